Background: an optimization exercise with open tools, aiming at small area and a short achievable clock period. Do not read the settings as production practice.
Where RTL was checked, it was by simulation tests only, not by an equivalence proof against the original.
Order is by start time. A run may have started before the one above it ended, and the first run may already hold edits.
The series may have gaps, and a smaller design here may also do less where the tests do not look.
Only the layout flow was run in runs 2 to 10, 12, 16, 18, 24, 25, 27, 28, 30, 38, 41, 45, 46 and 49 to 51; the RTL was not checked for function there.
The flow treats the clock pin as an ideal source, which a real chip does not have.
No activity file was given, so power comes from the tool's default toggle rates.

==> design.v <==
module DSP (a,b,c,d,clk,rst_n,p);
    parameter OPERATION = "ADD" ;
    input [17:0]a,b,d;
    input [47:0]c;
    input clk,rst_n;
    output reg [47:0]p;
    reg [17:0] a0,a1,b0,d0,adder1out;
    reg [47:0] c0,multiout;
    always @(posedge clk or negedge rst_n) begin
        if(!rst_n)begin
            p<=0;
            a0<=0;
            a1<=0;
            b0<=0;
            d0<=0;
            c0<=0;
            adder1out<=0;
            multiout<=0;
        end
        else begin
            a0<=a;
            a1<=a0;
            b0<=b;
            c0<=c;
            d0<=d;
            multiout <= adder1out*a1;
            if (OPERATION == "ADD")begin
                adder1out<= b0+d0;
                p<= c0+multiout;
            end
            else if(OPERATION =="SUBTRACT") begin
                adder1out <= d0-b0;
                p <= multiout - c0;
            end
        end
    end
endmodule
==> run.sh <==
#!/bin/bash
# synth_recipe.tcl (not shown) runs the flow's synth.tcl, then flattens the netlist and writes it again
# the make line also repeats each setting of config.mk as NAME=value (left out here)
make -C /OpenROAD-flow-scripts/flow DESIGN_CONFIG=/design/flow/config.mk WORK_HOME=/design/flow/orfs CLKGATE_MAP_FILE= SYNTH_SCRIPT=/design/flow/synth_recipe.tcl finish
==> config.mk <==
export PLATFORM = sky130hd
export DESIGN_NAME = DSP
export DESIGN_NICKNAME = DSP
export VERILOG_FILES = /design/flow/design.v
export SDC_FILE = /design/flow/constraint.sdc
export NUM_CORES = 4
export LEC_CHECK = 0
export CAP_MARGIN = 20
export CORE_MARGIN = 2
export CORE_UTILIZATION = 40
export SLEW_MARGIN = 20
==> constraint.sdc <==
create_clock -name core_clock -period 7.0 [get_ports {clk}]
set_input_delay 1.4000 -clock core_clock [delete_from_list [all_inputs] [get_ports {clk}]]
set_output_delay 1.4000 -clock core_clock [all_outputs]
set_load 0.01 [all_outputs]
==> metrics.log, run 1 <==
[metrics] Reg clk slew, reported paths: 60 ps
[metrics] number of storage elements in the synthesis netlist: 222
[metrics] NumNets Final: 2469
[metrics] clock latency (worst-skew pair): 560 ps
[metrics] final cell area excluding filler cells: 21800 um^2
[metrics] # setup viols final: 0
[metrics] sequential cell area fraction in the yosys report: 29.5%
[metrics] worst path required time: 7470 ps
[metrics] final critical delay including setup and external delays: 6470 ps
[metrics] largest family of logic cells by synthesized area: adder cells
[metrics] maximum clock path buffer count: 3
[metrics] starting density of the core: 40.5%
[metrics] warnings from Yosys: 1
[metrics] global-route wire length before repair: 71700 um
[metrics] post-route ant nets: 0
[metrics] quantity of hold-fixing buffers added after cts: 0
[metrics] dominant register cell in the synthesized netlist: dfrtp_1
[metrics] total I/O pin count: 152
[metrics] headroom to the max-slew limit: 40.5%
[metrics] die span in y: 221 um
[metrics] simple-gate area share of the yosys netlist: 12.5%
[metrics] count of instances resized after the clock tree is built: 0
[metrics] startpoint kind of the worst setup timing path: register
[metrics] ratio of final minimum period to clock period: 92.4%
[metrics] share of the synthesized area in compound gates (AO/OA/AOI/OAI): 7.94%
[metrics] Crit Path Class: register to register
[metrics] data arrival time at the worst-slack endpoint: 6940 ps
[metrics] Total Routing Usage GR: 18.1%
[metrics] Port Buffers: 151
[metrics] status: complete, no violations
[metrics] post-detailed-placement half-perimeter wirelength: 34000 um
[metrics] largest fanout of any net on the critical path: 18
[metrics] area grow syn2layout: 15.8%
[metrics] fraction of registers with async set or reset after synthesis: 100%
[metrics] fmax: 0.155 GHz
[metrics] largest net degree at the start of global routing: 118
[metrics] WL/cell: 16.8 um
[metrics] count of fill cells added during filler insertion: 4383
[metrics] clock tree skew after final layout: 15.4 ps
[metrics] final RePlAce weighted congestion: 0.947
[metrics] max-slew violation count: 0
[metrics] detailed-route vias per instance: 4.91
[metrics] adder-cell area share of the yosys netlist: 38.3%
[metrics] cell at the root of the clock tree: clkbuf_16
[metrics] count of unique library cells instantiated by Yosys: 64
[metrics] DRC violation count after routing: 0
[metrics] row count: 79
[metrics] cell types occupying the most area after synthesis: dfrtp_1, fa_1, ha_1
[metrics] number of search-and-repair iterations in the first detailed-routing pass: 5
[metrics] portion of netlist area occupied by mux cells: 0%
[metrics] path class of the lowest-slack min-delay path: register to register
[metrics] H-Tree Depth: 1
[metrics] fraction of synthesized cell area taken by the top area cell type: 29.5%
[metrics] Gate Count Post-Synth: 1816
[metrics] Post-CTS Repair Setup Buffers: 0
[metrics] width of the die: 221 um
[metrics] setup repair after global routing missed its margin: no
[metrics] summed instance area of the synthesized netlist: 18800 um^2
[metrics] Worst Max-Slew Pin Slew: 892 ps
[metrics] clock tree from TritonCTS: done
[metrics] vias in the first global route: 13500
[metrics] number of violations reported at the end of detailed-routing iteration 0: 593
[metrics] Sinks on Clock Net: 222
[metrics] detailed-route via count: 12600
[metrics] post-synthesis share of cell area spent on xor and xnor gates: 4.19%
[metrics] Remaining Overflow, GRT: 0
[metrics] multi-input combinational cell area: 11800 um^2
[metrics] total core area: 46500 um^2
[metrics] total negative slack for setup checks: 0 ps
[metrics] number of antenna violations at the first check in global routing: 1
[metrics] fraction of final layout cells sized beyond drive strength 1: 4.18%
[metrics] final-report hold violation count: 0
[metrics] crit path capture type: register
[metrics] max cap viols: 0
[metrics] EDFF count, synth: 0
[metrics] Post-DP Area: 20900 um^2
[metrics] Avg Synthesized Cell Area: 10.4 um^2
[metrics] cell type contributing the most total cell area after synthesis: dfrtp_1
[metrics] TritonCTS buffer count: 26
[metrics] Total Die Area: 48800 um^2
[metrics] Seq. cell area: 5560 um^2
[metrics] wire length after detailed routing: 43100 um
layout make-up:
type,count,share of cell area (%)
Clock inverter,9,0.436
Multi-Input combinational cell,1219,54.4
Tap cell,607,3.48
Sequential cell,222,25.5
Timing Repair Buffer,161,7.36
Clock buffer,37,3.45
Inverter,314,5.41
Antenna cell,1,0.0115
cell families after synthesis:
group	Yosys count
fa+ha+maj	421
compound gates	217
simple gates	491
xor+xnor	90
buf+inv	375
flops	222
synth_stat cells (4+ instances only):
library cell  instances
o21bai_1              7
a21o_2                9
a211oi_1              8
a21o_1               25
xnor2_1              64
fa_1                258
a21oi_1              62
clkbuf_1             56
o21a_1               11
inv_1               314
nor2b_1               7
nand2_1             239
nand2b_1              9
ha_1                163
xor2_1               26
nand3_1              13
dfrtp_1             222
or2_2                 4
nand4_1              15
nor2_1               45
and2_1              135
nor3_1               11
o21ai_0              39
a31oi_1              10
placed cells by master, fill, tap and decap left out, types with 4 or more instances in the layout:
| cell type | n |
|---|---|
| a21oi_1 | 62 |
| nor2b_1 | 7 |
| nand2_1 | 239 |
| nand4_1 | 15 |
| clkbuf_16 | 26 |
| xnor2_1 | 64 |
| clkbuf_8 | 6 |
| o21ai_0 | 39 |
| a21o_1 | 25 |
| o21bai_1 | 7 |
| nand2b_1 | 9 |
| and2_1 | 135 |
| fa_1 | 258 |
| ha_1 | 163 |
| nor2_1 | 45 |
| buf_4 | 9 |
| nor3_1 | 11 |
| xor2_1 | 26 |
| clkbuf_1 | 5 |
| o21a_1 | 11 |
| a21o_2 | 9 |
| dfrtp_1 | 222 |
| or2_2 | 4 |
| inv_1 | 314 |
| a211oi_1 | 8 |
| nand3_1 | 13 |
| clkdlybuf4s50_1 | 150 |
| a31oi_1 | 10 |
critical path, cell delays in order, from the launching register on:
cell	delay, ps
dfrtp_1	880
nand2_1	180
fa_1	540
fa_1	570
fa_1	530
inv_1	60
fa_1	450
fa_1	510
inv_1	40
fa_1	470
inv_1	40
ha_1	350
o21ai_0	110
o21ai_0	250
a211oi_1	130
or2_2	300
a311o_1	380
a21oi_1	130
o21ai_0	110
a21oi_1	200
xnor2_1	130
sequential cells by signal (all words and copies together) (netlist names):
signal     cells
a1            18
b0            18
d0            18
p             48
a0            18
adder1out     18
multiout      36
c0            48
metrics by stage:
step	worst slack, ps	utilization (%)	std cells	hold slack (ps)
finish	531	46.9	2570	346
global route	68.1	46.9	2569	352
CTS	552	46.9	2569	348
detailed placement	539	45.1	2523	336
global placement	613	45.1	2523	334
floorplan	1070	-	1816	331
final timing paths:
check | slack (ps) | from | cells after the start | endpoint
min | 350 | a0[7] | 0 | a1[7]
min reg2reg | 350 | a0[7] | 0 | a1[7]
min in group asynchronous | 810 | rst_n | 1 | a0[17]
max reg2reg | 530 | adder1out[13] | 20 | multiout[35]
max | 530 | adder1out[13] | 20 | multiout[35]
max in group asynchronous | 5090 | rst_n | 2 | multiout[10]
layer usage:
layer	wire length [um]	vias up	track usage (%)
li1	-	5912	-
met1	19800	6277	25.9
met2	19600	360	29.0
met3	2520	64	2.67
met4	1120	0	4.89
met5	0	-	0
Power of run 1 is not shown: default switching activity piles up to over one toggle a cycle in this logic, so the estimate is an artifact.
==> run 2: too many edits to list; what changed since run 1 <==
design.v: 37 -> 585 lines; modules unchanged: 0
  fa: new, 4 lines
  ha: new, 4 lines
  DSP: edited, 37 -> 577 lines, shown in part
==> module fa as of run 2 <==
module fa (input a, input b, input c, output s, output co);
    assign s  = a ^ b ^ c;
    assign co = (a & b) | (a & c) | (b & c);
endmodule
==> module ha as of run 2 <==
module ha (input a, input b, output s, output co);
    assign s  = a ^ b;
    assign co = a & b;
endmodule
==> module DSP, changes in run 2, first 51 of 605 lines <==
@@ -2,34 +2,574 @@
     parameter OPERATION = "ADD" ;
-    input [17:0]a,b,d;
-    input [47:0]c;
+    input [17:0] a,b,d;
+    input [47:0] c;
     input clk,rst_n;
-    output reg [47:0]p;
-    reg [17:0] a0,a1,b0,d0,adder1out;
-    reg [47:0] c0,multiout;
-    always @(posedge clk or negedge rst_n) begin
-        if(!rst_n)begin
-            p<=0;
-            a0<=0;
-            a1<=0;
-            b0<=0;
-            d0<=0;
-            c0<=0;
-            adder1out<=0;
-            multiout<=0;
+    output reg [47:0] p;
+    reg [17:0] a1, s1;
+    reg [35:0] csx, csy;
+    reg [35:0] prod;
+    reg [47:0] c0;
+    wire [323:0] pp;
+    genvar gi, gj;
+    generate for (gi = 0; gi < 18; gi = gi + 1) begin : g_i
+        for (gj = 0; gj < 18; gj = gj + 1) begin : g_j
+            assign pp[gi*18+gj] = a1[gi] & s1[gj];
         end
-        else begin
-            a0<=a;
-            a1<=a0;
-            b0<=b;
-            c0<=c;
-            d0<=d;
-            multiout <= adder1out*a1;
-            if (OPERATION == "ADD")begin
-                adder1out<= b0+d0;
-                p<= c0+multiout;
-            end
-            else if(OPERATION =="SUBTRACT") begin
-                adder1out <= d0-b0;
-                p <= multiout - c0;
-            end
+    end endgenerate
+    wire fs1, fc1;
+    wire fs2, fc2;
+    wire fs3, fc3;
+    wire fs4, fc4;
--- a/config.mk
+++ b/config.mk
@@ -11 +11,3 @@
 export SLEW_MARGIN = 20
+export SYNTH_HIERARCHICAL = 1
+export SYNTH_MINIMUM_KEEP_SIZE = 0
==> run 2 against run 1 <==
Against the previous run: via count decreased by 9.3%; critical path depth fell by 13; count of clock-buffer cells in the layout grew 6; clock skew up 1.7 ps; cell area decreased by 4.0%; synthesized area down 4.4%; non-clock buffer count is 9 lower; die area is 4.3% lower; core utilization increased by 0.29 points; routed wire length fell by 0.62%.
==> metrics.log, run 2 <==
[metrics] global-route wire length before repair: 69800 um
[metrics] Crit Path Class: register to register
[metrics] registers with the most flip-flops: c0: 48 flops, p: 48 flops, prod: 36 flops
[metrics] post-route core utilization: 47.2%
[metrics] final-report hold violation count: 0
[metrics] setup slack after layout: 2920 ps
[metrics] most frequent cells in the layout: and2_1, fa_1, dfrtp_1
[metrics] leading cell type in the layout, fill and taps excluded: and2_1
[metrics] H-Tree Depth: 1
[metrics] maximum clock path buffer count: 3
[metrics] Sinks on Clock Net: 237
[metrics] VDD IR-drop max: 228 uV
[metrics] Reg clk slew, reported paths: 60 ps
[metrics] largest net degree at the start of global routing: 135
[metrics] WHS Path Cells: 0
[metrics] width of the die: 216 um
[metrics] total I/O pin count: 152
[metrics] number of violations reported at the end of detailed-routing iteration 0: 740
[metrics] number of antenna violations at the first check in global routing: 1
[metrics] Worst Max-Slew Pin Slew: 870 ps
[metrics] headroom to the max-slew limit: 42.0%
[metrics] cell at the root of the clock tree: clkbuf_16
[metrics] Crit-path slowest cell: dfrtp_1
[metrics] path class of the lowest-slack min-delay path: register to register
[metrics] Setup WS pre-CTS: 2520 ps
[metrics] summed instance area of the synthesized netlist: 18000 um^2
[metrics] final RePlAce weighted congestion: 0.864
[metrics] max cap viols: 0
[metrics] total core area: 44300 um^2
[metrics] endpoint of the worst register-to-register path: csy[20]
[metrics] fraction of synthesized cell area taken by the top area cell type: 33.0%
[metrics] library cell with the highest instance count after synthesis: and2_1
[metrics] status: complete, no violations
[metrics] antenna diode count: 0
[metrics] wire length after detailed routing: 42800 um
[metrics] NumNets Final: 2092
[metrics] crit path capture type: register
[metrics] Worst path top cell family by delay: adder cells
[metrics] Total Die Area: 46700 um^2
[metrics] largest fanout of any net on the critical path: 18
[metrics] # setup viols final: 0
[metrics] clock tree skew after final layout: 17.1 ps
[metrics] most common library cells after synthesis: and2_1, fa_1, dfrtp_1
[metrics] detailed-route vias per instance: 5.11
[metrics] startpoint kind of the worst setup timing path: register
[metrics] count of unique library cells instantiated by Yosys: 68
[metrics] fraction of final layout cells sized beyond drive strength 1: 4.31%
[metrics] capture endpoint of the worst hold path: prod[0]
[metrics] ratio of final minimum period to clock period: 58.4%
[metrics] Gate Count Post-Synth: 1498
[metrics] Remaining Overflow, GRT: 0
[metrics] worst path required time: 7440 ps
[metrics] final critical delay including setup and external delays: 4080 ps
[metrics] data arrival time at the worst-slack endpoint: 4520 ps
[metrics] clock tree from TritonCTS: done
[metrics] Port Buffers: 151
[metrics] vias in the first global route: 12900
[metrics] post-detailed-placement half-perimeter wirelength: 30500 um
[metrics] cell types occupying the most area after synthesis: dfrtp_1, fa_1, and2_1
[metrics] fraction of registers with async set or reset after synthesis: 100%
[metrics] Post-CTS Repair Setup Buffers: 0
[metrics] EDFF count, synth: 0
[metrics] hold_sp: csx[0]
[metrics] sequential cell area fraction in the yosys report: 33.0%
[metrics] Leakage Power: 9.37 nW
[metrics] clock latency (worst-skew pair): 560 ps
[metrics] number of storage elements in the synthesis netlist: 237
[metrics] cell-by-cell listing of the critical path: and2_1 -> fa_1 -> fa_1 -> fa_1 -> fa_1 -> fa_1 -> fa_1
[metrics] dominant register cell in the synthesized netlist: dfrtp_1
[metrics] detailed-route via count: 11400
[metrics] count of instances resized after the clock tree is built: 0
[metrics] minimum setup slack among reg-to-reg paths: 2920 ps
[metrics] most used cell, CP: fa_1
[metrics] Final Total Pwr: 9.78 mW
[metrics] die span in y: 216 um
[metrics] worst reg2reg path depth: 7
[metrics] origin of the critical flop-to-flop path: s1[16]
[metrics] Power Density: 468 nW/um^2
[metrics] quantity of hold-fixing buffers added after cts: 0
[metrics] setup repair after global routing missed its margin: no
[metrics] worst stage delay on the critical path: 840 ps
[metrics] number of search-and-repair iterations in the first detailed-routing pass: 5
[metrics] fmax: 0.245 GHz
[metrics] DRC violation count after routing: 0
[metrics] Avg Synthesized Cell Area: 12.0 um^2
[metrics] total negative slack for setup checks: 0 ps
[metrics] TritonCTS buffer count: 29
[metrics] max-slew violation count: 0
[metrics] row count: 77
[metrics] area grow syn2layout: 16.3%
[metrics] cell type contributing the most total cell area after synthesis: dfrtp_1
[metrics] WL/cell: 19.1 um
[metrics] starting density of the core: 40.6%
[metrics] post-route ant nets: 0
[metrics] Total Routing Usage GR: 19.0%
[metrics] warnings from Yosys: 7
[metrics] buffering stage count on the worst path with inverters included: 0
==> run 2: changes by cell type in the layout (fill, tap and decap cells not counted), moves of 15 or more <==
cell,previous run,this run
nand2_1,239,45
a21o_1,25,43
dfrtp_1,222,237
ha_1,163,104
and2_1,135,330
inv_1,314,23
==> run 2: layout make-up <==
type | count | area, um^2
fill | 4012 | 23400
clock inverter | 9 | 65.1
clock buffer | 43 | 838
tap | 592 | 741
inverter | 23 | 86.3
multi-input combinational | 1183 | 11700
sequential | 237 | 5930
timing repair buffer | 152 | 1540
==> run 2: Yosys stat by module (local to each module, per instance) <==
module  area [um^2]  flip-flops and latches
DSP           12700                     237
fa             20.0                       0
ha             12.5                       0
==> run 2: how the worst max path moves through the flow <==
stage / from / to / cells after the start
final: s1[16] / csy[20] / 7
after global routing: a1[12] / csy[21] / 7
after CTS: a1[12] / csy[20] / 7
after detailed placement: b[0] / s1[16] / 12
after global placement: b[0] / s1[16] / 12
after floorplan: s1[14] / csy[18] / 8
==> run 2: cells by family (layout without fill, tap and decap cells) <==
family	Yosys count	after routing	share of synthesized area [%]
flops	237	237	33.0
compound gates	237	237	9.15
buf+inv	78	227	1.87
mux	1	1	0.0626
fa+ha+maj	362	362	35.9
xor+xnor	86	86	4.19
simple gates	497	497	15.8
==> run 2: metrics by stage <==
step	std cells	hold slack [ps]	cell area, um^2
6_report	2239	353	20900
5_1_grt	2239	368	20900
4_1_cts	2239	356	20900
3_5_place_dp	2187	343	20000
3_3_place_gp	2187	337	20000
2_1_floorplan	1498	331	18000
==> run 2: power breakdown <==
| group | leakage (nW) | switching (mW) | internal (mW) |
|---|---|---|---|
| logic | 6.13 | 3.24 | 2.87 |
| registers | 2.80 | 0.320 | 1.95 |
| clock network | 0.440 | 0.573 | 0.826 |
| total | 9.37 | 4.14 | 5.65 |
==> run 2: per-layer routing <==
metal / track usage [%] / up-vias / wire length [um]
met5: 0 / - / 0
met4: 5.96 / 0 / 1280
met3: 3.78 / 87 / 2450
met2: 31.3 / 305 / 20000
met1: 25.2 / 5822 / 19100
li1: - / 5230 / -
==> run 3: too many edits to list; what changed since run 2 <==
design.v: 585 -> 853 lines; modules unchanged: 2
  DSP: edited, 577 -> 845 lines, shown in part
==> module DSP as of run 3, first 73 of 845 lines <==
module DSP (a,b,c,d,clk,rst_n,p);
    parameter OPERATION = "ADD" ;
    input [17:0] a,b,d;
    input [47:0] c;
    input clk,rst_n;
    output reg [47:0] p;
    reg [17:0] a1, s1;
    reg [122:0] x;
    reg [47:0] r0, r1;
    wire [122:0] xn;
    wire [323:0] pp;
    genvar gi, gj;
    generate for (gi = 0; gi < 18; gi = gi + 1) begin : g_i
        for (gj = 0; gj < 18; gj = gj + 1) begin : g_j
            assign pp[gi*18+gj] = a1[gi] & s1[gj];
        end
    end endgenerate
    wire hs1, hk1;
    wire fs1, fk1;
    wire fs2, fk2;
    wire fs3, fk3;
    wire hs2, hk2;
    wire fs4, fk4;
    wire fs5, fk5;
    wire fs6, fk6;
    wire fs7, fk7;
    wire fs8, fk8;
    wire fs9, fk9;
    wire hs3, hk3;
    wire fs10, fk10;
    wire fs11, fk11;
    wire fs12, fk12;
    wire fs13, fk13;
    wire fs14, fk14;
    wire fs15, fk15;
    wire fs16, fk16;
    wire fs17, fk17;
    wire fs18, fk18;
    wire hs4, hk4;
    wire fs19, fk19;
    wire fs20, fk20;
    wire fs21, fk21;
    wire fs22, fk22;
    wire fs23, fk23;
    wire fs24, fk24;
    wire fs25, fk25;
    wire fs26, fk26;
    wire fs27, fk27;
    wire fs28, fk28;
    wire fs29, fk29;
    wire fs30, fk30;
    wire hs5, hk5;
    wire fs31, fk31;
    wire fs32, fk32;
    wire fs33, fk33;
    wire fs34, fk34;
    wire fs35, fk35;
    wire fs36, fk36;
    wire fs37, fk37;
    wire fs38, fk38;
    wire fs39, fk39;
    wire fs40, fk40;
    wire fs41, fk41;
    wire fs42, fk42;
    wire fs43, fk43;
    wire fs44, fk44;
    wire fs45, fk45;
    wire hs6, hk6;
    wire fs46, fk46;
    wire fs47, fk47;
    wire fs48, fk48;
    wire fs49, fk49;
    wire fs50, fk50;
--- a/config.mk
+++ b/config.mk
@@ -9,3 +9,4 @@
 export CORE_MARGIN = 2
-export CORE_UTILIZATION = 40
+export CORE_UTILIZATION = 50
+export SETUP_SLACK_MARGIN = 4.3
 export SLEW_MARGIN = 20
==> run 3 against run 2 <==
Against the previous run: via count up 3.9%; die area down 14%; critical path depth up 3; first-iteration DRC count down 19%; non-clock buffer count up 40; clock skew down 1.2 ps; cell area up 12%; global-route usage up 5.0 points; sequential share of layout area up 3.0 points; synthesized area up 7.3%; still clean; critical endpoint is now s1[14].
==> metrics.log, run 3 <==
[metrics] total core area: 37800 um^2
[metrics] minimum setup slack among reg-to-reg paths: 4290 ps
[metrics] width of the die: 200 um
[metrics] largest fanout of any net on the critical path: 2
[metrics] detailed-route via count: 11900
[metrics] antenna diode count: 0
[metrics] leading cell type in the layout, fill and taps excluded: and2_1
[metrics] buffering stage count on the worst path with inverters included: 1
[metrics] combinational fraction of design power: 56.1%
[metrics] H-Tree Depth: 2
[metrics] number of search-and-repair iterations in the first detailed-routing pass: 5
[metrics] Total Routing Usage GR: 24.0%
[metrics] clock tree from TritonCTS: done
[metrics] fraction of registers with async set or reset after synthesis: 100%
[metrics] vias in the first global route: 13100
[metrics] startpoint kind of the worst setup timing path: input pin
[metrics] total negative slack for setup checks: 0 ps
[metrics] status: complete, no violations
[metrics] NumNets Final: 2169
[metrics] cell types occupying the most area after synthesis: dfrtp_1, fa_1, and2_1
[metrics] starting density of the core: 51.0%
[metrics] number of violations reported at the end of detailed-routing iteration 0: 603
[metrics] area grow syn2layout: 21.2%
[metrics] worst path required time: 7450 ps
[metrics] Avg Synthesized Cell Area: 13.0 um^2
[metrics] Crit Path Class: input pin to register
[metrics] count of fill cells added during filler insertion: 3046
[metrics] post-route ant nets: 0
[metrics] Leakage Power: 10.5 nW
[metrics] cell type contributing the most total cell area after synthesis: dfrtp_1
[metrics] max FFs per register: 123
[metrics] cell-by-cell listing of the critical path: buf_6 -> ha_4 -> fa_2 -> a21o_1 -> a21oi_2 -> o21a_1 -> nor3_4 -> o31ai_4 -> or4b_4 -> o211ai_1
[metrics] dominant register cell in the synthesized netlist: dfrtp_1
[metrics] Power Density: 466 nW/um^2
[metrics] clock latency (worst-skew pair): 550 ps
[metrics] wire length after detailed routing: 46300 um
[metrics] sequential fraction of design power: 27.2%
[metrics] cell at the root of the clock tree: clkbuf_16
[metrics] die span in y: 200 um
[metrics] warnings from Yosys: 7
[metrics] most frequent cells in the layout: and2_1, fa_1, dfrtp_1
[metrics] Crit-path slowest cell: or4b_4
[metrics] sw power: 4.44 mW
[metrics] path class of the lowest-slack min-delay path: register to register
[metrics] DRC violation count after routing: 0
[metrics] internal portion of total power: 6.47 mW
[metrics] Reg clk slew, reported paths: 50 ps
[metrics] setup repair after global routing missed its margin: yes
[metrics] count of unique library cells instantiated by Yosys: 63
[metrics] Remaining Overflow, GRT: 0
[metrics] share of total power consumed by net switching: 40.7%
[metrics] number of storage elements in the synthesis netlist: 292
[metrics] WL/cell: 21.0 um
[metrics] sequential cell area fraction in the yosys report: 37.9%
[metrics] summed instance area of the synthesized netlist: 19300 um^2
[metrics] max-slew violation count: 0
[metrics] number of antenna violations at the first check in global routing: 1
[metrics] fraction of synthesized cell area taken by the top area cell type: 37.9%
[metrics] count of instances resized after the clock tree is built: 152
[metrics] clock tree skew after final layout: 16.0 ps
[metrics] quantity of hold-fixing buffers added after cts: 0
[metrics] max cap viols: 0
[metrics] crit path capture type: register
[metrics] worst stage delay on the critical path: 480 ps
[metrics] EDFF count, synth: 0
[metrics] Worst path top cell family by delay: compound AO/OA/AOI/OAI gates
[metrics] fmax: 0.338 GHz
[metrics] VDD IR-drop max: 221 uV
[metrics] final RePlAce weighted congestion: 0.846
[metrics] clock share of power: 16.6%
[metrics] Sinks on Clock Net: 292
[metrics] registers with the most flip-flops: x: 123 flops, p: 48 flops, r0: 48 flops
[metrics] Gate Count Post-Synth: 1481
[metrics] global-route wire length before repair: 74200 um
[metrics] largest net degree at the start of global routing: 140
[metrics] library cell with the highest instance count after synthesis: and2_1
[metrics] TritonCTS buffer count: 35
[metrics] post-detailed-placement half-perimeter wirelength: 31800 um
[metrics] most common library cells after synthesis: and2_1, dfrtp_1, fa_1
[metrics] final-report hold violation count: 0
[metrics] Post-CTS Repair Setup Buffers: 22
[metrics] maximum clock path buffer count: 3
[metrics] final critical delay including setup and external delays: 2960 ps
[metrics] detailed-route vias per instance: 5.40
[metrics] post-route core utilization: 61.8%
[metrics] ratio of final minimum period to clock period: 42.3%
[metrics] Total Die Area: 40200 um^2
[metrics] data arrival time at the worst-slack endpoint: 3410 ps
[metrics] headroom to the max-slew limit: 38.9%
[metrics] # setup viols final: 0
[metrics] register bank with the most flops: x
[metrics] total I/O pin count: 152
[metrics] fraction of final layout cells sized beyond drive strength 1: 13.2%
[metrics] row count: 71
[metrics] Port Buffers: 151
[metrics] Worst Max-Slew Pin Slew: 916 ps
==> run 3: cell type report <==
type | instances | area [um^2] | share of cell area [%]
Clock inverter | 18 | 184 | 0.786
Sequential cell | 292 | 7340 | 31.4
Timing Repair Buffer | 192 | 1780 | 7.61
Inverter | 24 | 90.1 | 0.385
Tap cell | 511 | 639 | 2.73
Clock buffer | 45 | 965 | 4.12
Multi-Input combinational cell | 1119 | 12400 | 53.0
==> run 3: cells by family after synthesis <==
logic type	share of synthesized area, %
adder cells (fa/ha/maj)	37.2
AO/OA/AOI/OAI	6.15
XOR/XNOR	2.13
multiplexers	0.104
buffers and inverters	1.41
AND/OR/NAND/NOR	15.1
flip-flops	37.9
==> run 3: power groups by stage <==
stage,Combinational [mW],Clock (mW),Sequential (mW)
after floorplan,3.96,0,2.79
after global placement,5.60,0,2.94
after detailed placement,5.72,0,2.95
after CTS,5.91,1.86,2.95
after global routing,6.94,1.94,3.04
final,6.13,1.82,2.97
==> run 3: metrics by stage <==
| step | instances | total power [mW] | cell area (um^2) | hold WS (ps) | setup slack (ps) |
|---|---|---|---|---|---|
| floorplan | 1481 | 6.75 | 19300 | 331 | 3620 |
| global placement | 2099 | 8.54 | 21300 | 333 | 2970 |
| detailed placement | 2099 | 8.67 | 21300 | 360 | 2940 |
| CTS | 2184 | 10.7 | 23000 | 371 | 4030 |
| global route | 2201 | 11.9 | 23400 | 377 | 4000 |
| finish | 2201 | 10.9 | 23400 | 364 | 4040 |
==> run 3: final timing paths <==
| kind | from | endpoint | cells after the start |
|---|---|---|---|
| max in group asynchronous | rst_n | x[38] | 2 |
| worst max-delay path | d[0] | s1[14] | 10 |
| worst min-delay path | r0[0] | p[0] | 0 |
| worst max register to register | s1[14] | x[43] | 4 |
| min in group asynchronous | rst_n | r1[37] | 1 |
| worst min register to register | r0[0] | p[0] | 0 |
==> run 3: layer usage <==
| metal | vias to the layer above | track usage (%) | share of wire [%] |
|---|---|---|---|
| met2 | 340 | 37.4 | 46 |
| met1 | 6196 | 34.9 | 46 |
| met3 | 103 | 4.27 | 5.0 |
| met5 | - | 0 | 0 |
| li1 | 5256 | - | - |
| met4 | 0 | 7.14 | 2.7 |
==> run 3: per-module statistics from Yosys, one instance, submodules excluded <==
module | flops+latches | times used | cells | area, um^2
DSP | 292 | 1 | 1136 | 12800
fa | 0 | 287 | 1 | 20.0
ha | 0 | 58 | 1 | 12.5
==> run 4, diff against run 3 <==
--- a/config.mk
+++ b/config.mk
@@ -10,3 +10,2 @@
 export CORE_UTILIZATION = 50
-export SETUP_SLACK_MARGIN = 4.3
 export SLEW_MARGIN = 20
==> run 4 against run 3 <==
Against the previous run: largest power group unchanged; highest routed layer unchanged; clock skew grew 3.1 ps; critical path depth stayed put; cell area down 4.0%; maximum frequency is 24% lower; count of clock-buffer cells in the layout is 2 higher; critical path type unchanged; largest cell class unchanged; register-to-register slack got worse by 100 ps.
==> metrics.log, run 4 <==
[metrics] status: complete, no violations
[metrics] share of total power consumed by net switching: 40.6%
[metrics] clock latency (worst-skew pair): 540 ps
[metrics] WL/cell: 20.4 um
[metrics] capture endpoint of the worst hold path: p[0]
[metrics] width of the die: 200 um
[metrics] fraction of synthesized cell area taken by the top area cell type: 37.9%
[metrics] most common library cells after synthesis: and2_1, dfrtp_1, fa_1
[metrics] antenna diode count: 0
[metrics] most frequent cells in the layout: and2_1, dfrtp_1, fa_1
[metrics] wire length after detailed routing: 44200 um
[metrics] clock share of power: 17.2%
[metrics] Cell Count, Final, Fillers Out: 2164
[metrics] warnings from Yosys: 7
[metrics] fmax: 0.256 GHz
[metrics] Reg clk slew, reported paths: 50 ps
[metrics] origin of the critical flop-to-flop path: r0[6]
[metrics] largest net degree at the start of global routing: 138
[metrics] row count: 71
[metrics] crit path capture type: register
[metrics] setup repair after global routing missed its margin: no
[metrics] max cap viols: 0
[metrics] TritonCTS buffer count: 36
[metrics] met2 Use GR: 36.2%
[metrics] total negative slack for setup checks: 0 ps
[metrics] Total Die Area: 40200 um^2
[metrics] hold_sp: r0[0]
[metrics] registers with the most flip-flops: x: 123 flops, p: 48 flops, r0: 48 flops
[metrics] number of storage elements in the synthesis netlist: 292
[metrics] number of antenna violations at the first check in global routing: 0
[metrics] sequential fraction of design power: 28.1%
[metrics] final critical delay including setup and external delays: 3910 ps
[metrics] worst path required time: 7450 ps
[metrics] worst reg2reg path depth: 8
[metrics] number of search-and-repair iterations in the first detailed-routing pass: 5
[metrics] area grow syn2layout: 16.4%
[metrics] vias in the first global route: 12800
[metrics] cell type contributing the most total cell area after synthesis: dfrtp_1
[metrics] H-Tree Depth: 2
[metrics] Port Buffers: 151
[metrics] Total Routing Usage GR: 23.0%
[metrics] maximum clock path buffer count: 3
[metrics] headroom to the max-slew limit: 39.1%
[metrics] max-slew violation count: 0
[metrics] cell types occupying the most area after synthesis: dfrtp_1, fa_1, and2_1
[metrics] path class of the lowest-slack min-delay path: register to register
[metrics] sequential cell area fraction in the yosys report: 37.9%
[metrics] VDD IR-drop max: 181 uV
[metrics] fraction of registers with async set or reset after synthesis: 100%
[metrics] register bank with the most flops: x
[metrics] combinational fraction of design power: 54.7%
[metrics] final-report hold violation count: 0
[metrics] count of unique library cells instantiated by Yosys: 63
[metrics] clock tree skew after final layout: 19.1 ps
[metrics] Sinks on Clock Net: 292
[metrics] count of instances resized after the clock tree is built: 0
[metrics] WHS Path Cells: 0
[metrics] max FFs per register: 123
[metrics] Crit Path Class: input pin to register
[metrics] endpoint of the worst register-to-register path: p[39]
[metrics] Power Density: 461 nW/um^2
[metrics] detailed-route via count: 11600
[metrics] ratio of final minimum period to clock period: 55.8%
[metrics] Post-CTS Repair Setup Buffers: 0
[metrics] minimum setup slack among reg-to-reg paths: 4190 ps
[metrics] sw power: 4.21 mW
[metrics] internal portion of total power: 6.15 mW
[metrics] Worst Max-Slew Pin Slew: 914 ps
[metrics] post-detailed-placement half-perimeter wirelength: 31500 um
[metrics] number of violations reported at the end of detailed-routing iteration 0: 630
[metrics] total I/O pin count: 152
[metrics] startpoint kind of the worst setup timing path: input pin
[metrics] met3 track demand over resource: 4.77%
[metrics] die span in y: 200 um
[metrics] fraction of final layout cells sized beyond drive strength 1: 4.72%
[metrics] final RePlAce weighted congestion: 0.847
[metrics] leading cell type in the layout, fill and taps excluded: and2_1
[metrics] Worst Hold Slack: 351 ps
[metrics] highest-utilization routing layer at the global route stage: met2
[metrics] Remaining Overflow, GRT: 0
[metrics] clock tree from TritonCTS: done
[metrics] detailed-route vias per instance: 5.37
[metrics] summed instance area of the synthesized netlist: 19300 um^2
[metrics] library cell with the highest instance count after synthesis: and2_1
[metrics] largest fanout of any net on the critical path: 4
[metrics] quantity of hold-fixing buffers added after cts: 0
[metrics] dominant register cell in the synthesized netlist: dfrtp_1
[metrics] global-route wire length before repair: 71400 um
[metrics] DRC violation count after routing: 0
[metrics] number of placed cells counting well taps: 2100
[metrics] data arrival time at the worst-slack endpoint: 4350 ps
[metrics] cell at the root of the clock tree: clkbuf_16
[metrics] starting density of the core: 51.0%
[metrics] total core area: 37800 um^2
[metrics] Avg Synthesized Cell Area: 13.0 um^2
[metrics] EDFF count, synth: 0
[metrics] NumNets Final: 2132
[metrics] # setup viols final: 0
[metrics] Gate Count Post-Synth: 1481
[metrics] Leakage Power: 10.1 nW
[metrics] post-route ant nets: 0
[metrics] met1 track utilization from global routing: 32.7%
## run 4: worst max-delay path by stage
stage          from  endpoint  slack [ps]
2_1_floorplan  b[0]    s1[14]        3330
3_3_place_gp   b[0]    s1[14]        2660
3_5_place_dp   b[0]    s1[14]        2570
4_1_cts        b[0]    s1[14]        3120
5_1_grt        d[0]    s1[14]        2920
6_report       b[0]    s1[14]        3090
## run 4: logic make-up (layout without fill, tap and decap cells)
logic type      Yosys count  in the layout  share of synthesized area (%)
compound gates          167            167                           6.15
xor+xnor                 47             47                           2.13
fa+ha+maj               401            401                           37.2
buf+inv                  70            242                           1.41
flops                   292            292                           37.9
mux                       2              2                          0.104
simple gates            502            502                           15.1
## run 4: area by class of cell
type	instances	area, um^2
repair buffers	154	1550
inverters	24	90.1
multi-input cells	1119	11700
flip-flops and latches	292	7310
clock buffers	47	1010
clock inverters	17	134
well taps	511	639
fillers	3087	15400
## run 4: layer usage
layer	part of all wire [%]	vias to the layer above	wire length [um]
met5	0	-	0
met2	47	348	20600
met3	5.5	87	2430
li1	-	5187	-
met4	2.5	0	1100
met1	45	5998	20100
## run 4: through the flow
| stage | total power [mW] | util (%) | cell area (um^2) | setup slack, ps |
|---|---|---|---|---|
| final | 10.4 | 59.3 | 22500 | 3090 |
| after global routing | 11.4 | 59.3 | 22500 | 2920 |
| after CTS | 10.5 | 59.3 | 22500 | 3120 |
| after detailed placement | 8.66 | 56.3 | 21300 | 2570 |
| after global placement | 8.52 | 56.3 | 21300 | 2660 |
| after floorplan | 6.75 | - | 19300 | 3330 |
## run 4: worst max-delay path: stages
cell and delay, ps:
clkdlybuf4s50_1 400, ha_1 230, fa_1 420, a21o_1 180, a21oi_1 250, o21a_1 180, nor3_1 80, o31ai_1 590
or4b_1 500, o211ai_1 100
## run 4: Yosys stat by module, one instance, submodules excluded
module	cells inside	copies in the design	flip-flops and latches	area, um^2
DSP	1136	1	292	12800
fa	1	287	0	20.0
ha	1	58	0	12.5
## run 4: power groups by stage
| stage | clock network (mW) | logic [mW] | registers [mW] |
|---|---|---|---|
| after floorplan | 0 | 3.95 | 2.79 |
| after global routing | 1.91 | 6.53 | 2.99 |
| after CTS | 1.84 | 5.76 | 2.92 |
| final | 1.78 | 5.67 | 2.91 |
| after global placement | 0 | 5.59 | 2.93 |
| after detailed placement | 0 | 5.71 | 2.95 |
==> run 5, diff against run 4 <==
--- a/config.mk
+++ b/config.mk
@@ -7,2 +7,3 @@
 export LEC_CHECK = 0
+export ABC_CLOCK_PERIOD_IN_PS = 1500
 export CAP_MARGIN = 20
@@ -10,2 +11,3 @@
 export CORE_UTILIZATION = 50
+export SETUP_SLACK_MARGIN = 4.3
 export SLEW_MARGIN = 20
==> run 5 against run 4 <==
Against the previous run: count of clock-buffer cells in the layout shrank 2; synthesized cell count stayed put; non-clock buffer count increased by 38; worst setup slack gained 950 ps; global-route usage rose by 0.96 points; register-to-register slack better by 100 ps; final cell count increased by 1.7%; maximum frequency is 32% higher; critical path type unchanged; critical endpoint unchanged; largest cell class unchanged; largest power group unchanged; highest routed layer unchanged.
==> metrics.log, run 5 <==
[metrics] status: complete, no violations
[metrics] H-Tree Depth: 2
[metrics] Remaining Overflow, GRT: 0
[metrics] internal portion of total power: 6.47 mW
[metrics] maximum clock path buffer count: 3
[metrics] Seq. cell area: 7340 um^2
[metrics] met3 track demand over resource: 4.27%
[metrics] VDD IR-drop max: 221 uV
[metrics] clock tree skew after final layout: 16.0 ps
[metrics] Seq group: 2.97 mW
[metrics] combinational fraction of design power: 56.1%
[metrics] final critical delay including setup and external delays: 2960 ps
[metrics] wire length after detailed routing: 46300 um
[metrics] multi-input combinational cell area: 12400 um^2
[metrics] worst path required time: 7450 ps
[metrics] setup repair after global routing missed its margin: yes
[metrics] amount of wire on met3 after detailed routing: 2330 um
[metrics] final RePlAce weighted congestion: 0.846
[metrics] sequential cell area fraction in the yosys report: 37.9%
[metrics] clock tree from TritonCTS: done
[metrics] highest metal layer with signal wires: met4
[metrics] EDFF count, synth: 0
[metrics] clock share of power: 16.6%
[metrics] most frequent cells in the layout: and2_1, fa_1, dfrtp_1
[metrics] post-detailed-placement half-perimeter wirelength: 31800 um
[metrics] global-route wire length before repair: 74200 um
[metrics] largest net degree at the start of global routing: 140
[metrics] clock latency (worst-skew pair): 550 ps
[metrics] combinational cell power: 6.13 mW
[metrics] Gate Count Post-Synth: 1481
[metrics] Port Buffers: 151
[metrics] max-slew violation count: 0
[metrics] Worst Max-Slew Pin Slew: 916 ps
[metrics] vias in the first global route: 13100
[metrics] Leakage Power: 10.5 nW
[metrics] cell at the root of the clock tree: clkbuf_16
[metrics] Power Density: 466 nW/um^2
[metrics] warnings from Yosys: 7
[metrics] highest-utilization routing layer at the global route stage: met2
[metrics] count of unique library cells instantiated by Yosys: 63
[metrics] detailed-route vias per instance: 5.40
[metrics] post-route ant nets: 0
[metrics] leading cell type in the layout, fill and taps excluded: and2_1
[metrics] number of search-and-repair iterations in the first detailed-routing pass: 5
[metrics] Crit Path Class: input pin to register
[metrics] Total Routing Usage GR: 24.0%
[metrics] most common library cells after synthesis: and2_1, dfrtp_1, fa_1
[metrics] WL/cell: 21.0 um
[metrics] die span in y: 200 um
[metrics] wire length on met1: 21400 um
[metrics] Reg clk slew, reported paths: 50 ps
[metrics] TritonCTS buffer count: 35
[metrics] count of fill cells added during filler insertion: 3046
[metrics] DRC violation count after routing: 0
[metrics] largest fanout of any net on the critical path: 2
[metrics] Total Die Area: 40200 um^2
[metrics] met2 Use GR: 37.4%
[metrics] antenna diode count: 0
[metrics] crit path capture type: register
[metrics] max cap viols: 0
[metrics] fraction of synthesized cell area taken by the top area cell type: 37.9%
[metrics] library cell with the highest instance count after synthesis: and2_1
[metrics] cell type contributing the most total cell area after synthesis: dfrtp_1
[metrics] starting density of the core: 51.0%
[metrics] width of the die: 200 um
[metrics] data arrival time at the worst-slack endpoint: 3410 ps
[metrics] sequential fraction of design power: 27.2%
[metrics] met1 track utilization from global routing: 34.9%
[metrics] number of antenna violations at the first check in global routing: 1
[metrics] cell types occupying the most area after synthesis: dfrtp_1, fa_1, and2_1
[metrics] share of total power consumed by net switching: 40.7%
[metrics] max FFs per register: 123
[metrics] startpoint kind of the worst setup timing path: input pin
[metrics] dominant register cell in the synthesized netlist: dfrtp_1
[metrics] fmax: 0.338 GHz
[metrics] total negative slack for setup checks: 0 ps
[metrics] row count: 71
[metrics] total core area: 37800 um^2
[metrics] # setup viols final: 0
[metrics] registers with the most flip-flops: x: 123 flops, p: 48 flops, r0: 48 flops
[metrics] headroom to the max-slew limit: 38.9%
[metrics] ratio of final minimum period to clock period: 42.3%
[metrics] fraction of final layout cells sized beyond drive strength 1: 13.2%
[metrics] fraction of registers with async set or reset after synthesis: 100%
[metrics] total I/O pin count: 152
[metrics] Sinks on Clock Net: 292
[metrics] heaviest power group: combinational logic
[metrics] Worst Hold Slack: 364 ps
[metrics] sw power: 4.44 mW
[metrics] NumNets Final: 2169
[metrics] detailed-route via count: 11900
[metrics] Avg Synthesized Cell Area: 13.0 um^2
[metrics] power attributed to the clock group: 1.82 mW
[metrics] amount of wire on met2 after detailed routing: 21400 um
[metrics] summed instance area of the synthesized netlist: 19300 um^2
[metrics] number of violations reported at the end of detailed-routing iteration 0: 603
[metrics] register bank with the most flops: x
[metrics] path class of the lowest-slack min-delay path: register to register
[metrics] area grow syn2layout: 21.2%
[metrics] final-report hold violation count: 0
[metrics] number of storage elements in the synthesis netlist: 292
-- run 5: cell types whose count changed in the layout (fill, tap and decap cells not counted), sizes merged --
cell,delta
clkdlybuf4s50,-66
dlygate4sd2,+60
buf,+42
bufinv,+2
clkbuf,-2
clkdlybuf4s15,+2
clkinvlp,-2
clkinv,+1
-- run 5: Yosys stat by module (local to each module, per instance) --
module | times used | flops+latches | cells
fa | 287 | 0 | 1
ha | 58 | 0 | 1
DSP | 1 | 292 | 1136
-- run 5: what timing repair did --
action,4_1_cts,5_1_grt
hold buffers,0,0
buffers inserted,22,17
resized for setup,152,74
pin swaps,28,44
endpoints found under the setup margin,82,63
gates cloned,0,0
-- run 5: worst paths after layout --
| path | from | endpoint | slack, ps | cells past startpoint |
|---|---|---|---|---|
| min in group asynchronous | rst_n | r1[37] | 820 | 1 |
| max reg2reg | s1[14] | x[43] | 4290 | 4 |
| max | d[0] | s1[14] | 4040 | 10 |
| min | r0[0] | p[0] | 360 | 0 |
| max in group asynchronous | rst_n | x[38] | 4780 | 2 |
| min reg2reg | r0[0] | p[0] | 360 | 0 |
-- run 5: kinds of logic after synthesis --
| group | share of synthesized area, % |
|---|---|
| xor gates and xnor gates | 2.13 |
| AOI/OAI and AO/OA | 6.15 |
| DFF | 37.9 |
| and+or+nand+nor | 15.1 |
| buffers and inverters | 1.41 |
| muxes | 0.104 |
| adders and majority gates | 37.2 |
-- run 5: worst max-delay path: stages --
cell and delay (ps):
buf_6 100, ha_4 160, fa_2 340, a21o_1 210, a21oi_2 160, o21a_1 210, nor3_4 60, o31ai_4 200
or4b_4 480, o211ai_1 100
-- run 5: final cells by class --
| cell class | count | area share [%] |
|---|---|---|
| tap | 511 | 2.73 |
| clock buffer | 45 | 4.12 |
| multi-input combinational | 1119 | 53.0 |
| inverter | 24 | 0.385 |
| sequential | 292 | 31.4 |
| clock inverter | 18 | 0.786 |
| timing repair buffer | 192 | 7.61 |
-- run 5: metrics by stage --
stage          setup WS (ps)  cells  instance area, um^2  power, mW  utilization (%)
2_1_floorplan           3620   1481                19300       6.75                -
3_3_place_gp            2970   2099                21300       8.54             56.4
3_5_place_dp            2940   2099                21300       8.67             56.4
6_report                4040   2201                23400       10.9             61.8
5_1_grt                 4000   2201                23400       11.9             61.8
4_1_cts                 4030   2184                23000       10.7             60.7
==> run 6, diff against run 5 <==
--- a/config.mk
+++ b/config.mk
@@ -10,3 +10,4 @@
 export CORE_MARGIN = 2
-export CORE_UTILIZATION = 50
+export CORE_UTILIZATION = 60
+export CTS_BUF_LIST = sky130_fd_sc_hd__clkbuf_4
 export SETUP_SLACK_MARGIN = 4.3
==> run 6 against run 5 <==
Against the previous run: first-iteration DRC count up 22%; cell area decreased by 3.8%; largest cell class unchanged; non-clock buffer count fell by 19; global-route usage increased by 4.2 points; highest routed layer unchanged.
==> metrics.log, run 6 <==
[metrics] dominant register cell in the synthesized netlist: dfrtp_1
[metrics] Worst Max-Slew Pin Slew: 944 ps
[metrics] setup repair after global routing missed its margin: yes
[metrics] DRC violation count after routing: 0
[metrics] setup slack after layout: 4190 ps
[metrics] Cell Count, Final, Fillers Out: 2135
[metrics] WHS Path Cells: 0
[metrics] starting density of the core: 61.0%
[metrics] headroom to the max-slew limit: 37.1%
[metrics] Sinks on Clock Net: 292
[metrics] adder-cell area share of the yosys netlist: 37.2%
[metrics] count of unique library cells instantiated by Yosys: 63
[metrics] Reg clk slew, reported paths: 60 ps
[metrics] warnings from Yosys: 7
[metrics] H-Tree Depth: 3
[metrics] cell at the root of the clock tree: clkbuf_4
[metrics] hold_sp: r0[0]
[metrics] row count: 65
[metrics] Gate Count Post-Synth: 1481
[metrics] clock tree from TritonCTS: done
[metrics] WL/cell: 21.0 um
[metrics] status: complete, no violations
[metrics] count of fill cells added during filler insertion: 2237
[metrics] path class of the lowest-slack min-delay path: register to register
[metrics] cell type contributing the most total cell area after synthesis: dfrtp_1
[metrics] EDFF count, synth: 0
[metrics] minimum setup slack among reg-to-reg paths: 4370 ps
[metrics] max FFs per register: 123
[metrics] max-slew violation count: 0
[metrics] global-route wire length before repair: 71800 um
[metrics] ratio of final minimum period to clock period: 40.1%
[metrics] largest family of logic cells by synthesized area: adder cells
[metrics] Crit-path slowest cell: or4b_1
[metrics] wire length on met1: 18900 um
[metrics] Power Density: 453 nW/um^2
[metrics] clock latency (worst-skew pair): 710 ps
[metrics] fraction of registers with async set or reset after synthesis: 100%
[metrics] portion of netlist area occupied by mux cells: 0.104%
[metrics] Port Buffers: 151
[metrics] registers with the most flip-flops: x: 123 flops, p: 48 flops, r0: 48 flops
[metrics] Total Die Area: 33600 um^2
[metrics] quantity of hold-fixing buffers added after cts: 0
[metrics] clock tree skew after final layout: 48.0 ps
[metrics] detailed-route vias per instance: 5.81
[metrics] endpoint of the worst register-to-register path: p[43]
[metrics] sequential cell area fraction in the yosys report: 37.9%
[metrics] Crit Path Class: input pin to register
[metrics] final-report hold violation count: 0
[metrics] fmax: 0.356 GHz
[metrics] post-route ant nets: 0
[metrics] Remaining Overflow, GRT: 0
[metrics] Avg Synthesized Cell Area: 13.0 um^2
[metrics] width of the die: 183 um
[metrics] summed instance area of the synthesized netlist: 19300 um^2
[metrics] simple-gate area share of the yosys netlist: 15.1%
[metrics] amount of wire on met3 after detailed routing: 3170 um
[metrics] library cell with the highest instance count after synthesis: and2_1
[metrics] total I/O pin count: 152
[metrics] data arrival time at the worst-slack endpoint: 3420 ps
[metrics] worst path required time: 7610 ps
[metrics] number of storage elements in the synthesis netlist: 292
[metrics] wire length after detailed routing: 44900 um
[metrics] register bank with the most flops: x
[metrics] cell-by-cell listing of the critical path: buf_6 -> ha_4 -> fa_2 -> a21o_1 -> a21oi_2 -> o21a_1 -> nor3_4 -> o31ai_4 -> or4b_1 -> o211ai_1
[metrics] Setup WS pre-CTS: 2880 ps
[metrics] Worst path top cell family by delay: compound AO/OA/AOI/OAI gates
[metrics] final RePlAce weighted congestion: 0.848
[metrics] worst reg2reg path depth: 8
[metrics] number of placed cells counting well taps: 1991
[metrics] post-detailed-placement half-perimeter wirelength: 31300 um
[metrics] fraction of final layout cells sized beyond drive strength 1: 16.3%
[metrics] total core area: 31600 um^2
[metrics] maximum clock path buffer count: 3
[metrics] vias in the first global route: 13700
[metrics] highest metal layer with signal wires: met4
[metrics] start point of the critical path: d[0]
[metrics] Seq. cell area: 7340 um^2
[metrics] NumNets Final: 2194
[metrics] TritonCTS buffer count: 79
[metrics] # setup viols final: 0
[metrics] die span in y: 183 um
[metrics] cell types occupying the most area after synthesis: dfrtp_1, fa_1, and2_1
[metrics] Worst Hold Slack: 355 ps
[metrics] amount of wire on met2 after detailed routing: 21500 um
[metrics] Final Total Pwr: 10.2 mW
[metrics] most frequent cells in the layout: and2_1, fa_1, dfrtp_1
[metrics] capture endpoint of the worst hold path: p[0]
[metrics] area grow syn2layout: 16.7%
[metrics] detailed-route via count: 12400
[metrics] most common library cells after synthesis: and2_1, dfrtp_1, fa_1
[metrics] startpoint kind of the worst setup timing path: input pin
[metrics] post-synthesis share of cell area spent on xor and xnor gates: 2.13%
[metrics] multi-input combinational cell area: 12200 um^2
[metrics] number of violations reported at the end of detailed-routing iteration 0: 734
[metrics] number of search-and-repair iterations in the first detailed-routing pass: 7
[metrics] buffering stage count on the worst path with inverters included: 1
[metrics] total negative slack for setup checks: 0 ps
[metrics] Total Routing Usage GR: 28.2%
[metrics] largest net degree at the start of global routing: 122
[metrics] share of the synthesized area in compound gates (AO/OA/AOI/OAI): 6.15%
[metrics] max cap viols: 0
[metrics] crit path capture type: register
run 6: worst max path at each step:
stage | end | slack, ps | depth (start not counted)
finish | s1[14] | 4190 | 10
global route | s1[14] | 4140 | 10
CTS | s1[14] | 4210 | 10
detailed placement | s1[14] | 2880 | 10
global placement | s1[14] | 2940 | 10
floorplan | s1[14] | 3620 | 9
run 6: cells by family (layout without fill, tap and decap cells):
logic type | after synthesis | in the layout
AND/OR/NAND/NOR | 502 | 502
adder cells (fa/ha/maj) | 401 | 401
flip-flops | 292 | 292
AO/OA/AOI/OAI | 167 | 167
buffers and inverters | 70 | 321
XOR/XNOR | 47 | 47
multiplexers | 2 | 2
other | 0 | 1
run 6: metrics by stage:
stage                     area [um^2]  util [%]
after detailed placement        21200      67.0
final                           22500      71.2
after floorplan                 19300         -
after CTS                       22300      70.5
after global placement          21200      67.0
after global routing            22500      71.2
run 6: power by group:
part / total [mW] / switching, mW / internal (mW)
Clock: 1.43 / 0.668 / 0.764
Combinational: 5.82 / 3.12 / 2.70
Sequential: 2.95 / 0.478 / 2.47
Total: 10.2 / 4.26 / 5.93
run 6: Yosys stat by module, one instance, submodules excluded:
module / copies in the design / cells / flops+latches / cell area (um^2)
DSP: 1 / 1136 / 292 / 12800
fa: 287 / 1 / 0 / 20.0
ha: 58 / 1 / 0 / 12.5
run 6: final cells by class:
cell class	count	area share (%)
clock buffers	113	3.77
flip-flops and latches	292	32.6
repair buffers	173	6.42
well taps	402	2.23
multi-input cells	1119	54.3
diodes	1	0.0111
inverters	24	0.400
clock inverters	11	0.317
run 6: timing repair:
action                                  CTS  global route
resized for setup                       244            75
endpoints found under the setup margin   74            51
pin swaps                                26            19
gates cloned                              0             0
buffers inserted                         16             3
run 6: metal layers:
metal  vias up  GRT usage [%]
met5         -              0
met4         0           10.2
met3       123           6.91
met2       480           45.3
met1      6442           37.9
li1       5359              -
run 6: worst reg2reg max path: stages, from the launching register on:
cell and delay, ps:
dfrtp_1 360, ha_1 460, nand2_1 190, or4_4 500, nand4_4 150, a2111oi_4 90
buf_4 160, or4_1 530, o311ai_2 100
==> run 7, diff against run 6 <==
--- a/design.v
+++ b/design.v
@@ -8,2 +8,23 @@
 endmodule
+module ks18 (input [17:0] a, input [17:0] b, output [17:0] s);
+    localparam W = 18;
+    localparam L = $clog2(W);
+    wire [W-1:0] g [0:L];
+    wire [W-1:0] p [0:L];
+    assign g[0] = a & b;
+    assign p[0] = a ^ b;
+    genvar l, i;
+    generate for (l = 0; l < L; l = l + 1) begin : g_l
+        for (i = 0; i < W; i = i + 1) begin : g_i
+            if (i >= (1 << l)) begin : g_m
+                assign g[l+1][i] = g[l][i] | (p[l][i] & g[l][i-(1<<l)]);
+                assign p[l+1][i] = p[l][i] & p[l][i-(1<<l)];
+            end else begin : g_k
+                assign g[l+1][i] = g[l][i];
+                assign p[l+1][i] = p[l][i];
+            end
+        end
+    end endgenerate
+    assign s = p[0] ^ {g[L][W-2:0], 1'b0};
+endmodule
 module DSP (a,b,c,d,clk,rst_n,p);
@@ -15,2 +36,4 @@
     reg [17:0] a1, s1;
+    wire [17:0] s0;
+    ks18 u_pre (.a(b), .b(d), .s(s0));
     reg [122:0] x;
@@ -845,3 +868,3 @@
             a1 <= a;
-            s1 <= b + d;
+            s1 <= s0;
             x  <= xn;
--- a/config.mk
+++ b/config.mk
@@ -7,3 +7,2 @@
 export LEC_CHECK = 0
-export ABC_CLOCK_PERIOD_IN_PS = 1500
 export CAP_MARGIN = 20
@@ -11,3 +10,2 @@
 export CORE_UTILIZATION = 60
-export CTS_BUF_LIST = sky130_fd_sc_hd__clkbuf_4
 export SETUP_SLACK_MARGIN = 4.3
==> run 7 against run 6 <==
Against the previous run: still clean on timing, DRC and antenna; via count down 5.9%; worst hold slack worse by 4.4 ps; clock power up 14%.
==> metrics.log, run 7 <==
[metrics] clock tree skew after final layout: 20.6 ps
[metrics] NumNets Final: 2118
[metrics] Power Density: 452 nW/um^2
[metrics] register bank with the most flops: x
[metrics] Avg Synthesized Cell Area: 13.2 um^2
[metrics] detailed-route via count: 11700
[metrics] die span in y: 183 um
[metrics] count of unique library cells instantiated by Yosys: 68
[metrics] fraction of final layout cells sized beyond drive strength 1: 9.69%
[metrics] number of storage elements in the synthesis netlist: 292
[metrics] headroom to the max-slew limit: 44.8%
[metrics] maximum clock path buffer count: 3
[metrics] post-route ant nets: 0
[metrics] Total Routing Usage GR: 27.7%
[metrics] Leakage Power: 10.2 nW
[metrics] status: complete, no violations
[metrics] simple-gate area share of the yosys netlist: 14.4%
[metrics] hold_sp: r0[0]
[metrics] largest net degree at the start of global routing: 139
[metrics] adder-cell area share of the yosys netlist: 37.4%
[metrics] count of fill cells added during filler insertion: 2246
[metrics] global-route wire length before repair: 70800 um
[metrics] TritonCTS buffer count: 34
[metrics] final RePlAce weighted congestion: 0.849
[metrics] crit path capture type: register
[metrics] clock latency (worst-skew pair): 510 ps
[metrics] Crit Path Class: input pin to register
[metrics] Sinks on Clock Net: 292
[metrics] post-synthesis share of cell area spent on xor and xnor gates: 2.55%
[metrics] cell type contributing the most total cell area after synthesis: dfrtp_1
[metrics] EDFF count, synth: 0
[metrics] Port Buffers: 151
[metrics] leading cell type in the layout, fill and taps excluded: and2_1
[metrics] detailed-route vias per instance: 5.75
[metrics] row count: 65
[metrics] number of placed cells counting well taps: 1964
[metrics] max-slew violation count: 0
[metrics] WL/cell: 21.7 um
[metrics] most common library cells after synthesis: and2_1, dfrtp_1, fa_1
[metrics] largest family of logic cells by synthesized area: adder cells
[metrics] fmax: 0.378 GHz
[metrics] buffering stage count on the worst path with inverters included: 1
[metrics] total I/O pin count: 152
[metrics] fraction of synthesized cell area taken by the top area cell type: 38.0%
[metrics] origin of the critical flop-to-flop path: s1[2]
[metrics] H-Tree Depth: 2
[metrics] final-report hold violation count: 0
[metrics] registers with the most flip-flops: x: 123 flops, p: 48 flops, r0: 48 flops
[metrics] Remaining Overflow, GRT: 0
[metrics] Setup WS pre-CTS: 3560 ps
[metrics] final critical delay including setup and external delays: 2640 ps
[metrics] area grow syn2layout: 17.1%
[metrics] quantity of hold-fixing buffers added after cts: 0
[metrics] worst stage delay on the critical path: 450 ps
[metrics] startpoint kind of the worst setup timing path: input pin
[metrics] Cell Count, Final, Fillers Out: 2032
[metrics] summed instance area of the synthesized netlist: 19200 um^2
[metrics] total core area: 31600 um^2
[metrics] data arrival time at the worst-slack endpoint: 3060 ps
[metrics] cell types occupying the most area after synthesis: dfrtp_1, fa_1, and2_1
[metrics] VDD IR-drop max: 250 uV
[metrics] worst path required time: 7420 ps
[metrics] cell at the root of the clock tree: clkbuf_16
[metrics] setup repair after global routing missed its margin: yes
[metrics] total negative slack for setup checks: 0 ps
[metrics] clock tree from TritonCTS: done
[metrics] Crit-path slowest cell: clkdlybuf4s50_1
[metrics] number of antenna violations at the first check in global routing: 0
[metrics] most frequent cells in the layout: and2_1, fa_1, dfrtp_1
[metrics] warnings from Yosys: 8
[metrics] cell-by-cell listing of the critical path: clkdlybuf4s50_1 -> ha_4 -> nand2_1 -> or3_1 -> o31ai_1 -> xor2_1
[metrics] Final Total Pwr: 10.2 mW
[metrics] Gate Count Post-Synth: 1458
[metrics] largest fanout of any net on the critical path: 6
[metrics] antenna diode count: 0
[metrics] sequential cell area fraction in the yosys report: 38.0%
[metrics] fraction of registers with async set or reset after synthesis: 100%
[metrics] final cell area excluding filler cells: 22500 um^2
[metrics] portion of netlist area occupied by mux cells: 0.111%
[metrics] library cell with the highest instance count after synthesis: and2_1
[metrics] Reg clk slew, reported paths: 60 ps
[metrics] # setup viols final: 0
[metrics] post-detailed-placement half-perimeter wirelength: 30400 um
[metrics] Worst Max-Slew Pin Slew: 828 ps
[metrics] max cap viols: 0
[metrics] vias in the first global route: 12800
[metrics] start point of the critical path: b[8]
[metrics] path class of the lowest-slack min-delay path: register to register
[metrics] number of violations reported at the end of detailed-routing iteration 0: 731
[metrics] share of the synthesized area in compound gates (AO/OA/AOI/OAI): 6.22%
[metrics] starting density of the core: 60.9%
[metrics] Total Die Area: 33500 um^2
[metrics] Post-DP Area: 21100 um^2
[metrics] ratio of final minimum period to clock period: 37.8%
[metrics] width of the die: 183 um
[metrics] max FFs per register: 123
[metrics] number of search-and-repair iterations in the first detailed-routing pass: 5
[metrics] wire length after detailed routing: 44100 um
[metrics] setup slack after layout: 4360 ps
[metrics] DRC violation count after routing: 0
[metrics] dominant register cell in the synthesized netlist: dfrtp_1
[metrics] Worst path top cell family by delay: buffers and inverters
## run 7: cell count changes after synthesis, moves of 6 or more
cell	previous run	this run
a21o_1	17	11
inv_1	24	16
nand4_1	8	15
nor2_1	45	27
o21ai_0	22	28
xor2_1	10	22
## run 7: per-module statistics from Yosys, one instance, submodules excluded
module  flip-flops and latches  cells
DSP                        292    998
ha                           0      1
fa                           0      1
ks18                         0    115
## run 7: final timing paths
path | to | slack [ps] | depth (start not counted)
max | s1[14] | 4360 | 6
max reg2reg | x[34] | 4360 | 4
min reg2reg | p[0] | 350 | 0
min in group asynchronous | p[39] | 870 | 1
min | p[0] | 350 | 0
max in group asynchronous | s1[11] | 4750 | 2
## run 7: per-stage QoR
step	util (%)	hold slack [ps]
3_3_place_gp	66.9	334
4_1_cts	70.3	355
2_1_floorplan	-	331
3_5_place_dp	66.9	342
6_report	71.3	351
5_1_grt	71.3	360
## run 7: area by class of cell
cell class	instances	area, um^2	share of cell area [%]
clock buffer	45	953	4.24
sequential	292	7340	32.6
timing repair buffer	168	1630	7.23
inverter	16	60.1	0.267
multi-input combinational	1101	12000	53.2
clock inverter	8	51.3	0.228
tap	402	503	2.24
## run 7: routing by layer
metal	vias to the layer above	routed length, um	global-route usage [%]
met3	77	2910	5.24
met4	0	994	6.98
met5	-	0	0
met2	421	20300	43.3
met1	6065	19900	40.9
li1	5112	-	-
## run 7: worst register-to-register path, delay by kind of cell (launching register included)
kind	cells	cell delay, ps
adder cells (fa/ha/maj)	3	1450
flip-flops	1	800
AND/OR/NAND/NOR	1	250
## run 7: timing repair
| action | CTS | global route |
|---|---|---|
| cloned | 0 | 0 |
| pin swaps | 8 | 23 |
| gates resized for setup | 77 | 66 |
| setup endpoints to repair | 78 | 43 |
| buffers inserted | 6 | 9 |
## run 7: cells by family after synthesis
kind of cell / count (synthesis)
AO/OA/AOI/OAI: 172
XOR/XNOR: 56
adder cells (fa/ha/maj): 401
buffers and inverters: 65
flip-flops: 292
multiplexers: 2
AND/OR/NAND/NOR: 470
## run 7: where the power goes
| part | total [mW] | internal (mW) | switching [mW] |
|---|---|---|---|
| Sequential | 2.92 | 2.47 | 0.458 |
| Combinational | 5.60 | 2.55 | 3.05 |
| Clock | 1.63 | 0.951 | 0.681 |
| Total | 10.2 | 5.97 | 4.19 |
==> run 8, diff against run 7 <==
==> flow/run.sh (new file) <==
#!/bin/bash
# Standard ORFS layout (standard.sh, unchanged synthesis), except that the
# input and output ports are buffered with a plain buffer cell instead of the
# delay-type buffer that buffer_ports picks by default.
set -euo pipefail
bash standard.sh "BUFFER_PORTS_ARGS=-buffer_cell sky130_fd_sc_hd__buf_2" finish > orfs_make.log 2>&1
==> standard.sh (new file) <==
#!/bin/bash
# synth_recipe.tcl (not shown) runs the flow's synth.tcl, then flattens the netlist and writes it again
# the make line also repeats each setting of config.mk as NAME=value (left out here)
make -C /OpenROAD-flow-scripts/flow DESIGN_CONFIG=/design/flow/config.mk WORK_HOME=/design/flow/orfs CLKGATE_MAP_FILE= SYNTH_SCRIPT=/design/flow/synth_recipe.tcl "${@:-finish}"
removed: run.sh
==> run 8 against run 7 <==
Against the previous run: still clean on timing, DRC and antenna; cell area fell by 3.3%; synthesized cell count did not move; via count fell by 0.86%; combinational power fell by 2%; sequential cell count did not move; critical path type is now register to register; largest cell class unchanged; largest power group unchanged.
==> metrics.log, run 8 <==
[metrics] status: complete, no violations
[metrics] cell type contributing the most total cell area after synthesis: dfrtp_1
[metrics] quantity of hold-fixing buffers added after cts: 0
[metrics] post-synthesis share of cell area spent on xor and xnor gates: 2.55%
[metrics] fraction of registers with async set or reset after synthesis: 100%
[metrics] # setup viols final: 0
[metrics] largest fanout of any net on the critical path: 18
[metrics] row count: 65
[metrics] fmax: 0.378 GHz
[metrics] fraction of synthesized cell area taken by the top area cell type: 38.0%
[metrics] vias in the first global route: 12700
[metrics] post-detailed-placement half-perimeter wirelength: 30500 um
[metrics] most common library cells after synthesis: and2_1, dfrtp_1, fa_1
[metrics] total I/O pin count: 152
[metrics] number of search-and-repair iterations in the first detailed-routing pass: 5
[metrics] wire length after detailed routing: 42800 um
[metrics] TritonCTS buffer count: 35
[metrics] detailed-route vias per instance: 5.71
[metrics] die span in y: 183 um
[metrics] global-route wire length before repair: 69300 um
[metrics] most frequent cells in the layout: and2_1, fa_1, dfrtp_1
[metrics] Leakage Power: 10.1 nW
[metrics] worst path required time: 7400 ps
[metrics] max FFs per register: 123
[metrics] detailed-route via count: 11600
[metrics] Worst Hold Slack: 348 ps
[metrics] startpoint kind of the worst setup timing path: register
[metrics] simple-gate area share of the yosys netlist: 14.4%
[metrics] antenna diode count: 0
[metrics] clock latency (worst-skew pair): 530 ps
[metrics] Total Routing Usage GR: 27.3%
[metrics] portion of netlist area occupied by mux cells: 0.111%
[metrics] DRC violation count after routing: 0
[metrics] clock tree from TritonCTS: done
[metrics] largest family of logic cells by synthesized area: adder cells
[metrics] buffering stage count on the worst path with inverters included: 0
[metrics] number of antenna violations at the first check in global routing: 0
[metrics] library cell with the highest instance count after synthesis: and2_1
[metrics] Crit Path Class: register to register
[metrics] Sinks on Clock Net: 292
[metrics] total negative slack for setup checks: 0 ps
[metrics] worst stage delay on the critical path: 810 ps
[metrics] most used cell, CP: fa_1
[metrics] setup repair after global routing missed its margin: yes
[metrics] largest net degree at the start of global routing: 166
[metrics] post-route ant nets: 0
[metrics] share of the synthesized area in compound gates (AO/OA/AOI/OAI): 6.22%
[metrics] number of placed cells counting well taps: 1963
[metrics] ratio of final minimum period to clock period: 37.8%
[metrics] start point of the critical path: s1[2]
[metrics] number of storage elements in the synthesis netlist: 292
[metrics] H-Tree Depth: 2
[metrics] Setup WS pre-CTS: 3930 ps
[metrics] Total Die Area: 33500 um^2
[metrics] final-report hold violation count: 0
[metrics] end point of the critical path: x[34]
[metrics] Crit-path slowest cell: dfrtp_1
[metrics] VDD IR-drop max: 336 uV
[metrics] register bank with the most flops: x
[metrics] cell types occupying the most area after synthesis: dfrtp_1, fa_1, and2_1
[metrics] max cap viols: 0
[metrics] Port Buffers: 151
[metrics] warnings from Yosys: 8
[metrics] cell at the root of the clock tree: clkbuf_16
[metrics] count of unique library cells instantiated by Yosys: 68
[metrics] worst reg2reg path depth: 4
[metrics] adder-cell area share of the yosys netlist: 37.4%
[metrics] summed instance area of the synthesized netlist: 19200 um^2
[metrics] Reg clk slew, reported paths: 60 ps
[metrics] area grow syn2layout: 13.1%
[metrics] origin of the critical flop-to-flop path: s1[2]
[metrics] fraction of final layout cells sized beyond drive strength 1: 17.5%
[metrics] Worst path top cell family by delay: adder cells
[metrics] number of violations reported at the end of detailed-routing iteration 0: 660
[metrics] max-slew violation count: 0
[metrics] registers with the most flip-flops: x: 123 flops, p: 48 flops, r0: 48 flops
[metrics] Avg Synthesized Cell Area: 13.2 um^2
[metrics] total core area: 31600 um^2
[metrics] endpoint of the worst register-to-register path: x[34]
[metrics] headroom to the max-slew limit: 36.4%
[metrics] Worst Max-Slew Pin Slew: 954 ps
[metrics] cell-by-cell listing of the critical path: and2_1 -> fa_1 -> fa_1 -> fa_1
[metrics] dominant register cell in the synthesized netlist: dfrtp_1
[metrics] final critical delay including setup and external delays: 2640 ps
[metrics] setup slack after layout: 4360 ps
[metrics] Remaining Overflow, GRT: 0
[metrics] leading cell type in the layout, fill and taps excluded: and2_1
[metrics] NumNets Final: 2105
[metrics] minimum setup slack among reg-to-reg paths: 4360 ps
[metrics] Gate Count Post-Synth: 1458
[metrics] Power Density: 473 nW/um^2
[metrics] path class of the lowest-slack min-delay path: register to register
[metrics] clock tree skew after final layout: 13.7 ps
[metrics] data arrival time at the worst-slack endpoint: 3040 ps
[metrics] width of the die: 183 um
[metrics] sequential cell area fraction in the yosys report: 38.0%
[metrics] maximum clock path buffer count: 3
[metrics] WL/cell: 21.1 um
[metrics] crit path capture type: register
[metrics] EDFF count, synth: 0
[metrics] final RePlAce weighted congestion: 0.865
[metrics] starting density of the core: 60.9%
[metrics] number of stages on the worst setup path: 4
[metrics] Cell Count, Final, Fillers Out: 2028
[metrics] hold_sp: r0[0]
-- run 8: timing repair --
action                     in CTS  in global routing
setup buffers                   1                  1
pin swaps                       1                  5
setup endpoints to repair      13                 37
gates resized for setup         9                 41
-- run 8: cell families (layout without fill, tap and decap cells) --
kind of cell	Yosys count	count (layout)
xor+xnor	56	56
flops	292	292
buf+inv	65	233
compound gates	172	172
mux	2	2
simple gates	470	470
fa+ha+maj	401	401
-- run 8: report_power, final --
group	internal, mW	switching (mW)
clock	1.19	0.720
sequential	2.47	0.441
combinational	2.45	3.02
-- run 8: worst reg2reg max path, stage by stage (launching register included) --
cell	delay, ps
dfrtp_1	810
and2_1	250
fa_1	450
fa_1	570
fa_1	430
-- run 8: metrics by stage --
step	power [mW]	utilization, %	cell area (um^2)
floorplan	6.64	-	19300
global placement	8.19	64.5	20400
detailed placement	8.36	64.5	20400
CTS	10.3	68.5	21600
global route	11.3	68.9	21700
finish	10.3	68.9	21700
-- run 8: layout make-up --
| cell class | instances | area (um^2) |
|---|---|---|
| timing repair buffer | 154 | 801 |
| inverter | 16 | 60.1 |
| clock inverter | 13 | 233 |
| sequential | 292 | 7340 |
| multi-input combinational | 1101 | 11800 |
| clock buffer | 50 | 1000 |
| tap | 402 | 503 |
| fill | 2319 | 9810 |
-- run 8: worst min-delay path by stage --
stage	to	slack, ps	cells after the start
floorplan	p[0]	330	0
global placement	p[0]	330	0
detailed placement	p[0]	340	0
CTS	p[0]	350	0
global route	p[0]	350	0
finish	p[0]	350	0
-- run 8: metal layers --
metal  up-vias  GRT usage (%)  wire [um]
li1       5105              -          -
met1      6025           40.7      19900
met2       385           41.7      19400
met3        60           5.46       2670
met4         0           7.01        833
met5         -          0.148          0
-- run 8: per-module statistics from Yosys (local to each module, per instance) --
module / cells inside / flip-flops and latches / area, um^2 / copies in the design
DSP: 998 / 292 / 11900 / 1
fa: 1 / 0 / 20.0 / 287
ha: 1 / 0 / 12.5 / 58
ks18: 115 / 0 / 841 / 1
==> run 9, diff against run 8 <==
--- a/config.mk
+++ b/config.mk
@@ -10,3 +10,3 @@
 export CORE_UTILIZATION = 60
-export SETUP_SLACK_MARGIN = 4.3
+export SETUP_SLACK_MARGIN = 4.5
 export SLEW_MARGIN = 20
==> run 9 against run 8 <==
Against the previous run: still clean; sequential power about the same; register-to-register slack improved by 120 ps; die area unchanged; critical path type unchanged; total power increased by 1.2%; largest cell class unchanged.
==> metrics.log, run 9 <==
[metrics] status: complete, no violations
[metrics] Gate Count Post-Synth: 1458
[metrics] count of fill cells added during filler insertion: 2208
[metrics] Power Density: 463 nW/um^2
[metrics] Worst path top cell family by delay: compound AO/OA/AOI/OAI gates
[metrics] worst stage delay on the critical path: 380 ps
[metrics] most frequent cells in the layout: and2_1, fa_1, dfrtp_1
[metrics] row count: 65
[metrics] fraction of registers with async set or reset after synthesis: 100%
[metrics] total negative slack for setup checks: 0 ps
[metrics] most common library cells after synthesis: and2_1, dfrtp_1, fa_1
[metrics] buffering stage count on the worst path with inverters included: 2
[metrics] registers with the most flip-flops: x: 123 flops, p: 48 flops, r0: 48 flops
[metrics] starting density of the core: 60.9%
[metrics] Worst Max-Slew Pin Slew: 768 ps
[metrics] worst path required time: 7480 ps
[metrics] fmax: 0.396 GHz
[metrics] WL/cell: 22.2 um
[metrics] Seq. cell area: 7400 um^2
[metrics] Total Die Area: 33500 um^2
[metrics] vias in the first global route: 13000
[metrics] # setup viols final: 0
[metrics] headroom to the max-slew limit: 48.8%
[metrics] setup repair after global routing missed its margin: yes
[metrics] largest net degree at the start of global routing: 163
[metrics] TritonCTS buffer count: 31
[metrics] cell-by-cell listing of the critical path: ha_2 -> inv_2 -> fa_2 -> nor2b_2 -> o2111a_2 -> o311ai_2 -> nand2_2 -> nor4_4 -> o31ai_4 -> buf_4 -> nand2_1 -> xnor2_1
[metrics] final critical delay including setup and external delays: 2520 ps
[metrics] max-slew violation count: 0
[metrics] final-report hold violation count: 0
[metrics] Port Buffers: 151
[metrics] number of search-and-repair iterations in the first detailed-routing pass: 5
[metrics] cell type contributing the most total cell area after synthesis: dfrtp_1
[metrics] wire length after detailed routing: 45900 um
[metrics] warnings from Yosys: 8
[metrics] leading cell type in the layout, fill and taps excluded: and2_1
[metrics] number of antenna violations at the first check in global routing: 1
[metrics] max cap viols: 0
[metrics] VDD IR-drop max: 262 uV
[metrics] maximum clock path buffer count: 3
[metrics] register bank with the most flops: x
[metrics] origin of the critical flop-to-flop path: r0[1]
[metrics] Final Total Pwr: 10.4 mW
[metrics] Total Routing Usage GR: 27.5%
[metrics] number of placed cells counting well taps: 1963
[metrics] Post-DP Area: 20500 um^2
[metrics] cell at the root of the clock tree: clkbuf_16
[metrics] number of storage elements in the synthesis netlist: 292
[metrics] max FFs per register: 123
[metrics] Avg Synthesized Cell Area: 13.2 um^2
[metrics] cell types occupying the most area after synthesis: dfrtp_1, fa_1, and2_1
[metrics] ratio of final minimum period to clock period: 36.0%
[metrics] worst reg2reg path depth: 12
[metrics] total core area: 31600 um^2
[metrics] EDFF count, synth: 0
[metrics] multi-input combinational cell area: 12200 um^2
[metrics] WHS Path Cells: 0
[metrics] quantity of hold-fixing buffers added after cts: 0
[metrics] global-route wire length before repair: 70500 um
[metrics] library cell with the highest instance count after synthesis: and2_1
[metrics] Remaining Overflow, GRT: 0
[metrics] number of violations reported at the end of detailed-routing iteration 0: 702
[metrics] fraction of synthesized cell area taken by the top area cell type: 38.0%
[metrics] final cell area excluding filler cells: 22500 um^2
[metrics] final RePlAce weighted congestion: 0.876
[metrics] post-detailed-placement half-perimeter wirelength: 30700 um
[metrics] clock tree from TritonCTS: done
[metrics] capture endpoint of the worst hold path: p[0]
[metrics] post-route ant nets: 0
[metrics] minimum setup slack among reg-to-reg paths: 4480 ps
[metrics] largest fanout of any net on the critical path: 4
[metrics] NumNets Final: 2149
[metrics] detailed-route vias per instance: 5.75
[metrics] total I/O pin count: 152
[metrics] fraction of final layout cells sized beyond drive strength 1: 23.3%
[metrics] die span in y: 183 um
[metrics] Cell Count, Final, Fillers Out: 2067
[metrics] data arrival time at the worst-slack endpoint: 3000 ps
[metrics] startpoint kind of the worst setup timing path: register
[metrics] Reg clk slew, reported paths: 60 ps
[metrics] Sinks on Clock Net: 292
[metrics] Crit Path Class: register to register
[metrics] clock tree skew after final layout: 12.0 ps
[metrics] width of the die: 183 um
[metrics] crit path capture type: register
[metrics] endpoint of the worst register-to-register path: p[39]
[metrics] H-Tree Depth: 1
[metrics] detailed-route via count: 11900
[metrics] summed instance area of the synthesized netlist: 19200 um^2
[metrics] Crit-path slowest cell: dfrtp_1
[metrics] DRC violation count after routing: 0
[metrics] count of unique library cells instantiated by Yosys: 68
[metrics] hold_sp: r0[0]
[metrics] Leakage Power: 10.2 nW
[metrics] clock latency (worst-skew pair): 560 ps
[metrics] area grow syn2layout: 17.0%
[metrics] sequential cell area fraction in the yosys report: 38.0%
[metrics] dominant register cell in the synthesized netlist: dfrtp_1
[metrics] path class of the lowest-slack min-delay path: register to register
-- run 9: cell counts after synthesis --
Identical to the previous run, type by type.
-- run 9: layer usage --
| metal | up-vias | routed length, um | GRT usage [%] |
|---|---|---|---|
| li1 | 5177 | - | - |
| met1 | 6149 | 19500 | 38.8 |
| met2 | 457 | 21700 | 44.7 |
| met3 | 99 | 3440 | 5.34 |
| met4 | 0 | 1320 | 7.10 |
| met5 | - | 0 | 0 |
-- run 9: timing repair --
action                     in CTS  in global routing
resized for setup              74                 65
pin swaps                      19                 34
buffers inserted                6                 44
setup endpoints to repair     107                215
hold endpoints to repair        0                  0
-- run 9: cell type report --
type | instances | area share [%]
inverter | 16 | 0.267
tap | 402 | 2.24
sequential | 292 | 32.9
antenna | 1 | 0.0111
timing repair buffer | 202 | 5.81
clock inverter | 7 | 0.312
clock buffer | 46 | 4.15
multi-input combinational | 1101 | 54.3
-- run 9: Yosys stat by module (local to each module, per instance) --
module | flip-flops and latches | cells | copies in the design | area (um^2)
DSP | 292 | 998 | 1 | 11900
ks18 | 0 | 115 | 1 | 841
ha | 0 | 1 | 58 | 12.5
fa | 0 | 1 | 287 | 20.0
-- run 9: cell families after synthesis --
family	count (synthesis)	share of synthesized area, %
XOR/XNOR	56	2.55
AO/OA/AOI/OAI	172	6.22
multiplexers	2	0.111
buffers and inverters	65	1.30
adder cells (fa/ha/maj)	401	37.4
AND/OR/NAND/NOR	470	14.4
flip-flops	292	38.0
-- run 9: per-stage QoR --
step	hold WS [ps]	setup slack [ps]	util, %
4_1_cts	357	4480	69.2
5_1_grt	368	4380	71.3
3_3_place_gp	335	3940	65.0
6_report	354	4480	71.3
2_1_floorplan	331	4390	-
3_5_place_dp	343	3910	65.0
-- run 9: worst max-delay path by stage --
stage               start      to  slack (ps)  cells after the start
floorplan            b[0]  s1[14]        4390                      7
global placement     b[1]  s1[13]        3940                      7
detailed placement   b[1]  s1[15]        3910                      7
CTS                 r1[1]   p[47]        4480                     11
global route        r0[1]   p[43]        4380                     11
finish              r0[1]   p[39]        4480                     12
-- run 9: power by group --
part,internal (mW),switching [mW],total (mW)
Sequential,2.48,0.432,2.91
Combinational,2.69,3.21,5.91
Clock,0.948,0.649,1.60
--- run 10: outline of the changes from run 9 ---
design.v: 876 -> 693 lines; modules unchanged: 3
  fa1: new, 4 lines
  DSP: edited, 847 -> 660 lines, not shown
==> module fa1 as of run 10 <==
module fa1 (input a, input b, output s, output co);
    assign s  = ~(a ^ b);
    assign co = a | b;
endmodule
--- a/config.mk
+++ b/config.mk
@@ -10,3 +10,3 @@
 export CORE_UTILIZATION = 60
-export SETUP_SLACK_MARGIN = 4.5
+export SETUP_SLACK_MARGIN = 4.3
 export SLEW_MARGIN = 20
==> run 10 against run 9 <==
Against the previous run: critical path type unchanged; highest routed layer unchanged; worst setup slack worse by 130 ps; register-to-register slack worse by 130 ps; synthesized cell count up 9.7%.
==> metrics.log, run 10 <==
[metrics] clock tree from TritonCTS: done
[metrics] sequential fraction of design power: 29.1%
[metrics] most frequent cells in the layout: dfrtp_1, xnor2_1, fa_1
[metrics] number of storage elements in the synthesis netlist: 305
[metrics] Total Die Area: 33100 um^2
[metrics] Port Buffers: 151
[metrics] DRC violation count after routing: 0
[metrics] fmax: 0.378 GHz
[metrics] fraction of final layout cells sized beyond drive strength 1: 17.0%
[metrics] Seq group: 3.17 mW
[metrics] sequential cell area fraction in the yosys report: 40.3%
[metrics] sw power: 4.48 mW
[metrics] setup repair after global routing missed its margin: yes
[metrics] adder-cell area share of the yosys netlist: 25.9%
[metrics] cell type contributing the most total cell area after synthesis: dfrtp_1
[metrics] simple-gate area share of the yosys netlist: 5.39%
[metrics] headroom to the max-slew limit: 38.3%
[metrics] cell types occupying the most area after synthesis: dfrtp_1, fa_1, xnor2_1
[metrics] summed instance area of the synthesized netlist: 19000 um^2
[metrics] vias in the first global route: 12800
[metrics] max-slew violation count: 0
[metrics] buffering stage count on the worst path with inverters included: 0
[metrics] Sinks on Clock Net: 305
[metrics] number of violations reported at the end of detailed-routing iteration 0: 1153
[metrics] worst path required time: 7420 ps
[metrics] worst stage delay on the critical path: 400 ps
[metrics] H-Tree Depth: 2
[metrics] Worst Hold Slack: 360 ps
[metrics] # setup viols final: 0
[metrics] starting density of the core: 60.6%
[metrics] path class of the lowest-slack min-delay path: register to register
[metrics] die span in y: 182 um
[metrics] row count: 65
[metrics] Remaining Overflow, GRT: 0
[metrics] number of search-and-repair iterations in the first detailed-routing pass: 6
[metrics] fraction of synthesized cell area taken by the top area cell type: 37.8%
[metrics] global-route wire length before repair: 69500 um
[metrics] final-report hold violation count: 0
[metrics] data arrival time at the worst-slack endpoint: 3070 ps
[metrics] largest family of logic cells by synthesized area: adder cells
[metrics] status: complete, no violations
[metrics] capture endpoint of the worst hold path: p[0]
[metrics] register bank with the most flops: x
[metrics] Total Routing Usage GR: 26.9%
[metrics] fraction of registers with async set or reset after synthesis: 100%
[metrics] max cap viols: 0
[metrics] post-route ant nets: 0
[metrics] ratio of final minimum period to clock period: 37.8%
[metrics] detailed-route vias per instance: 5.90
[metrics] post-synthesis share of cell area spent on xor and xnor gates: 10.9%
[metrics] cell at the root of the clock tree: clkbuf_16
[metrics] clock latency (worst-skew pair): 520 ps
[metrics] heaviest power group: combinational logic
[metrics] crit path capture type: register
[metrics] antenna diode count: 0
[metrics] registers with the most flip-flops: x: 117 flops, p: 48 flops, r0: 48 flops
[metrics] VDD IR-drop max: 216 uV
[metrics] maximum clock path buffer count: 3
[metrics] max FFs per register: 117
[metrics] share of the synthesized area in compound gates (AO/OA/AOI/OAI): 13.5%
[metrics] Reg clk slew, reported paths: 60 ps
[metrics] count of unique library cells instantiated by Yosys: 64
[metrics] endpoint of the worst register-to-register path: p[42]
[metrics] wire length after detailed routing: 43500 um
[metrics] clock tree skew after final layout: 14.3 ps
[metrics] leading cell type in the layout, fill and taps excluded: dfrtp_1
[metrics] Worst path top cell family by delay: compound AO/OA/AOI/OAI gates
[metrics] largest net degree at the start of global routing: 137
[metrics] detailed-route via count: 12500
[metrics] WL/cell: 20.5 um
[metrics] dominant register cell in the synthesized netlist: dfrtp_1
[metrics] WHS Path Cells: 0
[metrics] startpoint kind of the worst setup timing path: register
[metrics] Gate Count Post-Synth: 1600
[metrics] total core area: 31300 um^2
[metrics] library cell with the highest instance count after synthesis: dfrtp_1
[metrics] Crit Path Class: register to register
[metrics] hold_sp: r0[0]
[metrics] cell-by-cell listing of the critical path: ha_4 -> a21o_1 -> a31o_4 -> o21ai_4 -> o31a_1 -> a211o_1 -> o31a_4 -> o211a_1 -> a211oi_2
[metrics] Worst Max-Slew Pin Slew: 925 ps
[metrics] warnings from Yosys: 8
[metrics] internal portion of total power: 6.44 mW
[metrics] origin of the critical flop-to-flop path: r1[5]
[metrics] power attributed to the clock group: 1.73 mW
[metrics] combinational fraction of design power: 55.0%
[metrics] total I/O pin count: 152
[metrics] number of antenna violations at the first check in global routing: 1
[metrics] portion of netlist area occupied by mux cells: 0.165%
[metrics] Crit-path slowest cell: dfrtp_1
[metrics] NumNets Final: 2090
[metrics] quantity of hold-fixing buffers added after cts: 0
[metrics] EDFF count, synth: 0
[metrics] final RePlAce weighted congestion: 0.875
[metrics] share of total power consumed by net switching: 41.0%
[metrics] final critical delay including setup and external delays: 2650 ps
[metrics] width of the die: 182 um
[metrics] post-detailed-placement half-perimeter wirelength: 30200 um
[metrics] combinational cell power: 6.01 mW
[metrics] Power Density: 510 nW/um^2
[metrics] minimum setup slack among reg-to-reg paths: 4350 ps
[metrics] Leakage Power: 9.33 nW
[metrics] worst reg2reg path depth: 9
[run 10: changes by cell type after synthesis, sizes merged, moves of 8 or more]
cell,change
a21o,+11
a21oi,+16
a22oi,+153
and2,-304
buf,+16
clkbuf,+45
dfstp,+18
fa,-117
inv,+62
nand2,+30
nand2b,+8
o21ai,+15
xnor2,+167
xor2,+13
[run 10: through the flow]
step                power, mW  instance area (um^2)  std cells  utilization (%)  setup slack [ps]
detailed placement       8.79                 19900       2052             63.6              3940
finish                   10.9                 21400       2124             68.3              4350
global placement         8.58                 19900       2052             63.6              4000
global route             11.9                 21400       2124             68.3              4290
CTS                      10.7                 21100       2118             67.5              4250
floorplan                7.02                 19000       1600                -              4300
[run 10: final cells by class]
class	instances	area [um^2]
Clock inverter	13	134
Sequential cell	305	7660
Timing Repair Buffer	169	930
Tap cell	402	503
Inverter	78	293
Multi-Input combinational cell	1107	10900
Fill cell	2346	9930
Clock buffer	50	972
[run 10: modules after synthesis (local to each module, per instance)]
module / cells / times used / flip-flops and latches / area [um^2]
DSP: 1218 / 1 / 305 / 13900
ks18: 117 / 1 / 0 / 845
fa1: 5 / 10 / 0 / 27.5
fa: 1 / 170 / 0 / 20.0
ha: 1 / 45 / 0 / 12.5
[run 10: how the worst max path moves through the flow]
stage | cells after the start | startpoint | end | slack, ps
CTS | 7 | r0[14] | p[27] | 4250
detailed placement | 7 | b[1] | s1[17] | 3940
global placement | 7 | b[1] | s1[17] | 4000
global route | 9 | r1[5] | p[46] | 4290
finish | 9 | r1[5] | p[42] | 4350
floorplan | 6 | b[2] | s1[17] | 4300
[run 10: repair_timing]
action | CTS | global route
endpoints found under the setup margin | 13 | 16
pin swaps | 3 | 16
gates resized for setup | 12 | 41
setup buffers | 3 | 6
[run 10: metal layers]
layer / global-route usage (%) / wire length [um] / vias up
met2: 41.7 / 19900 / 513
met3: 4.85 / 3170 / 70
met4: 7.84 / 845 / 0
met1: 39.4 / 19600 / 6285
met5: 0 / 0 / -
li1: - / - / 5667
[run 10: kinds of logic (layout without fill, tap and decap cells)]
group | Yosys count | after routing
AO/OA/AOI/OAI | 373 | 373
flip-flops | 305 | 305
adder cells (fa/ha/maj) | 290 | 290
XOR/XNOR | 236 | 236
AND/OR/NAND/NOR | 205 | 205
buffers and inverters | 188 | 310
multiplexers | 3 | 3
==> run 11, diff against run 10 <==
--- a/design.v
+++ b/design.v
@@ -14,3 +14,3 @@
     localparam W = 18;
-    localparam L = $clog2(W);
+    localparam L = 5;
     wire [W-1:0] g [0:L];
--- a/config.mk
+++ b/config.mk
@@ -10,3 +10,3 @@
 export CORE_UTILIZATION = 60
-export SETUP_SLACK_MARGIN = 4.3
+export SETUP_SLACK_MARGIN = 4.5
 export SLEW_MARGIN = 20
==> run 11 against run 10 <==
Against the previous run: first-iteration DRC count fell by 9.1%; highest routed layer unchanged; total power increased by 1.3%; worst setup slack improved by 63 ps; largest power group unchanged; sequential share of layout area shrank 0.53 points; critical endpoint unchanged; maximum frequency rose by 2.4%; still clean on timing, DRC and antenna; final cell count is 0.33% higher; sequential power hardly changed; cell area is 2.1% higher; sequential cell count stayed put; critical path type unchanged.
==> metrics.log, run 11 <==
[metrics] post-route ant nets: 0
[metrics] vias in the first global route: 13400
[metrics] final cell area excluding filler cells: 21800 um^2
[metrics] cell types occupying the most area after synthesis: dfrtp_1, fa_1, xnor2_1
[metrics] NumNets Final: 2101
[metrics] path class of the lowest-slack min-delay path: register to register
[metrics] warnings from Yosys: 8
[metrics] Total Die Area: 33100 um^2
[metrics] cell-by-cell listing of the critical path: ha_4 -> nand3_1 -> nor2_2 -> o21ai_2 -> o31a_1 -> a211o_4 -> o31a_4 -> o211a_1 -> a211oi_2
[metrics] fraction of registers with async set or reset after synthesis: 100%
[metrics] Total Routing Usage GR: 27.8%
[metrics] fmax: 0.387 GHz
[metrics] number of storage elements in the synthesis netlist: 305
[metrics] Leakage Power: 9.37 nW
[metrics] fraction of final layout cells sized beyond drive strength 1: 21.3%
[metrics] Crit Path Class: register to register
[metrics] VDD IR-drop max: 237 uV
[metrics] fraction of synthesized cell area taken by the top area cell type: 37.8%
[metrics] final RePlAce weighted congestion: 0.882
[metrics] Final Total Pwr: 11.1 mW
[metrics] Cell Count, Final, Fillers Out: 2131
[metrics] most common library cells after synthesis: dfrtp_1, xnor2_1, fa_1
[metrics] count of fill cells added during filler insertion: 2302
[metrics] clock latency (worst-skew pair): 520 ps
[metrics] total core area: 31300 um^2
[metrics] maximum clock path buffer count: 3
[metrics] buffering stage count on the worst path with inverters included: 0
[metrics] total I/O pin count: 152
[metrics] detailed-route vias per instance: 5.97
[metrics] die span in y: 182 um
[metrics] number of violations reported at the end of detailed-routing iteration 0: 1048
[metrics] antenna diode count: 0
[metrics] setup slack after layout: 4420 ps
[metrics] leading cell type in the layout, fill and taps excluded: dfrtp_1
[metrics] # setup viols final: 0
[metrics] clock tree from TritonCTS: done
[metrics] count of unique library cells instantiated by Yosys: 64
[metrics] startpoint kind of the worst setup timing path: register
[metrics] crit path capture type: register
[metrics] Setup WS pre-CTS: 4020 ps
[metrics] ratio of final minimum period to clock period: 36.9%
[metrics] cell at the root of the clock tree: clkbuf_16
[metrics] cell type contributing the most total cell area after synthesis: dfrtp_1
[metrics] max cap viols: 0
[metrics] H-Tree Depth: 2
[metrics] wire length after detailed routing: 44300 um
[metrics] largest fanout of any net on the critical path: 5
[metrics] TritonCTS buffer count: 34
[metrics] number of placed cells counting well taps: 2054
[metrics] library cell with the highest instance count after synthesis: dfrtp_1
[metrics] data arrival time at the worst-slack endpoint: 3010 ps
[metrics] Port Buffers: 151
[metrics] number of search-and-repair iterations in the first detailed-routing pass: 5
[metrics] summed instance area of the synthesized netlist: 19000 um^2
[metrics] Worst path top cell family by delay: compound AO/OA/AOI/OAI gates
[metrics] starting density of the core: 60.6%
[metrics] worst stage delay on the critical path: 410 ps
[metrics] Worst Max-Slew Pin Slew: 817 ps
[metrics] status: complete, no violations
[metrics] Reg clk slew, reported paths: 60 ps
[metrics] most frequent cells in the layout: dfrtp_1, xnor2_1, fa_1
[metrics] global-route wire length before repair: 71900 um
[metrics] Gate Count Post-Synth: 1600
[metrics] headroom to the max-slew limit: 45.5%
[metrics] post-route core utilization: 69.7%
[metrics] clock tree skew after final layout: 22.1 ps
[metrics] registers with the most flip-flops: x: 117 flops, p: 48 flops, r0: 48 flops
[metrics] detailed-route via count: 12700
[metrics] width of the die: 182 um
[metrics] dominant register cell in the synthesized netlist: dfrtp_1
[metrics] Post-DP Area: 20100 um^2
[metrics] Worst Hold Slack: 351 ps
[metrics] register bank with the most flops: x
[metrics] Crit-path slowest cell: dfrtp_1
[metrics] final-report hold violation count: 0
[metrics] Power Density: 507 nW/um^2
[metrics] post-detailed-placement half-perimeter wirelength: 30600 um
[metrics] Remaining Overflow, GRT: 0
[metrics] setup repair after global routing missed its margin: yes
[metrics] row count: 65
[metrics] max FFs per register: 117
[metrics] DRC violation count after routing: 0
[metrics] Sinks on Clock Net: 305
[metrics] EDFF count, synth: 0
[metrics] total negative slack for setup checks: 0 ps
[metrics] final critical delay including setup and external delays: 2580 ps
[metrics] sequential cell area fraction in the yosys report: 40.3%
[metrics] WL/cell: 20.8 um
[metrics] worst path required time: 7420 ps
[metrics] max-slew violation count: 0
[metrics] Avg Synthesized Cell Area: 11.9 um^2
[metrics] number of antenna violations at the first check in global routing: 1
[metrics] area grow syn2layout: 15.0%
[metrics] largest net degree at the start of global routing: 95
[run 11: what timing repair did]
action | in CTS | in global routing
setup endpoints to repair | 60 | 149
hold buffers | 0 | 0
setup buffers | 14 | 5
pin swaps | 9 | 7
resized for setup | 59 | 48
[run 11: cell type report]
cell class	count	area [um^2]	area share [%]
clock buffer	50	1000	4.59
clock inverter	8	87.6	0.401
inverter	78	293	1.34
multi-input combinational	1107	11200	51.3
sequential	305	7700	35.3
tap	402	503	2.31
timing repair buffer	181	1030	4.73
[run 11: modules after synthesis (local to each module, per instance)]
module / copies in the design / flops+latches
fa1: 10 / 0
DSP: 1 / 305
ha: 45 / 0
ks18: 1 / 0
fa: 170 / 0
[run 11: path summary, 6_finish.rpt]
| kind | depth (start not counted) | from | slack, ps | to |
|---|---|---|---|---|
| min in group asynchronous | 1 | rst_n | 900 | r0[8] |
| min | 0 | r0[0] | 350 | p[0] |
| max in group asynchronous | 2 | rst_n | 4840 | x[108] |
| max reg2reg | 9 | r1[4] | 4420 | p[42] |
| min reg2reg | 0 | r0[0] | 350 | p[0] |
| max | 9 | r1[4] | 4420 | p[42] |
[run 11: worst reg2reg max path: stages (launching register included)]
cell and delay (ps):
dfrtp_1 410, ha_4 320, nand3_1 120, nor2_2 130, o21ai_2 100, o31a_1 320, a211o_4 400, o31a_4 330
o211a_1 240, a211oi_2 150
[run 11: kinds of logic after synthesis]
group | count (synthesis) | share of synthesized area (%)
flip-flops | 305 | 40.3
buffers and inverters | 188 | 3.78
multiplexers | 3 | 0.165
adder cells (fa/ha/maj) | 290 | 25.9
XOR/XNOR | 236 | 10.9
AND/OR/NAND/NOR | 205 | 5.39
AO/OA/AOI/OAI | 373 | 13.5
[run 11: power by group]
| group | internal [mW] | total [mW] | switching [mW] |
|---|---|---|---|
| logic | 2.87 | 6.13 | 3.25 |
| registers | 2.64 | 3.20 | 0.563 |
| clock network | 1.03 | 1.73 | 0.697 |
| total | 6.54 | 11.1 | 4.51 |
[run 11: routing by layer]
| metal | wire length (um) | global-route usage (%) | vias to the layer above | share of wire (%) |
|---|---|---|---|---|
| met5 | 0 | 0 | - | 0 |
| met4 | 1130 | 8.65 | 0 | 2.5 |
| met3 | 3690 | 6.06 | 108 | 8.3 |
| met2 | 19900 | 42.5 | 557 | 45 |
| met1 | 19600 | 40.1 | 6388 | 44 |
| li1 | - | - | 5674 | - |
--- run 12: outline of the changes from run 11 ---
design.v: 693 -> 654 lines; modules unchanged: 4
  DSP: edited, 660 -> 621 lines, not shown
--- a/config.mk
+++ b/config.mk
@@ -10,2 +10,5 @@
 export CORE_UTILIZATION = 60
+export CTS_BUF_LIST = sky130_fd_sc_hd__clkbuf_8
+export CTS_CLUSTER_DIAMETER = 60
+export CTS_CLUSTER_SIZE = 30
 export SETUP_SLACK_MARGIN = 4.5
==> run 12 against run 11 <==
Against the previous run: worst hold slack better by 41 ps; via count down 0.84%; clock power down 33%; routed wire length down 2.1%; sequential power down 3%; still clean; total power down 4.2%; sequential share of layout area up 0.95 points; worst setup slack worse by 47 ps; critical path depth down 1; highest routed layer unchanged.
==> metrics.log, run 12 <==
[metrics] status: complete, no violations
[metrics] post-synthesis share of cell area spent on xor and xnor gates: 11.0%
[metrics] path class of the lowest-slack min-delay path: register to register
[metrics] register bank with the most flops: x
[metrics] TritonCTS buffer count: 27
[metrics] portion of netlist area occupied by mux cells: 0.167%
[metrics] data arrival time at the worst-slack endpoint: 3160 ps
[metrics] setup repair after global routing missed its margin: yes
[metrics] number of search-and-repair iterations in the first detailed-routing pass: 5
[metrics] origin of the critical flop-to-flop path: r0[9]
[metrics] most common library cells after synthesis: dfrtp_1, xnor2_1, fa_1
[metrics] VDD IR-drop max: 224 uV
[metrics] cell types occupying the most area after synthesis: dfrtp_1, fa_1, xnor2_1
[metrics] post-route ant nets: 0
[metrics] number of placed cells counting well taps: 2026
[metrics] cell at the root of the clock tree: clkbuf_8
[metrics] Total Die Area: 32600 um^2
[metrics] summed instance area of the synthesized netlist: 18700 um^2
[metrics] Leakage Power: 9.00 nW
[metrics] Crit-path slowest cell: dfrtp_1
[metrics] # setup viols final: 0
[metrics] Remaining Overflow, GRT: 0
[metrics] DRC violation count after routing: 0
[metrics] antenna diode count: 0
[metrics] most frequent cells in the layout: dfrtp_1, xnor2_1, fa_1
[metrics] ratio of final minimum period to clock period: 37.6%
[metrics] max-slew violation count: 0
[metrics] final RePlAce weighted congestion: 0.896
[metrics] adder-cell area share of the yosys netlist: 25.0%
[metrics] largest family of logic cells by synthesized area: adder cells
[metrics] worst reg2reg path depth: 8
[metrics] leading cell type in the layout, fill and taps excluded: dfrtp_1
[metrics] cell type contributing the most total cell area after synthesis: dfrtp_1
[metrics] crit path capture type: register
[metrics] headroom to the max-slew limit: 44.6%
[metrics] fmax: 0.380 GHz
[metrics] EDFF count, synth: 0
[metrics] post-route core utilization: 69.0%
[metrics] cell-by-cell listing of the critical path: ha_4 -> and3_4 -> nand2_1 -> o31a_1 -> a211o_1 -> o31a_4 -> o31ai_4 -> xor2_1
[metrics] registers with the most flip-flops: x: 116 flops, p: 48 flops, r0: 48 flops
[metrics] Reg clk slew, reported paths: 110 ps
[metrics] total core area: 30700 um^2
[metrics] Avg Synthesized Cell Area: 11.8 um^2
[metrics] worst stage delay on the critical path: 430 ps
[metrics] library cell with the highest instance count after synthesis: dfrtp_1
[metrics] largest fanout of any net on the critical path: 5
[metrics] minimum setup slack among reg-to-reg paths: 4370 ps
[metrics] total negative slack for setup checks: 0 ps
[metrics] sequential cell area fraction in the yosys report: 40.8%
[metrics] number of violations reported at the end of detailed-routing iteration 0: 965
[metrics] vias in the first global route: 13100
[metrics] max FFs per register: 116
[metrics] final critical delay including setup and external delays: 2630 ps
[metrics] Sinks on Clock Net: 304
[metrics] clock tree skew after final layout: 28.3 ps
[metrics] Worst Max-Slew Pin Slew: 831 ps
[metrics] detailed-route vias per instance: 6.00
[metrics] NumNets Final: 2063
[metrics] quantity of hold-fixing buffers added after cts: 0
[metrics] Total Routing Usage GR: 26.7%
[metrics] hold_sp: r0[0]
[metrics] fraction of final layout cells sized beyond drive strength 1: 22.6%
[metrics] WL/cell: 20.6 um
[metrics] detailed-route via count: 12600
[metrics] dominant register cell in the synthesized netlist: dfrtp_1
[metrics] largest net degree at the start of global routing: 147
[metrics] wire length after detailed routing: 43400 um
[metrics] buffering stage count on the worst path with inverters included: 0
[metrics] count of unique library cells instantiated by Yosys: 64
[metrics] number of storage elements in the synthesis netlist: 304
[metrics] number of antenna violations at the first check in global routing: 1
-- run 12: cell types whose count changed after synthesis --
cell	delta
ha_1	-19
dfstp_2	-1
-- run 12: cell type report --
class                           count  area [um^2]
Sequential cell                   304         7670
Multi-Input combinational cell   1088        11000
Tap cell                          396          495
Clock inverter                     20          219
Clock buffer                       30          413
Inverter                           78          293
Fill cell                        2314         9500
Timing Repair Buffer              189         1090
-- run 12: through the flow --
step,area [um^2],worst slack [ps]
final,21200,4370
after global routing,21200,4250
after CTS,20800,4400
after detailed placement,19900,4010
after global placement,19900,4050
after floorplan,18900,4390
-- run 12: kinds of logic (layout without fill, tap and decap cells) --
logic type                 after synthesis  count (layout)
AOI/OAI and AO/OA                      373             373
DFF                                    304             304
adders and majority gates              271             271
xor gates and xnor gates               236             236
and+or+nand+nor                        205             205
buffers and inverters                  188             317
muxes                                    3               3
-- run 12: how the worst max path moves through the flow --
stage | depth (start not counted) | slack [ps] | startpoint | end
after CTS | 8 | 4400 | r0[20] | p[45]
after detailed placement | 7 | 4010 | b[1] | s1[15]
after global routing | 12 | 4250 | r0[1] | p[41]
after global placement | 7 | 4050 | b[1] | s1[17]
final | 8 | 4370 | r0[9] | p[46]
after floorplan | 6 | 4390 | b[1] | s1[17]
-- run 12: worst reg2reg max path, cell delays in order (launching register included) --
cell and delay (ps):
dfrtp_1 430, ha_4 320, and3_4 200, nand2_1 110, o31a_1 380, a211o_1 360, o31a_4 350, o31ai_4 250
xor2_1 160
-- run 12: power breakdown --
part | internal, mW | total [mW] | switching, mW
Sequential | 2.59 | 3.12 | 0.529
Clock | 0.479 | 1.16 | 0.680
Combinational | 2.99 | 6.31 | 3.32
-- run 12: what timing repair did --
action / CTS / global route
setup endpoints to repair: 105 / 94
pin swaps: 14 / 21
buffers inserted: 12 / 17
gates resized for setup: 62 / 61
-- run 12: Yosys stat by module, one instance, submodules excluded --
module,times used,cells,cell area (um^2),flip-flops and latches
ks18,1,117,845,0
ha,26,1,12.5,0
fa1,10,5,27.5,0
DSP,1,1217,13900,304
fa,170,1,20.0,0
-- run 12: metal layers --
| layer | vias to the layer above | wire, um | global-route usage [%] |
|---|---|---|---|
| li1 | 5588 | - | - |
| met1 | 6331 | 19000 | 38.6 |
| met2 | 588 | 19600 | 41.1 |
| met3 | 113 | 3470 | 5.30 |
| met4 | 0 | 1320 | 8.32 |
| met5 | - | 0 | 0 |
==> run 13, diff against run 12 <==
--- a/design.v
+++ b/design.v
@@ -46,3 +46,6 @@
     reg [115:0] x;
-    reg [47:0] r0, r1;
+    reg [47:0] r0;
+    reg [47:8] r1;
+    reg rc;
+    wire [47:0] cd = {c[47:36] - 12'd1, c[35:0]};
     wire [115:0] xn;
@@ -266,14 +269,3 @@
     wire fs170, fk170;
-    wire gs10, gk10;
-    wire ni1;
-    wire ni2;
-    wire ni3;
-    wire ni4;
-    wire ni5;
-    wire ni6;
-    wire ni7;
-    wire ni8;
-    wire ni9;
-    wire ni10;
-    wire ni11;
+    wire hs27, hk27;
     fa u1 (.a(pp0[2]), .b(pp1[0]), .c(bn[1]), .s(fs1), .co(fk1));
@@ -447,50 +439,39 @@
     ha h23 (.a(x[112]), .b(x[113]), .s(hs23), .co(hk23));
-    fa u138 (.a(x[0]), .b(x[1]), .c(c[0]), .s(fs138), .co(fk138));
-    ha h24 (.a(x[2]), .b(c[1]), .s(hs24), .co(hk24));
-    ha h25 (.a(x[3]), .b(c[2]), .s(hs25), .co(hk25));
-    ha h26 (.a(x[4]), .b(c[3]), .s(hs26), .co(hk26));
-    fa u139 (.a(x[7]), .b(hs17), .c(c[4]), .s(fs139), .co(fk139));
-    fa u140 (.a(hk17), .b(hs18), .c(c[5]), .s(fs140), .co(fk140));
-    fa u141 (.a(hk18), .b(hs19), .c(c[6]), .s(fs141), .co(fk141));
-    fa u142 (.a(hk19), .b(hs20), .c(c[7]), .s(fs142), .co(fk142));
-    fa u143 (.a(hk20), .b(hs21), .c(c[8]), .s(fs143), .co(fk143));
-    fa u144 (.a(hk21), .b(fs114), .c(c[9]), .s(fs144), .co(fk144));
-    fa u145 (.a(fk114), .b(fs115), .c(c[10]), .s(fs145), .co(fk145));
-    fa u146 (.a(fk115), .b(fs116), .c(c[11]), .s(fs146), .co(fk146));
-    fa u147 (.a(fk116), .b(fs117), .c(c[12]), .s(fs147), .co(fk147));
-    fa u148 (.a(fk117), .b(fs118), .c(c[13]), .s(fs148), .co(fk148));
-    fa u149 (.a(fk118), .b(fs119), .c(c[14]), .s(fs149), .co(fk149));
-    fa u150 (.a(fk119), .b(fs120), .c(c[15]), .s(fs150), .co(fk150));
-    fa u151 (.a(fk120), .b(fs121), .c(c[16]), .s(fs151), .co(fk151));
-    fa u152 (.a(fk121), .b(fs122), .c(c[17]), .s(fs152), .co(fk152));
-    fa u153 (.a(fk122), .b(fs123), .c(c[18]), .s(fs153), .co(fk153));
-    fa u154 (.a(fk123), .b(fs124), .c(c[19]), .s(fs154), .co(fk154));
-    fa u155 (.a(fk124), .b(fs125), .c(c[20]), .s(fs155), .co(fk155));
-    fa u156 (.a(fk125), .b(fs126), .c(c[21]), .s(fs156), .co(fk156));
-    fa u157 (.a(fk126), .b(fs127), .c(c[22]), .s(fs157), .co(fk157));
-    fa u158 (.a(fk127), .b(fs128), .c(c[23]), .s(fs158), .co(fk158));
-    fa u159 (.a(fk128), .b(fs129), .c(c[24]), .s(fs159), .co(fk159));
-    fa u160 (.a(fk129), .b(fs130), .c(c[25]), .s(fs160), .co(fk160));
-    fa u161 (.a(fk130), .b(fs131), .c(c[26]), .s(fs161), .co(fk161));
-    fa u162 (.a(fk131), .b(fs132), .c(c[27]), .s(fs162), .co(fk162));
-    fa u163 (.a(fk132), .b(fs133), .c(c[28]), .s(fs163), .co(fk163));
-    fa u164 (.a(fk133), .b(fs134), .c(c[29]), .s(fs164), .co(fk164));
-    fa u165 (.a(fk134), .b(fs135), .c(c[30]), .s(fs165), .co(fk165));
-    fa u166 (.a(fk135), .b(fs136), .c(c[31]), .s(fs166), .co(fk166));
-    fa u167 (.a(fk136), .b(hs22), .c(c[32]), .s(fs167), .co(fk167));
-    fa u168 (.a(hk22), .b(fs137), .c(c[33]), .s(fs168), .co(fk168));
-    fa u169 (.a(fk137), .b(hs23), .c(c[34]), .s(fs169), .co(fk169));
-    fa u170 (.a(x[114]), .b(hk23), .c(c[35]), .s(fs170), .co(fk170));
-    fa1 v10 (.a(x[115]), .b(c[36]), .s(gs10), .co(gk10));
-    assign ni1 = ~c[37];
-    assign ni2 = ~c[38];
-    assign ni3 = ~c[39];
-    assign ni4 = ~c[40];
-    assign ni5 = ~c[41];
-    assign ni6 = ~c[42];
-    assign ni7 = ~c[43];
-    assign ni8 = ~c[44];
-    assign ni9 = ~c[45];
-    assign ni10 = ~c[46];
-    assign ni11 = ~c[47];
+    fa u138 (.a(x[0]), .b(x[1]), .c(cd[0]), .s(fs138), .co(fk138));
+    ha h24 (.a(x[2]), .b(cd[1]), .s(hs24), .co(hk24));
+    ha h25 (.a(x[3]), .b(cd[2]), .s(hs25), .co(hk25));
+    ha h26 (.a(x[4]), .b(cd[3]), .s(hs26), .co(hk26));
+    fa u139 (.a(x[7]), .b(hs17), .c(cd[4]), .s(fs139), .co(fk139));
+    fa u140 (.a(hk17), .b(hs18), .c(cd[5]), .s(fs140), .co(fk140));
+    fa u141 (.a(hk18), .b(hs19), .c(cd[6]), .s(fs141), .co(fk141));
+    fa u142 (.a(hk19), .b(hs20), .c(cd[7]), .s(fs142), .co(fk142));
+    fa u143 (.a(hk20), .b(hs21), .c(cd[8]), .s(fs143), .co(fk143));
+    fa u144 (.a(hk21), .b(fs114), .c(cd[9]), .s(fs144), .co(fk144));
+    fa u145 (.a(fk114), .b(fs115), .c(cd[10]), .s(fs145), .co(fk145));
+    fa u146 (.a(fk115), .b(fs116), .c(cd[11]), .s(fs146), .co(fk146));
+    fa u147 (.a(fk116), .b(fs117), .c(cd[12]), .s(fs147), .co(fk147));
+    fa u148 (.a(fk117), .b(fs118), .c(cd[13]), .s(fs148), .co(fk148));
+    fa u149 (.a(fk118), .b(fs119), .c(cd[14]), .s(fs149), .co(fk149));
+    fa u150 (.a(fk119), .b(fs120), .c(cd[15]), .s(fs150), .co(fk150));
+    fa u151 (.a(fk120), .b(fs121), .c(cd[16]), .s(fs151), .co(fk151));
+    fa u152 (.a(fk121), .b(fs122), .c(cd[17]), .s(fs152), .co(fk152));
+    fa u153 (.a(fk122), .b(fs123), .c(cd[18]), .s(fs153), .co(fk153));
+    fa u154 (.a(fk123), .b(fs124), .c(cd[19]), .s(fs154), .co(fk154));
+    fa u155 (.a(fk124), .b(fs125), .c(cd[20]), .s(fs155), .co(fk155));
+    fa u156 (.a(fk125), .b(fs126), .c(cd[21]), .s(fs156), .co(fk156));
+    fa u157 (.a(fk126), .b(fs127), .c(cd[22]), .s(fs157), .co(fk157));
+    fa u158 (.a(fk127), .b(fs128), .c(cd[23]), .s(fs158), .co(fk158));
+    fa u159 (.a(fk128), .b(fs129), .c(cd[24]), .s(fs159), .co(fk159));
+    fa u160 (.a(fk129), .b(fs130), .c(cd[25]), .s(fs160), .co(fk160));
+    fa u161 (.a(fk130), .b(fs131), .c(cd[26]), .s(fs161), .co(fk161));
+    fa u162 (.a(fk131), .b(fs132), .c(cd[27]), .s(fs162), .co(fk162));
+    fa u163 (.a(fk132), .b(fs133), .c(cd[28]), .s(fs163), .co(fk163));
+    fa u164 (.a(fk133), .b(fs134), .c(cd[29]), .s(fs164), .co(fk164));
+    fa u165 (.a(fk134), .b(fs135), .c(cd[30]), .s(fs165), .co(fk165));
+    fa u166 (.a(fk135), .b(fs136), .c(cd[31]), .s(fs166), .co(fk166));
+    fa u167 (.a(fk136), .b(hs22), .c(cd[32]), .s(fs167), .co(fk167));
+    fa u168 (.a(hk22), .b(fs137), .c(cd[33]), .s(fs168), .co(fk168));
+    fa u169 (.a(fk137), .b(hs23), .c(cd[34]), .s(fs169), .co(fk169));
+    fa u170 (.a(x[114]), .b(hk23), .c(cd[35]), .s(fs170), .co(fk170));
+    ha h27 (.a(x[115]), .b(cd[36]), .s(hs27), .co(hk27));
     assign xn[0] = pp0[0];
@@ -611,4 +592,6 @@
     assign xn[115] = fk91;
-    wire [47:0] r0n = {c[46], c[45], c[44], c[43], c[42], c[41], c[40], c[39], c[38], c[37], gk10, fk170, fk169, fk168, fk167, fk166, fk165, fk164, fk163, fk162, fk161, fk160, fk159, fk158, fk157, fk156, fk155, fk154, fk153, fk152, fk151, fk150, fk149, fk148, fk147, fk146, fk145, fk144, fk143, fk142, fk141, fk140, fk139, hk26, hk25, hk24, fk138, fs138};
-    wire [47:0] r1n = {ni11, ni10, ni9, ni8, ni7, ni6, ni5, ni4, ni3, ni2, ni1, gs10, fs170, fs169, fs168, fs167, fs166, fs165, fs164, fs163, fs162, fs161, fs160, fs159, fs158, fs157, fs156, fs155, fs154, fs153, fs152, fs151, fs150, fs149, fs148, fs147, fs146, fs145, fs144, fs143, fs142, fs141, fs140, fs139, hs26, hs25, hs24, 1'b0};
+    wire [47:0] r0n = {cd[47], cd[46], cd[45], cd[44], cd[43], cd[42], cd[41], cd[40], cd[39], cd[38], hk27, fk170, fk169, fk168, fk167, fk166, fk165, fk164, fk163, fk162, fk161, fk160, fk159, fk158, fk157, fk156, fk155, fk154, fk153, fk152, fk151, fk150, fk149, fk148, fk147, fk146, fk145, fk144, fk143, fk142, fk141, fk140, fk139, hk26, hk25, hk24, fk138, fs138};
+    wire [47:0] r1n = {1'b0, 1'b0, 1'b0, 1'b0, 1'b0, 1'b0, 1'b0, 1'b0, 1'b0, 1'b0, cd[37], hs27, fs170, fs169, fs168, fs167, fs166, fs165, fs164, fs163, fs162, fs161, fs160, fs159, fs158, fs157, fs156, fs155, fs154, fs153, fs152, fs151, fs150, fs149, fs148, fs147, fs146, fs145, fs144, fs143, fs142, fs141, fs140, fs139, hs26, hs25, hs24, 1'b0};
+    wire [8:0] lo = r0n[7:0] + r1n[7:0];
+    wire [40:0] hi = {r0[47:8], 1'b1} + {r1[47:8], rc};
     always @(posedge clk or negedge rst_n) begin
@@ -616,3 +599,3 @@
             bo <= 0; bt <= 0; bn <= 0; bz <= 0;
-            s1 <= 0; x <= 116'b01101001010010001001001000100010001000100010001000011000000000000000000000000000000000000000000000000000000000000000; r0 <= 0; r1 <= 0; p <= 0;
+            s1 <= 0; x <= 116'b01101001010010001001001000100010001000100010001000011000000000000000000000000000000000000000000000000000000000000000; r0 <= 0; r1 <= 0; rc <= 0; p <= 0;
         end else begin
@@ -648,5 +631,6 @@
             x  <= xn;
-            r0 <= r0n;
-            r1 <= r1n;
-            p  <= r0 + r1;
+            r0 <= {r0n[47:8], lo[7:0]};
+            r1 <= r1n[47:8];
+            rc <= lo[8];
+            p  <= {hi[40:1], r0[7:0]};
         end
--- a/config.mk
+++ b/config.mk
@@ -10,5 +10,2 @@
 export CORE_UTILIZATION = 60
-export CTS_BUF_LIST = sky130_fd_sc_hd__clkbuf_8
-export CTS_CLUSTER_DIAMETER = 60
-export CTS_CLUSTER_SIZE = 30
 export SETUP_SLACK_MARGIN = 4.5
==> run 13 against run 12 <==
Against the previous run: still clean; clock skew shrank 17 ps; register-to-register slack gained 70 ps; clock power grew 59%; critical path type is now input pin to register.
==> metrics.log, run 13 <==
[metrics] Worst Max-Slew Pin Slew: 847 ps
[metrics] Remaining Overflow, GRT: 0
[metrics] met1 track utilization from global routing: 39.2%
[metrics] Crit Path Class: input pin to register
[metrics] hold_sp: r0[4]
[metrics] Avg Synthesized Cell Area: 11.9 um^2
[metrics] Total Die Area: 31500 um^2
[metrics] detailed-route via count: 12100
[metrics] total negative slack for setup checks: 0 ps
[metrics] origin of the critical flop-to-flop path: x[63]
[metrics] leading cell type in the layout, fill and taps excluded: dfrtp_1
[metrics] clock tree skew after final layout: 11.2 ps
[metrics] Seq. cell area: 7270 um^2
[metrics] number of violations reported at the end of detailed-routing iteration 0: 977
[metrics] multi-input combinational cell area: 10500 um^2
[metrics] status: complete, no violations
[metrics] final-report hold violation count: 0
[metrics] start point of the critical path: c[0]
[metrics] WL/cell: 20.7 um
[metrics] clock latency (worst-skew pair): 510 ps
[metrics] area grow syn2layout: 14.4%
[metrics] sequential cell area fraction in the yosys report: 40.0%
[metrics] global-route wire length before repair: 67200 um
[metrics] fmax: 0.389 GHz
[metrics] final RePlAce weighted congestion: 0.849
[metrics] largest fanout of any net on the critical path: 2
[metrics] post-route ant nets: 0
[metrics] Port Buffers: 151
[metrics] Sinks on Clock Net: 288
[metrics] warnings from Yosys: 8
[metrics] Leakage Power: 8.71 nW
[metrics] Power Density: 512 nW/um^2
[metrics] Post-DP Area: 19200 um^2
[metrics] fraction of final layout cells sized beyond drive strength 1: 21.0%
[metrics] max FFs per register: 116
[metrics] largest net degree at the start of global routing: 162
[metrics] row count: 63
[metrics] EDFF count, synth: 0
[metrics] DRC violation count after routing: 0
[metrics] highest-utilization routing layer at the global route stage: met2
[metrics] maximum clock path buffer count: 3
[metrics] VDD IR-drop max: 221 uV
[metrics] max-slew violation count: 0
[metrics] most frequent cells in the layout: dfrtp_1, xnor2_1, fa_1
[metrics] registers with the most flip-flops: x: 116 flops, p: 48 flops, r0: 48 flops
[metrics] fraction of synthesized cell area taken by the top area cell type: 37.5%
[metrics] met2 Use GR: 42.6%
[metrics] cell types occupying the most area after synthesis: dfrtp_1, fa_1, xnor2_1
[metrics] wire length after detailed routing: 42000 um
[metrics] cell-by-cell listing of the critical path: buf_6 -> fa_2 -> ha_4 -> inv_2 -> fa_2 -> inv_2 -> a21oi_2 -> o21bai_1 -> a21o_1 -> a21oi_2 -> xnor2_1
[metrics] startpoint kind of the worst setup timing path: input pin
[metrics] # setup viols final: 0
[metrics] number of search-and-repair iterations in the first detailed-routing pass: 6
[metrics] total core area: 29600 um^2
[metrics] met3 track demand over resource: 5.98%
[metrics] cell type contributing the most total cell area after synthesis: dfrtp_1
[metrics] headroom to the max-slew limit: 43.5%
[metrics] ratio of final minimum period to clock period: 36.7%
[metrics] vias in the first global route: 12700
[metrics] width of the die: 178 um
[metrics] worst path required time: 7430 ps
[metrics] TritonCTS buffer count: 34
[metrics] Gate Count Post-Synth: 1515
[metrics] data arrival time at the worst-slack endpoint: 3000 ps
[metrics] final cell area excluding filler cells: 20700 um^2
[metrics] post-detailed-placement half-perimeter wirelength: 29100 um
[metrics] number of antenna violations at the first check in global routing: 0
[metrics] number of storage elements in the synthesis netlist: 288
[metrics] H-Tree Depth: 2
[metrics] count of fill cells added during filler insertion: 2161
[metrics] clock tree from TritonCTS: done
[metrics] crit path capture type: register
[metrics] detailed-route vias per instance: 5.95
[metrics] Crit-path slowest cell: fa_2
[metrics] library cell with the highest instance count after synthesis: dfrtp_1
[metrics] total I/O pin count: 152
[metrics] fraction of registers with async set or reset after synthesis: 100%
[metrics] dominant register cell in the synthesized netlist: dfrtp_1
[metrics] summed instance area of the synthesized netlist: 18100 um^2
[metrics] path class of the lowest-slack min-delay path: register to register
[metrics] register bank with the most flops: x
[metrics] Total Routing Usage GR: 27.5%
[metrics] starting density of the core: 61.0%
[metrics] setup repair after global routing missed its margin: yes
[metrics] most common library cells after synthesis: dfrtp_1, xnor2_1, fa_1
[metrics] antenna diode count: 0
[metrics] NumNets Final: 1979
[metrics] die span in y: 178 um
[metrics] worst stage delay on the critical path: 380 ps
[metrics] count of unique library cells instantiated by Yosys: 58
[metrics] max cap viols: 0
[metrics] Reg clk slew, reported paths: 60 ps
[metrics] final critical delay including setup and external delays: 2570 ps
[metrics] cell at the root of the clock tree: clkbuf_16
-- run 13: changes by cell type after synthesis, moves of 8 or more --
| cell | delta |
|---|---|
| buf_1 | +9 |
| nand2_1 | -16 |
| a21oi_1 | -17 |
| ha_1 | -8 |
| nand4_1 | +8 |
| inv_1 | -10 |
| dfrtp_1 | -16 |
-- run 13: modules after synthesis (local to each module, per instance) --
module  copies in the design  area, um^2  cells  flops+latches
ks18                       1         845    117              0
ha                        27        12.5      1              0
fa                       170        20.0      1              0
DSP                        1       13200   1156            288
fa1                        9        27.5      5              0
-- run 13: worst max-delay path, delay by kind of cell --
kind                       cells  cell delay, ps
xor gates and xnor gates       1             130
buffers and inverters          3             180
adders and majority gates      3             760
AOI/OAI and AO/OA              4             540
-- run 13: cells by family after synthesis --
kind of cell / synth area share (%)
buf+inv: 3.77
simple gates: 5.58
compound gates: 13.3
xor+xnor: 11.7
mux: 0.166
flops: 40.0
fa+ha+maj: 25.5
-- run 13: per-stage QoR --
step                setup WS, ps  util (%)  total power, mW  cells  hold slack (ps)
finish                      4430      69.7             10.6   2026              347
global route                4370      69.7             11.5   2026              341
CTS                         4450      69.3             10.6   2022              348
detailed placement          3850      64.9             8.57   1953              335
global placement            3880      64.9             8.34   1952              332
floorplan                   4120         -             6.85   1515              331
-- run 13: power breakdown --
group          internal (mW)  total, mW  switching (mW)
combinational           2.63       5.77            3.14
sequential              2.49       2.98           0.485
clock                   1.15       1.84           0.694
-- run 13: per-layer routing --
metal / vias up / routed length [um]
li1: 5382 / -
met1: 6071 / 18400
met2: 522 / 19300
met3: 85 / 3430
met4: 0 / 923
met5: - / 0
-- run 13: final timing paths --
kind | to | slack [ps] | cells after the start
worst max-delay path | r0[7] | 4430 | 11
worst min-delay path | p[4] | 350 | 0
worst max register to register | r1[12] | 4440 | 4
worst min register to register | p[4] | 350 | 0
max in group asynchronous | s1[14] | 4760 | 2
min in group asynchronous | p[2] | 880 | 1
-- run 13: final cells by class --
cell class | instances | share of cell area, %
Tap cell | 390 | 2.36
Sequential cell | 288 | 35.2
Multi-Input combinational cell | 1048 | 50.8
Inverter | 68 | 1.24
Clock inverter | 17 | 1.17
Clock buffer | 44 | 4.59
Timing Repair Buffer | 171 | 4.60
-- run 13: what timing repair did --
action	4_1_cts	5_1_grt
endpoints found under the setup margin	40	217
setup buffers	8	4
hold endpoints to repair	0	0
resized for setup	23	34
hold buffers	0	0
pin swaps	9	16
==> run 14, diff against run 13 <==
--- a/config.mk
+++ b/config.mk
@@ -10,2 +10,3 @@
 export CORE_UTILIZATION = 60
+export CTS_BUF_LIST = sky130_fd_sc_hd__clkbuf_8
 export SETUP_SLACK_MARGIN = 4.5
==> run 14 against run 13 <==
Against the previous run: first-iteration DRC count up 0.10%; largest cell class unchanged; register-to-register slack about the same; worst setup slack better by 17 ps; final cell count up 1.0%; synthesized cell count unchanged; die area unchanged; routed wire length down 2.1%; clock power down 21%; maximum frequency up 0.66%.
==> metrics.log, run 14 <==
[metrics] clock tree from TritonCTS: done
[metrics] fraction of final layout cells sized beyond drive strength 1: 21.4%
[metrics] area grow syn2layout: 13.1%
[metrics] most frequent cells in the layout: dfrtp_1, xnor2_1, fa_1
[metrics] leading cell type in the layout, fill and taps excluded: dfrtp_1
[metrics] crit path capture type: register
[metrics] global-route wire length before repair: 66300 um
[metrics] wire length after detailed routing: 41200 um
[metrics] detailed-route via count: 12100
[metrics] fmax: 0.392 GHz
[metrics] clock tree skew after final layout: 37.0 ps
[metrics] antenna diode count: 0
[metrics] Worst Hold Slack: 339 ps
[metrics] row count: 63
[metrics] Worst Max-Slew Pin Slew: 834 ps
[metrics] final cell area excluding filler cells: 20400 um^2
[metrics] Setup WS pre-CTS: 3850 ps
[metrics] Post-DP Area: 19200 um^2
[metrics] hold_sp: r0[1]
[metrics] capture endpoint of the worst hold path: p[1]
[metrics] most common library cells after synthesis: dfrtp_1, xnor2_1, fa_1
[metrics] EDFF count, synth: 0
[metrics] final-report hold violation count: 0
[metrics] max FFs per register: 116
[metrics] Leakage Power: 8.68 nW
[metrics] post-route ant nets: 0
[metrics] cell type contributing the most total cell area after synthesis: dfrtp_1
[metrics] warnings from Yosys: 8
[metrics] setup slack after layout: 4450 ps
[metrics] number of storage elements in the synthesis netlist: 288
[metrics] count of unique library cells instantiated by Yosys: 58
[metrics] final critical delay including setup and external delays: 2550 ps
[metrics] dominant register cell in the synthesized netlist: dfrtp_1
[metrics] total negative slack for setup checks: 0 ps
[metrics] minimum setup slack among reg-to-reg paths: 4450 ps
[metrics] start point of the critical path: x[63]
[metrics] H-Tree Depth: 2
[metrics] die span in y: 178 um
[metrics] Avg Synthesized Cell Area: 11.9 um^2
[metrics] vias in the first global route: 12600
[metrics] share of total power consumed by net switching: 41.9%
[metrics] sequential fraction of design power: 29.3%
[metrics] number of search-and-repair iterations in the first detailed-routing pass: 6
[metrics] register bank with the most flops: x
[metrics] starting density of the core: 61.0%
[metrics] sequential cell area fraction in the yosys report: 40.0%
[metrics] multi-input combinational cell area: 10500 um^2
[metrics] total core area: 29600 um^2
[metrics] registers with the most flip-flops: x: 116 flops, p: 48 flops, r0: 48 flops
[metrics] combinational fraction of design power: 56.4%
[metrics] headroom to the max-slew limit: 44.4%
[metrics] status: complete, no violations
[metrics] count of fill cells added during filler insertion: 2197
[metrics] DRC violation count after routing: 0
[metrics] Total Routing Usage GR: 27.0%
[metrics] path class of the lowest-slack min-delay path: register to register
[metrics] max cap viols: 0
[metrics] data arrival time at the worst-slack endpoint: 2990 ps
[metrics] clock latency (worst-skew pair): 590 ps
[metrics] endpoint of the worst register-to-register path: r1[12]
[metrics] number of violations reported at the end of detailed-routing iteration 0: 978
[metrics] cell types occupying the most area after synthesis: dfrtp_1, fa_1, xnor2_1
[metrics] number of antenna violations at the first check in global routing: 0
[metrics] Remaining Overflow, GRT: 0
[metrics] ratio of final minimum period to clock period: 36.5%
[metrics] library cell with the highest instance count after synthesis: dfrtp_1
[metrics] worst reg2reg path depth: 4
[metrics] WHS Path Cells: 0
[metrics] Port Buffers: 151
[metrics] largest net degree at the start of global routing: 162
[metrics] Seq. cell area: 7270 um^2
[metrics] summed instance area of the synthesized netlist: 18100 um^2
[metrics] width of the die: 178 um
[metrics] post-detailed-placement half-perimeter wirelength: 29100 um
[metrics] TritonCTS buffer count: 47
[metrics] internal portion of total power: 5.89 mW
[metrics] VDD IR-drop max: 200 uV
[metrics] NumNets Final: 1990
[metrics] setup repair after global routing missed its margin: yes
[metrics] final RePlAce weighted congestion: 0.849
[metrics] Total Die Area: 31500 um^2
[metrics] total I/O pin count: 152
[metrics] detailed-route vias per instance: 5.90
[metrics] fraction of synthesized cell area taken by the top area cell type: 37.5%
[metrics] startpoint kind of the worst setup timing path: register
[metrics] quantity of hold-fixing buffers added after cts: 0
[metrics] origin of the critical flop-to-flop path: x[63]
[metrics] maximum clock path buffer count: 3
[metrics] Crit Path Class: register to register
[metrics] Gate Count Post-Synth: 1515
[metrics] fraction of registers with async set or reset after synthesis: 100%
[metrics] cell at the root of the clock tree: clkbuf_8
[metrics] Sinks on Clock Net: 288
[metrics] Power Density: 497 nW/um^2
[metrics] sw power: 4.25 mW
[metrics] # setup viols final: 0
[metrics] largest fanout of any net on the critical path: 1
[metrics] clock share of power: 14.3%
[metrics] WL/cell: 20.1 um
[metrics] Reg clk slew, reported paths: 60 ps
[metrics] worst path required time: 7440 ps
[metrics] max-slew violation count: 0
run 14: cell counts after synthesis:
Identical to the previous run, type by type.
run 14: worst max path at each step:
stage	slack (ps)	cells past startpoint	to
after global routing	4390	4	r1[12]
after CTS	4460	4	r1[12]
after global placement	3880	11	r0[7]
after detailed placement	3850	11	r0[7]
final	4450	4	r1[12]
after floorplan	4120	10	r0[7]
run 14: worst max-delay path, cell delays in order (launching register included):
cell and delay [ps]:
dfstp_2 530, fa_1 440, fa_1 470, fa_2 550, fa_1 410
run 14: per-stage QoR:
stage / total power [mW] / instances / util [%]
detailed placement: 8.57 / 1953 / 64.9
finish: 10.1 / 2047 / 69.0
global placement: 8.34 / 1952 / 64.9
global route: 11.1 / 2047 / 69.0
floorplan: 6.85 / 1515 / -
CTS: 10.1 / 2043 / 68.5
run 14: what timing repair did:
item,in CTS,in global routing
pin swaps,8,12
resized for setup,18,40
hold endpoints to repair,0,0
cloned,0,0
buffers inserted,6,4
endpoints found under the setup margin,53,203
run 14: layout make-up:
class | count | area share (%)
multi-input cells | 1048 | 51.4
flip-flops and latches | 288 | 35.6
repair buffers | 169 | 4.67
clock buffers | 58 | 3.91
well taps | 390 | 2.39
inverters | 68 | 1.25
clock inverters | 26 | 0.778
run 14: Yosys stat by module, one instance, submodules excluded:
module | cell area (um^2) | cells | flops+latches
fa1 | 27.5 | 5 | 0
ks18 | 845 | 117 | 0
fa | 20.0 | 1 | 0
ha | 12.5 | 1 | 0
DSP | 13200 | 1156 | 288
run 14: per-layer routing:
layer | track usage (%) | vias up | part of all wire, %
met5 | 0 | - | 0
met4 | 8.71 | 0 | 2.5
met3 | 5.42 | 91 | 8.2
met2 | 41.6 | 518 | 45
met1 | 39.0 | 6062 | 44
li1 | - | 5398 | -
run 14: kinds of logic after synthesis:
| family | after synthesis | synth area share [%] |
|---|---|---|
| buffers and inverters | 179 | 3.77 |
| AO/OA/AOI/OAI | 344 | 13.3 |
| AND/OR/NAND/NOR | 196 | 5.58 |
| multiplexers | 3 | 0.166 |
| flip-flops | 288 | 40.0 |
| XOR/XNOR | 241 | 11.7 |
| adder cells (fa/ha/maj) | 264 | 25.5 |
run 14: power groups by stage:
stage	sequential, mW	combinational [mW]	clock, mW
3_5_place_dp	2.98	5.59	0
3_3_place_gp	2.96	5.38	0
2_1_floorplan	2.78	4.07	0
4_1_cts	2.96	5.69	1.49
5_1_grt	3.04	6.48	1.58
6_report	2.97	5.73	1.45
==> run 15, diff against run 14 <==
--- a/config.mk
+++ b/config.mk
@@ -9,3 +9,3 @@
 export CORE_MARGIN = 2
-export CORE_UTILIZATION = 60
+export CORE_UTILIZATION = 70
 export CTS_BUF_LIST = sky130_fd_sc_hd__clkbuf_8
==> run 15 against run 14 <==
Against the previous run: synthesized area unchanged; worst hold slack improved by 9.3 ps; total power increased by 1.3%; register-to-register slack about the same; global-route usage increased by 5.1 points; cell area decreased by 0.41%; routed wire length increased by 2.7%; clock power about the same; count of clock-buffer cells in the layout unchanged; still clean.
==> metrics.log, run 15 <==
[metrics] clock latency (worst-skew pair): 570 ps
[metrics] fraction of registers with async set or reset after synthesis: 100%
[metrics] library cell with the highest instance count after synthesis: dfrtp_1
[metrics] final RePlAce weighted congestion: 0.908
[metrics] Setup WS pre-CTS: 3820 ps
[metrics] Reg clk slew, reported paths: 60 ps
[metrics] Worst Max-Slew Pin Slew: 866 ps
[metrics] number of storage elements in the synthesis netlist: 288
[metrics] sequential cell area fraction in the yosys report: 40.0%
[metrics] Worst Hold Slack: 348 ps
[metrics] total negative slack for setup checks: 0 ps
[metrics] Sinks on Clock Net: 288
[metrics] setup slack after layout: 4300 ps
[metrics] VDD IR-drop max: 316 uV
[metrics] status: complete, no violations
[metrics] H-Tree Depth: 2
[metrics] largest family of logic cells by synthesized area: adder cells
[metrics] sequential fraction of design power: 29.1%
[metrics] final-report hold violation count: 0
[metrics] fmax: 0.371 GHz
[metrics] Crit Path Class: input pin to register
[metrics] Crit-path slowest cell: fa_2
[metrics] sw power: 4.35 mW
[metrics] Total Routing Usage GR: 32.2%
[metrics] number of search-and-repair iterations in the first detailed-routing pass: 5
[metrics] final cell area excluding filler cells: 20400 um^2
[metrics] width of the die: 165 um
[metrics] headroom to the max-slew limit: 42.3%
[metrics] fraction of final layout cells sized beyond drive strength 1: 21.6%
[metrics] clock tree skew after final layout: 18.3 ps
[metrics] detailed-route vias per instance: 6.27
[metrics] number of antenna violations at the first check in global routing: 2
[metrics] NumNets Final: 1990
[metrics] TritonCTS buffer count: 46
[metrics] EDFF count, synth: 0
[metrics] leading cell type in the layout, fill and taps excluded: dfrtp_1
[metrics] global-route wire length before repair: 67500 um
[metrics] ratio of final minimum period to clock period: 38.5%
[metrics] cell at the root of the clock tree: clkbuf_8
[metrics] largest fanout of any net on the critical path: 2
[metrics] adder-cell area share of the yosys netlist: 25.5%
[metrics] share of total power consumed by net switching: 42.3%
[metrics] dominant register cell in the synthesized netlist: dfrtp_1
[metrics] Final Total Pwr: 10.3 mW
[metrics] quantity of hold-fixing buffers added after cts: 0
[metrics] most common library cells after synthesis: dfrtp_1, xnor2_1, fa_1
[metrics] internal portion of total power: 5.93 mW
[metrics] number of violations reported at the end of detailed-routing iteration 0: 1512
[metrics] share of the synthesized area in compound gates (AO/OA/AOI/OAI): 13.3%
[metrics] startpoint kind of the worst setup timing path: input pin
[metrics] die span in y: 165 um
[metrics] Total Die Area: 27100 um^2
[metrics] data arrival time at the worst-slack endpoint: 3180 ps
[metrics] simple-gate area share of the yosys netlist: 5.58%
[metrics] post-synthesis share of cell area spent on xor and xnor gates: 11.7%
[metrics] cell type contributing the most total cell area after synthesis: dfrtp_1
[metrics] combinational fraction of design power: 56.9%
[metrics] Port Buffers: 151
[metrics] most frequent cells in the layout: dfrtp_1, xnor2_1, fa_1
[metrics] detailed-route via count: 12400
[metrics] fraction of synthesized cell area taken by the top area cell type: 37.5%
[metrics] WL/cell: 21.3 um
[metrics] max-slew violation count: 0
[metrics] Leakage Power: 8.68 nW
[metrics] total core area: 25300 um^2
[metrics] warnings from Yosys: 8
[metrics] clock tree from TritonCTS: done
[metrics] Gate Count Post-Synth: 1515
[metrics] area grow syn2layout: 12.6%
[metrics] clock share of power: 13.9%
[metrics] DRC violation count after routing: 0
[metrics] vias in the first global route: 13000
[metrics] post-detailed-placement half-perimeter wirelength: 29000 um
[metrics] setup repair after global routing missed its margin: yes
[metrics] Avg Synthesized Cell Area: 11.9 um^2
[metrics] summed instance area of the synthesized netlist: 18100 um^2
[metrics] registers with the most flip-flops: x: 116 flops, p: 48 flops, r0: 48 flops
[metrics] register bank with the most flops: x
[metrics] antenna diode count: 0
[metrics] max cap viols: 0
[metrics] max FFs per register: 116
[metrics] Post-DP Area: 19100 um^2
[metrics] crit path capture type: register
[metrics] cell-by-cell listing of the critical path: buf_6 -> fa_2 -> ha_4 -> inv_2 -> fa_2 -> inv_2 -> a21oi_4 -> o21bai_2 -> a21o_1 -> a21oi_2 -> xnor2_1
[metrics] wire length after detailed routing: 42300 um
[metrics] total I/O pin count: 152
[metrics] Power Density: 505 nW/um^2
[metrics] final critical delay including setup and external delays: 2700 ps
[metrics] buffering stage count on the worst path with inverters included: 3
[metrics] starting density of the core: 71.6%
[metrics] row count: 58
[metrics] post-route ant nets: 0
[metrics] path class of the lowest-slack min-delay path: register to register
[metrics] worst path required time: 7480 ps
[metrics] largest net degree at the start of global routing: 171
[metrics] Remaining Overflow, GRT: 0
[metrics] Worst path top cell family by delay: adder cells
[metrics] worst stage delay on the critical path: 380 ps
[metrics] # setup viols final: 0
[metrics] maximum clock path buffer count: 3
[metrics] cell types occupying the most area after synthesis: dfrtp_1, fa_1, xnor2_1
[metrics] count of unique library cells instantiated by Yosys: 58
[metrics] portion of netlist area occupied by mux cells: 0.166%
run 15: per-stage QoR:
step,util [%],cells
global route,80.6,1981
floorplan,-,1515
finish,80.6,1981
CTS,79.9,1976
detailed placement,75.8,1892
global placement,75.8,1892
run 15: power by group through the flow:
| stage | logic [mW] | clock network, mW | registers (mW) |
|---|---|---|---|
| floorplan | 4.07 | 0 | 2.78 |
| global placement | 5.27 | 0 | 2.96 |
| detailed placement | 5.61 | 0 | 2.99 |
| CTS | 5.72 | 1.45 | 2.98 |
| global route | 6.56 | 1.53 | 3.06 |
| finish | 5.85 | 1.43 | 3.00 |
run 15: final timing paths:
check,start,end,slack (ps),depth (start not counted)
hold reg to reg,r0[3],p[3],350,0
setup / recovery,c[0],r0[7],4300,11
max in group asynchronous,rst_n,x[85],5060,2
setup reg to reg,x[63],r1[12],4460,4
min in group asynchronous,rst_n,p[8],890,1
hold / removal,r0[3],p[3],350,0
run 15: routing by layer:
| metal | GRT usage [%] | share of wire (%) |
|---|---|---|
| met1 | 45.9 | 41 |
| met3 | 6.50 | 9.1 |
| met2 | 50.8 | 48 |
| met5 | 0 | 0.026 |
| met4 | 10.0 | 2.3 |
run 15: area by class of cell:
cell class              instances  area [um^2]
well taps                     330          413
flip-flops and latches        288         7270
fillers                      1501         4900
clock inverters                19          121
multi-input cells            1048        10500
repair buffers                170          985
clock buffers                  58          798
inverters                      68          255
run 15: Yosys stat by module, one instance, submodules excluded:
module,cells,times used,flip-flops and latches,area (um^2)
ks18,117,1,0,845
fa1,5,9,0,27.5
ha,1,27,0,12.5
fa,1,170,0,20.0
DSP,1156,1,288,13200
run 15: logic make-up after synthesis:
group	Yosys count
adders and majority gates	264
AOI/OAI and AO/OA	344
DFF	288
buffers and inverters	179
and+or+nand+nor	196
muxes	3
xor gates and xnor gates	241
run 15: repair_timing:
| item | 4_1_cts | 5_1_grt |
|---|---|---|
| endpoints found under the setup margin | 47 | 215 |
| gates resized for setup | 25 | 45 |
| pin swaps | 9 | 24 |
| setup buffers | 7 | 4 |
| gates cloned | 0 | 1 |
==> run 16: too many edits to list; what changed since run 15 <==
design.v: 638 -> 1047 lines; modules unchanged: 2
  xn2: new, 3 lines
  or2: new, 3 lines
  fa1: edited, 4 -> 4 lines
  add18: new, 140 lines, not shown
  addlo: new, 37 lines, not shown
  addhi: new, 245 lines, shown in part
  DSP: edited, 605 -> 607 lines, not shown
  removed: ks18
==> module xn2 as of run 16 <==
module xn2 (input a, input b, output y);
    assign y = ~(a ^ b);
endmodule
==> module or2 as of run 16 <==
module or2 (input a, input b, output y);
    assign y = a | b;
endmodule
==> module fa1 as of run 16 <==
module fa1 (input a, input b, output s, output co);
    xn2 u_s (.a(a), .b(b), .y(s));
    or2 u_c (.a(a), .b(b), .y(co));
endmodule
==> module addhi as of run 16, first 30 of 245 lines <==
module addhi (input [39:0] a, input [39:0] b, input ci, output [39:0] s);
    wire [39:0] g0 = a & b;
    wire [39:0] p0 = a | b;
    wire gc0 = g0[0] | (p0[0] & ci);
    wire gg1 = g0[1] | (p0[1] & gc0);
    wire pp1 = p0[1] & p0[0];
    wire gg2 = g0[3] | (p0[3] & g0[2]);
    wire pp2 = p0[3] & p0[2];
    wire gg3 = g0[5] | (p0[5] & g0[4]);
    wire pp3 = p0[5] & p0[4];
    wire gg4 = g0[7] | (p0[7] & g0[6]);
    wire pp4 = p0[7] & p0[6];
    wire gg5 = g0[9] | (p0[9] & g0[8]);
    wire pp5 = p0[9] & p0[8];
    wire gg6 = g0[11] | (p0[11] & g0[10]);
    wire pp6 = p0[11] & p0[10];
    wire gg7 = g0[13] | (p0[13] & g0[12]);
    wire pp7 = p0[13] & p0[12];
    wire gg8 = g0[15] | (p0[15] & g0[14]);
    wire pp8 = p0[15] & p0[14];
    wire gg9 = g0[17] | (p0[17] & g0[16]);
    wire pp9 = p0[17] & p0[16];
    wire gg10 = g0[19] | (p0[19] & g0[18]);
    wire pp10 = p0[19] & p0[18];
    wire gg11 = g0[21] | (p0[21] & g0[20]);
    wire pp11 = p0[21] & p0[20];
    wire gg12 = g0[23] | (p0[23] & g0[22]);
    wire pp12 = p0[23] & p0[22];
    wire gg13 = g0[25] | (p0[25] & g0[24]);
    wire pp13 = p0[25] & p0[24];
--- a/config.mk
+++ b/config.mk
@@ -9,3 +9,3 @@
 export CORE_MARGIN = 2
-export CORE_UTILIZATION = 70
+export CORE_UTILIZATION = 60
 export CTS_BUF_LIST = sky130_fd_sc_hd__clkbuf_8
==> run 16 against run 15 <==
Against the previous run: count of clock-buffer cells in the layout is the same; routed wire length down 9.6%; via count down 7.4%; clock skew up 2.7 ps; first-iteration DRC count fell by 42%; synthesized area decreased by 1.7%; worst setup slack got worse by 1200 ps; global-route usage down 7.2 points; register-to-register slack got worse by 1300 ps; worst hold slack improved by 1.1 ps; critical path type is now register to register; critical endpoint is now p[23].
==> metrics.log, run 16 <==
[metrics] number of antenna violations at the first check in global routing: 0
[metrics] total I/O pin count: 152
[metrics] NumNets Final: 1933
[metrics] library cell with the highest instance count after synthesis: xnor2_1
[metrics] simple-gate area share of the yosys netlist: 5.77%
[metrics] antenna diode count: 0
[metrics] EDFF count, synth: 0
[metrics] Gate Count Post-Synth: 1431
[metrics] DRC violation count after routing: 0
[metrics] fraction of synthesized cell area taken by the top area cell type: 38.2%
[metrics] highest-utilization routing layer at the global route stage: met2
[metrics] number of search-and-repair iterations in the first detailed-routing pass: 6
[metrics] crit path capture type: register
[metrics] Total Die Area: 31000 um^2
[metrics] multi-input combinational cell area: 10500 um^2
[metrics] clock tree from TritonCTS: done
[metrics] vias in the first global route: 12100
[metrics] cell type contributing the most total cell area after synthesis: dfrtp_1
[metrics] minimum setup slack among reg-to-reg paths: 3140 ps
[metrics] path class of the lowest-slack min-delay path: register to register
[metrics] VDD IR-drop max: 313 uV
[metrics] fmax: 0.259 GHz
[metrics] Sinks on Clock Net: 288
[metrics] dominant register cell in the synthesized netlist: dfrtp_1
[metrics] post-detailed-placement half-perimeter wirelength: 25500 um
[metrics] status: complete, no violations
[metrics] clock latency (worst-skew pair): 570 ps
[metrics] wire length after detailed routing: 38200 um
[metrics] final cell area excluding filler cells: 20700 um^2
[metrics] registers with the most flip-flops: x: 116 flops, p: 48 flops, r0: 48 flops
[metrics] post-synthesis share of cell area spent on xor and xnor gates: 14.8%
[metrics] sw power: 3.77 mW
[metrics] detailed-route via count: 11500
[metrics] wire length on met1: 16800 um
[metrics] headroom to the max-slew limit: 42.2%
[metrics] clock share of power: 14.8%
[metrics] row count: 62
[metrics] fraction of registers with async set or reset after synthesis: 100%
[metrics] register bank with the most flops: x
[metrics] largest fanout of any net on the critical path: 2
[metrics] amount of wire on met2 after detailed routing: 18000 um
[metrics] cell types occupying the most area after synthesis: dfrtp_1, fa_1, xnor2_1
[metrics] Power Density: 470 nW/um^2
[metrics] Seq. cell area: 7270 um^2
[metrics] total core area: 28900 um^2
[metrics] Worst Max-Slew Pin Slew: 867 ps
[metrics] width of the die: 176 um
[metrics] most frequent cells in the layout: xnor2_1, dfrtp_1, fa_1
[metrics] H-Tree Depth: 2
[metrics] data arrival time at the worst-slack endpoint: 4300 ps
[metrics] met1 track utilization from global routing: 36.3%
[metrics] ratio of final minimum period to clock period: 55.2%
[metrics] Avg Synthesized Cell Area: 12.4 um^2
[metrics] count of unique library cells instantiated by Yosys: 67
[metrics] final critical delay including setup and external delays: 3860 ps
[metrics] worst path required time: 7430 ps
[metrics] setup repair after global routing missed its margin: yes
[metrics] summed instance area of the synthesized netlist: 17800 um^2
[metrics] post-route core utilization: 71.5%
[metrics] fraction of final layout cells sized beyond drive strength 1: 25.5%
[metrics] max-slew violation count: 0
[metrics] die span in y: 176 um
[metrics] # setup viols final: 0
[metrics] detailed-route vias per instance: 5.64
[metrics] sequential fraction of design power: 32.0%
[metrics] share of total power consumed by net switching: 38.7%
[metrics] final RePlAce weighted congestion: 0.845
[metrics] max cap viols: 0
[metrics] largest net degree at the start of global routing: 184
[metrics] combinational fraction of design power: 53.2%
[metrics] internal portion of total power: 5.96 mW
[metrics] global-route wire length before repair: 61400 um
[metrics] met3 track demand over resource: 4.78%
[metrics] TritonCTS buffer count: 48
[metrics] leading cell type in the layout, fill and taps excluded: xnor2_1
[metrics] cell at the root of the clock tree: clkbuf_8
[metrics] starting density of the core: 61.4%
[metrics] met2 Use GR: 39.0%
[metrics] Leakage Power: 8.51 nW
[metrics] post-route ant nets: 0
[metrics] most common library cells after synthesis: xnor2_1, dfrtp_1, fa_1
[metrics] sequential cell area fraction in the yosys report: 40.7%
[metrics] largest family of logic cells by synthesized area: adder cells
[metrics] number of placed cells counting well taps: 1907
[metrics] Total Routing Usage GR: 25.0%
[metrics] number of violations reported at the end of detailed-routing iteration 0: 870
[metrics] number of storage elements in the synthesis netlist: 288
[metrics] portion of netlist area occupied by mux cells: 0%
[metrics] Cell Count, Final, Fillers Out: 2037
[metrics] highest metal layer with signal wires: met4
[metrics] Remaining Overflow, GRT: 0
[metrics] adder-cell area share of the yosys netlist: 24.1%
[metrics] total negative slack for setup checks: 0 ps
[metrics] startpoint kind of the worst setup timing path: register
[metrics] maximum clock path buffer count: 3
[metrics] Crit Path Class: register to register
[metrics] final-report hold violation count: 0
[metrics] quantity of hold-fixing buffers added after cts: 0
[metrics] max FFs per register: 116
[metrics] Port Buffers: 151
[metrics] area grow syn2layout: 16.5%
[metrics] Final Total Pwr: 9.72 mW
-- run 16: changes by cell type in the layout (fill, tap and decap cells not counted), sizes merged, moves of 28 or more --
cell | previous run | this run
buf | 169 | 201
xnor2 | 205 | 275
inv | 83 | 55
a21oi | 54 | 16
conb | 0 | 31
ha | 91 | 30
-- run 16: modules after synthesis (local to each module, per instance), a selection --
module | cell area (um^2) | times used
addhi | 1690 | 1
xn2 | 8.76 | 9
DSP | 11000 | 1
ha | 12.5 | 27
addlo | 233 | 1
fa | 20.0 | 170
-- run 16: final cells by class --
cell class,count,area share [%]
sequential,288,35.1
clock buffer,58,3.86
inverter,39,0.708
clock inverter,27,0.726
timing repair buffer,202,6.29
tap,384,2.32
multi-input combinational,1039,51.0
-- run 16: worst max-delay path, stage by stage, from the launching register on --
cell and delay (ps):
dfrtp_1 390, fa_2 410, fa_2 370, maj3_2 330, o211a_4 250, o31ai_4 230, buf_4 170, a21oi_4 50
maj3_2 330, o21ai_2 70, nand2_2 70, maj3_2 310, maj3_2 320, maj3_2 300, xnor2_1 120
-- run 16: kinds of logic after synthesis --
family / count (synthesis)
AND/OR/NAND/NOR: 200
other: 1
XOR/XNOR: 300
AO/OA/AOI/OAI: 270
adder cells (fa/ha/maj): 238
flip-flops: 288
buffers and inverters: 134
-- run 16: power groups by stage --
stage               logic, mW  clock network, mW  registers (mW)
floorplan                3.57                  0            2.90
global placement         4.53                  0            3.10
detailed placement       4.73                  0            3.12
CTS                      5.03               1.48            3.10
global route             5.92               1.55            3.20
finish                   5.17               1.44            3.11
-- run 16: final timing paths --
| kind | from | endpoint | cells past startpoint |
|---|---|---|---|
| max | rc | p[23] | 14 |
| min | r0[6] | p[6] | 0 |
| max reg2reg | rc | p[23] | 14 |
| min reg2reg | r0[6] | p[6] | 0 |
| max in group asynchronous | rst_n | x[93] | 2 |
| min in group asynchronous | rst_n | p[12] | 1 |
-- run 16: per-stage QoR --
step | hold slack, ps | worst slack [ps]
after global placement | 333 | 2980
after global routing | 353 | 3010
after detailed placement | 337 | 2960
after floorplan | 331 | 3380
final | 349 | 3140
after CTS | 351 | 3090
-- run 16: what timing repair did --
action                                  in CTS  in global routing
gates resized for setup                     43                 80
pin swaps                                   39                 34
cloned                                       0                  1
endpoints found under the setup margin      71                187
buffers inserted                            33                 11
==> run 17, diff against run 16 <==
==> design.v: back to that of run 13 <==
--- a/config.mk
+++ b/config.mk
@@ -11,3 +11,3 @@
 export CTS_BUF_LIST = sky130_fd_sc_hd__clkbuf_8
-export SETUP_SLACK_MARGIN = 4.5
+export SETUP_SLACK_MARGIN = 4.7
 export SLEW_MARGIN = 20
==> run 17 against run 16 <==
Against the previous run: die area is 1.7% higher; sequential share of layout area shrank 0.74 points; worst hold slack better by 5.6 ps; worst setup slack improved by 1300 ps; still clean on timing, DRC and antenna; combinational power is 22% higher; maximum frequency up 52%; register-to-register slack better by 1300 ps; sequential cell count is the same; critical endpoint is now r1[12].
==> metrics.log, run 17 <==
[metrics] status: complete, no violations
[metrics] H-Tree Depth: 2
[metrics] Setup WS pre-CTS: 3870 ps
[metrics] final RePlAce weighted congestion: 0.859
[metrics] fraction of synthesized cell area taken by the top area cell type: 37.5%
[metrics] VDD IR-drop max: 215 uV
[metrics] width of the die: 178 um
[metrics] Gate Count Post-Synth: 1515
[metrics] cell at the root of the clock tree: clkbuf_8
[metrics] met3 track demand over resource: 5.46%
[metrics] post-detailed-placement half-perimeter wirelength: 29100 um
[metrics] largest fanout of any net on the critical path: 1
[metrics] clock tree skew after final layout: 29.9 ps
[metrics] Crit-path slowest cell: fa_2
[metrics] startpoint kind of the worst setup timing path: register
[metrics] met1 track utilization from global routing: 40.0%
[metrics] Leakage Power: 8.93 nW
[metrics] quantity of hold-fixing buffers added after cts: 0
[metrics] largest net degree at the start of global routing: 122
[metrics] data arrival time at the worst-slack endpoint: 3060 ps
[metrics] buffering stage count on the worst path with inverters included: 0
[metrics] area grow syn2layout: 17.6%
[metrics] registers with the most flip-flops: x: 116 flops, p: 48 flops, r0: 48 flops
[metrics] NumNets Final: 2021
[metrics] antenna diode count: 0
[metrics] detailed-route via count: 12500
[metrics] library cell with the highest instance count after synthesis: dfrtp_1
[metrics] max FFs per register: 116
[metrics] Sinks on Clock Net: 288
[metrics] register bank with the most flops: x
[metrics] fraction of final layout cells sized beyond drive strength 1: 27.0%
[metrics] total negative slack for setup checks: 0 ps
[metrics] setup repair after global routing missed its margin: yes
[metrics] Worst Max-Slew Pin Slew: 885 ps
[metrics] Total Die Area: 31500 um^2
[metrics] cell types occupying the most area after synthesis: dfrtp_1, fa_1, xnor2_1
[metrics] path class of the lowest-slack min-delay path: register to register
[metrics] headroom to the max-slew limit: 41.0%
[metrics] maximum clock path buffer count: 3
[metrics] sequential cell area fraction in the yosys report: 40.0%
[metrics] Crit Path Class: register to register
[metrics] fraction of registers with async set or reset after synthesis: 100%
[metrics] worst stage delay on the critical path: 550 ps
[metrics] warnings from Yosys: 8
[metrics] total I/O pin count: 152
[metrics] global-route wire length before repair: 68100 um
[metrics] post-route ant nets: 0
[metrics] final cell area excluding filler cells: 21300 um^2
[metrics] detailed-route vias per instance: 6.00
[metrics] dominant register cell in the synthesized netlist: dfrtp_1
[metrics] final critical delay including setup and external delays: 2540 ps
[metrics] number of violations reported at the end of detailed-routing iteration 0: 1038
[metrics] starting density of the core: 61.0%
[metrics] total core area: 29600 um^2
[metrics] Reg clk slew, reported paths: 60 ps
[metrics] summed instance area of the synthesized netlist: 18100 um^2
[metrics] Power Density: 509 nW/um^2
[metrics] highest-utilization routing layer at the global route stage: met2
[metrics] Port Buffers: 151
[metrics] worst path required time: 7520 ps
[metrics] number of storage elements in the synthesis netlist: 288
[metrics] most common library cells after synthesis: dfrtp_1, xnor2_1, fa_1
[metrics] TritonCTS buffer count: 48
[metrics] final-report hold violation count: 0
[metrics] vias in the first global route: 12800
[metrics] row count: 63
[metrics] die span in y: 178 um
[metrics] most used cell, CP: fa_2
[metrics] cell type contributing the most total cell area after synthesis: dfrtp_1
[metrics] count of unique library cells instantiated by Yosys: 58
[metrics] clock tree from TritonCTS: done
[metrics] cell-by-cell listing of the critical path: fa_2 -> fa_2 -> fa_2 -> fa_2
[metrics] fmax: 0.393 GHz
[metrics] ratio of final minimum period to clock period: 36.3%
[metrics] Total Routing Usage GR: 27.9%
[metrics] Remaining Overflow, GRT: 0
[metrics] Post-DP Area: 19200 um^2
[metrics] max-slew violation count: 0
[metrics] most frequent cells in the layout: dfrtp_1, xnor2_1, fa_1
[metrics] setup slack after layout: 4460 ps
[metrics] clock latency (worst-skew pair): 590 ps
[metrics] minimum setup slack among reg-to-reg paths: 4460 ps
[metrics] Worst path top cell family by delay: adder cells
[metrics] met2 Use GR: 43.3%
[metrics] max cap viols: 0
[metrics] EDFF count, synth: 0
[metrics] leading cell type in the layout, fill and taps excluded: dfrtp_1
[metrics] crit path capture type: register
[metrics] count of fill cells added during filler insertion: 2097
[metrics] number of search-and-repair iterations in the first detailed-routing pass: 5
[metrics] DRC violation count after routing: 0
[metrics] number of antenna violations at the first check in global routing: 2
[metrics] WL/cell: 20.7 um
[metrics] wire length after detailed routing: 43100 um
[metrics] Avg Synthesized Cell Area: 11.9 um^2
[metrics] # setup viols final: 0
run 17: cell types whose count changed after synthesis, sizes merged, moves of 27 or more:
cell    before  now
xnor2      275  205
ha          30   91
clkbuf      32   82
a21oi       16   54
buf         63   29
inv         39   68
maj3        27    0
run 17: final timing paths:
| kind | from | end | cells after the start |
|---|---|---|---|
| hold reg to reg | r0[2] | p[2] | 0 |
| hold / removal | r0[2] | p[2] | 0 |
| setup / recovery | x[63] | r1[12] | 4 |
| max in group asynchronous | rst_n | x[93] | 2 |
| setup reg to reg | x[63] | r1[12] | 4 |
| min in group asynchronous | rst_n | p[8] | 1 |
run 17: logic make-up (layout without fill, tap and decap cells):
logic type / count (synthesis) / after routing / synth area share (%)
XOR/XNOR: 241 / 241 / 11.7
adder cells (fa/ha/maj): 264 / 264 / 25.5
multiplexers: 3 / 3 / 0.166
AO/OA/AOI/OAI: 344 / 344 / 13.3
AND/OR/NAND/NOR: 196 / 196 / 5.58
flip-flops: 288 / 288 / 40.0
buffers and inverters: 179 / 356 / 3.77
run 17: per-stage QoR:
stage	power [mW]	util [%]	instances	hold WS, ps
floorplan	6.86	-	1515	331
global placement	8.33	64.9	1952	332
detailed placement	8.59	64.9	1952	339
CTS	10.4	69.7	2057	357
global route	11.8	71.7	2082	366
finish	10.8	71.7	2082	355
run 17: power breakdown:
part / switching, mW / internal [mW]
Sequential: 0.521 / 2.50
Combinational: 3.33 / 2.98
Clock: 0.673 / 0.804
Total: 4.53 / 6.29
run 17: what timing repair did:
item | 4_1_cts | 5_1_grt
resized for setup | 84 | 90
gates cloned | 1 | 0
pin swaps | 30 | 53
buffers inserted | 15 | 25
setup endpoints to repair | 219 | 103
endpoints found under the hold margin | 0 | 0
run 17: Yosys stat by module, one instance, submodules excluded:
module,flops+latches,times used
DSP,288,1
fa,0,170
fa1,0,9
ha,0,27
ks18,0,1
run 17: final cells by class:
type	instances	area [um^2]	area share, %
multi-input combinational	1048	10900	51.5
sequential	288	7310	34.4
timing repair buffer	199	1270	5.96
clock buffer	59	812	3.82
tap	390	488	2.30
inverter	68	255	1.20
clock inverter	30	174	0.818
run 17: metal layers:
metal | routed length [um] | vias to the layer above
met4 | 1170 | 0
met1 | 18300 | 6329
li1 | - | 5469
met5 | 0 | -
met3 | 3400 | 107
met2 | 20300 | 578
## Run 18: large edit since run 17, in outline
design.v: 638 -> 619 lines; modules unchanged: 3
  xn2: new, 3 lines
  or2: new, 3 lines
  fa1: edited, 4 -> 4 lines
  DSP: edited, 605 -> 580 lines, shown in part
==> module xn2 as of run 18 <==
module xn2 (input a, input b, output y);
    assign y = ~(a ^ b);
endmodule
==> module or2 as of run 18 <==
module or2 (input a, input b, output y);
    assign y = a | b;
endmodule
==> module fa1 as of run 18 <==
module fa1 (input a, input b, output s, output co);
    xn2 u_s (.a(a), .b(b), .y(s));
    or2 u_c (.a(a), .b(b), .y(co));
endmodule
==> module DSP, changes in run 18, first 55 of 514 lines <==
@@ -12,3 +12,3 @@
     ks18 u_pre (.a(b), .b(d), .s(s0));
-    reg [115:0] x;
+    reg [90:0] x;
     reg [47:0] r0;
@@ -17,3 +17,3 @@
     wire [47:0] cd = {c[47:36] - 12'd1, c[35:0]};
-    wire [115:0] xn;
+    wire [90:0] xn;
     wire [8:0] nn = ~bn;
@@ -131,22 +131,8 @@
     wire fs91, fk91;
-    wire hs1, hk1;
-    wire hs2, hk2;
-    wire hs3, hk3;
-    wire hs4, hk4;
-    wire hs5, hk5;
     wire fs92, fk92;
     wire fs93, fk93;
-    wire hs6, hk6;
     wire fs94, fk94;
-    wire hs7, hk7;
     wire fs95, fk95;
-    wire hs8, hk8;
     wire fs96, fk96;
-    wire hs9, hk9;
     wire fs97, fk97;
-    wire hs10, hk10;
-    wire hs11, hk11;
-    wire hs12, hk12;
-    wire hs13, hk13;
-    wire hs14, hk14;
     wire fs98, fk98;
@@ -159,2 +145,3 @@
     wire fs105, fk105;
+    wire hs1, hk1;
     wire fs106, fk106;
@@ -166,10 +153,3 @@
     wire fs112, fk112;
-    wire hs15, hk15;
     wire fs113, fk113;
-    wire hs16, hk16;
-    wire hs17, hk17;
-    wire hs18, hk18;
-    wire hs19, hk19;
-    wire hs20, hk20;
-    wire hs21, hk21;
     wire fs114, fk114;
@@ -177,7 +157,24 @@
     wire fs116, fk116;
+    wire hs2, hk2;
+    wire hs3, hk3;
+    wire hs4, hk4;
+    wire hs5, hk5;
+    wire hs6, hk6;
--- a/config.mk
+++ b/config.mk
@@ -11,3 +11,3 @@
 export CTS_BUF_LIST = sky130_fd_sc_hd__clkbuf_8
-export SETUP_SLACK_MARGIN = 4.7
+export SETUP_SLACK_MARGIN = 4.5
 export SLEW_MARGIN = 20
==> run 18 against run 17 <==
Against the previous run: maximum frequency is 7.1% lower; sequential cell count shrank 25; die area is 4.0% lower; count of clock-buffer cells in the layout is 3 lower; global-route usage rose by 1.1 points; worst hold slack got worse by 7.9 ps; cell area rose by 0.22%; sequential share of layout area down 2.7 points; synthesized cell count shrank 3.4%; clock skew rose by 7.6 ps; first-iteration DRC count increased by 5.6%; sequential power shrank 11%; critical path type unchanged; highest routed layer unchanged.
==> metrics.log, run 18 <==
[metrics] status: complete, no violations
[metrics] fraction of registers with async set or reset after synthesis: 100%
[metrics] max cap viols: 0
[metrics] max-slew violation count: 0
[metrics] clock latency (worst-skew pair): 570 ps
[metrics] width of the die: 174 um
[metrics] cell at the root of the clock tree: clkbuf_8
[metrics] Worst Hold Slack: 347 ps
[metrics] most common library cells after synthesis: dfrtp_1, xnor2_1, fa_1
[metrics] end point of the critical path: x[65]
[metrics] clock tree from TritonCTS: done
[metrics] H-Tree Depth: 2
[metrics] path class of the lowest-slack min-delay path: register to register
[metrics] final RePlAce weighted congestion: 0.878
[metrics] summed instance area of the synthesized netlist: 17300 um^2
[metrics] # setup viols final: 0
[metrics] row count: 62
[metrics] ratio of final minimum period to clock period: 39.1%
[metrics] Sinks on Clock Net: 263
[metrics] quantity of hold-fixing buffers added after cts: 0
[metrics] data arrival time at the worst-slack endpoint: 3220 ps
[metrics] maximum clock path buffer count: 3
[metrics] leading cell type in the layout, fill and taps excluded: dfrtp_1
[metrics] wire length after detailed routing: 44700 um
[metrics] final critical delay including setup and external delays: 2740 ps
[metrics] Remaining Overflow, GRT: 0
[metrics] fraction of final layout cells sized beyond drive strength 1: 35.9%
[metrics] headroom to the max-slew limit: 40.6%
[metrics] vias in the first global route: 12800
[metrics] most frequent cells in the layout: dfrtp_1, xnor2_1, buf_2
[metrics] antenna diode count: 0
[metrics] heaviest power group: combinational logic
[metrics] number of search-and-repair iterations in the first detailed-routing pass: 6
[metrics] library cell with the highest instance count after synthesis: dfrtp_1
[metrics] Port Buffers: 151
[metrics] setup repair after global routing missed its margin: yes
[metrics] clock tree skew after final layout: 37.5 ps
[metrics] post-route core utilization: 74.6%
[metrics] Total Routing Usage GR: 28.9%
[metrics] combinational fraction of design power: 58.2%
[metrics] post-route ant nets: 0
[metrics] total negative slack for setup checks: 0 ps
[metrics] Cell Count, Final, Fillers Out: 2057
[metrics] largest fanout of any net on the critical path: 9
[metrics] power attributed to the clock group: 1.39 mW
[metrics] TritonCTS buffer count: 43
[metrics] registers with the most flip-flops: x: 91 flops, p: 48 flops, r0: 48 flops
[metrics] post-detailed-placement half-perimeter wirelength: 28300 um
[metrics] area grow syn2layout: 22.9%
[metrics] clock share of power: 14.2%
[metrics] origin of the critical flop-to-flop path: s1[12]
[metrics] Crit Path Class: register to register
[metrics] warnings from Yosys: 8
[metrics] start point of the critical path: s1[12]
[metrics] share of total power consumed by net switching: 41.7%
[metrics] dominant register cell in the synthesized netlist: dfrtp_1
[metrics] sequential fraction of design power: 27.5%
[metrics] detailed-route vias per instance: 6.02
[metrics] worst reg2reg path depth: 6
[metrics] Reg clk slew, reported paths: 60 ps
[metrics] Avg Synthesized Cell Area: 11.8 um^2
[metrics] VDD IR-drop max: 169 uV
[metrics] number of storage elements in the synthesis netlist: 263
[metrics] sequential cell area fraction in the yosys report: 38.1%
[metrics] sw power: 4.09 mW
[metrics] count of instances resized after the clock tree is built: 137
[metrics] detailed-route via count: 12400
[metrics] die span in y: 174 um
[metrics] fraction of synthesized cell area taken by the top area cell type: 35.5%
[metrics] WL/cell: 21.7 um
[metrics] minimum setup slack among reg-to-reg paths: 4260 ps
-- run 18: per-layer routing --
| metal | up-vias | wire, um | GRT usage, % | part of all wire, % |
|---|---|---|---|---|
| met4 | 0 | 2130 | 10.8 | 4.8 |
| met2 | 653 | 19800 | 44.8 | 44 |
| met1 | 6121 | 18500 | 41.6 | 41 |
| met3 | 186 | 4190 | 5.03 | 9.4 |
| met5 | - | 0 | 0 | 0 |
| li1 | 5426 | - | - | - |
-- run 18: metrics by stage --
step           cell area (um^2)  worst slack, ps  total power, mW
6_report                  21300             4260             9.81
4_1_cts                   20400             4370             9.55
2_1_floorplan             18300             4120             6.47
5_1_grt                   21300             4220             10.7
3_5_place_dp              18700             3900             7.91
3_3_place_gp              18700             3930             7.71
-- run 18: worst min-delay path by stage --
stage	startpoint	endpoint	slack (ps)	depth (start not counted)
6_report	r0[4]	p[4]	350	0
3_5_place_dp	r0[1]	p[1]	340	0
3_3_place_gp	r0[0]	p[0]	330	0
2_1_floorplan	r0[0]	p[0]	330	0
4_1_cts	r0[1]	p[1]	350	0
5_1_grt	r0[4]	p[4]	350	0
-- run 18: area by class of cell --
type	instances	area (um^2)
Multi-Input combinational cell	1057	11300
Fill cell	1966	7250
Sequential cell	263	6750
Timing Repair Buffer	243	1720
Clock buffer	56	771
Tap cell	384	480
Clock inverter	22	158
Inverter	32	120
-- run 18: worst max-delay path, stage by stage, from the launching register on --
cell and delay [ps]:
dfrtp_4 540, buf_6 180, a22oi_1 280, xnor2_1 210, fa_1 490, fa_2 420, fa_2 550
-- run 18: Yosys stat by module (local to each module, per instance), a selection --
| module | copies in the design | area (um^2) | flip-flops and latches | cells |
|---|---|---|---|---|
| DSP | 1 | 12600 | 263 | 1131 |
| ks18 | 1 | 845 | 0 | 117 |
| fa | 170 | 20.0 | 0 | 1 |
| ha | 27 | 12.5 | 0 | 1 |
| xn2 | 9 | 8.76 | 0 | 1 |
| or2 | 9 | 6.26 | 0 | 1 |
-- run 18: cell families (layout without fill, tap and decap cells) --
logic type / after synthesis / in the layout / share of synthesized area [%]
muxes: 3 / 3 / 0.173
xor gates and xnor gates: 250 / 250 / 12.6
buffers and inverters: 143 / 353 / 3.15
adders and majority gates: 255 / 255 / 25.9
and+or+nand+nor: 205 / 205 / 6.14
AOI/OAI and AO/OA: 344 / 344 / 13.9
DFF: 263 / 263 / 38.1
--- run 19: outline of the changes from run 18 ---
design.v: 619 -> 644 lines; modules unchanged: 6
  DSP: edited, 580 -> 605 lines, shown in part
==> module DSP, changes in run 19, first 80 of 514 lines <==
@@ -12,3 +12,3 @@
     ks18 u_pre (.a(b), .b(d), .s(s0));
-    reg [90:0] x;
+    reg [115:0] x;
     reg [47:0] r0;
@@ -17,3 +17,3 @@
     wire [47:0] cd = {c[47:36] - 12'd1, c[35:0]};
-    wire [90:0] xn;
+    wire [115:0] xn;
     wire [8:0] nn = ~bn;
@@ -131,8 +131,22 @@
     wire fs91, fk91;
+    wire hs1, hk1;
+    wire hs2, hk2;
+    wire hs3, hk3;
+    wire hs4, hk4;
+    wire hs5, hk5;
     wire fs92, fk92;
     wire fs93, fk93;
+    wire hs6, hk6;
     wire fs94, fk94;
+    wire hs7, hk7;
     wire fs95, fk95;
+    wire hs8, hk8;
     wire fs96, fk96;
+    wire hs9, hk9;
     wire fs97, fk97;
+    wire hs10, hk10;
+    wire hs11, hk11;
+    wire hs12, hk12;
+    wire hs13, hk13;
+    wire hs14, hk14;
     wire fs98, fk98;
@@ -145,3 +159,2 @@
     wire fs105, fk105;
-    wire hs1, hk1;
     wire fs106, fk106;
@@ -153,3 +166,10 @@
     wire fs112, fk112;
+    wire hs15, hk15;
     wire fs113, fk113;
+    wire hs16, hk16;
+    wire hs17, hk17;
+    wire hs18, hk18;
+    wire hs19, hk19;
+    wire hs20, hk20;
+    wire hs21, hk21;
     wire fs114, fk114;
@@ -157,24 +177,7 @@
     wire fs116, fk116;
-    wire hs2, hk2;
-    wire hs3, hk3;
-    wire hs4, hk4;
-    wire hs5, hk5;
-    wire hs6, hk6;
     wire fs117, fk117;
-    wire hs7, hk7;
     wire fs118, fk118;
     wire fs119, fk119;
-    wire hs8, hk8;
     wire fs120, fk120;
-    wire hs9, hk9;
     wire fs121, fk121;
-    wire hs10, hk10;
-    wire hs11, hk11;
-    wire hs12, hk12;
-    wire hs13, hk13;
-    wire hs14, hk14;
-    wire hs15, hk15;
-    wire hs16, hk16;
-    wire hs17, hk17;
-    wire hs18, hk18;
     wire fs122, fk122;
@@ -194,10 +197,6 @@
     wire fs136, fk136;
-    wire hs19, hk19;
-    wire fs137, fk137;
-    wire hs20, hk20;
-    wire fs138, fk138;
-    wire hs21, hk21;
==> run 19 against run 18 <==
Against the previous run: sequential share of layout area grew 4.3 points; synthesized area is 3.6% higher; sequential cell count is 25 higher; final cell count shrank 1.9%; largest cell class unchanged.
==> metrics.log, run 19 <==
[metrics] fmax: 0.394 GHz
[metrics] # setup viols final: 0
[metrics] path class of the lowest-slack min-delay path: register to register
[metrics] post-route ant nets: 0
[metrics] row count: 63
[metrics] most common library cells after synthesis: dfrtp_1, xnor2_1, fa_1
[metrics] area grow syn2layout: 12.8%
[metrics] Final Total Pwr: 9.99 mW
[metrics] cell types occupying the most area after synthesis: dfrtp_1, fa_1, xnor2_1
[metrics] total core area: 29600 um^2
[metrics] Worst Max-Slew Pin Slew: 854 ps
[metrics] setup repair after global routing missed its margin: yes
[metrics] endpoint of the worst register-to-register path: r1[11]
[metrics] most used cell, CP: fa_1
[metrics] H-Tree Depth: 2
[metrics] Remaining Overflow, GRT: 0
[metrics] ratio of final minimum period to clock period: 36.3%
[metrics] setup slack after layout: 4460 ps
[metrics] buffering stage count on the worst path with inverters included: 0
[metrics] max cap viols: 0
[metrics] Worst path top cell family by delay: adder cells
[metrics] Crit-path slowest cell: fa_2
[metrics] origin of the critical flop-to-flop path: x[55]
[metrics] dominant register cell in the synthesized netlist: dfrtp_1
[metrics] crit path capture type: register
[metrics] headroom to the max-slew limit: 43.0%
[metrics] worst path required time: 7440 ps
[metrics] final critical delay including setup and external delays: 2540 ps
[metrics] fraction of registers with async set or reset after synthesis: 100%
[metrics] post-detailed-placement half-perimeter wirelength: 28200 um
[metrics] total negative slack for setup checks: 0 ps
[metrics] number of storage elements in the synthesis netlist: 288
[metrics] starting density of the core: 60.8%
[metrics] Sinks on Clock Net: 288
[metrics] total I/O pin count: 152
[metrics] clock latency (worst-skew pair): 580 ps
[metrics] fraction of final layout cells sized beyond drive strength 1: 21.8%
[metrics] Total Routing Usage GR: 27.3%
[metrics] worst stage delay on the critical path: 620 ps
[metrics] max FFs per register: 116
[metrics] cell at the root of the clock tree: clkbuf_8
[metrics] VDD IR-drop max: 252 uV
[metrics] register bank with the most flops: x
[metrics] Reg clk slew, reported paths: 60 ps
[metrics] number of placed cells counting well taps: 1925
[metrics] number of violations reported at the end of detailed-routing iteration 0: 1002
[metrics] EDFF count, synth: 0
[metrics] number of antenna violations at the first check in global routing: 1
[metrics] post-route core utilization: 68.5%
[metrics] Gate Count Post-Synth: 1488
[metrics] WL/cell: 20.5 um
[metrics] count of unique library cells instantiated by Yosys: 59
[metrics] library cell with the highest instance count after synthesis: dfrtp_1
[metrics] sequential cell area fraction in the yosys report: 40.2%
[metrics] NumNets Final: 1949
[metrics] max-slew violation count: 0
[metrics] registers with the most flip-flops: x: 116 flops, p: 48 flops, r0: 48 flops
[metrics] capture endpoint of the worst hold path: p[5]
[metrics] startpoint kind of the worst setup timing path: register
[metrics] Total Die Area: 31300 um^2
[metrics] final RePlAce weighted congestion: 0.843
[metrics] Power Density: 493 nW/um^2
[metrics] most frequent cells in the layout: dfrtp_1, xnor2_1, fa_1
[metrics] quantity of hold-fixing buffers added after cts: 0
[metrics] DRC violation count after routing: 0
[metrics] Port Buffers: 151
[metrics] cell type contributing the most total cell area after synthesis: dfrtp_1
[metrics] warnings from Yosys: 8
[metrics] data arrival time at the worst-slack endpoint: 2980 ps
[metrics] status: complete, no violations
[metrics] global-route wire length before repair: 66500 um
[metrics] Leakage Power: 8.45 nW
[metrics] Setup WS pre-CTS: 3870 ps
[metrics] width of the die: 177 um
[metrics] Cell Count, Final, Fillers Out: 2017
[metrics] summed instance area of the synthesized netlist: 18000 um^2
[metrics] maximum clock path buffer count: 3
[metrics] Avg Synthesized Cell Area: 12.1 um^2
[metrics] leading cell type in the layout, fill and taps excluded: dfrtp_1
[metrics] minimum setup slack among reg-to-reg paths: 4460 ps
[metrics] wire length after detailed routing: 41300 um
[metrics] TritonCTS buffer count: 47
[metrics] detailed-route via count: 12100
[metrics] clock tree skew after final layout: 27.7 ps
[metrics] cell-by-cell listing of the critical path: fa_2 -> fa_1 -> fa_1 -> fa_1
[metrics] antenna diode count: 0
[metrics] WHS Path Cells: 0
[metrics] hold_sp: r0[5]
[metrics] largest net degree at the start of global routing: 174
[metrics] number of search-and-repair iterations in the first detailed-routing pass: 6
[metrics] clock tree from TritonCTS: done
[metrics] vias in the first global route: 12500
[metrics] final-report hold violation count: 0
[metrics] fraction of synthesized cell area taken by the top area cell type: 37.8%
[metrics] Crit Path Class: register to register
[metrics] largest fanout of any net on the critical path: 1
[metrics] die span in y: 177 um
[metrics] detailed-route vias per instance: 6.00
[metrics] worst reg2reg path depth: 4
run 19: changes by cell type in the layout (fill, tap and decap cells not counted), moves of 38 or more:
cell	delta
dfrtp_4	-38
fa_1	+63
fa_2	-63
buf_4	-50
dfrtp_2	+38
a22oi_2	-86
a22oi_1	+86
run 19: worst max path at each step:
stage                     startpoint  endpoint  cells past startpoint  slack (ps)
after global routing           x[61]    r1[12]                      4        4410
final                          x[55]    r1[11]                      4        4460
after CTS                      x[57]    r1[11]                      4        4450
after floorplan                 c[1]     r0[7]                     10        4120
after global placement          c[0]     r0[7]                     11        3890
after detailed placement        c[1]     r0[7]                     11        3870
run 19: modules after synthesis (local to each module, per instance), excerpt:
module	cells	copies in the design	area, um^2
fa	1	170	20.0
DSP	1156	1	13200
or2	1	9	6.26
xn2	1	9	8.76
ks18	117	1	845
ha	1	27	12.5
run 19: stage by stage:
| step | area [um^2] | hold slack, ps |
|---|---|---|
| finish | 20300 | 345 |
| global route | 20300 | 357 |
| CTS | 20100 | 346 |
| global placement | 19100 | 333 |
| floorplan | 18200 | 331 |
| detailed placement | 19100 | 336 |
run 19: layout make-up:
type                    instances  area, um^2
clock buffers                  57         785
clock inverters                29         169
fillers                      2241        9310
inverters                      32         120
multi-input cells            1057       10500
flip-flops and latches        288        7280
well taps                     390         488
repair buffers                164         913
run 19: layer usage:
metal / routed length [um] / GRT usage (%)
met1: 18100 / 40.0
met2: 18200 / 40.6
met3: 3600 / 6.29
met4: 1330 / 9.13
met5: 7 / 0
run 19: repair_timing:
| action | in CTS | in global routing |
|---|---|---|
| setup buffers | 4 | 1 |
| pin swaps | 7 | 9 |
| endpoints found under the setup margin | 41 | 230 |
| resized for setup | 23 | 35 |
| gates cloned | 0 | 1 |
run 19: cells by family after synthesis:
logic type | synth area share [%]
buffers and inverters | 3.04
DFF | 40.2
and+or+nand+nor | 5.93
AOI/OAI and AO/OA | 13.4
adders and majority gates | 25.0
xor gates and xnor gates | 12.2
muxes | 0.167
run 19: report_power, final:
group	internal (mW)	switching [mW]	total (mW)	leakage [nW]
Clock	0.782	0.672	1.45	0.548
Combinational	2.54	3.02	5.56	4.58
Sequential	2.49	0.490	2.98	3.32
==> run 20, diff against run 19 <==
--- a/config.mk
+++ b/config.mk
@@ -7,2 +7,3 @@
 export LEC_CHECK = 0
+export ABC_AREA = 1
 export CAP_MARGIN = 20
==> run 20 against run 19 <==
Against the previous run: cell area up 3.5%; non-clock buffer count decreased by 5; clock skew decreased by 0.97 ps; register-to-register slack improved by 70 ps; critical path depth decreased by 3; global-route usage grew 0.78 points; synthesized area up 4.1%; clock power increased by 3%; highest routed layer is now met4; synthesized cell count is 28% higher.
==> metrics.log, run 20 <==
[metrics] width of the die: 181 um
[metrics] clock tree skew after final layout: 26.7 ps
[metrics] max-slew violation count: 0
[metrics] fmax: 0.403 GHz
[metrics] number of violations reported at the end of detailed-routing iteration 0: 862
[metrics] wire length after detailed routing: 44500 um
[metrics] total I/O pin count: 152
[metrics] detailed-route vias per instance: 5.43
[metrics] Port Buffers: 151
[metrics] # setup viols final: 0
[metrics] total negative slack for setup checks: 0 ps
[metrics] Avg Synthesized Cell Area: 9.84 um^2
[metrics] Remaining Overflow, GRT: 0
[metrics] count of unique library cells instantiated by Yosys: 35
[metrics] Crit Path Class: register to output pin
[metrics] fraction of synthesized cell area taken by the top area cell type: 36.3%
[metrics] cell at the root of the clock tree: clkbuf_8
[metrics] largest fanout of any net on the critical path: 1
[metrics] quantity of hold-fixing buffers added after cts: 0
[metrics] sequential cell area fraction in the yosys report: 38.7%
[metrics] count of fill cells added during filler insertion: 2464
[metrics] starting density of the core: 61.0%
[metrics] number of storage elements in the synthesis netlist: 288
[metrics] clock latency (worst-skew pair): 580 ps
[metrics] cell-by-cell listing of the critical path: buf_2
[metrics] summed instance area of the synthesized netlist: 18700 um^2
[metrics] largest net degree at the start of global routing: 77
[metrics] final critical delay including setup and external delays: 2480 ps
[metrics] max FFs per register: 116
[metrics] Total Routing Usage GR: 28.1%
[metrics] crit path capture type: output pin
[metrics] buffering stage count on the worst path with inverters included: 1
[metrics] worst path required time: 5600 ps
[metrics] status: complete, no violations
[metrics] final RePlAce weighted congestion: 0.948
[metrics] Worst Max-Slew Pin Slew: 927 ps
[metrics] Worst path top cell family by delay: flip-flops
[metrics] dominant register cell in the synthesized netlist: dfrtp_1
[metrics] headroom to the max-slew limit: 38.2%
[metrics] NumNets Final: 2411
[metrics] post-route ant nets: 0
[metrics] Reg clk slew, reported paths: 70 ps
[metrics] DRC violation count after routing: 0
[metrics] Total Die Area: 32600 um^2
[metrics] setup slack after layout: 4520 ps
[metrics] ratio of final minimum period to clock period: 35.4%
[metrics] cell type contributing the most total cell area after synthesis: dfrtp_1
[metrics] number of search-and-repair iterations in the first detailed-routing pass: 6
[metrics] register bank with the most flops: x
[metrics] row count: 64
[metrics] fraction of final layout cells sized beyond drive strength 1: 16.7%
[metrics] Gate Count Post-Synth: 1901
[metrics] Seq. cell area: 7240 um^2
[metrics] Crit-path slowest cell: dfrtp_1
[metrics] Post-DP Area: 19800 um^2
[metrics] EDFF count, synth: 0
[metrics] Leakage Power: 10.6 nW
[metrics] detailed-route via count: 13500
[metrics] antenna diode count: 0
[metrics] Sinks on Clock Net: 288
[metrics] final-report hold violation count: 0
[metrics] Final Total Pwr: 9.99 mW
[metrics] warnings from Yosys: 8
[metrics] leading cell type in the layout, fill and taps excluded: nand2_1
[metrics] H-Tree Depth: 2
[metrics] global-route wire length before repair: 72400 um
[metrics] library cell with the highest instance count after synthesis: nand2_1
[metrics] Setup WS pre-CTS: 3960 ps
[metrics] setup repair after global routing missed its margin: yes
[metrics] final cell area excluding filler cells: 21000 um^2
[metrics] fraction of registers with async set or reset after synthesis: 100%
[metrics] worst stage delay on the critical path: 370 ps
[metrics] VDD IR-drop max: 346 uV
[metrics] area grow syn2layout: 12.1%
[metrics] data arrival time at the worst-slack endpoint: 1080 ps
[metrics] Power Density: 477 nW/um^2
[metrics] Worst Hold Slack: 351 ps
[metrics] clock tree from TritonCTS: done
[metrics] die span in y: 181 um
[metrics] most frequent cells in the layout: nand2_1, dfrtp_1, inv_1
[metrics] registers with the most flip-flops: x: 116 flops, p: 48 flops, r0: 48 flops
[metrics] cell types occupying the most area after synthesis: dfrtp_1, fa_1, xor2_1
[metrics] path class of the lowest-slack min-delay path: register to register
[metrics] max cap viols: 0
[metrics] WL/cell: 17.9 um
[metrics] vias in the first global route: 13900
[metrics] multi-input combinational cell area: 10300 um^2
[metrics] post-detailed-placement half-perimeter wirelength: 33600 um
[metrics] maximum clock path buffer count: 3
[metrics] startpoint kind of the worst setup timing path: register
[metrics] TritonCTS buffer count: 47
[metrics] number of antenna violations at the first check in global routing: 0
[metrics] total core area: 30700 um^2
[metrics] most common library cells after synthesis: nand2_1, dfrtp_1, inv_1
[run 20: changes by cell type in the layout (fill, tap and decap cells not counted), sizes merged, moves of 148 or more]
| cell | before | now |
|---|---|---|
| a22oi | 154 | 0 |
| inv | 49 | 246 |
| nand2 | 57 | 415 |
| o22ai | 5 | 153 |
| xnor2 | 214 | 13 |
| xor2 | 36 | 205 |
[run 20: path summary, 6_finish.rpt]
| check | slack (ps) | start | endpoint | cells past startpoint |
|---|---|---|---|---|
| setup / recovery | 4520 | p[7] | p[7] | 1 |
| hold / removal | 350 | r0[4] | p[4] | 0 |
| hold reg to reg | 350 | r0[4] | p[4] | 0 |
| min in group asynchronous | 770 | rst_n | p[8] | 1 |
| max in group asynchronous | 4810 | rst_n | s1[17] | 2 |
| setup reg to reg | 4530 | x[63] | r1[12] | 4 |
[run 20: metal layers]
metal	global-route usage, %	part of all wire, %	routed length (um)	vias up
met4	9.61	3.3	1460	0
li1	-	-	-	6320
met5	0	0	0	-
met1	38.8	43	19000	6494
met2	44.8	46	20600	556
met3	5.66	7.8	3470	117
[run 20: layout make-up]
cell class / count / share of cell area (%)
clock buffers: 57 / 3.74
clock inverters: 30 / 0.997
inverters: 264 / 5.07
multi-input cells: 1292 / 49.3
flip-flops and latches: 288 / 34.5
well taps: 396 / 2.36
repair buffers: 159 / 3.96
[run 20: report_power, final]
group	leakage (nW)	switching, mW	internal, mW
combinational	6.61	3.40	2.32
clock	0.576	0.675	0.821
sequential	3.36	0.293	2.47
[run 20: logic make-up after synthesis]
group	count (synthesis)	synth area share, %
XOR/XNOR	218	10.2
adder cells (fa/ha/maj)	255	24.0
multiplexers	8	0.482
flip-flops	288	38.7
AND/OR/NAND/NOR	593	13.1
buffers and inverters	321	6.58
AO/OA/AOI/OAI	218	6.97
[run 20: what timing repair did]
item / 4_1_cts / 5_1_grt
endpoints found under the setup margin: 79 / 91
buffers inserted: 0 / 3
pin swaps: 0 / 7
resized for setup: 33 / 15
[run 20: through the flow]
stage	util, %	instances
4_1_cts	68.1	2483
2_1_floorplan	-	1901
3_3_place_gp	64.7	2396
6_report	68.3	2486
3_5_place_dp	64.7	2396
5_1_grt	68.3	2486
[run 20: Yosys stat by module, one instance, submodules excluded, excerpt]
module | flops+latches | cells inside
xn2 | 0 | 5
ks18 | 0 | 180
ha | 0 | 1
fa | 0 | 1
DSP | 288 | 1452
or2 | 0 | 3
==> run 21, diff against run 20 <==
--- a/flow/run.sh
+++ b/flow/run.sh
@@ -5,2 +5,2 @@
 set -euo pipefail
-bash standard.sh "BUFFER_PORTS_ARGS=-buffer_cell sky130_fd_sc_hd__buf_2" finish > orfs_make.log 2>&1
+bash standard.sh "BUFFER_PORTS_ARGS=-buffer_cell sky130_fd_sc_hd__buf_1" finish > orfs_make.log 2>&1
--- a/config.mk
+++ b/config.mk
@@ -7,3 +7,2 @@
 export LEC_CHECK = 0
-export ABC_AREA = 1
 export CAP_MARGIN = 20
==> run 21 against run 20 <==
Against the previous run: maximum frequency decreased by 2.6%; sequential power increased by 7.6%; via count decreased by 12%; sequential share of layout area increased by 1.6 points.
==> metrics.log, run 21 <==
[metrics] highest-utilization routing layer at the global route stage: met2
[metrics] antenna diode count: 0
[metrics] summed instance area of the synthesized netlist: 18000 um^2
[metrics] final critical delay including setup and external delays: 2550 ps
[metrics] post-detailed-placement half-perimeter wirelength: 28200 um
[metrics] path class of the lowest-slack min-delay path: register to register
[metrics] EDFF count, synth: 0
[metrics] largest fanout of any net on the critical path: 1
[metrics] row count: 63
[metrics] clock tree from TritonCTS: done
[metrics] clock tree skew after final layout: 43.4 ps
[metrics] ratio of final minimum period to clock period: 36.4%
[metrics] met2 Use GR: 39.7%
[metrics] sequential cell area fraction in the yosys report: 40.2%
[metrics] max FFs per register: 116
[metrics] crit path capture type: register
[metrics] dominant register cell in the synthesized netlist: dfrtp_1
[metrics] total negative slack for setup checks: 0 ps
[metrics] met3 track demand over resource: 6.74%
[metrics] fraction of synthesized cell area taken by the top area cell type: 37.8%
[metrics] detailed-route vias per instance: 5.87
[metrics] max-slew violation count: 0
[metrics] Total Die Area: 31300 um^2
[metrics] WL/cell: 20.3 um
[metrics] Leakage Power: 8.15 nW
[metrics] VDD IR-drop max: 194 uV
[metrics] Worst Hold Slack: 348 ps
[metrics] max cap viols: 0
[metrics] total core area: 29600 um^2
[metrics] Avg Synthesized Cell Area: 12.1 um^2
[metrics] data arrival time at the worst-slack endpoint: 2990 ps
[metrics] cell type contributing the most total cell area after synthesis: dfrtp_1
[metrics] cell-by-cell listing of the critical path: fa_1 -> fa_1 -> fa_1 -> fa_1
[metrics] most frequent cells in the layout: dfrtp_1, xnor2_1, fa_1
[metrics] library cell with the highest instance count after synthesis: dfrtp_1
[metrics] Remaining Overflow, GRT: 0
[metrics] clock latency (worst-skew pair): 590 ps
[metrics] Crit-path slowest cell: dfstp_2
[metrics] Reg clk slew, reported paths: 60 ps
[metrics] post-route ant nets: 0
[metrics] buffering stage count on the worst path with inverters included: 0
[metrics] largest net degree at the start of global routing: 175
[metrics] Sinks on Clock Net: 288
[metrics] most used cell, CP: fa_1
[metrics] minimum setup slack among reg-to-reg paths: 4450 ps
[metrics] TritonCTS buffer count: 48
[metrics] number of antenna violations at the first check in global routing: 1
[metrics] detailed-route via count: 11900
[metrics] global-route wire length before repair: 65000 um
[metrics] final-report hold violation count: 0
[metrics] starting density of the core: 60.8%
[metrics] cell types occupying the most area after synthesis: dfrtp_1, fa_1, xnor2_1
[metrics] fraction of final layout cells sized beyond drive strength 1: 13.7%
[metrics] wire length after detailed routing: 41100 um
[metrics] DRC violation count after routing: 0
[metrics] count of unique library cells instantiated by Yosys: 59
[metrics] vias in the first global route: 12100
[metrics] quantity of hold-fixing buffers added after cts: 0
[metrics] worst stage delay on the critical path: 530 ps
[metrics] final RePlAce weighted congestion: 0.870
[metrics] fmax: 0.393 GHz
[metrics] maximum clock path buffer count: 3
[metrics] width of the die: 177 um
[metrics] worst path required time: 7440 ps
[metrics] area grow syn2layout: 12.1%
[metrics] Power Density: 498 nW/um^2
[metrics] leading cell type in the layout, fill and taps excluded: dfrtp_1
[metrics] status: complete, no violations
[metrics] startpoint kind of the worst setup timing path: register
[metrics] Crit Path Class: register to register
[metrics] number of violations reported at the end of detailed-routing iteration 0: 946
[metrics] cell at the root of the clock tree: clkbuf_8
[metrics] met1 track utilization from global routing: 38.5%
[metrics] die span in y: 177 um
[metrics] setup repair after global routing missed its margin: yes
[metrics] NumNets Final: 1956
[metrics] registers with the most flip-flops: x: 116 flops, p: 48 flops, r0: 48 flops
[metrics] most common library cells after synthesis: dfrtp_1, xnor2_1, fa_1
[metrics] Worst path top cell family by delay: adder cells
[metrics] register bank with the most flops: x
[metrics] warnings from Yosys: 8
[metrics] # setup viols final: 0
[metrics] headroom to the max-slew limit: 43.2%
[metrics] Worst Max-Slew Pin Slew: 851 ps
[metrics] H-Tree Depth: 2
[metrics] total I/O pin count: 152
[metrics] Gate Count Post-Synth: 1488
[metrics] number of search-and-repair iterations in the first detailed-routing pass: 6
[metrics] number of storage elements in the synthesis netlist: 288
[metrics] Port Buffers: 151
[metrics] fraction of registers with async set or reset after synthesis: 100%
[metrics] Total Routing Usage GR: 26.6%
## run 21: cell count changes in the layout (fill, tap and decap cells not counted), sizes merged, moves of 65 or more
cell	change
nand2	-358
o22ai	-148
xnor2	+201
a22oi	+154
xor2	-169
nor2	-65
inv	-191
## run 21: cell type report
type / count / area, um^2
multi-input cells: 1057 / 10500
fillers: 2221 / 9430
flip-flops and latches: 288 / 7280
repair buffers: 170 / 796
clock buffers: 56 / 771
well taps: 390 / 488
clock inverters: 30 / 166
inverters: 32 / 120
## run 21: timing repair
action,CTS,global route
setup buffers,4,6
setup endpoints to repair,53,146
gates cloned,0,1
pin swaps,4,7
resized for setup,17,67
## run 21: layer usage
metal	part of all wire, %	wire length (um)	up-vias
met1	44	18100	5919
met4	2.6	1070	0
met2	44	18300	522
met3	8.8	3590	83
li1	-	-	5355
met5	0	0	-
## run 21: cell families (layout without fill, tap and decap cells)
group / after synthesis / in the layout / synth area share [%]
buffers and inverters: 143 / 288 / 3.04
xor gates and xnor gates: 250 / 250 / 12.2
DFF: 288 / 288 / 40.2
adders and majority gates: 255 / 255 / 25.0
and+or+nand+nor: 205 / 205 / 5.93
muxes: 3 / 3 / 0.167
AOI/OAI and AO/OA: 344 / 344 / 13.4
## run 21: per-module statistics from Yosys, one instance, submodules excluded, excerpt
module,flip-flops and latches,cells inside,area [um^2]
ha,0,1,12.5
xn2,0,1,8.76
DSP,288,1156,13200
fa,0,1,20.0
or2,0,1,6.26
ks18,0,117,845
## run 21: power by group
part           leakage (nW)  switching, mW  internal (mW)
combinational          4.27           3.07           2.55
sequential             3.32          0.479           2.49
clock                 0.551          0.662          0.767
total                  8.15           4.21           5.81
## run 21: final timing paths
path                       startpoint     end  depth (start not counted)
min in group asynchronous       rst_n    p[8]                          1
max                             x[63]  r1[12]                          4
max reg2reg                     x[63]  r1[12]                          4
max in group asynchronous       rst_n  x[107]                          2
min                             r0[3]    p[3]                          0
min reg2reg                     r0[3]    p[3]                          0
## run 21: through the flow
stage               instances  utilization, %  worst slack, ps  instance area (um^2)  power, mW
floorplan                1488               -             4120                 18200       6.85
global placement         1926            64.0             3910                 18900       8.30
detailed placement       1926            64.0             3890                 18900       8.45
CTS                      2016            67.4             4470                 19900       9.96
global route             2023            68.1             4390                 20100       11.0
finish                   2023            68.1             4450                 20100       10.0
==> run 22, diff against run 21 <==
--- a/flow/run.sh
+++ b/flow/run.sh
@@ -5,2 +5,2 @@
 set -euo pipefail
-bash standard.sh "BUFFER_PORTS_ARGS=-buffer_cell sky130_fd_sc_hd__buf_1" finish > orfs_make.log 2>&1
+bash standard.sh "BUFFER_PORTS_ARGS=-buffer_cell sky130_fd_sc_hd__buf_2" finish > orfs_make.log 2>&1
--- a/config.mk
+++ b/config.mk
@@ -11,3 +11,3 @@
 export CTS_BUF_LIST = sky130_fd_sc_hd__clkbuf_8
-export SETUP_SLACK_MARGIN = 4.5
+export SETUP_SLACK_MARGIN = 4.4
 export SLEW_MARGIN = 20
==> run 22 against run 21 <==
Against the previous run: sequential share of layout area down 0.28 points; via count about the same; critical path depth unchanged; first-iteration DRC count up 10%; global-route usage up 0.43 points; sequential power about the same; non-clock buffer count down 9; sequential cell count unchanged; total power up 1.2%; die area unchanged; maximum frequency down 1.4%; largest cell class unchanged; largest power group unchanged; highest routed layer unchanged.
==> metrics.log, run 22 <==
[metrics] Reg clk slew, reported paths: 60 ps
[metrics] max cap viols: 0
[metrics] summed instance area of the synthesized netlist: 18000 um^2
[metrics] antenna diode count: 0
[metrics] # setup viols final: 0
[metrics] most frequent cells in the layout: dfrtp_1, xnor2_1, fa_1
[metrics] endpoint of the worst register-to-register path: x[49]
[metrics] status: complete, no violations
[metrics] cell at the root of the clock tree: clkbuf_8
[metrics] Sinks on Clock Net: 288
[metrics] clock share of power: 15.9%
[metrics] post-route ant nets: 0
[metrics] die span in y: 177 um
[metrics] registers with the most flip-flops: x: 116 flops, p: 48 flops, r0: 48 flops
[metrics] fraction of synthesized cell area taken by the top area cell type: 37.8%
[metrics] VDD IR-drop max: 187 uV
[metrics] starting density of the core: 60.8%
[metrics] Crit Path Class: register to register
[metrics] minimum setup slack among reg-to-reg paths: 4420 ps
[metrics] number of search-and-repair iterations in the first detailed-routing pass: 6
[metrics] cell-by-cell listing of the critical path: a22oi_1 -> xnor2_1 -> fa_1 -> fa_1
[metrics] total core area: 29600 um^2
[metrics] combinational fraction of design power: 54.8%
[metrics] width of the die: 177 um
[metrics] Worst path top cell family by delay: adder cells
[metrics] Gate Count Post-Synth: 1488
[metrics] register bank with the most flops: x
[metrics] detailed-route via count: 11900
[metrics] Worst Max-Slew Pin Slew: 900 ps
[metrics] warnings from Yosys: 8
[metrics] worst reg2reg path depth: 4
[metrics] post-detailed-placement half-perimeter wirelength: 28400 um
[metrics] clock latency (worst-skew pair): 590 ps
[metrics] Avg Synthesized Cell Area: 12.1 um^2
[metrics] dominant register cell in the synthesized netlist: dfrtp_1
[metrics] Worst Hold Slack: 348 ps
[metrics] largest fanout of any net on the critical path: 18
[metrics] clock tree from TritonCTS: done
[metrics] number of stages on the worst setup path: 4
[metrics] Total Die Area: 31300 um^2
[metrics] ratio of final minimum period to clock period: 36.9%
[metrics] final RePlAce weighted congestion: 0.848
[metrics] number of storage elements in the synthesis netlist: 288
[metrics] hold_sp: r0[6]
[metrics] Remaining Overflow, GRT: 0
[metrics] count of unique library cells instantiated by Yosys: 59
[metrics] fmax: 0.387 GHz
[metrics] wire length after detailed routing: 40900 um
[metrics] Crit-path slowest cell: dfrtp_1
[metrics] TritonCTS buffer count: 47
[metrics] clock tree skew after final layout: 31.6 ps
[metrics] number of antenna violations at the first check in global routing: 1
[metrics] number of placed cells counting well taps: 1925
[metrics] WHS Path Cells: 0
[metrics] largest net degree at the start of global routing: 173
[metrics] worst path required time: 7410 ps
[metrics] buffering stage count on the worst path with inverters included: 0
[metrics] total negative slack for setup checks: 0 ps
[metrics] Port Buffers: 151
[metrics] vias in the first global route: 12400
[metrics] path class of the lowest-slack min-delay path: register to register
[metrics] cell type contributing the most total cell area after synthesis: dfrtp_1
[metrics] maximum clock path buffer count: 3
[metrics] worst stage delay on the critical path: 930 ps
[metrics] NumNets Final: 1946
[metrics] number of violations reported at the end of detailed-routing iteration 0: 1043
[metrics] crit path capture type: register
[metrics] total I/O pin count: 152
[metrics] most used cell, CP: fa_1
[metrics] Power Density: 501 nW/um^2
[metrics] quantity of hold-fixing buffers added after cts: 0
==> run 22: worst max-delay path by stage <==
stage	end	start	slack, ps
finish	x[49]	bt[5]	4420
global route	x[53]	bo[2]	4380
CTS	x[49]	bn[1]	4400
detailed placement	r0[7]	c[0]	3890
global placement	r0[7]	c[0]	3900
floorplan	r0[7]	c[1]	4120
==> run 22: power by group through the flow <==
| stage | Sequential (mW) | Clock (mW) | Combinational [mW] |
|---|---|---|---|
| global route | 3.04 | 1.74 | 6.32 |
| CTS | 2.96 | 1.66 | 5.57 |
| floorplan | 2.78 | 0 | 4.07 |
| detailed placement | 2.99 | 0 | 5.54 |
| finish | 2.97 | 1.61 | 5.56 |
| global placement | 2.97 | 0 | 5.35 |
==> run 22: area by class of cell <==
cell class / instances / area, um^2
timing repair buffer: 161 / 861
sequential: 288 / 7260
tap: 390 / 488
fill: 2240 / 9310
clock inverter: 26 / 260
inverter: 32 / 120
multi-input combinational: 1057 / 10400
clock buffer: 59 / 812
==> run 22: stage by stage <==
step | area [um^2] | utilization (%) | total power [mW]
5_1_grt | 20200 | 68.5 | 11.1
6_report | 20200 | 68.5 | 10.1
3_5_place_dp | 19100 | 64.6 | 8.53
4_1_cts | 20200 | 68.2 | 10.2
3_3_place_gp | 19100 | 64.6 | 8.32
2_1_floorplan | 18200 | - | 6.85
==> run 22: logic make-up (layout without fill, tap and decap cells) <==
family	count (synthesis)	in the layout	synth area share [%]
buf+inv	143	278	3.04
simple gates	205	205	5.93
compound gates	344	344	13.4
fa+ha+maj	255	255	25.0
flops	288	288	40.2
mux	3	3	0.167
xor+xnor	250	250	12.2
==> run 22: worst reg2reg max path, delay by kind of cell (launching register included) <==
family                     cells  cell delay [ps]
AOI/OAI and AO/OA              1              180
xor gates and xnor gates       1              240
DFF                            1              930
adders and majority gates      2             1050
==> run 22: per-module statistics from Yosys, one instance, submodules excluded, a selection <==
module,flip-flops and latches,copies in the design
ks18,0,1
or2,0,9
DSP,288,1
fa,0,170
ha,0,27
xn2,0,9
==> run 22: what timing repair did <==
action / CTS / global route
endpoints found under the setup margin: 9 / 35
gates resized for setup: 1 / 31
pin swaps: 1 / 3
setup buffers: 1 / 2
==> run 22: layer usage <==
metal | wire [um] | vias up | global-route usage (%)
met2 | 18500 | 472 | 40.8
met5 | 0 | - | 0
met4 | 912 | 0 | 8.33
met1 | 18300 | 6004 | 39.4
li1 | - | 5332 | -
met3 | 3200 | 79 | 6.21
==> run 23, diff against run 22 <==
--- a/design.v
+++ b/design.v
@@ -600,2 +600,3 @@
     wire [47:0] r1n = {1'b0, 1'b0, 1'b0, 1'b0, 1'b0, 1'b0, 1'b0, 1'b0, 1'b0, 1'b0, cd[37], hs27, fs170, fs169, fs168, fs167, fs166, fs165, fs164, fs163, fs162, fs161, fs160, fs159, fs158, fs157, fs156, fs155, fs154, fs153, fs152, fs151, fs150, fs149, fs148, fs147, fs146, fs145, fs144, fs143, fs142, fs141, fs140, fs139, hs26, hs25, hs24, 1'b0};
+    always @(posedge clk) s1 <= s0;
     wire [8:0] lo = r0n[7:0] + r1n[7:0];
@@ -605,3 +606,3 @@
             bo <= 0; bt <= 0; bn <= 0; bz <= 0;
-            s1 <= 0; x <= 116'b01101001010010001001001000100010001000100010001000011000000000000000000000000000000000000000000000000000000000000000; r0 <= 0; r1 <= 0; rc <= 0; p <= 0;
+            x <= 116'b01101001010010001001001000100010001000100010001000011000000000000000000000000000000000000000000000000000000000000000; r0 <= 0; r1 <= 0; rc <= 0; p <= 0;
         end else begin
@@ -635,3 +636,2 @@
             bz <= a[17];
-            s1 <= s0;
             x  <= xn;
--- a/flow/run.sh
+++ b/flow/run.sh
@@ -5,2 +5,2 @@
 set -euo pipefail
-bash standard.sh "BUFFER_PORTS_ARGS=-buffer_cell sky130_fd_sc_hd__buf_2" finish > orfs_make.log 2>&1
+bash standard.sh "BUFFER_PORTS_ARGS=-buffer_cell sky130_fd_sc_hd__buf_1" finish > orfs_make.log 2>&1
--- a/config.mk
+++ b/config.mk
@@ -11,3 +11,3 @@
 export CTS_BUF_LIST = sky130_fd_sc_hd__clkbuf_8
-export SETUP_SLACK_MARGIN = 4.4
+export SETUP_SLACK_MARGIN = 4.5
 export SLEW_MARGIN = 20
==> run 23 against run 22 <==
Against the previous run: worst hold slack better by 6.5 ps; synthesized cell count did not move; first-iteration DRC count shrank 14%; non-clock buffer count is 11 higher; total power shrank 1.3%; die area is 0.49% lower; critical path type unchanged; largest cell class unchanged.
==> metrics.log, run 23 <==
[metrics] setup slack after layout: 4460 ps
[metrics] final RePlAce weighted congestion: 0.852
[metrics] number of search-and-repair iterations in the first detailed-routing pass: 5
[metrics] NumNets Final: 1956
[metrics] post-route core utilization: 67.8%
[metrics] headroom to the max-slew limit: 41.4%
[metrics] number of storage elements in the synthesis netlist: 288
[metrics] antenna diode count: 0
[metrics] data arrival time at the worst-slack endpoint: 2970 ps
[metrics] largest fanout of any net on the critical path: 1
[metrics] final cell area excluding filler cells: 20000 um^2
[metrics] count of fill cells added during filler insertion: 2302
[metrics] leading cell type in the layout, fill and taps excluded: dfrtp_1
[metrics] buffering stage count on the worst path with inverters included: 0
[metrics] Remaining Overflow, GRT: 0
[metrics] quantity of hold-fixing buffers added after cts: 0
[metrics] VDD IR-drop max: 203 uV
[metrics] summed instance area of the synthesized netlist: 17900 um^2
[metrics] H-Tree Depth: 2
[metrics] detailed-route vias per instance: 5.94
[metrics] cell-by-cell listing of the critical path: fa_1 -> fa_1 -> fa_1 -> fa_1
[metrics] Leakage Power: 8.05 nW
[metrics] WL/cell: 20.4 um
[metrics] dominant register cell in the synthesized netlist: dfrtp_1
[metrics] fraction of synthesized cell area taken by the top area cell type: 35.4%
[metrics] row count: 63
[metrics] cell types occupying the most area after synthesis: dfrtp_1, fa_1, xnor2_1
[metrics] Crit-path slowest cell: dfstp_2
[metrics] library cell with the highest instance count after synthesis: dfrtp_1
[metrics] Port Buffers: 151
[metrics] Gate Count Post-Synth: 1488
[metrics] max FFs per register: 116
[metrics] most used cell, CP: fa_1
[metrics] width of the die: 177 um
[metrics] final-report hold violation count: 0
[metrics] Power Density: 501 nW/um^2
[metrics] DRC violation count after routing: 0
[metrics] number of violations reported at the end of detailed-routing iteration 0: 897
[metrics] global-route wire length before repair: 66900 um
[metrics] count of unique library cells instantiated by Yosys: 60
[metrics] startpoint kind of the worst setup timing path: register
[metrics] maximum clock path buffer count: 3
[metrics] Total Die Area: 31200 um^2
[metrics] cell type contributing the most total cell area after synthesis: dfrtp_1
[metrics] Worst Max-Slew Pin Slew: 878 ps
[metrics] vias in the first global route: 12400
[metrics] TritonCTS buffer count: 46
[metrics] register bank with the most flops: x
[metrics] detailed-route via count: 12000
[metrics] cell at the root of the clock tree: clkbuf_8
[metrics] wire length after detailed routing: 41100 um
[metrics] EDFF count, synth: 0
[metrics] Reg clk slew, reported paths: 60 ps
[metrics] path class of the lowest-slack min-delay path: register to register
[metrics] warnings from Yosys: 8
[metrics] clock latency (worst-skew pair): 580 ps
[metrics] largest net degree at the start of global routing: 69
[metrics] clock tree from TritonCTS: done
[metrics] Avg Synthesized Cell Area: 12.0 um^2
[metrics] starting density of the core: 60.6%
[metrics] fraction of final layout cells sized beyond drive strength 1: 12.8%
[metrics] ratio of final minimum period to clock period: 36.3%
[metrics] # setup viols final: 0
[metrics] fmax: 0.394 GHz
[metrics] Cell Count, Final, Fillers Out: 2019
[metrics] worst path required time: 7430 ps
[metrics] post-route ant nets: 0
[metrics] Total Routing Usage GR: 27.6%
[metrics] final critical delay including setup and external delays: 2540 ps
[metrics] number of placed cells counting well taps: 1929
[metrics] max cap viols: 0
[metrics] crit path capture type: register
[metrics] sequential cell area fraction in the yosys report: 39.9%
[metrics] most frequent cells in the layout: dfrtp_1, xnor2_1, fa_1
[metrics] status: complete, no violations
[metrics] Final Total Pwr: 10.0 mW
[metrics] registers with the most flip-flops: x: 116 flops, p: 48 flops, r0: 48 flops
[metrics] area grow syn2layout: 11.9%
[metrics] most common library cells after synthesis: dfrtp_1, xnor2_1, fa_1
[metrics] clock tree skew after final layout: 35.6 ps
[metrics] Worst path top cell family by delay: adder cells
[metrics] total I/O pin count: 152
[metrics] total core area: 29500 um^2
[metrics] worst stage delay on the critical path: 520 ps
[metrics] Sinks on Clock Net: 288
[metrics] fraction of registers with async set or reset after synthesis: 93.8%
[metrics] number of antenna violations at the first check in global routing: 0
[metrics] die span in y: 177 um
[metrics] Setup WS pre-CTS: 3840 ps
[metrics] post-detailed-placement half-perimeter wirelength: 28800 um
[metrics] Crit Path Class: register to register
[metrics] Worst Hold Slack: 355 ps
[metrics] max-slew violation count: 0
[metrics] total negative slack for setup checks: 0 ps
[metrics] Post-DP Area: 18900 um^2
[metrics] setup repair after global routing missed its margin: yes
==> run 23: cell count changes after synthesis, sizes merged <==
| cell | before | now |
|---|---|---|
| clkbuf | 90 | 72 |
| dfxtp | 0 | 18 |
| dfrtp | 271 | 253 |
| buf | 21 | 39 |
==> run 23: modules after synthesis (local to each module, per instance), a selection <==
module	flops+latches	times used	area, um^2
or2	0	9	6.26
DSP	288	1	13100
xn2	0	9	8.76
ha	0	27	12.5
ks18	0	1	845
fa	0	170	20.0
==> run 23: power by group <==
group / leakage [nW] / total [mW] / switching, mW / internal, mW
Sequential: 3.28 / 2.98 / 0.486 / 2.50
Clock: 0.546 / 1.46 / 0.643 / 0.817
Combinational: 4.22 / 5.57 / 3.06 / 2.51
==> run 23: cell type report <==
class,count,area (um^2),area share (%)
multi-input combinational,1057,10500,52.5
sequential,288,7190,35.9
clock buffer,58,798,3.99
timing repair buffer,172,753,3.77
tap,390,488,2.44
clock inverter,22,149,0.744
inverter,32,120,0.601
==> run 23: cells by family (layout without fill, tap and decap cells) <==
| group | count (synthesis) | in the layout | share of synthesized area (%) |
|---|---|---|---|
| buffers and inverters | 143 | 284 | 3.05 |
| multiplexers | 3 | 3 | 0.168 |
| adder cells (fa/ha/maj) | 255 | 255 | 25.1 |
| AO/OA/AOI/OAI | 344 | 344 | 13.5 |
| XOR/XNOR | 250 | 250 | 12.3 |
| flip-flops | 288 | 288 | 39.9 |
| AND/OR/NAND/NOR | 205 | 205 | 5.96 |
==> run 23: final timing paths <==
kind / startpoint / endpoint / slack (ps) / depth (start not counted)
max: x[63] / r1[12] / 4460 / 4
min: r0[2] / p[2] / 350 / 0
max reg2reg: x[63] / r1[12] / 4460 / 4
min reg2reg: r0[2] / p[2] / 350 / 0
max in group asynchronous: rst_n / r0[34] / 4790 / 2
min in group asynchronous: rst_n / p[2] / 980 / 1
==> run 23: timing repair <==
action                                 4_1_cts  5_1_grt
gates resized for setup                     27       33
endpoints found under the hold margin        0        0
setup endpoints to repair                   40      106
pin swaps                                    5        9
buffers inserted                             3        7
==> run 23: per-layer routing <==
metal	GRT usage (%)	up-vias	part of all wire, %
li1	-	5340	-
met1	40.6	6060	45
met2	41.1	487	45
met3	6.14	98	8.1
met4	8.75	0	2.4
met5	0	-	0
==> run 24, diff against run 23 <==
--- a/design.v
+++ b/design.v
@@ -53,3 +53,3 @@
     reg [47:0] r0;
-    reg [47:8] r1;
+    reg [47:12] r1;
     reg rc;
@@ -601,4 +601,4 @@
     always @(posedge clk) s1 <= s0;
-    wire [8:0] lo = r0n[7:0] + r1n[7:0];
-    wire [40:0] hi = {r0[47:8], 1'b1} + {r1[47:8], rc};
+    wire [12:0] lo = r0n[11:0] + r1n[11:0];
+    wire [36:0] hi = {r0[47:12], 1'b1} + {r1[47:12], rc};
     always @(posedge clk or negedge rst_n) begin
@@ -637,6 +637,6 @@
             x  <= xn;
-            r0 <= {r0n[47:8], lo[7:0]};
-            r1 <= r1n[47:8];
-            rc <= lo[8];
-            p  <= {hi[40:1], r0[7:0]};
+            r0 <= {r0n[47:12], lo[11:0]};
+            r1 <= r1n[47:12];
+            rc <= lo[12];
+            p  <= {hi[36:1], r0[11:0]};
         end
==> run 24 against run 23 <==
Against the previous run: sequential power about the same; global-route usage decreased by 0.45 points; core utilization increased by 1.9 points; cell area increased by 0.56%; largest power group unchanged; worst hold slack got worse by 15 ps; largest cell class unchanged.
==> metrics.log, run 24 <==
[metrics] library cell with the highest instance count after synthesis: dfrtp_1
[metrics] Remaining Overflow, GRT: 0
[metrics] total I/O pin count: 152
[metrics] WHS Path Cells: 0
[metrics] total core area: 28900 um^2
[metrics] number of search-and-repair iterations in the first detailed-routing pass: 7
[metrics] max cap viols: 0
[metrics] vias in the first global route: 12200
[metrics] Setup WS pre-CTS: 3370 ps
[metrics] max-slew violation count: 0
[metrics] worst stage delay on the critical path: 340 ps
[metrics] post-route ant nets: 0
[metrics] cell type contributing the most total cell area after synthesis: dfrtp_1
[metrics] minimum setup slack among reg-to-reg paths: 4190 ps
[metrics] largest net degree at the start of global routing: 147
[metrics] most common library cells after synthesis: dfrtp_1, xnor2_1, fa_1
[metrics] status: complete, no violations
[metrics] Avg Synthesized Cell Area: 12.1 um^2
[metrics] post-route core utilization: 69.7%
[metrics] fmax: 0.349 GHz
[metrics] summed instance area of the synthesized netlist: 17700 um^2
[metrics] register bank with the most flops: x
[metrics] Power Density: 527 nW/um^2
[metrics] H-Tree Depth: 2
[metrics] buffering stage count on the worst path with inverters included: 1
[metrics] Crit-path slowest cell: fa_2
[metrics] data arrival time at the worst-slack endpoint: 3310 ps
[metrics] NumNets Final: 1943
[metrics] max FFs per register: 116
[metrics] Total Die Area: 30800 um^2
[metrics] global-route wire length before repair: 65600 um
[metrics] Gate Count Post-Synth: 1464
[metrics] clock tree skew after final layout: 30.4 ps
[metrics] WL/cell: 20.0 um
[metrics] clock latency (worst-skew pair): 570 ps
[metrics] origin of the critical flop-to-flop path: x[23]
[metrics] combinational fraction of design power: 57.6%
[metrics] starting density of the core: 61.2%
[metrics] worst reg2reg path depth: 8
[metrics] hold_sp: r0[2]
[metrics] Port Buffers: 151
[metrics] Seq. cell area: 7090 um^2
[metrics] Crit Path Class: input pin to register
[metrics] # setup viols final: 0
[metrics] cell-by-cell listing of the critical path: buf_6 -> fa_2 -> ha_4 -> a21o_1 -> a21oi_2 -> nand2b_4 -> a21boi_4 -> o41ai_4 -> o211ai_1 -> o31a_1
[metrics] maximum clock path buffer count: 3
[metrics] Leakage Power: 8.08 nW
[metrics] fraction of final layout cells sized beyond drive strength 1: 15.3%
[metrics] headroom to the max-slew limit: 49.3%
[metrics] cell types occupying the most area after synthesis: dfrtp_1, fa_1, xnor2_1
[metrics] TritonCTS buffer count: 48
[metrics] worst path required time: 7440 ps
[metrics] largest fanout of any net on the critical path: 2
[metrics] clock tree from TritonCTS: done
[metrics] sequential fraction of design power: 28.0%
[metrics] count of fill cells added during filler insertion: 2145
[metrics] startpoint kind of the worst setup timing path: input pin
[metrics] Total Routing Usage GR: 27.1%
[metrics] area grow syn2layout: 13.9%
[metrics] Worst Max-Slew Pin Slew: 760 ps
[metrics] width of the die: 176 um
[metrics] die span in y: 176 um
[metrics] internal portion of total power: 6.22 mW
[metrics] detailed-route vias per instance: 5.88
[metrics] cell at the root of the clock tree: clkbuf_8
[metrics] endpoint of the worst register-to-register path: r0[11]
[metrics] registers with the most flip-flops: x: 116 flops, p: 48 flops, r0: 48 flops
[metrics] DRC violation count after routing: 0
[metrics] total negative slack for setup checks: 0 ps
[metrics] final RePlAce weighted congestion: 0.876
[metrics] fraction of synthesized cell area taken by the top area cell type: 35.3%
-- run 24: cell types whose count changed after synthesis, sizes merged, moves of 5 or more --
cell and delta:
a21oi -8, and4 +5, o21bai -6, a31oi +8, nor2 -5, nand3 +9
and3 +8, nand2 +7, buf -18, nand4 -11, o21ai -7, clkbuf +9
-- run 24: timing repair --
action	4_1_cts	5_1_grt
gates resized for setup	40	60
setup buffers	4	9
pin swaps	13	12
endpoints found under the setup margin	42	97
-- run 24: cell families after synthesis --
group	synth area share, %
flip-flops	39.9
AND/OR/NAND/NOR	6.50
multiplexers	0.113
buffers and inverters	2.92
adder cells (fa/ha/maj)	25.4
AO/OA/AOI/OAI	13.0
XOR/XNOR	12.2
-- run 24: modules after synthesis, one instance, submodules excluded, a selection --
| module | area (um^2) | flops+latches |
|---|---|---|
| DSP | 12900 | 284 |
| fa | 20.0 | 0 |
| ha | 12.5 | 0 |
| ks18 | 845 | 0 |
| or2 | 6.26 | 0 |
| xn2 | 8.76 | 0 |
-- run 24: power groups by stage --
stage / Combinational [mW] / Sequential (mW) / Clock, mW
finish: 6.11 / 2.97 / 1.53
global placement: 5.52 / 2.94 / 0
floorplan: 4.28 / 2.75 / 0
global route: 6.93 / 3.03 / 1.65
detailed placement: 5.73 / 2.97 / 0
CTS: 5.89 / 2.95 / 1.57
-- run 24: how the worst max path moves through the flow --
stage / from / cells past startpoint / endpoint
2_1_floorplan: c[0] / 9 / rc
3_3_place_gp: c[0] / 10 / rc
3_5_place_dp: c[0] / 10 / rc
4_1_cts: c[0] / 12 / r0[11]
5_1_grt: x[23] / 8 / r0[11]
6_report: c[0] / 10 / rc
-- run 24: final cells by class --
type                       count  share of cell area (%)
timing repair buffer         172                    3.85
inverter                      33                   0.616
clock buffer                  63                    4.31
multi-input combinational   1045                    52.8
tap                          384                    2.39
sequential                   284                    35.2
clock inverter                26                   0.809
-- run 24: layer usage --
metal / global-route usage, % / up-vias / routed length (um)
li1: - / 5292 / -
met1: 40.1 / 5850 / 17800
met2: 40.4 / 581 / 17600
met3: 5.87 / 85 / 3700
met4: 8.92 / 0 / 1070
met5: 0 / - / 0
-- run 24: through the flow --
| stage | instance area [um^2] | cells |
|---|---|---|
| after floorplan | 17900 | 1464 |
| after global placement | 18700 | 1905 |
| after detailed placement | 18700 | 1905 |
| after CTS | 19900 | 1998 |
| after global routing | 20100 | 2007 |
| final | 20100 | 2007 |
==> run 25, diff against run 24 <==
--- a/design.v
+++ b/design.v
@@ -52,4 +52,5 @@
     reg [115:0] x;
+    wire [115:0] xe = x ^ 116'b01101001010010001001001000100010001000100010001000011000000000000000000000000000000000000000000000000000000000000000;
     reg [47:0] r0;
-    reg [47:12] r1;
+    reg [47:8] r1;
     reg rc;
@@ -376,49 +377,49 @@
     fa u91 (.a(gk9), .b(nn[8]), .c(pz[17]), .s(fs91), .co(fk91));
-    ha h1 (.a(x[29]), .b(x[30]), .s(hs1), .co(hk1));
-    ha h2 (.a(x[34]), .b(x[35]), .s(hs2), .co(hk2));
-    ha h3 (.a(x[38]), .b(x[39]), .s(hs3), .co(hk3));
-    ha h4 (.a(x[42]), .b(x[43]), .s(hs4), .co(hk4));
-    ha h5 (.a(x[46]), .b(x[47]), .s(hs5), .co(hk5));
-    fa u92 (.a(x[50]), .b(x[51]), .c(x[52]), .s(fs92), .co(fk92));
-    fa u93 (.a(x[55]), .b(x[56]), .c(x[57]), .s(fs93), .co(fk93));
-    ha h6 (.a(x[58]), .b(x[59]), .s(hs6), .co(hk6));
-    fa u94 (.a(x[61]), .b(x[62]), .c(x[63]), .s(fs94), .co(fk94));
-    ha h7 (.a(x[64]), .b(x[65]), .s(hs7), .co(hk7));
-    fa u95 (.a(x[66]), .b(x[67]), .c(x[68]), .s(fs95), .co(fk95));
-    ha h8 (.a(x[70]), .b(x[71]), .s(hs8), .co(hk8));
-    fa u96 (.a(x[74]), .b(x[75]), .c(x[76]), .s(fs96), .co(fk96));
-    ha h9 (.a(x[79]), .b(x[80]), .s(hs9), .co(hk9));
-    fa u97 (.a(x[83]), .b(x[84]), .c(x[85]), .s(fs97), .co(fk97));
-    ha h10 (.a(x[88]), .b(x[89]), .s(hs10), .co(hk10));
-    ha h11 (.a(x[16]), .b(x[17]), .s(hs11), .co(hk11));
-    ha h12 (.a(x[20]), .b(x[21]), .s(hs12), .co(hk12));
-    ha h13 (.a(x[23]), .b(x[24]), .s(hs13), .co(hk13));
-    ha h14 (.a(x[26]), .b(x[27]), .s(hs14), .co(hk14));
-    fa u98 (.a(x[31]), .b(x[32]), .c(x[33]), .s(fs98), .co(fk98));
-    fa u99 (.a(x[36]), .b(x[37]), .c(hk1), .s(fs99), .co(fk99));
-    fa u100 (.a(x[40]), .b(x[41]), .c(hk2), .s(fs100), .co(fk100));
-    fa u101 (.a(x[44]), .b(x[45]), .c(hk3), .s(fs101), .co(fk101));
-    fa u102 (.a(x[48]), .b(x[49]), .c(hk4), .s(fs102), .co(fk102));
-    fa u103 (.a(x[53]), .b(x[54]), .c(hk5), .s(fs103), .co(fk103));
-    fa u104 (.a(x[60]), .b(fk92), .c(fs93), .s(fs104), .co(fk104));
+    ha h1 (.a(xe[29]), .b(xe[30]), .s(hs1), .co(hk1));
+    ha h2 (.a(xe[34]), .b(xe[35]), .s(hs2), .co(hk2));
+    ha h3 (.a(xe[38]), .b(xe[39]), .s(hs3), .co(hk3));
+    ha h4 (.a(xe[42]), .b(xe[43]), .s(hs4), .co(hk4));
+    ha h5 (.a(xe[46]), .b(xe[47]), .s(hs5), .co(hk5));
+    fa u92 (.a(xe[50]), .b(xe[51]), .c(xe[52]), .s(fs92), .co(fk92));
+    fa u93 (.a(xe[55]), .b(xe[56]), .c(xe[57]), .s(fs93), .co(fk93));
+    ha h6 (.a(xe[58]), .b(xe[59]), .s(hs6), .co(hk6));
+    fa u94 (.a(xe[61]), .b(xe[62]), .c(xe[63]), .s(fs94), .co(fk94));
+    ha h7 (.a(xe[64]), .b(xe[65]), .s(hs7), .co(hk7));
+    fa u95 (.a(xe[66]), .b(xe[67]), .c(xe[68]), .s(fs95), .co(fk95));
+    ha h8 (.a(xe[70]), .b(xe[71]), .s(hs8), .co(hk8));
+    fa u96 (.a(xe[74]), .b(xe[75]), .c(xe[76]), .s(fs96), .co(fk96));
+    ha h9 (.a(xe[79]), .b(xe[80]), .s(hs9), .co(hk9));
+    fa u97 (.a(xe[83]), .b(xe[84]), .c(xe[85]), .s(fs97), .co(fk97));
+    ha h10 (.a(xe[88]), .b(xe[89]), .s(hs10), .co(hk10));
+    ha h11 (.a(xe[16]), .b(xe[17]), .s(hs11), .co(hk11));
+    ha h12 (.a(xe[20]), .b(xe[21]), .s(hs12), .co(hk12));
+    ha h13 (.a(xe[23]), .b(xe[24]), .s(hs13), .co(hk13));
+    ha h14 (.a(xe[26]), .b(xe[27]), .s(hs14), .co(hk14));
+    fa u98 (.a(xe[31]), .b(xe[32]), .c(xe[33]), .s(fs98), .co(fk98));
+    fa u99 (.a(xe[36]), .b(xe[37]), .c(hk1), .s(fs99), .co(fk99));
+    fa u100 (.a(xe[40]), .b(xe[41]), .c(hk2), .s(fs100), .co(fk100));
+    fa u101 (.a(xe[44]), .b(xe[45]), .c(hk3), .s(fs101), .co(fk101));
+    fa u102 (.a(xe[48]), .b(xe[49]), .c(hk4), .s(fs102), .co(fk102));
+    fa u103 (.a(xe[53]), .b(xe[54]), .c(hk5), .s(fs103), .co(fk103));
+    fa u104 (.a(xe[60]), .b(fk92), .c(fs93), .s(fs104), .co(fk104));
     fa u105 (.a(fk93), .b(hk6), .c(fs94), .s(fs105), .co(fk105));
-    fa u106 (.a(x[69]), .b(fk94), .c(hk7), .s(fs106), .co(fk106));
-    fa u107 (.a(x[72]), .b(x[73]), .c(fk95), .s(fs107), .co(fk107));
-    fa u108 (.a(x[77]), .b(x[78]), .c(hk8), .s(fs108), .co(fk108));
-    fa u109 (.a(x[81]), .b(x[82]), .c(fk96), .s(fs109), .co(fk109));
-    fa u110 (.a(x[86]), .b(x[87]), .c(hk9), .s(fs110), .co(fk110));
-    fa u111 (.a(x[90]), .b(x[91]), .c(fk97), .s(fs111), .co(fk111));
-    fa u112 (.a(x[92]), .b(x[93]), .c(x[94]), .s(fs112), .co(fk112));
-    ha h15 (.a(x[95]), .b(x[96]), .s(hs15), .co(hk15));
-    fa u113 (.a(x[98]), .b(x[99]), .c(x[100]), .s(fs113), .co(fk113));
-    ha h16 (.a(x[102]), .b(x[103]), .s(hs16), .co(hk16));
-    ha h17 (.a(x[5]), .b(x[6]), .s(hs17), .co(hk17));
-    ha h18 (.a(x[8]), .b(x[9]), .s(hs18), .co(hk18));
-    ha h19 (.a(x[10]), .b(x[11]), .s(hs19), .co(hk19));
-    ha h20 (.a(x[12]), .b(x[13]), .s(hs20), .co(hk20));
-    ha h21 (.a(x[14]), .b(x[15]), .s(hs21), .co(hk21));
-    fa u114 (.a(x[18]), .b(x[19]), .c(hs11), .s(fs114), .co(fk114));
-    fa u115 (.a(x[22]), .b(hk11), .c(hs12), .s(fs115), .co(fk115));
-    fa u116 (.a(x[25]), .b(hk12), .c(hs13), .s(fs116), .co(fk116));
-    fa u117 (.a(x[28]), .b(hk13), .c(hs14), .s(fs117), .co(fk117));
+    fa u106 (.a(xe[69]), .b(fk94), .c(hk7), .s(fs106), .co(fk106));
+    fa u107 (.a(xe[72]), .b(xe[73]), .c(fk95), .s(fs107), .co(fk107));
+    fa u108 (.a(xe[77]), .b(xe[78]), .c(hk8), .s(fs108), .co(fk108));
+    fa u109 (.a(xe[81]), .b(xe[82]), .c(fk96), .s(fs109), .co(fk109));
+    fa u110 (.a(xe[86]), .b(xe[87]), .c(hk9), .s(fs110), .co(fk110));
+    fa u111 (.a(xe[90]), .b(xe[91]), .c(fk97), .s(fs111), .co(fk111));
+    fa u112 (.a(xe[92]), .b(xe[93]), .c(xe[94]), .s(fs112), .co(fk112));
+    ha h15 (.a(xe[95]), .b(xe[96]), .s(hs15), .co(hk15));
+    fa u113 (.a(xe[98]), .b(xe[99]), .c(xe[100]), .s(fs113), .co(fk113));
+    ha h16 (.a(xe[102]), .b(xe[103]), .s(hs16), .co(hk16));
+    ha h17 (.a(xe[5]), .b(xe[6]), .s(hs17), .co(hk17));
+    ha h18 (.a(xe[8]), .b(xe[9]), .s(hs18), .co(hk18));
+    ha h19 (.a(xe[10]), .b(xe[11]), .s(hs19), .co(hk19));
+    ha h20 (.a(xe[12]), .b(xe[13]), .s(hs20), .co(hk20));
+    ha h21 (.a(xe[14]), .b(xe[15]), .s(hs21), .co(hk21));
+    fa u114 (.a(xe[18]), .b(xe[19]), .c(hs11), .s(fs114), .co(fk114));
+    fa u115 (.a(xe[22]), .b(hk11), .c(hs12), .s(fs115), .co(fk115));
+    fa u116 (.a(xe[25]), .b(hk12), .c(hs13), .s(fs116), .co(fk116));
+    fa u117 (.a(xe[28]), .b(hk13), .c(hs14), .s(fs117), .co(fk117));
     fa u118 (.a(hs1), .b(hk14), .c(fs98), .s(fs118), .co(fk118));
@@ -438,14 +439,14 @@
     fa u132 (.a(hk10), .b(fk111), .c(fs112), .s(fs132), .co(fk132));
-    fa u133 (.a(x[97]), .b(fk112), .c(hs15), .s(fs133), .co(fk133));
-    fa u134 (.a(x[101]), .b(hk15), .c(fs113), .s(fs134), .co(fk134));
-    fa u135 (.a(x[104]), .b(fk113), .c(hs16), .s(fs135), .co(fk135));
-    fa u136 (.a(x[105]), .b(x[106]), .c(hk16), .s(fs136), .co(fk136));
-    ha h22 (.a(x[107]), .b(x[108]), .s(hs22), .co(hk22));
-    fa u137 (.a(x[109]), .b(x[110]), .c(x[111]), .s(fs137), .co(fk137));
-    ha h23 (.a(x[112]), .b(x[113]), .s(hs23), .co(hk23));
-    fa u138 (.a(x[0]), .b(x[1]), .c(cd[0]), .s(fs138), .co(fk138));
-    ha h24 (.a(x[2]), .b(cd[1]), .s(hs24), .co(hk24));
-    ha h25 (.a(x[3]), .b(cd[2]), .s(hs25), .co(hk25));
-    ha h26 (.a(x[4]), .b(cd[3]), .s(hs26), .co(hk26));
-    fa u139 (.a(x[7]), .b(hs17), .c(cd[4]), .s(fs139), .co(fk139));
+    fa u133 (.a(xe[97]), .b(fk112), .c(hs15), .s(fs133), .co(fk133));
+    fa u134 (.a(xe[101]), .b(hk15), .c(fs113), .s(fs134), .co(fk134));
+    fa u135 (.a(xe[104]), .b(fk113), .c(hs16), .s(fs135), .co(fk135));
+    fa u136 (.a(xe[105]), .b(xe[106]), .c(hk16), .s(fs136), .co(fk136));
+    ha h22 (.a(xe[107]), .b(xe[108]), .s(hs22), .co(hk22));
+    fa u137 (.a(xe[109]), .b(xe[110]), .c(xe[111]), .s(fs137), .co(fk137));
+    ha h23 (.a(xe[112]), .b(xe[113]), .s(hs23), .co(hk23));
+    fa u138 (.a(xe[0]), .b(xe[1]), .c(cd[0]), .s(fs138), .co(fk138));
+    ha h24 (.a(xe[2]), .b(cd[1]), .s(hs24), .co(hk24));
+    ha h25 (.a(xe[3]), .b(cd[2]), .s(hs25), .co(hk25));
+    ha h26 (.a(xe[4]), .b(cd[3]), .s(hs26), .co(hk26));
+    fa u139 (.a(xe[7]), .b(hs17), .c(cd[4]), .s(fs139), .co(fk139));
     fa u140 (.a(hk17), .b(hs18), .c(cd[5]), .s(fs140), .co(fk140));
@@ -480,4 +481,4 @@
     fa u169 (.a(fk137), .b(hs23), .c(cd[34]), .s(fs169), .co(fk169));
-    fa u170 (.a(x[114]), .b(hk23), .c(cd[35]), .s(fs170), .co(fk170));
-    ha h27 (.a(x[115]), .b(cd[36]), .s(hs27), .co(hk27));
+    fa u170 (.a(xe[114]), .b(hk23), .c(cd[35]), .s(fs170), .co(fk170));
+    ha h27 (.a(xe[115]), .b(cd[36]), .s(hs27), .co(hk27));
     assign xn[0] = pp0[0];
@@ -601,4 +602,4 @@
     always @(posedge clk) s1 <= s0;
-    wire [12:0] lo = r0n[11:0] + r1n[11:0];
-    wire [36:0] hi = {r0[47:12], 1'b1} + {r1[47:12], rc};
+    wire [8:0] lo = r0n[7:0] + r1n[7:0];
+    wire [40:0] hi = {r0[47:8], 1'b1} + {r1[47:8], rc};
     always @(posedge clk or negedge rst_n) begin
@@ -606,3 +607,3 @@
             bo <= 0; bt <= 0; bn <= 0; bz <= 0;
-            x <= 116'b01101001010010001001001000100010001000100010001000011000000000000000000000000000000000000000000000000000000000000000; r0 <= 0; r1 <= 0; rc <= 0; p <= 0;
+            x <= 0; r0 <= 0; r1 <= 0; rc <= 0; p <= 0;
         end else begin
@@ -636,7 +637,7 @@
             bz <= a[17];
-            x  <= xn;
-            r0 <= {r0n[47:12], lo[11:0]};
-            r1 <= r1n[47:12];
-            rc <= lo[12];
-            p  <= {hi[36:1], r0[11:0]};
+            x  <= xn ^ 116'b01101001010010001001001000100010001000100010001000011000000000000000000000000000000000000000000000000000000000000000;
+            r0 <= {r0n[47:8], lo[7:0]};
+            r1 <= r1n[47:8];
+            rc <= lo[8];
+            p  <= {hi[40:1], r0[7:0]};
         end
==> run 25 against run 24 <==
Against the previous run: total power shrank 5.5%; clock power shrank 8%; synthesized cell count grew 4.0%; first-iteration DRC count shrank 19%; global-route usage shrank 0.23 points; sequential share of layout area grew 0.43 points; final cell count grew 2.3%; register-to-register slack gained 280 ps; largest power group unchanged; highest routed layer unchanged.
==> metrics.log, run 25 <==
[metrics] leading cell type in the layout, fill and taps excluded: dfrtp_1
[metrics] ratio of final minimum period to clock period: 36.2%
[metrics] clock tree from TritonCTS: done
[metrics] EDFF count, synth: 0
[metrics] WL/cell: 19.8 um
[metrics] vias in the first global route: 12300
[metrics] NumNets Final: 1988
[metrics] Crit-path slowest cell: fa_2
[metrics] total core area: 29600 um^2
[metrics] setup repair after global routing missed its margin: yes
[metrics] Cell Count, Final, Fillers Out: 2053
[metrics] maximum clock path buffer count: 3
[metrics] Reg clk slew, reported paths: 60 ps
[metrics] most common library cells after synthesis: dfrtp_1, xnor2_1, fa_1
[metrics] fraction of final layout cells sized beyond drive strength 1: 12.4%
[metrics] Total Routing Usage GR: 26.9%
[metrics] detailed-route via count: 12000
[metrics] met3 track demand over resource: 6.06%
[metrics] detailed-route vias per instance: 5.83
[metrics] max FFs per register: 116
[metrics] number of antenna violations at the first check in global routing: 0
[metrics] die span in y: 177 um
[metrics] path class of the lowest-slack min-delay path: register to register
[metrics] fmax: 0.395 GHz
[metrics] total negative slack for setup checks: 0 ps
[metrics] sequential fraction of design power: 29.2%
[metrics] # setup viols final: 0
[metrics] TritonCTS buffer count: 48
[metrics] quantity of hold-fixing buffers added after cts: 0
[metrics] cell type contributing the most total cell area after synthesis: dfrtp_1
[metrics] wire length after detailed routing: 40800 um
[metrics] number of search-and-repair iterations in the first detailed-routing pass: 5
[metrics] fraction of synthesized cell area taken by the top area cell type: 37.6%
[metrics] Crit Path Class: register to register
[metrics] data arrival time at the worst-slack endpoint: 2990 ps
[metrics] share of the synthesized area in compound gates (AO/OA/AOI/OAI): 13.4%
[metrics] startpoint kind of the worst setup timing path: register
[metrics] cell-by-cell listing of the critical path: fa_2 -> fa_1 -> fa_1 -> fa_1
[metrics] simple-gate area share of the yosys netlist: 5.92%
[metrics] clock latency (worst-skew pair): 600 ps
[metrics] H-Tree Depth: 2
[metrics] final critical delay including setup and external delays: 2530 ps
[metrics] largest net degree at the start of global routing: 156
[metrics] headroom to the max-slew limit: 43.7%
[metrics] largest fanout of any net on the critical path: 1
[metrics] max-slew violation count: 0
[metrics] adder-cell area share of the yosys netlist: 25.0%
[metrics] Gate Count Post-Synth: 1522
[metrics] Total Die Area: 31400 um^2
[metrics] number of violations reported at the end of detailed-routing iteration 0: 929
[metrics] area grow syn2layout: 11.7%
[metrics] count of unique library cells instantiated by Yosys: 59
[metrics] VDD IR-drop max: 200 uV
[metrics] internal portion of total power: 5.77 mW
[metrics] number of placed cells counting well taps: 1961
[metrics] sw power: 4.25 mW
[metrics] Power Density: 499 nW/um^2
[metrics] worst stage delay on the critical path: 620 ps
[metrics] Worst Max-Slew Pin Slew: 845 ps
[metrics] clock share of power: 14.1%
[metrics] Remaining Overflow, GRT: 0
[metrics] count of fill cells added during filler insertion: 2263
[metrics] largest family of logic cells by synthesized area: adder cells
[metrics] Avg Synthesized Cell Area: 11.8 um^2
[metrics] width of the die: 177 um
[metrics] antenna diode count: 0
[metrics] registers with the most flip-flops: x: 116 flops, p: 48 flops, r0: 48 flops
[metrics] final RePlAce weighted congestion: 0.837
[metrics] total I/O pin count: 152
[metrics] post-route ant nets: 0
[metrics] combinational fraction of design power: 56.7%
[metrics] multi-input combinational cell area: 10500 um^2
[metrics] met1 track utilization from global routing: 39.5%
[metrics] number of storage elements in the synthesis netlist: 288
[metrics] share of total power consumed by net switching: 42.4%
[metrics] dominant register cell in the synthesized netlist: dfrtp_1
[metrics] most used cell, CP: fa_1
[metrics] final-report hold violation count: 0
[metrics] highest-utilization routing layer at the global route stage: met2
[metrics] Worst path top cell family by delay: adder cells
[metrics] cell at the root of the clock tree: clkbuf_8
[metrics] max cap viols: 0
[metrics] setup slack after layout: 4470 ps
[metrics] status: complete, no violations
[metrics] most frequent cells in the layout: dfrtp_1, xnor2_1, fa_1
[metrics] Port Buffers: 151
[metrics] Sinks on Clock Net: 288
[metrics] crit path capture type: register
[metrics] register bank with the most flops: x
[metrics] fraction of registers with async set or reset after synthesis: 93.8%
[metrics] warnings from Yosys: 8
[metrics] DRC violation count after routing: 0
[metrics] cell types occupying the most area after synthesis: dfrtp_1, fa_1, xnor2_1
[metrics] clock tree skew after final layout: 48.9 ps
[metrics] Seq. cell area: 7160 um^2
[metrics] summed instance area of the synthesized netlist: 18000 um^2
[metrics] starting density of the core: 60.8%
[metrics] library cell with the highest instance count after synthesis: dfrtp_1
[metrics] portion of netlist area occupied by mux cells: 0.167%
[metrics] post-detailed-placement half-perimeter wirelength: 28600 um
[metrics] global-route wire length before repair: 65600 um
[metrics] Leakage Power: 8.27 nW
run 25: worst register-to-register path, cell delays in order (launching register included):
cell and delay (ps):
dfrtp_1 380, fa_2 620, fa_1 450, fa_1 520
fa_1 410
run 25: layout make-up:
type / instances / share of cell area [%]
Sequential cell: 288 / 35.7
Inverter: 66 / 1.23
Tap cell: 390 / 2.43
Timing Repair Buffer: 168 / 3.71
Clock inverter: 30 / 0.903
Clock buffer: 54 / 3.70
Multi-Input combinational cell: 1057 / 52.4
run 25: final timing paths:
check | startpoint | end | slack [ps] | cells after the start
max | x[56] | r1[11] | 4470 | 4
min | r0[2] | p[2] | 350 | 0
max reg2reg | x[56] | r1[11] | 4470 | 4
min reg2reg | r0[2] | p[2] | 350 | 0
max in group asynchronous | rst_n | bo[8] | 4850 | 2
min in group asynchronous | rst_n | r1[0] | 930 | 1
run 25: logic make-up after synthesis:
kind of cell,after synthesis
AO/OA/AOI/OAI,344
flip-flops,288
adder cells (fa/ha/maj),255
XOR/XNOR,250
AND/OR/NAND/NOR,205
buffers and inverters,177
multiplexers,3
run 25: power groups by stage:
stage / Sequential (mW) / Clock, mW / Combinational [mW]
6_report: 2.93 / 1.41 / 5.68
5_1_grt: 3.00 / 1.54 / 6.47
4_1_cts: 2.92 / 1.45 / 5.62
3_5_place_dp: 2.94 / 0 / 5.56
3_3_place_gp: 2.93 / 0 / 5.36
2_1_floorplan: 2.73 / 0 / 4.12
run 25: what timing repair did:
item | 4_1_cts | 5_1_grt
pin swaps | 9 | 11
resized for setup | 32 | 48
setup endpoints to repair | 52 | 93
hold endpoints to repair | 0 | 0
setup buffers | 4 | 4
run 25: Yosys stat by module (local to each module, per instance), a selection:
module	cells	copies in the design
DSP	1190	1
fa	1	170
ha	1	27
ks18	117	1
or2	1	9
xn2	1	9
run 25: metrics by stage:
stage	hold WS, ps	util, %	instance area, um^2	total power [mW]
2_1_floorplan	331	-	18200	6.86
3_3_place_gp	332	64.1	18900	8.29
3_5_place_dp	338	64.1	18900	8.50
4_1_cts	351	67.5	20000	10.0
5_1_grt	356	67.9	20100	11.0
6_report	349	67.9	20100	10.0
run 25: per-layer routing:
metal,up-vias,part of all wire [%]
met5,-,0
met4,0,2.5
met3,84,8.9
met2,525,44
met1,5941,44
li1,5423,-
==> run 26, diff against run 25 <==
==> design.v: back to that of run 23 <==
--- a/config.mk
+++ b/config.mk
@@ -11,2 +11,4 @@
 export CTS_BUF_LIST = sky130_fd_sc_hd__clkbuf_8
+export CTS_CLUSTER_DIAMETER = 60
+export CTS_CLUSTER_SIZE = 16
 export SETUP_SLACK_MARGIN = 4.5
==> run 26 against run 25 <==
Against the previous run: still clean; routed wire length is 0.53% lower; sequential cell count stayed put; maximum frequency is 0.62% higher; sequential power is 2% higher; core utilization is 1.6 points lower; synthesized cell count is 2.2% lower; largest power group unchanged.
==> metrics.log, run 26 <==
[metrics] worst path required time: 7460 ps
[metrics] starting density of the core: 60.6%
[metrics] number of placed cells counting well taps: 1929
[metrics] library cell with the highest instance count after synthesis: dfrtp_1
[metrics] warnings from Yosys: 8
[metrics] Gate Count Post-Synth: 1488
[metrics] total core area: 29500 um^2
[metrics] count of unique library cells instantiated by Yosys: 60
[metrics] leading cell type in the layout, fill and taps excluded: dfrtp_1
[metrics] row count: 63
[metrics] Crit-path slowest cell: dfstp_2
[metrics] internal portion of total power: 5.42 mW
[metrics] Port Buffers: 151
[metrics] clock latency (worst-skew pair): 580 ps
[metrics] VDD IR-drop max: 231 uV
[metrics] worst reg2reg path depth: 4
[metrics] largest net degree at the start of global routing: 69
[metrics] DRC violation count after routing: 0
[metrics] summed instance area of the synthesized netlist: 17900 um^2
[metrics] H-Tree Depth: 1
[metrics] Worst Max-Slew Pin Slew: 869 ps
[metrics] fraction of registers with async set or reset after synthesis: 93.8%
[metrics] WL/cell: 20.5 um
[metrics] most frequent cells in the layout: dfrtp_1, xnor2_1, fa_1
[metrics] most used cell, CP: fa_1
[metrics] vias in the first global route: 12300
[metrics] cell type contributing the most total cell area after synthesis: dfrtp_1
[metrics] hold_sp: r0[3]
[metrics] sequential cell area fraction in the yosys report: 39.9%
[metrics] fmax: 0.397 GHz
[metrics] max cap viols: 0
[metrics] Reg clk slew, reported paths: 100 ps
[metrics] cell-by-cell listing of the critical path: fa_1 -> fa_1 -> fa_1 -> fa_1
[metrics] buffering stage count on the worst path with inverters included: 0
[metrics] capture endpoint of the worst hold path: p[3]
[metrics] Crit Path Class: register to register
[metrics] clock tree skew after final layout: 25.8 ps
[metrics] max FFs per register: 116
[metrics] # setup viols final: 0
[metrics] TritonCTS buffer count: 25
[metrics] fraction of final layout cells sized beyond drive strength 1: 13.4%
[metrics] origin of the critical flop-to-flop path: x[63]
[metrics] total I/O pin count: 152
[metrics] detailed-route via count: 11800
[metrics] minimum setup slack among reg-to-reg paths: 4480 ps
[metrics] Worst Hold Slack: 353 ps
[metrics] ratio of final minimum period to clock period: 35.9%
[metrics] setup repair after global routing missed its margin: yes
[metrics] EDFF count, synth: 0
[metrics] cell at the root of the clock tree: clkbuf_8
[metrics] number of violations reported at the end of detailed-routing iteration 0: 995
[metrics] NumNets Final: 1934
[metrics] Worst path top cell family by delay: adder cells
[metrics] post-route ant nets: 0
[metrics] headroom to the max-slew limit: 42.1%
[metrics] clock share of power: 10.3%
[metrics] worst stage delay on the critical path: 540 ps
[metrics] share of total power consumed by net switching: 43.0%
[metrics] Leakage Power: 7.88 nW
[metrics] Remaining Overflow, GRT: 0
[metrics] final-report hold violation count: 0
[metrics] global-route wire length before repair: 66000 um
[metrics] Cell Count, Final, Fillers Out: 1981
[metrics] combinational fraction of design power: 58.4%
[metrics] path class of the lowest-slack min-delay path: register to register
[metrics] final cell area excluding filler cells: 19600 um^2
[metrics] final RePlAce weighted congestion: 0.852
[metrics] number of search-and-repair iterations in the first detailed-routing pass: 7
[metrics] most common library cells after synthesis: dfrtp_1, xnor2_1, fa_1
[metrics] fraction of synthesized cell area taken by the top area cell type: 35.4%
[metrics] maximum clock path buffer count: 3
[metrics] area grow syn2layout: 9.49%
[metrics] final critical delay including setup and external delays: 2520 ps
[metrics] sequential fraction of design power: 31.3%
[metrics] registers with the most flip-flops: x: 116 flops, p: 48 flops, r0: 48 flops
[metrics] Power Density: 486 nW/um^2
[metrics] dominant register cell in the synthesized netlist: dfrtp_1
[metrics] die span in y: 177 um
[metrics] total negative slack for setup checks: 0 ps
[metrics] clock tree from TritonCTS: done
[metrics] Sinks on Clock Net: 288
[metrics] quantity of hold-fixing buffers added after cts: 0
[metrics] crit path capture type: register
[metrics] Post-DP Area: 18900 um^2
[metrics] width of the die: 177 um
[metrics] register bank with the most flops: x
[metrics] sw power: 4.09 mW
[metrics] status: complete, no violations
[metrics] startpoint kind of the worst setup timing path: register
[metrics] cell types occupying the most area after synthesis: dfrtp_1, fa_1, xnor2_1
[metrics] WHS Path Cells: 0
[metrics] Total Routing Usage GR: 27.1%
[metrics] Avg Synthesized Cell Area: 12.0 um^2
[metrics] number of storage elements in the synthesis netlist: 288
[metrics] post-detailed-placement half-perimeter wirelength: 28800 um
[metrics] wire length after detailed routing: 40500 um
[metrics] data arrival time at the worst-slack endpoint: 2980 ps
[metrics] detailed-route vias per instance: 5.97
[metrics] Total Die Area: 31200 um^2
[metrics] endpoint of the worst register-to-register path: r1[12]
[metrics] max-slew violation count: 0
[metrics] antenna diode count: 0
[metrics] number of antenna violations at the first check in global routing: 0
[metrics] largest fanout of any net on the critical path: 1
## run 26: power groups by stage
stage          combinational [mW]  sequential, mW  clock (mW)
3_3_place_gp                 5.33            2.98           0
3_5_place_dp                 5.47            2.99           0
5_1_grt                      6.36            3.05        1.07
6_report                     5.56            2.98       0.978
4_1_cts                      5.52            2.96        1.01
2_1_floorplan                4.07            2.78           0
## run 26: cell type report
cell class | count | area [um^2]
clock inverters | 16 | 125
fillers | 2319 | 9920
repair buffers | 171 | 793
flip-flops and latches | 288 | 7190
multi-input cells | 1057 | 10500
inverters | 32 | 120
well taps | 390 | 488
clock buffers | 27 | 372
## run 26: modules after synthesis (local to each module, per instance), excerpt
module	flip-flops and latches	cells inside	area (um^2)
ks18	0	117	845
ha	0	1	12.5
xn2	0	1	8.76
DSP	288	1156	13100
fa	0	1	20.0
or2	0	1	6.26
## run 26: worst max-delay path by stage
stage          startpoint  endpoint  slack, ps  depth (start not counted)
3_5_place_dp         c[0]        rc       3840                          9
2_1_floorplan        c[1]     r0[7]       4120                         10
5_1_grt             x[63]    r1[12]       4420                          4
3_3_place_gp         c[0]     r0[7]       3900                         11
6_report            x[63]    r1[12]       4480                          4
4_1_cts             x[63]    r1[12]       4480                          4
## run 26: routing by layer
metal / GRT usage (%) / wire length [um] / vias to the layer above
met5: 0 / 0 / -
met4: 7.44 / 974 / 0
met3: 5.47 / 3260 / 86
met2: 40.8 / 17900 / 476
met1: 40.3 / 18400 / 5974
li1: - / - / 5284
## run 26: logic make-up (layout without fill, tap and decap cells)
group | after synthesis | count (layout) | synth area share [%]
fa+ha+maj | 255 | 255 | 25.1
compound gates | 344 | 344 | 13.5
xor+xnor | 250 | 250 | 12.3
buf+inv | 143 | 246 | 3.05
mux | 3 | 3 | 0.168
flops | 288 | 288 | 39.9
simple gates | 205 | 205 | 5.96
## run 26: timing repair
action,CTS,global route
hold endpoints to repair,0,0
gates resized for setup,23,72
setup endpoints to repair,58,106
pin swaps,4,8
buffers inserted,3,6
## run 26: per-stage QoR
step           power (mW)  setup slack [ps]  util [%]
4_1_cts              9.49              4480      65.8
3_3_place_gp         8.30              3900      63.9
2_1_floorplan        6.85              4120         -
6_report             9.51              4480      66.4
3_5_place_dp         8.46              3840      64.0
5_1_grt              10.5              4420      66.4
==> run 27, diff against run 26 <==
--- a/design.v
+++ b/design.v
@@ -52,4 +52,5 @@
     reg [115:0] x;
+    wire [115:0] xe = x ^ 116'b01101001010010001001001000100010001000100010001000011000000000000000000000000000000000000000000000000000000000000000;
     reg [47:0] r0;
-    reg [47:8] r1;
+    reg [47:6] r1;
     reg rc;
@@ -376,49 +377,49 @@
     fa u91 (.a(gk9), .b(nn[8]), .c(pz[17]), .s(fs91), .co(fk91));
-    ha h1 (.a(x[29]), .b(x[30]), .s(hs1), .co(hk1));
-    ha h2 (.a(x[34]), .b(x[35]), .s(hs2), .co(hk2));
-    ha h3 (.a(x[38]), .b(x[39]), .s(hs3), .co(hk3));
-    ha h4 (.a(x[42]), .b(x[43]), .s(hs4), .co(hk4));
-    ha h5 (.a(x[46]), .b(x[47]), .s(hs5), .co(hk5));
-    fa u92 (.a(x[50]), .b(x[51]), .c(x[52]), .s(fs92), .co(fk92));
-    fa u93 (.a(x[55]), .b(x[56]), .c(x[57]), .s(fs93), .co(fk93));
-    ha h6 (.a(x[58]), .b(x[59]), .s(hs6), .co(hk6));
-    fa u94 (.a(x[61]), .b(x[62]), .c(x[63]), .s(fs94), .co(fk94));
-    ha h7 (.a(x[64]), .b(x[65]), .s(hs7), .co(hk7));
-    fa u95 (.a(x[66]), .b(x[67]), .c(x[68]), .s(fs95), .co(fk95));
-    ha h8 (.a(x[70]), .b(x[71]), .s(hs8), .co(hk8));
-    fa u96 (.a(x[74]), .b(x[75]), .c(x[76]), .s(fs96), .co(fk96));
-    ha h9 (.a(x[79]), .b(x[80]), .s(hs9), .co(hk9));
-    fa u97 (.a(x[83]), .b(x[84]), .c(x[85]), .s(fs97), .co(fk97));
-    ha h10 (.a(x[88]), .b(x[89]), .s(hs10), .co(hk10));
-    ha h11 (.a(x[16]), .b(x[17]), .s(hs11), .co(hk11));
-    ha h12 (.a(x[20]), .b(x[21]), .s(hs12), .co(hk12));
-    ha h13 (.a(x[23]), .b(x[24]), .s(hs13), .co(hk13));
-    ha h14 (.a(x[26]), .b(x[27]), .s(hs14), .co(hk14));
-    fa u98 (.a(x[31]), .b(x[32]), .c(x[33]), .s(fs98), .co(fk98));
-    fa u99 (.a(x[36]), .b(x[37]), .c(hk1), .s(fs99), .co(fk99));
-    fa u100 (.a(x[40]), .b(x[41]), .c(hk2), .s(fs100), .co(fk100));
-    fa u101 (.a(x[44]), .b(x[45]), .c(hk3), .s(fs101), .co(fk101));
-    fa u102 (.a(x[48]), .b(x[49]), .c(hk4), .s(fs102), .co(fk102));
-    fa u103 (.a(x[53]), .b(x[54]), .c(hk5), .s(fs103), .co(fk103));
-    fa u104 (.a(x[60]), .b(fk92), .c(fs93), .s(fs104), .co(fk104));
+    ha h1 (.a(xe[29]), .b(xe[30]), .s(hs1), .co(hk1));
+    ha h2 (.a(xe[34]), .b(xe[35]), .s(hs2), .co(hk2));
+    ha h3 (.a(xe[38]), .b(xe[39]), .s(hs3), .co(hk3));
+    ha h4 (.a(xe[42]), .b(xe[43]), .s(hs4), .co(hk4));
+    ha h5 (.a(xe[46]), .b(xe[47]), .s(hs5), .co(hk5));
+    fa u92 (.a(xe[50]), .b(xe[51]), .c(xe[52]), .s(fs92), .co(fk92));
+    fa u93 (.a(xe[55]), .b(xe[56]), .c(xe[57]), .s(fs93), .co(fk93));
+    ha h6 (.a(xe[58]), .b(xe[59]), .s(hs6), .co(hk6));
+    fa u94 (.a(xe[61]), .b(xe[62]), .c(xe[63]), .s(fs94), .co(fk94));
+    ha h7 (.a(xe[64]), .b(xe[65]), .s(hs7), .co(hk7));
+    fa u95 (.a(xe[66]), .b(xe[67]), .c(xe[68]), .s(fs95), .co(fk95));
+    ha h8 (.a(xe[70]), .b(xe[71]), .s(hs8), .co(hk8));
+    fa u96 (.a(xe[74]), .b(xe[75]), .c(xe[76]), .s(fs96), .co(fk96));
+    ha h9 (.a(xe[79]), .b(xe[80]), .s(hs9), .co(hk9));
+    fa u97 (.a(xe[83]), .b(xe[84]), .c(xe[85]), .s(fs97), .co(fk97));
+    ha h10 (.a(xe[88]), .b(xe[89]), .s(hs10), .co(hk10));
+    ha h11 (.a(xe[16]), .b(xe[17]), .s(hs11), .co(hk11));
+    ha h12 (.a(xe[20]), .b(xe[21]), .s(hs12), .co(hk12));
+    ha h13 (.a(xe[23]), .b(xe[24]), .s(hs13), .co(hk13));
+    ha h14 (.a(xe[26]), .b(xe[27]), .s(hs14), .co(hk14));
+    fa u98 (.a(xe[31]), .b(xe[32]), .c(xe[33]), .s(fs98), .co(fk98));
+    fa u99 (.a(xe[36]), .b(xe[37]), .c(hk1), .s(fs99), .co(fk99));
+    fa u100 (.a(xe[40]), .b(xe[41]), .c(hk2), .s(fs100), .co(fk100));
+    fa u101 (.a(xe[44]), .b(xe[45]), .c(hk3), .s(fs101), .co(fk101));
+    fa u102 (.a(xe[48]), .b(xe[49]), .c(hk4), .s(fs102), .co(fk102));
+    fa u103 (.a(xe[53]), .b(xe[54]), .c(hk5), .s(fs103), .co(fk103));
+    fa u104 (.a(xe[60]), .b(fk92), .c(fs93), .s(fs104), .co(fk104));
     fa u105 (.a(fk93), .b(hk6), .c(fs94), .s(fs105), .co(fk105));
-    fa u106 (.a(x[69]), .b(fk94), .c(hk7), .s(fs106), .co(fk106));
-    fa u107 (.a(x[72]), .b(x[73]), .c(fk95), .s(fs107), .co(fk107));
-    fa u108 (.a(x[77]), .b(x[78]), .c(hk8), .s(fs108), .co(fk108));
-    fa u109 (.a(x[81]), .b(x[82]), .c(fk96), .s(fs109), .co(fk109));
-    fa u110 (.a(x[86]), .b(x[87]), .c(hk9), .s(fs110), .co(fk110));
-    fa u111 (.a(x[90]), .b(x[91]), .c(fk97), .s(fs111), .co(fk111));
-    fa u112 (.a(x[92]), .b(x[93]), .c(x[94]), .s(fs112), .co(fk112));
-    ha h15 (.a(x[95]), .b(x[96]), .s(hs15), .co(hk15));
-    fa u113 (.a(x[98]), .b(x[99]), .c(x[100]), .s(fs113), .co(fk113));
-    ha h16 (.a(x[102]), .b(x[103]), .s(hs16), .co(hk16));
-    ha h17 (.a(x[5]), .b(x[6]), .s(hs17), .co(hk17));
-    ha h18 (.a(x[8]), .b(x[9]), .s(hs18), .co(hk18));
-    ha h19 (.a(x[10]), .b(x[11]), .s(hs19), .co(hk19));
-    ha h20 (.a(x[12]), .b(x[13]), .s(hs20), .co(hk20));
-    ha h21 (.a(x[14]), .b(x[15]), .s(hs21), .co(hk21));
-    fa u114 (.a(x[18]), .b(x[19]), .c(hs11), .s(fs114), .co(fk114));
-    fa u115 (.a(x[22]), .b(hk11), .c(hs12), .s(fs115), .co(fk115));
-    fa u116 (.a(x[25]), .b(hk12), .c(hs13), .s(fs116), .co(fk116));
-    fa u117 (.a(x[28]), .b(hk13), .c(hs14), .s(fs117), .co(fk117));
+    fa u106 (.a(xe[69]), .b(fk94), .c(hk7), .s(fs106), .co(fk106));
+    fa u107 (.a(xe[72]), .b(xe[73]), .c(fk95), .s(fs107), .co(fk107));
+    fa u108 (.a(xe[77]), .b(xe[78]), .c(hk8), .s(fs108), .co(fk108));
+    fa u109 (.a(xe[81]), .b(xe[82]), .c(fk96), .s(fs109), .co(fk109));
+    fa u110 (.a(xe[86]), .b(xe[87]), .c(hk9), .s(fs110), .co(fk110));
+    fa u111 (.a(xe[90]), .b(xe[91]), .c(fk97), .s(fs111), .co(fk111));
+    fa u112 (.a(xe[92]), .b(xe[93]), .c(xe[94]), .s(fs112), .co(fk112));
+    ha h15 (.a(xe[95]), .b(xe[96]), .s(hs15), .co(hk15));
+    fa u113 (.a(xe[98]), .b(xe[99]), .c(xe[100]), .s(fs113), .co(fk113));
+    ha h16 (.a(xe[102]), .b(xe[103]), .s(hs16), .co(hk16));
+    ha h17 (.a(xe[5]), .b(xe[6]), .s(hs17), .co(hk17));
+    ha h18 (.a(xe[8]), .b(xe[9]), .s(hs18), .co(hk18));
+    ha h19 (.a(xe[10]), .b(xe[11]), .s(hs19), .co(hk19));
+    ha h20 (.a(xe[12]), .b(xe[13]), .s(hs20), .co(hk20));
+    ha h21 (.a(xe[14]), .b(xe[15]), .s(hs21), .co(hk21));
+    fa u114 (.a(xe[18]), .b(xe[19]), .c(hs11), .s(fs114), .co(fk114));
+    fa u115 (.a(xe[22]), .b(hk11), .c(hs12), .s(fs115), .co(fk115));
+    fa u116 (.a(xe[25]), .b(hk12), .c(hs13), .s(fs116), .co(fk116));
+    fa u117 (.a(xe[28]), .b(hk13), .c(hs14), .s(fs117), .co(fk117));
     fa u118 (.a(hs1), .b(hk14), .c(fs98), .s(fs118), .co(fk118));
@@ -438,14 +439,14 @@
     fa u132 (.a(hk10), .b(fk111), .c(fs112), .s(fs132), .co(fk132));
-    fa u133 (.a(x[97]), .b(fk112), .c(hs15), .s(fs133), .co(fk133));
-    fa u134 (.a(x[101]), .b(hk15), .c(fs113), .s(fs134), .co(fk134));
-    fa u135 (.a(x[104]), .b(fk113), .c(hs16), .s(fs135), .co(fk135));
-    fa u136 (.a(x[105]), .b(x[106]), .c(hk16), .s(fs136), .co(fk136));
-    ha h22 (.a(x[107]), .b(x[108]), .s(hs22), .co(hk22));
-    fa u137 (.a(x[109]), .b(x[110]), .c(x[111]), .s(fs137), .co(fk137));
-    ha h23 (.a(x[112]), .b(x[113]), .s(hs23), .co(hk23));
-    fa u138 (.a(x[0]), .b(x[1]), .c(cd[0]), .s(fs138), .co(fk138));
-    ha h24 (.a(x[2]), .b(cd[1]), .s(hs24), .co(hk24));
-    ha h25 (.a(x[3]), .b(cd[2]), .s(hs25), .co(hk25));
-    ha h26 (.a(x[4]), .b(cd[3]), .s(hs26), .co(hk26));
-    fa u139 (.a(x[7]), .b(hs17), .c(cd[4]), .s(fs139), .co(fk139));
+    fa u133 (.a(xe[97]), .b(fk112), .c(hs15), .s(fs133), .co(fk133));
+    fa u134 (.a(xe[101]), .b(hk15), .c(fs113), .s(fs134), .co(fk134));
+    fa u135 (.a(xe[104]), .b(fk113), .c(hs16), .s(fs135), .co(fk135));
+    fa u136 (.a(xe[105]), .b(xe[106]), .c(hk16), .s(fs136), .co(fk136));
+    ha h22 (.a(xe[107]), .b(xe[108]), .s(hs22), .co(hk22));
+    fa u137 (.a(xe[109]), .b(xe[110]), .c(xe[111]), .s(fs137), .co(fk137));
+    ha h23 (.a(xe[112]), .b(xe[113]), .s(hs23), .co(hk23));
+    fa u138 (.a(xe[0]), .b(xe[1]), .c(cd[0]), .s(fs138), .co(fk138));
+    ha h24 (.a(xe[2]), .b(cd[1]), .s(hs24), .co(hk24));
+    ha h25 (.a(xe[3]), .b(cd[2]), .s(hs25), .co(hk25));
+    ha h26 (.a(xe[4]), .b(cd[3]), .s(hs26), .co(hk26));
+    fa u139 (.a(xe[7]), .b(hs17), .c(cd[4]), .s(fs139), .co(fk139));
     fa u140 (.a(hk17), .b(hs18), .c(cd[5]), .s(fs140), .co(fk140));
@@ -480,4 +481,4 @@
     fa u169 (.a(fk137), .b(hs23), .c(cd[34]), .s(fs169), .co(fk169));
-    fa u170 (.a(x[114]), .b(hk23), .c(cd[35]), .s(fs170), .co(fk170));
-    ha h27 (.a(x[115]), .b(cd[36]), .s(hs27), .co(hk27));
+    fa u170 (.a(xe[114]), .b(hk23), .c(cd[35]), .s(fs170), .co(fk170));
+    ha h27 (.a(xe[115]), .b(cd[36]), .s(hs27), .co(hk27));
     assign xn[0] = pp0[0];
@@ -601,4 +602,4 @@
     always @(posedge clk) s1 <= s0;
-    wire [8:0] lo = r0n[7:0] + r1n[7:0];
-    wire [40:0] hi = {r0[47:8], 1'b1} + {r1[47:8], rc};
+    wire [6:0] lo = r0n[5:0] + r1n[5:0];
+    wire [42:0] hi = {r0[47:6], 1'b1} + {r1[47:6], rc};
     always @(posedge clk or negedge rst_n) begin
@@ -606,3 +607,3 @@
             bo <= 0; bt <= 0; bn <= 0; bz <= 0;
-            x <= 116'b01101001010010001001001000100010001000100010001000011000000000000000000000000000000000000000000000000000000000000000; r0 <= 0; r1 <= 0; rc <= 0; p <= 0;
+            x <= 0; r0 <= 0; r1 <= 0; rc <= 0; p <= 0;
         end else begin
@@ -636,7 +637,7 @@
             bz <= a[17];
-            x  <= xn;
-            r0 <= {r0n[47:8], lo[7:0]};
-            r1 <= r1n[47:8];
-            rc <= lo[8];
-            p  <= {hi[40:1], r0[7:0]};
+            x  <= xn ^ 116'b01101001010010001001001000100010001000100010001000011000000000000000000000000000000000000000000000000000000000000000;
+            r0 <= {r0n[47:6], lo[5:0]};
+            r1 <= r1n[47:6];
+            rc <= lo[6];
+            p  <= {hi[42:1], r0[5:0]};
         end
==> run 27 against run 26 <==
Against the previous run: final cell count grew 0.66%; global-route usage fell by 0.88 points; core utilization up 1.8 points; cell area is 2.8% higher; worst hold slack gained 1.4 ps; worst setup slack about the same; largest cell class unchanged.
==> metrics.log, run 27 <==
[metrics] final RePlAce weighted congestion: 0.878
[metrics] Worst Max-Slew Pin Slew: 782 ps
[metrics] area grow syn2layout: 12.3%
[metrics] count of fill cells added during filler insertion: 2234
[metrics] largest net degree at the start of global routing: 137
[metrics] register bank with the most flops: x
[metrics] number of violations reported at the end of detailed-routing iteration 0: 968
[metrics] startpoint kind of the worst setup timing path: register
[metrics] starting density of the core: 60.7%
[metrics] # setup viols final: 0
[metrics] sequential cell area fraction in the yosys report: 40.0%
[metrics] clock tree skew after final layout: 22.1 ps
[metrics] WL/cell: 20.2 um
[metrics] status: complete, no violations
[metrics] Port Buffers: 151
[metrics] Total Die Area: 31200 um^2
[metrics] warnings from Yosys: 8
[metrics] row count: 63
[metrics] most common library cells after synthesis: dfrtp_1, xnor2_1, fa_1
[metrics] data arrival time at the worst-slack endpoint: 2970 ps
[metrics] end point of the critical path: p[36]
[metrics] Setup WS pre-CTS: 3910 ps
[metrics] final critical delay including setup and external delays: 2520 ps
[metrics] max cap viols: 0
[metrics] clock tree from TritonCTS: done
[metrics] Leakage Power: 8.17 nW
[metrics] max-slew violation count: 0
[metrics] setup slack after layout: 4480 ps
[metrics] number of search-and-repair iterations in the first detailed-routing pass: 6
[metrics] VDD IR-drop max: 222 uV
[metrics] dominant register cell in the synthesized netlist: dfrtp_1
[metrics] post-detailed-placement half-perimeter wirelength: 27800 um
[metrics] largest fanout of any net on the critical path: 4
[metrics] number of storage elements in the synthesis netlist: 290
[metrics] cell at the root of the clock tree: clkbuf_8
[metrics] H-Tree Depth: 1
[metrics] cell-by-cell listing of the critical path: ha_4 -> a211oi_4 -> nor2_4 -> o21ai_4 -> o311ai_4 -> a31oi_4 -> o21a_1 -> o41ai_2 -> xnor2_1
[metrics] fraction of registers with async set or reset after synthesis: 93.8%
[metrics] number of antenna violations at the first check in global routing: 0
[metrics] most frequent cells in the layout: dfrtp_1, xnor2_1, fa_1
[metrics] Gate Count Post-Synth: 1491
[metrics] cell types occupying the most area after synthesis: dfrtp_1, fa_1, xnor2_1
[metrics] DRC violation count after routing: 0
[metrics] ratio of final minimum period to clock period: 35.9%
[metrics] Reg clk slew, reported paths: 100 ps
[metrics] Cell Count, Final, Fillers Out: 1994
[metrics] multi-input combinational cell area: 10800 um^2
[metrics] setup repair after global routing missed its margin: yes
[metrics] antenna diode count: 0
[metrics] total I/O pin count: 152
[metrics] detailed-route via count: 11700
[metrics] NumNets Final: 1950
[metrics] Avg Synthesized Cell Area: 12.0 um^2
[metrics] worst reg2reg path depth: 9
[metrics] Seq. cell area: 7210 um^2
[metrics] fmax: 0.397 GHz
[metrics] count of unique library cells instantiated by Yosys: 68
[metrics] number of placed cells counting well taps: 1936
[metrics] registers with the most flip-flops: x: 116 flops, p: 48 flops, r0: 48 flops
[metrics] minimum setup slack among reg-to-reg paths: 4480 ps
[metrics] max FFs per register: 116
[metrics] leading cell type in the layout, fill and taps excluded: dfrtp_1
[metrics] TritonCTS buffer count: 26
[metrics] crit path capture type: register
[metrics] Total Routing Usage GR: 26.2%
[metrics] Worst Hold Slack: 354 ps
[metrics] die span in y: 177 um
[metrics] Remaining Overflow, GRT: 0
[metrics] fraction of final layout cells sized beyond drive strength 1: 15.6%
[metrics] origin of the critical flop-to-flop path: r0[6]
[metrics] Sinks on Clock Net: 290
## run 27: cell count changes in the layout (fill, tap and decap cells not counted), sizes merged, moves of 5 or more
| cell | change |
|---|---|
| nand2 | +6 |
| dfstp | -17 |
| o21ai | -5 |
| xnor2 | +6 |
| nand4 | -6 |
| a21oi | -7 |
| inv | +32 |
| o211ai | -5 |
| dfrtp | +19 |
| o22ai | -5 |
## run 27: where the power goes
group	internal [mW]	switching, mW	total (mW)	leakage, nW
Sequential	2.47	0.541	3.01	3.34
Clock	0.425	0.581	1.01	0.270
Combinational	2.78	3.10	5.88	4.56
Total	5.67	4.22	9.90	8.17
## run 27: worst max-delay path, delay by kind of cell, from the launching register on
| kind | cells | cell delay (ps) |
|---|---|---|
| xor gates and xnor gates | 1 | 130 |
| adders and majority gates | 1 | 300 |
| AOI/OAI and AO/OA | 6 | 1330 |
| and+or+nand+nor | 1 | 170 |
| DFF | 1 | 440 |
## run 27: final cells by class
| type | count | area share (%) |
|---|---|---|
| Clock buffer | 28 | 1.92 |
| Inverter | 65 | 1.21 |
| Sequential cell | 290 | 35.8 |
| Timing Repair Buffer | 178 | 4.25 |
| Multi-Input combinational cell | 1030 | 53.7 |
| Tap cell | 390 | 2.43 |
| Clock inverter | 13 | 0.647 |
## run 27: how the worst min path moves through the flow
stage	end	cells after the start	slack [ps]	start
2_1_floorplan	p[0]	0	330	r0[0]
4_1_cts	p[3]	0	350	r0[3]
3_3_place_gp	p[0]	0	330	r0[0]
6_report	p[5]	0	350	r0[5]
5_1_grt	p[3]	0	360	r0[3]
3_5_place_dp	p[0]	0	340	r0[0]
## run 27: kinds of logic (layout without fill, tap and decap cells)
| group | Yosys count | after routing | synth area share, % |
|---|---|---|---|
| fa+ha+maj | 255 | 255 | 25.1 |
| xor+xnor | 255 | 255 | 12.5 |
| buf+inv | 171 | 284 | 3.87 |
| flops | 290 | 290 | 40.0 |
| mux | 2 | 2 | 0.112 |
| simple gates | 202 | 202 | 5.91 |
| compound gates | 316 | 316 | 12.5 |
## run 27: layer usage
metal,wire length (um),vias to the layer above,track usage (%),part of all wire [%]
met3,2820,100,2.99,7.0
met4,1070,0,7.71,2.7
met1,18100,5915,39.6,45
li1,-,5237,-,-
met5,0,-,0,0
met2,18200,486,40.4,45
## run 27: timing repair
item,4_1_cts,5_1_grt
gates resized for setup,70,84
setup buffers,7,10
endpoints found under the setup margin,87,100
pin swaps,22,35
==> run 28, diff against run 27 <==
--- a/design.v
+++ b/design.v
@@ -45,5 +45,6 @@
     output reg [47:0] p;
-    wire [19:0] ax = {2'b00, a};
-        reg [8:0] bo, bt, bn;
-    reg bz;
+    reg [17:0] a1;
+    wire [19:0] ax = {2'b00, a1};
+    wire [8:0] bo, bt, bn;
+    wire bz;
     reg [17:0] s1;
@@ -52,5 +53,5 @@
     reg [115:0] x;
-    wire [115:0] xe = x ^ 116'b01101001010010001001001000100010001000100010001000011000000000000000000000000000000000000000000000000000000000000000;
+    wire [115:0] xe = x;
     reg [47:0] r0;
-    reg [47:6] r1;
+    reg [47:8] r1;
     reg rc;
@@ -71,2 +72,30 @@
     wire [18:0] pp8 = (({19{bo[8]}} & sx) | ({19{bt[8]}} & sy)) ^ {19{bn[8]}};
+    assign bo[0] = ax[0] ^ 1'b0;
+    assign bt[0] = (ax[1] & ~ax[0] & ~1'b0) | (~ax[1] & ax[0] & 1'b0);
+    assign bn[0] = ax[1];
+    assign bo[1] = ax[2] ^ ax[1];
+    assign bt[1] = (ax[3] & ~ax[2] & ~ax[1]) | (~ax[3] & ax[2] & ax[1]);
+    assign bn[1] = ax[3];
+    assign bo[2] = ax[4] ^ ax[3];
+    assign bt[2] = (ax[5] & ~ax[4] & ~ax[3]) | (~ax[5] & ax[4] & ax[3]);
+    assign bn[2] = ax[5];
+    assign bo[3] = ax[6] ^ ax[5];
+    assign bt[3] = (ax[7] & ~ax[6] & ~ax[5]) | (~ax[7] & ax[6] & ax[5]);
+    assign bn[3] = ax[7];
+    assign bo[4] = ax[8] ^ ax[7];
+    assign bt[4] = (ax[9] & ~ax[8] & ~ax[7]) | (~ax[9] & ax[8] & ax[7]);
+    assign bn[4] = ax[9];
+    assign bo[5] = ax[10] ^ ax[9];
+    assign bt[5] = (ax[11] & ~ax[10] & ~ax[9]) | (~ax[11] & ax[10] & ax[9]);
+    assign bn[5] = ax[11];
+    assign bo[6] = ax[12] ^ ax[11];
+    assign bt[6] = (ax[13] & ~ax[12] & ~ax[11]) | (~ax[13] & ax[12] & ax[11]);
+    assign bn[6] = ax[13];
+    assign bo[7] = ax[14] ^ ax[13];
+    assign bt[7] = (ax[15] & ~ax[14] & ~ax[13]) | (~ax[15] & ax[14] & ax[13]);
+    assign bn[7] = ax[15];
+    assign bo[8] = ax[16] ^ ax[15];
+    assign bt[8] = (ax[17] & ~ax[16] & ~ax[15]) | (~ax[17] & ax[16] & ax[15]);
+    assign bn[8] = ax[17];
+    assign bz = a1[17];
     wire fs1, fk1;
@@ -602,42 +631,15 @@
     always @(posedge clk) s1 <= s0;
-    wire [6:0] lo = r0n[5:0] + r1n[5:0];
-    wire [42:0] hi = {r0[47:6], 1'b1} + {r1[47:6], rc};
+    wire [8:0] lo = r0n[7:0] + r1n[7:0];
+    wire [40:0] hi = {r0[47:8], 1'b1} + {r1[47:8], rc};
     always @(posedge clk or negedge rst_n) begin
         if (!rst_n) begin
-            bo <= 0; bt <= 0; bn <= 0; bz <= 0;
-            x <= 0; r0 <= 0; r1 <= 0; rc <= 0; p <= 0;
+            a1 <= 0;
+            x <= 116'b01101001010010001001001000100010001000100010001000011000000000000000000000000000000000000000000000000000000000000000; r0 <= 0; r1 <= 0; rc <= 0; p <= 0;
         end else begin
-            bo[0] <= ax[0] ^ 1'b0;
-            bt[0] <= (ax[1] & ~ax[0] & ~1'b0) | (~ax[1] & ax[0] & 1'b0);
-            bn[0] <= ax[1];
-            bo[1] <= ax[2] ^ ax[1];
-            bt[1] <= (ax[3] & ~ax[2] & ~ax[1]) | (~ax[3] & ax[2] & ax[1]);
-            bn[1] <= ax[3];
-            bo[2] <= ax[4] ^ ax[3];
-            bt[2] <= (ax[5] & ~ax[4] & ~ax[3]) | (~ax[5] & ax[4] & ax[3]);
-            bn[2] <= ax[5];
-            bo[3] <= ax[6] ^ ax[5];
-            bt[3] <= (ax[7] & ~ax[6] & ~ax[5]) | (~ax[7] & ax[6] & ax[5]);
-            bn[3] <= ax[7];
-            bo[4] <= ax[8] ^ ax[7];
-            bt[4] <= (ax[9] & ~ax[8] & ~ax[7]) | (~ax[9] & ax[8] & ax[7]);
-            bn[4] <= ax[9];
-            bo[5] <= ax[10] ^ ax[9];
-            bt[5] <= (ax[11] & ~ax[10] & ~ax[9]) | (~ax[11] & ax[10] & ax[9]);
-            bn[5] <= ax[11];
-            bo[6] <= ax[12] ^ ax[11];
-            bt[6] <= (ax[13] & ~ax[12] & ~ax[11]) | (~ax[13] & ax[12] & ax[11]);
-            bn[6] <= ax[13];
-            bo[7] <= ax[14] ^ ax[13];
-            bt[7] <= (ax[15] & ~ax[14] & ~ax[13]) | (~ax[15] & ax[14] & ax[13]);
-            bn[7] <= ax[15];
-            bo[8] <= ax[16] ^ ax[15];
-            bt[8] <= (ax[17] & ~ax[16] & ~ax[15]) | (~ax[17] & ax[16] & ax[15]);
-            bn[8] <= ax[17];
-            bz <= a[17];
-            x  <= xn ^ 116'b01101001010010001001001000100010001000100010001000011000000000000000000000000000000000000000000000000000000000000000;
-            r0 <= {r0n[47:6], lo[5:0]};
-            r1 <= r1n[47:6];
-            rc <= lo[6];
-            p  <= {hi[42:1], r0[5:0]};
+            a1 <= a;
+            x  <= xn;
+            r0 <= {r0n[47:8], lo[7:0]};
+            r1 <= r1n[47:8];
+            rc <= lo[8];
+            p  <= {hi[40:1], r0[7:0]};
         end
==> flow/run.sh (replaced) <==
#!/bin/bash
# Standard ORFS layout (standard.sh, unchanged synthesis), except:
# - the input and output ports are buffered with a plain buf_1 instead of the
#   delay-type buffer that buffer_ports picks by default;
# - clock tree synthesis inserts no dummy load cells.
set -euo pipefail
bash standard.sh \
  "BUFFER_PORTS_ARGS=-buffer_cell sky130_fd_sc_hd__buf_1" \
  "CTS_ARGS=-sink_clustering_enable -repair_clock_nets -sink_clustering_size 16 -sink_clustering_max_diameter 60 -buf_list sky130_fd_sc_hd__clkbuf_8 -dont_use_dummy_load" \
  finish > orfs_make.log 2>&1
==> run 28 against run 27 <==
Against the previous run: first-iteration DRC count increased by 93%; combinational power grew 3.6%; critical path type unchanged; die area up 6.1%; core utilization rose by 6.0 points; worst hold slack got worse by 5.5 ps; register-to-register slack worse by 80 ps; sequential share of layout area shrank 6.0 points; routed wire length grew 43%; count of clock-buffer cells in the layout shrank 1; final cell count up 25%.
==> metrics.log, run 28 <==
[metrics] most common library cells after synthesis: nand2_1, dfrtp_1, a21oi_1
[metrics] max FFs per register: 116
[metrics] register bank with the most flops: x
[metrics] number of violations reported at the end of detailed-routing iteration 0: 1865
[metrics] registers with the most flip-flops: x: 116 flops, p: 48 flops, r0: 48 flops
[metrics] combinational fraction of design power: 62.6%
[metrics] Leakage Power: 9.66 nW
[metrics] clock tree skew after final layout: 48.6 ps
[metrics] NumNets Final: 2454
[metrics] library cell with the highest instance count after synthesis: nand2_1
[metrics] final cell area excluding filler cells: 23300 um^2
[metrics] clock tree from TritonCTS: done
[metrics] sequential cell area fraction in the yosys report: 36.4%
[metrics] VDD IR-drop max: 203 uV
[metrics] Gate Count Post-Synth: 1943
[metrics] maximum clock path buffer count: 3
[metrics] post-route core utilization: 74.2%
[metrics] Final Total Pwr: 9.73 mW
[metrics] final RePlAce weighted congestion: 0.909
[metrics] largest fanout of any net on the critical path: 1
[metrics] clock share of power: 8.9%
[metrics] cell at the root of the clock tree: clkbuf_8
[metrics] fmax: 0.385 GHz
[metrics] post-detailed-placement half-perimeter wirelength: 35500 um
[metrics] Sinks on Clock Net: 279
[metrics] fraction of final layout cells sized beyond drive strength 1: 23.4%
[metrics] fraction of synthesized cell area taken by the top area cell type: 32.1%
[metrics] clock latency (worst-skew pair): 600 ps
[metrics] total negative slack for setup checks: 0 ps
[metrics] number of search-and-repair iterations in the first detailed-routing pass: 6
[metrics] buffering stage count on the worst path with inverters included: 0
[metrics] max-slew violation count: 0
[metrics] share of total power consumed by net switching: 44.3%
[metrics] total I/O pin count: 152
[metrics] cell-by-cell listing of the critical path: fa_2 -> fa_2 -> fa_2 -> fa_1
[metrics] final critical delay including setup and external delays: 2600 ps
[metrics] starting density of the core: 60.6%
[metrics] total core area: 31400 um^2
[metrics] die span in y: 182 um
[metrics] post-route ant nets: 0
[metrics] Avg Synthesized Cell Area: 9.78 um^2
[metrics] TritonCTS buffer count: 27
[metrics] antenna diode count: 0
[metrics] area grow syn2layout: 22.6%
[metrics] headroom to the max-slew limit: 43.2%
[metrics] detailed-route via count: 16100
[metrics] ratio of final minimum period to clock period: 37.1%
[metrics] most used cell, CP: fa_2
[metrics] Total Routing Usage GR: 32.9%
[metrics] Port Buffers: 151
[metrics] row count: 65
[metrics] count of unique library cells instantiated by Yosys: 62
[metrics] Worst path top cell family by delay: adder cells
[metrics] Crit Path Class: register to register
[metrics] max cap viols: 0
[metrics] Crit-path slowest cell: fa_2
[metrics] startpoint kind of the worst setup timing path: register
[metrics] crit path capture type: register
[metrics] vias in the first global route: 15200
[metrics] global-route wire length before repair: 85100 um
[metrics] dominant register cell in the synthesized netlist: dfrtp_1
[metrics] Setup WS pre-CTS: 3420 ps
[metrics] status: complete, no violations
[metrics] warnings from Yosys: 8
[metrics] cell types occupying the most area after synthesis: dfrtp_1, fa_1, a221oi_1
[metrics] setup slack after layout: 4400 ps
[metrics] number of storage elements in the synthesis netlist: 279
[metrics] Remaining Overflow, GRT: 0
[metrics] # setup viols final: 0
[metrics] count of fill cells added during filler insertion: 2225
[metrics] internal portion of total power: 5.42 mW
[metrics] path class of the lowest-slack min-delay path: register to register
[metrics] Total Die Area: 33100 um^2
[metrics] cell type contributing the most total cell area after synthesis: dfrtp_1
[metrics] final-report hold violation count: 0
[metrics] Cell Count, Final, Fillers Out: 2495
[metrics] Worst Hold Slack: 349 ps
[metrics] data arrival time at the worst-slack endpoint: 3060 ps
[metrics] DRC violation count after routing: 0
[metrics] Post-DP Area: 20200 um^2
[metrics] summed instance area of the synthesized netlist: 19000 um^2
[metrics] fraction of registers with async set or reset after synthesis: 93.5%
[metrics] number of antenna violations at the first check in global routing: 0
[metrics] largest net degree at the start of global routing: 136
[metrics] sw power: 4.31 mW
[metrics] Reg clk slew, reported paths: 90 ps
[metrics] Worst Max-Slew Pin Slew: 852 ps
[metrics] width of the die: 182 um
[metrics] number of placed cells counting well taps: 2345
[metrics] wire length after detailed routing: 57500 um
[metrics] detailed-route vias per instance: 6.45
[metrics] worst stage delay on the critical path: 560 ps
[metrics] WL/cell: 23.0 um
[metrics] H-Tree Depth: 1
[metrics] sequential fraction of design power: 28.6%
[metrics] Power Density: 418 nW/um^2
[metrics] most frequent cells in the layout: nand2_1, dfrtp_1, nor2_1
[metrics] leading cell type in the layout, fill and taps excluded: nand2_1
[metrics] EDFF count, synth: 0
[metrics] worst path required time: 7460 ps
[metrics] setup repair after global routing missed its margin: yes
==> run 28: cell count changes after synthesis, moves of 14 or more <==
| cell | change |
|---|---|
| a221oi_1 | +136 |
| clkbuf_1 | +69 |
| mux2i_1 | +17 |
| and2_1 | +14 |
| nand2_1 | +236 |
| nor2_1 | +169 |
| xnor2_1 | -172 |
| a22oi_1 | -155 |
| inv_1 | -37 |
| a22o_1 | +17 |
| a21oi_1 | +160 |
| dfstp_2 | +17 |
| o22ai_1 | +17 |
| dfrtp_1 | -28 |
==> run 28: final cells by class <==
class	instances	area [um^2]	area share, %
multi-input cells	1465	13200	56.6
flip-flops and latches	279	6960	29.9
repair buffers	294	2170	9.32
well taps	402	503	2.16
clock buffers	27	372	1.59
inverters	28	105	0.451
==> run 28: per-layer routing <==
| layer | GRT usage [%] | wire [um] | up-vias |
|---|---|---|---|
| li1 | - | - | 7019 |
| met1 | 47.3 | 22800 | 7833 |
| met2 | 50.4 | 25400 | 1036 |
| met3 | 8.44 | 6880 | 207 |
| met4 | 8.65 | 2440 | 0 |
| met5 | 0 | 0 | - |
==> run 28: what timing repair did <==
item / 4_1_cts / 5_1_grt
resized for setup: 180 / 173
setup buffers: 36 / 67
pin swaps: 29 / 61
hold buffers: 0 / 0
gates cloned: 9 / 11
endpoints found under the hold margin: 0 / 0
endpoints found under the setup margin: 138 / 175
==> run 28: cell families (layout without fill, tap and decap cells) <==
group | Yosys count | after routing | synth area share (%)
AOI/OAI and AO/OA | 488 | 488 | 17.4
xor gates and xnor gates | 92 | 92 | 4.24
adders and majority gates | 255 | 255 | 23.6
buffers and inverters | 212 | 349 | 4.29
DFF | 279 | 279 | 36.4
muxes | 19 | 19 | 1.00
and+or+nand+nor | 598 | 611 | 13.1
==> run 28: worst paths after layout <==
check | start | end | slack, ps | cells after the start
max in group asynchronous | rst_n | a1[1] | 4960 | 2
max | x[63] | r1[12] | 4400 | 4
max reg2reg | x[63] | r1[12] | 4400 | 4
min in group asynchronous | rst_n | p[8] | 780 | 1
min reg2reg | r0[5] | p[5] | 350 | 0
min | r0[5] | p[5] | 350 | 0
==> run 28: power groups by stage <==
stage	combinational, mW	sequential, mW	clock (mW)
floorplan	3.95	2.68	0
finish	6.09	2.78	0.862
global route	6.78	2.84	0.941
detailed placement	5.40	2.80	0
global placement	5.16	2.79	0
CTS	5.68	2.79	0.886
==> run 29, diff against run 28 <==
==> design.v: back to that of run 23 <==
--- a/config.mk
+++ b/config.mk
@@ -13,3 +13,3 @@
 export CTS_CLUSTER_SIZE = 16
-export SETUP_SLACK_MARGIN = 4.5
+export SETUP_SLACK_MARGIN = 4.6
 export SLEW_MARGIN = 20
==> run 29 against run 28 <==
Against the previous run: critical path type unchanged; still clean on timing, DRC and antenna; final cell count is 21% lower; core utilization is 7.8 points lower; first-iteration DRC count is 55% lower; clock power is 3.8% lower; cell area is 16% lower.
==> metrics.log, run 29 <==
[metrics] startpoint kind of the worst setup timing path: register
[metrics] Total Routing Usage GR: 26.5%
[metrics] total I/O pin count: 152
[metrics] cell at the root of the clock tree: clkbuf_8
[metrics] Seq group: 2.97 mW
[metrics] Reg clk slew, reported paths: 90 ps
[metrics] data arrival time at the worst-slack endpoint: 2990 ps
[metrics] Port Buffers: 151
[metrics] vias in the first global route: 12000
[metrics] register bank with the most flops: x
[metrics] antenna diode count: 0
[metrics] count of unique library cells instantiated by Yosys: 60
[metrics] Worst Max-Slew Pin Slew: 999 ps
[metrics] DRC violation count after routing: 0
[metrics] most frequent cells in the layout: dfrtp_1, xnor2_1, fa_1
[metrics] quantity of hold-fixing buffers added after cts: 0
[metrics] headroom to the max-slew limit: 33.4%
[metrics] setup slack after layout: 4480 ps
[metrics] number of antenna violations at the first check in global routing: 2
[metrics] end point of the critical path: r1[12]
[metrics] clock tree from TritonCTS: done
[metrics] final-report hold violation count: 0
[metrics] status: complete, no violations
[metrics] most common library cells after synthesis: dfrtp_1, xnor2_1, fa_1
[metrics] cell-by-cell listing of the critical path: fa_2 -> fa_2 -> fa_2 -> fa_1
[metrics] fraction of registers with async set or reset after synthesis: 93.8%
[metrics] H-Tree Depth: 1
[metrics] worst reg2reg path depth: 4
[metrics] post-route ant nets: 0
[metrics] clock share of power: 8.7%
[metrics] starting density of the core: 60.6%
[metrics] capture endpoint of the worst hold path: p[3]
[metrics] buffering stage count on the worst path with inverters included: 0
[metrics] final critical delay including setup and external delays: 2520 ps
[metrics] combinational fraction of design power: 60.3%
[metrics] largest fanout of any net on the critical path: 1
[metrics] library cell with the highest instance count after synthesis: dfrtp_1
[metrics] WL/cell: 20.3 um
[metrics] cell type contributing the most total cell area after synthesis: dfrtp_1
[metrics] crit path capture type: register
[metrics] area grow syn2layout: 9.66%
[metrics] worst stage delay on the critical path: 540 ps
[metrics] clock tree skew after final layout: 51.0 ps
[metrics] dominant register cell in the synthesized netlist: dfrtp_1
[metrics] Crit Path Class: register to register
[metrics] fraction of final layout cells sized beyond drive strength 1: 14.4%
[metrics] sequential cell area fraction in the yosys report: 39.9%
[metrics] Avg Synthesized Cell Area: 12.0 um^2
[metrics] VDD IR-drop max: 206 uV
[metrics] wire length after detailed routing: 40000 um
[metrics] Power Density: 489 nW/um^2
[metrics] setup repair after global routing missed its margin: yes
[metrics] width of the die: 177 um
[metrics] Setup WS pre-CTS: 3900 ps
[metrics] multi-input combinational cell area: 10600 um^2
[metrics] detailed-route vias per instance: 5.91
[metrics] total negative slack for setup checks: 0 ps
[metrics] Leakage Power: 7.80 nW
[metrics] start point of the critical path: x[63]
[metrics] hold_sp: r0[3]
[metrics] fmax: 0.396 GHz
[metrics] maximum clock path buffer count: 3
[metrics] heaviest power group: combinational logic
[metrics] global-route wire length before repair: 64500 um
[metrics] share of total power consumed by net switching: 42.7%
[metrics] number of stages on the worst setup path: 4
[metrics] # setup viols final: 0
[metrics] registers with the most flip-flops: x: 116 flops, p: 48 flops, r0: 48 flops
[metrics] final RePlAce weighted congestion: 0.848
[metrics] worst path required time: 7460 ps
[metrics] Crit-path slowest cell: fa_2
[metrics] Gate Count Post-Synth: 1488
[metrics] max cap viols: 0
[metrics] row count: 63
[metrics] path class of the lowest-slack min-delay path: register to register
[metrics] count of fill cells added during filler insertion: 2303
[metrics] combinational cell power: 5.78 mW
[metrics] post-route core utilization: 66.5%
[metrics] fraction of synthesized cell area taken by the top area cell type: 35.4%
[metrics] most used cell, CP: fa_2
[metrics] origin of the critical flop-to-flop path: x[63]
[metrics] Worst path top cell family by delay: adder cells
[metrics] Seq. cell area: 7190 um^2
[metrics] ratio of final minimum period to clock period: 36.1%
[metrics] NumNets Final: 1940
[metrics] number of storage elements in the synthesis netlist: 288
[metrics] post-detailed-placement half-perimeter wirelength: 28500 um
[metrics] summed instance area of the synthesized netlist: 17900 um^2
[metrics] die span in y: 177 um
[metrics] leading cell type in the layout, fill and taps excluded: dfrtp_1
[metrics] warnings from Yosys: 8
[metrics] TritonCTS buffer count: 26
[metrics] max-slew violation count: 0
[metrics] Total Die Area: 31200 um^2
[metrics] minimum setup slack among reg-to-reg paths: 4480 ps
[metrics] WHS Path Cells: 0
[metrics] largest net degree at the start of global routing: 190
[metrics] Remaining Overflow, GRT: 0
[metrics] internal portion of total power: 5.49 mW
[metrics] EDFF count, synth: 0
[metrics] sw power: 4.10 mW
[metrics] number of violations reported at the end of detailed-routing iteration 0: 834
-- run 29: cell count changes in the layout (fill, tap and decap cells not counted), moves of 18 or more --
cell,change
a21oi_1,-135
a21oi_2,-18
a221oi_1,-46
a221oi_2,-50
a221oi_4,-38
a22oi_1,+153
and2_4,-23
buf_12,-18
buf_4,-75
nand2_1,-230
nor2_1,-156
xnor2_1,+165
-- run 29: worst register-to-register path, delay by kind of cell (launching register included) --
kind	cells	cell delay, ps
flops	1	530
fa+ha+maj	4	1880
-- run 29: Yosys stat by module (local to each module, per instance), excerpt --
| module | cells inside | flip-flops and latches | cell area, um^2 |
|---|---|---|---|
| DSP | 1156 | 288 | 13100 |
| ks18 | 117 | 0 | 845 |
| fa | 1 | 0 | 20.0 |
| ha | 1 | 0 | 12.5 |
| xn2 | 1 | 0 | 8.76 |
| or2 | 1 | 0 | 6.26 |
-- run 29: timing repair --
action / in CTS / in global routing
pin swaps: 12 / 12
buffers inserted: 8 / 8
resized for setup: 42 / 80
setup endpoints to repair: 132 / 121
-- run 29: routing by layer --
| metal | GRT usage (%) | vias up | wire length, um |
|---|---|---|---|
| li1 | - | 5275 | - |
| met1 | 39.3 | 5804 | 18000 |
| met2 | 39.6 | 466 | 17800 |
| met3 | 5.64 | 84 | 3280 |
| met4 | 7.78 | 0 | 954 |
| met5 | 0 | - | 0 |
-- run 29: final cells by class --
cell class                 count  share of cell area, %
clock buffer                  26                   1.83
inverter                      32                  0.613
multi-input combinational   1057                   54.1
sequential                   288                   36.7
tap                          390                   2.49
timing repair buffer         176                   4.34
-- run 29: metrics by stage --
step | hold slack [ps] | std cells | area (um^2) | total power [mW]
3_3_place_gp | 332 | 1927 | 18800 | 8.31
2_1_floorplan | 331 | 1488 | 18100 | 6.85
3_5_place_dp | 339 | 1927 | 18800 | 8.52
6_report | 351 | 1969 | 19600 | 9.58
5_1_grt | 360 | 1969 | 19600 | 10.6
4_1_cts | 351 | 1961 | 19400 | 9.47
-- run 29: cell families after synthesis --
group	synth area share, %
AOI/OAI and AO/OA	13.5
DFF	39.9
and+or+nand+nor	5.96
muxes	0.168
buffers and inverters	3.05
adders and majority gates	25.1
xor gates and xnor gates	12.3
==> run 30: too many edits to list; what changed since run 29 <==
design.v: 644 -> 634 lines; modules unchanged: 6
  benc: new, 5 lines
  DSP: edited, 605 -> 590 lines, not shown
==> module benc as of run 30 <==
module benc (input h, input m, input l, output one, output two, output neg);
    assign one = m ^ l;
    assign two = (h & ~m & ~l) | (~h & m & l);
    assign neg = h;
endmodule
--- a/config.mk
+++ b/config.mk
@@ -13,3 +13,3 @@
 export CTS_CLUSTER_SIZE = 16
-export SETUP_SLACK_MARGIN = 4.6
+export SETUP_SLACK_MARGIN = 4.5
 export SLEW_MARGIN = 20
==> run 30 against run 29 <==
Against the previous run: worst setup slack worse by 150 ps; cell area is 10% higher; via count grew 9.2%; final cell count increased by 6.2%; synthesized cell count rose by 0.20%; register-to-register slack worse by 150 ps; non-clock buffer count increased by 126; sequential power fell by 1%.
==> metrics.log, run 30 <==
[metrics] Worst Max-Slew Pin Slew: 869 ps
[metrics] warnings from Yosys: 8
[metrics] clock tree skew after final layout: 55.0 ps
[metrics] most common library cells after synthesis: dfrtp_1, xnor2_1, fa_1
[metrics] combinational fraction of design power: 61.0%
[metrics] adder-cell area share of the yosys netlist: 25.3%
[metrics] Reg clk slew, reported paths: 90 ps
[metrics] final cell area excluding filler cells: 21600 um^2
[metrics] maximum clock path buffer count: 3
[metrics] wire length after detailed routing: 47400 um
[metrics] registers with the most flip-flops: x: 116 flops, p: 48 flops, r0: 48 flops
[metrics] final critical delay including setup and external delays: 2670 ps
[metrics] Worst path top cell family by delay: adder cells
[metrics] sequential cell area fraction in the yosys report: 38.9%
[metrics] library cell with the highest instance count after synthesis: dfrtp_1
[metrics] sequential fraction of design power: 30.3%
[metrics] Crit Path Class: register to register
[metrics] Setup WS pre-CTS: 3530 ps
[metrics] total I/O pin count: 152
[metrics] fmax: 0.375 GHz
[metrics] detailed-route vias per instance: 6.07
[metrics] vias in the first global route: 12800
[metrics] buffering stage count on the worst path with inverters included: 4
[metrics] sw power: 4.17 mW
[metrics] DRC violation count after routing: 0
[metrics] most frequent cells in the layout: dfrtp_1, xnor2_1, fa_1
[metrics] dominant register cell in the synthesized netlist: dfrtp_1
[metrics] width of the die: 176 um
[metrics] detailed-route via count: 12700
[metrics] Post-DP Area: 18800 um^2
[metrics] Gate Count Post-Synth: 1491
[metrics] Crit-path slowest cell: fa_2
[metrics] H-Tree Depth: 1
[metrics] number of search-and-repair iterations in the first detailed-routing pass: 5
[metrics] path class of the lowest-slack min-delay path: register to register
[metrics] largest net degree at the start of global routing: 64
[metrics] largest family of logic cells by synthesized area: adder cells
[metrics] portion of netlist area occupied by mux cells: 0.169%
[metrics] max-slew violation count: 0
[metrics] cell type contributing the most total cell area after synthesis: dfrtp_1
[metrics] startpoint kind of the worst setup timing path: register
[metrics] Avg Synthesized Cell Area: 11.9 um^2
[metrics] Remaining Overflow, GRT: 0
[metrics] Total Routing Usage GR: 29.5%
[metrics] Port Buffers: 151
[metrics] number of antenna violations at the first check in global routing: 0
[metrics] headroom to the max-slew limit: 42.1%
[metrics] row count: 63
[metrics] post-detailed-placement half-perimeter wirelength: 29300 um
[metrics] clock share of power: 8.7%
[metrics] Leakage Power: 8.77 nW
[metrics] fraction of synthesized cell area taken by the top area cell type: 34.4%
[metrics] multi-input combinational cell area: 11200 um^2
[metrics] share of total power consumed by net switching: 43.2%
[metrics] Sinks on Clock Net: 279
[metrics] data arrival time at the worst-slack endpoint: 3180 ps
[metrics] NumNets Final: 2063
[metrics] die span in y: 176 um
[metrics] count of fill cells added during filler insertion: 2005
[metrics] ratio of final minimum period to clock period: 38.1%
[metrics] max FFs per register: 116
[metrics] fraction of registers with async set or reset after synthesis: 93.5%
[metrics] clock tree from TritonCTS: done
[metrics] crit path capture type: register
[metrics] clock latency (worst-skew pair): 590 ps
[metrics] status: complete, no violations
[metrics] final RePlAce weighted congestion: 0.891
[metrics] quantity of hold-fixing buffers added after cts: 0
[metrics] setup slack after layout: 4330 ps
[metrics] register bank with the most flops: x
[metrics] Seq. cell area: 6950 um^2
[metrics] Total Die Area: 31000 um^2
[metrics] count of unique library cells instantiated by Yosys: 62
[metrics] cell-by-cell listing of the critical path: buf_12 -> buf_8 -> o22ai_4 -> buf_6 -> clkbuf_16 -> a22oi_1 -> xnor2_1 -> fa_1 -> fa_2
[metrics] # setup viols final: 0
[metrics] simple-gate area share of the yosys netlist: 5.85%
[metrics] summed instance area of the synthesized netlist: 17800 um^2
[metrics] worst stage delay on the critical path: 590 ps
[metrics] area grow syn2layout: 21.6%
[metrics] max cap viols: 0
[metrics] fraction of final layout cells sized beyond drive strength 1: 24.3%
[metrics] worst path required time: 7510 ps
[metrics] internal portion of total power: 5.48 mW
[metrics] number of violations reported at the end of detailed-routing iteration 0: 1274
[metrics] largest fanout of any net on the critical path: 6
[metrics] post-route ant nets: 0
[metrics] global-route wire length before repair: 70100 um
[metrics] EDFF count, synth: 0
[metrics] WL/cell: 22.7 um
[metrics] share of the synthesized area in compound gates (AO/OA/AOI/OAI): 14.0%
[metrics] cell at the root of the clock tree: clkbuf_8
[metrics] total negative slack for setup checks: 0 ps
[metrics] TritonCTS buffer count: 26
[metrics] final-report hold violation count: 0
[metrics] setup repair after global routing missed its margin: yes
[metrics] cell types occupying the most area after synthesis: dfrtp_1, fa_1, xnor2_1
[metrics] Power Density: 447 nW/um^2
[metrics] leading cell type in the layout, fill and taps excluded: dfrtp_1
[metrics] number of storage elements in the synthesis netlist: 279
[metrics] antenna diode count: 0
[metrics] VDD IR-drop max: 189 uV
[metrics] post-synthesis share of cell area spent on xor and xnor gates: 12.4%
run 30: kinds of logic (layout without fill, tap and decap cells):
group           count (synthesis)  in the layout
mux                             3              3
buf+inv                       151            360
flops                         279            279
other cells                     1              3
simple gates                  206            206
fa+ha+maj                     255            255
xor+xnor                      251            251
compound gates                345            345
run 30: cell type report:
cell class / count / share of cell area [%]
multi-input combinational: 1063 / 51.7
sequential: 279 / 32.2
timing repair buffer: 302 / 11.6
tap: 390 / 2.26
clock buffer: 26 / 1.66
inverter: 32 / 0.556
run 30: through the flow:
step | instances | power (mW) | utilization [%] | hold WS, ps
after floorplan | 1493 | 6.82 | - | 331
after global placement | 1931 | 8.21 | 63.8 | 332
after detailed placement | 1931 | 8.38 | 63.8 | 336
after CTS | 2043 | 9.41 | 70.1 | 341
after global routing | 2092 | 10.6 | 73.5 | 341
final | 2092 | 9.66 | 73.5 | 341
run 30: path summary, 6_finish.rpt:
check / from / end / slack, ps / cells past startpoint
hold reg to reg: r0[3] / p[3] / 340 / 0
setup / recovery: a1[5] / x[24] / 4330 / 9
min in group asynchronous: rst_n / p[2] / 930 / 1
setup reg to reg: a1[5] / x[24] / 4330 / 9
max in group asynchronous: rst_n / p[37] / 4860 / 2
hold / removal: r0[3] / p[3] / 340 / 0
run 30: modules after synthesis, one instance, submodules excluded, a selection:
module  copies in the design  flops+latches
fa                       170              0
xn2                        9              0
ks18                       1              0
ha                        27              0
benc                       9              0
DSP                        1            279
or2                        9              0
run 30: per-layer routing:
metal  wire length (um)  global-route usage (%)
met1              19500                    41.1
met2              21500                    46.1
met3               4640                    6.55
met4               1790                    10.4
met5                  0                       0
run 30: worst register-to-register path: cells and delay by family (launching register included):
family,cells,cell delay (ps)
buf+inv,4,540
fa+ha+maj,2,1100
flops,1,430
xor+xnor,1,280
compound gates,2,230
run 30: timing repair:
action,CTS,global route
setup endpoints to repair,139,187
setup buffers,74,43
gates resized for setup,84,153
pin swaps,48,97
cloned,12,6
run 30: power groups by stage:
stage	clock network (mW)	registers [mW]	logic [mW]
4_1_cts	0.867	2.88	5.67
3_3_place_gp	0	2.89	5.32
6_report	0.839	2.93	5.89
2_1_floorplan	0	2.73	4.10
5_1_grt	0.929	2.98	6.67
3_5_place_dp	0	2.90	5.48
==> run 31, diff against run 30 <==
==> design.v: back to that of run 23 <==
==> run 31 against run 30 <==
Against the previous run: still clean on timing, DRC and antenna; critical endpoint is now r1[12]; register-to-register slack better by 150 ps; die area is 0.56% higher; highest routed layer unchanged; global-route usage is 2.5 points lower.
==> metrics.log, run 31 <==
[metrics] total core area: 29500 um^2
[metrics] max FFs per register: 116
[metrics] count of fill cells added during filler insertion: 2337
[metrics] NumNets Final: 1935
[metrics] Avg Synthesized Cell Area: 12.0 um^2
[metrics] Total Die Area: 31200 um^2
[metrics] path class of the lowest-slack min-delay path: register to register
[metrics] clock share of power: 8.7%
[metrics] internal portion of total power: 5.33 mW
[metrics] clock tree from TritonCTS: done
[metrics] setup slack after layout: 4480 ps
[metrics] status: complete, no violations
[metrics] wire length after detailed routing: 40500 um
[metrics] cell type contributing the most total cell area after synthesis: dfrtp_1
[metrics] startpoint kind of the worst setup timing path: register
[metrics] sequential fraction of design power: 31.8%
[metrics] number of violations reported at the end of detailed-routing iteration 0: 965
[metrics] detailed-route via count: 11800
[metrics] most common library cells after synthesis: dfrtp_1, xnor2_1, fa_1
[metrics] cell types occupying the most area after synthesis: dfrtp_1, fa_1, xnor2_1
[metrics] ratio of final minimum period to clock period: 36.0%
[metrics] origin of the critical flop-to-flop path: x[63]
[metrics] Reg clk slew, reported paths: 90 ps
[metrics] global-route wire length before repair: 65800 um
[metrics] number of storage elements in the synthesis netlist: 288
[metrics] setup repair after global routing missed its margin: yes
[metrics] crit path capture type: register
[metrics] Port Buffers: 151
[metrics] minimum setup slack among reg-to-reg paths: 4480 ps
[metrics] post-detailed-placement half-perimeter wirelength: 28800 um
[metrics] die span in y: 177 um
[metrics] EDFF count, synth: 0
[metrics] vias in the first global route: 12200
[metrics] clock latency (worst-skew pair): 570 ps
[metrics] max cap viols: 0
[metrics] sw power: 4.03 mW
[metrics] number of antenna violations at the first check in global routing: 0
[metrics] most frequent cells in the layout: dfrtp_1, xnor2_1, fa_1
[metrics] row count: 63
[metrics] Gate Count Post-Synth: 1488
[metrics] dominant register cell in the synthesized netlist: dfrtp_1
[metrics] Setup WS pre-CTS: 3840 ps
[metrics] starting density of the core: 60.6%
[metrics] fraction of synthesized cell area taken by the top area cell type: 35.4%
[metrics] max-slew violation count: 0
[metrics] final RePlAce weighted congestion: 0.852
[metrics] fraction of registers with async set or reset after synthesis: 93.8%
[metrics] Remaining Overflow, GRT: 0
[metrics] clock tree skew after final layout: 64.8 ps
[metrics] hold_sp: r0[4]
[metrics] multi-input combinational cell area: 10500 um^2
[metrics] endpoint of the worst register-to-register path: r1[12]
[metrics] final critical delay including setup and external delays: 2520 ps
[metrics] antenna diode count: 0
[metrics] # setup viols final: 0
[metrics] Crit Path Class: register to register
[metrics] maximum clock path buffer count: 3
[metrics] DRC violation count after routing: 0
[metrics] TritonCTS buffer count: 25
[metrics] share of total power consumed by net switching: 43.1%
[metrics] largest fanout of any net on the critical path: 1
[metrics] data arrival time at the worst-slack endpoint: 2970 ps
[metrics] cell at the root of the clock tree: clkbuf_8
[metrics] registers with the most flip-flops: x: 116 flops, p: 48 flops, r0: 48 flops
[metrics] library cell with the highest instance count after synthesis: dfrtp_1
[metrics] WL/cell: 20.6 um
[metrics] Seq. cell area: 7180 um^2
[metrics] total negative slack for setup checks: 0 ps
[metrics] post-route ant nets: 0
[metrics] start point of the critical path: x[63]
[metrics] fraction of final layout cells sized beyond drive strength 1: 11.9%
[metrics] H-Tree Depth: 1
[metrics] fmax: 0.397 GHz
[metrics] register bank with the most flops: x
[metrics] Total Routing Usage GR: 27.0%
[metrics] Worst Max-Slew Pin Slew: 876 ps
[metrics] Sinks on Clock Net: 288
[metrics] final-report hold violation count: 0
[metrics] leading cell type in the layout, fill and taps excluded: dfrtp_1
[metrics] warnings from Yosys: 8
[metrics] headroom to the max-slew limit: 41.6%
[metrics] count of unique library cells instantiated by Yosys: 60
[metrics] combinational fraction of design power: 59.5%
[metrics] Leakage Power: 7.75 nW
[metrics] number of search-and-repair iterations in the first detailed-routing pass: 5
[metrics] worst path required time: 7450 ps
[metrics] VDD IR-drop max: 221 uV
[metrics] Power Density: 482 nW/um^2
[metrics] total I/O pin count: 152
[metrics] WHS Path Cells: 0
[metrics] worst reg2reg path depth: 4
[metrics] sequential cell area fraction in the yosys report: 39.9%
[metrics] area grow syn2layout: 8.70%
[metrics] summed instance area of the synthesized netlist: 17900 um^2
[metrics] quantity of hold-fixing buffers added after cts: 0
[metrics] width of the die: 177 um
[metrics] capture endpoint of the worst hold path: p[4]
[metrics] largest net degree at the start of global routing: 69
[metrics] detailed-route vias per instance: 6.02
-- run 31: routing by layer --
| metal | part of all wire [%] | global-route usage, % | wire, um | vias up |
|---|---|---|---|---|
| li1 | - | - | - | 5262 |
| met1 | 45 | 40.4 | 18300 | 5959 |
| met2 | 44 | 40.5 | 17800 | 503 |
| met3 | 8.1 | 5.19 | 3260 | 91 |
| met4 | 2.7 | 7.75 | 1100 | 0 |
| met5 | 0 | 0 | 0 | - |
-- run 31: worst max-delay path, stage by stage (launching register included) --
cell and delay, ps:
dfstp_2 530, fa_1 430, fa_1 520, fa_1 440
fa_1 460
-- run 31: cell type report --
class	instances	area share (%)
multi-input cells	1057	54.1
flip-flops and latches	288	37.0
clock buffers	25	1.77
repair buffers	172	4.05
well taps	390	2.51
inverters	32	0.618
-- run 31: per-module statistics from Yosys, one instance, submodules excluded, a selection --
module,copies in the design,cells inside
DSP,1,1156
fa,170,1
ha,27,1
xn2,9,1
or2,9,1
ks18,1,117
-- run 31: cell families (layout without fill, tap and decap cells) --
family | count (synthesis) | in the layout | share of synthesized area, %
DFF | 288 | 288 | 39.9
buffers and inverters | 143 | 229 | 3.05
adders and majority gates | 255 | 255 | 25.1
and+or+nand+nor | 205 | 205 | 5.96
AOI/OAI and AO/OA | 344 | 344 | 13.5
muxes | 3 | 3 | 0.168
xor gates and xnor gates | 250 | 250 | 12.3
-- run 31: through the flow --
stage	power [mW]	cells	hold WS, ps	util, %	area, um^2
3_5_place_dp	8.46	1929	339	64.0	18900
4_1_cts	9.34	1957	361	65.3	19300
6_report	9.36	1964	358	65.9	19400
2_1_floorplan	6.85	1488	331	-	18100
3_3_place_gp	8.30	1928	332	63.9	18800
5_1_grt	10.3	1964	372	65.9	19400
-- run 31: repair_timing --
action / in CTS / in global routing
buffers inserted: 3 / 7
pin swaps: 4 / 8
gates resized for setup: 21 / 62
endpoints found under the setup margin: 43 / 92
-- run 31: worst max path at each step --
stage	to	depth (start not counted)
2_1_floorplan	r0[7]	10
3_3_place_gp	r0[7]	11
3_5_place_dp	rc	9
4_1_cts	r0[7]	11
5_1_grt	r1[12]	4
6_report	r1[12]	4
-- run 31: power by group through the flow --
stage	Combinational, mW	Clock [mW]	Sequential, mW
floorplan	4.07	0	2.78
global placement	5.33	0	2.98
detailed placement	5.47	0	2.99
CTS	5.53	0.846	2.96
global route	6.37	0.910	3.05
finish	5.57	0.813	2.98
==> run 32, diff against run 31 <==
--- a/config.mk
+++ b/config.mk
@@ -9,3 +9,3 @@
 export CORE_MARGIN = 2
-export CORE_UTILIZATION = 60
+export CORE_UTILIZATION = 50
 export CTS_BUF_LIST = sky130_fd_sc_hd__clkbuf_8
==> run 32 against run 31 <==
Against the previous run: worst setup slack lost 47 ps; core utilization shrank 11 points; largest cell class unchanged; sequential cell count is the same; synthesized area is the same; die area grew 20%; clock skew grew 2.8 ps; critical endpoint unchanged; worst hold slack lost 43 ps; still clean; sequential power is essentially flat.
==> metrics.log, run 32 <==
[metrics] worst path required time: 7530 ps
[metrics] detailed-route via count: 11700
[metrics] Reg clk slew, reported paths: 90 ps
[metrics] count of unique library cells instantiated by Yosys: 60
[metrics] total core area: 35400 um^2
[metrics] clock tree from TritonCTS: done
[metrics] Total Routing Usage GR: 23.1%
[metrics] DRC violation count after routing: 0
[metrics] Leakage Power: 7.80 nW
[metrics] fraction of synthesized cell area taken by the top area cell type: 35.4%
[metrics] row count: 69
[metrics] width of the die: 193 um
[metrics] dominant register cell in the synthesized netlist: dfrtp_1
[metrics] summed instance area of the synthesized netlist: 17900 um^2
[metrics] most frequent cells in the layout: dfrtp_1, xnor2_1, fa_1
[metrics] # setup viols final: 0
[metrics] largest net degree at the start of global routing: 157
[metrics] fraction of registers with async set or reset after synthesis: 93.8%
[metrics] number of placed cells counting well taps: 1998
[metrics] sequential cell area fraction in the yosys report: 39.9%
[metrics] status: complete, no violations
[metrics] most common library cells after synthesis: dfrtp_1, xnor2_1, fa_1
[metrics] combinational fraction of design power: 58.9%
[metrics] leading cell type in the layout, fill and taps excluded: dfrtp_1
[metrics] Worst path top cell family by delay: adder cells
[metrics] share of total power consumed by net switching: 42.9%
[metrics] largest fanout of any net on the critical path: 1
[metrics] max cap viols: 0
[metrics] total negative slack for setup checks: 0 ps
[metrics] total I/O pin count: 152
[metrics] Sinks on Clock Net: 288
[metrics] crit path capture type: register
[metrics] registers with the most flip-flops: x: 116 flops, p: 48 flops, r0: 48 flops
[metrics] Gate Count Post-Synth: 1488
[metrics] number of search-and-repair iterations in the first detailed-routing pass: 5
[metrics] Crit Path Class: register to register
[metrics] number of violations reported at the end of detailed-routing iteration 0: 905
[metrics] H-Tree Depth: 1
[metrics] max FFs per register: 116
[metrics] clock tree skew after final layout: 67.5 ps
[metrics] starting density of the core: 50.5%
[metrics] cell-by-cell listing of the critical path: fa_1 -> fa_2 -> fa_2 -> fa_2
[metrics] final-report hold violation count: 0
[metrics] cell type contributing the most total cell area after synthesis: dfrtp_1
[metrics] WL/cell: 20.6 um
[metrics] antenna diode count: 0
[metrics] internal portion of total power: 5.39 mW
[metrics] Power Density: 482 nW/um^2
[metrics] area grow syn2layout: 9.50%
[metrics] startpoint kind of the worst setup timing path: register
[metrics] quantity of hold-fixing buffers added after cts: 0
[metrics] detailed-route vias per instance: 5.74
[metrics] cell at the root of the clock tree: clkbuf_8
[metrics] post-detailed-placement half-perimeter wirelength: 29300 um
[metrics] final RePlAce weighted congestion: 0.838
[metrics] Worst Max-Slew Pin Slew: 818 ps
[metrics] final critical delay including setup and external delays: 2570 ps
[metrics] fraction of final layout cells sized beyond drive strength 1: 13.0%
[metrics] Avg Synthesized Cell Area: 12.0 um^2
[metrics] library cell with the highest instance count after synthesis: dfrtp_1
[metrics] max-slew violation count: 0
[metrics] clock latency (worst-skew pair): 620 ps
[metrics] number of antenna violations at the first check in global routing: 0
[metrics] register bank with the most flops: x
[metrics] post-route ant nets: 0
[metrics] data arrival time at the worst-slack endpoint: 3100 ps
[metrics] vias in the first global route: 12300
[metrics] path class of the lowest-slack min-delay path: register to register
[metrics] global-route wire length before repair: 67000 um
[metrics] Port Buffers: 151
[metrics] maximum clock path buffer count: 3
[metrics] Crit-path slowest cell: fa_2
[metrics] fmax: 0.389 GHz
[metrics] die span in y: 193 um
[metrics] Cell Count, Final, Fillers Out: 2032
[metrics] TritonCTS buffer count: 29
[metrics] Remaining Overflow, GRT: 0
[metrics] cell types occupying the most area after synthesis: dfrtp_1, fa_1, xnor2_1
[metrics] buffering stage count on the worst path with inverters included: 0
[metrics] ratio of final minimum period to clock period: 36.7%
[metrics] Worst Hold Slack: 316 ps
[metrics] warnings from Yosys: 8
[metrics] hold_sp: r0[0]
[metrics] origin of the critical flop-to-flop path: x[63]
[metrics] headroom to the max-slew limit: 45.5%
[metrics] worst stage delay on the critical path: 550 ps
[metrics] EDFF count, synth: 0
[metrics] clock share of power: 9.4%
[metrics] wire length after detailed routing: 41900 um
[metrics] Total Die Area: 37300 um^2
[metrics] sw power: 4.04 mW
[metrics] start point of the critical path: x[63]
[metrics] number of storage elements in the synthesis netlist: 288
[metrics] most used cell, CP: fa_2
[metrics] setup repair after global routing missed its margin: yes
[metrics] NumNets Final: 1932
[metrics] sequential fraction of design power: 31.7%
[metrics] VDD IR-drop max: 219 uV
[run 32: cell counts after synthesis]
Identical to the previous run, type by type.
[run 32: cell families after synthesis]
group / synth area share (%)
compound gates: 13.5
xor+xnor: 12.3
fa+ha+maj: 25.1
buf+inv: 3.05
flops: 39.9
mux: 0.168
simple gates: 5.96
[run 32: worst paths after layout]
path	endpoint	slack, ps	depth (start not counted)
min in group asynchronous	p[22]	890	1
worst max register to register	r1[12]	4430	4
max in group asynchronous	r1[5]	4830	2
worst min register to register	p[0]	320	0
worst max-delay path	r1[12]	4430	4
worst min-delay path	p[0]	320	0
[run 32: through the flow]
stage	total power [mW]	util, %	worst slack, ps	cell area, um^2
after floorplan	6.85	-	4120	18100
after global placement	8.32	53.5	3900	18900
after detailed placement	8.47	53.5	3850	18900
after CTS	9.46	54.8	4410	19400
after global routing	10.4	55.3	4380	19600
final	9.43	55.3	4430	19600
[run 32: Yosys stat by module, one instance, submodules excluded, excerpt]
module,cells inside,flops+latches,cell area [um^2]
DSP,1156,288,13100
ks18,117,0,845
fa,1,0,20.0
ha,1,0,12.5
xn2,1,0,8.76
or2,1,0,6.26
[run 32: area by class of cell]
class,count,area (um^2)
repair buffers,165,763
well taps,461,577
clock buffers,29,399
flip-flops and latches,288,7180
fillers,3072,15800
multi-input cells,1057,10500
inverters,32,120
[run 32: per-layer routing]
metal / vias to the layer above / global-route usage, % / share of wire [%]
li1: 5252 / - / -
met1: 5869 / 33.8 / 45
met2: 472 / 34.7 / 44
met3: 76 / 4.72 / 8.0
met4: 0 / 7.60 / 2.6
met5: - / 0 / 0
[run 32: what timing repair did]
action,CTS,global route
resized for setup,28,73
endpoints found under the setup margin,104,111
cloned,0,0
setup buffers,3,2
pin swaps,6,5
[run 32: power by group through the flow]
stage          Combinational (mW)  Sequential (mW)  Clock (mW)
3_5_place_dp                 5.46             3.01           0
4_1_cts                      5.54             2.98       0.940
5_1_grt                      6.37             3.06        1.01
2_1_floorplan                4.07             2.78           0
6_report                     5.55             2.99       0.890
3_3_place_gp                 5.33             2.99           0
==> run 33, diff against run 32 <==
--- a/config.mk
+++ b/config.mk
@@ -9,3 +9,3 @@
 export CORE_MARGIN = 2
-export CORE_UTILIZATION = 50
+export CORE_UTILIZATION = 67
 export CTS_BUF_LIST = sky130_fd_sc_hd__clkbuf_8
==> run 33 against run 32 <==
Against the previous run: non-clock buffer count grew 3; clock skew shrank 5.8 ps; routed wire length fell by 5.7%; critical endpoint is now r0[7]; largest cell class unchanged; largest power group unchanged; highest routed layer unchanged.
==> metrics.log, run 33 <==
[metrics] data arrival time at the worst-slack endpoint: 3010 ps
[metrics] cell type contributing the most total cell area after synthesis: dfrtp_1
[metrics] Remaining Overflow, GRT: 0
[metrics] clock tree skew after final layout: 61.7 ps
[metrics] Worst Max-Slew Pin Slew: 889 ps
[metrics] headroom to the max-slew limit: 40.7%
[metrics] minimum setup slack among reg-to-reg paths: 4510 ps
[metrics] EDFF count, synth: 0
[metrics] Seq. cell area: 7170 um^2
[metrics] fmax: 0.400 GHz
[metrics] total I/O pin count: 152
[metrics] width of the die: 167 um
[metrics] warnings from Yosys: 8
[metrics] met1 track utilization from global routing: 41.9%
[metrics] post-route ant nets: 0
[metrics] post-route core utilization: 73.7%
[metrics] Total Routing Usage GR: 29.1%
[metrics] Avg Synthesized Cell Area: 12.0 um^2
[metrics] leading cell type in the layout, fill and taps excluded: dfrtp_1
[metrics] cell types occupying the most area after synthesis: dfrtp_1, fa_1, xnor2_1
[metrics] setup slack after layout: 4500 ps
[metrics] # setup viols final: 0
[metrics] cell at the root of the clock tree: clkbuf_8
[metrics] maximum clock path buffer count: 3
[metrics] Crit Path Class: input pin to register
[metrics] die span in y: 167 um
[metrics] TritonCTS buffer count: 23
[metrics] endpoint of the worst register-to-register path: x[13]
[metrics] quantity of hold-fixing buffers added after cts: 0
[metrics] capture endpoint of the worst hold path: p[5]
[metrics] status: complete, no violations
[metrics] vias in the first global route: 12200
[metrics] Final Total Pwr: 9.41 mW
[metrics] total core area: 26100 um^2
[metrics] count of fill cells added during filler insertion: 1800
[metrics] cell-by-cell listing of the critical path: buf_1 -> ha_4 -> ha_4 -> inv_2 -> fa_2 -> inv_2 -> a21oi_2 -> o21bai_1 -> a21o_1 -> a21oi_2 -> xnor2_1
[metrics] Total Die Area: 28000 um^2
[metrics] count of unique library cells instantiated by Yosys: 60
[metrics] Gate Count Post-Synth: 1488
[metrics] area grow syn2layout: 7.85%
[metrics] multi-input combinational cell area: 10500 um^2
[metrics] origin of the critical flop-to-flop path: s1[3]
[metrics] fraction of registers with async set or reset after synthesis: 93.8%
[metrics] NumNets Final: 1929
[metrics] highest-utilization routing layer at the global route stage: met2
[metrics] number of search-and-repair iterations in the first detailed-routing pass: 17
[metrics] fraction of final layout cells sized beyond drive strength 1: 10.8%
[metrics] register bank with the most flops: x
[metrics] met2 Use GR: 45.9%
[metrics] ratio of final minimum period to clock period: 35.7%
[metrics] post-detailed-placement half-perimeter wirelength: 28600 um
[metrics] worst path required time: 7510 ps
[metrics] most frequent cells in the layout: dfrtp_1, xnor2_1, fa_1
[metrics] sequential cell area fraction in the yosys report: 39.9%
[metrics] path class of the lowest-slack min-delay path: register to register
[metrics] final-report hold violation count: 0
[metrics] crit path capture type: register
[metrics] fraction of synthesized cell area taken by the top area cell type: 35.4%
[metrics] final critical delay including setup and external delays: 2500 ps
[metrics] Worst Hold Slack: 356 ps
[metrics] number of violations reported at the end of detailed-routing iteration 0: 1251
[metrics] summed instance area of the synthesized netlist: 17900 um^2
[metrics] clock tree from TritonCTS: done
[metrics] max FFs per register: 116
[metrics] final cell area excluding filler cells: 19300 um^2
[metrics] clock latency (worst-skew pair): 580 ps
[metrics] Cell Count, Final, Fillers Out: 1903
[metrics] WL/cell: 20.8 um
[metrics] registers with the most flip-flops: x: 116 flops, p: 48 flops, r0: 48 flops
[metrics] setup repair after global routing missed its margin: yes
[metrics] Crit-path slowest cell: fa_2
[metrics] number of placed cells counting well taps: 1871
[metrics] DRC violation count after routing: 0
[metrics] Reg clk slew, reported paths: 90 ps
[metrics] antenna diode count: 0
[metrics] largest net degree at the start of global routing: 161
[metrics] Power Density: 488 nW/um^2
[metrics] total negative slack for setup checks: 0 ps
[metrics] max cap viols: 0
[metrics] row count: 59
[metrics] detailed-route via count: 11800
[metrics] VDD IR-drop max: 217 uV
[metrics] Sinks on Clock Net: 288
[metrics] detailed-route vias per instance: 6.20
[metrics] final RePlAce weighted congestion: 0.887
[metrics] WHS Path Cells: 0
[metrics] library cell with the highest instance count after synthesis: dfrtp_1
[metrics] Setup WS pre-CTS: 3850 ps
[metrics] worst stage delay on the critical path: 380 ps
[metrics] met3 track demand over resource: 6.10%
[metrics] hold_sp: r0[5]
[metrics] starting density of the core: 68.4%
[metrics] largest fanout of any net on the critical path: 2
[metrics] H-Tree Depth: 1
[metrics] dominant register cell in the synthesized netlist: dfrtp_1
[metrics] Post-DP Area: 18800 um^2
[metrics] Leakage Power: 7.71 nW
[metrics] number of storage elements in the synthesis netlist: 288
[metrics] worst reg2reg path depth: 4
[metrics] global-route wire length before repair: 64400 um
[metrics] most common library cells after synthesis: dfrtp_1, xnor2_1, fa_1
[metrics] wire length after detailed routing: 39500 um
[run 33: logic make-up after synthesis]
logic type / count (synthesis) / share of synthesized area (%)
and+or+nand+nor: 205 / 5.96
adders and majority gates: 255 / 25.1
buffers and inverters: 143 / 3.05
AOI/OAI and AO/OA: 344 / 13.5
DFF: 288 / 39.9
xor gates and xnor gates: 250 / 12.3
muxes: 3 / 0.168
[run 33: report_power, final]
group,switching (mW),internal [mW],total (mW)
combinational,3.10,2.55,5.66
sequential,0.479,2.49,2.97
clock,0.491,0.294,0.785
total,4.07,5.33,9.41
[run 33: routing by layer]
| metal | vias to the layer above | routed length [um] | share of wire [%] |
|---|---|---|---|
| li1 | 5258 | - | - |
| met1 | 5978 | 16600 | 42 |
| met2 | 502 | 18700 | 47 |
| met3 | 63 | 3380 | 8.5 |
| met4 | 0 | 866 | 2.2 |
| met5 | - | 0 | 0 |
[run 33: per-module statistics from Yosys (local to each module, per instance), a selection]
module | flip-flops and latches | area (um^2) | copies in the design | cells inside
DSP | 288 | 13100 | 1 | 1156
fa | 0 | 20.0 | 170 | 1
ha | 0 | 12.5 | 27 | 1
ks18 | 0 | 845 | 1 | 117
or2 | 0 | 6.26 | 9 | 1
xn2 | 0 | 8.76 | 9 | 1
[run 33: worst max path at each step]
stage | startpoint | to | slack, ps | cells after the start
floorplan | c[1] | r0[7] | 4120 | 10
global placement | c[1] | r0[7] | 3920 | 11
detailed placement | c[1] | r0[7] | 3850 | 11
CTS | p[7] | p[7] | 4470 | 1
global route | c[1] | r0[7] | 4430 | 11
finish | c[1] | r0[7] | 4500 | 11
[run 33: area by class of cell]
cell class | count | share of cell area [%]
clock buffers | 23 | 1.64
inverters | 32 | 0.623
multi-input cells | 1057 | 54.5
flip-flops and latches | 288 | 37.2
well taps | 335 | 2.17
repair buffers | 168 | 3.90
[run 33: what timing repair did]
action	4_1_cts	5_1_grt
endpoints found under the setup margin	42	142
pin swaps	4	7
setup buffers	4	5
gates cloned	0	0
gates resized for setup	4	64
hold endpoints to repair	0	0
[run 33: worst max-delay path: cells and delay by family]
family                     cells  cell delay (ps)
xor gates and xnor gates       1              160
AOI/OAI and AO/OA              4              440
adders and majority gates      3              790
buffers and inverters          3              220
==> run 34, diff against run 33 <==
==> flow/run.sh (replaced) <==
#!/bin/bash
# Standard ORFS layout (standard.sh, unchanged synthesis), except:
# - the input and output ports are buffered with a plain buf_1 instead of the
#   delay-type buffer that buffer_ports picks by default;
# - clock tree synthesis inserts no dummy load cells;
# - after clock tree synthesis, skew.tcl delays the clock of the internal
#   stage-2 registers by one buffer (useful skew between internal stages).
set -euo pipefail
VARS=("BUFFER_PORTS_ARGS=-buffer_cell sky130_fd_sc_hd__buf_1"
      "CTS_ARGS=-sink_clustering_enable -repair_clock_nets -sink_clustering_size 16 -sink_clustering_max_diameter 60 -buf_list sky130_fd_sc_hd__clkbuf_8 -dont_use_dummy_load")
bash standard.sh "${VARS[@]}" cts > orfs_make_cts.log 2>&1
SKEW_ODB=orfs/results/sky130hd/DSP/base/4_cts.odb SKEW_CELL=sky130_fd_sc_hd__clkbuf_16 \
  openroad -no_init -exit flow/skew.tcl > skew.log 2>&1
bash standard.sh "${VARS[@]}" finish > orfs_make.log 2>&1
==> flow/skew.tcl (new file) <==
# Useful skew between internal pipeline stages: the stage-2 registers (r0, r1,
# rc) get their clock through one more buffer, which moves time from the
# stage-3 paths (r -> p) to the stage-2 paths (x -> r). Only internal
# register-to-register paths change: r registers neither take inputs from
# nor drive ports.
read_db $::env(SKEW_ODB)
set block [ord::get_db_block]
set master [[ord::get_db] findMaster $::env(SKEW_CELL)]
array set groups {}
foreach inst [$block getInsts] {
  set name [$inst getName]
  if {[regexp {^(r0|r1)\\?\[} $name] || [regexp {^rc\\?\$} $name]} {
    set it [$inst findITerm CLK]
    lappend groups([[$it getNet] getName]) $inst
  }
}
set n 0
foreach netname [lsort [array names groups]] {
  set net [$block findNet $netname]
  set insts $groups($netname)
  set sx 0; set sy 0
  foreach i $insts {
    set loc [$i getLocation]
    set sx [expr {$sx + [lindex $loc 0]}]
    set sy [expr {$sy + [lindex $loc 1]}]
  }
  set cx [expr {$sx / [llength $insts]}]
  set cy [expr {$sy / [llength $insts]}]
  set buf [odb::dbInst_create $block $master "skewbuf_$n"]
  set nn [odb::dbNet_create $block "skewnet_$n"]
  $nn setSigType CLOCK
  [$buf findITerm A] connect $net
  [$buf findITerm X] connect $nn
  foreach i $insts {
    set it [$i findITerm CLK]
    $it disconnect
    $it connect $nn
  }
  $buf setLocation $cx $cy
  $buf setPlacementStatus PLACED
  puts "skewbuf_$n: [llength $insts] registers from $netname"
  incr n
}
global_connect
detailed_placement
check_placement -verbose
write_db $::env(SKEW_ODB)
--- a/config.mk
+++ b/config.mk
@@ -9,3 +9,3 @@
 export CORE_MARGIN = 2
-export CORE_UTILIZATION = 67
+export CORE_UTILIZATION = 60
 export CTS_BUF_LIST = sky130_fd_sc_hd__clkbuf_8
==> run 34 against run 33 <==
Against the previous run: sequential cell count unchanged; worst setup slack worse by 29 ps; clock power rose by 46%; die area is 11% higher; sequential power about the same; core utilization down 6.7 points; non-clock buffer count up 15; register-to-register slack got worse by 40 ps; combinational power grew 0.9%; sequential share of layout area is 0.85 points lower; final cell count rose by 3.8%; largest power group unchanged; highest routed layer unchanged.
==> metrics.log, run 34 <==
[metrics] fraction of synthesized cell area taken by the top area cell type: 35.4%
[metrics] vias in the first global route: 12300
[metrics] endpoint of the worst register-to-register path: p[33]
[metrics] number of placed cells counting well taps: 1929
[metrics] clock tree from TritonCTS: done
[metrics] fmax: 0.395 GHz
[metrics] maximum clock path buffer count: 3
[metrics] leading cell type in the layout, fill and taps excluded: dfrtp_1
[metrics] fraction of final layout cells sized beyond drive strength 1: 12.7%
[metrics] start point of the critical path: r1[0]
[metrics] number of antenna violations at the first check in global routing: 0
[metrics] hold_sp: x[115]
[metrics] final cell area excluding filler cells: 19800 um^2
[metrics] registers with the most flip-flops: x: 116 flops, p: 48 flops, r0: 48 flops
[metrics] wire length after detailed routing: 41100 um
[metrics] origin of the critical flop-to-flop path: r1[0]
[metrics] post-route ant nets: 0
[metrics] most common library cells after synthesis: dfrtp_1, xnor2_1, fa_1
[metrics] NumNets Final: 1946
[metrics] max FFs per register: 116
[metrics] cell types occupying the most area after synthesis: dfrtp_1, fa_1, xnor2_1
[metrics] Avg Synthesized Cell Area: 12.0 um^2
[metrics] row count: 63
[metrics] starting density of the core: 60.6%
[metrics] setup repair after global routing missed its margin: yes
[metrics] Worst Max-Slew Pin Slew: 869 ps
[metrics] library cell with the highest instance count after synthesis: dfrtp_1
[metrics] dominant register cell in the synthesized netlist: dfrtp_1
[metrics] crit path capture type: register
[metrics] VDD IR-drop max: 221 uV
[metrics] total negative slack for setup checks: 0 ps
[metrics] data arrival time at the worst-slack endpoint: 3020 ps
[metrics] capture endpoint of the worst hold path: r0[37]
[metrics] post-detailed-placement half-perimeter wirelength: 28800 um
[metrics] sequential cell area fraction in the yosys report: 39.9%
[metrics] largest fanout of any net on the critical path: 3
[metrics] worst reg2reg path depth: 7
[metrics] register bank with the most flops: x
[metrics] Leakage Power: 7.86 nW
[metrics] most frequent cells in the layout: dfrtp_1, xnor2_1, fa_1
[metrics] Final Total Pwr: 9.84 mW
[metrics] Remaining Overflow, GRT: 0
[metrics] Reg clk slew, reported paths: 60 ps
[metrics] Worst Hold Slack: 335 ps
[metrics] max-slew violation count: 0
[metrics] startpoint kind of the worst setup timing path: register
[metrics] # setup viols final: 0
[metrics] EDFF count, synth: 0
[metrics] detailed-route vias per instance: 6.01
[metrics] number of search-and-repair iterations in the first detailed-routing pass: 6
[metrics] cell type contributing the most total cell area after synthesis: dfrtp_1
[metrics] Gate Count Post-Synth: 1488
[metrics] Post-DP Area: 18900 um^2
[metrics] quantity of hold-fixing buffers added after cts: 0
[metrics] setup slack after layout: 4470 ps
[metrics] Crit Path Class: register to register
[metrics] final critical delay including setup and external delays: 2530 ps
[metrics] final-report hold violation count: 0
[metrics] Setup WS pre-CTS: 3840 ps
[metrics] clock latency (worst-skew pair): 690 ps
[metrics] clock tree skew after final layout: 183 ps
[metrics] global-route wire length before repair: 66400 um
[metrics] total I/O pin count: 152
[metrics] detailed-route via count: 11900
[metrics] Total Die Area: 31200 um^2
[metrics] total core area: 29500 um^2
[metrics] fraction of registers with async set or reset after synthesis: 93.8%
[metrics] Total Routing Usage GR: 27.3%
[metrics] WHS Path Cells: 1
[metrics] final RePlAce weighted congestion: 0.852
[metrics] Cell Count, Final, Fillers Out: 1975
[metrics] WL/cell: 20.8 um
[metrics] post-route core utilization: 67.1%
[metrics] ratio of final minimum period to clock period: 36.1%
[metrics] die span in y: 177 um
[metrics] minimum setup slack among reg-to-reg paths: 4470 ps
[metrics] Power Density: 498 nW/um^2
[metrics] largest net degree at the start of global routing: 69
[metrics] antenna diode count: 0
[metrics] number of violations reported at the end of detailed-routing iteration 0: 937
[metrics] headroom to the max-slew limit: 42.0%
[metrics] H-Tree Depth: 1
[metrics] Port Buffers: 151
[metrics] width of the die: 177 um
[metrics] worst path required time: 7490 ps
[metrics] cell at the root of the clock tree: clkbuf_8
[metrics] TritonCTS buffer count: 25
[metrics] area grow syn2layout: 10.6%
[metrics] warnings from Yosys: 8
[metrics] number of storage elements in the synthesis netlist: 288
[metrics] max cap viols: 0
[metrics] DRC violation count after routing: 0
[metrics] path class of the lowest-slack min-delay path: register to register
[metrics] status: complete, no violations
[metrics] count of unique library cells instantiated by Yosys: 60
[metrics] summed instance area of the synthesized netlist: 17900 um^2
[metrics] Sinks on Clock Net: 288
## run 34: cell counts after synthesis
No cell type changed its count.
## run 34: kinds of logic (layout without fill, tap and decap cells)
logic type | count (synthesis) | after routing | share of synthesized area (%)
muxes | 3 | 3 | 0.168
buffers and inverters | 143 | 240 | 3.05
xor gates and xnor gates | 250 | 250 | 12.3
AOI/OAI and AO/OA | 344 | 344 | 13.5
and+or+nand+nor | 205 | 205 | 5.96
DFF | 288 | 288 | 39.9
adders and majority gates | 255 | 255 | 25.1
## run 34: report_power, final
part	internal [mW]	switching, mW	leakage, nW	total (mW)
clock network	0.586	0.559	0.315	1.15
logic	2.59	3.12	4.26	5.71
registers	2.49	0.492	3.28	2.99
total	5.67	4.17	7.86	9.84
## run 34: what timing repair did
action | CTS | global route
pin swaps | 4 | 14
resized for setup | 21 | 69
endpoints found under the setup margin | 43 | 86
setup buffers | 3 | 7
## run 34: worst max-delay path, stage by stage, from the launching register on
cell and delay [ps]:
dfrtp_1 400, fa_2 400, a21o_1 210, a221oi_4 310, o2111a_2 290, nor3_4 60
or4_1 540, nand3_2 100
## run 34: worst max path at each step
stage | endpoint
after floorplan | r0[7]
after global placement | r0[7]
after detailed placement | rc
after CTS | r0[7]
after global routing | p[47]
final | p[33]
## run 34: area by class of cell
type | count | area [um^2]
Buffer | 11 | 275
Clock buffer | 25 | 344
Fill cell | 2294 | 9710
Inverter | 32 | 120
Multi-Input combinational cell | 1057 | 10600
Sequential cell | 288 | 7190
Tap cell | 390 | 488
Timing Repair Buffer | 172 | 769
## run 34: metal layers
layer  global-route usage [%]  routed length [um]  up-vias
met4                     7.75                 997        0
met1                     40.8               18500     6014
met3                     5.08                3340       84
li1                         -                   -     5283
met2                     41.1               18300      489
met5                        0                   0        -
## run 34: modules after synthesis, one instance, submodules excluded, a selection
module  cell area, um^2  flip-flops and latches
DSP               13100                     288
ks18                845                       0
fa                 20.0                       0
ha                 12.5                       0
xn2                8.76                       0
or2                6.26                       0
==> run 35, diff against run 34 <==
==> flow/run.sh (replaced) <==
#!/bin/bash
# Standard ORFS layout (standard.sh, unchanged synthesis), except:
# - the input and output ports are buffered with a plain buf_1 instead of the
#   delay-type buffer that buffer_ports picks by default;
# - clock tree synthesis inserts no dummy load cells.
set -euo pipefail
bash standard.sh \
  "BUFFER_PORTS_ARGS=-buffer_cell sky130_fd_sc_hd__buf_1" \
  "CTS_ARGS=-sink_clustering_enable -repair_clock_nets -sink_clustering_size 16 -sink_clustering_max_diameter 60 -buf_list sky130_fd_sc_hd__clkbuf_8 -dont_use_dummy_load" \
  finish > orfs_make.log 2>&1
--- a/config.mk
+++ b/config.mk
@@ -13,2 +13,3 @@
 export CTS_CLUSTER_SIZE = 16
+export PLACE_DENSITY = 0.75
 export SETUP_SLACK_MARGIN = 4.5
removed: flow/skew.tcl
==> run 35 against run 34 <==
Against the previous run: critical path depth fell by 3; largest cell class unchanged; core utilization shrank 0.99 points; count of clock-buffer cells in the layout up 1; global-route usage down 1.3 points; via count decreased by 0.83%.
==> metrics.log, run 35 <==
[metrics] clock latency (worst-skew pair): 590 ps
[metrics] sequential fraction of design power: 31.6%
[metrics] max FFs per register: 116
[metrics] row count: 63
[metrics] adder-cell area share of the yosys netlist: 25.1%
[metrics] hold_sp: r0[4]
[metrics] final-report hold violation count: 0
[metrics] Port Buffers: 151
[metrics] number of antenna violations at the first check in global routing: 1
[metrics] area grow syn2layout: 8.98%
[metrics] setup repair after global routing missed its margin: yes
[metrics] status: complete, no violations
[metrics] global-route wire length before repair: 63800 um
[metrics] WL/cell: 20.1 um
[metrics] register bank with the most flops: x
[metrics] Post-DP Area: 18900 um^2
[metrics] clock share of power: 8.9%
[metrics] library cell with the highest instance count after synthesis: dfrtp_1
[metrics] Cell Count, Final, Fillers Out: 1963
[metrics] wire length after detailed routing: 39500 um
[metrics] detailed-route vias per instance: 6.00
[metrics] fmax: 0.392 GHz
[metrics] cell type contributing the most total cell area after synthesis: dfrtp_1
[metrics] largest family of logic cells by synthesized area: adder cells
[metrics] vias in the first global route: 12200
[metrics] DRC violation count after routing: 0
[metrics] Worst Max-Slew Pin Slew: 898 ps
[metrics] registers with the most flip-flops: x: 116 flops, p: 48 flops, r0: 48 flops
[metrics] maximum clock path buffer count: 3
[metrics] H-Tree Depth: 1
[metrics] summed instance area of the synthesized netlist: 17900 um^2
[metrics] Setup WS pre-CTS: 3840 ps
[metrics] combinational fraction of design power: 59.5%
[metrics] largest fanout of any net on the critical path: 1
[metrics] dominant register cell in the synthesized netlist: dfrtp_1
[metrics] fraction of synthesized cell area taken by the top area cell type: 35.4%
[metrics] setup slack after layout: 4450 ps
[metrics] share of total power consumed by net switching: 42.8%
[metrics] portion of netlist area occupied by mux cells: 0.168%
[metrics] Crit Path Class: register to register
[metrics] Total Die Area: 31200 um^2
[metrics] max-slew violation count: 0
[metrics] sequential cell area fraction in the yosys report: 39.9%
[metrics] crit path capture type: register
[metrics] post-detailed-placement half-perimeter wirelength: 27700 um
[metrics] TritonCTS buffer count: 26
[metrics] path class of the lowest-slack min-delay path: register to register
[metrics] internal portion of total power: 5.36 mW
[metrics] final cell area excluding filler cells: 19500 um^2
[metrics] Avg Synthesized Cell Area: 12.0 um^2
[metrics] largest net degree at the start of global routing: 133
[metrics] worst path required time: 7410 ps
[metrics] Power Density: 482 nW/um^2
[metrics] final RePlAce weighted congestion: 0.874
[metrics] simple-gate area share of the yosys netlist: 5.96%
[metrics] EDFF count, synth: 0
[metrics] Sinks on Clock Net: 288
[metrics] width of the die: 177 um
[metrics] Leakage Power: 7.74 nW
[metrics] antenna diode count: 0
[metrics] fraction of registers with async set or reset after synthesis: 93.8%
[metrics] cell types occupying the most area after synthesis: dfrtp_1, fa_1, xnor2_1
[metrics] NumNets Final: 1934
[metrics] Total Routing Usage GR: 26.0%
[metrics] VDD IR-drop max: 226 uV
[metrics] starting density of the core: 60.6%
[metrics] count of fill cells added during filler insertion: 2291
[metrics] clock tree from TritonCTS: done
[metrics] max cap viols: 0
[metrics] # setup viols final: 0
[metrics] number of violations reported at the end of detailed-routing iteration 0: 1084
[metrics] number of placed cells counting well taps: 1927
[metrics] leading cell type in the layout, fill and taps excluded: dfrtp_1
[metrics] total I/O pin count: 152
[metrics] number of search-and-repair iterations in the first detailed-routing pass: 6
[metrics] Gate Count Post-Synth: 1488
[metrics] clock tree skew after final layout: 50.3 ps
[metrics] number of storage elements in the synthesis netlist: 288
[metrics] ratio of final minimum period to clock period: 36.5%
[metrics] most common library cells after synthesis: dfrtp_1, xnor2_1, fa_1
[metrics] Final Total Pwr: 9.39 mW
[metrics] Worst Hold Slack: 323 ps
[metrics] final critical delay including setup and external delays: 2550 ps
[metrics] most frequent cells in the layout: dfrtp_1, xnor2_1, fa_1
[metrics] data arrival time at the worst-slack endpoint: 2970 ps
[metrics] quantity of hold-fixing buffers added after cts: 0
[metrics] Reg clk slew, reported paths: 100 ps
[metrics] startpoint kind of the worst setup timing path: register
[metrics] fraction of final layout cells sized beyond drive strength 1: 11.8%
[metrics] share of the synthesized area in compound gates (AO/OA/AOI/OAI): 13.5%
[metrics] count of unique library cells instantiated by Yosys: 60
[metrics] headroom to the max-slew limit: 40.0%
[metrics] detailed-route via count: 11800
[metrics] post-synthesis share of cell area spent on xor and xnor gates: 12.3%
[metrics] post-route core utilization: 66.1%
[metrics] origin of the critical flop-to-flop path: x[57]
[metrics] sw power: 4.02 mW
[metrics] cell at the root of the clock tree: clkbuf_8
[metrics] Remaining Overflow, GRT: 0
[metrics] post-route ant nets: 0
[metrics] total negative slack for setup checks: 0 ps
[metrics] warnings from Yosys: 8
[metrics] start point of the critical path: x[57]
[metrics] die span in y: 177 um
[metrics] total core area: 29500 um^2
[run 35: cell count changes in the layout (fill, tap and decap cells not counted), sizes merged]
cell    delta
clkbuf     +2
buf       -14
[run 35: critical path, cell delays in order (launching register included)]
cell and delay (ps):
dfrtp_1 390, fa_1 600, fa_1 450, fa_1 540, fa_1 420
[run 35: power groups by stage]
stage	Combinational (mW)	Clock [mW]	Sequential (mW)
6_report	5.58	0.836	2.97
5_1_grt	6.34	0.933	3.03
4_1_cts	5.54	0.870	2.96
3_5_place_dp	5.46	0	2.99
3_3_place_gp	5.23	0	2.97
2_1_floorplan	4.07	0	2.78
[run 35: worst paths after layout]
path / end / slack [ps] / cells after the start
setup / recovery: r1[11] / 4450 / 4
hold / removal: p[4] / 320 / 0
setup reg to reg: r1[11] / 4450 / 4
hold reg to reg: p[4] / 320 / 0
max in group asynchronous: bo[8] / 4910 / 2
min in group asynchronous: p[8] / 890 / 1
[run 35: cells by family after synthesis]
group                    count (synthesis)
AO/OA/AOI/OAI                          344
adder cells (fa/ha/maj)                255
flip-flops                             288
XOR/XNOR                               250
buffers and inverters                  143
multiplexers                             3
AND/OR/NAND/NOR                        205
[run 35: per-module statistics from Yosys, one instance, submodules excluded, a selection]
module | times used | flops+latches
DSP | 1 | 288
fa | 170 | 0
ha | 27 | 0
ks18 | 1 | 0
or2 | 9 | 0
xn2 | 9 | 0
[run 35: routing by layer]
layer / GRT usage [%] / up-vias / wire length [um]
met4: 7.30 / 2 / 824
li1: - / 5273 / -
met5: 0 / - / 13
met3: 4.82 / 73 / 3560
met2: 40.3 / 591 / 18000
met1: 37.9 / 5832 / 17100
[run 35: cell type report]
cell class                 count  area [um^2]  share of cell area (%)
inverter                      32          120                   0.617
timing repair buffer         170          787                    4.04
sequential                   288         7180                    36.9
clock buffer                  26          358                    1.84
multi-input combinational   1057        10500                    54.1
tap                          390          488                    2.51
[run 35: what timing repair did]
| action | CTS | global route |
|---|---|---|
| setup buffers | 4 | 6 |
| pin swaps | 8 | 11 |
| setup endpoints to repair | 76 | 93 |
| endpoints found under the hold margin | 0 | 0 |
| resized for setup | 23 | 55 |
==> run 36, diff against run 35 <==
--- a/flow/run.sh
+++ b/flow/run.sh
@@ -8,3 +8,3 @@
   "BUFFER_PORTS_ARGS=-buffer_cell sky130_fd_sc_hd__buf_1" \
-  "CTS_ARGS=-sink_clustering_enable -repair_clock_nets -sink_clustering_size 16 -sink_clustering_max_diameter 60 -buf_list sky130_fd_sc_hd__clkbuf_8 -dont_use_dummy_load" \
+  "CTS_ARGS=-sink_clustering_enable -repair_clock_nets -sink_clustering_size 30 -sink_clustering_max_diameter 80 -buf_list sky130_fd_sc_hd__clkbuf_16 -dont_use_dummy_load" \
   finish > orfs_make.log 2>&1
--- a/config.mk
+++ b/config.mk
@@ -10,6 +10,5 @@
 export CORE_UTILIZATION = 60
-export CTS_BUF_LIST = sky130_fd_sc_hd__clkbuf_8
-export CTS_CLUSTER_DIAMETER = 60
-export CTS_CLUSTER_SIZE = 16
-export PLACE_DENSITY = 0.75
+export CTS_BUF_LIST = sky130_fd_sc_hd__clkbuf_16
+export CTS_CLUSTER_DIAMETER = 80
+export CTS_CLUSTER_SIZE = 30
 export SETUP_SLACK_MARGIN = 4.5
==> run 36 against run 35 <==
Against the previous run: critical path depth rose by 7; sequential power barely moved; cell area is 0.12% lower; worst setup slack worse by 9.2 ps; synthesized cell count unchanged; final cell count is 0.36% lower; largest power group unchanged.
==> metrics.log, run 36 <==
[metrics] status: complete, no violations
[metrics] Final Total Pwr: 9.43 mW
[metrics] sequential cell area fraction in the yosys report: 39.9%
[metrics] DRC violation count after routing: 0
[metrics] Worst Max-Slew Pin Slew: 877 ps
[metrics] number of search-and-repair iterations in the first detailed-routing pass: 5
[metrics] Power Density: 485 nW/um^2
[metrics] final RePlAce weighted congestion: 0.852
[metrics] summed instance area of the synthesized netlist: 17900 um^2
[metrics] Gate Count Post-Synth: 1488
[metrics] number of antenna violations at the first check in global routing: 1
[metrics] starting density of the core: 60.6%
[metrics] maximum clock path buffer count: 3
[metrics] minimum setup slack among reg-to-reg paths: 4540 ps
[metrics] wire length after detailed routing: 40500 um
[metrics] Total Routing Usage GR: 27.1%
[metrics] worst path required time: 7450 ps
[metrics] number of stages on the worst setup path: 11
[metrics] clock latency (worst-skew pair): 510 ps
[metrics] Sinks on Clock Net: 288
[metrics] final critical delay including setup and external delays: 2560 ps
[metrics] detailed-route vias per instance: 6.01
[metrics] area grow syn2layout: 8.85%
[metrics] row count: 63
[metrics] setup slack after layout: 4440 ps
[metrics] global-route wire length before repair: 66000 um
[metrics] fmax: 0.390 GHz
[metrics] VDD IR-drop max: 232 uV
[metrics] Total Die Area: 31200 um^2
[metrics] TritonCTS buffer count: 16
[metrics] max-slew violation count: 0
[metrics] Crit Path Class: input pin to register
[metrics] library cell with the highest instance count after synthesis: dfrtp_1
[metrics] path class of the lowest-slack min-delay path: register to register
[metrics] end point of the critical path: r0[7]
[metrics] worst reg2reg path depth: 4
[metrics] data arrival time at the worst-slack endpoint: 3010 ps
[metrics] clock tree skew after final layout: 55.3 ps
[metrics] buffering stage count on the worst path with inverters included: 3
[metrics] setup repair after global routing missed its margin: yes
[metrics] total core area: 29500 um^2
[metrics] worst stage delay on the critical path: 380 ps
[metrics] registers with the most flip-flops: x: 116 flops, p: 48 flops, r0: 48 flops
[metrics] cell type contributing the most total cell area after synthesis: dfrtp_1
[metrics] number of storage elements in the synthesis netlist: 288
[metrics] WL/cell: 20.7 um
[metrics] # setup viols final: 0
[metrics] total I/O pin count: 152
[metrics] dominant register cell in the synthesized netlist: dfrtp_1
[metrics] final cell area excluding filler cells: 19500 um^2
[metrics] Crit-path slowest cell: fa_2
[metrics] EDFF count, synth: 0
[metrics] clock tree from TritonCTS: done
[metrics] startpoint kind of the worst setup timing path: input pin
[metrics] Setup WS pre-CTS: 3840 ps
[metrics] post-route ant nets: 0
[metrics] vias in the first global route: 12200
[metrics] max cap viols: 0
[metrics] cell-by-cell listing of the critical path: buf_1 -> fa_2 -> ha_4 -> inv_2 -> fa_2 -> inv_1 -> a21oi_2 -> o21bai_1 -> a21o_1 -> a21oi_2 -> xnor2_1
[metrics] register bank with the most flops: x
[metrics] count of unique library cells instantiated by Yosys: 60
[metrics] largest net degree at the start of global routing: 69
[metrics] final-report hold violation count: 0
[metrics] fraction of synthesized cell area taken by the top area cell type: 35.4%
[metrics] Worst path top cell family by delay: adder cells
[metrics] most common library cells after synthesis: dfrtp_1, xnor2_1, fa_1
[metrics] Leakage Power: 7.68 nW
[metrics] largest fanout of any net on the critical path: 2
[metrics] number of violations reported at the end of detailed-routing iteration 0: 888
[metrics] Avg Synthesized Cell Area: 12.0 um^2
[metrics] Post-DP Area: 18900 um^2
[metrics] endpoint of the worst register-to-register path: r1[12]
[metrics] width of the die: 177 um
[metrics] fraction of final layout cells sized beyond drive strength 1: 9.83%
[metrics] H-Tree Depth: 1
[metrics] Port Buffers: 151
[metrics] antenna diode count: 0
[metrics] cell at the root of the clock tree: clkbuf_16
[metrics] quantity of hold-fixing buffers added after cts: 0
[metrics] NumNets Final: 1927
[metrics] ratio of final minimum period to clock period: 36.6%
[metrics] headroom to the max-slew limit: 41.5%
[metrics] leading cell type in the layout, fill and taps excluded: dfrtp_1
[metrics] max FFs per register: 116
[metrics] die span in y: 177 um
[metrics] cell types occupying the most area after synthesis: dfrtp_1, fa_1, xnor2_1
[metrics] total negative slack for setup checks: 0 ps
[metrics] start point of the critical path: c[0]
[metrics] fraction of registers with async set or reset after synthesis: 93.8%
[metrics] Reg clk slew, reported paths: 100 ps
[metrics] warnings from Yosys: 8
[metrics] Remaining Overflow, GRT: 0
[metrics] origin of the critical flop-to-flop path: x[63]
[metrics] crit path capture type: register
[metrics] most frequent cells in the layout: dfrtp_1, xnor2_1, fa_1
[metrics] post-detailed-placement half-perimeter wirelength: 28800 um
[metrics] detailed-route via count: 11800
## run 36: cell count changes in the layout (fill, tap and decap cells not counted), sizes merged
cell / before / now
buf: 142 / 171
clkbuf: 54 / 18
## run 36: worst min path at each step
stage	slack, ps	to	depth (start not counted)	start
2_1_floorplan	330	p[0]	0	r0[0]
3_3_place_gp	330	p[4]	0	r0[4]
3_5_place_dp	340	p[3]	0	r0[3]
4_1_cts	360	p[3]	0	r0[3]
5_1_grt	370	p[0]	0	r0[0]
6_report	360	p[0]	0	r0[0]
## run 36: worst register-to-register path: cells and delay by family, from the launching register on
family | cells | cell delay, ps
adders and majority gates | 4 | 1850
DFF | 1 | 530
## run 36: what timing repair did
action	4_1_cts	5_1_grt
buffers inserted	9	2
resized for setup	13	41
pin swaps	12	5
endpoints found under the setup margin	27	156
## run 36: layout make-up
class,instances,area [um^2]
clock buffer,16,400
multi-input combinational,1057,10500
inverter,32,120
fill,2342,10000
sequential,288,7180
tap,390,488
timing repair buffer,173,752
## run 36: logic make-up (layout without fill, tap and decap cells)
group                      count (synthesis)  count (layout)  synth area share, %
xor gates and xnor gates                 250             250                 12.3
AOI/OAI and AO/OA                        344             344                 13.5
adders and majority gates                255             255                 25.1
muxes                                      3               3                0.168
buffers and inverters                    143             221                 3.05
DFF                                      288             288                 39.9
and+or+nand+nor                          205             205                 5.96
## run 36: report_power, final
group	total, mW	switching, mW	internal [mW]
Combinational	5.56	3.05	2.51
Clock	0.902	0.493	0.409
Sequential	2.98	0.488	2.49
Total	9.43	4.03	5.40
## run 36: per-module statistics from Yosys, one instance, submodules excluded, excerpt
module  cells  flops+latches  times used  cell area, um^2
ha          1              0          27             12.5
fa          1              0         170             20.0
ks18      117              0           1              845
xn2         1              0           9             8.76
or2         1              0           9             6.26
DSP      1156            288           1            13100
## run 36: per-stage QoR
stage	utilization, %	cells	hold slack (ps)
2_1_floorplan	-	1488	331
3_3_place_gp	63.9	1928	332
3_5_place_dp	64.0	1929	339
4_1_cts	65.6	1954	363
5_1_grt	66.0	1956	374
6_report	66.0	1956	359
## run 36: metal layers
| layer | wire length, um | GRT usage [%] | vias to the layer above |
|---|---|---|---|
| li1 | - | - | 5254 |
| met3 | 3130 | 5.30 | 89 |
| met4 | 1000 | 7.64 | 2 |
| met5 | 23 | 0 | - |
| met1 | 18300 | 40.4 | 5953 |
| met2 | 18100 | 40.9 | 465 |
==> run 37, diff against run 36 <==
--- a/flow/run.sh
+++ b/flow/run.sh
@@ -8,3 +8,3 @@
   "BUFFER_PORTS_ARGS=-buffer_cell sky130_fd_sc_hd__buf_1" \
-  "CTS_ARGS=-sink_clustering_enable -repair_clock_nets -sink_clustering_size 30 -sink_clustering_max_diameter 80 -buf_list sky130_fd_sc_hd__clkbuf_16 -dont_use_dummy_load" \
+  "CTS_ARGS=-sink_clustering_enable -repair_clock_nets -sink_clustering_size 16 -sink_clustering_max_diameter 60 -buf_list sky130_fd_sc_hd__clkbuf_8 -dont_use_dummy_load" \
   finish > orfs_make.log 2>&1
--- a/config.mk
+++ b/config.mk
@@ -10,6 +10,6 @@
 export CORE_UTILIZATION = 60
-export CTS_BUF_LIST = sky130_fd_sc_hd__clkbuf_16
-export CTS_CLUSTER_DIAMETER = 80
-export CTS_CLUSTER_SIZE = 30
-export SETUP_SLACK_MARGIN = 4.5
+export CTS_BUF_LIST = sky130_fd_sc_hd__clkbuf_8
+export CTS_CLUSTER_DIAMETER = 60
+export CTS_CLUSTER_SIZE = 16
+export SETUP_SLACK_MARGIN = 4.55
 export SLEW_MARGIN = 20
==> run 37 against run 36 <==
Against the previous run: non-clock buffer count decreased by 1; first-iteration DRC count increased by 0.34%; still clean; sequential cell count stayed put; critical path type unchanged; worst hold slack worse by 2.9 ps; critical endpoint unchanged; total power is essentially flat; largest power group unchanged; global-route usage up 0.13 points; highest routed layer is now met4; count of clock-buffer cells in the layout rose by 9; combinational power up 1%.
==> metrics.log, run 37 <==
[metrics] status: complete, no violations
[metrics] portion of netlist area occupied by mux cells: 0.168%
[metrics] Total Die Area: 31200 um^2
[metrics] fmax: 0.396 GHz
[metrics] total negative slack for setup checks: 0 ps
[metrics] worst path required time: 7510 ps
[metrics] crit path capture type: register
[metrics] fraction of final layout cells sized beyond drive strength 1: 13.5%
[metrics] largest fanout of any net on the critical path: 2
[metrics] capture endpoint of the worst hold path: p[3]
[metrics] number of antenna violations at the first check in global routing: 0
[metrics] clock tree from TritonCTS: done
[metrics] NumNets Final: 1935
[metrics] final critical delay including setup and external delays: 2530 ps
[metrics] wire length after detailed routing: 40900 um
[metrics] hold_sp: r0[3]
[metrics] clock latency (worst-skew pair): 580 ps
[metrics] total core area: 29500 um^2
[metrics] Sinks on Clock Net: 288
[metrics] area grow syn2layout: 9.07%
[metrics] post-route ant nets: 0
[metrics] final RePlAce weighted congestion: 0.852
[metrics] count of unique library cells instantiated by Yosys: 60
[metrics] leading cell type in the layout, fill and taps excluded: dfrtp_1
[metrics] summed instance area of the synthesized netlist: 17900 um^2
[metrics] library cell with the highest instance count after synthesis: dfrtp_1
[metrics] registers with the most flip-flops: x: 116 flops, p: 48 flops, r0: 48 flops
[metrics] global-route wire length before repair: 66600 um
[metrics] max cap viols: 0
[metrics] dominant register cell in the synthesized netlist: dfrtp_1
[metrics] # setup viols final: 0
[metrics] fraction of registers with async set or reset after synthesis: 93.8%
[metrics] simple-gate area share of the yosys netlist: 5.96%
[metrics] Power Density: 484 nW/um^2
[metrics] startpoint kind of the worst setup timing path: input pin
[metrics] detailed-route via count: 11700
[metrics] Remaining Overflow, GRT: 0
[metrics] Gate Count Post-Synth: 1488
[metrics] cell types occupying the most area after synthesis: dfrtp_1, fa_1, xnor2_1
[metrics] ratio of final minimum period to clock period: 36.1%
[metrics] number of storage elements in the synthesis netlist: 288
[metrics] Worst Hold Slack: 357 ps
[metrics] TritonCTS buffer count: 25
[metrics] adder-cell area share of the yosys netlist: 25.1%
[metrics] cell type contributing the most total cell area after synthesis: dfrtp_1
[metrics] path class of the lowest-slack min-delay path: register to register
[metrics] number of violations reported at the end of detailed-routing iteration 0: 891
[metrics] post-detailed-placement half-perimeter wirelength: 28800 um
[metrics] antenna diode count: 0
[metrics] H-Tree Depth: 1
[metrics] warnings from Yosys: 8
[metrics] width of the die: 177 um
[metrics] detailed-route vias per instance: 5.98
[metrics] Reg clk slew, reported paths: 100 ps
[metrics] vias in the first global route: 12200
[metrics] share of the synthesized area in compound gates (AO/OA/AOI/OAI): 13.5%
[metrics] row count: 63
[metrics] clock tree skew after final layout: 64.1 ps
[metrics] largest family of logic cells by synthesized area: adder cells
[metrics] starting density of the core: 60.6%
[metrics] Port Buffers: 151
[metrics] DRC violation count after routing: 0
[metrics] sequential cell area fraction in the yosys report: 39.9%
[metrics] cell at the root of the clock tree: clkbuf_8
[metrics] setup repair after global routing missed its margin: yes
[metrics] max-slew violation count: 0
[metrics] most common library cells after synthesis: dfrtp_1, xnor2_1, fa_1
[metrics] fraction of synthesized cell area taken by the top area cell type: 35.4%
[metrics] WHS Path Cells: 0
[metrics] EDFF count, synth: 0
[metrics] data arrival time at the worst-slack endpoint: 3040 ps
[metrics] headroom to the max-slew limit: 46.4%
[metrics] VDD IR-drop max: 237 uV
[metrics] post-synthesis share of cell area spent on xor and xnor gates: 12.3%
[metrics] Total Routing Usage GR: 27.2%
[metrics] count of fill cells added during filler insertion: 2287
[metrics] total I/O pin count: 152
[metrics] post-route core utilization: 66.1%
[metrics] number of search-and-repair iterations in the first detailed-routing pass: 5
[metrics] register bank with the most flops: x
[metrics] maximum clock path buffer count: 3
[metrics] Worst Max-Slew Pin Slew: 805 ps
[metrics] endpoint of the worst register-to-register path: r1[12]
[metrics] largest net degree at the start of global routing: 69
[metrics] max FFs per register: 116
[metrics] minimum setup slack among reg-to-reg paths: 4480 ps
[metrics] Avg Synthesized Cell Area: 12.0 um^2
[metrics] Leakage Power: 7.77 nW
[metrics] Crit Path Class: input pin to register
[metrics] die span in y: 177 um
[metrics] origin of the critical flop-to-flop path: x[63]
[metrics] worst reg2reg path depth: 4
[metrics] WL/cell: 20.8 um
[metrics] final-report hold violation count: 0
[metrics] most frequent cells in the layout: dfrtp_1, xnor2_1, fa_1
run 37: cell counts after synthesis:
Identical to the previous run, type by type.
run 37: cell families (layout without fill, tap and decap cells):
family,after synthesis,count (layout)
simple gates,205,205
xor+xnor,250,250
fa+ha+maj,255,255
mux,3,3
buf+inv,143,229
flops,288,288
compound gates,344,344
run 37: modules after synthesis, one instance, submodules excluded, a selection:
module	flip-flops and latches	cells inside
or2	0	1
ha	0	1
fa	0	1
xn2	0	1
ks18	0	117
DSP	288	1156
run 37: final cells by class:
type                    instances  area (um^2)  share of cell area, %
multi-input cells            1057        10600                   54.1
flip-flops and latches        288         7190                   36.9
repair buffers                172          800                   4.10
well taps                     390          488                   2.50
clock buffers                  25          344                   1.77
inverters                      32          120                  0.616
run 37: where the power goes:
group	switching, mW	internal, mW
combinational	3.07	2.56
sequential	0.492	2.49
clock	0.508	0.317
total	4.07	5.36
run 37: metrics by stage:
| step | power, mW | setup slack (ps) | instances | area [um^2] |
|---|---|---|---|---|
| global route | 10.4 | 4420 | 1964 | 19500 |
| finish | 9.43 | 4470 | 1964 | 19500 |
| floorplan | 6.85 | 4120 | 1488 | 18100 |
| global placement | 8.30 | 3900 | 1928 | 18800 |
| detailed placement | 8.46 | 3850 | 1929 | 18900 |
| CTS | 9.37 | 4480 | 1959 | 19300 |
run 37: worst max path at each step:
stage | start | endpoint | slack [ps] | cells after the start
global route | x[63] | r1[12] | 4420 | 4
global placement | c[0] | r0[7] | 3900 | 11
CTS | p[3] | p[3] | 4480 | 1
floorplan | c[1] | r0[7] | 4120 | 10
finish | c[0] | r0[7] | 4470 | 11
detailed placement | c[0] | r0[7] | 3850 | 11
run 37: metal layers:
metal | global-route usage, % | vias to the layer above | part of all wire [%]
met5 | 0 | - | 0
met4 | 7.61 | 0 | 2.4
met3 | 4.95 | 88 | 7.5
met2 | 41.4 | 474 | 45
met1 | 40.6 | 5917 | 45
li1 | - | 5268 | -
run 37: repair_timing:
item                       CTS  global route
gates resized for setup     33            76
setup endpoints to repair  102           163
hold buffers                 0             0
setup buffers                5             5
pin swaps                    7             8
hold endpoints to repair     0             0
run 37: worst max-delay path, cell delays in order:
cell and delay, ps:
buf_1 90, fa_2 380, ha_4 180, inv_2 50
fa_2 210, inv_1 50, a21oi_2 150, o21bai_2 100
a21o_1 170, a21oi_2 120, xnor2_1 120
--- run 38: outline of the changes from run 37 ---
design.v: 644 -> 677 lines; modules unchanged: 6
  DSP: edited, 605 -> 638 lines, shown in part
==> module DSP, changes in run 38, first 76 of 673 lines <==
@@ -7,3 +7,3 @@
     wire [19:0] ax = {2'b00, a};
-        reg [8:0] bo, bt, bn;
+    reg [8:0] bo, bt, bn;
     reg bz;
@@ -13,4 +13,5 @@
     reg [115:0] x;
+    wire [115:0] xe = x;
     reg [47:0] r0;
-    reg [47:8] r1;
+    reg [47:12] r1;
     reg rc;
@@ -31,3 +32,5 @@
     wire [18:0] pp8 = (({19{bo[8]}} & sx) | ({19{bt[8]}} & sy)) ^ {19{bn[8]}};
+    wire hs1, hk1;
     wire fs1, fk1;
+    wire hs2, hk2;
     wire fs2, fk2;
@@ -35,2 +38,3 @@
     wire fs4, fk4;
+    wire hs3, hk3;
     wire fs5, fk5;
@@ -39,2 +43,3 @@
     wire fs8, fk8;
+    wire hs4, hk4;
     wire fs9, fk9;
@@ -45,2 +50,3 @@
     wire fs14, fk14;
+    wire hs5, hk5;
     wire fs15, fk15;
@@ -52,2 +58,3 @@
     wire fs21, fk21;
+    wire hs6, hk6;
     wire fs22, fk22;
@@ -64,2 +71,3 @@
     wire fs32, fk32;
+    wire hs7, hk7;
     wire gs2, gk2;
@@ -75,4 +83,6 @@
     wire fs41, fk41;
+    wire hs8, hk8;
     wire gs4, gk4;
     wire fs42, fk42;
+    wire hs9, hk9;
     wire fs43, fk43;
@@ -86,3 +96,5 @@
     wire fs49, fk49;
+    wire hs10, hk10;
     wire gs7, gk7;
+    wire hs11, hk11;
     wire fs50, fk50;
@@ -91,3 +103,7 @@
     wire gs9, gk9;
+    wire hs12, hk12;
+    wire hs13, hk13;
+    wire hs14, hk14;
     wire fs52, fk52;
+    wire hs15, hk15;
     wire fs53, fk53;
@@ -97,4 +113,6 @@
     wire fs57, fk57;
+    wire hs16, hk16;
     wire fs58, fk58;
     wire fs59, fk59;
+    wire hs17, hk17;
     wire fs60, fk60;
@@ -102,2 +120,3 @@
     wire fs62, fk62;
+    wire hs18, hk18;
     wire fs63, fk63;
@@ -114,2 +133,3 @@
     wire fs74, fk74;
+    wire hs19, hk19;
     wire fs75, fk75;
@@ -125,2 +145,3 @@
     wire fs85, fk85;
--- a/config.mk
+++ b/config.mk
@@ -13,3 +13,3 @@
 export CTS_CLUSTER_SIZE = 16
-export SETUP_SLACK_MARGIN = 4.55
+export SETUP_SLACK_MARGIN = 4.5
 export SLEW_MARGIN = 20
==> run 38 against run 37 <==
Against the previous run: still clean; largest cell class unchanged; register-to-register slack got worse by 190 ps; synthesized cell count decreased by 3.1%; via count decreased by 1.8%.
==> metrics.log, run 38 <==
[metrics] status: complete, no violations
[metrics] Avg Synthesized Cell Area: 12.2 um^2
[metrics] Crit Path Class: input pin to register
[metrics] library cell with the highest instance count after synthesis: dfrtp_1
[metrics] number of storage elements in the synthesis netlist: 285
[metrics] H-Tree Depth: 1
[metrics] TritonCTS buffer count: 25
[metrics] ratio of final minimum period to clock period: 39.1%
[metrics] Setup WS pre-CTS: 3530 ps
[metrics] max FFs per register: 116
[metrics] # setup viols final: 0
[metrics] DRC violation count after routing: 0
[metrics] sequential cell area fraction in the yosys report: 40.1%
[metrics] wire length after detailed routing: 39300 um
[metrics] crit path capture type: register
[metrics] most frequent cells in the layout: dfrtp_1, xnor2_1, fa_1
[metrics] die span in y: 175 um
[metrics] Worst Max-Slew Pin Slew: 942 ps
[metrics] register bank with the most flops: x
[metrics] clock tree from TritonCTS: done
[metrics] area grow syn2layout: 13.3%
[metrics] final cell area excluding filler cells: 20000 um^2
[metrics] starting density of the core: 61.3%
[metrics] clock tree skew after final layout: 42.1 ps
[metrics] largest fanout of any net on the critical path: 2
[metrics] max cap viols: 0
[metrics] vias in the first global route: 11900
[metrics] setup slack after layout: 4260 ps
[metrics] summed instance area of the synthesized netlist: 17600 um^2
[metrics] total negative slack for setup checks: 0 ps
[metrics] Total Die Area: 30800 um^2
[metrics] total core area: 28800 um^2
[metrics] VDD IR-drop max: 319 uV
[metrics] setup repair after global routing missed its margin: yes
[metrics] final critical delay including setup and external delays: 2740 ps
[metrics] max-slew violation count: 0
[metrics] Sinks on Clock Net: 285
[metrics] post-detailed-placement half-perimeter wirelength: 27300 um
[metrics] quantity of hold-fixing buffers added after cts: 0
[metrics] path class of the lowest-slack min-delay path: register to register
[metrics] Gate Count Post-Synth: 1442
[metrics] number of placed cells counting well taps: 1888
[metrics] final RePlAce weighted congestion: 0.862
[metrics] antenna diode count: 0
[metrics] registers with the most flip-flops: x: 116 flops, p: 48 flops, r0: 48 flops
[metrics] warnings from Yosys: 8
[metrics] data arrival time at the worst-slack endpoint: 3200 ps
[metrics] detailed-route via count: 11500
[metrics] fraction of synthesized cell area taken by the top area cell type: 35.5%
[metrics] width of the die: 175 um
[metrics] Post-DP Area: 18800 um^2
[metrics] number of violations reported at the end of detailed-routing iteration 0: 791
[metrics] detailed-route vias per instance: 5.90
[metrics] EDFF count, synth: 0
[metrics] worst path required time: 7460 ps
[metrics] leading cell type in the layout, fill and taps excluded: dfrtp_1
[metrics] maximum clock path buffer count: 3
[metrics] cell at the root of the clock tree: clkbuf_8
[metrics] Power Density: 490 nW/um^2
[metrics] most common library cells after synthesis: dfrtp_1, xnor2_1, fa_1
[metrics] Leakage Power: 8.01 nW
[metrics] cell types occupying the most area after synthesis: dfrtp_1, fa_1, xnor2_1
[metrics] fmax: 0.365 GHz
[metrics] fraction of registers with async set or reset after synthesis: 93.7%
[metrics] count of unique library cells instantiated by Yosys: 57
[metrics] Cell Count, Final, Fillers Out: 1954
[metrics] post-route ant nets: 0
[metrics] dominant register cell in the synthesized netlist: dfrtp_1
[metrics] total I/O pin count: 152
[metrics] Remaining Overflow, GRT: 0
[metrics] Final Total Pwr: 9.78 mW
[metrics] NumNets Final: 1949
[metrics] clock latency (worst-skew pair): 580 ps
[metrics] fraction of final layout cells sized beyond drive strength 1: 18.1%
[metrics] number of search-and-repair iterations in the first detailed-routing pass: 5
[metrics] WL/cell: 20.1 um
[metrics] Total Routing Usage GR: 26.1%
[metrics] global-route wire length before repair: 63800 um
[metrics] headroom to the max-slew limit: 37.2%
[metrics] row count: 62
[metrics] number of antenna violations at the first check in global routing: 0
[metrics] startpoint kind of the worst setup timing path: input pin
[metrics] Reg clk slew, reported paths: 100 ps
[metrics] final-report hold violation count: 0
[metrics] Port Buffers: 151
[metrics] largest net degree at the start of global routing: 173
[metrics] cell type contributing the most total cell area after synthesis: dfrtp_1
-- run 38: cell count changes after synthesis, sizes merged, moves of 5 or more --
cell	before	now
xnor2	214	223
ha	82	102
buf	39	19
clkbuf	72	77
xor2	36	30
nor2b	4	9
nand4	16	2
-- run 38: path summary, 6_finish.rpt --
kind | cells past startpoint | slack, ps | to | startpoint
max | 9 | 4260 | rc | c[4]
max reg2reg | 10 | 4290 | p[36] | r1[0]
min | 0 | 330 | p[4] | r0[4]
min in group asynchronous | 1 | 770 | p[9] | rst_n
max in group asynchronous | 2 | 4930 | bo[8] | rst_n
min reg2reg | 0 | 330 | p[4] | r0[4]
-- run 38: worst max-delay path, stage by stage --
cell,delay (ps)
buf_6,90
fa_1,510
ha_4,210
a21boi_4,140
o21ai_2,170
a21oi_2,90
o211a_1,240
a211oi_2,230
a21oi_1,110
-- run 38: logic make-up (layout without fill, tap and decap cells) --
kind of cell               Yosys count  count (layout)  synth area share, %
buffers and inverters              125             253                 2.68
muxes                                2               2                0.114
xor gates and xnor gates           253             253                 12.6
AOI/OAI and AO/OA                  320             320                 12.7
adders and majority gates          273             273                 26.7
DFF                                285             285                 40.1
and+or+nand+nor                    184             184                 5.23
-- run 38: repair_timing --
action                     4_1_cts  5_1_grt
pin swaps                       16       45
gates resized for setup         50      113
setup endpoints to repair       61       87
setup buffers                    8       33
-- run 38: power by group --
part	leakage (nW)	internal (mW)	switching (mW)
Sequential	3.27	2.48	0.547
Clock	0.180	0.318	0.506
Combinational	4.56	2.90	3.03
-- run 38: stage by stage --
step	hold WS [ps]	util, %
finish	327	69.4
global route	326	69.4
CTS	327	67.2
detailed placement	336	65.2
global placement	332	65.2
floorplan	331	-
-- run 38: layout make-up --
class                      count  area [um^2]
clock buffer                  25          344
fill                        2130         8810
inverter                      29          109
multi-input combinational   1032        10900
sequential                   285         7110
tap                          384          480
timing repair buffer         199         1010
-- run 38: Yosys stat by module, one instance, submodules excluded, a selection --
module | times used | area [um^2] | cells inside
xn2 | 9 | 8.76 | 1
ha | 45 | 12.5 | 1
ks18 | 1 | 845 | 117
or2 | 9 | 6.26 | 1
DSP | 1 | 12700 | 1094
fa | 168 | 20.0 | 1
-- run 38: layer usage --
metal	wire length [um]	global-route usage (%)	vias up
met4	884	6.39	0
li1	-	-	5170
met5	0	0	-
met2	17700	39.5	481
met1	17700	39.9	5800
met3	3050	4.26	79
==> run 39, diff against run 38 <==
--- a/design.v
+++ b/design.v
@@ -54,3 +54,3 @@
     reg [47:0] r0;
-    reg [47:12] r1;
+    reg [47:8] r1;
     reg rc;
@@ -634,4 +634,4 @@
     always @(posedge clk) s1 <= s0;
-    wire [12:0] lo = r0n[11:0] + r1n[11:0];
-    wire [36:0] hi = {r0[47:12], 1'b1} + {r1[47:12], rc};
+    wire [8:0] lo = r0n[7:0] + r1n[7:0];
+    wire [40:0] hi = {r0[47:8], 1'b1} + {r1[47:8], rc};
     always @(posedge clk or negedge rst_n) begin
@@ -670,6 +670,6 @@
             x  <= xn;
-            r0 <= {r0n[47:12], lo[11:0]};
-            r1 <= r1n[47:12];
-            rc <= lo[12];
-            p  <= {hi[36:1], r0[11:0]};
+            r0 <= {r0n[47:8], lo[7:0]};
+            r1 <= r1n[47:8];
+            rc <= lo[8];
+            p  <= {hi[40:1], r0[7:0]};
         end
==> run 39 against run 38 <==
Against the previous run: still clean on timing, DRC and antenna; worst setup slack better by 250 ps; global-route usage rose by 0.055 points; non-clock buffer count down 33; synthesized area rose by 1.6%; clock skew rose by 13 ps; critical path type is now register to output pin; largest cell class unchanged; highest routed layer unchanged.
==> metrics.log, run 39 <==
[metrics] Setup WS pre-CTS: 3920 ps
[metrics] post-route ant nets: 0
[metrics] largest family of logic cells by synthesized area: adder cells
[metrics] width of the die: 177 um
[metrics] Sinks on Clock Net: 289
[metrics] sequential cell area fraction in the yosys report: 40.0%
[metrics] clock tree skew after final layout: 55.5 ps
[metrics] NumNets Final: 1956
[metrics] antenna diode count: 0
[metrics] share of the synthesized area in compound gates (AO/OA/AOI/OAI): 12.6%
[metrics] total negative slack for setup checks: 0 ps
[metrics] Port Buffers: 151
[metrics] die span in y: 177 um
[metrics] total core area: 29500 um^2
[metrics] VDD IR-drop max: 196 uV
[metrics] setup slack after layout: 4510 ps
[metrics] fraction of registers with async set or reset after synthesis: 93.8%
[metrics] detailed-route via count: 11600
[metrics] startpoint kind of the worst setup timing path: register
[metrics] row count: 63
[metrics] leading cell type in the layout, fill and taps excluded: dfrtp_1
[metrics] Remaining Overflow, GRT: 0
[metrics] EDFF count, synth: 0
[metrics] number of antenna violations at the first check in global routing: 0
[metrics] area grow syn2layout: 9.07%
[metrics] crit path capture type: output pin
[metrics] DRC violation count after routing: 0
[metrics] Avg Synthesized Cell Area: 12.1 um^2
[metrics] cell at the root of the clock tree: clkbuf_8
[metrics] maximum clock path buffer count: 3
[metrics] H-Tree Depth: 1
[metrics] portion of netlist area occupied by mux cells: 0.175%
[metrics] largest fanout of any net on the critical path: 1
[metrics] Crit-path slowest cell: dfrtp_1
[metrics] fmax: 0.401 GHz
[metrics] Worst Hold Slack: 330 ps
[metrics] Power Density: 462 nW/um^2
[metrics] Crit Path Class: register to output pin
[metrics] dominant register cell in the synthesized netlist: dfrtp_1
[metrics] status: complete, no violations
[metrics] final critical delay including setup and external delays: 2490 ps
[metrics] Total Die Area: 31200 um^2
[metrics] registers with the most flip-flops: x: 116 flops, p: 48 flops, r0: 48 flops
[metrics] max cap viols: 0
[metrics] fraction of final layout cells sized beyond drive strength 1: 12.4%
[metrics] warnings from Yosys: 8
[metrics] global-route wire length before repair: 63400 um
[metrics] worst path required time: 5600 ps
[metrics] setup repair after global routing missed its margin: yes
[metrics] # setup viols final: 0
[metrics] total I/O pin count: 152
[metrics] max FFs per register: 116
[metrics] data arrival time at the worst-slack endpoint: 1090 ps
[metrics] Worst Max-Slew Pin Slew: 845 ps
[metrics] post-route core utilization: 66.3%
[metrics] most common library cells after synthesis: dfrtp_1, xnor2_1, fa_1
[metrics] number of violations reported at the end of detailed-routing iteration 0: 1148
[metrics] largest net degree at the start of global routing: 68
[metrics] cell type contributing the most total cell area after synthesis: dfrtp_1
[metrics] post-detailed-placement half-perimeter wirelength: 29100 um
[metrics] vias in the first global route: 11600
[metrics] headroom to the max-slew limit: 43.6%
[metrics] quantity of hold-fixing buffers added after cts: 0
[metrics] cell types occupying the most area after synthesis: dfrtp_1, fa_1, xnor2_1
[metrics] Total Routing Usage GR: 26.2%
[metrics] Reg clk slew, reported paths: 100 ps
[metrics] clock latency (worst-skew pair): 580 ps
[metrics] post-synthesis share of cell area spent on xor and xnor gates: 12.4%
[metrics] number of storage elements in the synthesis netlist: 289
[metrics] fraction of synthesized cell area taken by the top area cell type: 35.5%
[metrics] WL/cell: 20.3 um
[metrics] summed instance area of the synthesized netlist: 17900 um^2
[metrics] Final Total Pwr: 9.02 mW
[metrics] count of unique library cells instantiated by Yosys: 63
[metrics] most frequent cells in the layout: dfrtp_1, xnor2_1, fa_1
[metrics] Worst path top cell family by delay: flip-flops
[metrics] cell-by-cell listing of the critical path: buf_6
[metrics] final RePlAce weighted congestion: 0.913
[metrics] buffering stage count on the worst path with inverters included: 1
[metrics] worst stage delay on the critical path: 390 ps
[metrics] simple-gate area share of the yosys netlist: 5.88%
[metrics] TritonCTS buffer count: 24
[metrics] library cell with the highest instance count after synthesis: dfrtp_1
[metrics] register bank with the most flops: x
[metrics] max-slew violation count: 0
[metrics] starting density of the core: 60.8%
[metrics] wire length after detailed routing: 39900 um
[metrics] Gate Count Post-Synth: 1486
[metrics] Leakage Power: 7.90 nW
[metrics] number of search-and-repair iterations in the first detailed-routing pass: 7
[metrics] detailed-route vias per instance: 5.88
[metrics] path class of the lowest-slack min-delay path: register to register
[metrics] adder-cell area share of the yosys netlist: 26.2%
[metrics] final-report hold violation count: 0
[metrics] ratio of final minimum period to clock period: 35.6%
[metrics] clock tree from TritonCTS: done
-- run 39: per-layer routing --
metal  track usage, %  vias up  routed length [um]
met5                0        -                   0
met4             5.44        0                 646
met3             5.48       54                3440
met2             38.9      466               17600
met1             40.2     5783               18300
li1                 -     5264                   -
-- run 39: cell type report --
| cell class | count | area (um^2) |
|---|---|---|
| clock buffers | 24 | 330 |
| fillers | 2298 | 9940 |
| inverters | 28 | 105 |
| multi-input cells | 1070 | 10700 |
| flip-flops and latches | 289 | 7210 |
| well taps | 390 | 488 |
| repair buffers | 166 | 732 |
-- run 39: path summary, 6_finish.rpt --
check	start	depth (start not counted)	slack, ps	end
setup / recovery	p[2]	1	4510	p[2]
hold / removal	r0[3]	0	330	p[3]
setup reg to reg	bt[8]	4	4610	x[69]
hold reg to reg	r0[3]	0	330	p[3]
max in group asynchronous	rst_n	2	4910	r0[34]
min in group asynchronous	rst_n	1	840	x[15]
-- run 39: Yosys stat by module (local to each module, per instance), a selection --
| module | cells | copies in the design | area (um^2) | flops+latches |
|---|---|---|---|---|
| DSP | 1138 | 1 | 13000 | 289 |
| fa | 1 | 168 | 20.0 | 0 |
| ha | 1 | 45 | 12.5 | 0 |
| ks18 | 117 | 1 | 845 | 0 |
| xn2 | 1 | 9 | 8.76 | 0 |
| or2 | 1 | 9 | 6.26 | 0 |
-- run 39: repair_timing --
action / in CTS / in global routing
pin swaps: 1 / 9
gates resized for setup: 23 / 66
endpoints found under the setup margin: 57 / 90
buffers inserted: 2 / 2
-- run 39: power by group --
part           switching [mW]  internal (mW)  total, mW
Clock                   0.500          0.305      0.805
Sequential              0.505           2.51       3.01
Combinational            2.85           2.35       5.21
-- run 39: cell families after synthesis --
| group | Yosys count |
|---|---|
| AO/OA/AOI/OAI | 331 |
| flip-flops | 289 |
| adder cells (fa/ha/maj) | 273 |
| XOR/XNOR | 253 |
| AND/OR/NAND/NOR | 210 |
| buffers and inverters | 127 |
| multiplexers | 3 |
-- run 39: per-stage QoR --
stage / instances / instance area [um^2]
after floorplan: 1486 / 18300
after global placement: 1939 / 19000
after detailed placement: 1939 / 19000
after CTS: 1965 / 19400
after global routing: 1967 / 19500
final: 1967 / 19500
==> run 40, diff against run 39 <==
--- a/config.mk
+++ b/config.mk
@@ -13,3 +13,3 @@
 export CTS_CLUSTER_SIZE = 16
-export SETUP_SLACK_MARGIN = 4.5
+export SETUP_SLACK_MARGIN = 4.6
 export SLEW_MARGIN = 20
==> run 40 against run 39 <==
Against the previous run: still clean; worst setup slack lost 26 ps; sequential share of layout area shrank 0.52 points; register-to-register slack is essentially flat; worst hold slack gained 24 ps; count of clock-buffer cells in the layout is the same; core utilization grew 0.97 points.
==> metrics.log, run 40 <==
[metrics] status: complete, no violations
[metrics] starting density of the core: 60.8%
[metrics] post-synthesis share of cell area spent on xor and xnor gates: 12.4%
[metrics] area grow syn2layout: 10.7%
[metrics] final cell area excluding filler cells: 19800 um^2
[metrics] DRC violation count after routing: 0
[metrics] fraction of final layout cells sized beyond drive strength 1: 15.6%
[metrics] Power Density: 467 nW/um^2
[metrics] dominant register cell in the synthesized netlist: dfrtp_1
[metrics] Post-DP Area: 19100 um^2
[metrics] number of placed cells counting well taps: 1937
[metrics] summed instance area of the synthesized netlist: 17900 um^2
[metrics] Crit-path slowest cell: fa_1
[metrics] global-route wire length before repair: 63500 um
[metrics] clock tree skew after final layout: 59.1 ps
[metrics] row count: 63
[metrics] Gate Count Post-Synth: 1486
[metrics] die span in y: 177 um
[metrics] number of storage elements in the synthesis netlist: 289
[metrics] fmax: 0.397 GHz
[metrics] cell-by-cell listing of the critical path: buf_6 -> fa_1 -> ha_4 -> a21boi_4 -> o21ai_2 -> nand2b_1 -> a21o_1 -> a21o_1
[metrics] number of antenna violations at the first check in global routing: 1
[metrics] adder-cell area share of the yosys netlist: 26.2%
[metrics] hold_sp: r0[7]
[metrics] vias in the first global route: 11900
[metrics] warnings from Yosys: 8
[metrics] WL/cell: 20.2 um
[metrics] share of the synthesized area in compound gates (AO/OA/AOI/OAI): 12.6%
[metrics] register bank with the most flops: x
[metrics] registers with the most flip-flops: x: 116 flops, p: 48 flops, r0: 48 flops
[metrics] final-report hold violation count: 0
[metrics] VDD IR-drop max: 180 uV
[metrics] startpoint kind of the worst setup timing path: input pin
[metrics] width of the die: 177 um
[metrics] cell at the root of the clock tree: clkbuf_8
[metrics] NumNets Final: 1962
[metrics] worst path required time: 7460 ps
[metrics] worst reg2reg path depth: 9
[metrics] total I/O pin count: 152
[metrics] clock latency (worst-skew pair): 570 ps
[metrics] Remaining Overflow, GRT: 0
[metrics] EDFF count, synth: 0
[metrics] max-slew violation count: 0
[metrics] cell types occupying the most area after synthesis: dfrtp_1, fa_1, xnor2_1
[metrics] crit path capture type: register
[metrics] start point of the critical path: c[4]
[metrics] WHS Path Cells: 0
[metrics] Reg clk slew, reported paths: 100 ps
[metrics] most used cell, CP: a21o_1
[metrics] post-detailed-placement half-perimeter wirelength: 28800 um
[metrics] Total Die Area: 31200 um^2
[metrics] Leakage Power: 7.98 nW
[metrics] H-Tree Depth: 1
[metrics] largest family of logic cells by synthesized area: adder cells
[metrics] wire length after detailed routing: 39800 um
[metrics] Cell Count, Final, Fillers Out: 1973
[metrics] detailed-route vias per instance: 5.90
[metrics] setup repair after global routing missed its margin: yes
[metrics] library cell with the highest instance count after synthesis: dfrtp_1
[metrics] max cap viols: 0
[metrics] Avg Synthesized Cell Area: 12.1 um^2
[metrics] detailed-route via count: 11600
[metrics] total negative slack for setup checks: 0 ps
[metrics] data arrival time at the worst-slack endpoint: 2980 ps
[metrics] most common library cells after synthesis: dfrtp_1, xnor2_1, fa_1
[metrics] Crit Path Class: input pin to register
[metrics] origin of the critical flop-to-flop path: r0[10]
[metrics] final critical delay including setup and external delays: 2520 ps
[metrics] number of violations reported at the end of detailed-routing iteration 0: 1104
[metrics] portion of netlist area occupied by mux cells: 0.175%
[metrics] TritonCTS buffer count: 24
[metrics] # setup viols final: 0
[metrics] fraction of synthesized cell area taken by the top area cell type: 35.5%
[metrics] fraction of registers with async set or reset after synthesis: 93.8%
[metrics] Port Buffers: 151
[metrics] ratio of final minimum period to clock period: 36.0%
[metrics] maximum clock path buffer count: 3
[metrics] Worst path top cell family by delay: adder cells
[metrics] leading cell type in the layout, fill and taps excluded: dfrtp_1
[metrics] number of stages on the worst setup path: 8
[metrics] largest fanout of any net on the critical path: 2
[metrics] largest net degree at the start of global routing: 110
[metrics] final RePlAce weighted congestion: 0.884
[metrics] total core area: 29500 um^2
[metrics] most frequent cells in the layout: dfrtp_1, xnor2_1, a22oi_1
[metrics] Total Routing Usage GR: 26.1%
[metrics] Final Total Pwr: 9.25 mW
[metrics] number of search-and-repair iterations in the first detailed-routing pass: 6
[metrics] simple-gate area share of the yosys netlist: 5.88%
[metrics] cell type contributing the most total cell area after synthesis: dfrtp_1
[metrics] post-route ant nets: 0
[metrics] path class of the lowest-slack min-delay path: register to register
[metrics] antenna diode count: 0
[metrics] Sinks on Clock Net: 289
[metrics] buffering stage count on the worst path with inverters included: 1
[metrics] Worst Max-Slew Pin Slew: 761 ps
[metrics] max FFs per register: 116
[metrics] worst stage delay on the critical path: 580 ps
[metrics] clock tree from TritonCTS: done
[metrics] sequential cell area fraction in the yosys report: 40.0%
[metrics] headroom to the max-slew limit: 49.3%
[metrics] count of unique library cells instantiated by Yosys: 63
==> run 40: cell counts after synthesis <==
Identical to the previous run, type by type.
==> run 40: cell type report <==
cell class                      instances  area [um^2]
Clock buffer                           24          330
Timing Repair Buffer                  172          831
Inverter                               28          105
Fill cell                            2268         9660
Tap cell                              390          488
Multi-Input combinational cell       1070        10900
Sequential cell                       289         7210
==> run 40: power by group <==
part | switching (mW) | internal (mW)
registers | 0.523 | 2.51
clock network | 0.499 | 0.306
logic | 2.94 | 2.48
total | 3.96 | 5.29
==> run 40: worst register-to-register path: stages, from the launching register on <==
cell,delay [ps]
dfrtp_1,420
ha_4,300
o211ai_1,120
o21ai_1,210
nand4_1,140
buf_6,150
a31o_4,250
o41ai_4,470
o21ai_2,90
xnor2_1,130
==> run 40: modules after synthesis, one instance, submodules excluded, excerpt <==
module | copies in the design | cell area [um^2] | cells inside
xn2 | 9 | 8.76 | 1
fa | 168 | 20.0 | 1
ha | 45 | 12.5 | 1
ks18 | 1 | 845 | 117
or2 | 9 | 6.26 | 1
DSP | 1 | 13000 | 1138
==> run 40: through the flow <==
step | setup slack, ps | utilization (%) | hold WS [ps]
finish | 4480 | 67.2 | 354
global route | 4450 | 67.2 | 377
CTS | 4460 | 66.1 | 361
detailed placement | 3890 | 64.7 | 340
global placement | 3930 | 64.7 | 332
floorplan | 4110 | - | 331
==> run 40: repair_timing <==
item	CTS	global route
hold buffers	0	0
pin swaps	3	25
setup endpoints to repair	124	102
resized for setup	44	94
setup buffers	2	10
==> run 40: worst paths after layout <==
kind / to / slack (ps)
max: rc / 4480
max in group asynchronous: bo[8] / 5030
min reg2reg: p[7] / 350
min: p[7] / 350
max reg2reg: p[40] / 4610
min in group asynchronous: p[11] / 900
==> run 40: logic make-up after synthesis <==
family                   Yosys count
flip-flops                       289
buffers and inverters            127
AND/OR/NAND/NOR                  210
multiplexers                       3
AO/OA/AOI/OAI                    331
adder cells (fa/ha/maj)          273
XOR/XNOR                         253
==> run 40: routing by layer <==
metal / track usage [%] / wire length, um / vias up
met5: 0 / 16 / -
met4: 7.23 / 902 / 2
met3: 5.28 / 3150 / 72
met2: 37.9 / 17200 / 452
met1: 40.1 / 18500 / 5833
li1: - / - / 5273
==> run 41, diff against run 40 <==
--- a/design.v
+++ b/design.v
@@ -54,3 +54,3 @@
     reg [47:0] r0;
-    reg [47:8] r1;
+    reg [47:6] r1;
     reg rc;
@@ -634,4 +634,4 @@
     always @(posedge clk) s1 <= s0;
-    wire [8:0] lo = r0n[7:0] + r1n[7:0];
-    wire [40:0] hi = {r0[47:8], 1'b1} + {r1[47:8], rc};
+    wire [6:0] lo = r0n[5:0] + r1n[5:0];
+    wire [42:0] hi = {r0[47:6], 1'b1} + {r1[47:6], rc};
     always @(posedge clk or negedge rst_n) begin
@@ -670,6 +670,6 @@
             x  <= xn;
-            r0 <= {r0n[47:8], lo[7:0]};
-            r1 <= r1n[47:8];
-            rc <= lo[8];
-            p  <= {hi[40:1], r0[7:0]};
+            r0 <= {r0n[47:6], lo[5:0]};
+            r1 <= r1n[47:6];
+            rc <= lo[6];
+            p  <= {hi[42:1], r0[5:0]};
         end
--- a/config.mk
+++ b/config.mk
@@ -13,3 +13,3 @@
 export CTS_CLUSTER_SIZE = 16
-export SETUP_SLACK_MARGIN = 4.6
+export SETUP_SLACK_MARGIN = 4.5
 export SLEW_MARGIN = 20
==> run 41 against run 40 <==
Against the previous run: still clean on timing, DRC and antenna; total power up 4.2%; combinational power up 6.1%; count of clock-buffer cells in the layout up 1; critical endpoint is now p[27]; highest routed layer is now met4.
==> metrics.log, run 41 <==
[metrics] wire length after detailed routing: 41600 um
[metrics] largest family of logic cells by synthesized area: adder cells
[metrics] headroom to the max-slew limit: 44.4%
[metrics] cell at the root of the clock tree: clkbuf_8
[metrics] Sinks on Clock Net: 291
[metrics] sw power: 4.13 mW
[metrics] clock tree from TritonCTS: done
[metrics] fraction of registers with async set or reset after synthesis: 93.8%
[metrics] largest net degree at the start of global routing: 100
[metrics] hold_sp: r0[3]
[metrics] Gate Count Post-Synth: 1519
[metrics] final critical delay including setup and external delays: 2540 ps
[metrics] max FFs per register: 116
[metrics] crit path capture type: register
[metrics] EDFF count, synth: 0
[metrics] Total Die Area: 31800 um^2
[metrics] maximum clock path buffer count: 3
[metrics] Worst Max-Slew Pin Slew: 834 ps
[metrics] clock latency (worst-skew pair): 580 ps
[metrics] leading cell type in the layout, fill and taps excluded: dfrtp_1
[metrics] cell types occupying the most area after synthesis: dfrtp_1, fa_1, xnor2_1
[metrics] share of total power consumed by net switching: 42.8%
[metrics] most common library cells after synthesis: dfrtp_1, xnor2_1, fa_1
[metrics] total negative slack for setup checks: 0 ps
[metrics] H-Tree Depth: 1
[metrics] detailed-route via count: 12100
[metrics] NumNets Final: 2001
[metrics] adder-cell area share of the yosys netlist: 25.8%
[metrics] max cap viols: 0
[metrics] area grow syn2layout: 10.9%
[metrics] sequential fraction of design power: 31.9%
[metrics] Crit Path Class: register to register
[metrics] post-route ant nets: 0
[metrics] setup slack after layout: 4460 ps
[metrics] Leakage Power: 8.13 nW
[metrics] Seq group: 3.07 mW
[metrics] warnings from Yosys: 8
[metrics] setup repair after global routing missed its margin: yes
[metrics] library cell with the highest instance count after synthesis: dfrtp_1
[metrics] clock share of power: 8.5%
[metrics] fraction of final layout cells sized beyond drive strength 1: 14.7%
[metrics] number of violations reported at the end of detailed-routing iteration 0: 1037
[metrics] Port Buffers: 151
[metrics] sequential cell area fraction in the yosys report: 39.6%
[metrics] max-slew violation count: 0
[metrics] total core area: 29800 um^2
[metrics] WHS Path Cells: 0
[metrics] minimum setup slack among reg-to-reg paths: 4460 ps
[metrics] VDD IR-drop max: 213 uV
[metrics] # setup viols final: 0
[metrics] combinational cell power: 5.75 mW
[metrics] ratio of final minimum period to clock period: 36.3%
[metrics] origin of the critical flop-to-flop path: rc
[metrics] status: complete, no violations
[metrics] summed instance area of the synthesized netlist: 18200 um^2
[metrics] cell type contributing the most total cell area after synthesis: dfrtp_1
[metrics] dominant register cell in the synthesized netlist: dfrtp_1
[metrics] Reg clk slew, reported paths: 100 ps
[metrics] TritonCTS buffer count: 25
[metrics] registers with the most flip-flops: x: 116 flops, p: 48 flops, r0: 48 flops
[metrics] power attributed to the clock group: 0.821 mW
[metrics] data arrival time at the worst-slack endpoint: 2960 ps
[metrics] worst reg2reg path depth: 9
[metrics] post-synthesis share of cell area spent on xor and xnor gates: 12.2%
[metrics] antenna diode count: 0
[metrics] Final Total Pwr: 9.64 mW
[metrics] portion of netlist area occupied by mux cells: 0.110%
[metrics] largest fanout of any net on the critical path: 3
[metrics] clock tree skew after final layout: 59.0 ps
[metrics] width of the die: 178 um
[metrics] global-route wire length before repair: 66700 um
[metrics] Remaining Overflow, GRT: 0
[metrics] starting density of the core: 61.1%
[metrics] Avg Synthesized Cell Area: 12.0 um^2
[metrics] fmax: 0.394 GHz
[metrics] total I/O pin count: 152
[metrics] number of search-and-repair iterations in the first detailed-routing pass: 6
[metrics] worst path required time: 7420 ps
[metrics] detailed-route vias per instance: 6.03
[metrics] startpoint kind of the worst setup timing path: register
[metrics] endpoint of the worst register-to-register path: p[27]
[metrics] DRC violation count after routing: 0
[metrics] post-detailed-placement half-perimeter wirelength: 29700 um
[metrics] final RePlAce weighted congestion: 0.877
[metrics] fraction of synthesized cell area taken by the top area cell type: 35.2%
[metrics] Power Density: 478 nW/um^2
[metrics] capture endpoint of the worst hold path: p[3]
[metrics] path class of the lowest-slack min-delay path: register to register
[metrics] heaviest power group: combinational logic
[metrics] final-report hold violation count: 0
[metrics] row count: 63
[metrics] die span in y: 178 um
[metrics] number of storage elements in the synthesis netlist: 291
[metrics] WL/cell: 20.7 um
[metrics] share of the synthesized area in compound gates (AO/OA/AOI/OAI): 13.3%
[metrics] combinational fraction of design power: 59.6%
[metrics] Total Routing Usage GR: 27.1%
[metrics] most frequent cells in the layout: dfrtp_1, xnor2_1, fa_1
[metrics] number of antenna violations at the first check in global routing: 1
[metrics] Setup WS pre-CTS: 3970 ps
[metrics] simple-gate area share of the yosys netlist: 6.06%
[metrics] count of unique library cells instantiated by Yosys: 73
[metrics] register bank with the most flops: x
[metrics] internal portion of total power: 5.51 mW
[metrics] vias in the first global route: 12300
==> run 41: cell types whose count changed after synthesis, moves of 3 or more <==
| cell | delta |
|---|---|
| a211oi_1 | +4 |
| buf_2 | +3 |
| inv_1 | +6 |
| nand2_1 | -5 |
| nor3_1 | +8 |
| o21a_1 | +6 |
| o21ai_0 | -10 |
| o21ai_1 | +6 |
| o21bai_1 | +3 |
| or4_1 | +3 |
| xnor2_1 | +3 |
| xor2_1 | -3 |
==> run 41: area by class of cell <==
type | instances | area (um^2)
Clock buffer | 25 | 344
Fill cell | 2270 | 9610
Inverter | 34 | 128
Multi-Input combinational cell | 1091 | 11100
Sequential cell | 291 | 7250
Tap cell | 390 | 488
Timing Repair Buffer | 181 | 887
==> run 41: kinds of logic after synthesis <==
group / after synthesis
buf+inv: 137
fa+ha+maj: 273
xor+xnor: 253
compound gates: 349
mux: 2
flops: 291
simple gates: 214
==> run 41: Yosys stat by module (local to each module, per instance), excerpt <==
module  area (um^2)  flops+latches
DSP           13300            291
fa             20.0              0
ha             12.5              0
ks18            845              0
or2            6.26              0
xn2            8.76              0
==> run 41: critical path, cell delays in order, from the launching register on <==
cell      delay, ps
dfrtp_1         400
inv_2            60
fa_2            410
nor2b_2         150
o211ai_1        150
a21bo_2         270
a21o_4          240
o41ai_4         400
a21oi_2         120
xnor2_2         160
==> run 41: through the flow <==
step / std cells / hold slack (ps) / util (%) / instance area [um^2]
finish: 2012 / 358 / 67.8 / 20200
global route: 2012 / 354 / 67.8 / 20200
CTS: 2007 / 360 / 67.0 / 20000
detailed placement: 1968 / 338 / 64.7 / 19300
global placement: 1968 / 337 / 64.7 / 19300
floorplan: 1519 / 331 / - / 18500
==> run 41: repair_timing <==
action                     4_1_cts  5_1_grt
setup endpoints to repair       72       96
gates resized for setup         39       89
hold buffers                     0        0
buffers inserted                14        5
pin swaps                       18       13
==> run 41: routing by layer <==
metal,routed length (um),vias to the layer above,global-route usage (%)
li1,-,5412,-
met1,18700,6079,40.4
met2,18600,545,40.7
met3,3270,93,5.29
met4,1120,0,8.06
met5,0,-,0
==> run 41: worst max path at each step <==
stage                     start      to  slack [ps]
after floorplan           c[21]  r1[16]        4260
after global placement     b[1]  s1[17]        3980
after detailed placement   b[1]  s1[17]        3970
after CTS                  p[2]    p[2]        4460
after global routing         rc   p[27]        4360
final                        rc   p[27]        4460
==> run 42, diff against run 41 <==
--- a/design.v
+++ b/design.v
@@ -54,3 +54,3 @@
     reg [47:0] r0;
-    reg [47:6] r1;
+    reg [47:8] r1;
     reg rc;
@@ -634,4 +634,4 @@
     always @(posedge clk) s1 <= s0;
-    wire [6:0] lo = r0n[5:0] + r1n[5:0];
-    wire [42:0] hi = {r0[47:6], 1'b1} + {r1[47:6], rc};
+    wire [8:0] lo = r0n[7:0] + r1n[7:0];
+    wire [40:0] hi = {r0[47:8], 1'b1} + {r1[47:8], rc};
     always @(posedge clk or negedge rst_n) begin
@@ -670,6 +670,6 @@
             x  <= xn;
-            r0 <= {r0n[47:6], lo[5:0]};
-            r1 <= r1n[47:6];
-            rc <= lo[6];
-            p  <= {hi[42:1], r0[5:0]};
+            r0 <= {r0n[47:8], lo[7:0]};
+            r1 <= r1n[47:8];
+            rc <= lo[8];
+            p  <= {hi[40:1], r0[7:0]};
         end
--- a/config.mk
+++ b/config.mk
@@ -13,2 +13,3 @@
 export CTS_CLUSTER_SIZE = 16
+export GPL_ROUTABILITY_DRIVEN = 0
 export SETUP_SLACK_MARGIN = 4.5
==> run 42 against run 41 <==
Against the previous run: still clean on timing, DRC and antenna; via count fell by 4.5%; sequential share of layout area rose by 1.0 points; clock skew rose by 18 ps; die area fell by 1.6%; combinational power fell by 11%; synthesized cell count fell by 2.2%; critical path type is now register to output pin.
==> metrics.log, run 42 <==
[metrics] cell types occupying the most area after synthesis: dfrtp_1, fa_1, xnor2_1
[metrics] clock tree from TritonCTS: done
[metrics] Total Routing Usage GR: 26.1%
[metrics] largest fanout of any net on the critical path: 1
[metrics] row count: 63
[metrics] start point of the critical path: p[32]
[metrics] registers with the most flip-flops: x: 116 flops, p: 48 flops, r0: 48 flops
[metrics] starting density of the core: 60.8%
[metrics] Port Buffers: 151
[metrics] number of antenna violations at the first check in global routing: 1
[metrics] area grow syn2layout: 8.91%
[metrics] number of storage elements in the synthesis netlist: 289
[metrics] total core area: 29500 um^2
[metrics] portion of netlist area occupied by mux cells: 0.175%
[metrics] multi-input combinational cell area: 10600 um^2
[metrics] post-detailed-placement half-perimeter wirelength: 28000 um
[metrics] Gate Count Post-Synth: 1486
[metrics] global-route wire length before repair: 63800 um
[metrics] fraction of final layout cells sized beyond drive strength 1: 12.6%
[metrics] fraction of registers with async set or reset after synthesis: 93.8%
[metrics] die span in y: 177 um
[metrics] met2 Use GR: 37.9%
[metrics] origin of the critical flop-to-flop path: bt[1]
[metrics] path class of the lowest-slack min-delay path: register to register
[metrics] WL/cell: 19.9 um
[metrics] final cell area excluding filler cells: 19500 um^2
[metrics] max cap viols: 0
[metrics] largest family of logic cells by synthesized area: adder cells
[metrics] worst reg2reg path depth: 4
[metrics] Crit Path Class: register to output pin
[metrics] met3 track demand over resource: 5.58%
[metrics] number of stages on the worst setup path: 1
[metrics] clock tree skew after final layout: 76.8 ps
[metrics] highest-utilization routing layer at the global route stage: met1
[metrics] Post-DP Area: 19000 um^2
[metrics] DRC violation count after routing: 0
[metrics] # setup viols final: 0
[metrics] number of search-and-repair iterations in the first detailed-routing pass: 7
[metrics] count of unique library cells instantiated by Yosys: 63
[metrics] final critical delay including setup and external delays: 2500 ps
[metrics] TritonCTS buffer count: 24
[metrics] WHS Path Cells: 0
[metrics] largest net degree at the start of global routing: 170
[metrics] worst path required time: 5600 ps
[metrics] headroom to the max-slew limit: 43.2%
[metrics] count of fill cells added during filler insertion: 2277
[metrics] warnings from Yosys: 8
[metrics] fraction of synthesized cell area taken by the top area cell type: 35.5%
[metrics] most frequent cells in the layout: dfrtp_1, xnor2_1, fa_1
[metrics] setup repair after global routing missed its margin: yes
[metrics] status: complete, no violations
[metrics] Worst path top cell family by delay: flip-flops
[metrics] hold_sp: r0[3]
[metrics] adder-cell area share of the yosys netlist: 26.2%
[metrics] leading cell type in the layout, fill and taps excluded: dfrtp_1
[metrics] maximum clock path buffer count: 3
[metrics] ratio of final minimum period to clock period: 35.7%
[metrics] register bank with the most flops: x
[metrics] wire length after detailed routing: 39100 um
[metrics] Final Total Pwr: 8.93 mW
[metrics] Worst Max-Slew Pin Slew: 852 ps
[metrics] EDFF count, synth: 0
[metrics] summed instance area of the synthesized netlist: 17900 um^2
[metrics] data arrival time at the worst-slack endpoint: 1100 ps
[metrics] buffering stage count on the worst path with inverters included: 1
[metrics] post-route core utilization: 66.2%
[metrics] Sinks on Clock Net: 289
[metrics] NumNets Final: 1953
[metrics] max-slew violation count: 0
[metrics] post-route ant nets: 0
[metrics] Reg clk slew, reported paths: 90 ps
[metrics] H-Tree Depth: 1
[metrics] Avg Synthesized Cell Area: 12.1 um^2
[metrics] Seq. cell area: 7210 um^2
[metrics] most common library cells after synthesis: dfrtp_1, xnor2_1, fa_1
[metrics] VDD IR-drop max: 229 uV
[metrics] post-synthesis share of cell area spent on xor and xnor gates: 12.4%
[metrics] final-report hold violation count: 0
[metrics] vias in the first global route: 11700
[metrics] library cell with the highest instance count after synthesis: dfrtp_1
[metrics] total I/O pin count: 152
[metrics] number of violations reported at the end of detailed-routing iteration 0: 1087
[metrics] fmax: 0.401 GHz
[metrics] crit path capture type: output pin
[metrics] sequential cell area fraction in the yosys report: 40.0%
[metrics] startpoint kind of the worst setup timing path: register
[metrics] worst stage delay on the critical path: 400 ps
[metrics] minimum setup slack among reg-to-reg paths: 4560 ps
[metrics] max FFs per register: 116
[metrics] Total Die Area: 31200 um^2
[metrics] Remaining Overflow, GRT: 0
[metrics] met1 track utilization from global routing: 40.6%
[metrics] clock latency (worst-skew pair): 570 ps
[metrics] detailed-route via count: 11600
[metrics] dominant register cell in the synthesized netlist: dfrtp_1
[metrics] cell type contributing the most total cell area after synthesis: dfrtp_1
[metrics] cell at the root of the clock tree: clkbuf_8
[metrics] Power Density: 458 nW/um^2
[metrics] cell-by-cell listing of the critical path: clkbuf_2
[metrics] share of the synthesized area in compound gates (AO/OA/AOI/OAI): 12.6%
[metrics] width of the die: 177 um
[metrics] simple-gate area share of the yosys netlist: 5.88%
[metrics] detailed-route vias per instance: 5.90
[metrics] Leakage Power: 7.92 nW
[metrics] total negative slack for setup checks: 0 ps
[metrics] Crit-path slowest cell: dfrtp_1
run 42: cell count changes after synthesis, moves of 5 or more:
cell,change
inv_1,-6
nand2_1,+5
nor3_1,-8
o21a_1,-6
o21ai_0,+10
o21ai_1,-6
run 42: where the power goes:
part           total, mW  leakage (nW)  internal, mW  switching [mW]
clock              0.796         0.173         0.305           0.491
combinational       5.13          4.43          2.32            2.81
sequential          3.01          3.32          2.51           0.500
run 42: what timing repair did:
item | in CTS | in global routing
endpoints found under the setup margin | 78 | 106
pin swaps | 2 | 3
hold buffers | 0 | 0
setup buffers | 2 | 0
gates resized for setup | 15 | 76
run 42: path summary, 6_finish.rpt:
path                         end
setup / recovery           p[32]
hold / removal              p[3]
setup reg to reg           x[49]
hold reg to reg             p[3]
max in group asynchronous  bo[4]
min in group asynchronous   p[8]
run 42: Yosys stat by module (local to each module, per instance), a selection:
module / flops+latches / area (um^2)
DSP: 289 / 13000
ks18: 0 / 845
fa: 0 / 20.0
ha: 0 / 12.5
xn2: 0 / 8.76
or2: 0 / 6.26
run 42: area by class of cell:
class	count	area share, %
repair buffers	163	3.74
inverters	28	0.539
multi-input cells	1070	54.6
flip-flops and latches	289	36.9
well taps	390	2.50
diodes	1	0.0128
clock buffers	24	1.69
run 42: cell families after synthesis:
group / count (synthesis)
AOI/OAI and AO/OA: 331
DFF: 289
adders and majority gates: 273
xor gates and xnor gates: 253
and+or+nand+nor: 210
buffers and inverters: 127
muxes: 3
run 42: routing by layer:
| layer | vias to the layer above | part of all wire (%) |
|---|---|---|
| li1 | 5262 | - |
| met1 | 5760 | 46 |
| met2 | 491 | 43 |
| met3 | 74 | 8.8 |
| met4 | 0 | 2.3 |
| met5 | - | 0 |
run 42: metrics by stage:
step | std cells | hold WS (ps) | setup slack (ps)
floorplan | 1486 | 331 | 4110
global placement | 1938 | 333 | 3960
CTS | 1964 | 345 | 4440
global route | 1964 | 355 | 4440
finish | 1965 | 342 | 4500
detailed placement | 1938 | 335 | 3930
==> run 43, diff against run 42 <==
--- a/flow/run.sh
+++ b/flow/run.sh
@@ -8,3 +8,3 @@
   "BUFFER_PORTS_ARGS=-buffer_cell sky130_fd_sc_hd__buf_1" \
-  "CTS_ARGS=-sink_clustering_enable -repair_clock_nets -sink_clustering_size 16 -sink_clustering_max_diameter 60 -buf_list sky130_fd_sc_hd__clkbuf_8 -dont_use_dummy_load" \
+  "CTS_ARGS=-sink_clustering_enable -repair_clock_nets -sink_clustering_size 12 -sink_clustering_max_diameter 60 -buf_list sky130_fd_sc_hd__clkbuf_8 -dont_use_dummy_load" \
   finish > orfs_make.log 2>&1
--- a/config.mk
+++ b/config.mk
@@ -12,4 +12,3 @@
 export CTS_CLUSTER_DIAMETER = 60
-export CTS_CLUSTER_SIZE = 16
-export GPL_ROUTABILITY_DRIVEN = 0
+export CTS_CLUSTER_SIZE = 12
 export SETUP_SLACK_MARGIN = 4.5
==> run 43 against run 42 <==
Against the previous run: combinational power grew 2%; clock power rose by 11%; highest routed layer unchanged; synthesized cell count unchanged; still clean; worst hold slack worse by 1.7 ps; largest power group unchanged; core utilization grew 0.34 points; routed wire length up 2.2%; critical path depth unchanged; sequential power about the same; die area unchanged; global-route usage up 0.15 points.
==> metrics.log, run 43 <==
[metrics] status: complete, no violations
[metrics] number of storage elements in the synthesis netlist: 289
[metrics] Cell Count, Final, Fillers Out: 1972
[metrics] crit path capture type: output pin
[metrics] clock tree skew after final layout: 35.6 ps
[metrics] max-slew violation count: 0
[metrics] DRC violation count after routing: 0
[metrics] row count: 63
[metrics] max FFs per register: 116
[metrics] Remaining Overflow, GRT: 0
[metrics] Total Die Area: 31200 um^2
[metrics] global-route wire length before repair: 63600 um
[metrics] leading cell type in the layout, fill and taps excluded: dfrtp_1
[metrics] starting density of the core: 60.8%
[metrics] setup repair after global routing missed its margin: yes
[metrics] clock latency (worst-skew pair): 580 ps
[metrics] count of unique library cells instantiated by Yosys: 63
[metrics] buffering stage count on the worst path with inverters included: 1
[metrics] Worst path top cell family by delay: flip-flops
[metrics] post-detailed-placement half-perimeter wirelength: 29100 um
[metrics] dominant register cell in the synthesized netlist: dfrtp_1
[metrics] Post-DP Area: 19000 um^2
[metrics] data arrival time at the worst-slack endpoint: 1090 ps
[metrics] final-report hold violation count: 0
[metrics] cell type contributing the most total cell area after synthesis: dfrtp_1
[metrics] maximum clock path buffer count: 3
[metrics] worst stage delay on the critical path: 390 ps
[metrics] number of search-and-repair iterations in the first detailed-routing pass: 8
[metrics] width of the die: 177 um
[metrics] cell-by-cell listing of the critical path: buf_6
[metrics] number of violations reported at the end of detailed-routing iteration 0: 926
[metrics] fraction of final layout cells sized beyond drive strength 1: 12.5%
[metrics] number of antenna violations at the first check in global routing: 1
[metrics] Crit-path slowest cell: dfrtp_1
[metrics] max cap viols: 0
[metrics] antenna diode count: 0
[metrics] final critical delay including setup and external delays: 2490 ps
[metrics] Avg Synthesized Cell Area: 12.1 um^2
[metrics] multi-input combinational cell area: 10700 um^2
[metrics] count of fill cells added during filler insertion: 2284
[metrics] total I/O pin count: 152
[metrics] setup slack after layout: 4510 ps
[metrics] vias in the first global route: 11700
[metrics] Seq. cell area: 7210 um^2
[metrics] post-route ant nets: 0
[metrics] Final Total Pwr: 9.11 mW
[metrics] registers with the most flip-flops: x: 116 flops, p: 48 flops, r0: 48 flops
[metrics] library cell with the highest instance count after synthesis: dfrtp_1
[metrics] WL/cell: 20.3 um
[metrics] Worst Max-Slew Pin Slew: 791 ps
[metrics] EDFF count, synth: 0
[metrics] register bank with the most flops: x
[metrics] fraction of synthesized cell area taken by the top area cell type: 35.5%
[metrics] cell types occupying the most area after synthesis: dfrtp_1, fa_1, xnor2_1
[metrics] Power Density: 465 nW/um^2
[metrics] final cell area excluding filler cells: 19600 um^2
[metrics] total negative slack for setup checks: 0 ps
[metrics] clock tree from TritonCTS: done
[metrics] Crit Path Class: register to output pin
[metrics] startpoint kind of the worst setup timing path: register
[metrics] Gate Count Post-Synth: 1486
[metrics] quantity of hold-fixing buffers added after cts: 0
[metrics] path class of the lowest-slack min-delay path: register to register
[metrics] Reg clk slew, reported paths: 80 ps
[metrics] cell at the root of the clock tree: clkbuf_8
[metrics] largest net degree at the start of global routing: 68
[metrics] H-Tree Depth: 1
[metrics] wire length after detailed routing: 40000 um
[metrics] TritonCTS buffer count: 29
[metrics] final RePlAce weighted congestion: 0.913
[metrics] VDD IR-drop max: 178 uV
[metrics] detailed-route vias per instance: 5.90
[metrics] Sinks on Clock Net: 289
[metrics] Setup WS pre-CTS: 3920 ps
[metrics] Total Routing Usage GR: 26.3%
[metrics] detailed-route via count: 11600
[metrics] area grow syn2layout: 9.47%
[metrics] headroom to the max-slew limit: 47.2%
[metrics] die span in y: 177 um
[metrics] summed instance area of the synthesized netlist: 17900 um^2
[metrics] worst path required time: 5600 ps
[metrics] # setup viols final: 0
[metrics] most frequent cells in the layout: dfrtp_1, xnor2_1, fa_1
[metrics] fmax: 0.402 GHz
[metrics] Leakage Power: 7.93 nW
[metrics] most common library cells after synthesis: dfrtp_1, xnor2_1, fa_1
[metrics] Worst Hold Slack: 340 ps
[metrics] sequential cell area fraction in the yosys report: 40.0%
[metrics] total core area: 29500 um^2
[metrics] number of placed cells counting well taps: 1939
[metrics] post-route core utilization: 66.5%
[metrics] NumNets Final: 1961
[metrics] largest fanout of any net on the critical path: 1
[metrics] fraction of registers with async set or reset after synthesis: 93.8%
[metrics] ratio of final minimum period to clock period: 35.6%
[metrics] warnings from Yosys: 8
[metrics] Port Buffers: 151
run 43: cell count changes in the layout (fill, tap and decap cells not counted), moves of 2 or more:
cell,before,now
clkbuf_2,39,24
buf_1,110,124
clkbuf_8,24,29
buf_4,11,15
a21oi_1,49,47
dfrtp_1,236,234
dfrtp_2,18,20
run 43: final timing paths:
kind	slack, ps	endpoint	cells after the start	start
setup / recovery	4510	p[2]	1	p[2]
hold / removal	340	p[3]	0	r0[3]
setup reg to reg	4580	x[49]	4	bt[8]
hold reg to reg	340	p[3]	0	r0[3]
max in group asynchronous	4920	r1[15]	2	rst_n
min in group asynchronous	840	x[15]	1	rst_n
run 43: report_power, final:
group / internal, mW / switching, mW / leakage, nW
combinational: 2.36 / 2.87 / 4.40
sequential: 2.51 / 0.503 / 3.32
clock: 0.366 / 0.514 / 0.209
total: 5.23 / 3.88 / 7.93
run 43: cell families (layout without fill, tap and decap cells):
| family | after synthesis | count (layout) | share of synthesized area, % |
|---|---|---|---|
| XOR/XNOR | 253 | 253 | 12.4 |
| flip-flops | 289 | 289 | 40.0 |
| multiplexers | 3 | 3 | 0.175 |
| AO/OA/AOI/OAI | 331 | 331 | 12.6 |
| adder cells (fa/ha/maj) | 273 | 273 | 26.2 |
| AND/OR/NAND/NOR | 210 | 210 | 5.88 |
| buffers and inverters | 127 | 223 | 2.71 |
run 43: area by class of cell:
| type | instances | area share, % |
|---|---|---|
| clock buffers | 29 | 2.04 |
| inverters | 28 | 0.536 |
| multi-input cells | 1070 | 54.5 |
| flip-flops and latches | 289 | 36.8 |
| well taps | 390 | 2.49 |
| repair buffers | 166 | 3.71 |
run 43: modules after synthesis, one instance, submodules excluded, a selection:
module  cells  cell area [um^2]
DSP      1138             13000
fa          1              20.0
ha          1              12.5
ks18      117               845
or2         1              6.26
xn2         1              8.76
run 43: metal layers:
layer | vias to the layer above | GRT usage [%] | part of all wire (%)
li1 | 5272 | - | -
met1 | 5835 | 40.6 | 46
met2 | 477 | 39.1 | 44
met3 | 58 | 4.94 | 8.2
met4 | 0 | 5.85 | 1.9
met5 | - | 0 | 0
run 43: timing repair:
| item | 4_1_cts | 5_1_grt |
|---|---|---|
| resized for setup | 25 | 62 |
| buffers inserted | 2 | 2 |
| endpoints found under the setup margin | 77 | 86 |
| pin swaps | 2 | 8 |
==> run 44, diff against run 43 <==
--- a/flow/run.sh
+++ b/flow/run.sh
@@ -8,3 +8,3 @@
   "BUFFER_PORTS_ARGS=-buffer_cell sky130_fd_sc_hd__buf_1" \
-  "CTS_ARGS=-sink_clustering_enable -repair_clock_nets -sink_clustering_size 12 -sink_clustering_max_diameter 60 -buf_list sky130_fd_sc_hd__clkbuf_8 -dont_use_dummy_load" \
+  "CTS_ARGS=-sink_clustering_enable -repair_clock_nets -sink_clustering_size 20 -sink_clustering_max_diameter 60 -buf_list sky130_fd_sc_hd__clkbuf_8 -dont_use_dummy_load" \
   finish > orfs_make.log 2>&1
--- a/config.mk
+++ b/config.mk
@@ -12,3 +12,3 @@
 export CTS_CLUSTER_DIAMETER = 60
-export CTS_CLUSTER_SIZE = 12
+export CTS_CLUSTER_SIZE = 20
 export SETUP_SLACK_MARGIN = 4.5
==> run 44 against run 43 <==
Against the previous run: still clean; clock power down 14%; sequential share of layout area rose by 0.27 points; sequential power about the same; via count is 1.1% lower; final cell count decreased by 0.46%; maximum frequency decreased by 0.37%; first-iteration DRC count is 13% higher; non-clock buffer count fell by 1; worst hold slack improved by 19 ps; critical endpoint is now p[32].
==> metrics.log, run 44 <==
[metrics] clock latency (worst-skew pair): 580 ps
[metrics] maximum clock path buffer count: 3
[metrics] worst reg2reg path depth: 4
[metrics] number of search-and-repair iterations in the first detailed-routing pass: 8
[metrics] Worst Max-Slew Pin Slew: 786 ps
[metrics] buffering stage count on the worst path with inverters included: 1
[metrics] cell-by-cell listing of the critical path: clkbuf_2
[metrics] WL/cell: 20.3 um
[metrics] startpoint kind of the worst setup timing path: register
[metrics] final critical delay including setup and external delays: 2500 ps
[metrics] total core area: 29500 um^2
[metrics] Power Density: 459 nW/um^2
[metrics] Total Die Area: 31200 um^2
[metrics] H-Tree Depth: 1
[metrics] Avg Synthesized Cell Area: 12.1 um^2
[metrics] Post-DP Area: 19000 um^2
[metrics] worst path required time: 5600 ps
[metrics] wire length after detailed routing: 39800 um
[metrics] VDD IR-drop max: 214 uV
[metrics] number of stages on the worst setup path: 1
[metrics] Worst path top cell family by delay: flip-flops
[metrics] total I/O pin count: 152
[metrics] TritonCTS buffer count: 21
[metrics] DRC violation count after routing: 0
[metrics] registers with the most flip-flops: x: 116 flops, p: 48 flops, r0: 48 flops
[metrics] detailed-route via count: 11500
[metrics] crit path capture type: output pin
[metrics] setup repair after global routing missed its margin: yes
[metrics] most common library cells after synthesis: dfrtp_1, xnor2_1, fa_1
[metrics] multi-input combinational cell area: 10700 um^2
[metrics] row count: 63
[metrics] clock tree from TritonCTS: done
[metrics] Sinks on Clock Net: 289
[metrics] dominant register cell in the synthesized netlist: dfrtp_1
[metrics] detailed-route vias per instance: 5.86
[metrics] status: complete, no violations
[metrics] Crit Path Class: register to output pin
[metrics] post-detailed-placement half-perimeter wirelength: 29100 um
[metrics] count of fill cells added during filler insertion: 2297
[metrics] final cell area excluding filler cells: 19500 um^2
[metrics] number of storage elements in the synthesis netlist: 289
[metrics] number of antenna violations at the first check in global routing: 1
[metrics] Reg clk slew, reported paths: 100 ps
[metrics] post-route ant nets: 0
[metrics] final-report hold violation count: 0
[metrics] library cell with the highest instance count after synthesis: dfrtp_1
[metrics] Gate Count Post-Synth: 1486
[metrics] EDFF count, synth: 0
[metrics] final RePlAce weighted congestion: 0.913
[metrics] largest net degree at the start of global routing: 68
[metrics] # setup viols final: 0
[metrics] vias in the first global route: 11600
[metrics] NumNets Final: 1952
[metrics] most frequent cells in the layout: dfrtp_1, xnor2_1, fa_1
[metrics] starting density of the core: 60.8%
[metrics] count of unique library cells instantiated by Yosys: 63
[metrics] Remaining Overflow, GRT: 0
[metrics] number of violations reported at the end of detailed-routing iteration 0: 1042
[metrics] antenna diode count: 0
[metrics] largest fanout of any net on the critical path: 1
[metrics] Crit-path slowest cell: dfrtp_1
[metrics] cell type contributing the most total cell area after synthesis: dfrtp_1
[metrics] sequential cell area fraction in the yosys report: 40.0%
[metrics] headroom to the max-slew limit: 47.6%
[metrics] max cap viols: 0
[metrics] ratio of final minimum period to clock period: 35.7%
[metrics] Total Routing Usage GR: 26.2%
[metrics] data arrival time at the worst-slack endpoint: 1100 ps
[metrics] summed instance area of the synthesized netlist: 17900 um^2
[metrics] worst stage delay on the critical path: 400 ps
[metrics] fraction of registers with async set or reset after synthesis: 93.8%
[metrics] register bank with the most flops: x
[metrics] end point of the critical path: p[32]
[metrics] global-route wire length before repair: 63300 um
[metrics] die span in y: 177 um
[metrics] max FFs per register: 116
[metrics] cell at the root of the clock tree: clkbuf_8
[metrics] origin of the critical flop-to-flop path: bt[8]
[metrics] area grow syn2layout: 8.64%
[metrics] warnings from Yosys: 8
[metrics] fmax: 0.400 GHz
[metrics] total negative slack for setup checks: 0 ps
[metrics] width of the die: 177 um
[metrics] start point of the critical path: p[32]
[metrics] leading cell type in the layout, fill and taps excluded: dfrtp_1
[metrics] minimum setup slack among reg-to-reg paths: 4570 ps
[metrics] fraction of final layout cells sized beyond drive strength 1: 11.6%
[metrics] max-slew violation count: 0
[metrics] Seq. cell area: 7210 um^2
[metrics] clock tree skew after final layout: 42.0 ps
[metrics] endpoint of the worst register-to-register path: x[69]
[metrics] path class of the lowest-slack min-delay path: register to register
[metrics] Port Buffers: 151
[metrics] Leakage Power: 7.86 nW
[metrics] cell types occupying the most area after synthesis: dfrtp_1, fa_1, xnor2_1
[metrics] fraction of synthesized cell area taken by the top area cell type: 35.5%
[metrics] Worst Hold Slack: 359 ps
## run 44: area by class of cell
| type | instances | area share (%) |
|---|---|---|
| clock buffer | 21 | 1.49 |
| inverter | 28 | 0.540 |
| multi-input combinational | 1070 | 54.7 |
| sequential | 289 | 37.0 |
| tap | 390 | 2.51 |
| timing repair buffer | 165 | 3.69 |
## run 44: per-module statistics from Yosys (local to each module, per instance), excerpt
module / cells inside / cell area, um^2 / copies in the design / flip-flops and latches
ha: 1 / 12.5 / 45 / 0
fa: 1 / 20.0 / 168 / 0
xn2: 1 / 8.76 / 9 / 0
DSP: 1138 / 13000 / 1 / 289
or2: 1 / 6.26 / 9 / 0
ks18: 117 / 845 / 1 / 0
## run 44: power by group
part / internal, mW / switching [mW] / total, mW
Sequential: 2.51 / 0.504 / 3.01
Combinational: 2.34 / 2.83 / 5.17
Clock: 0.269 / 0.491 / 0.760
## run 44: per-stage QoR
stage	instances	power (mW)	setup slack [ps]	utilization, %
after floorplan	1486	6.46	4110	-
after global placement	1939	7.92	3950	64.5
after detailed placement	1939	8.13	3920	64.5
after CTS	1962	8.92	4460	65.6
after global routing	1963	9.78	4450	66.0
final	1963	8.94	4500	66.0
## run 44: how the worst min path moves through the flow
stage,start,end,slack (ps),depth (start not counted)
6_report,r0[0],p[0],360,0
5_1_grt,r0[0],p[0],380,0
4_1_cts,r0[6],p[6],360,0
3_5_place_dp,r0[0],p[0],340,0
3_3_place_gp,r0[0],p[0],330,0
2_1_floorplan,r0[0],p[0],330,0
## run 44: kinds of logic after synthesis
logic type	synth area share, %
compound gates	12.6
flops	40.0
fa+ha+maj	26.2
xor+xnor	12.4
simple gates	5.88
buf+inv	2.71
mux	0.175
## run 44: repair_timing
| action | 4_1_cts | 5_1_grt |
|---|---|---|
| buffers inserted | 2 | 1 |
| pin swaps | 1 | 8 |
| gates resized for setup | 23 | 57 |
| hold buffers | 0 | 0 |
| setup endpoints to repair | 52 | 83 |
| endpoints found under the hold margin | 0 | 0 |
## run 44: metal layers
layer | GRT usage (%) | wire length (um)
met3 | 5.22 | 3310
met4 | 6.47 | 873
met5 | 0 | 0
met1 | 40.0 | 18100
met2 | 38.8 | 17500
==> run 45, diff against run 44 <==
--- a/design.v
+++ b/design.v
@@ -52,3 +52,3 @@
     reg [115:0] x;
-    wire [115:0] xe = x;
+    wire [115:0] xe = x ^ 116'b00101010100100100100100100010010001000100010001000001100000000000000000000000000000000000000000000000000000000000000;
     reg [47:0] r0;
@@ -639,3 +639,3 @@
             bo <= 0; bt <= 0; bn <= 0; bz <= 0;
-            x <= 116'b00101010100100100100100100010010001000100010001000001100000000000000000000000000000000000000000000000000000000000000; r0 <= 0; r1 <= 0; rc <= 0; p <= 0;
+            x <= 0; r0 <= 0; r1 <= 0; rc <= 0; p <= 0;
         end else begin
@@ -669,3 +669,3 @@
             bz <= a[17];
-            x  <= xn;
+            x  <= xn ^ 116'b00101010100100100100100100010010001000100010001000001100000000000000000000000000000000000000000000000000000000000000;
             r0 <= {r0n[47:8], lo[7:0]};
--- a/flow/run.sh
+++ b/flow/run.sh
@@ -8,3 +8,3 @@
   "BUFFER_PORTS_ARGS=-buffer_cell sky130_fd_sc_hd__buf_1" \
-  "CTS_ARGS=-sink_clustering_enable -repair_clock_nets -sink_clustering_size 20 -sink_clustering_max_diameter 60 -buf_list sky130_fd_sc_hd__clkbuf_8 -dont_use_dummy_load" \
+  "CTS_ARGS=-sink_clustering_enable -repair_clock_nets -sink_clustering_size 16 -sink_clustering_max_diameter 60 -buf_list sky130_fd_sc_hd__clkbuf_8 -dont_use_dummy_load" \
   finish > orfs_make.log 2>&1
--- a/config.mk
+++ b/config.mk
@@ -12,3 +12,3 @@
 export CTS_CLUSTER_DIAMETER = 60
-export CTS_CLUSTER_SIZE = 20
+export CTS_CLUSTER_SIZE = 16
 export SETUP_SLACK_MARGIN = 4.5
==> run 45 against run 44 <==
Against the previous run: via count rose by 1.8%; global-route usage rose by 0.13 points; worst setup slack improved by 3.2 ps; clock power rose by 4.6%; die area rose by 0.58%; first-iteration DRC count rose by 4.1%; largest power group unchanged; critical endpoint is now rc; non-clock buffer count did not move; synthesized cell count rose by 2.3%; final cell count rose by 1.9%; largest cell class unchanged; combinational power rose by 2%; total power rose by 0.75%.
==> metrics.log, run 45 <==
[metrics] Total Routing Usage GR: 26.3%
[metrics] DRC violation count after routing: 0
[metrics] number of storage elements in the synthesis netlist: 289
[metrics] fraction of synthesized cell area taken by the top area cell type: 37.6%
[metrics] Sinks on Clock Net: 289
[metrics] detailed-route vias per instance: 5.86
[metrics] WL/cell: 20.1 um
[metrics] post-detailed-placement half-perimeter wirelength: 28600 um
[metrics] NumNets Final: 1989
[metrics] clock share of power: 8.8%
[metrics] dominant register cell in the synthesized netlist: dfrtp_1
[metrics] H-Tree Depth: 1
[metrics] detailed-route via count: 11700
[metrics] global-route wire length before repair: 64400 um
[metrics] setup repair after global routing missed its margin: yes
[metrics] Total Die Area: 31400 um^2
[metrics] maximum clock path buffer count: 3
[metrics] most frequent cells in the layout: dfrtp_1, xnor2_1, fa_1
[metrics] Power Density: 458 nW/um^2
[metrics] register bank with the most flops: x
[metrics] max FFs per register: 116
[metrics] count of fill cells added during filler insertion: 2312
[metrics] total I/O pin count: 152
[metrics] fraction of registers with async set or reset after synthesis: 93.8%
[metrics] clock tree from TritonCTS: done
[metrics] Leakage Power: 8.10 nW
[metrics] Seq. cell area: 7190 um^2
[metrics] Gate Count Post-Synth: 1520
[metrics] fraction of final layout cells sized beyond drive strength 1: 10.9%
[metrics] Port Buffers: 151
[metrics] largest fanout of any net on the critical path: 2
[metrics] final critical delay including setup and external delays: 2500 ps
[metrics] Setup WS pre-CTS: 3820 ps
[metrics] cell type contributing the most total cell area after synthesis: dfrtp_1
[metrics] data arrival time at the worst-slack endpoint: 2960 ps
[metrics] number of violations reported at the end of detailed-routing iteration 0: 1085
[metrics] setup slack after layout: 4500 ps
[metrics] total core area: 29600 um^2
[metrics] number of placed cells counting well taps: 1970
[metrics] area grow syn2layout: 9.25%
[metrics] row count: 63
[metrics] number of antenna violations at the first check in global routing: 0
[metrics] ratio of final minimum period to clock period: 35.7%
[metrics] TritonCTS buffer count: 24
[metrics] max cap viols: 0
[metrics] fmax: 0.401 GHz
[metrics] width of the die: 177 um
[metrics] count of unique library cells instantiated by Yosys: 62
[metrics] combinational fraction of design power: 58.2%
[metrics] final-report hold violation count: 0
[metrics] library cell with the highest instance count after synthesis: dfrtp_1
[metrics] cell types occupying the most area after synthesis: dfrtp_1, fa_1, xnor2_1
[metrics] post-route core utilization: 66.4%
[metrics] clock tree skew after final layout: 35.9 ps
[metrics] cell at the root of the clock tree: clkbuf_8
[metrics] quantity of hold-fixing buffers added after cts: 0
[metrics] sequential cell area fraction in the yosys report: 39.6%
[metrics] number of search-and-repair iterations in the first detailed-routing pass: 6
[metrics] path class of the lowest-slack min-delay path: register to register
[metrics] Crit Path Class: input pin to register
[metrics] Avg Synthesized Cell Area: 11.9 um^2
[metrics] startpoint kind of the worst setup timing path: input pin
[metrics] Worst Max-Slew Pin Slew: 624 ps
[metrics] VDD IR-drop max: 226 uV
[metrics] Remaining Overflow, GRT: 0
[metrics] crit path capture type: register
[metrics] multi-input combinational cell area: 10700 um^2
[metrics] Post-DP Area: 19100 um^2
[metrics] largest net degree at the start of global routing: 102
[metrics] # setup viols final: 0
[metrics] clock latency (worst-skew pair): 550 ps
[metrics] vias in the first global route: 12100
[metrics] most common library cells after synthesis: dfrtp_1, xnor2_1, fa_1
[metrics] warnings from Yosys: 8
[metrics] registers with the most flip-flops: x: 116 flops, p: 48 flops, r0: 48 flops
[metrics] starting density of the core: 60.8%
[metrics] wire length after detailed routing: 40100 um
[metrics] sequential fraction of design power: 32.9%
[metrics] Cell Count, Final, Fillers Out: 2000
[metrics] summed instance area of the synthesized netlist: 18000 um^2
[metrics] die span in y: 177 um
[metrics] total negative slack for setup checks: 0 ps
[metrics] worst path required time: 7460 ps
[metrics] headroom to the max-slew limit: 58.0%
[metrics] final cell area excluding filler cells: 19700 um^2
[metrics] EDFF count, synth: 0
[metrics] antenna diode count: 0
[metrics] sw power: 3.88 mW
[metrics] status: complete, no violations
[metrics] final RePlAce weighted congestion: 0.909
[metrics] share of total power consumed by net switching: 43.0%
[metrics] internal portion of total power: 5.13 mW
[metrics] Reg clk slew, reported paths: 100 ps
[metrics] max-slew violation count: 0
[metrics] leading cell type in the layout, fill and taps excluded: dfrtp_1
[metrics] post-route ant nets: 0
-- run 45: changes by cell type after synthesis, sizes merged --
cell    previous run  this run
inv               28        62
dfrtp            254       271
dfstp             17         0
buf               30        26
clkbuf            69        73
-- run 45: power by group through the flow --
stage                     clock network [mW]  registers, mW  logic [mW]
after floorplan                            0           2.78        3.69
after global placement                     0           2.97        4.96
after detailed placement                   0           2.99        5.13
after CTS                              0.832           2.96        5.15
after global routing                   0.901           3.04        5.95
final                                  0.795           2.97        5.25
-- run 45: logic make-up (layout without fill, tap and decap cells) --
family,count (synthesis),after routing,synth area share [%]
compound gates,331,331,12.6
simple gates,210,210,5.85
fa+ha+maj,273,273,26.1
flops,289,289,39.6
buf+inv,161,251,3.40
xor+xnor,253,253,12.3
mux,3,3,0.174
-- run 45: modules after synthesis (local to each module, per instance), a selection --
module,cells inside,flops+latches,times used
or2,1,0,9
DSP,1172,289,1
fa,1,0,168
ks18,117,0,1
ha,1,0,45
xn2,1,0,9
-- run 45: final timing paths --
path	slack (ps)	to	start	depth (start not counted)
max in group asynchronous	5020	bo[0]	rst_n	3
worst min-delay path	360	p[2]	r0[2]	0
worst min register to register	360	p[2]	r0[2]	0
worst max register to register	4640	x[69]	bo[5]	5
min in group asynchronous	760	r0[3]	rst_n	1
worst max-delay path	4500	rc	c[4]	8
-- run 45: through the flow --
step                      total power, mW  hold WS (ps)
after floorplan                      6.47           331
after global placement               7.92           332
after detailed placement             8.12           338
after CTS                            8.95           363
after global routing                 9.88           368
final                                9.01           359
-- run 45: layout make-up --
cell class	instances	area share, %
Sequential cell	289	36.5
Multi-Input combinational cell	1070	54.2
Inverter	62	1.18
Timing Repair Buffer	165	3.94
Tap cell	390	2.48
Clock buffer	24	1.68
-- run 45: critical path: stages --
cell and delay (ps):
buf_1 90, fa_1 550, ha_4 220, a21boi_4 140, o21ai_2 140, nand2b_1 90
a21o_1 160, a21o_1 170
-- run 45: routing by layer --
metal,part of all wire [%],wire (um),GRT usage (%),up-vias
li1,-,-,-,5325
met3,7.4,2980,5.16,50
met4,1.6,647,6.01,0
met1,47,18800,40.3,5892
met2,44,17700,39.2,450
met5,0,0,0,-
-- run 45: repair_timing --
item                       CTS  global route
resized for setup           29            56
gates cloned                 1             0
buffers inserted             2             2
setup endpoints to repair  257            62
pin swaps                    1             8
==> run 46, diff against run 45 <==
--- a/design.v
+++ b/design.v
@@ -52,5 +52,5 @@
     reg [115:0] x;
-    wire [115:0] xe = x ^ 116'b00101010100100100100100100010010001000100010001000001100000000000000000000000000000000000000000000000000000000000000;
+    wire [115:0] xe = x;
     reg [47:0] r0;
-    reg [47:8] r1;
+    reg [47:7] r1;
     reg rc;
@@ -634,4 +634,4 @@
     always @(posedge clk) s1 <= s0;
-    wire [8:0] lo = r0n[7:0] + r1n[7:0];
-    wire [40:0] hi = {r0[47:8], 1'b1} + {r1[47:8], rc};
+    wire [7:0] lo = r0n[6:0] + r1n[6:0];
+    wire [41:0] hi = {r0[47:7], 1'b1} + {r1[47:7], rc};
     always @(posedge clk or negedge rst_n) begin
@@ -639,3 +639,3 @@
             bo <= 0; bt <= 0; bn <= 0; bz <= 0;
-            x <= 0; r0 <= 0; r1 <= 0; rc <= 0; p <= 0;
+            x <= 116'b00101010100100100100100100010010001000100010001000001100000000000000000000000000000000000000000000000000000000000000; r0 <= 0; r1 <= 0; rc <= 0; p <= 0;
         end else begin
@@ -669,7 +669,7 @@
             bz <= a[17];
-            x  <= xn ^ 116'b00101010100100100100100100010010001000100010001000001100000000000000000000000000000000000000000000000000000000000000;
-            r0 <= {r0n[47:8], lo[7:0]};
-            r1 <= r1n[47:8];
-            rc <= lo[8];
-            p  <= {hi[40:1], r0[7:0]};
+            x  <= xn;
+            r0 <= {r0n[47:7], lo[6:0]};
+            r1 <= r1n[47:7];
+            rc <= lo[7];
+            p  <= {hi[41:1], r0[6:0]};
         end
==> run 46 against run 45 <==
Against the previous run: via count fell by 2.9%; cell area rose by 0.15%; clock skew rose by 19 ps; die area fell by 1.0%; sequential cell count rose by 1; worst hold slack got worse by 3.3 ps; sequential power rose by 3%; sequential share of layout area rose by 0.13 points; worst setup slack got worse by 110 ps; final cell count fell by 2.9%.
==> metrics.log, run 46 <==
[metrics] share of the synthesized area in compound gates (AO/OA/AOI/OAI): 12.6%
[metrics] detailed-route via count: 11400
[metrics] crit path capture type: register
[metrics] max FFs per register: 116
[metrics] largest net degree at the start of global routing: 152
[metrics] post-detailed-placement half-perimeter wirelength: 27400 um
[metrics] setup slack after layout: 4390 ps
[metrics] DRC violation count after routing: 0
[metrics] simple-gate area share of the yosys netlist: 5.40%
[metrics] Setup WS pre-CTS: 3960 ps
[metrics] highest-utilization routing layer at the global route stage: met2
[metrics] met2 Use GR: 39.7%
[metrics] number of antenna violations at the first check in global routing: 1
[metrics] detailed-route vias per instance: 5.86
[metrics] setup repair after global routing missed its margin: yes
[metrics] Avg Synthesized Cell Area: 12.3 um^2
[metrics] quantity of hold-fixing buffers added after cts: 0
[metrics] final RePlAce weighted congestion: 0.901
[metrics] startpoint kind of the worst setup timing path: register
[metrics] Gate Count Post-Synth: 1447
[metrics] number of violations reported at the end of detailed-routing iteration 0: 705
[metrics] ratio of final minimum period to clock period: 37.3%
[metrics] total core area: 29500 um^2
[metrics] final-report hold violation count: 0
[metrics] number of search-and-repair iterations in the first detailed-routing pass: 7
[metrics] post-route core utilization: 66.9%
[metrics] Seq. cell area: 7230 um^2
[metrics] Cell Count, Final, Fillers Out: 1942
[metrics] max cap viols: 0
[metrics] met1 track utilization from global routing: 39.4%
[metrics] Port Buffers: 151
[metrics] summed instance area of the synthesized netlist: 17800 um^2
[metrics] worst path required time: 7480 ps
[metrics] Worst Hold Slack: 356 ps
[metrics] warnings from Yosys: 8
[metrics] Reg clk slew, reported paths: 100 ps
[metrics] starting density of the core: 60.5%
[metrics] total I/O pin count: 152
[metrics] maximum clock path buffer count: 3
[metrics] H-Tree Depth: 1
[metrics] width of the die: 176 um
[metrics] row count: 63
[metrics] final cell area excluding filler cells: 19700 um^2
[metrics] final critical delay including setup and external delays: 2610 ps
[metrics] portion of netlist area occupied by mux cells: 0.112%
[metrics] fraction of final layout cells sized beyond drive strength 1: 14.2%
[metrics] Total Die Area: 31100 um^2
[metrics] number of placed cells counting well taps: 1899
[metrics] count of unique library cells instantiated by Yosys: 58
[metrics] cell at the root of the clock tree: clkbuf_8
[metrics] adder-cell area share of the yosys netlist: 26.4%
[metrics] path class of the lowest-slack min-delay path: register to register
[metrics] EDFF count, synth: 0
[metrics] sequential cell area fraction in the yosys report: 40.3%
[metrics] cell types occupying the most area after synthesis: dfrtp_1, fa_1, xnor2_1
[metrics] clock latency (worst-skew pair): 590 ps
[metrics] Final Total Pwr: 9.20 mW
[metrics] post-synthesis share of cell area spent on xor and xnor gates: 12.6%
[metrics] max-slew violation count: 0
[metrics] clock tree from TritonCTS: done
[metrics] most frequent cells in the layout: dfrtp_1, xnor2_1, fa_1
[metrics] Post-DP Area: 18900 um^2
[metrics] TritonCTS buffer count: 27
[metrics] Remaining Overflow, GRT: 0
[metrics] dominant register cell in the synthesized netlist: dfrtp_1
[metrics] cell type contributing the most total cell area after synthesis: dfrtp_1
[metrics] fmax: 0.383 GHz
[metrics] Leakage Power: 7.95 nW
[metrics] Worst Max-Slew Pin Slew: 834 ps
[metrics] vias in the first global route: 11900
[metrics] area grow syn2layout: 10.6%
[metrics] largest fanout of any net on the critical path: 4
[metrics] fraction of registers with async set or reset after synthesis: 93.8%
[metrics] WL/cell: 20.2 um
[metrics] # setup viols final: 0
[metrics] total negative slack for setup checks: 0 ps
[metrics] register bank with the most flops: x
[metrics] VDD IR-drop max: 308 uV
[metrics] leading cell type in the layout, fill and taps excluded: dfrtp_1
[metrics] post-route ant nets: 0
[metrics] die span in y: 176 um
[metrics] Sinks on Clock Net: 290
[metrics] NumNets Final: 1930
[metrics] met3 track demand over resource: 4.13%
[metrics] Crit Path Class: register to register
[metrics] clock tree skew after final layout: 55.2 ps
[metrics] Power Density: 466 nW/um^2
[metrics] global-route wire length before repair: 63600 um
[metrics] data arrival time at the worst-slack endpoint: 3080 ps
[metrics] largest family of logic cells by synthesized area: adder cells
[metrics] fraction of synthesized cell area taken by the top area cell type: 35.8%
[metrics] status: complete, no violations
[metrics] number of storage elements in the synthesis netlist: 290
[metrics] registers with the most flip-flops: x: 116 flops, p: 48 flops, r0: 48 flops
[metrics] headroom to the max-slew limit: 44.4%
[metrics] most common library cells after synthesis: dfrtp_1, xnor2_1, fa_1
[metrics] multi-input combinational cell area: 10700 um^2
[metrics] library cell with the highest instance count after synthesis: dfrtp_1
[metrics] wire length after detailed routing: 39300 um
[metrics] Total Routing Usage GR: 26.0%
[metrics] count of fill cells added during filler insertion: 2276
## run 46: kinds of logic after synthesis
logic type,Yosys count
buffers and inverters,123
and+or+nand+nor,190
DFF,290
xor gates and xnor gates,256
muxes,2
AOI/OAI and AO/OA,313
adders and majority gates,273
## run 46: worst max-delay path, cell delays in order (launching register included)
cell      delay [ps]
dfrtp_1          420
ha_4             300
o211ai_1         120
o211a_1          320
or4_4            510
nand2_4          100
a41oi_4          160
o31ai_4          310
a221oi_2         110
xnor2_1          140
## run 46: layer usage
layer | wire length [um] | vias to the layer above | part of all wire, %
li1 | - | 5148 | -
met1 | 17900 | 5691 | 46
met2 | 17500 | 463 | 45
met3 | 3080 | 74 | 7.8
met4 | 822 | 0 | 2.1
met5 | 0 | - | 0
## run 46: power by group
| group | total, mW | switching [mW] | internal (mW) |
|---|---|---|---|
| Clock | 0.863 | 0.521 | 0.342 |
| Sequential | 3.05 | 0.531 | 2.51 |
| Combinational | 5.29 | 2.81 | 2.48 |
| Total | 9.20 | 3.86 | 5.34 |
## run 46: cell type report
class	instances	share of cell area [%]
Multi-Input combinational cell	1034	54.4
Sequential cell	290	36.7
Timing Repair Buffer	175	4.14
Tap cell	390	2.48
Clock buffer	27	1.88
Inverter	25	0.476
Antenna cell	1	0.0127
## run 46: final timing paths
path / start / end / slack [ps] / cells after the start
hold reg to reg: r0[5] / p[5] / 360 / 0
min in group asynchronous: rst_n / r0[7] / 880 / 1
setup / recovery: r0[9] / p[36] / 4390 / 9
hold / removal: r0[5] / p[5] / 360 / 0
max in group asynchronous: rst_n / x[100] / 4820 / 2
setup reg to reg: r0[9] / p[36] / 4390 / 9
## run 46: what timing repair did
item                       in CTS  in global routing
buffers inserted                9                  6
gates resized for setup        36                 73
setup endpoints to repair      66                128
cloned                          0                  0
pin swaps                      20                 14
## run 46: Yosys stat by module (local to each module, per instance), excerpt
| module | times used | cell area, um^2 |
|---|---|---|
| ks18 | 1 | 845 |
| xn2 | 9 | 8.76 |
| DSP | 1 | 12900 |
| fa | 168 | 20.0 |
| or2 | 9 | 6.26 |
| ha | 45 | 12.5 |
==> run 47, diff against run 46 <==
--- a/design.v
+++ b/design.v
@@ -54,3 +54,3 @@
     reg [47:0] r0;
-    reg [47:7] r1;
+    reg [47:8] r1;
     reg rc;
@@ -634,4 +634,4 @@
     always @(posedge clk) s1 <= s0;
-    wire [7:0] lo = r0n[6:0] + r1n[6:0];
-    wire [41:0] hi = {r0[47:7], 1'b1} + {r1[47:7], rc};
+    wire [8:0] lo = r0n[7:0] + r1n[7:0];
+    wire [40:0] hi = {r0[47:8], 1'b1} + {r1[47:8], rc};
     always @(posedge clk or negedge rst_n) begin
@@ -670,6 +670,6 @@
             x  <= xn;
-            r0 <= {r0n[47:7], lo[6:0]};
-            r1 <= r1n[47:7];
-            rc <= lo[7];
-            p  <= {hi[41:1], r0[6:0]};
+            r0 <= {r0n[47:8], lo[7:0]};
+            r1 <= r1n[47:8];
+            rc <= lo[8];
+            p  <= {hi[40:1], r0[7:0]};
         end
--- a/config.mk
+++ b/config.mk
@@ -17 +17,2 @@
 export SYNTH_MINIMUM_KEEP_SIZE = 0
+export TNS_END_PERCENT = 50
==> run 47 against run 46 <==
Against the previous run: core utilization is 1.1 points lower; sequential cell count shrank 1; still clean; clock skew increased by 19 ps; via count grew 2.4%; final cell count is 1.2% higher; largest cell class unchanged; cell area down 1.6%.
==> metrics.log, run 47 <==
[metrics] status: complete, no violations
[metrics] detailed-route via count: 11600
[metrics] total core area: 29500 um^2
[metrics] dominant register cell in the synthesized netlist: dfrtp_1
[metrics] leading cell type in the layout, fill and taps excluded: dfrtp_1
[metrics] TritonCTS buffer count: 23
[metrics] start point of the critical path: p[0]
[metrics] area grow syn2layout: 8.29%
[metrics] fraction of synthesized cell area taken by the top area cell type: 35.5%
[metrics] cell type contributing the most total cell area after synthesis: dfrtp_1
[metrics] fmax: 0.401 GHz
[metrics] row count: 63
[metrics] origin of the critical flop-to-flop path: bt[1]
[metrics] wire length on met1: 18700 um
[metrics] Worst Max-Slew Pin Slew: 818 ps
[metrics] largest fanout of any net on the critical path: 1
[metrics] cell at the root of the clock tree: clkbuf_8
[metrics] final-report hold violation count: 0
[metrics] end point of the critical path: p[0]
[metrics] final critical delay including setup and external delays: 2490 ps
[metrics] fraction of registers with async set or reset after synthesis: 93.8%
[metrics] number of stages on the worst setup path: 1
[metrics] Total Die Area: 31200 um^2
[metrics] Worst path top cell family by delay: flip-flops
[metrics] post-route ant nets: 0
[metrics] Reg clk slew, reported paths: 100 ps
[metrics] crit path capture type: output pin
[metrics] clock latency (worst-skew pair): 570 ps
[metrics] cell-by-cell listing of the critical path: buf_1
[metrics] most common library cells after synthesis: dfrtp_1, xnor2_1, fa_1
[metrics] summed instance area of the synthesized netlist: 17900 um^2
[metrics] library cell with the highest instance count after synthesis: dfrtp_1
[metrics] max cap viols: 0
[metrics] Cell Count, Final, Fillers Out: 1965
[metrics] Port Buffers: 151
[metrics] H-Tree Depth: 1
[metrics] amount of wire on met3 after detailed routing: 3190 um
[metrics] worst reg2reg path depth: 4
[metrics] endpoint of the worst register-to-register path: x[49]
[metrics] worst path required time: 5600 ps
[metrics] number of storage elements in the synthesis netlist: 289
[metrics] DRC violation count after routing: 0
[metrics] count of unique library cells instantiated by Yosys: 63
[metrics] number of violations reported at the end of detailed-routing iteration 0: 1006
[metrics] WL/cell: 20.4 um
[metrics] Power Density: 460 nW/um^2
[metrics] fraction of final layout cells sized beyond drive strength 1: 9.90%
[metrics] path class of the lowest-slack min-delay path: register to register
[metrics] Setup WS pre-CTS: 3900 ps
[metrics] buffering stage count on the worst path with inverters included: 1
[metrics] Gate Count Post-Synth: 1486
[metrics] sequential cell area fraction in the yosys report: 40.0%
[metrics] Total Routing Usage GR: 26.4%
[metrics] ratio of final minimum period to clock period: 35.6%
[metrics] number of antenna violations at the first check in global routing: 0
[metrics] Crit Path Class: register to output pin
[metrics] max-slew violation count: 0
[metrics] headroom to the max-slew limit: 45.5%
[metrics] Remaining Overflow, GRT: 0
[metrics] vias in the first global route: 11700
[metrics] minimum setup slack among reg-to-reg paths: 4510 ps
[metrics] EDFF count, synth: 0
[metrics] final cell area excluding filler cells: 19400 um^2
[metrics] total negative slack for setup checks: 0 ps
[metrics] total I/O pin count: 152
[metrics] Crit-path slowest cell: dfrtp_1
[metrics] VDD IR-drop max: 206 uV
[metrics] setup repair after global routing missed its margin: yes
[metrics] amount of wire on met2 after detailed routing: 17500 um
[metrics] NumNets Final: 1954
[metrics] Avg Synthesized Cell Area: 12.1 um^2
[metrics] detailed-route vias per instance: 5.93
[metrics] number of search-and-repair iterations in the first detailed-routing pass: 6
[metrics] Leakage Power: 7.80 nW
[metrics] largest net degree at the start of global routing: 80
[metrics] # setup viols final: 0
[metrics] cell types occupying the most area after synthesis: dfrtp_1, fa_1, xnor2_1
[metrics] die span in y: 177 um
[metrics] clock tree from TritonCTS: done
[metrics] data arrival time at the worst-slack endpoint: 1090 ps
[metrics] setup slack after layout: 4510 ps
[metrics] global-route wire length before repair: 64400 um
[metrics] wire length after detailed routing: 40100 um
[metrics] number of placed cells counting well taps: 1940
[metrics] registers with the most flip-flops: x: 116 flops, p: 48 flops, r0: 48 flops
[metrics] register bank with the most flops: x
[metrics] most frequent cells in the layout: dfrtp_1, xnor2_1, fa_1
[metrics] final RePlAce weighted congestion: 0.892
[metrics] maximum clock path buffer count: 3
[metrics] antenna diode count: 0
[metrics] max FFs per register: 116
[metrics] post-detailed-placement half-perimeter wirelength: 28900 um
[metrics] Post-DP Area: 19000 um^2
[metrics] worst stage delay on the critical path: 390 ps
[metrics] clock tree skew after final layout: 74.5 ps
[metrics] Worst Hold Slack: 357 ps
[metrics] startpoint kind of the worst setup timing path: register
[metrics] Sinks on Clock Net: 289
[metrics] highest metal layer with signal wires: met4
[metrics] starting density of the core: 60.8%
[metrics] width of the die: 177 um
[metrics] warnings from Yosys: 8
[run 47: cell types whose count changed after synthesis, sizes merged, moves of 4 or more]
cell,change
o21ai,+17
nor2,+6
xor2,+7
a21oi,+11
o21a,-5
xnor2,-10
nand2,+8
o31ai,-4
[run 47: worst min-delay path by stage]
stage,from,to,cells past startpoint
3_5_place_dp,r0[1],p[1],0
6_report,r0[1],p[1],0
3_3_place_gp,r0[5],p[5],0
5_1_grt,r0[3],p[3],0
2_1_floorplan,r0[0],p[0],0
4_1_cts,r0[1],p[1],0
[run 47: cell type report]
class	instances	area, um^2
Inverter	28	105
Multi-Input combinational cell	1070	10600
Clock buffer	23	317
Sequential cell	289	7210
Fill cell	2329	10100
Tap cell	390	488
Timing Repair Buffer	165	683
[run 47: cells by family after synthesis]
family | Yosys count | synth area share [%]
XOR/XNOR | 253 | 12.4
multiplexers | 3 | 0.175
buffers and inverters | 127 | 2.71
flip-flops | 289 | 40.0
AND/OR/NAND/NOR | 210 | 5.88
adder cells (fa/ha/maj) | 273 | 26.2
AO/OA/AOI/OAI | 331 | 12.6
[run 47: metrics by stage]
stage               power, mW  utilization [%]
floorplan                6.43                -
global placement         7.87             64.3
detailed placement       8.08             64.3
CTS                      8.89             65.5
global route             9.78             65.8
finish                   8.92             65.8
[run 47: per-module statistics from Yosys (local to each module, per instance), excerpt]
module / flip-flops and latches / cell area [um^2] / cells / times used
or2: 0 / 6.26 / 1 / 9
ks18: 0 / 845 / 117 / 1
ha: 0 / 12.5 / 1 / 45
DSP: 289 / 13000 / 1138 / 1
xn2: 0 / 8.76 / 1 / 9
fa: 0 / 20.0 / 1 / 168
[run 47: repair_timing]
item	in CTS	in global routing
cloned	0	0
hold buffers	0	0
buffers inserted	2	0
pin swaps	1	3
endpoints found under the hold margin	0	0
resized for setup	22	32
endpoints found under the setup margin	47	241
[run 47: layer usage]
layer	up-vias	global-route usage, %
met4	0	6.89
met1	5834	41.1
met3	65	4.66
met2	495	38.6
met5	-	0
li1	5253	-
[run 47: power breakdown]
group          switching (mW)  internal [mW]
Clock                   0.488          0.293
Sequential              0.502           2.51
Combinational            2.84           2.29
==> run 48, diff against run 47 <==
--- a/config.mk
+++ b/config.mk
@@ -13,3 +13,3 @@
 export CTS_CLUSTER_SIZE = 16
-export SETUP_SLACK_MARGIN = 4.5
+export SETUP_SLACK_MARGIN = 4.45
 export SLEW_MARGIN = 20
@@ -17,2 +17 @@
 export SYNTH_MINIMUM_KEEP_SIZE = 0
-export TNS_END_PERCENT = 50
==> run 48 against run 47 <==
Against the previous run: still clean; cell area grew 0.39%; synthesized cell count is the same; non-clock buffer count shrank 2; first-iteration DRC count grew 0.89%; synthesized area is the same; count of clock-buffer cells in the layout grew 1; sequential share of layout area shrank 0.16 points; clock skew shrank 40 ps; worst setup slack lost 8.8 ps; critical path depth grew 3; register-to-register slack is essentially flat; final cell count is essentially flat; largest power group unchanged; highest routed layer unchanged.
==> metrics.log, run 48 <==
[metrics] path class of the lowest-slack min-delay path: register to register
[metrics] status: complete, no violations
[metrics] most common library cells after synthesis: dfrtp_1, xnor2_1, fa_1
[metrics] row count: 63
[metrics] EDFF count, synth: 0
[metrics] TritonCTS buffer count: 24
[metrics] Leakage Power: 7.81 nW
[metrics] crit path capture type: register
[metrics] registers with the most flip-flops: x: 116 flops, p: 48 flops, r0: 48 flops
[metrics] vias in the first global route: 12100
[metrics] internal portion of total power: 5.14 mW
[metrics] portion of netlist area occupied by mux cells: 0.175%
[metrics] clock latency (worst-skew pair): 560 ps
[metrics] count of fill cells added during filler insertion: 2250
[metrics] cell at the root of the clock tree: clkbuf_8
[metrics] sw power: 3.87 mW
[metrics] largest fanout of any net on the critical path: 19
[metrics] sequential cell area fraction in the yosys report: 40.0%
[metrics] hold_sp: r0[2]
[metrics] detailed-route vias per instance: 5.95
[metrics] Port Buffers: 151
[metrics] starting density of the core: 60.8%
[metrics] setup repair after global routing missed its margin: no
[metrics] warnings from Yosys: 8
[metrics] amount of wire on met3 after detailed routing: 3170 um
[metrics] minimum setup slack among reg-to-reg paths: 4500 ps
[metrics] final critical delay including setup and external delays: 2500 ps
[metrics] Remaining Overflow, GRT: 0
[metrics] data arrival time at the worst-slack endpoint: 2920 ps
[metrics] post-route core utilization: 66.0%
[metrics] wire length on met1: 18700 um
[metrics] antenna diode count: 0
[metrics] fraction of synthesized cell area taken by the top area cell type: 35.5%
[metrics] max cap viols: 0
[metrics] clock tree from TritonCTS: done
[metrics] area grow syn2layout: 8.70%
[metrics] endpoint of the worst register-to-register path: x[49]
[metrics] worst stage delay on the critical path: 870 ps
[metrics] Sinks on Clock Net: 289
[metrics] detailed-route via count: 11700
[metrics] share of the synthesized area in compound gates (AO/OA/AOI/OAI): 12.6%
[metrics] most frequent cells in the layout: dfrtp_1, xnor2_1, fa_1
[metrics] Power Density: 462 nW/um^2
[metrics] final-report hold violation count: 0
[metrics] Worst Max-Slew Pin Slew: 863 ps
[metrics] WHS Path Cells: 0
[metrics] share of total power consumed by net switching: 42.9%
[metrics] highest metal layer with signal wires: met4
[metrics] Crit Path Class: register to register
[metrics] adder-cell area share of the yosys netlist: 26.2%
[metrics] origin of the critical flop-to-flop path: s1[0]
[metrics] number of search-and-repair iterations in the first detailed-routing pass: 8
[metrics] clock tree skew after final layout: 34.7 ps
[metrics] post-synthesis share of cell area spent on xor and xnor gates: 12.4%
[metrics] register bank with the most flops: x
[metrics] clock share of power: 8.9%
[metrics] maximum clock path buffer count: 3
[metrics] post-detailed-placement half-perimeter wirelength: 28800 um
[metrics] total I/O pin count: 152
[metrics] library cell with the highest instance count after synthesis: dfrtp_1
[metrics] width of the die: 177 um
[metrics] WL/cell: 20.5 um
[metrics] wire length after detailed routing: 40300 um
[metrics] combinational fraction of design power: 57.5%
[metrics] setup slack after layout: 4500 ps
[metrics] fraction of registers with async set or reset after synthesis: 93.8%
[metrics] number of storage elements in the synthesis netlist: 289
[metrics] post-route ant nets: 0
[metrics] total core area: 29500 um^2
[metrics] sequential fraction of design power: 33.5%
[metrics] largest family of logic cells by synthesized area: adder cells
==> run 48: cell types whose count changed in the layout (fill, tap and decap cells not counted), moves of 2 or more <==
cell / delta
ha_1: -5
ha_4: +5
buf_6: -2
dfrtp_1: +2
dfrtp_2: -2
==> run 48: cell families (layout without fill, tap and decap cells) <==
| family | after synthesis | in the layout |
|---|---|---|
| mux | 3 | 3 |
| flops | 289 | 289 |
| xor+xnor | 253 | 253 |
| fa+ha+maj | 273 | 273 |
| simple gates | 210 | 210 |
| buf+inv | 127 | 215 |
| compound gates | 331 | 331 |
==> run 48: metrics by stage <==
| stage | area, um^2 | cells |
|---|---|---|
| global placement | 19000 | 1937 |
| CTS | 19400 | 1963 |
| floorplan | 18200 | 1486 |
| finish | 19500 | 1964 |
| detailed placement | 19000 | 1937 |
| global route | 19500 | 1964 |
==> run 48: metal layers <==
metal,GRT usage (%),vias to the layer above
met5,0,-
met3,5.07,77
li1,-,5248
met2,39.8,500
met1,40.4,5853
met4,6.75,0
==> run 48: power by group through the flow <==
stage               combinational, mW  sequential (mW)  clock (mW)
floorplan                        3.63             2.83           0
global placement                 4.91             3.02           0
detailed placement               5.09             3.04           0
CTS                              5.11             3.01       0.840
global route                     5.85             3.09       0.901
finish                           5.18             3.02       0.805
==> run 48: worst max-delay path by stage <==
stage / from / to / slack [ps] / depth (start not counted)
after floorplan: c[4] / rc / 4110 / 7
after global placement: c[0] / rc / 3920 / 11
after detailed placement: c[0] / rc / 3900 / 11
after CTS: r0[8] / p[42] / 4430 / 8
after global routing: bt[5] / x[44] / 4440 / 4
final: s1[0] / x[49] / 4500 / 4
==> run 48: area by class of cell <==
type                       count  area [um^2]  area share [%]
clock buffer                  24          330            1.70
inverter                      28          105           0.540
multi-input combinational   1070        10700            54.8
sequential                   289         7200            37.0
tap                          390          488            2.51
timing repair buffer         163          681            3.50
==> run 48: timing repair <==
action                                  CTS  global route
pin swaps                                 1             6
endpoints found under the setup margin   23            47
gates resized for setup                   9            42
hold buffers                              0             0
buffers inserted                          2             1
==> run 48: per-module statistics from Yosys (local to each module, per instance), a selection <==
module,times used,cells,flops+latches,area [um^2]
or2,9,1,0,6.26
fa,168,1,0,20.0
xn2,9,1,0,8.76
DSP,1,1138,289,13000
ha,45,1,0,12.5
ks18,1,117,0,845
==> run 49, diff against run 48 <==
--- a/design.v
+++ b/design.v
@@ -28,5 +28,5 @@
         for (i = 0; i < W; i = i + 1) begin : g_i
-            if (i >= (1 << l)) begin : g_m
-                assign g[l+1][i] = g[l][i] | (p[l][i] & g[l][i-(1<<l)]);
-                assign p[l+1][i] = p[l][i] & p[l][i-(1<<l)];
+            if ((i >> l) % 2 == 1) begin : g_m
+                assign g[l+1][i] = g[l][i] | (p[l][i] & g[l][((i >> (l+1)) << (l+1)) + (1 << l) - 1]);
+                assign p[l+1][i] = p[l][i] & p[l][((i >> (l+1)) << (l+1)) + (1 << l) - 1];
             end else begin : g_k
--- a/config.mk
+++ b/config.mk
@@ -13,3 +13,3 @@
 export CTS_CLUSTER_SIZE = 16
-export SETUP_SLACK_MARGIN = 4.45
+export SETUP_SLACK_MARGIN = 4.5
 export SLEW_MARGIN = 20
==> run 49 against run 48 <==
Against the previous run: clock skew grew 13 ps; sequential power barely moved; clock power is 2% higher; critical path type is now input pin to register; largest cell class unchanged.
==> metrics.log, run 49 <==
[metrics] number of placed cells counting well taps: 1899
[metrics] global-route wire length before repair: 63800 um
[metrics] largest fanout of any net on the critical path: 4
[metrics] fraction of registers with async set or reset after synthesis: 93.8%
[metrics] Leakage Power: 8.00 nW
[metrics] total core area: 28900 um^2
[metrics] number of antenna violations at the first check in global routing: 0
[metrics] Power Density: 463 nW/um^2
[metrics] ratio of final minimum period to clock period: 41.3%
[metrics] Avg Synthesized Cell Area: 12.2 um^2
[metrics] Sinks on Clock Net: 289
[metrics] most common library cells after synthesis: dfrtp_1, xnor2_1, fa_1
[metrics] post-route ant nets: 0
[metrics] max-slew violation count: 0
[metrics] total I/O pin count: 152
[metrics] width of the die: 176 um
[metrics] post-route core utilization: 67.1%
[metrics] final critical delay including setup and external delays: 2890 ps
[metrics] fmax: 0.346 GHz
[metrics] library cell with the highest instance count after synthesis: dfrtp_1
[metrics] worst path required time: 7520 ps
[metrics] post-detailed-placement half-perimeter wirelength: 28200 um
[metrics] setup repair after global routing missed its margin: yes
[metrics] fraction of synthesized cell area taken by the top area cell type: 35.8%
[metrics] Cell Count, Final, Fillers Out: 1939
[metrics] minimum setup slack among reg-to-reg paths: 4550 ps
[metrics] die span in y: 176 um
[metrics] largest net degree at the start of global routing: 102
[metrics] met3 track demand over resource: 5.40%
[metrics] count of fill cells added during filler insertion: 2202
[metrics] number of violations reported at the end of detailed-routing iteration 0: 864
[metrics] clock tree skew after final layout: 48.2 ps
[metrics] Gate Count Post-Synth: 1452
[metrics] quantity of hold-fixing buffers added after cts: 0
[metrics] VDD IR-drop max: 187 uV
[metrics] # setup viols final: 0
[metrics] total negative slack for setup checks: 0 ps
[metrics] number of search-and-repair iterations in the first detailed-routing pass: 5
[metrics] maximum clock path buffer count: 3
[metrics] Reg clk slew, reported paths: 100 ps
[metrics] DRC violation count after routing: 0
[metrics] most used cell, CP: fa_2
[metrics] register bank with the most flops: x
[metrics] TritonCTS buffer count: 25
[metrics] max cap viols: 0
[metrics] met2 Use GR: 41.0%
[metrics] Worst Max-Slew Pin Slew: 797 ps
[metrics] cell-by-cell listing of the critical path: buf_6 -> ha_4 -> fa_2 -> a211oi_4 -> o21ai_4 -> a21oi_4 -> o311ai_4 -> a21o_1 -> fa_2
[metrics] starting density of the core: 61.4%
[metrics] clock tree from TritonCTS: done
[metrics] endpoint of the worst register-to-register path: p[46]
[metrics] hold_sp: r0[4]
[metrics] most frequent cells in the layout: dfrtp_1, xnor2_1, fa_1
[metrics] antenna diode count: 0
[metrics] leading cell type in the layout, fill and taps excluded: dfrtp_1
[metrics] Worst Hold Slack: 329 ps
[metrics] startpoint kind of the worst setup timing path: input pin
[metrics] Remaining Overflow, GRT: 0
[metrics] buffering stage count on the worst path with inverters included: 1
[metrics] summed instance area of the synthesized netlist: 17800 um^2
[metrics] capture endpoint of the worst hold path: p[4]
[metrics] dominant register cell in the synthesized netlist: dfrtp_1
[metrics] row count: 62
[metrics] WHS Path Cells: 0
[metrics] H-Tree Depth: 1
[metrics] Total Routing Usage GR: 26.3%
[metrics] met1 track utilization from global routing: 38.7%
[metrics] headroom to the max-slew limit: 46.9%
[metrics] vias in the first global route: 11900
[metrics] EDFF count, synth: 0
[metrics] clock latency (worst-skew pair): 570 ps
[metrics] highest-utilization routing layer at the global route stage: met2
[metrics] Total Die Area: 31000 um^2
[metrics] registers with the most flip-flops: x: 116 flops, p: 48 flops, r0: 48 flops
[metrics] Crit Path Class: input pin to register
[metrics] fraction of final layout cells sized beyond drive strength 1: 13.4%
[metrics] cell at the root of the clock tree: clkbuf_8
[metrics] worst stage delay on the critical path: 520 ps
[metrics] Seq. cell area: 7210 um^2
[metrics] Crit-path slowest cell: fa_2
[metrics] number of storage elements in the synthesis netlist: 289
[metrics] path class of the lowest-slack min-delay path: register to register
[metrics] detailed-route via count: 11400
[metrics] area grow syn2layout: 9.36%
[metrics] multi-input combinational cell area: 10400 um^2
[metrics] status: complete, no violations
[metrics] wire length after detailed routing: 39800 um
[metrics] worst reg2reg path depth: 8
[metrics] Port Buffers: 151
[metrics] sequential cell area fraction in the yosys report: 40.3%
[metrics] crit path capture type: register
[metrics] cell types occupying the most area after synthesis: dfrtp_1, fa_1, xnor2_1
[metrics] warnings from Yosys: 8
[metrics] count of unique library cells instantiated by Yosys: 63
[metrics] NumNets Final: 1936
[metrics] max FFs per register: 116
[metrics] final-report hold violation count: 0
[metrics] final RePlAce weighted congestion: 0.884
[metrics] Worst path top cell family by delay: adder cells
[metrics] detailed-route vias per instance: 5.90
[metrics] cell type contributing the most total cell area after synthesis: dfrtp_1
[metrics] WL/cell: 20.5 um
==> run 49: cell count changes in the layout (fill, tap and decap cells not counted), moves of 8 or more <==
cell,before,now
a21oi_1,49,40
buf_1,150,106
buf_4,11,23
clkbuf_2,0,41
ha_4,20,11
o21ai_0,37,29
==> run 49: what timing repair did <==
| item | 4_1_cts | 5_1_grt |
|---|---|---|
| resized for setup | 27 | 87 |
| endpoints found under the setup margin | 63 | 122 |
| pin swaps | 10 | 15 |
| setup buffers | 6 | 9 |
==> run 49: Yosys stat by module (local to each module, per instance), excerpt <==
module,cells,area [um^2]
DSP,1138,13000
fa,1,20.0
ks18,83,692
or2,1,6.26
xn2,1,8.76
ha,1,12.5
==> run 49: worst reg2reg max path, stage by stage, from the launching register on <==
cell      delay, ps
dfrtp_1         370
ha_1            410
a21o_1          250
o21bai_1        160
a221oi_1        480
o211ai_1        210
nor2b_2         220
o21ai_2         150
xnor2_1         130
==> run 49: per-stage QoR <==
stage	total power, mW	setup slack [ps]	instance area, um^2
after global placement	7.88	3270	18700
after detailed placement	8.05	3240	18700
final	9.00	4110	19400
after CTS	8.92	4110	19200
after global routing	9.89	4090	19400
after floorplan	6.42	3600	18000
==> run 49: report_power, final <==
group          internal [mW]  switching [mW]  leakage [nW]
Combinational           2.34            2.83          4.50
Sequential              2.51           0.503          3.32
Clock                  0.317           0.504         0.180
Total                   5.16            3.84          8.00
==> run 49: how the worst max path moves through the flow <==
| stage | start | end | slack, ps | depth (start not counted) |
|---|---|---|---|---|
| finish | d[0] | s1[16] | 4110 | 9 |
| global route | d[0] | s1[17] | 4090 | 10 |
| CTS | d[0] | s1[16] | 4110 | 9 |
| detailed placement | b[0] | s1[17] | 3240 | 10 |
| global placement | b[0] | s1[17] | 3270 | 10 |
| floorplan | b[0] | s1[17] | 3600 | 9 |
==> run 49: logic make-up after synthesis <==
group	after synthesis	share of synthesized area, %
simple gates	203	5.79
buf+inv	130	2.80
compound gates	304	11.9
mux	2	0.120
flops	289	40.3
fa+ha+maj	275	26.8
xor+xnor	249	12.3
==> run 49: area by class of cell <==
type | count | area share (%)
tap | 384 | 2.47
inverter | 31 | 0.599
multi-input combinational | 1033 | 53.6
sequential | 289 | 37.1
clock buffer | 25 | 1.77
timing repair buffer | 177 | 4.43
==> run 49: metal layers <==
metal	routed length (um)	vias to the layer above
li1	-	5129
met1	17900	5752
met2	17900	491
met3	3320	70
met4	707	0
met5	0	-
==> run 50, diff against run 49 <==
--- a/design.v
+++ b/design.v
@@ -39,2 +39,25 @@
 endmodule
+module addhi (input [39:0] a, input [39:0] b, input ci, output [39:0] s);
+    localparam W = 40;
+    localparam L = 6;
+    wire [W-1:0] g [0:L];
+    wire [W-1:0] p [0:L];
+    wire [W-1:0] p0 = a ^ b;
+    wire [W-1:0] g0 = a & b;
+    assign g[0] = {g0[W-1:1], g0[0] | (p0[0] & ci)};
+    assign p[0] = p0;
+    genvar l, i;
+    generate for (l = 0; l < L; l = l + 1) begin : g_l
+        for (i = 0; i < W; i = i + 1) begin : g_i
+            if ((i >> l) % 2 == 1) begin : g_m
+                assign g[l+1][i] = g[l][i] | (p[l][i] & g[l][((i >> (l+1)) << (l+1)) + (1 << l) - 1]);
+                assign p[l+1][i] = p[l][i] & p[l][((i >> (l+1)) << (l+1)) + (1 << l) - 1];
+            end else begin : g_k
+                assign g[l+1][i] = g[l][i];
+                assign p[l+1][i] = p[l][i];
+            end
+        end
+    end endgenerate
+    assign s = p0 ^ {g[L][W-2:0], ci};
+endmodule
 module DSP (a,b,c,d,clk,rst_n,p);
@@ -635,3 +658,3 @@
     wire [8:0] lo = r0n[7:0] + r1n[7:0];
-    wire [40:0] hi = {r0[47:8], 1'b1} + {r1[47:8], rc};
+    wire [40:0] hi; addhi u_hi (.a(r0[47:8]), .b(r1[47:8]), .ci(rc), .s(hi[40:1])); assign hi[0] = 1'b0;
     always @(posedge clk or negedge rst_n) begin
==> run 50 against run 49 <==
Against the previous run: worst hold slack improved by 6.7 ps; core utilization up 0.53 points; total power down 3.8%; count of clock-buffer cells in the layout up 4; non-clock buffer count is 3 higher; sequential power hardly changed; clock skew is 2.2 ps lower; synthesized area down 0.60%; register-to-register slack got worse by 330 ps.
==> metrics.log, run 50 <==
[metrics] total core area: 28900 um^2
[metrics] summed instance area of the synthesized netlist: 17700 um^2
[metrics] Crit Path Class: input pin to register
[metrics] Reg clk slew, reported paths: 80 ps
[metrics] sw power: 3.48 mW
[metrics] data arrival time at the worst-slack endpoint: 3370 ps
[metrics] hold_sp: r0[1]
[metrics] minimum setup slack among reg-to-reg paths: 4220 ps
[metrics] Total Routing Usage GR: 24.1%
[metrics] fraction of final layout cells sized beyond drive strength 1: 14.9%
[metrics] Post-DP Area: 18600 um^2
[metrics] Setup WS pre-CTS: 3290 ps
[metrics] number of violations reported at the end of detailed-routing iteration 0: 632
[metrics] clock tree from TritonCTS: done
[metrics] ratio of final minimum period to clock period: 40.5%
[metrics] largest net degree at the start of global routing: 180
[metrics] Leakage Power: 8.05 nW
[metrics] total negative slack for setup checks: 0 ps
[metrics] die span in y: 176 um
[metrics] sequential fraction of design power: 34.6%
[metrics] library cell with the highest instance count after synthesis: dfrtp_1
[metrics] WL/cell: 18.8 um
[metrics] antenna diode count: 0
[metrics] final-report hold violation count: 0
[metrics] combinational fraction of design power: 55.1%
[metrics] clock share of power: 10.3%
[metrics] worst stage delay on the critical path: 510 ps
[metrics] most common library cells after synthesis: dfrtp_1, xnor2_1, fa_1
[metrics] EDFF count, synth: 0
[metrics] fmax: 0.353 GHz
[metrics] starting density of the core: 61.2%
[metrics] max cap viols: 0
[metrics] setup repair after global routing missed its margin: yes
[metrics] most used cell, CP: fa_2
[metrics] row count: 62
[metrics] VDD IR-drop max: 283 uV
[metrics] fraction of synthesized cell area taken by the top area cell type: 36.0%
[metrics] clock tree skew after final layout: 46.0 ps
[metrics] share of total power consumed by net switching: 40.2%
[metrics] dominant register cell in the synthesized netlist: dfrtp_1
[metrics] register bank with the most flops: x
[metrics] Cell Count, Final, Fillers Out: 1891
[metrics] worst reg2reg path depth: 14
[metrics] leading cell type in the layout, fill and taps excluded: dfrtp_1
[metrics] worst path required time: 7530 ps
[metrics] internal portion of total power: 5.18 mW
[metrics] startpoint kind of the worst setup timing path: input pin
[metrics] H-Tree Depth: 1
[metrics] Crit-path slowest cell: fa_2
[metrics] crit path capture type: register
[metrics] final cell area excluding filler cells: 19500 um^2
[metrics] fraction of registers with async set or reset after synthesis: 93.8%
[metrics] cell types occupying the most area after synthesis: dfrtp_1, fa_1, xnor2_1
[metrics] number of stages on the worst setup path: 9
[metrics] post-route ant nets: 0
[metrics] Power Density: 443 nW/um^2
[metrics] number of storage elements in the synthesis netlist: 289
[metrics] Total Die Area: 30800 um^2
[metrics] post-route core utilization: 67.6%
[metrics] cell at the root of the clock tree: clkbuf_8
[metrics] area grow syn2layout: 10.6%
[metrics] # setup viols final: 0
[metrics] post-detailed-placement half-perimeter wirelength: 25800 um
[metrics] most frequent cells in the layout: dfrtp_1, xnor2_1, fa_1
[metrics] cell type contributing the most total cell area after synthesis: dfrtp_1
[metrics] TritonCTS buffer count: 29
[metrics] number of antenna violations at the first check in global routing: 0
[metrics] max-slew violation count: 0
[metrics] Sinks on Clock Net: 289
[metrics] setup slack after layout: 4160 ps
[metrics] Worst Max-Slew Pin Slew: 988 ps
[metrics] warnings from Yosys: 9
[metrics] Avg Synthesized Cell Area: 12.8 um^2
[metrics] number of search-and-repair iterations in the first detailed-routing pass: 5
[metrics] final RePlAce weighted congestion: 0.814
[metrics] wire length after detailed routing: 35600 um
[metrics] largest fanout of any net on the critical path: 4
[metrics] Gate Count Post-Synth: 1382
[metrics] Final Total Pwr: 8.66 mW
[metrics] buffering stage count on the worst path with inverters included: 1
[metrics] detailed-route via count: 10800
[metrics] DRC violation count after routing: 0
[metrics] headroom to the max-slew limit: 34.1%
[metrics] global-route wire length before repair: 59400 um
[metrics] number of placed cells counting well taps: 1840
[metrics] status: complete, no violations
[metrics] max FFs per register: 116
[metrics] Port Buffers: 151
[metrics] width of the die: 176 um
[metrics] detailed-route vias per instance: 5.71
[metrics] maximum clock path buffer count: 3
[metrics] clock latency (worst-skew pair): 600 ps
[metrics] Remaining Overflow, GRT: 0
[metrics] quantity of hold-fixing buffers added after cts: 0
[metrics] start point of the critical path: d[0]
[metrics] path class of the lowest-slack min-delay path: register to register
[metrics] registers with the most flip-flops: x: 116 flops, p: 48 flops, r0: 48 flops
[metrics] vias in the first global route: 11400
[metrics] NumNets Final: 1900
[metrics] final critical delay including setup and external delays: 2840 ps
[metrics] count of unique library cells instantiated by Yosys: 64
[metrics] cell-by-cell listing of the critical path: buf_6 -> ha_4 -> fa_2 -> a211oi_2 -> o21ai_2 -> a21oi_4 -> o311ai_4 -> a21o_1 -> fa_2
## run 50: cells by family after synthesis
kind of cell	Yosys count	share of synthesized area, %
AO/OA/AOI/OAI	255	10.7
adder cells (fa/ha/maj)	287	28.0
other	1	0.0212
flip-flops	289	40.6
XOR/XNOR	244	12.1
buffers and inverters	136	3.24
multiplexers	1	0.0567
AND/OR/NAND/NOR	169	5.28
## run 50: worst register-to-register path, delay by kind of cell, from the launching register on
| kind | cells | cell delay (ps) |
|---|---|---|
| buffers and inverters | 5 | 550 |
| XOR/XNOR | 1 | 160 |
| adder cells (fa/ha/maj) | 2 | 620 |
| AO/OA/AOI/OAI | 5 | 850 |
| AND/OR/NAND/NOR | 1 | 240 |
| flip-flops | 1 | 340 |
## run 50: area by class of cell
| type | instances | area (um^2) |
|---|---|---|
| Inverter | 43 | 161 |
| Timing Repair Buffer | 180 | 890 |
| Clock buffer | 29 | 399 |
| Fill cell | 2165 | 9340 |
| Sequential cell | 289 | 7190 |
| Multi-Input combinational cell | 966 | 10400 |
| Tap cell | 384 | 480 |
## run 50: per-layer routing
| metal | GRT usage, % | part of all wire [%] |
|---|---|---|
| met4 | 5.48 | 1.8 |
| met5 | 0 | 0 |
| met2 | 39.2 | 48 |
| met1 | 35.2 | 45 |
| met3 | 3.31 | 5.3 |
## run 50: how the worst min path moves through the flow
stage / endpoint / slack (ps) / cells past startpoint
after global routing: p[1] / 340 / 0
after CTS: p[1] / 340 / 0
after detailed placement: p[1] / 340 / 0
after floorplan: p[0] / 330 / 0
final: p[1] / 340 / 0
after global placement: p[6] / 330 / 0
## run 50: power groups by stage
stage,registers [mW],clock network (mW),logic [mW]
2_1_floorplan,2.84,0,3.39
5_1_grt,3.09,0.991,5.48
4_1_cts,2.99,0.929,4.68
3_5_place_dp,3.02,0,4.55
3_3_place_gp,3.01,0,4.35
6_report,3.00,0.889,4.77
## run 50: per-module statistics from Yosys, one instance, submodules excluded, a selection
| module | cells inside | copies in the design |
|---|---|---|
| ks18 | 83 | 1 |
| xn2 | 1 | 9 |
| DSP | 853 | 1 |
| or2 | 1 | 9 |
| addhi | 215 | 1 |
| fa | 1 | 168 |
| ha | 1 | 45 |
## run 50: what timing repair did
item | CTS | global route
endpoints found under the setup margin | 92 | 110
resized for setup | 36 | 78
setup buffers | 12 | 10
pin swaps | 21 | 19
==> run 51, diff against run 50 <==
--- a/design.v
+++ b/design.v
@@ -28,5 +28,5 @@
         for (i = 0; i < W; i = i + 1) begin : g_i
-            if ((i >> l) % 2 == 1) begin : g_m
-                assign g[l+1][i] = g[l][i] | (p[l][i] & g[l][((i >> (l+1)) << (l+1)) + (1 << l) - 1]);
-                assign p[l+1][i] = p[l][i] & p[l][((i >> (l+1)) << (l+1)) + (1 << l) - 1];
+            if (i >= (1 << l)) begin : g_m
+                assign g[l+1][i] = g[l][i] | (p[l][i] & g[l][i-(1<<l)]);
+                assign p[l+1][i] = p[l][i] & p[l][i-(1<<l)];
             end else begin : g_k
==> run 51 against run 50 <==
Against the previous run: still clean; die area grew 0.83%; clock power decreased by 5.8%; worst hold slack improved by 20 ps; first-iteration DRC count is 54% higher; final cell count grew 1.3%; sequential cell count unchanged; via count rose by 2.2%; synthesized cell count increased by 2.3%; sequential power about the same; critical path depth is 3 higher; count of clock-buffer cells in the layout fell by 3; highest routed layer unchanged.
==> metrics.log, run 51 <==
[metrics] status: complete, no violations
[metrics] library cell with the highest instance count after synthesis: dfrtp_1
[metrics] leading cell type in the layout, fill and taps excluded: dfrtp_1
[metrics] Leakage Power: 7.93 nW
[metrics] clock share of power: 9.8%
[metrics] number of placed cells counting well taps: 1877
[metrics] cell type contributing the most total cell area after synthesis: dfrtp_1
[metrics] Sinks on Clock Net: 289
[metrics] final critical delay including setup and external delays: 2790 ps
[metrics] warnings from Yosys: 9
[metrics] max-slew violation count: 0
[metrics] setup repair after global routing missed its margin: yes
[metrics] crit path capture type: register
[metrics] max cap viols: 0
[metrics] data arrival time at the worst-slack endpoint: 3290 ps
[metrics] # setup viols final: 0
[metrics] Avg Synthesized Cell Area: 12.6 um^2
[metrics] Worst Hold Slack: 355 ps
[metrics] most frequent cells in the layout: dfrtp_1, xnor2_1, fa_1
[metrics] fraction of final layout cells sized beyond drive strength 1: 14.1%
[metrics] quantity of hold-fixing buffers added after cts: 0
[metrics] total core area: 29400 um^2
[metrics] Remaining Overflow, GRT: 0
[metrics] max FFs per register: 116
[metrics] cell at the root of the clock tree: clkbuf_8
[metrics] headroom to the max-slew limit: 37.8%
[metrics] setup slack after layout: 4210 ps
[metrics] final-report hold violation count: 0
[metrics] width of the die: 176 um
[metrics] detailed-route via count: 11000
[metrics] Final Total Pwr: 8.58 mW
[metrics] die span in y: 176 um
[metrics] antenna diode count: 0
[metrics] number of search-and-repair iterations in the first detailed-routing pass: 5
[metrics] DRC violation count after routing: 0
[metrics] registers with the most flip-flops: x: 116 flops, p: 48 flops, r0: 48 flops
[metrics] Total Routing Usage GR: 24.9%
[metrics] largest fanout of any net on the critical path: 6
[metrics] starting density of the core: 60.5%
[metrics] worst stage delay on the critical path: 410 ps
[metrics] Cell Count, Final, Fillers Out: 1916
[metrics] WL/cell: 19.2 um
[metrics] Power Density: 439 nW/um^2
[metrics] row count: 63
[metrics] startpoint kind of the worst setup timing path: register
[metrics] fmax: 0.358 GHz
[metrics] maximum clock path buffer count: 3
[metrics] post-route ant nets: 0
[metrics] global-route wire length before repair: 61700 um
[metrics] sw power: 3.50 mW
[metrics] minimum setup slack among reg-to-reg paths: 4210 ps
[metrics] internal portion of total power: 5.08 mW
[metrics] share of total power consumed by net switching: 40.8%
[metrics] total negative slack for setup checks: 0 ps
[metrics] Post-DP Area: 18900 um^2
[metrics] dominant register cell in the synthesized netlist: dfrtp_1
[metrics] most common library cells after synthesis: dfrtp_1, xnor2_1, fa_1
[metrics] path class of the lowest-slack min-delay path: register to register
[metrics] clock tree skew after final layout: 55.4 ps
[metrics] Port Buffers: 151
[metrics] H-Tree Depth: 1
[metrics] Total Die Area: 31100 um^2
[metrics] clock latency (worst-skew pair): 570 ps
[metrics] wire length after detailed routing: 36900 um
[metrics] number of antenna violations at the first check in global routing: 0
[metrics] Gate Count Post-Synth: 1414
[metrics] fraction of synthesized cell area taken by the top area cell type: 35.7%
[metrics] final cell area excluding filler cells: 19600 um^2
[metrics] Reg clk slew, reported paths: 80 ps
[metrics] worst path required time: 7500 ps
[metrics] post-route core utilization: 66.5%
[run 51: cell types whose count changed in the layout (fill, tap and decap cells not counted), sizes merged, moves of 3 or more]
cell / delta
or3: +3
clkbuf: -14
o211ai: +3
a31oi: +3
fa: -4
nand2: +9
nand3: +4
inv: -5
o21ai: +7
a21oi: +10
xor2: +4
[run 51: layout make-up]
cell class / instances / area, um^2
Tap cell: 390 / 488
Clock buffer: 26 / 358
Fill cell: 2277 / 9850
Timing Repair Buffer: 170 / 771
Inverter: 38 / 143
Sequential cell: 289 / 7210
Multi-Input combinational cell: 1003 / 10600
[run 51: worst paths after layout]
path                       startpoint    end  cells after the start
min in group asynchronous       rst_n  p[10]                      1
min                             r0[6]   p[6]                      0
max in group asynchronous       rst_n  bo[7]                      2
max                                rc  p[35]                     12
max reg2reg                        rc  p[35]                     12
min reg2reg                     r0[6]   p[6]                      0
[run 51: power groups by stage]
stage,Sequential [mW],Clock (mW),Combinational [mW]
after floorplan,2.84,0,3.41
after global placement,3.04,0,4.38
after detailed placement,3.05,0,4.57
after CTS,3.02,0.876,4.63
after global routing,3.11,0.943,5.45
final,3.03,0.837,4.72
[run 51: cells by family (layout without fill, tap and decap cells)]
| family | after synthesis | in the layout | synth area share [%] |
|---|---|---|---|
| buffers and inverters | 131 | 234 | 3.11 |
| muxes | 2 | 2 | 0.119 |
| xor gates and xnor gates | 248 | 248 | 12.2 |
| other | 1 | 10 | 0.0211 |
| DFF | 289 | 289 | 40.2 |
| AOI/OAI and AO/OA | 279 | 279 | 11.3 |
| and+or+nand+nor | 179 | 179 | 5.48 |
| adders and majority gates | 285 | 285 | 27.5 |
[run 51: timing repair]
item,in CTS,in global routing
setup buffers,4,9
pin swaps,13,13
gates resized for setup,25,68
endpoints found under the setup margin,82,99
[run 51: per-module statistics from Yosys, one instance, submodules excluded, excerpt]
| module | flip-flops and latches | cell area, um^2 |
|---|---|---|
| or2 | 0 | 6.26 |
| ha | 0 | 12.5 |
| ks18 | 0 | 841 |
| xn2 | 0 | 8.76 |
| fa | 0 | 20.0 |
| addhi | 0 | 1720 |
| DSP | 289 | 11200 |
[run 51: routing by layer]
layer | part of all wire [%] | up-vias | global-route usage (%)
met5 | 0 | - | 0
met2 | 44 | 391 | 37.2
met3 | 7.9 | 36 | 4.31
met4 | 1.1 | 0 | 4.92
met1 | 47 | 5603 | 38.9
li1 | - | 5006 | -
==> run 52, diff against run 51 <==
--- a/design.v
+++ b/design.v
@@ -39,25 +39,2 @@
 endmodule
-module addhi (input [39:0] a, input [39:0] b, input ci, output [39:0] s);
-    localparam W = 40;
-    localparam L = 6;
-    wire [W-1:0] g [0:L];
-    wire [W-1:0] p [0:L];
-    wire [W-1:0] p0 = a ^ b;
-    wire [W-1:0] g0 = a & b;
-    assign g[0] = {g0[W-1:1], g0[0] | (p0[0] & ci)};
-    assign p[0] = p0;
-    genvar l, i;
-    generate for (l = 0; l < L; l = l + 1) begin : g_l
-        for (i = 0; i < W; i = i + 1) begin : g_i
-            if ((i >> l) % 2 == 1) begin : g_m
-                assign g[l+1][i] = g[l][i] | (p[l][i] & g[l][((i >> (l+1)) << (l+1)) + (1 << l) - 1]);
-                assign p[l+1][i] = p[l][i] & p[l][((i >> (l+1)) << (l+1)) + (1 << l) - 1];
-            end else begin : g_k
-                assign g[l+1][i] = g[l][i];
-                assign p[l+1][i] = p[l][i];
-            end
-        end
-    end endgenerate
-    assign s = p0 ^ {g[L][W-2:0], ci};
-endmodule
 module DSP (a,b,c,d,clk,rst_n,p);
@@ -658,3 +635,3 @@
     wire [8:0] lo = r0n[7:0] + r1n[7:0];
-    wire [40:0] hi; addhi u_hi (.a(r0[47:8]), .b(r1[47:8]), .ci(rc), .s(hi[40:1])); assign hi[0] = 1'b0;
+    wire [40:0] hi = {r0[47:8], 1'b1} + {r1[47:8], rc};
     always @(posedge clk or negedge rst_n) begin
--- a/flow/run.sh
+++ b/flow/run.sh
@@ -8,3 +8,3 @@
   "BUFFER_PORTS_ARGS=-buffer_cell sky130_fd_sc_hd__buf_1" \
-  "CTS_ARGS=-sink_clustering_enable -repair_clock_nets -sink_clustering_size 16 -sink_clustering_max_diameter 60 -buf_list sky130_fd_sc_hd__clkbuf_8 -dont_use_dummy_load" \
+  "CTS_ARGS=-sink_clustering_enable -repair_clock_nets -sink_clustering_size 16 -sink_clustering_max_diameter 60 -buf_list {sky130_fd_sc_hd__clkbuf_8 sky130_fd_sc_hd__clkbuf_16} -root_buf sky130_fd_sc_hd__clkbuf_16 -dont_use_dummy_load" \
   finish > orfs_make.log 2>&1
==> run 52 against run 51 <==
Against the previous run: still clean; clock power increased by 35%; total power increased by 9.4%; routed wire length increased by 8.6%; critical path type is now input pin to register; largest cell class unchanged; highest routed layer unchanged.
==> metrics.log, run 52 <==
[metrics] status: complete, no violations
[metrics] Gate Count Post-Synth: 1486
[metrics] H-Tree Depth: 1
[metrics] Port Buffers: 151
[metrics] final cell area excluding filler cells: 19800 um^2
[metrics] minimum setup slack among reg-to-reg paths: 4580 ps
[metrics] final-report hold violation count: 0
[metrics] Total Routing Usage GR: 26.4%
[metrics] antenna diode count: 0
[metrics] Reg clk slew, reported paths: 60 ps
[metrics] worst stage delay on the critical path: 550 ps
[metrics] library cell with the highest instance count after synthesis: dfrtp_1
[metrics] most used cell, CP: fa_2
[metrics] register bank with the most flops: x
[metrics] simple-gate area share of the yosys netlist: 5.88%
[metrics] number of storage elements in the synthesis netlist: 289
[metrics] post-route ant nets: 0
[metrics] met1 track utilization from global routing: 40.3%
[metrics] max FFs per register: 116
[metrics] sequential fraction of design power: 32.1%
[metrics] endpoint of the worst register-to-register path: x[49]
[metrics] warnings from Yosys: 8
[metrics] total I/O pin count: 152
[metrics] sequential cell area fraction in the yosys report: 40.0%
[metrics] detailed-route via count: 11700
[metrics] max cap viols: 0
[metrics] TritonCTS buffer count: 24
[metrics] VDD IR-drop max: 201 uV
[metrics] path class of the lowest-slack min-delay path: register to register
[metrics] EDFF count, synth: 0
[metrics] area grow syn2layout: 10.5%
[metrics] dominant register cell in the synthesized netlist: dfrtp_1
[metrics] maximum clock path buffer count: 3
[metrics] cell type contributing the most total cell area after synthesis: dfrtp_1
[metrics] largest fanout of any net on the critical path: 1
[metrics] post-synthesis share of cell area spent on xor and xnor gates: 12.4%
[metrics] combinational fraction of design power: 55.8%
[metrics] clock tree from TritonCTS: done
[metrics] origin of the critical flop-to-flop path: s1[0]
[metrics] Worst Hold Slack: 346 ps
[metrics] end point of the critical path: r1[14]
[metrics] Avg Synthesized Cell Area: 12.1 um^2
[metrics] fmax: 0.407 GHz
[metrics] fraction of synthesized cell area taken by the top area cell type: 35.5%
[metrics] clock tree skew after final layout: 35.5 ps
[metrics] cell at the root of the clock tree: clkbuf_16
[metrics] buffering stage count on the worst path with inverters included: 1
[metrics] number of search-and-repair iterations in the first detailed-routing pass: 5
[metrics] Worst Max-Slew Pin Slew: 832 ps
[metrics] starting density of the core: 60.8%
[metrics] Sinks on Clock Net: 289
[metrics] Total Die Area: 31200 um^2
[metrics] fraction of final layout cells sized beyond drive strength 1: 11.0%
[metrics] die span in y: 177 um
[metrics] data arrival time at the worst-slack endpoint: 2830 ps
[metrics] row count: 63
[metrics] detailed-route vias per instance: 5.92
[metrics] Remaining Overflow, GRT: 0
[metrics] cell types occupying the most area after synthesis: dfrtp_1, fa_1, xnor2_1
[metrics] most common library cells after synthesis: dfrtp_1, xnor2_1, fa_1
[metrics] DRC violation count after routing: 0
[metrics] largest family of logic cells by synthesized area: adder cells
[metrics] clock share of power: 12.1%
[metrics] WL/cell: 20.3 um
[metrics] largest net degree at the start of global routing: 68
[metrics] max-slew violation count: 0
[metrics] worst path required time: 7370 ps
[metrics] number of antenna violations at the first check in global routing: 1
[metrics] internal portion of total power: 5.46 mW
[metrics] # setup viols final: 0
[metrics] share of total power consumed by net switching: 41.8%
[metrics] post-detailed-placement half-perimeter wirelength: 29100 um
[metrics] vias in the first global route: 11800
[metrics] total negative slack for setup checks: 0 ps
[metrics] Post-DP Area: 19000 um^2
[metrics] start point of the critical path: c[21]
[metrics] post-route core utilization: 67.2%
[metrics] sw power: 3.92 mW
[metrics] Leakage Power: 7.94 nW
[metrics] clock latency (worst-skew pair): 530 ps
[metrics] summed instance area of the synthesized netlist: 17900 um^2
[metrics] total core area: 29500 um^2
[metrics] headroom to the max-slew limit: 44.5%
[metrics] fraction of registers with async set or reset after synthesis: 93.8%
[metrics] portion of netlist area occupied by mux cells: 0.175%
[metrics] most frequent cells in the layout: dfrtp_1, xnor2_1, fa_1
[metrics] number of stages on the worst setup path: 4
[metrics] share of the synthesized area in compound gates (AO/OA/AOI/OAI): 12.6%
[metrics] final critical delay including setup and external delays: 2460 ps
[metrics] cell-by-cell listing of the critical path: buf_1 -> fa_2 -> fa_2 -> fa_2
[metrics] ratio of final minimum period to clock period: 35.1%
[metrics] met2 Use GR: 39.3%
[metrics] highest-utilization routing layer at the global route stage: met1
[metrics] final RePlAce weighted congestion: 0.913
[metrics] width of the die: 177 um
[metrics] count of unique library cells instantiated by Yosys: 63
[metrics] Worst path top cell family by delay: adder cells
[metrics] Crit-path slowest cell: fa_2
[metrics] crit path capture type: register
[metrics] leading cell type in the layout, fill and taps excluded: dfrtp_1
[metrics] wire length after detailed routing: 40000 um
[metrics] number of violations reported at the end of detailed-routing iteration 0: 964
## run 52: logic make-up (layout without fill, tap and decap cells)
logic type | Yosys count | count (layout)
AO/OA/AOI/OAI | 331 | 331
buffers and inverters | 127 | 219
flip-flops | 289 | 289
XOR/XNOR | 253 | 253
AND/OR/NAND/NOR | 210 | 210
multiplexers | 3 | 3
adder cells (fa/ha/maj) | 273 | 273
## run 52: worst reg2reg max path, delay by kind of cell, from the launching register on
kind	cells	cell delay [ps]
fa+ha+maj	2	1040
flops	1	850
xor+xnor	1	240
compound gates	1	170
## run 52: how the worst min path moves through the flow
stage               start  endpoint  cells past startpoint
CTS                 r0[3]      p[3]                      0
global route        r0[1]      p[1]                      0
global placement    r0[0]      p[0]                      0
detailed placement  r0[0]      p[0]                      0
floorplan           r0[0]      p[0]                      0
finish              r0[0]      p[0]                      0
## run 52: stage by stage
stage / total power, mW / setup WS [ps] / std cells
4_1_cts: 9.34 / 4490 / 1967
5_1_grt: 10.2 / 4490 / 1968
3_5_place_dp: 8.13 / 3920 / 1939
3_3_place_gp: 7.92 / 3950 / 1939
6_report: 9.39 / 4540 / 1968
2_1_floorplan: 6.46 / 4110 / 1486
## run 52: power by group through the flow
stage                     registers [mW]  clock network (mW)  logic [mW]
final                               3.01                1.13        5.24
after floorplan                     2.83                   0        3.64
after detailed placement            3.04                   0        5.10
after global routing                3.09                1.24        5.91
after CTS                           3.01                1.17        5.16
after global placement              3.02                   0        4.91
## run 52: cell type report
cell class	count	area (um^2)	area share [%]
sequential	289	7210	36.4
inverter	28	105	0.531
clock buffer	24	601	3.03
tap	390	488	2.46
multi-input combinational	1070	10700	54.0
timing repair buffer	167	698	3.53
## run 52: metal layers
layer,routed length [um],share of wire (%)
met1,18200,45
met3,3490,8.7
met2,17600,44
met4,740,1.8
met5,0,0
## run 52: per-module statistics from Yosys, one instance, submodules excluded, excerpt
| module | copies in the design | flip-flops and latches | cells | area (um^2) |
|---|---|---|---|---|
| or2 | 9 | 0 | 1 | 6.26 |
| ha | 45 | 0 | 1 | 12.5 |
| DSP | 1 | 289 | 1138 | 13000 |
| ks18 | 1 | 0 | 117 | 845 |
| xn2 | 9 | 0 | 1 | 8.76 |
| fa | 168 | 0 | 1 | 20.0 |
## run 52: repair_timing
action,4_1_cts,5_1_grt
pin swaps,7,8
gates resized for setup,28,37
setup endpoints to repair,47,48
setup buffers,4,1
hold buffers,0,0
hold endpoints to repair,0,0
==> run 53, diff against run 52 <==
--- a/config.mk
+++ b/config.mk
@@ -13,3 +13,3 @@
 export CTS_CLUSTER_SIZE = 16
-export SETUP_SLACK_MARGIN = 4.5
+export SETUP_SLACK_MARGIN = 4.6
 export SLEW_MARGIN = 20
==> run 53 against run 52 <==
Against the previous run: still clean on timing, DRC and antenna; non-clock buffer count grew 4; first-iteration DRC count grew 11%; via count is essentially flat; sequential cell count is the same; maximum frequency shrank 1.4%; core utilization grew 0.93 points; worst setup slack lost 35 ps; sequential power is essentially flat; synthesized area is the same; highest routed layer unchanged.
==> metrics.log, run 53 <==
[metrics] fraction of registers with async set or reset after synthesis: 93.8%
[metrics] # setup viols final: 0
[metrics] registers with the most flip-flops: x: 116 flops, p: 48 flops, r0: 48 flops
[metrics] setup repair after global routing missed its margin: yes
[metrics] total negative slack for setup checks: 0 ps
[metrics] Worst Max-Slew Pin Slew: 760 ps
[metrics] final-report hold violation count: 0
[metrics] cell types occupying the most area after synthesis: dfrtp_1, fa_1, xnor2_1
[metrics] VDD IR-drop max: 188 uV
[metrics] Remaining Overflow, GRT: 0
[metrics] number of placed cells counting well taps: 1937
[metrics] detailed-route via count: 11700
[metrics] antenna diode count: 0
[metrics] post-route core utilization: 68.1%
[metrics] count of fill cells added during filler insertion: 2235
[metrics] number of storage elements in the synthesis netlist: 289
[metrics] dominant register cell in the synthesized netlist: dfrtp_1
[metrics] max FFs per register: 116
[metrics] total core area: 29500 um^2
[metrics] fraction of synthesized cell area taken by the top area cell type: 35.5%
[metrics] Seq. cell area: 7210 um^2
[metrics] Cell Count, Final, Fillers Out: 1972
[metrics] max cap viols: 0
[metrics] multi-input combinational cell area: 10800 um^2
[metrics] crit path capture type: register
[metrics] headroom to the max-slew limit: 49.3%
[metrics] Total Die Area: 31200 um^2
[metrics] clock tree skew after final layout: 56.2 ps
[metrics] post-route ant nets: 0
[metrics] fmax: 0.401 GHz
[metrics] Crit Path Class: input pin to register
[metrics] global-route wire length before repair: 64200 um
[metrics] vias in the first global route: 11900
[metrics] Sinks on Clock Net: 289
[metrics] ratio of final minimum period to clock period: 35.6%
[metrics] final RePlAce weighted congestion: 0.884
[metrics] clock tree from TritonCTS: done
[metrics] WL/cell: 20.2 um
[metrics] number of antenna violations at the first check in global routing: 0
[metrics] wire length after detailed routing: 39800 um
[metrics] worst path required time: 7430 ps
[metrics] Power Density: 477 nW/um^2
[metrics] Total Routing Usage GR: 26.4%
[metrics] Setup WS pre-CTS: 3890 ps
[metrics] status: complete, no violations
[metrics] cell type contributing the most total cell area after synthesis: dfrtp_1
[metrics] data arrival time at the worst-slack endpoint: 2920 ps
[metrics] maximum clock path buffer count: 3
[metrics] register bank with the most flops: x
[metrics] Reg clk slew, reported paths: 60 ps
[metrics] EDFF count, synth: 0
[metrics] number of violations reported at the end of detailed-routing iteration 0: 1074
[metrics] NumNets Final: 1961
[metrics] H-Tree Depth: 1
[metrics] setup slack after layout: 4510 ps
[metrics] leading cell type in the layout, fill and taps excluded: dfrtp_1
[metrics] startpoint kind of the worst setup timing path: input pin
[metrics] cell at the root of the clock tree: clkbuf_16
[metrics] Leakage Power: 8.10 nW
[metrics] most frequent cells in the layout: dfrtp_1, xnor2_1, a22oi_1
[metrics] Port Buffers: 151
[metrics] max-slew violation count: 0
[metrics] Avg Synthesized Cell Area: 12.1 um^2
[metrics] sequential cell area fraction in the yosys report: 40.0%
[metrics] total I/O pin count: 152
[metrics] number of search-and-repair iterations in the first detailed-routing pass: 5
[metrics] path class of the lowest-slack min-delay path: register to register
[metrics] area grow syn2layout: 12.1%
[metrics] row count: 63
[metrics] most common library cells after synthesis: dfrtp_1, xnor2_1, fa_1
[metrics] final critical delay including setup and external delays: 2490 ps
[metrics] post-detailed-placement half-perimeter wirelength: 28800 um
[metrics] largest net degree at the start of global routing: 110
[metrics] die span in y: 177 um
[metrics] fraction of final layout cells sized beyond drive strength 1: 15.7%
[metrics] library cell with the highest instance count after synthesis: dfrtp_1
[metrics] starting density of the core: 60.8%
[metrics] TritonCTS buffer count: 24
[metrics] count of unique library cells instantiated by Yosys: 63
[metrics] warnings from Yosys: 8
[metrics] Gate Count Post-Synth: 1486
[metrics] width of the die: 177 um
[metrics] detailed-route vias per instance: 5.91
[metrics] largest fanout of any net on the critical path: 2
[metrics] summed instance area of the synthesized netlist: 17900 um^2
[metrics] DRC violation count after routing: 0
[metrics] clock latency (worst-skew pair): 540 ps
[metrics] quantity of hold-fixing buffers added after cts: 0
==> run 53: area by class of cell <==
| type | instances | area share, % |
|---|---|---|
| multi-input cells | 1070 | 54.0 |
| flip-flops and latches | 289 | 35.9 |
| repair buffers | 171 | 4.09 |
| clock buffers | 24 | 2.99 |
| well taps | 390 | 2.43 |
| inverters | 28 | 0.524 |
==> run 53: worst paths after layout <==
kind	from	end	slack [ps]	depth (start not counted)
max	c[4]	rc	4510	8
max reg2reg	r0[9]	p[40]	4700	9
max in group asynchronous	rst_n	bt[8]	5000	2
min reg2reg	r0[5]	p[5]	350	0
min in group asynchronous	rst_n	p[11]	940	1
min	r0[5]	p[5]	350	0
==> run 53: stage by stage <==
| stage | power (mW) | area, um^2 | hold slack (ps) |
|---|---|---|---|
| CTS | 9.41 | 19800 | 356 |
| global placement | 7.96 | 19100 | 332 |
| floorplan | 6.50 | 18300 | 331 |
| global route | 10.4 | 20100 | 370 |
| detailed placement | 8.16 | 19100 | 340 |
| finish | 9.57 | 20100 | 352 |
==> run 53: cells by family after synthesis <==
logic type	Yosys count	synth area share, %
adder cells (fa/ha/maj)	273	26.2
multiplexers	3	0.175
XOR/XNOR	253	12.4
buffers and inverters	127	2.71
flip-flops	289	40.0
AND/OR/NAND/NOR	210	5.88
AO/OA/AOI/OAI	331	12.6
==> run 53: critical path, stage by stage <==
cell and delay [ps]:
buf_6 90, fa_1 510, ha_4 210, a21boi_4 140, o21ai_2 110, nand2b_1 90
a21o_1 190, a21o_1 180
==> run 53: where the power goes <==
| part | internal (mW) | switching (mW) |
|---|---|---|
| clock network | 0.601 | 0.540 |
| registers | 2.51 | 0.518 |
| logic | 2.47 | 2.93 |
| total | 5.58 | 3.99 |
==> run 53: repair_timing <==
item                       in CTS  in global routing
hold endpoints to repair        0                  0
resized for setup              47                 89
gates cloned                    0                  0
setup buffers                   5                  6
pin swaps                       4                 15
setup endpoints to repair     125                 99
==> run 53: Yosys stat by module (local to each module, per instance), a selection <==
module  flops+latches  cell area (um^2)  times used
ha                  0              12.5          45
DSP               289             13000           1
fa                  0              20.0         168
ks18                0               845           1
xn2                 0              8.76           9
or2                 0              6.26           9
==> run 53: per-layer routing <==
layer	track usage, %	share of wire (%)	up-vias
met5	0	0	-
met1	40.6	47	5855
met4	7.54	2.3	0
met3	5.09	7.8	73
met2	38.4	43	465
li1	-	-	5269
==> run 54, diff against run 53 <==
--- a/flow/run.sh
+++ b/flow/run.sh
@@ -8,3 +8,3 @@
   "BUFFER_PORTS_ARGS=-buffer_cell sky130_fd_sc_hd__buf_1" \
-  "CTS_ARGS=-sink_clustering_enable -repair_clock_nets -sink_clustering_size 16 -sink_clustering_max_diameter 60 -buf_list {sky130_fd_sc_hd__clkbuf_8 sky130_fd_sc_hd__clkbuf_16} -root_buf sky130_fd_sc_hd__clkbuf_16 -dont_use_dummy_load" \
+  "CTS_ARGS=-sink_clustering_enable -repair_clock_nets -sink_clustering_size 16 -sink_clustering_max_diameter 60 -buf_list sky130_fd_sc_hd__clkbuf_8 -root_buf sky130_fd_sc_hd__clkbuf_16 -dont_use_dummy_load" \
   finish > orfs_make.log 2>&1
--- a/config.mk
+++ b/config.mk
@@ -13,3 +13,3 @@
 export CTS_CLUSTER_SIZE = 16
-export SETUP_SLACK_MARGIN = 4.6
+export SETUP_SLACK_MARGIN = 4.5
 export SLEW_MARGIN = 20
==> run 54 against run 53 <==
Against the previous run: first-iteration DRC count is 1.5% higher; die area stayed put; routed wire length hardly changed; clock power is 26% lower; sequential power hardly changed; count of clock-buffer cells in the layout stayed put; final cell count is 0.20% lower; sequential cell count stayed put; maximum frequency is 0.59% higher; core utilization is 1.8 points lower; sequential share of layout area is 0.94 points higher; non-clock buffer count is 4 lower; highest routed layer unchanged.
==> metrics.log, run 54 <==
[metrics] final-report hold violation count: 0
[metrics] EDFF count, synth: 0
[metrics] Worst path top cell family by delay: adder cells
[metrics] clock tree skew after final layout: 49.3 ps
[metrics] starting density of the core: 60.8%
[metrics] maximum clock path buffer count: 3
[metrics] headroom to the max-slew limit: 44.6%
[metrics] max FFs per register: 116
[metrics] Total Die Area: 31200 um^2
[metrics] summed instance area of the synthesized netlist: 17900 um^2
[metrics] register bank with the most flops: x
[metrics] number of search-and-repair iterations in the first detailed-routing pass: 8
[metrics] start point of the critical path: c[21]
[metrics] data arrival time at the worst-slack endpoint: 2830 ps
[metrics] Remaining Overflow, GRT: 0
[metrics] Crit Path Class: input pin to register
[metrics] total negative slack for setup checks: 0 ps
[metrics] area grow syn2layout: 9.14%
[metrics] fmax: 0.404 GHz
[metrics] Port Buffers: 151
[metrics] count of fill cells added during filler insertion: 2288
[metrics] Worst Hold Slack: 353 ps
[metrics] post-detailed-placement half-perimeter wirelength: 29100 um
[metrics] Cell Count, Final, Fillers Out: 1968
[metrics] leading cell type in the layout, fill and taps excluded: dfrtp_1
[metrics] largest fanout of any net on the critical path: 1
[metrics] cell at the root of the clock tree: clkbuf_16
[metrics] final RePlAce weighted congestion: 0.913
[metrics] sequential cell area fraction in the yosys report: 40.0%
[metrics] Sinks on Clock Net: 289
[metrics] NumNets Final: 1957
[metrics] dominant register cell in the synthesized netlist: dfrtp_1
[metrics] origin of the critical flop-to-flop path: s1[0]
[metrics] path class of the lowest-slack min-delay path: register to register
[metrics] end point of the critical path: r1[14]
[metrics] DRC violation count after routing: 0
[metrics] detailed-route vias per instance: 5.88
[metrics] Power Density: 463 nW/um^2
[metrics] status: complete, no violations
[metrics] most used cell, CP: fa_2
[metrics] width of the die: 177 um
[metrics] cell types occupying the most area after synthesis: dfrtp_1, fa_1, xnor2_1
[metrics] H-Tree Depth: 1
[metrics] number of stages on the worst setup path: 4
[metrics] die span in y: 177 um
[metrics] minimum setup slack among reg-to-reg paths: 4600 ps
[metrics] Leakage Power: 7.83 nW
[metrics] largest net degree at the start of global routing: 68
[metrics] total core area: 29500 um^2
[metrics] registers with the most flip-flops: x: 116 flops, p: 48 flops, r0: 48 flops
[metrics] number of antenna violations at the first check in global routing: 1
[metrics] antenna diode count: 0
[metrics] number of violations reported at the end of detailed-routing iteration 0: 1090
[metrics] # setup viols final: 0
[metrics] Reg clk slew, reported paths: 80 ps
[metrics] cell type contributing the most total cell area after synthesis: dfrtp_1
[metrics] crit path capture type: register
[metrics] max cap viols: 0
[metrics] vias in the first global route: 11700
[metrics] final critical delay including setup and external delays: 2480 ps
[metrics] buffering stage count on the worst path with inverters included: 1
[metrics] post-route core utilization: 66.3%
[metrics] warnings from Yosys: 8
[metrics] setup repair after global routing missed its margin: yes
[metrics] wire length after detailed routing: 39800 um
[metrics] final cell area excluding filler cells: 19500 um^2
[metrics] VDD IR-drop max: 185 uV
[metrics] Final Total Pwr: 9.05 mW
[metrics] total I/O pin count: 152
[metrics] Crit-path slowest cell: fa_2
[metrics] Gate Count Post-Synth: 1486
run 54: cell counts after synthesis:
Identical to the previous run, type by type.
run 54: what timing repair did:
| action | CTS | global route |
|---|---|---|
| setup buffers | 5 | 0 |
| cloned | 0 | 0 |
| endpoints found under the setup margin | 47 | 54 |
| hold buffers | 0 | 0 |
| gates resized for setup | 27 | 37 |
| pin swaps | 7 | 9 |
run 54: final cells by class:
| cell class | count | area, um^2 | share of cell area (%) |
|---|---|---|---|
| multi-input cells | 1070 | 10700 | 54.7 |
| flip-flops and latches | 289 | 7210 | 36.9 |
| repair buffers | 167 | 698 | 3.57 |
| well taps | 390 | 488 | 2.50 |
| clock buffers | 24 | 364 | 1.86 |
| inverters | 28 | 105 | 0.538 |
run 54: how the worst min path moves through the flow:
stage | startpoint | endpoint | slack, ps | depth (start not counted)
2_1_floorplan | r0[0] | p[0] | 330 | 0
3_3_place_gp | r0[0] | p[0] | 330 | 0
3_5_place_dp | r0[0] | p[0] | 340 | 0
4_1_cts | r0[3] | p[3] | 330 | 0
5_1_grt | r0[3] | p[3] | 360 | 0
6_report | r0[0] | p[0] | 350 | 0
run 54: kinds of logic after synthesis:
| logic type | Yosys count | share of synthesized area (%) |
|---|---|---|
| compound gates | 331 | 12.6 |
| flops | 289 | 40.0 |
| fa+ha+maj | 273 | 26.2 |
| xor+xnor | 253 | 12.4 |
| simple gates | 210 | 5.88 |
| buf+inv | 127 | 2.71 |
| mux | 3 | 0.175 |
run 54: Yosys stat by module, one instance, submodules excluded, excerpt:
| module | area (um^2) | cells inside |
|---|---|---|
| DSP | 13000 | 1138 |
| fa | 20.0 | 1 |
| ha | 12.5 | 1 |
| ks18 | 845 | 117 |
| or2 | 6.26 | 1 |
| xn2 | 8.76 | 1 |
run 54: layer usage:
metal | vias up | global-route usage, % | part of all wire, %
met5 | - | 0 | 0
li1 | 5266 | - | -
met2 | 456 | 39.1 | 44
met4 | 0 | 5.65 | 1.9
met3 | 67 | 5.18 | 8.8
met1 | 5776 | 40.2 | 45
run 54: power breakdown:
group,leakage (nW),switching [mW],internal [mW]
registers,3.32,0.503,2.51
clock network,0.188,0.498,0.347
logic,4.33,2.86,2.34
total,7.83,3.86,5.19
run 54: worst register-to-register path, stage by stage (launching register included):
cell and delay [ps]:
dfxtp_1 850, a22oi_1 170, xnor2_1 230, fa_1 490
fa_1 620

-- static timing again, ports no longer ideal --
Ports are ideal in the flow. The routed layouts listed here were re-timed in OpenROAD.
Step 1, drivers: a clkbuf_16 drives clk and a buf_2 each remaining input, both assumed.
Step 2, shift: input delay + t, output delay - t, t = (earliest + latest rising clock arrival at the registers) / 2. This alone moves slack from input paths to output paths.
a / b / c = ideal / step 1 / step 2; a / b = the first two.
run	t (ns)	setup slack, ns	hold WS [ns]	worst slew at a driven data input, ns
run 1	0.604	0.531 / 0.531 / 0.531	0.346 / 0.346 / 0.346	0.08
run 2	0.599	2.915 / 2.915 / 2.496	0.353 / 0.353 / 0.353	0.06
run 3	0.587	4.042 / 4.057 / 3.470	0.364 / 0.364 / 0.364	0.05
run 4	0.583	3.093 / 3.114 / 2.531	0.351 / 0.351 / 0.351	0.05
run 5	0.587	4.042 / 4.057 / 3.470	0.364 / 0.364 / 0.364	0.05
run 6	0.730	4.191 / 4.206 / 3.476	0.355 / 0.355 / 0.355	0.05
run 7	0.557	4.356 / 4.358 / 3.829	0.351 / 0.351 / 0.351	0.06
run 8	0.581	4.356 / 4.356 / 3.957	0.348 / 0.348 / 0.348	0.05
run 9	0.601	4.478 / 4.478 / 4.017	0.354 / 0.354 / 0.354	0.06
run 10	0.561	4.352 / 4.352 / 3.903	0.360 / 0.360 / 0.360	0.05
run 11	0.563	4.415 / 4.415 / 4.081	0.351 / 0.351 / 0.351	0.05
run 12	0.661	4.368 / 4.368 / 3.961	0.392 / 0.392 / 0.392	0.06
run 13	0.565	4.430 / 4.437 / 3.889	0.347 / 0.347 / 0.347	0.06
run 14	0.619	4.447 / 4.447 / 3.851	0.339 / 0.339 / 0.339	0.06
run 15	0.603	4.302 / 4.311 / 3.708	0.348 / 0.348 / 0.348	0.05
run 16	0.605	3.138 / 3.138 / 3.138	0.349 / 0.349 / 0.349	0.06
run 17	0.624	4.457 / 4.449 / 3.917	0.355 / 0.355 / 0.355	0.05
run 18	0.600	4.264 / 4.264 / 3.903	0.347 / 0.347 / 0.347	0.05
run 19	0.619	4.459 / 4.459 / 3.917	0.345 / 0.345 / 0.345	0.05
run 20	0.615	4.519 / 4.472 / 3.973	0.351 / 0.351 / 0.351	0.05
run 21	0.619	4.454 / 4.454 / 3.908	0.348 / 0.348 / 0.348	0.04
run 22	0.621	4.419 / 4.419 / 3.887	0.348 / 0.348 / 0.348	0.05
run 23	0.611	4.460 / 4.460 / 3.873	0.355 / 0.355 / 0.355	0.05
run 24	0.603	4.132 / 4.150 / 3.547	0.340 / 0.340 / 0.340	0.04
run 25	0.629	4.468 / 4.468 / 3.891	0.349 / 0.349 / 0.349	0.04
run 26	0.619	4.484 / 4.469 / 3.903	0.353 / 0.353 / 0.353	0.05
run 27	0.627	4.484 / 4.448 / 4.033	0.354 / 0.354 / 0.354	0.04
run 28	0.628	4.400 / 4.400 / 3.879	0.349 / 0.349 / 0.349	0.05
run 29	0.603	4.476 / 4.467 / 3.919	0.351 / 0.351 / 0.351	0.04
run 30	0.611	4.331 / 4.331 / 3.902	0.341 / 0.341 / 0.341	0.04
run 31	0.592	4.479 / 4.475 / 3.916	0.358 / 0.358 / 0.358	0.05
run 32	0.639	4.432 / 4.418 / 3.880	0.316 / 0.316 / 0.316	0.06
run 33	0.598	4.500 / 4.466 / 3.920	0.356 / 0.356 / 0.356	0.04
run 34	0.652	4.471 / 4.471 / 3.934	0.335 / 0.335 / 0.335	0.05
run 35	0.607	4.446 / 4.446 / 3.905	0.323 / 0.323 / 0.323	0.04
run 36	0.539	4.437 / 4.468 / 3.929	0.359 / 0.359 / 0.359	0.05
run 37	0.601	4.472 / 4.466 / 3.899	0.357 / 0.357 / 0.357	0.05
run 38	0.605	4.262 / 4.277 / 3.672	0.327 / 0.327 / 0.327	0.04
run 39	0.597	4.507 / 4.460 / 3.937	0.330 / 0.330 / 0.330	0.04
run 40	0.595	4.481 / 4.459 / 3.900	0.354 / 0.354 / 0.354	0.05
run 41	0.603	4.460 / 4.460 / 4.023	0.358 / 0.358 / 0.358	0.04
run 42	0.581	4.503 / 4.457 / 3.953	0.342 / 0.342 / 0.342	0.03
run 43	0.607	4.510 / 4.462 / 3.926	0.340 / 0.340 / 0.340	0.04
run 44	0.604	4.501 / 4.453 / 3.932	0.359 / 0.359 / 0.359	0.04
run 45	0.591	4.504 / 4.488 / 3.943	0.359 / 0.359 / 0.359	0.04
run 46	0.612	4.392 / 4.392 / 4.001	0.356 / 0.356 / 0.356	0.04
run 47	0.590	4.506 / 4.456 / 3.975	0.357 / 0.357 / 0.357	0.04
run 48	0.599	4.497 / 4.457 / 3.929	0.352 / 0.352 / 0.352	0.04
run 49	0.597	4.110 / 4.123 / 3.525	0.329 / 0.329 / 0.329	0.05
run 50	0.622	4.163 / 4.180 / 3.558	0.335 / 0.335 / 0.335	0.06
run 51	0.591	4.206 / 4.206 / 4.054	0.355 / 0.355 / 0.355	0.05
run 52	0.565	4.545 / 4.514 / 3.999	0.346 / 0.346 / 0.346	0.04
run 53	0.564	4.509 / 4.505 / 3.962	0.352 / 0.352 / 0.352	0.04
run 54	0.532	4.524 / 4.532 / 4.019	0.353 / 0.353 / 0.353	0.04
After both steps setup and hold are still met in every run listed. For run 6, which loses most, drivers alone change the setup slack by +0.015 ns; drivers and shift together by -0.715 ns.
